Context: an optimization exercise on an open-source flow, tuned for small area, a short achievable clock period and few clock cycles per item. The choices shown serve that exercise and are no tape-out recipe. At most, simulation tests tie the RTL to the original design; equivalence was not proved. The runs stand in the order in which they began. Some may have run side by side, so a run need not build on the results above it, and the first need not be the original design. Some runs may be left out. An edit can pass the tests and still lose a function that they never use. Function not checked in runs 7 to 9, 12, 15 to 20, 28 and 29: the RTL went through the layout flow alone. No activity file was given, so power comes from the tool's default toggle rates.

--- flow/design.v ---
module alu #(
    parameter INST_W = 4,
    parameter INT_W  = 6,
    parameter FRAC_W = 10,
    parameter DATA_W = INT_W + FRAC_W
)(
    input                      i_clk,
    input                      i_rst_n,
    input                      i_in_valid,
    output                     o_busy,
    input         [INST_W-1:0] i_inst,
    input  signed [DATA_W-1:0] i_data_a,
    input  signed [DATA_W-1:0] i_data_b,
    output                     o_out_valid,
    output        [DATA_W-1:0] o_data
);
localparam IDLE = 3'b000;
localparam INPUT = 3'b001;
localparam COMPUTE = 3'b010;
localparam TEMP = 3'b011; 
localparam OUTPUT = 3'b100;
reg o_busy_in ;
reg out_valid_in;
reg signed [DATA_W-1:0] i_A, i_B, nxt_i_A, nxt_i_B;
reg [INST_W-1:0] inst, nxt_inst;
reg signed [DATA_W-1:0] out1, nxt_out1;
reg [2:0] state, nxt_state;
reg       busy, nxt_busy;
reg       valid, nxt_valid;
reg signed [DATA_W:0] add, sub;
reg signed [2*DATA_W-1 :0] mul, nxt_mul;
reg signed [22:0] mul_part, sat_mul;
reg signed [22:0] round_mul;
reg signed  [2*DATA_W - 1:0] left, part_left;
reg [DATA_W - 1:0] revermatch; 
reg signed [DATA_W+3:0] data_acc [0:DATA_W-1], nxt_data_acc [0:DATA_W-1];
reg signed [20:0] temp_data_acc;
wire [3:0] index ;
reg flag ;
reg signed [15:0] mul_temp;
reg signed [45:0] soft_mul;
reg signed [15:0] soft_test;
reg signed [15:0] soft_neg; 
reg [15:0] val16;
reg [7:0] val8;
reg [3:0] val4;
reg [4:0] result;
assign o_data = out1;
assign index  = i_A[3:0];  
assign o_busy = o_busy_in;
assign o_out_valid = out_valid_in;
always @(*) begin
    if (state == COMPUTE) begin
        flag = 1'b1;
    end
    else flag = 1'b0;
end
always @(*) begin
    case (state)
        IDLE:begin
            nxt_state = INPUT;
        end 
        INPUT:begin
            if (i_in_valid) begin
                nxt_state = COMPUTE;
            end
            else nxt_state = state;
        end
        COMPUTE:begin
            nxt_state = TEMP;
        end
        TEMP:begin
            nxt_state = OUTPUT;
        end
        OUTPUT:begin
            nxt_state = IDLE;
        end
        default: nxt_state = state;
    endcase
end
always @(*) begin
    case (state)
        INPUT:begin
        if (i_in_valid) begin
            nxt_i_A = i_data_a;
            nxt_i_B = i_data_b;
            nxt_inst = i_inst;
        end
        else begin
            nxt_i_A = i_A;
            nxt_i_B = i_B;
            nxt_inst = inst;
        end
        end 
        default: begin
            nxt_i_A = i_A;
            nxt_i_B = i_B;
            nxt_inst = inst;
        end
    endcase
end
always @(*) begin
    if (state == OUTPUT) begin
        out_valid_in = 1'b1;  
    end
    else out_valid_in = 1'b0;  
end
always @(*) begin
    if (state == INPUT) begin
        o_busy_in = 1'b0;
    end
    else o_busy_in = 1'b1;
end
integer i;
always @(*) begin
    for(i=0;i<DATA_W;i=i+1)begin
    nxt_data_acc[i] = data_acc[i];
    end
    add = 0; sub = 0; mul = 0; mul_part = 0; round_mul = 0; sat_mul = 0;
    temp_data_acc = 0; soft_mul = 0; soft_test = 0; soft_neg = 0;
    left = 0; part_left = 0; result = 0; val16 = 0; val8 = 0; val4 = 0;
    case (inst)
        0: begin
            add = i_A + i_B;
            nxt_out1 = (!add[DATA_W] && add[DATA_W - 1]) ? 16'b0111_1111_1111_1111 :
                      (add[DATA_W] && !add[DATA_W - 1]) ? 16'b1000_0000_0000_0000 : add[DATA_W-1:0];
        end
        1:begin
            sub = i_A - i_B;
            nxt_out1 = (!sub[DATA_W] && sub[DATA_W - 1]) ?  16'b0111_1111_1111_1111 : 
                      (sub[DATA_W] && !sub[DATA_W - 1]) ?  16'b1000_0000_0000_0000 : sub[DATA_W-1:0];
        end
        2:begin
            mul = i_A*i_B;  
            mul_part = mul[2*DATA_W-1:9]; 
            if(mul_part[0] == 1'b1)begin
                round_mul = mul_part + 1'b1;
            end
            else begin
                round_mul = mul_part ;
            end
            sat_mul = (!round_mul[22] && (round_mul[21:11]> 11'b000_0001_1111)) ? 23'b011_1111_1111_1111_1111_1111 :  
                      (round_mul[22]  && (round_mul[21:11]< 11'b111_1110_0000)) ? 23'b100_0000_0000_0000_0000_0000 : round_mul;
            if ((sat_mul == 23'b011_1111_1111_1111_1111_1111) || (sat_mul == 23'b100_0000_0000_0000_0000_0000)) begin
                nxt_out1 = sat_mul[22:7];
            end
            else nxt_out1 = sat_mul[16:1];
        end
        3:begin
            if (flag == 1'b1) begin
            temp_data_acc = data_acc[index] + i_B;
            nxt_data_acc[index] = temp_data_acc[19:0]; 
            end
            else nxt_data_acc[index] = data_acc[index];
            nxt_out1 = (!data_acc[index][DATA_W+3] && (data_acc[index][19:10]>10'b00_0001_1111))? 16'b0111_1111_1111_1111 :
                       (data_acc[index][DATA_W+3]  && (data_acc[index][19:10]<10'b11_1110_0000)) ? 16'b1000_0000_0000_0000 : data_acc[index][DATA_W-1:0];
        end
        4:begin  
            if(!i_A[DATA_W-1] &&  i_A[14:10]>=5'b00010) soft_mul = {6'b0,i_A,24'b0};  
            else if (!i_A[DATA_W-1] && i_A[15:10]>=5'b0) begin   
                    soft_mul = ((i_A<<<1'b1) + 16'b0000_1000_0000_0000)*(30'b000000_01010101010101_0101_010101);
            end
            else if (i_A[15:10] == 6'b111111) begin    
                soft_test = i_A + 16'b0000_1000_0000_0000;
                soft_mul = (soft_test)*(30'b000000_01010101010101_0101_010101);
            end
            else if (i_A[15:10] == 6'b111110) begin
                soft_neg = (i_A<<<1'b1) + 16'b0001_0100_0000_0000;
                soft_mul = soft_neg*(30'b000000_000111000111000111_000111);
            end
            else if (i_A[15:10] == 6'b111101) begin
                soft_neg = (i_A + 16'b0000_1100_0000_0000);
                soft_mul = soft_neg*(30'b000000_000111000111000111_000111);
            end
            else soft_mul = 46'b0;
            nxt_out1 = ((soft_mul != 46'b01_1111_1111_1111_1111_1111_1111_1111_1111_1111_1111_1111) || (soft_mul != 46'b10_0000_0000_0000_0000_0000_0000_0000_0000_0000_0000_0000)) && (soft_mul[23] == 1'b1)?
                      soft_mul[DATA_W+23:24] + 1'b1:
                      ((soft_mul != 46'b01_1111_1111_1111_1111_1111_1111_1111_1111_1111_1111_1111) || (soft_mul != 46'b10_0000_0000_0000_0000_0000_0000_0000_0000_0000_0000_0000)) && (soft_mul[23] == 1'b0)?
                      soft_mul[DATA_W+23:24]:soft_mul[39:24];
        end
        5:begin   
            nxt_out1 = i_A ^ i_B;
        end
        6:begin   
            nxt_out1 = i_A >>> i_B;
        end
        7:begin   
            left = {i_A,i_A};
            part_left = left << i_B;
            nxt_out1 = part_left[2*DATA_W-1:DATA_W];
        end
        8:begin   
            result[4] = (i_A[15:0] == 16'b0) ? 1 : 0;
            val16     = (result[4]) ? 16'b1111_1111_1111_1111 : i_A;
            result[3] = (val16[15:8] == 8'b0) ? 1 : 0;
            val8      = (result[3]) ? val16[7:0] : val16[15:8];
            result[2] = (val8[7:4] == 4'b0) ? 1 : 0;
            val4      = (result[2]) ? val8[3:0] : val8[7:4];
            result[1] = (val4[3:2] == 2'b0) ? 1 : 0;
            result[0] = (result[1]) ? ~val4[1] : ~val4[3];
            nxt_out1 = {11'b0,result};
        end
        9:begin   
            nxt_out1[0] = (i_A[3:0] == i_B[15:12])  ? 1'b1 : 1'b0;
            nxt_out1[1] = (i_A[4:1] == i_B[14:11])  ? 1'b1 : 1'b0;
            nxt_out1[2] = (i_A[5:2] == i_B[13:10])  ? 1'b1 : 1'b0;
            nxt_out1[3] = (i_A[6:3] == i_B[12:9])   ? 1'b1 : 1'b0;
            nxt_out1[4] = (i_A[7:4] == i_B[11:8])   ? 1'b1 : 1'b0;
            nxt_out1[5] = (i_A[8:5] == i_B[10:7])   ? 1'b1 : 1'b0;
            nxt_out1[6] = (i_A[9:6] == i_B[9:6])    ? 1'b1 : 1'b0;
            nxt_out1[7] = (i_A[10:7] == i_B[8:5])   ? 1'b1 : 1'b0;
            nxt_out1[8] = (i_A[11:8] == i_B[7:4])   ? 1'b1 : 1'b0;
            nxt_out1[9] = (i_A[12:9] == i_B[6:3])   ? 1'b1 : 1'b0;
            nxt_out1[10] = (i_A[13:10] == i_B[5:2]) ? 1'b1 : 1'b0;
            nxt_out1[11] = (i_A[14:11] == i_B[4:1]) ? 1'b1 : 1'b0;
            nxt_out1[12] = (i_A[15:12] == i_B[3:0]) ? 1'b1 : 1'b0;
            nxt_out1[15:13] = 3'b000;
            end
        default: begin 
            nxt_out1 = out1;
        end
    endcase
end
    always @(posedge i_clk or negedge i_rst_n) begin
        if (!i_rst_n) begin
            out1 <= 0;
            i_A <= 0;
            i_B <= 0;
            state <= 0;
            inst <= 0;
            for ( i=0 ;i<DATA_W ;i=i+1) begin
                data_acc[i] <= 0;
            end
        end
        else begin
            out1 <= nxt_out1;
            i_A <= nxt_i_A;
            i_B <= nxt_i_B;
            state <= nxt_state;
            inst <= nxt_inst;
            for ( i=0 ;i<DATA_W ;i=i+1) begin
                data_acc[i] <= nxt_data_acc[i];
            end
        end
    end
endmodule
--- flow/run.sh ---
#!/bin/bash
# synth_recipe.tcl (not shown) runs the flow's synth.tcl, then flattens the netlist and writes it again
# the make line also repeats each setting of config.mk as NAME=value (left out here)
make -C /OpenROAD-flow-scripts/flow DESIGN_CONFIG=/design/flow/config.mk WORK_HOME=/design/flow/orfs CLKGATE_MAP_FILE= SYNTH_SCRIPT=/design/flow/synth_recipe.tcl finish
--- flow/config.mk ---
export PLATFORM = sky130hd
export DESIGN_NAME = alu
export DESIGN_NICKNAME = alu
export VERILOG_FILES = /design/flow/design.v
export SDC_FILE = /design/flow/constraint.sdc
export NUM_CORES = 4
export LEC_CHECK = 0
export CAP_MARGIN = 20
export CORE_MARGIN = 2
export CORE_UTILIZATION = 40
export SLEW_MARGIN = 20
--- flow/constraint.sdc ---
create_clock -name core_clock -period 10.0 [get_ports {i_clk}]
set_input_delay 2.0000 -clock core_clock [delete_from_list [all_inputs] [get_ports {i_clk}]]
set_output_delay 2.0000 -clock core_clock [all_outputs]
set_load 0.01 [all_outputs]
==> run_results.csv, run 1 <==
group,metric,value,unit
sta,setup_violations,0,
clocking,clockBufferDepth,3,
sta,fmax,106.8,MHz
clocking,cts_setup_buffers,0,
final_layout,final_common_cell,"inv_1",
sta,max_slew_margin,26.31,%
logic_synthesis,async_reset_ff_share,100.0,%
worst_setup_path,critPathKind,"flip-flop to flip-flop",
routing,ant_nets,0,
sta,final-hold-violation-count,0,
job,max-cap-violations,0,
floorplanning,fp.dieArea,125800,µm²
final_layout,drive_gt1_share,5.410,%
logic_synthesis,yosys-top-cells-area,"fa_1, dfrtp_1, ha_1",
logic_synthesis,synth_fp_nets,6804,
sta,worst_pin_slew,1091,ps
clocking,clk_latency,640,ps
final_layout,n_fill_cell,12015,
worst_setup_path,critPathArrivalTime,9890,ps
floorplanning,die_h,354.7,µm
place,io_buffers,56,
final_layout,final_cell_mix,"inv_1, ha_1, nand2_1, fa_1, nor2_1",
clocking,cts_resized,0,
global_route,grt_pass1_vias,42404,
global_route,grt_max_degree,77,
routing,wirelength,173.6,mm
worst_setup_path,crit_fanout,25,
clocking,hold_buffers,0,
worst_setup_path,cp.required,10520,ps
routing,firstDrtPassIters,8,
final_layout,multiInputGateArea,35980,µm²
hold_path,min_path_type,"flip-flop to flip-flop",
sta,min_period,9363,ps
routing,routed-wl-met2,77.59,mm
logic_synthesis,avgSynthCellArea,8.772,µm²
sta,fin_skew,70.80,ps
final_layout,fin_nets,6768,
clocking,numCtsBuffers,41,
floorplanning,die_x,354.7,µm
clocking,cts.root.buffer_cell,"clkbuf_16",
routing,dr.max_layer_used,"met5",
routing,first_iter_violations,3579,
logic_synthesis,yosys_warnings,3,
logic_synthesis,synth_edf_count,0,
floorplanning,ioPinCount,57,
routing,route.detailed.drc,0,
global_route,track_usage,27.72,%
routing,m1WireLength,76.24,mm
floorplanning,num_rows,128,
final_layout,ff_latch_area,9389,µm²
clocking,clkSlewWorstSetupHoldPaths,70,ps
sta,post-route-period-util,93.63,%
logic_synthesis,synth_top_area_share,21.33,%
worst_setup_path,critPathCaptureType,"flip-flop",
logic_synthesis,yosys.area.top_type,"fa_1",
clocking,cts_max_level,2,
status,outcome,"no timing/DRC/antenna violations",
sta,finalMaxSlewViolations,0,
logic_synthesis,ys.flop_type,"dfrtp_1",
routing,wl_met3,12.01,mm
place,hpwl,135.8,mm
logic_synthesis,synth_cell_type_count,93,
logic_synthesis,syn_area,49190,µm²
logic_synthesis,ys_seq_elements,375,
global_route,overflow,0,
clocking,cts_tree,"built",
place,gp_congestion,1.016,
worst_setup_path,startpoint_type,"flip-flop",
routing,avgViaCountPerCell,5.817,
logic_synthesis,syn_inst,5607,
routing,wl_per_cell,24.03,µm
global_route,grt_pass1_wl,266.7,mm
floorplanning,start_util,40.36,%
final_layout,syn2layout_area_growth,8.254,%
sta,fin_hold_ws,480.2,ps
sta,grt_setup_unrepaired,"no",
floorplanning,core_area,121900,µm²
logic_synthesis,seq_area_frac_synth,19.08,%
clocking,cts_sinks,375,
routing,dr_total_vias,42038,
global_route,antenna_found_initial,5,
sta,tns,0,ps
## cells in the mapped netlist (15+ instances only)
cell type,n
a211oi_1,52
a21o_1,56
a21oi_1,338
a221oi_1,39
a222oi_1,23
a22o_1,31
a22oi_1,68
a31oi_1,25
a41oi_1,18
and2_1,43
and3_1,47
buf_1,28
clkbuf_1,230
dfrtp_1,375
fa_1,524
ha_1,634
inv_1,759
mux2_2,28
mux2i_1,62
nand2_1,524
nand2b_1,35
nand3_1,93
nand4_1,46
nor2_1,441
nor2b_1,17
nor3_1,81
nor4_1,22
o211ai_1,29
o21a_1,29
o21ai_0,387
o21ai_1,21
o21bai_1,20
o221ai_1,15
o22ai_1,33
o31ai_1,16
or2_2,17
or3_1,21
or4_1,19
xnor2_1,97
xor2_1,41
## per-layer routing
metal / GRT usage, % / vias up
met3: 3.805 / 350
met5: 0 / -
met2: 43.33 / 1622
met4: 11.23 / 6
li1: - / 19097
met1: 38.71 / 20963
## worst max-delay path, cell delays in order, from the launching register on
cell	delay, ps
dfrtp_1	700
buf_4	480
nand2_1	320
fa_1	530
fa_1	420
fa_1	490
inv_1	50
fa_1	520
fa_1	570
inv_1	60
fa_1	540
inv_1	50
ha_1	400
a21oi_1	180
o21a_1	190
a211oi_1	520
a2111oi_0	210
nor3_1	420
or4b_1	530
or2_1	340
nor4_4	250
xnor2_1	360
and3_1	700
a21oi_2	220
a21oi_1	190
## state kept, by name, summed over array words and instances, names as in the netlist
| register | count |
|---|---|
| data_acc | 320 |
| inst | 4 |
| i_B | 16 |
| i_A | 16 |
| out1 | 16 |
| state | 3 |
## kinds of logic after synthesis
group | count (synthesis) | synth area share [%]
xor+xnor | 138 | 2.457
fa+ha+maj | 1159 | 37.47
compound gates | 1345 | 17.46
flops | 375 | 19.08
buf+inv | 1039 | 7.985
mux | 94 | 2.063
simple gates | 1457 | 13.48
## final timing paths
| check | startpoint | to | slack, ps | cells after the start |
|---|---|---|---|---|
| max | i_A[14] | out1[12] | 640 | 24 |
| max reg2reg | i_A[14] | out1[12] | 640 | 24 |
| min reg2reg | data_acc[11][10] | data_acc[11][10] | 480 | 2 |
| min | data_acc[11][10] | data_acc[11][10] | 480 | 2 |
| max in group asynchronous | i_rst_n | i_B[1] | 6480 | 3 |
| min in group asynchronous | i_rst_n | data_acc[12][4] | 1340 | 1 |
## area by class of cell
| type | instances | area share, % |
|---|---|---|
| antenna | 1 | 0.004700 |
| clock buffer | 55 | 2.214 |
| clock inverter | 18 | 0.3877 |
| inverter | 774 | 5.456 |
| multi-input combinational | 4193 | 67.57 |
| sequential | 375 | 17.63 |
| tap | 1625 | 3.818 |
| timing repair buffer | 186 | 2.918 |
## stage by stage
stage | setup slack [ps] | instances | cell area, µm² | utilization [%]
final | 636.5 | 7227 | 53250 | 43.69
after global routing | 107.8 | 7226 | 53240 | 43.69
after CTS | 755.6 | 7225 | 53200 | 43.65
after detailed placement | 796.7 | 7152 | 51820 | 42.52
after global placement | 779.2 | 7152 | 51800 | 42.50
after floorplan | 1496 | 5607 | 49190 | -
Testbench counts, summed over its fixed seeds: cycles 15,992, items 3,200.
Power of run 1 is not shown: default switching activity piles up to over one toggle a cycle in this logic, so the estimate is an artifact.
==> inputs of run 2 (changes only) <==
==> flow/design.v (replaced) <==
module alu #(
    parameter INST_W = 4,
    parameter INT_W  = 6,
    parameter FRAC_W = 10,
    parameter DATA_W = INT_W + FRAC_W
)(
    input                      i_clk,
    input                      i_rst_n,
    input                      i_in_valid,
    output                     o_busy,
    input         [INST_W-1:0] i_inst,
    input  signed [DATA_W-1:0] i_data_a,
    input  signed [DATA_W-1:0] i_data_b,
    output                     o_out_valid,
    output        [DATA_W-1:0] o_data
);
reg        busy_q;
reg        v1;
reg [3:0]  inst1;
reg [15:0] a1, b1;
wire sp_c1 = (i_data_a[15:11] == 5'b00000);             
wire sp_c5 = !i_data_a[15] && !sp_c1;                   
wire sp_c2 = (i_data_a[15:10] == 6'b111111);            
wire sp_c3 = (i_data_a[15:10] == 6'b111110);            
wire sp_c4 = (i_data_a[15:10] == 6'b111101);            
wire [15:0] sp_k = sp_c1 ? 16'd10922 :
                   sp_c2 ? 16'd5461  :
                   sp_c3 ? 16'd3641  :
                   sp_c4 ? 16'd1820  :
                   sp_c5 ? 16'd16384 : 16'd0;
wire [15:0] op_b = (i_inst == 4'd4) ? sp_k : i_data_b;
assign o_busy = busy_q;
always @(posedge i_clk or negedge i_rst_n) begin
    if (!i_rst_n) begin
        busy_q <= 1'b1;
        v1     <= 1'b0;
    end else begin
        busy_q <= 1'b0;
        v1     <= i_in_valid && !busy_q;
    end
end
always @(posedge i_clk) begin
    inst1 <= i_inst;
    a1    <= i_data_a;
    b1    <= op_b;
end
reg        v2;
reg [1:0]  kind2;      
reg [1:0]  icode2;     
reg [19:0] x2;         
reg [23:0] ph2;        
reg [19:0] acc [0:15];
reg [15:0] accw;
wire [3:0] idx = a1[3:0];
reg [19:0] acc_rd;
integer i;
always @(*) begin
    acc_rd = 20'd0;
    for (i = 0; i < 16; i = i + 1)
        if (idx == i) acc_rd = acc[i];
end
wire [19:0] acc_cur = accw[idx] ? acc_rd : 20'd0;
wire [19:0] acc_sum = acc_cur + {{4{b1[15]}}, b1};
wire        acc_we  = v1 && (inst1 == 4'd3);
always @(posedge i_clk) begin
    for (i = 0; i < 16; i = i + 1)
        if (acc_we && idx == i) acc[i] <= acc_sum;
end
always @(posedge i_clk or negedge i_rst_n) begin
    if (!i_rst_n) accw <= 16'd0;
    else if (acc_we) accw[idx] <= 1'b1;
end
wire signed [15:0] sa1 = a1;
wire signed [15:0] sb1 = b1;
wire signed [8:0]  blo = {1'b0, b1[7:0]};
wire signed [7:0]  bhi = b1[15:8];
wire signed [23:0] pl = sa1 * blo;
wire signed [23:0] ph = sa1 * bhi;
wire signed [16:0] add = sa1 + sb1;
wire signed [16:0] sub = sa1 - sb1;
wire [15:0] add_s = (!add[16] && add[15]) ? 16'h7fff : (add[16] && !add[15]) ? 16'h8000 : add[15:0];
wire [15:0] sub_s = (!sub[16] && sub[15]) ? 16'h7fff : (sub[16] && !sub[15]) ? 16'h8000 : sub[15:0];
wire [15:0] asr   = sa1 >>> b1;
wire [31:0] rot   = {a1, a1} << b1;
reg  [4:0]  clz;
always @(*) begin
    clz = 5'd16;
    for (i = 0; i < 16; i = i + 1)
        if (a1[i]) clz = 5'd15 - i[4:0];
end
reg [15:0] rmatch;
always @(*) begin
    rmatch = 16'd0;
    for (i = 0; i < 13; i = i + 1)
        rmatch[i] = (a1[i +: 4] == {b1[15-i], b1[14-i], b1[13-i], b1[12-i]});
end
reg [15:0] simple;
always @(*) begin
    case (inst1)
        4'd0:    simple = add_s;
        4'd1:    simple = sub_s;
        4'd5:    simple = a1 ^ b1;
        4'd6:    simple = asr;
        4'd7:    simple = rot[31:16];
        4'd8:    simple = {11'd0, clz};
        default: simple = rmatch;
    endcase
end
wire is_mul = (inst1 == 4'd2);
wire is_sp  = (inst1 == 4'd4);
wire is_acc = (inst1 == 4'd3);
always @(posedge i_clk or negedge i_rst_n) begin
    if (!i_rst_n) v2 <= 1'b0;
    else          v2 <= v1;
end
always @(posedge i_clk) begin
    kind2  <= is_acc ? 2'd1 : is_mul ? 2'd2 : is_sp ? 2'd3 : 2'd0;
    icode2 <= !is_sp ? 2'd0 :
              (a1[15:11] == 5'b00000 || a1[15:10] == 6'b111111) ? 2'd1 :
              (a1[15:10] == 6'b111110) ? 2'd2 :
              (a1[15:10] == 6'b111101) ? 2'd3 : 2'd0;
    x2     <= is_acc ? acc_sum : (is_mul || is_sp) ? {4'd0, pl[23:8]} : {4'd0, simple};
    ph2    <= ph;
end
reg        vo;
reg [15:0] out_q;
wire [23:0] icst = (icode2 == 2'd1) ? 24'd43720 :
                   (icode2 == 2'd2) ? 24'd36440 :
                   (icode2 == 2'd3) ? 24'd21872 : 24'd2;
wire [23:0] t = ph2 + {{8{x2[15]}}, x2[15:0]} + icst;
wire [15:0] mul_r = (t[23:17] == 7'h00 || t[23:17] == 7'h7f) ? t[17:2] :
                    t[23] ? 16'h8000 : 16'h7fff;
wire [15:0] acc_r = (x2[19:15] == 5'h00 || x2[19:15] == 5'h1f) ? x2[15:0] :
                    x2[19] ? 16'h8000 : 16'h7fff;
always @(posedge i_clk or negedge i_rst_n) begin
    if (!i_rst_n) vo <= 1'b0;
    else          vo <= v2;
end
always @(posedge i_clk) begin
    case (kind2)
        2'd1:    out_q <= acc_r;
        2'd2:    out_q <= mul_r;
        2'd3:    out_q <= t[21:6];
        default: out_q <= x2[15:0];
    endcase
end
assign o_out_valid = vo;
assign o_data      = out_q;
endmodule
==> run 2 against run 1 <==
Still clean on timing, DRC and antenna. Critical path depth unchanged. Non-clock buffer count decreased by 47. Synthesized cell count decreased by 45%. Wire length decreased by 46%. Clock skew decreased by 12 ps. Hold slack got worse by 130 ps. Utilization increased by 1.4 points. Global-route usage decreased by 4.6 points. Register-to-register slack improved by 1500 ps. Die area decreased by 36%. Final area decreased by 34%. Sequential share of layout area increased by 17 points. Critical path type unchanged. Critical endpoint is now x2[19].
==> run_results.csv, run 2 <==
group,metric,value,unit
status,outcome,"no timing/DRC/antenna violations",
final_layout,multiInputGateArea,17460,µm²
hold_path,hold_depth,0,
clocking,clk_latency,630,ps
floorplanning,die_x,284.1,µm
logic_synthesis,syn_area,31370,µm²
global_route,grt_pass1_wl,144.0,mm
final_layout,largest_register,"acc",
clocking,cts_sinks,440,
sta,layout_setup_ws,2162,ps
final_layout,final_cell_mix,"inv_1, edfxtp_1, nor2_1, nand2_1, ha_1",
final_layout,drive_gt1_share,6.918,%
global_route,track_usage,23.10,%
global_route,grt_pass1_vias,23671,
worst_setup_path,timing.critical_path.cells,"inv_1, ha_1, and2_1, a221oi_1, nor3_1, a221oi_1, o211ai_1, o211ai_1, a311oi_1, a21oi_1, a211o_1, inv_1, ha_1, a21o_1, a21oi_1, o21bai_1, a21boi_1, o21bai_1, a21o_1, a2111oi_0, o31ai_1, o41ai_1, xnor2_2, and2_1",
worst_setup_path,crit_fanout,22,
sta,tns,0,ps
pwr,leakage,0.01426,µW
worst_setup_path,cp_slowest_cell,"and2_1",
floorplanning,num_rows,102,
hold_path,min_path_type,"flip-flop to flip-flop",
final_layout,fin_nets,3600,
pwr,power.density,224.5,nW/µm²
worst_setup_path,max_stage_delay,790,ps
place,io_buffers,56,
logic_synthesis,avgSynthCellArea,10.21,µm²
final_layout,ff_latch_area,12120,µm²
logic_synthesis,syn_inst,3073,
job,max-cap-violations,0,
final_layout,syn2layout_area_growth,11.63,%
logic_synthesis,synth_common_cells,"inv_1, edfxtp_1, nor2_1, nand2_1, ha_1",
logic_synthesis,yosys_warnings,2,
floorplanning,ioPinCount,57,
sta,post-route-period-util,78.38,%
worst_setup_path,r2r_cells,24,
routing,ant_nets,0,
logic_synthesis,yosys-top-cells-area,"edfxtp_1, fa_1, ha_1",
logic_synthesis,async_reset_ff_share,4.545,%
pwr,ir_worst_vdd,0.1534,mV
logic_synthesis,ys_seq_elements,440,
routing,route.detailed.drc,0,
floorplanning,fp.dieArea,80690,µm²
logic_synthesis,synth_top_area_share,30.63,%
clocking,cts_setup_buffers,0,
clocking,cts_resized,0,
clocking,clockBufferDepth,3,
worst_setup_path,cp.required,10470,ps
sta,grt_setup_unrepaired,"no",
final_layout,n_fill_cell,7409,
routing,first_iter_violations,2780,
worst_setup_path,startpoint,"a1[1]",
routing,dr_total_vias,23919,
logic_synthesis,synth_fp_nets,3561,
sta,worst_pin_slew,1094,ps
place,dp_slack,2417,ps
floorplanning,die_h,284.1,µm
clocking,clkSlewWorstSetupHoldPaths,60,ps
sta,setup_violations,0,
worst_setup_path,rr_endpoint,"x2[19]",
sta,fin_skew,58.83,ps
worst_setup_path,critPathCaptureType,"flip-flop",
worst_setup_path,critPathArrivalTime,8310,ps
logic_synthesis,synth.most_common_cell,"inv_1",
sta,max_slew_margin,27.04,%
hold_path,holdPathEnd,"vo",
routing,firstDrtPassIters,6,
sta,min_period,7838,ps
logic_synthesis,seq_area_frac_synth,38.61,%
hold_path,hp-start,"v2",
clocking,cts_max_level,2,
routing,wirelength,93.48,mm
clocking,hold_buffers,0,
clocking,cts_tree,"built",
final_layout,largest_reg_flops,320,
pwr,total_power,7861,µW
floorplanning,core_area,77590,µm²
clocking,cts.root.buffer_cell,"clkbuf_16",
routing,wl_per_cell,22.29,µm
sta,final-hold-violation-count,0,
worst_setup_path,startpoint_type,"flip-flop",
sta,fmax,127.6,MHz
logic_synthesis,ys.flop_type,"edfxtp_1",
final_layout,final_common_cell,"inv_1",
worst_setup_path,r2r-start,"a1[1]",
clocking,numCtsBuffers,48,
global_route,overflow,0,
logic_synthesis,synth_edf_count,320,
final_layout,top_regs,"acc: 320 flops, ph2: 24 flops, x2: 20 flops",
logic_synthesis,yosys.area.top_type,"edfxtp_1",
place,hpwl,68.41,mm
global_route,antenna_found_initial,2,
place,gp_congestion,0.9550,
floorplanning,start_util,40.43,%
routing,avgViaCountPerCell,5.705,
sta,finalMaxSlewViolations,0,
worst_setup_path,critPathKind,"flip-flop to flip-flop",
worst_setup_path,r2r_slack,2160,ps
worst_setup_path,cpLargestDelayFamily,"compound AO/OA/AOI/OAI gates",
global_route,grt_max_degree,47,
logic_synthesis,synth_cell_type_count,96,
worst_setup_path,crit_buf_inv,2,
-- run 2: cell types whose count changed after synthesis, moves of 279 or more --
cell	change
inv_1	-424
ha_1	-405
dfrtp_1	-356
edfxtp_1	+320
fa_1	-304
nand2_1	-279
-- run 2: worst max path at each step --
stage	slack, ps	end	cells past startpoint
2_1_floorplan	3700	x2[15]	24
3_3_place_gp	2600	acc[6][19]	23
3_5_place_dp	2420	acc[10][19]	23
4_1_cts	2190	acc[5][19]	23
5_1_grt	1610	x2[19]	24
6_report	2160	x2[19]	24
-- run 2: metrics by stage --
step | instances | area, µm² | hold WS, ps | util [%]
final | 4193 | 35020 | 348.8 | 45.14
after global routing | 4191 | 35020 | 367.5 | 45.13
after CTS | 4191 | 35000 | 351.5 | 45.10
after detailed placement | 4102 | 33340 | 345.1 | 42.97
after global placement | 4102 | 33340 | 332.8 | 42.97
after floorplan | 3073 | 31370 | 331.2 | -
-- run 2: power breakdown --
part	switching (µW)	leakage, µW	internal, µW
sequential	106	0.00399	2170
combinational	2160	0.00948	1560
clock	782	0.000788	1080
total	3050	0.0143	4810
-- run 2: metal layers --
layer	vias to the layer above	track usage, %	share of wire, %
met4	0	7.671	3.5
li1	10997	-	-
met3	171	3.668	7.9
met2	981	35.18	44
met1	11770	33.55	45
met5	-	0	0
-- run 2: cell type report --
cell class	instances	area share, %
tap	1040	3.715
antenna	2	0.01429
sequential	440	34.60
multi-input combinational	2134	49.84
clock buffer	61	3.569
clock inverter	28	1.154
timing repair buffer	139	3.365
inverter	349	3.741
-- run 2: kinds of logic (layout without fill, tap and decap cells) --
group | Yosys count | in the layout | share of synthesized area [%]
AND/OR/NAND/NOR | 840 | 840 | 12.26
AO/OA/AOI/OAI | 712 | 712 | 15.56
buffers and inverters | 499 | 577 | 6.038
adder cells (fa/ha/maj) | 449 | 449 | 23.17
flip-flops | 440 | 440 | 38.61
XOR/XNOR | 95 | 95 | 2.652
multiplexers | 37 | 37 | 1.695
other | 1 | 3 | 0.01195
-- run 2: worst register-to-register path, cell delays in order, from the launching register on --
cell	delay, ps
dfxtp_1	610
inv_1	630
ha_1	700
and2_1	790
a221oi_1	180
nor3_1	220
a221oi_1	90
o211ai_1	230
o211ai_1	140
a311oi_1	260
a21oi_1	70
a211o_1	330
inv_1	70
ha_1	220
a21o_1	170
a21oi_1	210
o21bai_1	110
a21boi_1	270
o21bai_1	120
a21o_1	230
a2111oi_0	670
o31ai_1	240
o41ai_1	540
xnor2_2	360
and2_1	240
Testbench counts for the RTL of run 2, summed over its fixed seeds: cycles 3,224, items 3,200.
==> inputs of run 3 (changes only) <==
--- a/flow/config.mk
+++ b/flow/config.mk
@@ -6,6 +6,8 @@
 export NUM_CORES = 4
 export LEC_CHECK = 0
+export ABC_CLOCK_PERIOD_IN_PS = 2500
 export CAP_MARGIN = 20
 export CORE_MARGIN = 2
 export CORE_UTILIZATION = 40
+export SETUP_SLACK_MARGIN = 5
 export SLEW_MARGIN = 20
==> run 3 against run 2 <==
Still clean on timing, DRC and antenna. Sequential power hardly changed. Register-to-register slack better by 2600 ps. Final area is 9.0% higher. Clock power hardly changed. Wire length is 8.8% higher. Hold slack better by 17 ps. Utilization is 4.0 points higher. Largest power group unchanged.
==> run_results.csv, run 3 <==
group,metric,value,unit
status,outcome,"no timing/DRC/antenna violations",
worst_setup_path,cp.required,10450,ps
global_route,use_met3,5.875,%
logic_synthesis,avgSynthCellArea,10.21,µm²
logic_synthesis,seq_area_frac_synth,38.61,%
floorplanning,start_util,40.43,%
global_route,track_usage,24.75,%
worst_setup_path,startpoint_type,"flip-flop",
sta,max_slew_margin,27.31,%
pwr,seqPwrFrac,27.2,%
sta,tns,0,ps
sta,fin_skew,37.34,ps
routing,wl_per_cell,23.28,µm
final_layout,top_regs,"acc: 320 flops, ph2: 24 flops, x2: 20 flops",
clocking,clkSlewWorstSetupHoldPaths,70,ps
sta,setup_violations,0,
floorplanning,ioPinCount,57,
floorplanning,num_rows,102,
global_route,grtUsageMet1,34.24,%
logic_synthesis,async_reset_ff_share,4.545,%
hold_path,hold_depth,0,
logic_synthesis,yosys_warnings,2,
place,dpl_cell_area,33530,µm²
sta,fmax,192.4,MHz
sta,min_period,5197,ps
pwr,power.density,219.1,nW/µm²
worst_setup_path,critPathCaptureType,"flip-flop",
routing,first_iter_violations,2659,
global_route,grt_util_met2,38.00,%
routing,route.detailed.drc,0,
logic_synthesis,yosys.area.top_type,"edfxtp_1",
worst_setup_path,critPathArrivalTime,5650,ps
sta,worst_pin_slew,1080,ps
routing,ant_nets,0,
job,max-cap-violations,0,
worst_setup_path,rr_endpoint,"x2[10]",
pwr,p_int,5102,µW
logic_synthesis,ys_seq_elements,440,
final_layout,final_common_cell,"edfxtp_1",
floorplanning,fp.dieArea,80690,µm²
logic_synthesis,synth_top_area_share,30.63,%
place,hpwl,68.85,mm
sta,grt_setup_unrepaired,"yes",
pwr,leakage,0.01563,µW
global_route,grt_max_degree,38,
pwr,netSwitchingFraction,38.99,%
floorplanning,core_area,77590,µm²
floorplanning,die_x,284.1,µm
pwr,ir_worst_vdd,0.1527,mV
worst_setup_path,r2r_slack,4800,ps
routing,wirelength,101.7,mm
place,io_buffers,56,
clocking,cts.root.buffer_cell,"clkbuf_16",
pwr,clockPowerShare,21.9,%
pwr,p_switching,3260,µW
logic_synthesis,ys.flop_type,"edfxtp_1",
routing,dr_total_vias,25166,
worst_setup_path,r2r-start,"b1[4]",
logic_synthesis,synth_edf_count,320,
final_layout,largest_register,"acc",
logic_synthesis,synth_fp_nets,3561,
logic_synthesis,yosys-top-cells-area,"edfxtp_1, fa_1, ha_1",
final_layout,final_cell_mix,"edfxtp_1, inv_1, nor2_1, nand2_1, fa_1",
worst_setup_path,crit_fanout,4,
final_layout,largest_reg_flops,320,
pwr,pwr-share-comb,50.9,%
hold_path,holdPathEnd,"vo",
routing,firstDrtPassIters,6,
sta,fin_hold_ws,365.9,ps
hold_path,min_path_type,"flip-flop to flip-flop",
floorplanning,die_h,284.1,µm
logic_synthesis,synth_common_cells,"inv_1, edfxtp_1, nor2_1, nand2_1, ha_1",
final_layout,finalNonFillerCells,4370,
sta,post-route-period-util,51.97,%
clocking,clockBufferDepth,3,
final_layout,syn2layout_area_growth,21.64,%
global_route,gr-max-usage-layer,"met2",
routing,avgViaCountPerCell,5.759,
clocking,numCtsBuffers,48,
logic_synthesis,syn_area,31370,µm²
clocking,clk_latency,620,ps
hold_path,hp-start,"v2",
logic_synthesis,synth.most_common_cell,"inv_1",
final_layout,final_cell_area,38160,µm²
place,dp_cells,4105,
sta,finalMaxSlewViolations,0,
global_route,grt_pass1_vias,24665,
worst_setup_path,r2r_cells,21,
global_route,grt_pass1_wl,152.7,mm
clocking,cts_tree,"built",
logic_synthesis,synth_cell_type_count,96,
clocking,cts_sinks,440,
global_route,overflow,0,
final_layout,fin_nets,3778,
global_route,antenna_found_initial,5,
worst_setup_path,critPathKind,"flip-flop to flip-flop",
logic_synthesis,syn_inst,3073,
final_layout,drive_gt1_share,16.97,%
clocking,cts_max_level,2,
sta,final-hold-violation-count,0,
place,gp_congestion,0.9745,
-- run 3: changes by cell type in the layout (fill, tap and decap cells not counted), moves of 17 or more --
cell	change
buf_6	+19
ha_1	-20
inv_1	-17
buf_4	+108
o21ai_0	-18
buf_12	+27
-- run 3: cell type report --
cell class                      instances  area, µm²
Fill cell                            7079      39430
Multi-Input combinational cell       2136      18350
Sequential cell                       440      12170
Timing Repair Buffer                  314       3297
Inverter                              349       1395
Tap cell                             1040       1301
Clock buffer                           53       1220
Clock inverter                         36      414.1
Timing Repair inverter                  1      8.758
Antenna cell                            1      2.502
-- run 3: kinds of logic after synthesis --
family | share of synthesized area, %
multiplexers | 1.695
flip-flops | 38.61
XOR/XNOR | 2.652
other | 0.01195
adder cells (fa/ha/maj) | 23.17
buffers and inverters | 6.038
AO/OA/AOI/OAI | 15.56
AND/OR/NAND/NOR | 12.26
-- run 3: worst max-delay path: stages (launching register included) --
cell        delay [ps]
dfxtp_4            360
buf_12             130
clkinvlp_4         150
nor2_4             150
fa_1               440
fa_1               510
inv_2               40
fa_1               490
inv_2               40
fa_1               560
ha_4               230
a21o_1             190
a211o_1            310
a41oi_2            210
o21ai_2            130
a31oi_4            250
nor2b_1             70
nor2_1             140
nor2b_1             70
or3_1              310
a32oi_1            170
o211ai_1           100
-- run 3: worst max-delay path by stage --
stage                        to  slack, ps  startpoint
floorplan                x2[15]       4660       b1[2]
global placement     acc[0][18]       3370       a1[1]
detailed placement   acc[2][18]       3250       a1[1]
CTS                 acc[11][19]       4870       a1[1]
global route             x2[15]       4630       b1[4]
finish                   x2[10]       4800       b1[4]
-- run 3: power by group through the flow --
stage | logic, µW | clock network, µW | registers [µW]
after floorplan | 2790 | 0 | 2280
final | 4250 | 1830 | 2280
after detailed placement | 3710 | 0 | 2320
after CTS | 4010 | 1860 | 2280
after global placement | 3660 | 0 | 2320
after global routing | 4720 | 1940 | 2290
-- run 3: through the flow --
| step | utilization [%] | power [µW] | setup slack, ps |
|---|---|---|---|
| final | 49.18 | 8362 | 4803 |
| after global routing | 49.18 | 8952 | 4626 |
| after CTS | 48.02 | 8145 | 4869 |
| after global placement | 43.21 | 5980 | 3373 |
| after floorplan | - | 5070 | 4656 |
| after detailed placement | 43.21 | 6028 | 3247 |
-- run 3: routing by layer --
| layer | vias to the layer above | share of wire [%] |
|---|---|---|
| li1 | 11355 | - |
| met1 | 12428 | 42 |
| met2 | 1179 | 44 |
| met3 | 200 | 9.6 |
| met4 | 4 | 3.7 |
| met5 | - | 0.025 |
-- run 3: timing repair --
action | CTS | global route
hold buffers | 0 | 0
setup endpoints to repair | 285 | 163
gates cloned | 15 | 3
pin swaps | 49 | 70
gates resized for setup | 201 | 101
setup buffers | 100 | 57
==> inputs of run 4 (changes only) <==
==> flow/flow/run.sh (new file) <==
#!/bin/bash
cd "$(dirname "$0")/.."
echo "export SETUP_SLACK_MARGIN = 7" >> config.mk
bash standard.sh > standard.log 2>&1
==> flow/standard.sh (new file) <==
#!/bin/bash
# synth_recipe.tcl (not shown) runs the flow's synth.tcl, then flattens the netlist and writes it again
# the make line also repeats each setting of config.mk as NAME=value (left out here)
make -C /OpenROAD-flow-scripts/flow DESIGN_CONFIG=/design/flow/config.mk WORK_HOME=/design/flow/orfs CLKGATE_MAP_FILE= SYNTH_SCRIPT=/design/flow/synth_recipe.tcl "${@:-finish}"
--- a/flow/config.mk
+++ b/flow/config.mk
@@ -6,8 +6,7 @@
 export NUM_CORES = 4
 export LEC_CHECK = 0
-export ABC_CLOCK_PERIOD_IN_PS = 2500
 export CAP_MARGIN = 20
 export CORE_MARGIN = 2
 export CORE_UTILIZATION = 40
-export SETUP_SLACK_MARGIN = 5
 export SLEW_MARGIN = 20
+export SETUP_SLACK_MARGIN = 7
removed: flow/run.sh
==> run 4 against run 3 <==
Critical path depth unchanged. Die area unchanged. Final area increased by 5.4%. Setup slack got worse by 77 ps. Final cell count increased by 1.2%. Sequential share of layout area decreased by 1.5 points. Area after synthesis unchanged. Utilization increased by 2.6 points. Combinational power increased by 21%. Largest cell class unchanged. Largest power group unchanged.
==> run_results.csv, run 4 <==
group,metric,value,unit
hold_path,min_path_type,"flip-flop to flip-flop",
pwr,ir_worst_vdd,0.1391,mV
floorplanning,core_area,77590,µm²
global_route,grt_pass1_vias,26218,
clocking,cts_sinks,440,
logic_synthesis,ys_seq_elements,440,
logic_synthesis,synth_common_cells,"inv_1, edfxtp_1, nor2_1, nand2_1, ha_1",
hold_path,hold_depth,0,
final_layout,fin_util,51.82,%
sta,setup_violations,0,
routing,first_iter_violations,2628,
logic_synthesis,avgSynthCellArea,10.21,µm²
global_route,antenna_found_initial,7,
routing,route.detailed.drc,0,
logic_synthesis,yosys_warnings,2,
place,gp_congestion,0.9700,
global_route,grt_max_degree,40,
routing,ant_nets,0,
final_layout,largest_reg_flops,320,
floorplanning,die_x,284.1,µm
logic_synthesis,yosys-top-cells-area,"edfxtp_1, fa_1, ha_1",
logic_synthesis,synth_fp_nets,3561,
final_layout,drive_gt1_share,24.18,%
routing,wl_per_cell,24.82,µm
worst_setup_path,r2r_cells,21,
worst_setup_path,critPathKind,"flip-flop to flip-flop",
final_layout,final_cell_mix,"edfxtp_1, inv_1, nor2_1, nand2_1, fa_1",
worst_setup_path,startpoint_type,"flip-flop",
logic_synthesis,synth_top_area_share,30.63,%
clocking,clkSlewWorstSetupHoldPaths,70,ps
worst_setup_path,startpoint,"a1[8]",
clocking,numCtsBuffers,50,
worst_setup_path,r2r-start,"a1[8]",
worst_setup_path,rr_endpoint,"x2[15]",
logic_synthesis,synth_cell_type_count,96,
sta,fin_skew,86.05,ps
floorplanning,ioPinCount,57,
worst_setup_path,r2r_slack,4730,ps
floorplanning,num_rows,102,
final_layout,n_fill_cell,6820,
clocking,clk_latency,670,ps
clocking,clockBufferDepth,3,
sta,final-hold-violation-count,0,
final_layout,finalNonFillerCells,4421,
worst_setup_path,crit_fanout,13,
global_route,grt_pass1_wl,164.4,mm
worst_setup_path,cp.required,10500,ps
place,dp_cells,4086,
floorplanning,fp.dieArea,80690,µm²
logic_synthesis,ys.flop_type,"edfxtp_1",
worst_setup_path,critPathCaptureType,"flip-flop",
worst_setup_path,critPathArrivalTime,5770,ps
final_layout,largest_register,"acc",
sta,worst_pin_slew,1122,ps
status,outcome,"no timing/DRC/antenna violations",
final_layout,final_cell_area,40210,µm²
final_layout,syn2layout_area_growth,28.16,%
logic_synthesis,async_reset_ff_share,4.545,%
logic_synthesis,syn_area,31370,µm²
logic_synthesis,seq_area_frac_synth,38.61,%
clocking,cts_tree,"built",
sta,max_slew_margin,25.14,%
sta,fin_hold_ws,350.4,ps
clocking,hold_buffers,0,
floorplanning,start_util,40.43,%
pwr,leakage,0.01630,µW
final_layout,fin_nets,3825,
final_layout,final_common_cell,"edfxtp_1",
hold_path,holdPathEnd,"vo",
sta,fmax,189.6,MHz
sta,finalMaxSlewViolations,0,
place,io_buffers,56,
routing,wirelength,109.7,mm
place,dpl_cell_area,33950,µm²
hold_path,hp-start,"v2",
sta,min_period,5274,ps
logic_synthesis,synth_edf_count,320,
sta,post-route-period-util,52.74,%
final_layout,top_regs,"acc: 320 flops, ph2: 24 flops, x2: 20 flops",
routing,firstDrtPassIters,6,
logic_synthesis,synth.most_common_cell,"inv_1",
floorplanning,die_h,284.1,µm
logic_synthesis,syn_inst,3073,
place,hpwl,73.85,mm
job,max-cap-violations,0,
pwr,power.density,236.2,nW/µm²
sta,tns,0,ps
clocking,cts.root.buffer_cell,"clkbuf_16",
routing,dr_total_vias,25911,
global_route,track_usage,26.74,%
routing,avgViaCountPerCell,5.861,
clocking,cts_max_level,2,
global_route,overflow,0,
logic_synthesis,yosys.area.top_type,"edfxtp_1",
sta,grt_setup_unrepaired,"yes",
==> run 4: changes by cell type in the layout (fill, tap and decap cells not counted), moves of 12 or more <==
cell | previous run | this run
buf_6 | 19 | 62
ha_1 | 209 | 179
ha_4 | 11 | 37
clkdlybuf4s50_1 | 55 | 36
dfxtp_1 | 83 | 64
a21oi_1 | 142 | 125
inv_1 | 318 | 303
nand2_1 | 242 | 229
nor2_1 | 262 | 249
dfxtp_2 | 3 | 15
nand2_2 | 0 | 12
==> run 4: layout make-up <==
type                            instances  area, µm²  share of cell area (%)
Clock inverter                         38      555.5                   1.382
Timing Repair Buffer                  355       3695                   9.189
Sequential cell                       440      12210                   30.37
Clock buffer                           56       1284                   3.193
Antenna cell                            2      5.005                 0.01245
Tap cell                             1040       1301                   3.236
Inverter                              349       1416                   3.523
Multi-Input combinational cell       2140      19730                   49.07
Timing Repair inverter                  1      8.758                 0.02178
==> run 4: how the worst max path moves through the flow <==
stage / to / slack [ps]
final: x2[15] / 4730
after global routing: acc[0][18] / 4510
after CTS: acc[9][19] / 4750
after detailed placement: acc[9][18] / 2950
after global placement: acc[0][18] / 3120
after floorplan: x2[15] / 4660
==> run 4: power breakdown <==
part | internal (µW) | switching [µW]
Sequential | 2170 | 119
Clock | 1230 | 828
Combinational | 2370 | 2780
==> run 4: through the flow <==
stage / setup slack, ps / total power (µW)
finish: 4726 / 9496
global route: 4507 / 10070
CTS: 4746 / 9065
detailed placement: 2948 / 6299
global placement: 3116 / 6221
floorplan: 4661 / 5261
==> run 4: kinds of logic (layout without fill, tap and decap cells) <==
kind of cell	count (synthesis)	after routing	share of synthesized area (%)
AND/OR/NAND/NOR	840	841	12.26
AO/OA/AOI/OAI	712	712	15.56
buffers and inverters	499	799	6.038
adder cells (fa/ha/maj)	449	449	23.17
flip-flops	440	440	38.61
XOR/XNOR	95	100	2.652
multiplexers	37	37	1.695
other	1	3	0.01195
==> run 4: metal layers <==
| metal | wire length [µm] | global-route usage, % | share of wire [%] |
|---|---|---|---|
| met1 | 45700 | 36.30 | 42 |
| met2 | 50540 | 43.21 | 46 |
| met3 | 8603 | 3.981 | 7.8 |
| met4 | 4863 | 10.43 | 4.4 |
| met5 | 31 | 0 | 0.028 |
==> run 4: worst max-delay path, cell delays in order, from the launching register on <==
cell     delay [ps]
dfxtp_4         360
buf_12          160
nand2_2         110
fa_1            510
inv_1            50
fa_1            480
inv_1            60
fa_1            530
inv_1            50
fa_1            520
ha_4            210
a21o_1          190
a211o_1         300
a41oi_2         210
o21ai_2         120
a31oi_4         250
o21ai_4         110
a31oi_4         210
o21ai_2          90
xnor2_1         180
nor2_2           80
o32a_1          370
==> run 4: timing repair <==
item / CTS / global route
pin swaps: 118 / 102
gates cloned: 15 / 3
resized for setup: 401 / 165
endpoints found under the setup margin: 519 / 400
buffers inserted: 171 / 50
==> inputs of run 5 (changes only) <==
--- a/flow/design.v
+++ b/flow/design.v
@@ -47,7 +47,7 @@
 reg        v2;
 reg [1:0]  kind2;      
-reg [1:0]  icode2;     
 reg [19:0] x2;         
-reg [23:0] ph2;        
+reg [23:0] m0, m1;     
+reg        mc;         
 reg [19:0] acc [0:15];
 reg [15:0] accw;
@@ -71,21 +71,447 @@
     else if (acc_we) accw[idx] <= 1'b1;
 end
-wire signed [15:0] sa1 = a1;
-wire signed [15:0] sb1 = b1;
-wire signed [8:0]  blo = {1'b0, b1[7:0]};
-wire signed [7:0]  bhi = b1[15:8];
-wire signed [23:0] pl = sa1 * blo;
-wire signed [23:0] ph = sa1 * bhi;
-wire signed [16:0] add = sa1 + sb1;
-wire signed [16:0] sub = sa1 - sb1;
-wire [15:0] add_s = (!add[16] && add[15]) ? 16'h7fff : (add[16] && !add[15]) ? 16'h8000 : add[15:0];
-wire [15:0] sub_s = (!sub[16] && sub[15]) ? 16'h7fff : (sub[16] && !sub[15]) ? 16'h8000 : sub[15:0];
-wire [15:0] asr   = sa1 >>> b1;
-wire [31:0] rot   = {a1, a1} << b1;
+wire is_mul = (inst1 == 4'd2);
+wire is_sp  = (inst1 == 4'd4);
+wire is_acc = (inst1 == 4'd3);
+wire [1:0] icode = !is_sp ? 2'd0 :
+                   (a1[15:11] == 5'b00000 || a1[15:10] == 6'b111111) ? 2'd1 :
+                   (a1[15:10] == 6'b111110) ? 2'd2 :
+                   (a1[15:10] == 6'b111101) ? 2'd3 : 2'd0;
+wire bo0 = b1[0] ^ 1'b0;
+wire bt0 = (b1[1] & ~b1[0] & ~1'b0) | (~b1[1] & b1[0] & 1'b0);
+wire bn0 = b1[1];
+wire pp0_0 = ((bo0 & a1[0]) | (bt0 & 1'b0)) ^ bn0;
+wire pp0_1 = ((bo0 & a1[1]) | (bt0 & a1[0])) ^ bn0;
+wire pp0_2 = ((bo0 & a1[2]) | (bt0 & a1[1])) ^ bn0;
+wire pp0_3 = ((bo0 & a1[3]) | (bt0 & a1[2])) ^ bn0;
+wire pp0_4 = ((bo0 & a1[4]) | (bt0 & a1[3])) ^ bn0;
+wire pp0_5 = ((bo0 & a1[5]) | (bt0 & a1[4])) ^ bn0;
+wire pp0_6 = ((bo0 & a1[6]) | (bt0 & a1[5])) ^ bn0;
+wire pp0_7 = ((bo0 & a1[7]) | (bt0 & a1[6])) ^ bn0;
+wire pp0_8 = ((bo0 & a1[8]) | (bt0 & a1[7])) ^ bn0;
+wire pp0_9 = ((bo0 & a1[9]) | (bt0 & a1[8])) ^ bn0;
+wire pp0_10 = ((bo0 & a1[10]) | (bt0 & a1[9])) ^ bn0;
+wire pp0_11 = ((bo0 & a1[11]) | (bt0 & a1[10])) ^ bn0;
+wire pp0_12 = ((bo0 & a1[12]) | (bt0 & a1[11])) ^ bn0;
+wire pp0_13 = ((bo0 & a1[13]) | (bt0 & a1[12])) ^ bn0;
+wire pp0_14 = ((bo0 & a1[14]) | (bt0 & a1[13])) ^ bn0;
+wire pp0_15 = ((bo0 & a1[15]) | (bt0 & a1[14])) ^ bn0;
+wire pp0_16 = ~(((bo0 & a1[15]) | (bt0 & a1[15])) ^ bn0);
+wire bo1 = b1[2] ^ b1[1];
+wire bt1 = (b1[3] & ~b1[2] & ~b1[1]) | (~b1[3] & b1[2] & b1[1]);
+wire bn1 = b1[3];
+wire pp1_0 = ((bo1 & a1[0]) | (bt1 & 1'b0)) ^ bn1;
+wire pp1_1 = ((bo1 & a1[1]) | (bt1 & a1[0])) ^ bn1;
+wire pp1_2 = ((bo1 & a1[2]) | (bt1 & a1[1])) ^ bn1;
+wire pp1_3 = ((bo1 & a1[3]) | (bt1 & a1[2])) ^ bn1;
+wire pp1_4 = ((bo1 & a1[4]) | (bt1 & a1[3])) ^ bn1;
+wire pp1_5 = ((bo1 & a1[5]) | (bt1 & a1[4])) ^ bn1;
+wire pp1_6 = ((bo1 & a1[6]) | (bt1 & a1[5])) ^ bn1;
+wire pp1_7 = ((bo1 & a1[7]) | (bt1 & a1[6])) ^ bn1;
+wire pp1_8 = ((bo1 & a1[8]) | (bt1 & a1[7])) ^ bn1;
+wire pp1_9 = ((bo1 & a1[9]) | (bt1 & a1[8])) ^ bn1;
+wire pp1_10 = ((bo1 & a1[10]) | (bt1 & a1[9])) ^ bn1;
+wire pp1_11 = ((bo1 & a1[11]) | (bt1 & a1[10])) ^ bn1;
+wire pp1_12 = ((bo1 & a1[12]) | (bt1 & a1[11])) ^ bn1;
+wire pp1_13 = ((bo1 & a1[13]) | (bt1 & a1[12])) ^ bn1;
+wire pp1_14 = ((bo1 & a1[14]) | (bt1 & a1[13])) ^ bn1;
+wire pp1_15 = ((bo1 & a1[15]) | (bt1 & a1[14])) ^ bn1;
+wire pp1_16 = ~(((bo1 & a1[15]) | (bt1 & a1[15])) ^ bn1);
+wire bo2 = b1[4] ^ b1[3];
+wire bt2 = (b1[5] & ~b1[4] & ~b1[3]) | (~b1[5] & b1[4] & b1[3]);
+wire bn2 = b1[5];
+wire pp2_0 = ((bo2 & a1[0]) | (bt2 & 1'b0)) ^ bn2;
+wire pp2_1 = ((bo2 & a1[1]) | (bt2 & a1[0])) ^ bn2;
+wire pp2_2 = ((bo2 & a1[2]) | (bt2 & a1[1])) ^ bn2;
+wire pp2_3 = ((bo2 & a1[3]) | (bt2 & a1[2])) ^ bn2;
+wire pp2_4 = ((bo2 & a1[4]) | (bt2 & a1[3])) ^ bn2;
+wire pp2_5 = ((bo2 & a1[5]) | (bt2 & a1[4])) ^ bn2;
+wire pp2_6 = ((bo2 & a1[6]) | (bt2 & a1[5])) ^ bn2;
+wire pp2_7 = ((bo2 & a1[7]) | (bt2 & a1[6])) ^ bn2;
+wire pp2_8 = ((bo2 & a1[8]) | (bt2 & a1[7])) ^ bn2;
+wire pp2_9 = ((bo2 & a1[9]) | (bt2 & a1[8])) ^ bn2;
+wire pp2_10 = ((bo2 & a1[10]) | (bt2 & a1[9])) ^ bn2;
+wire pp2_11 = ((bo2 & a1[11]) | (bt2 & a1[10])) ^ bn2;
+wire pp2_12 = ((bo2 & a1[12]) | (bt2 & a1[11])) ^ bn2;
+wire pp2_13 = ((bo2 & a1[13]) | (bt2 & a1[12])) ^ bn2;
+wire pp2_14 = ((bo2 & a1[14]) | (bt2 & a1[13])) ^ bn2;
+wire pp2_15 = ((bo2 & a1[15]) | (bt2 & a1[14])) ^ bn2;
+wire pp2_16 = ~(((bo2 & a1[15]) | (bt2 & a1[15])) ^ bn2);
+wire bo3 = b1[6] ^ b1[5];
+wire bt3 = (b1[7] & ~b1[6] & ~b1[5]) | (~b1[7] & b1[6] & b1[5]);
+wire bn3 = b1[7];
+wire pp3_0 = ((bo3 & a1[0]) | (bt3 & 1'b0)) ^ bn3;
+wire pp3_1 = ((bo3 & a1[1]) | (bt3 & a1[0])) ^ bn3;
+wire pp3_2 = ((bo3 & a1[2]) | (bt3 & a1[1])) ^ bn3;
+wire pp3_3 = ((bo3 & a1[3]) | (bt3 & a1[2])) ^ bn3;
+wire pp3_4 = ((bo3 & a1[4]) | (bt3 & a1[3])) ^ bn3;
+wire pp3_5 = ((bo3 & a1[5]) | (bt3 & a1[4])) ^ bn3;
+wire pp3_6 = ((bo3 & a1[6]) | (bt3 & a1[5])) ^ bn3;
+wire pp3_7 = ((bo3 & a1[7]) | (bt3 & a1[6])) ^ bn3;
+wire pp3_8 = ((bo3 & a1[8]) | (bt3 & a1[7])) ^ bn3;
+wire pp3_9 = ((bo3 & a1[9]) | (bt3 & a1[8])) ^ bn3;
+wire pp3_10 = ((bo3 & a1[10]) | (bt3 & a1[9])) ^ bn3;
+wire pp3_11 = ((bo3 & a1[11]) | (bt3 & a1[10])) ^ bn3;
+wire pp3_12 = ((bo3 & a1[12]) | (bt3 & a1[11])) ^ bn3;
+wire pp3_13 = ((bo3 & a1[13]) | (bt3 & a1[12])) ^ bn3;
+wire pp3_14 = ((bo3 & a1[14]) | (bt3 & a1[13])) ^ bn3;
+wire pp3_15 = ((bo3 & a1[15]) | (bt3 & a1[14])) ^ bn3;
+wire pp3_16 = ~(((bo3 & a1[15]) | (bt3 & a1[15])) ^ bn3);
+wire bo4 = b1[8] ^ b1[7];
+wire bt4 = (b1[9] & ~b1[8] & ~b1[7]) | (~b1[9] & b1[8] & b1[7]);
+wire bn4 = b1[9];
+wire pp4_0 = ((bo4 & a1[0]) | (bt4 & 1'b0)) ^ bn4;
+wire pp4_1 = ((bo4 & a1[1]) | (bt4 & a1[0])) ^ bn4;
+wire pp4_2 = ((bo4 & a1[2]) | (bt4 & a1[1])) ^ bn4;
+wire pp4_3 = ((bo4 & a1[3]) | (bt4 & a1[2])) ^ bn4;
+wire pp4_4 = ((bo4 & a1[4]) | (bt4 & a1[3])) ^ bn4;
+wire pp4_5 = ((bo4 & a1[5]) | (bt4 & a1[4])) ^ bn4;
+wire pp4_6 = ((bo4 & a1[6]) | (bt4 & a1[5])) ^ bn4;
+wire pp4_7 = ((bo4 & a1[7]) | (bt4 & a1[6])) ^ bn4;
+wire pp4_8 = ((bo4 & a1[8]) | (bt4 & a1[7])) ^ bn4;
+wire pp4_9 = ((bo4 & a1[9]) | (bt4 & a1[8])) ^ bn4;
+wire pp4_10 = ((bo4 & a1[10]) | (bt4 & a1[9])) ^ bn4;
+wire pp4_11 = ((bo4 & a1[11]) | (bt4 & a1[10])) ^ bn4;
+wire pp4_12 = ((bo4 & a1[12]) | (bt4 & a1[11])) ^ bn4;
+wire pp4_13 = ((bo4 & a1[13]) | (bt4 & a1[12])) ^ bn4;
+wire pp4_14 = ((bo4 & a1[14]) | (bt4 & a1[13])) ^ bn4;
+wire pp4_15 = ((bo4 & a1[15]) | (bt4 & a1[14])) ^ bn4;
+wire pp4_16 = ~(((bo4 & a1[15]) | (bt4 & a1[15])) ^ bn4);
+wire bo5 = b1[10] ^ b1[9];
+wire bt5 = (b1[11] & ~b1[10] & ~b1[9]) | (~b1[11] & b1[10] & b1[9]);
+wire bn5 = b1[11];
+wire pp5_0 = ((bo5 & a1[0]) | (bt5 & 1'b0)) ^ bn5;
+wire pp5_1 = ((bo5 & a1[1]) | (bt5 & a1[0])) ^ bn5;
+wire pp5_2 = ((bo5 & a1[2]) | (bt5 & a1[1])) ^ bn5;
+wire pp5_3 = ((bo5 & a1[3]) | (bt5 & a1[2])) ^ bn5;
+wire pp5_4 = ((bo5 & a1[4]) | (bt5 & a1[3])) ^ bn5;
+wire pp5_5 = ((bo5 & a1[5]) | (bt5 & a1[4])) ^ bn5;
+wire pp5_6 = ((bo5 & a1[6]) | (bt5 & a1[5])) ^ bn5;
+wire pp5_7 = ((bo5 & a1[7]) | (bt5 & a1[6])) ^ bn5;
+wire pp5_8 = ((bo5 & a1[8]) | (bt5 & a1[7])) ^ bn5;
+wire pp5_9 = ((bo5 & a1[9]) | (bt5 & a1[8])) ^ bn5;
+wire pp5_10 = ((bo5 & a1[10]) | (bt5 & a1[9])) ^ bn5;
+wire pp5_11 = ((bo5 & a1[11]) | (bt5 & a1[10])) ^ bn5;
+wire pp5_12 = ((bo5 & a1[12]) | (bt5 & a1[11])) ^ bn5;
+wire pp5_13 = ((bo5 & a1[13]) | (bt5 & a1[12])) ^ bn5;
+wire pp5_14 = ((bo5 & a1[14]) | (bt5 & a1[13])) ^ bn5;
+wire pp5_15 = ((bo5 & a1[15]) | (bt5 & a1[14])) ^ bn5;
+wire pp5_16 = ~(((bo5 & a1[15]) | (bt5 & a1[15])) ^ bn5);
+wire bo6 = b1[12] ^ b1[11];
+wire bt6 = (b1[13] & ~b1[12] & ~b1[11]) | (~b1[13] & b1[12] & b1[11]);
+wire bn6 = b1[13];
+wire pp6_0 = ((bo6 & a1[0]) | (bt6 & 1'b0)) ^ bn6;
+wire pp6_1 = ((bo6 & a1[1]) | (bt6 & a1[0])) ^ bn6;
+wire pp6_2 = ((bo6 & a1[2]) | (bt6 & a1[1])) ^ bn6;
+wire pp6_3 = ((bo6 & a1[3]) | (bt6 & a1[2])) ^ bn6;
+wire pp6_4 = ((bo6 & a1[4]) | (bt6 & a1[3])) ^ bn6;
+wire pp6_5 = ((bo6 & a1[5]) | (bt6 & a1[4])) ^ bn6;
+wire pp6_6 = ((bo6 & a1[6]) | (bt6 & a1[5])) ^ bn6;
+wire pp6_7 = ((bo6 & a1[7]) | (bt6 & a1[6])) ^ bn6;
+wire pp6_8 = ((bo6 & a1[8]) | (bt6 & a1[7])) ^ bn6;
+wire pp6_9 = ((bo6 & a1[9]) | (bt6 & a1[8])) ^ bn6;
+wire pp6_10 = ((bo6 & a1[10]) | (bt6 & a1[9])) ^ bn6;
+wire pp6_11 = ((bo6 & a1[11]) | (bt6 & a1[10])) ^ bn6;
+wire pp6_12 = ((bo6 & a1[12]) | (bt6 & a1[11])) ^ bn6;
+wire pp6_13 = ((bo6 & a1[13]) | (bt6 & a1[12])) ^ bn6;
+wire pp6_14 = ((bo6 & a1[14]) | (bt6 & a1[13])) ^ bn6;
+wire pp6_15 = ((bo6 & a1[15]) | (bt6 & a1[14])) ^ bn6;
+wire pp6_16 = ~(((bo6 & a1[15]) | (bt6 & a1[15])) ^ bn6);
+wire bo7 = b1[14] ^ b1[13];
+wire bt7 = (b1[15] & ~b1[14] & ~b1[13]) | (~b1[15] & b1[14] & b1[13]);
+wire bn7 = b1[15];
+wire pp7_0 = ((bo7 & a1[0]) | (bt7 & 1'b0)) ^ bn7;
+wire pp7_1 = ((bo7 & a1[1]) | (bt7 & a1[0])) ^ bn7;
+wire pp7_2 = ((bo7 & a1[2]) | (bt7 & a1[1])) ^ bn7;
+wire pp7_3 = ((bo7 & a1[3]) | (bt7 & a1[2])) ^ bn7;
+wire pp7_4 = ((bo7 & a1[4]) | (bt7 & a1[3])) ^ bn7;
+wire pp7_5 = ((bo7 & a1[5]) | (bt7 & a1[4])) ^ bn7;
+wire pp7_6 = ((bo7 & a1[6]) | (bt7 & a1[5])) ^ bn7;
+wire pp7_7 = ((bo7 & a1[7]) | (bt7 & a1[6])) ^ bn7;
+wire pp7_8 = ((bo7 & a1[8]) | (bt7 & a1[7])) ^ bn7;
+wire pp7_9 = ((bo7 & a1[9]) | (bt7 & a1[8])) ^ bn7;
+wire pp7_10 = ((bo7 & a1[10]) | (bt7 & a1[9])) ^ bn7;
+wire pp7_11 = ((bo7 & a1[11]) | (bt7 & a1[10])) ^ bn7;
+wire pp7_12 = ((bo7 & a1[12]) | (bt7 & a1[11])) ^ bn7;
+wire pp7_13 = ((bo7 & a1[13]) | (bt7 & a1[12])) ^ bn7;
+wire pp7_14 = ((bo7 & a1[14]) | (bt7 & a1[13])) ^ bn7;
+wire pp7_15 = ((bo7 & a1[15]) | (bt7 & a1[14])) ^ bn7;
+wire pp7_16 = ~(((bo7 & a1[15]) | (bt7 & a1[15])) ^ bn7);
+wire kc9 = (icode == 2'd0);
+wire kc11 = (icode == 2'd1) | (icode == 2'd2);
+wire kc12 = (icode == 2'd2) | (icode == 2'd3);
+wire kc13 = (icode == 2'd3);
+wire kc14 = (icode == 2'd1) | (icode == 2'd2) | (icode == 2'd3);
+wire kc15 = (icode == 2'd1);
+wire kc16 = (icode == 2'd0) | (icode == 2'd1) | (icode == 2'd2);
+wire kc17 = (icode == 2'd0);
+wire kc18 = (icode == 2'd1);
+wire kc19 = (icode == 2'd0) | (icode == 2'd2);
+wire kc20 = (icode == 2'd1) | (icode == 2'd2);
+wire kc21 = (icode == 2'd0) | (icode == 2'd2);
+wire kc22 = (icode == 2'd1);
+wire kc23 = (icode == 2'd0);
+wire kc24 = (icode == 2'd1) | (icode == 2'd2) | (icode == 2'd3);
+wire fs0 = bn1 ^ pp0_2 ^ pp1_0;
+wire fc0 = (bn1 & pp0_2) | (bn1 & pp1_0) | (pp0_2 & pp1_0);
+wire fs1 = pp0_3 ^ pp1_1 ^ fc0;
+wire fc1 = (pp0_3 & pp1_1) | (pp0_3 & fc0) | (pp1_1 & fc0);
+wire fs2 = bn2 ^ pp0_4 ^ pp1_2;
+wire fc2 = (bn2 & pp0_4) | (bn2 & pp1_2) | (pp0_4 & pp1_2);
+wire fs3 = pp2_0 ^ fs2 ^ fc1;
+wire fc3 = (pp2_0 & fs2) | (pp2_0 & fc1) | (fs2 & fc1);
+wire fs4 = pp0_5 ^ pp1_3 ^ pp2_1;
+wire fc4 = (pp0_5 & pp1_3) | (pp0_5 & pp2_1) | (pp1_3 & pp2_1);
+wire fs5 = fc2 ^ fs4 ^ fc3;
+wire fc5 = (fc2 & fs4) | (fc2 & fc3) | (fs4 & fc3);
+wire fs6 = bn3 ^ pp0_6 ^ pp1_4;
+wire fc6 = (bn3 & pp0_6) | (bn3 & pp1_4) | (pp0_6 & pp1_4);
+wire fs7 = pp2_2 ^ pp3_0 ^ fc4;
+wire fc7 = (pp2_2 & pp3_0) | (pp2_2 & fc4) | (pp3_0 & fc4);
+wire fs8 = fs6 ^ fs7 ^ fc5;
+wire fc8 = (fs6 & fs7) | (fs6 & fc5) | (fs7 & fc5);
+wire fs9 = pp0_7 ^ pp1_5 ^ pp2_3;
+wire fc9 = (pp0_7 & pp1_5) | (pp0_7 & pp2_3) | (pp1_5 & pp2_3);
+wire fs10 = pp3_1 ^ fc6 ^ fs9;
+wire fc10 = (pp3_1 & fc6) | (pp3_1 & fs9) | (fc6 & fs9);
+wire fs11 = fc7 ^ fs10 ^ fc8;
+wire fc11 = (fc7 & fs10) | (fc7 & fc8) | (fs10 & fc8);
+wire fs12 = bn4 ^ pp0_8 ^ pp1_6;
+wire fc12 = (bn4 & pp0_8) | (bn4 & pp1_6) | (pp0_8 & pp1_6);
+wire fs13 = pp2_4 ^ pp3_2 ^ pp4_0;
+wire fc13 = (pp2_4 & pp3_2) | (pp2_4 & pp4_0) | (pp3_2 & pp4_0);
+wire fs14 = fc9 ^ fs12 ^ fs13;
+wire fc14 = (fc9 & fs12) | (fc9 & fs13) | (fs12 & fs13);
+wire fs15 = fc10 ^ fs14 ^ fc11;
+wire fc15 = (fc10 & fs14) | (fc10 & fc11) | (fs14 & fc11);
+wire fs16 = kc9 ^ pp0_9 ^ pp1_7;
+wire fc16 = (kc9 & pp0_9) | (kc9 & pp1_7) | (pp0_9 & pp1_7);
+wire fs17 = pp2_5 ^ pp3_3 ^ pp4_1;
+wire fc17 = (pp2_5 & pp3_3) | (pp2_5 & pp4_1) | (pp3_3 & pp4_1);
+wire fs18 = fc12 ^ fc13 ^ fs16;
+wire fc18 = (fc12 & fc13) | (fc12 & fs16) | (fc13 & fs16);
+wire fs19 = fs17 ^ fc14 ^ fs18;
+wire fc19 = (fs17 & fc14) | (fs17 & fs18) | (fc14 & fs18);
+wire fs20 = bn5 ^ pp0_10 ^ pp1_8;
+wire fc20 = (bn5 & pp0_10) | (bn5 & pp1_8) | (pp0_10 & pp1_8);
+wire fs21 = pp2_6 ^ pp3_4 ^ pp4_2;
+wire fc21 = (pp2_6 & pp3_4) | (pp2_6 & pp4_2) | (pp3_4 & pp4_2);
+wire fs22 = pp5_0 ^ fc16 ^ fc17;
+wire fc22 = (pp5_0 & fc16) | (pp5_0 & fc17) | (fc16 & fc17);
+wire fs23 = fs20 ^ fs21 ^ fc18;
+wire fc23 = (fs20 & fs21) | (fs20 & fc18) | (fs21 & fc18);
+wire fs24 = fs22 ^ fc19 ^ fs23;
+wire fc24 = (fs22 & fc19) | (fs22 & fs23) | (fc19 & fs23);
+wire fs25 = kc11 ^ pp0_11 ^ pp1_9;
+wire fc25 = (kc11 & pp0_11) | (kc11 & pp1_9) | (pp0_11 & pp1_9);
+wire fs26 = pp2_7 ^ pp3_5 ^ pp4_3;
+wire fc26 = (pp2_7 & pp3_5) | (pp2_7 & pp4_3) | (pp3_5 & pp4_3);
+wire fs27 = pp5_1 ^ fc20 ^ fc21;
+wire fc27 = (pp5_1 & fc20) | (pp5_1 & fc21) | (fc20 & fc21);
+wire fs28 = fs25 ^ fs26 ^ fc22;
+wire fc28 = (fs25 & fs26) | (fs25 & fc22) | (fs26 & fc22);
+wire fs29 = fs27 ^ fc23 ^ fs28;
+wire fc29 = (fs27 & fc23) | (fs27 & fs28) | (fc23 & fs28);
+wire fs30 = bn6 ^ kc12 ^ pp0_12;
+wire fc30 = (bn6 & kc12) | (bn6 & pp0_12) | (kc12 & pp0_12);
+wire fs31 = pp1_10 ^ pp2_8 ^ pp3_6;
+wire fc31 = (pp1_10 & pp2_8) | (pp1_10 & pp3_6) | (pp2_8 & pp3_6);
+wire fs32 = pp4_4 ^ pp5_2 ^ pp6_0;
+wire fc32 = (pp4_4 & pp5_2) | (pp4_4 & pp6_0) | (pp5_2 & pp6_0);
+wire fs33 = fc25 ^ fc26 ^ fs30;
+wire fc33 = (fc25 & fc26) | (fc25 & fs30) | (fc26 & fs30);
+wire fs34 = fs31 ^ fs32 ^ fc27;
+wire fc34 = (fs31 & fs32) | (fs31 & fc27) | (fs32 & fc27);
+wire fs35 = fs33 ^ fc28 ^ fs34;
+wire fc35 = (fs33 & fc28) | (fs33 & fs34) | (fc28 & fs34);
+wire fs36 = kc13 ^ pp0_13 ^ pp1_11;
+wire fc36 = (kc13 & pp0_13) | (kc13 & pp1_11) | (pp0_13 & pp1_11);
+wire fs37 = pp2_9 ^ pp3_7 ^ pp4_5;
+wire fc37 = (pp2_9 & pp3_7) | (pp2_9 & pp4_5) | (pp3_7 & pp4_5);
+wire fs38 = pp5_3 ^ pp6_1 ^ fc30;
+wire fc38 = (pp5_3 & pp6_1) | (pp5_3 & fc30) | (pp6_1 & fc30);
+wire fs39 = fc31 ^ fc32 ^ fs36;
+wire fc39 = (fc31 & fc32) | (fc31 & fs36) | (fc32 & fs36);
+wire fs40 = fs37 ^ fc33 ^ fs38;
+wire fc40 = (fs37 & fc33) | (fs37 & fs38) | (fc33 & fs38);
+wire fs41 = fs39 ^ fc34 ^ fs40;
+wire fc41 = (fs39 & fc34) | (fs39 & fs40) | (fc34 & fs40);
+wire fs42 = bn7 ^ kc14 ^ pp0_14;
+wire fc42 = (bn7 & kc14) | (bn7 & pp0_14) | (kc14 & pp0_14);
+wire fs43 = pp1_12 ^ pp2_10 ^ pp3_8;
+wire fc43 = (pp1_12 & pp2_10) | (pp1_12 & pp3_8) | (pp2_10 & pp3_8);
+wire fs44 = pp4_6 ^ pp5_4 ^ pp6_2;
+wire fc44 = (pp4_6 & pp5_4) | (pp4_6 & pp6_2) | (pp5_4 & pp6_2);
+wire fs45 = pp7_0 ^ fc36 ^ fc37;
+wire fc45 = (pp7_0 & fc36) | (pp7_0 & fc37) | (fc36 & fc37);
+wire fs46 = fs42 ^ fs43 ^ fs44;
+wire fc46 = (fs42 & fs43) | (fs42 & fs44) | (fs43 & fs44);
+wire fs47 = fc38 ^ fc39 ^ fs45;
+wire fc47 = (fc38 & fc39) | (fc38 & fs45) | (fc39 & fs45);
+wire fs48 = fs46 ^ fc40 ^ fs47;
+wire fc48 = (fs46 & fc40) | (fs46 & fs47) | (fc40 & fs47);
+wire fs49 = kc15 ^ pp0_15 ^ pp1_13;
+wire fc49 = (kc15 & pp0_15) | (kc15 & pp1_13) | (pp0_15 & pp1_13);
+wire fs50 = pp2_11 ^ pp3_9 ^ pp4_7;
+wire fc50 = (pp2_11 & pp3_9) | (pp2_11 & pp4_7) | (pp3_9 & pp4_7);
+wire fs51 = pp5_5 ^ pp6_3 ^ pp7_1;
+wire fc51 = (pp5_5 & pp6_3) | (pp5_5 & pp7_1) | (pp6_3 & pp7_1);
+wire fs52 = fc42 ^ fc43 ^ fc44;
+wire fc52 = (fc42 & fc43) | (fc42 & fc44) | (fc43 & fc44);
+wire fs53 = fs49 ^ fs50 ^ fs51;
+wire fc53 = (fs49 & fs50) | (fs49 & fs51) | (fs50 & fs51);
+wire fs54 = fc45 ^ fc46 ^ fs52;
+wire fc54 = (fc45 & fc46) | (fc45 & fs52) | (fc46 & fs52);
+wire fs55 = fs53 ^ fc47 ^ fs54;
+wire fc55 = (fs53 & fc47) | (fs53 & fs54) | (fc47 & fs54);
+wire fs56 = kc16 ^ pp0_16 ^ pp1_14;
+wire fc56 = (kc16 & pp0_16) | (kc16 & pp1_14) | (pp0_16 & pp1_14);
+wire fs57 = pp2_12 ^ pp3_10 ^ pp4_8;
+wire fc57 = (pp2_12 & pp3_10) | (pp2_12 & pp4_8) | (pp3_10 & pp4_8);
+wire fs58 = pp5_6 ^ pp6_4 ^ pp7_2;
+wire fc58 = (pp5_6 & pp6_4) | (pp5_6 & pp7_2) | (pp6_4 & pp7_2);
+wire fs59 = fc49 ^ fc50 ^ fc51;
+wire fc59 = (fc49 & fc50) | (fc49 & fc51) | (fc50 & fc51);
+wire fs60 = fs56 ^ fs57 ^ fs58;
+wire fc60 = (fs56 & fs57) | (fs56 & fs58) | (fs57 & fs58);
+wire fs61 = fc52 ^ fc53 ^ fs59;
+wire fc61 = (fc52 & fc53) | (fc52 & fs59) | (fc53 & fs59);
+wire fs62 = fs60 ^ fc54 ^ fs61;
+wire fc62 = (fs60 & fc54) | (fs60 & fs61) | (fc54 & fs61);
+wire fs63 = kc17 ^ pp1_15 ^ pp2_13;
+wire fc63 = (kc17 & pp1_15) | (kc17 & pp2_13) | (pp1_15 & pp2_13);
+wire fs64 = pp3_11 ^ pp4_9 ^ pp5_7;
+wire fc64 = (pp3_11 & pp4_9) | (pp3_11 & pp5_7) | (pp4_9 & pp5_7);
+wire fs65 = pp6_5 ^ pp7_3 ^ fc56;
+wire fc65 = (pp6_5 & pp7_3) | (pp6_5 & fc56) | (pp7_3 & fc56);
+wire fs66 = fc57 ^ fc58 ^ fs63;
+wire fc66 = (fc57 & fc58) | (fc57 & fs63) | (fc58 & fs63);
+wire fs67 = fs64 ^ fc59 ^ fc60;
+wire fc67 = (fs64 & fc59) | (fs64 & fc60) | (fc59 & fc60);
+wire fs68 = fs65 ^ fs66 ^ fc61;
+wire fc68 = (fs65 & fs66) | (fs65 & fc61) | (fs66 & fc61);
+wire fs69 = fs67 ^ fc62 ^ fs68;
+wire fc69 = (fs67 & fc62) | (fs67 & fs68) | (fc62 & fs68);
+wire fs70 = kc18 ^ pp1_16 ^ pp2_14;
+wire fc70 = (kc18 & pp1_16) | (kc18 & pp2_14) | (pp1_16 & pp2_14);
+wire fs71 = pp3_12 ^ pp4_10 ^ pp5_8;
+wire fc71 = (pp3_12 & pp4_10) | (pp3_12 & pp5_8) | (pp4_10 & pp5_8);
+wire fs72 = pp6_6 ^ pp7_4 ^ fc63;
+wire fc72 = (pp6_6 & pp7_4) | (pp6_6 & fc63) | (pp7_4 & fc63);
+wire fs73 = fc64 ^ fs70 ^ fs71;
+wire fc73 = (fc64 & fs70) | (fc64 & fs71) | (fs70 & fs71);
+wire fs74 = fc65 ^ fc66 ^ fs72;
+wire fc74 = (fc65 & fc66) | (fc65 & fs72) | (fc66 & fs72);
+wire fs75 = fs73 ^ fc67 ^ fs74;
+wire fc75 = (fs73 & fc67) | (fs73 & fs74) | (fc67 & fs74);
+wire fs76 = fc68 ^ fs75 ^ fc69;
+wire fc76 = (fc68 & fs75) | (fc68 & fc69) | (fs75 & fc69);
+wire fs77 = kc19 ^ pp2_15 ^ pp3_13;
+wire fc77 = (kc19 & pp2_15) | (kc19 & pp3_13) | (pp2_15 & pp3_13);
+wire fs78 = pp4_11 ^ pp5_9 ^ pp6_7;
+wire fc78 = (pp4_11 & pp5_9) | (pp4_11 & pp6_7) | (pp5_9 & pp6_7);
+wire fs79 = pp7_5 ^ fc70 ^ fc71;
+wire fc79 = (pp7_5 & fc70) | (pp7_5 & fc71) | (fc70 & fc71);
+wire fs80 = fs77 ^ fs78 ^ fc72;
+wire fc80 = (fs77 & fs78) | (fs77 & fc72) | (fs78 & fc72);
+wire fs81 = fc73 ^ fs79 ^ fc74;
+wire fc81 = (fc73 & fs79) | (fc73 & fc74) | (fs79 & fc74);
+wire fs82 = fs80 ^ fc75 ^ fs81;
+wire fc82 = (fs80 & fc75) | (fs80 & fs81) | (fc75 & fs81);
+wire fs83 = kc20 ^ pp2_16 ^ pp3_14;
+wire fc83 = (kc20 & pp2_16) | (kc20 & pp3_14) | (pp2_16 & pp3_14);
+wire fs84 = pp4_12 ^ pp5_10 ^ pp6_8;
+wire fc84 = (pp4_12 & pp5_10) | (pp4_12 & pp6_8) | (pp5_10 & pp6_8);
+wire fs85 = pp7_6 ^ fc77 ^ fc78;
+wire fc85 = (pp7_6 & fc77) | (pp7_6 & fc78) | (fc77 & fc78);
+wire fs86 = fs83 ^ fs84 ^ fc79;
+wire fc86 = (fs83 & fs84) | (fs83 & fc79) | (fs84 & fc79);
+wire fs87 = fs85 ^ fc80 ^ fs86;
+wire fc87 = (fs85 & fc80) | (fs85 & fs86) | (fc80 & fs86);
+wire fs88 = fc81 ^ fs87 ^ fc82;
+wire fc88 = (fc81 & fs87) | (fc81 & fc82) | (fs87 & fc82);
+wire fs89 = kc21 ^ pp3_15 ^ pp4_13;
+wire fc89 = (kc21 & pp3_15) | (kc21 & pp4_13) | (pp3_15 & pp4_13);
+wire fs90 = pp5_11 ^ pp6_9 ^ pp7_7;
+wire fc90 = (pp5_11 & pp6_9) | (pp5_11 & pp7_7) | (pp6_9 & pp7_7);
+wire fs91 = fc83 ^ fc84 ^ fs89;
+wire fc91 = (fc83 & fc84) | (fc83 & fs89) | (fc84 & fs89);
+wire fs92 = fs90 ^ fc85 ^ fs91;
+wire fc92 = (fs90 & fc85) | (fs90 & fs91) | (fc85 & fs91);
+wire fs93 = fc86 ^ fs92 ^ fc87;
+wire fc93 = (fc86 & fs92) | (fc86 & fc87) | (fs92 & fc87);
+wire fs94 = kc22 ^ pp3_16 ^ pp4_14;
+wire fc94 = (kc22 & pp3_16) | (kc22 & pp4_14) | (pp3_16 & pp4_14);
+wire fs95 = pp5_12 ^ pp6_10 ^ pp7_8;
+wire fc95 = (pp5_12 & pp6_10) | (pp5_12 & pp7_8) | (pp6_10 & pp7_8);
+wire fs96 = fc89 ^ fc90 ^ fs94;
+wire fc96 = (fc89 & fc90) | (fc89 & fs94) | (fc90 & fs94);
+wire fs97 = fs95 ^ fc91 ^ fs96;
+wire fc97 = (fs95 & fc91) | (fs95 & fs96) | (fc91 & fs96);
+wire fs98 = fc92 ^ fs97 ^ fc93;
+wire fc98 = (fc92 & fs97) | (fc92 & fc93) | (fs97 & fc93);
+wire fs99 = kc23 ^ pp4_15 ^ pp5_13;
+wire fc99 = (kc23 & pp4_15) | (kc23 & pp5_13) | (pp4_15 & pp5_13);
+wire fs100 = pp6_11 ^ pp7_9 ^ fc94;
+wire fc100 = (pp6_11 & pp7_9) | (pp6_11 & fc94) | (pp7_9 & fc94);
+wire fs101 = fc95 ^ fs99 ^ fc96;
+wire fc101 = (fc95 & fs99) | (fc95 & fc96) | (fs99 & fc96);
+wire fs102 = fs100 ^ fc97 ^ fs101;
+wire fc102 = (fs100 & fc97) | (fs100 & fs101) | (fc97 & fs101);
+wire fs103 = kc24 ^ pp4_16 ^ pp5_14;
+wire fc103 = (kc24 & pp4_16) | (kc24 & pp5_14) | (pp4_16 & pp5_14);
+wire fs104 = pp6_12 ^ pp7_10 ^ fc99;
+wire fc104 = (pp6_12 & pp7_10) | (pp6_12 & fc99) | (pp7_10 & fc99);
+wire fs105 = fs103 ^ fc100 ^ fs104;
+wire fc105 = (fs103 & fc100) | (fs103 & fs104) | (fc100 & fs104);
+wire fs106 = fc101 ^ fs105 ^ fc102;
+wire fc106 = (fc101 & fs105) | (fc101 & fc102) | (fs105 & fc102);
+wire fs107 = 1'b1 ^ pp5_15 ^ pp6_13;
+wire fc107 = (1'b1 & pp5_15) | (1'b1 & pp6_13) | (pp5_15 & pp6_13);
+wire fs108 = pp7_11 ^ fc103 ^ fs107;
+wire fc108 = (pp7_11 & fc103) | (pp7_11 & fs107) | (fc103 & fs107);
+wire fs109 = fc104 ^ fs108 ^ fc105;
+wire fc109 = (fc104 & fs108) | (fc104 & fc105) | (fs108 & fc105);
+wire fs110 = pp5_16 ^ pp6_14 ^ pp7_12;
+wire fc110 = (pp5_16 & pp6_14) | (pp5_16 & pp7_12) | (pp6_14 & pp7_12);
+wire fs111 = fc107 ^ fs110 ^ fc108;
+wire fc111 = (fc107 & fs110) | (fc107 & fc108) | (fs110 & fc108);
+wire fs112 = 1'b1 ^ pp6_15 ^ pp7_13;
+wire fc112 = (1'b1 & pp6_15) | (1'b1 & pp7_13) | (pp6_15 & pp7_13);
+wire fs113 = fc110 ^ fs112 ^ fc111;
+wire fc113 = (fc110 & fs112) | (fc110 & fc111) | (fs112 & fc111);
+wire fs114 = pp6_16 ^ pp7_14 ^ fc112;
+wire fc114 = (pp6_16 & pp7_14) | (pp6_16 & fc112) | (pp7_14 & fc112);
+wire fs115 = 1'b1 ^ pp7_15 ^ fc114;
+wire fc115 = (1'b1 & pp7_15) | (1'b1 & fc114) | (pp7_15 & fc114);
+wire [31:0] mr0 = {1'b1, pp7_16, fs115, fc113, fs113, fc109, fc106, fs106, fc98, fs98, fc88, fs88, fc76, fs76, fs69, fc55, fc48, fc41, fc35, fc29, fc24, fs24, fc15, fs15, fs11, fs8, fs5, fs3, fs1, fs0, pp0_1, pp0_0};
+wire [31:0] mr1 = {1'b0, fc115, 1'b0, fs114, 1'b0, fs111, fs109, 1'b0, fs102, 1'b0, fs93, 1'b0, fs82, 1'b0, 1'b0, fs62, fs55, fs48, fs41, fs35, fs29, 1'b0, fs19, 1'b0, 1'b0, 1'b0, 1'b0, 1'b0, 1'b0, 1'b0, 1'b0, bn0};
+wire [8:0] mlow = {1'b0, mr0[7:0]} + {1'b0, mr1[7:0]};
+wire        sub  = inst1[0];
+wire [15:0] bx   = b1 ^ {16{sub}};
+wire [16:0] as   = {a1[15], a1} + {bx[15], bx} + {16'd0, sub};
+wire [15:0] as_s = (as[16] == as[15]) ? as[15:0] : as[16] ? 16'h8000 : 16'h7fff;
+wire        is_rot = inst1[0];
+wire [3:0]  sh   = is_rot ? (4'd0 - b1[3:0]) : b1[3:0];
+wire [15:0] rr   = ({a1, a1} >> sh);
+reg  [15:0] therm;                        
+always @(*) begin
+    for (i = 0; i < 16; i = i + 1)
+        therm[i] = (b1[3:0] > i);
+end
+reg  [15:0] shf;
+always @(*) begin
+    for (i = 0; i < 16; i = i + 1) begin
+        if (is_rot)
+            shf[i] = (b1[15:5] != 11'd0 || (b1[4] && therm[i])) ? 1'b0 : rr[i];
+        else
+            shf[i] = (b1[15:4] != 12'd0 || therm[15-i]) ? a1[15] : rr[i];
+    end
+end
 reg  [4:0]  clz;
 always @(*) begin
     clz = 5'd16;
     for (i = 0; i < 16; i = i + 1)
-        if (a1[i]) clz = 5'd15 - i[4:0];
+        if (a1[i]) clz = 5'd15 - i;
 end
 reg [15:0] rmatch;
@@ -98,16 +524,11 @@
 always @(*) begin
     case (inst1)
-        4'd0:    simple = add_s;
-        4'd1:    simple = sub_s;
-        4'd5:    simple = a1 ^ b1;
-        4'd6:    simple = asr;
-        4'd7:    simple = rot[31:16];
-        4'd8:    simple = {11'd0, clz};
-        default: simple = rmatch;
+        4'd0, 4'd1: simple = as_s;
+        4'd5:       simple = a1 ^ b1;
+        4'd6, 4'd7: simple = shf;
+        4'd8:       simple = {11'd0, clz};
+        default:    simple = rmatch;
     endcase
 end
-wire is_mul = (inst1 == 4'd2);
-wire is_sp  = (inst1 == 4'd4);
-wire is_acc = (inst1 == 4'd3);
 always @(posedge i_clk or negedge i_rst_n) begin
     if (!i_rst_n) v2 <= 1'b0;
@@ -115,18 +536,13 @@
 end
 always @(posedge i_clk) begin
-    kind2  <= is_acc ? 2'd1 : is_mul ? 2'd2 : is_sp ? 2'd3 : 2'd0;
-    icode2 <= !is_sp ? 2'd0 :
-              (a1[15:11] == 5'b00000 || a1[15:10] == 6'b111111) ? 2'd1 :
-              (a1[15:10] == 6'b111110) ? 2'd2 :
-              (a1[15:10] == 6'b111101) ? 2'd3 : 2'd0;
-    x2     <= is_acc ? acc_sum : (is_mul || is_sp) ? {4'd0, pl[23:8]} : {4'd0, simple};
-    ph2    <= ph;
+    kind2 <= is_acc ? 2'd1 : is_mul ? 2'd2 : is_sp ? 2'd3 : 2'd0;
+    x2    <= is_acc ? acc_sum : {4'd0, simple};
+    m0    <= mr0[31:8];
+    m1    <= mr1[31:8];
+    mc    <= mlow[8];
 end
 reg        vo;
 reg [15:0] out_q;
-wire [23:0] icst = (icode2 == 2'd1) ? 24'd43720 :
-                   (icode2 == 2'd2) ? 24'd36440 :
-                   (icode2 == 2'd3) ? 24'd21872 : 24'd2;
-wire [23:0] t = ph2 + {{8{x2[15]}}, x2[15:0]} + icst;
+wire [23:0] t = m0 + m1 + {23'd0, mc};
 wire [15:0] mul_r = (t[23:17] == 7'h00 || t[23:17] == 7'h7f) ? t[17:2] :
                     t[23] ? 16'h8000 : 16'h7fff;
==> flow/run.sh (new file) <==
#!/bin/bash
# synth_recipe.tcl (not shown) runs the flow's synth.tcl, then flattens the netlist and writes it again
# the make line also repeats each setting of config.mk as NAME=value (left out here)
make -C /OpenROAD-flow-scripts/flow DESIGN_CONFIG=/design/flow/config.mk WORK_HOME=/design/flow/orfs CLKGATE_MAP_FILE= SYNTH_SCRIPT=/design/flow/synth_recipe.tcl finish
--- a/flow/config.mk
+++ b/flow/config.mk
@@ -9,4 +9,4 @@
 export CORE_MARGIN = 2
 export CORE_UTILIZATION = 40
+export SETUP_SLACK_MARGIN = 5
 export SLEW_MARGIN = 20
-export SETUP_SLACK_MARGIN = 7
removed: flow/flow/run.sh
removed: flow/standard.sh
==> run 5 against run 4 <==
Register-to-register slack better by 280 ps. First-iteration DRC count is 3.5% lower. Die area is 13% lower. Combinational power is 53% lower. Hold slack worse by 4.2 ps. Clock power is 8% lower. Global-route usage is 2.5 points lower. Critical path type unchanged. Critical endpoint is now acc[9][18]. Highest routed layer is now met4.
==> run_results.csv, run 5 <==
group,metric,value,unit
logic_synthesis,synth_cell_type_count,94,
clocking,clockBufferDepth,3,
final_layout,diodes,0,
sta,fin_hold_ws,346.1,ps
routing,ant_nets,0,
routing,wirelength,88.56,mm
worst_setup_path,crit_buf_inv,5,
global_route,track_usage,24.20,%
clocking,cts_sinks,452,
routing,avgViaCountPerCell,6.098,
pwr,ir_worst_vdd,0.1492,mV
sta,max_slew_margin,34.58,%
final_layout,fin_nets,2849,
logic_synthesis,synth_edf_count,320,
routing,wl_met3,7.012,mm
floorplanning,core_area,67510,µm²
global_route,grt_pass1_wl,130.5,mm
worst_setup_path,startpoint_type,"flip-flop",
floorplanning,start_util,40.57,%
logic_synthesis,synth_common_cells,"edfxtp_1, xnor2_1, nor2_1, inv_1, clkbuf_1",
logic_synthesis,synth_adder_area_share,11.67,%
logic_synthesis,async_reset_ff_share,4.425,%
clocking,cts_max_level,2,
place,gp_congestion,0.9056,
global_route,grt_pass1_vias,20966,
logic_synthesis,yosys-top-cells-area,"edfxtp_1, fa_1, dfxtp_1",
worst_setup_path,r2r-start,"a1[1]",
final_layout,top_regs,"acc: 320 flops, m0: 23 flops, x2: 20 flops",
logic_synthesis,synth_top_family_by_area,"compound AO/OA/AOI/OAI gates",
sta,grt_setup_unrepaired,"yes",
worst_setup_path,cp.required,10480,ps
clocking,cts.root.buffer_cell,"clkbuf_16",
logic_synthesis,ys.flop_type,"edfxtp_1",
pwr,total_power,6610,µW
worst_setup_path,critPathCaptureType,"flip-flop",
final_layout,syn2layout_area_growth,16.33,%
place,io_buffers,56,
routing,wl_per_cell,25.05,µm
routing,m1WireLength,37.07,mm
pwr,leakage,0.01181,µW
routing,dr_total_vias,21563,
worst_setup_path,crit_fanout,8,
worst_setup_path,cp_slowest_cell,"a2111oi_4",
hold_path,min_path_type,"flip-flop to flip-flop",
clocking,clkSlewWorstSetupHoldPaths,60,ps
worst_setup_path,worst-path-stages,25,
hold_path,hp-start,"v2",
logic_synthesis,synth_mux_area_share,2.736,%
routing,firstDrtPassIters,6,
global_route,antenna_found_initial,1,
place,dp_slack,3674,ps
sta,fin_skew,29.57,ps
routing,routed-wl-met2,41.09,mm
logic_synthesis,synth_top_area_share,35.08,%
hold_path,holdPathEnd,"vo",
routing,route.detailed.drc,0,
sta,post-route-period-util,49.97,%
global_route,overflow,0,
clocking,clk_latency,620,ps
sta,worst_pin_slew,978.2,ps
floorplanning,num_rows,95,
sta,tns,0,ps
floorplanning,ioPinCount,57,
hold_path,hold_depth,0,
logic_synthesis,synth-compound-area-share,18.57,%
logic_synthesis,synth_fp_nets,2779,
floorplanning,fp.dieArea,70580,µm²
final_layout,n_fill_cell,6107,
worst_setup_path,cpLargestDelayFamily,"compound AO/OA/AOI/OAI gates",
logic_synthesis,avgSynthCellArea,10.73,µm²
floorplanning,die_h,265.7,µm
sta,final-hold-violation-count,0,
logic_synthesis,syn_inst,2553,
logic_synthesis,yosys_warnings,2,
clocking,cts_tree,"built",
global_route,grt_max_degree,53,
sta,setup_violations,0,
clocking,hold_buffers,0,
worst_setup_path,critPathKind,"flip-flop to flip-flop",
routing,dr.max_layer_used,"met4",
final_layout,largest_register,"acc",
worst_setup_path,max_stage_delay,430,ps
floorplanning,die_x,265.7,µm
final_layout,largest_reg_flops,320,
job,max-cap-violations,0,
sta,finalMaxSlewViolations,0,
worst_setup_path,r2r_cells,25,
logic_synthesis,synthSimpleGateAreaFrac,8.725,%
logic_synthesis,seq_area_frac_synth,45.10,%
final_layout,final_common_cell,"edfxtp_1",
sta,layout_setup_ws,5003,ps
logic_synthesis,ys_seq_elements,452,
place,hpwl,58.02,mm
status,outcome,"no timing/DRC/antenna violations",
clocking,numCtsBuffers,49,
logic_synthesis,yosys.area.top_type,"edfxtp_1",
final_layout,final_cell_mix,"edfxtp_1, xnor2_1, nor2_1, inv_1, buf_4",
worst_setup_path,critPathArrivalTime,5480,ps
worst_setup_path,rr_endpoint,"acc[9][18]",
logic_synthesis,syn_area,27390,µm²
routing,first_iter_violations,2536,
sta,fmax,200.1,MHz
sta,min_period,4997,ps
pwr,power.density,207.4,nW/µm²
logic_synthesis,synth-xor-area-share,7.962,%
logic_synthesis,synth.most_common_cell,"edfxtp_1",
final_layout,drive_gt1_share,13.89,%
worst_setup_path,r2r_slack,5000,ps
-- run 5: changes by cell type in the layout (fill, tap and decap cells not counted), moves of 62 or more --
cell	change
fa_1	-94
xnor2_1	+115
nor2_1	-86
nand2_1	-109
ha_1	-118
a22oi_1	+104
xor2_1	+64
inv_1	-155
buf_4	-62
-- run 5: timing repair --
action / CTS / global route
gates resized for setup: 43 / 47
pin swaps: 7 / 15
endpoints found under the setup margin: 304 / 151
gates cloned: 1 / 9
setup buffers: 21 / 45
-- run 5: final cells by class --
| type | count | area (µm²) | share of cell area [%] |
|---|---|---|---|
| Tap cell | 873 | 1092 | 3.428 |
| Timing Repair Buffer | 218 | 2002 | 6.283 |
| Clock inverter | 26 | 331.6 | 1.041 |
| Timing Repair inverter | 1 | 5.005 | 0.01571 |
| Inverter | 162 | 629.4 | 1.975 |
| Clock buffer | 65 | 1343 | 4.213 |
| Multi-Input combinational cell | 1739 | 14090 | 44.22 |
| Sequential cell | 452 | 12370 | 38.83 |
-- run 5: logic make-up after synthesis --
group,count (synthesis)
AOI/OAI and AO/OA,734
and+or+nand+nor,500
DFF,452
buffers and inverters,364
xor gates and xnor gates,249
adders and majority gates,187
muxes,66
other,1
-- run 5: how the worst max path moves through the flow --
stage                      from           to  slack [ps]
after CTS                 a1[2]  acc[10][18]        5000
final                     a1[1]   acc[9][18]        5000
after global placement    a1[0]   acc[0][18]        3780
after floorplan           a1[1]   acc[0][18]        4940
after detailed placement  a1[0]   acc[1][18]        3670
after global routing      a1[1]       x2[18]        4740
-- run 5: where the power goes --
part           total [µW]  switching [µW]  internal [µW]
sequential           2310            79.6           2230
combinational        2430            1450            980
clock                1880             788           1090
total                6610            2310           4290
-- run 5: metrics by stage --
step,instance area [µm²],instances,util (%)
floorplan,27550,2553,-
global placement,29010,3367,42.97
detailed placement,29030,3368,42.99
CTS,31120,3481,46.09
global route,31860,3536,47.19
finish,31860,3536,47.19
-- run 5: routing by layer --
layer,GRT usage [%],vias to the layer above
met3,3.777,205
met1,33.21,10778
li1,-,9501
met4,9.095,0
met2,38.70,1079
met5,0,-
Testbench counts for the RTL of run 5, summed over its fixed seeds: cycles 3,224, items 3,200.
==> inputs of run 6 (changes only) <==
==> flow/flow/run.sh (new file) <==
#!/bin/bash
# The standard layout, with two setting changes: no full/half adder cells
# in synthesis (abc maps all logic), and repair_timing aiming for more slack.
cd "$(dirname "$0")/.."
echo "export SETUP_SLACK_MARGIN = 7" >> config.mk
bash standard.sh ADDER_MAP_FILE= finish > standard.log 2>&1
==> flow/standard.sh (new file) <==
#!/bin/bash
# synth_recipe.tcl (not shown) runs the flow's synth.tcl, then flattens the netlist and writes it again
# the make line also repeats each setting of config.mk as NAME=value (left out here)
make -C /OpenROAD-flow-scripts/flow DESIGN_CONFIG=/design/flow/config.mk WORK_HOME=/design/flow/orfs CLKGATE_MAP_FILE= SYNTH_SCRIPT=/design/flow/synth_recipe.tcl "${@:-finish}"
--- a/flow/config.mk
+++ b/flow/config.mk
@@ -9,4 +9,4 @@
 export CORE_MARGIN = 2
 export CORE_UTILIZATION = 40
-export SETUP_SLACK_MARGIN = 5
 export SLEW_MARGIN = 20
+export SETUP_SLACK_MARGIN = 7
removed: flow/run.sh
==> run 6 against run 5 <==
Still clean. Count of clock-buffer cells in the layout down 6. Combinational power up 65%. Clock skew down 1.2 ps. Critical path depth down 8. Sequential cell count unchanged. Final cell count up 35%. Hold slack better by 2.2 ps. Largest cell class unchanged. Highest routed layer is now met5.
==> run_results.csv, run 6 <==
group,metric,value,unit
pwr,clockPowerShare,23.0,%
pwr,ir_worst_vdd,0.1652,mV
logic_synthesis,syn_inst,3463,
clocking,cts_sinks,452,
worst_setup_path,crit_fanout,8,
worst_setup_path,critPathArrivalTime,4720,ps
sta,final-hold-violation-count,0,
worst_setup_path,critPathKind,"flip-flop to flip-flop",
clocking,numCtsBuffers,50,
sta,post-route-period-util,43.58,%
final_layout,syn2layout_area_growth,35.65,%
logic_synthesis,ys.flop_type,"edfxtp_1",
global_route,track_usage,31.23,%
place,gp_congestion,0.9241,
pwr,p_int,5086,µW
clocking,clkSlewWorstSetupHoldPaths,60,ps
sta,tns,0,ps
routing,wl_per_cell,28.85,µm
pwr,pwr-share-comb,48.5,%
logic_synthesis,ys_seq_elements,452,
sta,min_period,4358,ps
final_layout,finalNonFillerCells,4779,
floorplanning,core_area,77340,µm²
routing,firstDrtPassIters,7,
logic_synthesis,async_reset_ff_share,4.425,%
place,dp_cells,4321,
pwr,seqPwrFrac,28.5,%
logic_synthesis,synth_common_cells,"a21oi_1, edfxtp_1, nor2_1, xnor2_1, nand2_1",
floorplanning,start_util,40.41,%
logic_synthesis,yosys.area.top_type,"edfxtp_1",
final_layout,n_fill_cell,6605,
hold_path,min_path_type,"flip-flop to flip-flop",
clocking,cts.root.buffer_cell,"clkbuf_16",
worst_setup_path,r2r_slack,5640,ps
sta,fmax,229.4,MHz
pwr,netSwitchingFraction,38.55,%
logic_synthesis,synth.most_common_cell,"a21oi_1",
pwr,power.density,195.2,nW/µm²
floorplanning,ioPinCount,57,
logic_synthesis,synth_top_area_share,30.75,%
logic_synthesis,synth_fp_nets,3502,
logic_synthesis,synth_cell_type_count,96,
global_route,grt_max_degree,53,
floorplanning,num_rows,102,
routing,wirelength,137.9,mm
sta,max_slew_margin,32.14,%
routing,avgViaCountPerCell,6.503,
global_route,overflow,0,
pwr,p_switching,3190,µW
place,hpwl,72.43,mm
sta,finalMaxSlewViolations,0,
routing,ant_nets,0,
sta,setup_violations,0,
status,outcome,"no timing/DRC/antenna violations",
final_layout,drive_gt1_share,31.41,%
clocking,clockBufferDepth,3,
final_layout,ff_latch_area,12480,µm²
clocking,clk_latency,640,ps
logic_synthesis,avgSynthCellArea,9.024,µm²
logic_synthesis,syn_area,31250,µm²
sta,grt_setup_unrepaired,"yes",
routing,dr_total_vias,31077,
logic_synthesis,yosys-top-cells-area,"edfxtp_1, xnor2_1, dfxtp_1",
worst_setup_path,critPathCaptureType,"flip-flop",
floorplanning,die_h,283.5,µm
clocking,cts_max_level,2,
job,max-cap-violations,0,
sta,fin_hold_ws,348.4,ps
final_layout,final_common_cell,"edfxtp_1",
final_layout,fin_nets,3737,
worst_setup_path,startpoint_type,"flip-flop",
floorplanning,fp.dieArea,80380,µm²
place,io_buffers,56,
final_layout,top_regs,"acc: 320 flops, m0: 23 flops, x2: 20 flops",
routing,first_iter_violations,4856,
final_layout,largest_reg_flops,320,
logic_synthesis,seq_area_frac_synth,39.53,%
logic_synthesis,yosys_warnings,2,
clocking,cts_tree,"built",
routing,route.detailed.drc,0,
logic_synthesis,synth_edf_count,320,
final_layout,final_cell_mix,"edfxtp_1, a21oi_1, nor2_1, buf_4, nand2_1",
global_route,antenna_found_initial,3,
final_layout,fin_util,54.81,%
sta,fin_skew,28.35,ps
pwr,leakage,0.01546,µW
pwr,total_power,8276,µW
final_layout,multiInputGateArea,20370,µm²
final_layout,largest_register,"acc",
sta,worst_pin_slew,1007,ps
global_route,grt_pass1_wl,189.3,mm
worst_setup_path,cp.required,10360,ps
floorplanning,die_x,283.5,µm
global_route,grt_pass1_vias,28126,
==> run 6: cell type report <==
type / instances / share of cell area, %
Clock buffer: 59 / 3.081
Sequential cell: 452 / 29.44
Timing Repair Buffer: 492 / 14.72
Antenna cell: 1 / 0.005903
Inverter: 66 / 0.7556
Tap cell: 1040 / 3.069
Multi-Input combinational cell: 2634 / 48.05
Clock inverter: 33 / 0.8530
Timing Repair inverter: 2 / 0.02951
==> run 6: kinds of logic (layout without fill, tap and decap cells) <==
kind of cell,after synthesis,count (layout),share of synthesized area [%]
compound gates,1130,1131,23.23
mux,128,128,4.452
buf+inv,382,652,5.217
flops,452,452,39.53
fa+ha+maj,101,101,3.247
xor+xnor,399,399,11.37
simple gates,870,874,12.94
other cells,1,2,0.01200
==> run 6: critical path, cell delays in order, from the launching register on <==
cell and delay [ps]:
dfxtp_4 440, buf_12 150, buf_4 140, nand3b_1 150, buf_4 160, nor2_2 50
a221o_1 410, a32oi_2 340, nor3_4 110, a211oi_2 300, a41oi_4 80, a41oi_4 300
a311o_1 360, a221oi_4 110, buf_4 170, or3b_4 370, a21o_1 250, and2_4 200
==> run 6: metrics by stage <==
| step | setup slack, ps | area, µm² |
|---|---|---|
| finish | 5642 | 42390 |
| floorplan | 6169 | 32590 |
| CTS | 5721 | 39900 |
| global placement | 4138 | 33390 |
| global route | 5539 | 42390 |
| detailed placement | 3977 | 33390 |
==> run 6: timing repair <==
action | CTS | global route
hold buffers | 0 | 0
buffers inserted | 205 | 97
endpoints found under the setup margin | 666 | 396
gates resized for setup | 496 | 309
pin swaps | 119 | 149
gates cloned | 44 | 19
==> run 6: worst paths after layout <==
path | from | cells after the start | to
worst max-delay path | a1[3] | 17 | acc[0][16]
worst min-delay path | v2 | 0 | vo
worst max register to register | a1[3] | 17 | acc[0][16]
worst min register to register | v2 | 0 | vo
max in group asynchronous | i_rst_n | 2 | busy_q
min in group asynchronous | i_rst_n | 2 | accw[7]
==> run 6: power by group through the flow <==
stage,registers (µW),clock network [µW],logic [µW]
floorplan,2340,0,2230
global placement,2400,0,2890
detailed placement,2400,0,2930
CTS,2350,1920,3520
global route,2370,1990,4250
finish,2360,1900,4010
==> run 6: routing by layer <==
layer / GRT usage, % / vias to the layer above / wire length, µm
li1: - / 13288 / -
met1: 38.31 / 14770 / 48740
met2: 48.71 / 2266 / 60080
met3: 7.291 / 751 / 16600
met4: 21.57 / 2 / 12450
met5: 0 / - / 18
==> inputs of run 7 (changes only) <==
--- a/flow/design.v
+++ b/flow/design.v
@@ -19,4 +19,5 @@
 reg [3:0]  inst1;
 reg [15:0] a1, b1;
+reg [15:0] asel1;      
 wire sp_c1 = (i_data_a[15:11] == 5'b00000);             
 wire sp_c5 = !i_data_a[15] && !sp_c1;                   
@@ -31,11 +32,15 @@
 wire [15:0] op_b = (i_inst == 4'd4) ? sp_k : i_data_b;
 assign o_busy = busy_q;
+integer i;
 always @(posedge i_clk or negedge i_rst_n) begin
     if (!i_rst_n) begin
         busy_q <= 1'b1;
         v1     <= 1'b0;
+        asel1  <= 16'd0;
     end else begin
         busy_q <= 1'b0;
         v1     <= i_in_valid && !busy_q;
+        for (i = 0; i < 16; i = i + 1)
+            asel1[i] <= i_in_valid && !busy_q && (i_inst == 4'd3) && (i_data_a[3:0] == i);
     end
 end
@@ -52,22 +57,18 @@
 reg [19:0] acc [0:15];
 reg [15:0] accw;
-wire [3:0] idx = a1[3:0];
-reg [19:0] acc_rd;
-integer i;
+reg [19:0] acc_cur;
 always @(*) begin
-    acc_rd = 20'd0;
+    acc_cur = 20'd0;
     for (i = 0; i < 16; i = i + 1)
-        if (idx == i) acc_rd = acc[i];
+        acc_cur = acc_cur | ({20{asel1[i] & accw[i]}} & acc[i]);
 end
-wire [19:0] acc_cur = accw[idx] ? acc_rd : 20'd0;
 wire [19:0] acc_sum = acc_cur + {{4{b1[15]}}, b1};
-wire        acc_we  = v1 && (inst1 == 4'd3);
 always @(posedge i_clk) begin
     for (i = 0; i < 16; i = i + 1)
-        if (acc_we && idx == i) acc[i] <= acc_sum;
+        if (asel1[i]) acc[i] <= acc_sum;
 end
 always @(posedge i_clk or negedge i_rst_n) begin
     if (!i_rst_n) accw <= 16'd0;
-    else if (acc_we) accw[idx] <= 1'b1;
+    else          accw <= accw | asel1;
 end
 wire is_mul = (inst1 == 4'd2);
==> flow/flow/run.sh (replaced) <==
#!/bin/bash
cd "$(dirname "$0")/.."
echo "export SETUP_SLACK_MARGIN = 7" >> config.mk
bash standard.sh > standard.log 2>&1
==> run 7 against run 6 <==
Sequential cell count up 16. Count of clock-buffer cells in the layout is 2 higher. Register-to-register slack better by 320 ps. Global-route usage decreased by 2.4 points. Via count fell by 27%. Die area fell by 13%. First-iteration DRC count decreased by 41%. Fmax increased by 8.0%. Utilization fell by 0.10 points. Sequential share of layout area increased by 5.7 points. Sequential power decreased by 2%. Largest cell class unchanged.
==> run_results.csv, run 7 <==
group,metric,value,unit
global_route,grt_pass1_vias,21614,
global_route,overflow,0,
logic_synthesis,yosys.area.top_type,"edfxtp_1",
clocking,cts_sinks,468,
logic_synthesis,synth_top_area_share,35.59,%
sta,fin_skew,19.50,ps
floorplanning,ioPinCount,57,
clocking,numCtsBuffers,49,
routing,route.detailed.drc,0,
floorplanning,die_x,263.8,µm
worst_setup_path,cp.required,10480,ps
final_layout,top_regs,"acc: 320 flops, m0: 23 flops, x2: 20 flops",
floorplanning,start_util,40.28,%
floorplanning,num_rows,95,
worst_setup_path,rr_endpoint,"acc[7][18]",
status,outcome,"no timing/DRC/antenna violations",
floorplanning,die_h,263.8,µm
pwr,leakage,0.01381,µW
worst_setup_path,timing.critical_path.cells,"and2_4, buf_12, buf_4, a22o_1, a221oi_2, nand4_1, ha_4, nand4_1, a2111oi_4, o31a_1, o21a_1, o21ai_4, and4b_2, nor3_4, buf_12",
worst_setup_path,critPathCaptureType,"flip-flop",
logic_synthesis,synth_fp_nets,2578,
pwr,power.density,194.5,nW/µm²
final_layout,final_cell_area,36680,µm²
routing,firstDrtPassIters,6,
worst_setup_path,critPathArrivalTime,4520,ps
worst_setup_path,r2r_slack,5960,ps
sta,finalMaxSlewViolations,0,
logic_synthesis,yosys_warnings,2,
final_layout,final_common_cell,"edfxtp_1",
hold_path,hold_depth,0,
global_route,grt_max_degree,45,
clocking,cts_tree,"built",
logic_synthesis,syn_area,27000,µm²
global_route,grt_pass1_wl,148.1,mm
clocking,clockBufferDepth,3,
floorplanning,fp.dieArea,69600,µm²
pwr,ir_worst_vdd,0.1321,mV
sta,post-route-period-util,40.36,%
final_layout,drive_gt1_share,36.22,%
logic_synthesis,synth_common_cells,"edfxtp_1, xnor2_1, inv_1, clkbuf_1, a22oi_1",
sta,setup_violations,0,
clocking,clk_latency,620,ps
worst_setup_path,crit_fanout,8,
sta,final-hold-violation-count,0,
final_layout,multiInputGateArea,15280,µm²
worst_setup_path,max_stage_delay,500,ps
clocking,clkSlewWorstSetupHoldPaths,60,ps
logic_synthesis,async_reset_ff_share,7.692,%
final_layout,ff_latch_area,12900,µm²
clocking,cts.root.buffer_cell,"clkbuf_16",
routing,avgViaCountPerCell,6.245,
job,max-cap-violations,0,
hold_path,min_path_type,"flip-flop to flip-flop",
final_layout,largest_reg_flops,320,
sta,grt_setup_unrepaired,"yes",
logic_synthesis,synth_edf_count,320,
floorplanning,core_area,67040,µm²
worst_setup_path,critPathKind,"flip-flop to flip-flop",
worst_setup_path,startpoint,"asel1[3]",
logic_synthesis,yosys-top-cells-area,"edfxtp_1, fa_1, dfxtp_1",
global_route,track_usage,28.80,%
routing,ant_nets,0,
clocking,hold_buffers,0,
worst_setup_path,r2r-start,"asel1[3]",
logic_synthesis,ys_seq_elements,468,
final_layout,largest_register,"acc",
logic_synthesis,synth_cell_type_count,93,
place,dpl_cell_area,29000,µm²
hold_path,holdPathEnd,"vo",
worst_setup_path,cp_slowest_cell,"dfrtp_4",
routing,wirelength,102.8,mm
place,io_buffers,56,
final_layout,n_fill_cell,5401,
routing,wl_per_cell,28.47,µm
routing,first_iter_violations,2888,
hold_path,hp-start,"v2",
sta,worst_pin_slew,1105,ps
sta,fmax,247.8,MHz
logic_synthesis,synth.most_common_cell,"edfxtp_1",
logic_synthesis,avgSynthCellArea,11.44,µm²
sta,min_period,4036,ps
global_route,antenna_found_initial,10,
final_layout,fin_nets,2905,
logic_synthesis,ys.flop_type,"edfxtp_1",
place,hpwl,52.19,mm
worst_setup_path,cpLargestDelayFamily,"compound AO/OA/AOI/OAI gates",
worst_setup_path,crit_buf_inv,3,
final_layout,fin_util,54.71,%
sta,max_slew_margin,26.31,%
worst_setup_path,r2r_cells,15,
final_layout,syn2layout_area_growth,35.84,%
logic_synthesis,syn_inst,2360,
worst_setup_path,startpoint_type,"flip-flop",
logic_synthesis,seq_area_frac_synth,47.23,%
place,gp_congestion,0.9314,
routing,dr_total_vias,22545,
clocking,cts_max_level,2,
final_layout,final_cell_mix,"edfxtp_1, buf_4, xnor2_1, nor2_1, inv_1",
sta,tns,0,ps
[run 7: per-layer routing]
metal,routed length (µm),up-vias,global-route usage (%)
li1,-,9414,-
met1,40280,11244,39.71
met2,44990,1560,43.58
met3,12440,317,7.392
met4,5011,10,11.18
met5,64,-,0
[run 7: worst reg2reg max path: stages (launching register included)]
cell and delay (ps):
dfrtp_4 500, and2_4 180, buf_12 150, buf_4 150, a22o_1 200, a221oi_2 240
nand4_1 280, ha_4 360, nand4_1 160, a2111oi_4 450, o31a_1 210, o21a_1 180
o21ai_4 80, and4b_2 250, nor3_4 340, buf_12 180
[run 7: kinds of logic (layout without fill, tap and decap cells)]
| kind of cell | Yosys count | count (layout) | share of synthesized area, % |
|---|---|---|---|
| muxes | 60 | 60 | 3.276 |
| buffers and inverters | 332 | 683 | 4.708 |
| DFF | 468 | 468 | 47.23 |
| AOI/OAI and AO/OA | 641 | 641 | 17.02 |
| xor gates and xnor gates | 244 | 245 | 7.970 |
| adders and majority gates | 189 | 189 | 11.83 |
| and+or+nand+nor | 425 | 441 | 7.947 |
| other | 1 | 10 | 0.01389 |
[run 7: area by class of cell]
type | count | area share, %
multi-input cells | 1577 | 41.67
repair buffers | 437 | 13.48
well taps | 873 | 2.978
clock buffers | 61 | 3.554
flip-flops and latches | 468 | 35.17
diodes | 9 | 0.06140
inverters | 153 | 1.849
clock inverters | 31 | 1.221
repair inverters | 1 | 0.02047
[run 7: stage by stage]
| stage | hold slack [ps] | total power (µW) | cells | setup slack (ps) |
|---|---|---|---|---|
| 2_1_floorplan | 331.2 | 3950 | 2360 | 5895 |
| 3_3_place_gp | 345.1 | 4612 | 3154 | 4949 |
| 3_5_place_dp | 336.3 | 4668 | 3154 | 4885 |
| 4_1_cts | 360.4 | 6949 | 3546 | 6032 |
| 5_1_grt | 368.8 | 7515 | 3601 | 5882 |
| 6_report | 354.6 | 7132 | 3610 | 5964 |
[run 7: worst max-delay path by stage]
stage	end	slack (ps)	depth (start not counted)
finish	acc[7][18]	5960	15
global route	acc[7][18]	5880	18
CTS	m0[12]	6030	15
detailed placement	acc[4][18]	4890	16
global placement	acc[14][18]	4950	16
floorplan	m0[12]	5890	16
[run 7: power by group]
group          switching (µW)  internal, µW  total [µW]  leakage, µW
clock network             818          1150        1970     0.000845
registers                83.8          2230        2310      0.00430
logic                    1580          1270        2850      0.00867
[run 7: timing repair]
item                                   4_1_cts  5_1_grt
pin swaps                                  149      136
resized for setup                          476      169
endpoints found under the hold margin        0        0
setup endpoints to repair                  402      363
buffers inserted                           260       47
gates cloned                                40        8
==> inputs of run 8 (changes only) <==
--- a/flow/design.v
+++ b/flow/design.v
@@ -15,4 +15,5 @@
     output        [DATA_W-1:0] o_data
 );
+integer i;
 reg        busy_q;
 reg        v1;
@@ -20,4 +21,5 @@
 reg [15:0] a1, b1;
 reg [15:0] asel1;      
+reg [7:0]  enc_one, enc_two, enc_neg;
 wire sp_c1 = (i_data_a[15:11] == 5'b00000);             
 wire sp_c5 = !i_data_a[15] && !sp_c1;                   
@@ -31,16 +33,14 @@
                    sp_c5 ? 16'd16384 : 16'd0;
 wire [15:0] op_b = (i_inst == 4'd4) ? sp_k : i_data_b;
+wire [16:0] op_bx = {op_b, 1'b0};
+wire        take = i_in_valid && !busy_q;
 assign o_busy = busy_q;
-integer i;
 always @(posedge i_clk or negedge i_rst_n) begin
     if (!i_rst_n) begin
         busy_q <= 1'b1;
         v1     <= 1'b0;
-        asel1  <= 16'd0;
     end else begin
         busy_q <= 1'b0;
-        v1     <= i_in_valid && !busy_q;
-        for (i = 0; i < 16; i = i + 1)
-            asel1[i] <= i_in_valid && !busy_q && (i_inst == 4'd3) && (i_data_a[3:0] == i);
+        v1     <= take;
     end
 end
@@ -49,22 +49,38 @@
     a1    <= i_data_a;
     b1    <= op_b;
+    for (i = 0; i < 16; i = i + 1)
+        asel1[i] <= take && (i_inst == 4'd3) && (i_data_a[3:0] == i);
+    for (i = 0; i < 8; i = i + 1) begin
+        enc_one[i] <= op_bx[2*i+1] ^ op_bx[2*i];
+        enc_two[i] <= (op_bx[2*i+2] & ~op_bx[2*i+1] & ~op_bx[2*i]) | (~op_bx[2*i+2] & op_bx[2*i+1] & op_bx[2*i]);
+        enc_neg[i] <= op_bx[2*i+2];
+    end
 end
 reg        v2;
 reg [1:0]  kind2;      
-reg [19:0] x2;         
+reg [15:0] x2;         
 reg [23:0] m0, m1;     
 reg        mc;         
-reg [19:0] acc [0:15];
+reg [15:0] asel2;
+reg        aw2;        
+reg        ac2;        
+reg [5:0]  bh2;        
+reg [9:0]  acc_lo [0:15];
+reg [9:0]  acc_hi [0:15];
 reg [15:0] accw;
-reg [19:0] acc_cur;
+reg [9:0]  lo_cur;
+reg        aw1;
 always @(*) begin
-    acc_cur = 20'd0;
-    for (i = 0; i < 16; i = i + 1)
-        acc_cur = acc_cur | ({20{asel1[i] & accw[i]}} & acc[i]);
+    lo_cur = 10'd0;
+    aw1    = 1'b0;
+    for (i = 0; i < 16; i = i + 1) begin
+        lo_cur = lo_cur | ({10{asel1[i] & accw[i]}} & acc_lo[i]);
+        aw1    = aw1 | (asel1[i] & accw[i]);
+    end
 end
-wire [19:0] acc_sum = acc_cur + {{4{b1[15]}}, b1};
+wire [10:0] lo_sum = {1'b0, lo_cur} + {1'b0, b1[9:0]};
 always @(posedge i_clk) begin
     for (i = 0; i < 16; i = i + 1)
-        if (asel1[i]) acc[i] <= acc_sum;
+        if (asel1[i]) acc_lo[i] <= lo_sum[9:0];
 end
 always @(posedge i_clk or negedge i_rst_n) begin
@@ -79,7 +95,7 @@
                    (a1[15:10] == 6'b111110) ? 2'd2 :
                    (a1[15:10] == 6'b111101) ? 2'd3 : 2'd0;
-wire bo0 = b1[0] ^ 1'b0;
-wire bt0 = (b1[1] & ~b1[0] & ~1'b0) | (~b1[1] & b1[0] & 1'b0);
-wire bn0 = b1[1];
+wire bo0 = enc_one[0];
+wire bt0 = enc_two[0];
+wire bn0 = enc_neg[0];
 wire pp0_0 = ((bo0 & a1[0]) | (bt0 & 1'b0)) ^ bn0;
 wire pp0_1 = ((bo0 & a1[1]) | (bt0 & a1[0])) ^ bn0;
@@ -99,7 +115,7 @@
 wire pp0_15 = ((bo0 & a1[15]) | (bt0 & a1[14])) ^ bn0;
 wire pp0_16 = ~(((bo0 & a1[15]) | (bt0 & a1[15])) ^ bn0);
-wire bo1 = b1[2] ^ b1[1];
-wire bt1 = (b1[3] & ~b1[2] & ~b1[1]) | (~b1[3] & b1[2] & b1[1]);
-wire bn1 = b1[3];
+wire bo1 = enc_one[1];
+wire bt1 = enc_two[1];
+wire bn1 = enc_neg[1];
 wire pp1_0 = ((bo1 & a1[0]) | (bt1 & 1'b0)) ^ bn1;
 wire pp1_1 = ((bo1 & a1[1]) | (bt1 & a1[0])) ^ bn1;
@@ -119,7 +135,7 @@
 wire pp1_15 = ((bo1 & a1[15]) | (bt1 & a1[14])) ^ bn1;
 wire pp1_16 = ~(((bo1 & a1[15]) | (bt1 & a1[15])) ^ bn1);
-wire bo2 = b1[4] ^ b1[3];
-wire bt2 = (b1[5] & ~b1[4] & ~b1[3]) | (~b1[5] & b1[4] & b1[3]);
-wire bn2 = b1[5];
+wire bo2 = enc_one[2];
+wire bt2 = enc_two[2];
+wire bn2 = enc_neg[2];
 wire pp2_0 = ((bo2 & a1[0]) | (bt2 & 1'b0)) ^ bn2;
 wire pp2_1 = ((bo2 & a1[1]) | (bt2 & a1[0])) ^ bn2;
@@ -139,7 +155,7 @@
 wire pp2_15 = ((bo2 & a1[15]) | (bt2 & a1[14])) ^ bn2;
 wire pp2_16 = ~(((bo2 & a1[15]) | (bt2 & a1[15])) ^ bn2);
-wire bo3 = b1[6] ^ b1[5];
-wire bt3 = (b1[7] & ~b1[6] & ~b1[5]) | (~b1[7] & b1[6] & b1[5]);
-wire bn3 = b1[7];
+wire bo3 = enc_one[3];
+wire bt3 = enc_two[3];
+wire bn3 = enc_neg[3];
 wire pp3_0 = ((bo3 & a1[0]) | (bt3 & 1'b0)) ^ bn3;
 wire pp3_1 = ((bo3 & a1[1]) | (bt3 & a1[0])) ^ bn3;
@@ -159,7 +175,7 @@
 wire pp3_15 = ((bo3 & a1[15]) | (bt3 & a1[14])) ^ bn3;
 wire pp3_16 = ~(((bo3 & a1[15]) | (bt3 & a1[15])) ^ bn3);
-wire bo4 = b1[8] ^ b1[7];
-wire bt4 = (b1[9] & ~b1[8] & ~b1[7]) | (~b1[9] & b1[8] & b1[7]);
-wire bn4 = b1[9];
+wire bo4 = enc_one[4];
+wire bt4 = enc_two[4];
+wire bn4 = enc_neg[4];
 wire pp4_0 = ((bo4 & a1[0]) | (bt4 & 1'b0)) ^ bn4;
 wire pp4_1 = ((bo4 & a1[1]) | (bt4 & a1[0])) ^ bn4;
@@ -179,7 +195,7 @@
 wire pp4_15 = ((bo4 & a1[15]) | (bt4 & a1[14])) ^ bn4;
 wire pp4_16 = ~(((bo4 & a1[15]) | (bt4 & a1[15])) ^ bn4);
-wire bo5 = b1[10] ^ b1[9];
-wire bt5 = (b1[11] & ~b1[10] & ~b1[9]) | (~b1[11] & b1[10] & b1[9]);
-wire bn5 = b1[11];
+wire bo5 = enc_one[5];
+wire bt5 = enc_two[5];
+wire bn5 = enc_neg[5];
 wire pp5_0 = ((bo5 & a1[0]) | (bt5 & 1'b0)) ^ bn5;
 wire pp5_1 = ((bo5 & a1[1]) | (bt5 & a1[0])) ^ bn5;
@@ -199,7 +215,7 @@
 wire pp5_15 = ((bo5 & a1[15]) | (bt5 & a1[14])) ^ bn5;
 wire pp5_16 = ~(((bo5 & a1[15]) | (bt5 & a1[15])) ^ bn5);
-wire bo6 = b1[12] ^ b1[11];
-wire bt6 = (b1[13] & ~b1[12] & ~b1[11]) | (~b1[13] & b1[12] & b1[11]);
-wire bn6 = b1[13];
+wire bo6 = enc_one[6];
+wire bt6 = enc_two[6];
+wire bn6 = enc_neg[6];
 wire pp6_0 = ((bo6 & a1[0]) | (bt6 & 1'b0)) ^ bn6;
 wire pp6_1 = ((bo6 & a1[1]) | (bt6 & a1[0])) ^ bn6;
@@ -219,7 +235,7 @@
 wire pp6_15 = ((bo6 & a1[15]) | (bt6 & a1[14])) ^ bn6;
 wire pp6_16 = ~(((bo6 & a1[15]) | (bt6 & a1[15])) ^ bn6);
-wire bo7 = b1[14] ^ b1[13];
-wire bt7 = (b1[15] & ~b1[14] & ~b1[13]) | (~b1[15] & b1[14] & b1[13]);
-wire bn7 = b1[15];
+wire bo7 = enc_one[7];
+wire bt7 = enc_two[7];
+wire bn7 = enc_neg[7];
 wire pp7_0 = ((bo7 & a1[0]) | (bt7 & 1'b0)) ^ bn7;
 wire pp7_1 = ((bo7 & a1[1]) | (bt7 & a1[0])) ^ bn7;
@@ -538,16 +554,32 @@
 always @(posedge i_clk) begin
     kind2 <= is_acc ? 2'd1 : is_mul ? 2'd2 : is_sp ? 2'd3 : 2'd0;
-    x2    <= is_acc ? acc_sum : {4'd0, simple};
+    x2    <= is_acc ? {6'd0, lo_sum[9:0]} : simple;
     m0    <= mr0[31:8];
     m1    <= mr1[31:8];
     mc    <= mlow[8];
+    asel2 <= asel1;
+    aw2   <= aw1;
+    ac2   <= lo_sum[10];
+    bh2   <= b1[15:10];
 end
 reg        vo;
 reg [15:0] out_q;
+reg [9:0] hi_rd;
+always @(*) begin
+    hi_rd = 10'd0;
+    for (i = 0; i < 16; i = i + 1)
+        hi_rd = hi_rd | ({10{asel2[i]}} & acc_hi[i]);
+end
+wire [9:0] hi_cur = aw2 ? hi_rd : 10'd0;
+wire [9:0] hi_sum = hi_cur + {{4{bh2[5]}}, bh2} + {9'd0, ac2};
+always @(posedge i_clk) begin
+    for (i = 0; i < 16; i = i + 1)
+        if (asel2[i]) acc_hi[i] <= hi_sum;
+end
 wire [23:0] t = m0 + m1 + {23'd0, mc};
 wire [15:0] mul_r = (t[23:17] == 7'h00 || t[23:17] == 7'h7f) ? t[17:2] :
                     t[23] ? 16'h8000 : 16'h7fff;
-wire [15:0] acc_r = (x2[19:15] == 5'h00 || x2[19:15] == 5'h1f) ? x2[15:0] :
-                    x2[19] ? 16'h8000 : 16'h7fff;
+wire [15:0] acc_r = (hi_sum[9:5] == 5'h00 || hi_sum[9:5] == 5'h1f) ? {hi_sum[5:0], x2[9:0]} :
+                    hi_sum[9] ? 16'h8000 : 16'h7fff;
 always @(posedge i_clk or negedge i_rst_n) begin
     if (!i_rst_n) vo <= 1'b0;
@@ -559,5 +591,5 @@
         2'd2:    out_q <= mul_r;
         2'd3:    out_q <= t[21:6];
-        default: out_q <= x2[15:0];
+        default: out_q <= x2;
     endcase
 end
==> run 8 against run 7 <==
Wire length down 16%. Synthesized cell count down 3.0%. Non-clock buffer count down 148. Hold slack worse by 5.5 ps. Final cell count down 6.1%. Sequential cell count up 35. Clock power about the same. Fmax down 3.3%. Critical endpoint is now m0[10]. Largest cell class unchanged.
==> run_results.csv, run 8 <==
group,metric,value,unit
floorplanning,num_rows,95,
pwr,netSwitchingFraction,34.64,%
sta,min_period,4172,ps
routing,route.detailed.drc,0,
worst_setup_path,cp.required,10500,ps
floorplanning,core_area,67040,µm²
worst_setup_path,critPathArrivalTime,4670,ps
pwr,ir_worst_vdd,0.1456,mV
global_route,use_met3,4.409,%
logic_synthesis,synth_common_cells,"edfxtp_1, dfxtp_1, a22oi_1, inv_1, xnor2_1",
final_layout,n_fill_cell,5878,
worst_setup_path,cp_slowest_cell,"fa_1",
sta,final-hold-violation-count,0,
logic_synthesis,syn_inst,2290,
sta,setup_violations,0,
routing,firstDrtPassIters,5,
floorplanning,ioPinCount,57,
clocking,cts_max_level,2,
routing,dr_total_vias,20013,
logic_synthesis,synth_fp_nets,2500,
global_route,grt_max_degree,46,
place,gp_congestion,0.8906,
final_layout,final_cell_mix,"edfxtp_1, buf_4, a22oi_1, xnor2_1, xor2_1",
floorplanning,fp.dieArea,69720,µm²
pwr,total_power,6960,µW
logic_synthesis,synth_edf_count,320,
sta,worst_pin_slew,920.2,ps
status,outcome,"no timing/DRC/antenna violations",
final_layout,top_regs,"acc_hi: 160 flops, acc_lo: 160 flops, m0: 23 flops",
final_layout,fin_nets,2680,
sta,fin_hold_ws,349.0,ps
routing,avgViaCountPerCell,5.902,
logic_synthesis,ys_seq_elements,503,
final_layout,drive_gt1_share,28.96,%
global_route,antenna_found_initial,3,
pwr,p_int,4549,µW
floorplanning,die_x,264.0,µm
logic_synthesis,syn_area,27050,µm²
global_route,track_usage,24.21,%
clocking,cts_tree,"built",
worst_setup_path,startpoint_type,"flip-flop",
clocking,cts.root.buffer_cell,"clkbuf_16",
pwr,seqPwrFrac,35.8,%
sta,grt_setup_unrepaired,"yes",
pwr,leakage,0.01270,µW
logic_synthesis,yosys-top-cells-area,"edfxtp_1, dfxtp_1, fa_1",
worst_setup_path,max_stage_delay,560,ps
final_layout,syn2layout_area_growth,25.43,%
final_layout,fin_util,50.61,%
clocking,numCtsBuffers,55,
clocking,clockBufferDepth,3,
sta,post-route-period-util,41.72,%
global_route,grtUsageMet1,33.75,%
logic_synthesis,avgSynthCellArea,11.81,µm²
routing,wirelength,86.70,mm
job,max-cap-violations,0,
logic_synthesis,seq_area_frac_synth,49.44,%
worst_setup_path,critPathCaptureType,"flip-flop",
floorplanning,start_util,40.35,%
worst_setup_path,crit_fanout,2,
global_route,gr-max-usage-layer,"met2",
logic_synthesis,synth_top_area_share,35.53,%
clocking,clkSlewWorstSetupHoldPaths,60,ps
place,dp_cells,3102,
logic_synthesis,ys.flop_type,"edfxtp_1",
logic_synthesis,yosys_warnings,3,
sta,fmax,239.7,MHz
clocking,clk_latency,650,ps
global_route,grt_pass1_wl,128.0,mm
clocking,cts_sinks,503,
routing,ant_nets,0,
worst_setup_path,worst_path_most_repeated_cell,"fa_2",
final_layout,finalNonFillerCells,3391,
sta,fin_skew,56.34,ps
global_route,overflow,0,
logic_synthesis,synth.most_common_cell,"edfxtp_1",
logic_synthesis,async_reset_ff_share,3.976,%
global_route,grt_util_met2,38.34,%
sta,max_slew_margin,38.57,%
routing,first_iter_violations,1981,
global_route,grt_pass1_vias,19973,
routing,wl_per_cell,25.57,µm
floorplanning,die_h,264.0,µm
pwr,pwr-share-comb,35.9,%
worst_setup_path,timing.critical_path.cells,"buf_12, buf_4, buf_6, xor2_1, and3_4, or2_4, buf_4, buf_6, buf_6, fa_2, fa_2, fa_1, inv_2, fa_2, inv_2, fa_2, fa_2",
pwr,p_switching,2411,µW
hold_path,min_path_type,"flip-flop to flip-flop",
sta,tns,0,ps
pwr,clockPowerShare,28.3,%
place,io_buffers,56,
worst_setup_path,critPathKind,"flip-flop to flip-flop",
pwr,power.density,205.1,nW/µm²
logic_synthesis,yosys.area.top_type,"edfxtp_1",
final_layout,final_common_cell,"edfxtp_1",
place,hpwl,51.37,mm
logic_synthesis,synth_cell_type_count,88,
sta,finalMaxSlewViolations,0,
run 8: cell types whose count changed after synthesis, sizes merged, moves of 20 or more:
cell	delta
dfxtp	+51
xor2	+43
nor2	-27
xnor2	-25
a22oi	+22
a21oi	-20
run 8: logic make-up (layout without fill, tap and decap cells):
family                     Yosys count  in the layout  synth area share [%]
DFF                                503            503                 49.44
adders and majority gates          171            171                 11.13
other                                1              2               0.01386
AOI/OAI and AO/OA                  579            579                 15.75
muxes                               60             60                 3.039
and+or+nand+nor                    402            402                 7.633
buffers and inverters              312            539                 4.505
xor gates and xnor gates           262            262                 8.484
run 8: final cells by class:
cell class,count,area (µm²),area share (%)
clock buffers,74,1498,4.414
diodes,1,2.502,0.007376
flip-flops and latches,503,13520,39.85
inverters,146,555.5,1.637
clock inverters,30,274.0,0.8076
well taps,873,1092,3.220
multi-input cells,1475,13820,40.75
repair buffers,289,3162,9.319
run 8: repair_timing:
item	CTS	global route
hold buffers	0	0
gates resized for setup	423	117
setup endpoints to repair	370	299
cloned	13	4
buffers inserted	129	38
pin swaps	111	69
hold endpoints to repair	0	0
run 8: power by group through the flow:
| stage | Combinational, µW | Sequential [µW] | Clock (µW) |
|---|---|---|---|
| after detailed placement | 2220 | 2530 | 0 |
| after CTS | 2430 | 2490 | 2000 |
| after global placement | 2170 | 2530 | 0 |
| final | 2500 | 2490 | 1970 |
| after global routing | 2820 | 2500 | 2080 |
| after floorplan | 1640 | 2470 | 0 |
run 8: layer usage:
| layer | wire length, µm | share of wire (%) |
|---|---|---|
| met1 | 37350 | 43 |
| met2 | 39640 | 46 |
| met3 | 6853 | 7.9 |
| met4 | 2839 | 3.3 |
| met5 | 14 | 0.016 |
run 8: final timing paths:
kind | start | to | slack (ps) | depth (start not counted)
max reg2reg | a1[11] | m0[10] | 5830 | 17
max | a1[11] | m0[10] | 5830 | 17
max in group asynchronous | i_rst_n | busy_q | 8330 | 1
min in group asynchronous | i_rst_n | accw[12] | 1310 | 1
min reg2reg | v1 | v2 | 350 | 0
min | v1 | v2 | 350 | 0
run 8: worst max-delay path: cells and delay by family, from the launching register on:
kind,cells,cell delay [ps]
adders and majority gates,6,2300
buffers and inverters,8,820
and+or+nand+nor,2,440
DFF,1,350
xor gates and xnor gates,1,140
run 8: metrics by stage:
stage	setup WS, ps	cell area (µm²)
after floorplan	5845	27910
after CTS	5853	33170
final	5828	33930
after global routing	5733	33930
after detailed placement	5222	28910
after global placement	5297	28910
==> inputs of run 9 (changes only) <==
==> flow/flow/run.sh (replaced) <==
#!/bin/bash
cd "$(dirname "$0")/.."
echo "export SETUP_SLACK_MARGIN = 7" >> config.mk
echo "export TNS_END_PERCENT = 10" >> config.mk
bash standard.sh > standard.log 2>&1
--- a/flow/config.mk
+++ b/flow/config.mk
@@ -11,2 +11,3 @@
 export SLEW_MARGIN = 20
 export SETUP_SLACK_MARGIN = 7
+export TNS_END_PERCENT = 10
==> run 9 against run 8 <==
Still clean. Die area unchanged. Total power grew 0.19%. Area after synthesis unchanged. Via count fell by 1.1%. Hold slack gained 2.7 ps. Setup slack better by 59 ps. Global-route usage fell by 0.23 points. Final area fell by 3.4%. Wire length is 1.8% lower.
==> run_results.csv, run 9 <==
group,metric,value,unit
pwr,ir_worst_vdd,0.1575,mV
sta,post-route-period-util,41.12,%
sta,fmax,243.2,MHz
sta,finalMaxSlewViolations,0,
worst_setup_path,cp.required,10460,ps
final_layout,diodes,0,
logic_synthesis,yosys_warnings,3,
global_route,grt_pass1_vias,19852,
routing,wirelength,85.13,mm
global_route,overflow,0,
global_route,grt_pass1_wl,126.4,mm
logic_synthesis,synth_edf_count,320,
floorplanning,core_area,67040,µm²
sta,worst_pin_slew,939.5,ps
final_layout,syn2layout_area_growth,21.19,%
job,max-cap-violations,0,
floorplanning,ioPinCount,57,
routing,route.detailed.drc,0,
clocking,cts_max_level,2,
worst_setup_path,cpLargestDelayFamily,"compound AO/OA/AOI/OAI gates",
global_route,track_usage,23.98,%
clocking,cts_sinks,503,
floorplanning,fp.dieArea,69720,µm²
final_layout,top_regs,"acc_hi: 160 flops, acc_lo: 160 flops, m0: 23 flops",
hold_path,min_path_type,"flip-flop to flip-flop",
final_layout,drive_gt1_share,20.65,%
final_layout,fin_nets,2605,
final_layout,n_fill_cell,5887,
clocking,numCtsBuffers,54,
floorplanning,start_util,40.35,%
final_layout,final_cell_mix,"edfxtp_1, a22oi_1, inv_1, xnor2_1, xor2_1",
logic_synthesis,synth.most_common_cell,"edfxtp_1",
global_route,grt_max_degree,34,
place,dp_cells,3104,
sta,grt_setup_unrepaired,"yes",
clocking,clkSlewWorstSetupHoldPaths,60,ps
logic_synthesis,synth_fp_nets,2500,
logic_synthesis,synth_top_area_share,35.53,%
logic_synthesis,async_reset_ff_share,3.976,%
routing,ant_nets,0,
routing,first_iter_violations,2010,
final_layout,final_cell_area,32780,µm²
sta,final-hold-violation-count,0,
place,gp_congestion,0.9276,
logic_synthesis,avgSynthCellArea,11.81,µm²
worst_setup_path,timing.critical_path.cells,"buf_12, buf_4, buf_4, a22o_1, a221oi_1, a31oi_1, ha_1, and3_4, a221oi_2, xor2_1, inv_2, or4_4, o21a_4, a222oi_1, o211ai_1",
worst_setup_path,critPathArrivalTime,4570,ps
floorplanning,num_rows,95,
worst_setup_path,max_stage_delay,480,ps
logic_synthesis,synth_cell_type_count,88,
status,outcome,"no timing/DRC/antenna violations",
final_layout,final_common_cell,"edfxtp_1",
place,dpl_cell_area,28600,µm²
worst_setup_path,worst_path_most_repeated_cell,"buf_4",
logic_synthesis,seq_area_frac_synth,49.44,%
floorplanning,die_x,264.0,µm
worst_setup_path,startpoint_type,"flip-flop",
worst_setup_path,critPathCaptureType,"flip-flop",
global_route,antenna_found_initial,1,
logic_synthesis,ys.flop_type,"edfxtp_1",
logic_synthesis,yosys.area.top_type,"edfxtp_1",
pwr,leakage,0.01215,µW
routing,firstDrtPassIters,6,
clocking,clk_latency,650,ps
floorplanning,die_h,264.0,µm
clocking,cts_tree,"built",
sta,max_slew_margin,37.28,%
sta,setup_violations,0,
sta,tns,0,ps
routing,dr_total_vias,19786,
routing,avgViaCountPerCell,5.970,
worst_setup_path,crit_buf_inv,4,
place,hpwl,51.29,mm
worst_setup_path,crit_fanout,8,
pwr,power.density,212.7,nW/µm²
worst_setup_path,critPathKind,"flip-flop to flip-flop",
logic_synthesis,ys_seq_elements,503,
logic_synthesis,synth_common_cells,"edfxtp_1, dfxtp_1, a22oi_1, inv_1, xnor2_1",
worst_setup_path,cp_slowest_cell,"or4_4",
logic_synthesis,syn_area,27050,µm²
sta,fin_skew,54.44,ps
logic_synthesis,yosys-top-cells-area,"edfxtp_1, dfxtp_1, fa_1",
sta,min_period,4112,ps
clocking,clockBufferDepth,3,
final_layout,finalNonFillerCells,3314,
clocking,cts.root.buffer_cell,"clkbuf_16",
routing,wl_per_cell,25.69,µm
place,io_buffers,56,
clocking,hold_buffers,0,
logic_synthesis,syn_inst,2290,
-- run 9: cell counts after synthesis --
Identical to the previous run, type by type.
-- run 9: stage by stage --
| stage | util [%] | hold WS, ps | power [µW] | setup WS, ps |
|---|---|---|---|---|
| CTS | 48.10 | 349.8 | 6956 | 5814 |
| global placement | 42.61 | 337.1 | 4689 | 5067 |
| finish | 48.90 | 351.7 | 6973 | 5888 |
| floorplan | - | 329.0 | 4064 | 5833 |
| detailed placement | 42.67 | 335.6 | 4767 | 4958 |
| global route | 48.90 | 368.7 | 7399 | 5691 |
-- run 9: final timing paths --
path | slack, ps | depth (start not counted) | startpoint | endpoint
min in group asynchronous | 1320 | 1 | i_rst_n | accw[8]
max | 5890 | 15 | asel2[12] | out_q[9]
min reg2reg | 350 | 0 | v1 | v2
min | 350 | 0 | v1 | v2
max in group asynchronous | 8320 | 1 | i_rst_n | busy_q
max reg2reg | 5890 | 15 | asel2[12] | out_q[9]
-- run 9: repair_timing --
action	in CTS	in global routing
endpoints found under the setup margin	387	338
pin swaps	52	49
cloned	14	2
setup buffers	68	24
hold endpoints to repair	0	0
gates resized for setup	222	78
-- run 9: logic make-up (layout without fill, tap and decap cells) --
logic type / count (synthesis) / in the layout / synth area share (%)
AO/OA/AOI/OAI: 579 / 580 / 15.75
XOR/XNOR: 262 / 262 / 8.484
adder cells (fa/ha/maj): 171 / 171 / 11.13
buffers and inverters: 312 / 462 / 4.505
flip-flops: 503 / 503 / 49.44
multiplexers: 60 / 60 / 3.039
other: 1 / 1 / 0.01386
AND/OR/NAND/NOR: 402 / 402 / 7.633
-- run 9: per-layer routing --
| layer | share of wire (%) | vias up | global-route usage (%) | wire [µm] |
|---|---|---|---|---|
| met1 | 42 | 9871 | 33.09 | 35740 |
| met3 | 8.7 | 234 | 4.446 | 7430 |
| li1 | - | 8650 | - | - |
| met2 | 45 | 1029 | 37.59 | 38450 |
| met5 | 0.011 | - | 0 | 9 |
| met4 | 4.1 | 2 | 9.168 | 3502 |
-- run 9: final cells by class --
| class | instances | area, µm² | area share [%] |
|---|---|---|---|
| clock buffers | 68 | 1424 | 4.344 |
| flip-flops and latches | 503 | 13490 | 41.14 |
| inverters | 146 | 560.5 | 1.710 |
| clock inverters | 34 | 439.2 | 1.340 |
| repair buffers | 214 | 2477 | 7.558 |
| well taps | 873 | 1092 | 3.332 |
| multi-input cells | 1476 | 13300 | 40.57 |
-- run 9: power breakdown --
part           internal (µW)  switching [µW]
logic                   1020            1380
clock network           1230             852
registers               2370             127
total                   4610            2360
==> inputs of run 10 (changes only) <==
==> flow/design.v (replaced) <==
module alu #(
    parameter INST_W = 4,
    parameter INT_W  = 6,
    parameter FRAC_W = 10,
    parameter DATA_W = INT_W + FRAC_W
)(
    input                      i_clk,
    input                      i_rst_n,
    input                      i_in_valid,
    output                     o_busy,
    input         [INST_W-1:0] i_inst,
    input  signed [DATA_W-1:0] i_data_a,
    input  signed [DATA_W-1:0] i_data_b,
    output                     o_out_valid,
    output        [DATA_W-1:0] o_data
);
integer i;
reg        busy_q;
reg        v1;
reg [3:0]  inst1;
reg [15:0] a1, b1;
reg [15:0] asel1;      
reg [7:0]  enc_one, enc_two, enc_neg;
reg [1:0]  icode;      
wire sp_c1 = (i_data_a[15:11] == 5'b00000);             
wire sp_c5 = !i_data_a[15] && !sp_c1;                   
wire sp_c2 = (i_data_a[15:10] == 6'b111111);            
wire sp_c3 = (i_data_a[15:10] == 6'b111110);            
wire sp_c4 = (i_data_a[15:10] == 6'b111101);            
wire [15:0] sp_k = sp_c1 ? 16'd10922 :
                   sp_c2 ? 16'd5461  :
                   sp_c3 ? 16'd3641  :
                   sp_c4 ? 16'd1820  :
                   sp_c5 ? 16'd16384 : 16'd0;
wire        in_sp = (i_inst == 4'd4);
wire [15:0] op_b = in_sp ? sp_k : i_data_b;
wire [16:0] op_bx = {op_b, 1'b0};
wire        take = i_in_valid && !busy_q;
assign o_busy = busy_q;
always @(posedge i_clk or negedge i_rst_n) begin
    if (!i_rst_n) begin
        busy_q <= 1'b1;
        v1     <= 1'b0;
    end else begin
        busy_q <= 1'b0;
        v1     <= take;
    end
end
always @(posedge i_clk) begin
    inst1 <= i_inst;
    a1    <= i_data_a;
    b1    <= op_b;
    for (i = 0; i < 16; i = i + 1)
        asel1[i] <= take && (i_inst == 4'd3) && (i_data_a[3:0] == i);
    icode <= !in_sp ? 2'd0 : (sp_c1 || sp_c2) ? 2'd1 : sp_c3 ? 2'd2 : sp_c4 ? 2'd3 : 2'd0;
    for (i = 0; i < 8; i = i + 1) begin
        enc_one[i] <= op_bx[2*i+1] ^ op_bx[2*i];
        enc_two[i] <= (op_bx[2*i+2] & ~op_bx[2*i+1] & ~op_bx[2*i]) | (~op_bx[2*i+2] & op_bx[2*i+1] & op_bx[2*i]);
        enc_neg[i] <= op_bx[2*i+2];
    end
end
reg        v2;
reg [1:0]  kind2;      
reg [15:0] x2;         
reg [23:0] m0, m1;     
reg        mc;         
reg [15:0] asel2;
reg [9:0]  hi_rd2;     
reg        ac2;        
reg [5:0]  bh2;        
reg [9:0]  acc_lo [0:15];
reg [9:0]  acc_hi [0:15];
reg [15:0] accw;
reg [9:0]  lo_cur, hi_arr;
always @(*) begin
    lo_cur = 10'd0;
    hi_arr = 10'd0;
    for (i = 0; i < 16; i = i + 1) begin
        lo_cur = lo_cur | ({10{asel1[i] & accw[i]}} & acc_lo[i]);
        hi_arr = hi_arr | ({10{asel1[i] & accw[i]}} & acc_hi[i]);
    end
end
wire       hi_fwd = |(asel1 & asel2);
wire [9:0] hi_sum;
wire [9:0] hi_cur = hi_fwd ? hi_sum : hi_arr;
wire [10:0] lo_sum = {1'b0, lo_cur} + {1'b0, b1[9:0]};
always @(posedge i_clk) begin
    for (i = 0; i < 16; i = i + 1)
        if (asel1[i]) acc_lo[i] <= lo_sum[9:0];
end
always @(posedge i_clk or negedge i_rst_n) begin
    if (!i_rst_n) accw <= 16'd0;
    else          accw <= accw | asel1;
end
wire is_mul = (inst1 == 4'd2);
wire is_sp  = (inst1 == 4'd4);
wire is_acc = (inst1 == 4'd3);
wire bo0 = enc_one[0];
wire bt0 = enc_two[0];
wire bn0 = enc_neg[0];
wire pp0_0 = ((bo0 & a1[0]) | (bt0 & 1'b0)) ^ bn0;
wire pp0_1 = ((bo0 & a1[1]) | (bt0 & a1[0])) ^ bn0;
wire pp0_2 = ((bo0 & a1[2]) | (bt0 & a1[1])) ^ bn0;
wire pp0_3 = ((bo0 & a1[3]) | (bt0 & a1[2])) ^ bn0;
wire pp0_4 = ((bo0 & a1[4]) | (bt0 & a1[3])) ^ bn0;
wire pp0_5 = ((bo0 & a1[5]) | (bt0 & a1[4])) ^ bn0;
wire pp0_6 = ((bo0 & a1[6]) | (bt0 & a1[5])) ^ bn0;
wire pp0_7 = ((bo0 & a1[7]) | (bt0 & a1[6])) ^ bn0;
wire pp0_8 = ((bo0 & a1[8]) | (bt0 & a1[7])) ^ bn0;
wire pp0_9 = ((bo0 & a1[9]) | (bt0 & a1[8])) ^ bn0;
wire pp0_10 = ((bo0 & a1[10]) | (bt0 & a1[9])) ^ bn0;
wire pp0_11 = ((bo0 & a1[11]) | (bt0 & a1[10])) ^ bn0;
wire pp0_12 = ((bo0 & a1[12]) | (bt0 & a1[11])) ^ bn0;
wire pp0_13 = ((bo0 & a1[13]) | (bt0 & a1[12])) ^ bn0;
wire pp0_14 = ((bo0 & a1[14]) | (bt0 & a1[13])) ^ bn0;
wire pp0_15 = ((bo0 & a1[15]) | (bt0 & a1[14])) ^ bn0;
wire pp0_16 = ~(((bo0 & a1[15]) | (bt0 & a1[15])) ^ bn0);
wire bo1 = enc_one[1];
wire bt1 = enc_two[1];
wire bn1 = enc_neg[1];
wire pp1_0 = ((bo1 & a1[0]) | (bt1 & 1'b0)) ^ bn1;
wire pp1_1 = ((bo1 & a1[1]) | (bt1 & a1[0])) ^ bn1;
wire pp1_2 = ((bo1 & a1[2]) | (bt1 & a1[1])) ^ bn1;
wire pp1_3 = ((bo1 & a1[3]) | (bt1 & a1[2])) ^ bn1;
wire pp1_4 = ((bo1 & a1[4]) | (bt1 & a1[3])) ^ bn1;
wire pp1_5 = ((bo1 & a1[5]) | (bt1 & a1[4])) ^ bn1;
wire pp1_6 = ((bo1 & a1[6]) | (bt1 & a1[5])) ^ bn1;
wire pp1_7 = ((bo1 & a1[7]) | (bt1 & a1[6])) ^ bn1;
wire pp1_8 = ((bo1 & a1[8]) | (bt1 & a1[7])) ^ bn1;
wire pp1_9 = ((bo1 & a1[9]) | (bt1 & a1[8])) ^ bn1;
wire pp1_10 = ((bo1 & a1[10]) | (bt1 & a1[9])) ^ bn1;
wire pp1_11 = ((bo1 & a1[11]) | (bt1 & a1[10])) ^ bn1;
wire pp1_12 = ((bo1 & a1[12]) | (bt1 & a1[11])) ^ bn1;
wire pp1_13 = ((bo1 & a1[13]) | (bt1 & a1[12])) ^ bn1;
wire pp1_14 = ((bo1 & a1[14]) | (bt1 & a1[13])) ^ bn1;
wire pp1_15 = ((bo1 & a1[15]) | (bt1 & a1[14])) ^ bn1;
wire pp1_16 = ~(((bo1 & a1[15]) | (bt1 & a1[15])) ^ bn1);
wire bo2 = enc_one[2];
wire bt2 = enc_two[2];
wire bn2 = enc_neg[2];
wire pp2_0 = ((bo2 & a1[0]) | (bt2 & 1'b0)) ^ bn2;
wire pp2_1 = ((bo2 & a1[1]) | (bt2 & a1[0])) ^ bn2;
wire pp2_2 = ((bo2 & a1[2]) | (bt2 & a1[1])) ^ bn2;
wire pp2_3 = ((bo2 & a1[3]) | (bt2 & a1[2])) ^ bn2;
wire pp2_4 = ((bo2 & a1[4]) | (bt2 & a1[3])) ^ bn2;
wire pp2_5 = ((bo2 & a1[5]) | (bt2 & a1[4])) ^ bn2;
wire pp2_6 = ((bo2 & a1[6]) | (bt2 & a1[5])) ^ bn2;
wire pp2_7 = ((bo2 & a1[7]) | (bt2 & a1[6])) ^ bn2;
wire pp2_8 = ((bo2 & a1[8]) | (bt2 & a1[7])) ^ bn2;
wire pp2_9 = ((bo2 & a1[9]) | (bt2 & a1[8])) ^ bn2;
wire pp2_10 = ((bo2 & a1[10]) | (bt2 & a1[9])) ^ bn2;
wire pp2_11 = ((bo2 & a1[11]) | (bt2 & a1[10])) ^ bn2;
wire pp2_12 = ((bo2 & a1[12]) | (bt2 & a1[11])) ^ bn2;
wire pp2_13 = ((bo2 & a1[13]) | (bt2 & a1[12])) ^ bn2;
wire pp2_14 = ((bo2 & a1[14]) | (bt2 & a1[13])) ^ bn2;
wire pp2_15 = ((bo2 & a1[15]) | (bt2 & a1[14])) ^ bn2;
wire pp2_16 = ~(((bo2 & a1[15]) | (bt2 & a1[15])) ^ bn2);
wire bo3 = enc_one[3];
wire bt3 = enc_two[3];
wire bn3 = enc_neg[3];
wire pp3_0 = ((bo3 & a1[0]) | (bt3 & 1'b0)) ^ bn3;
wire pp3_1 = ((bo3 & a1[1]) | (bt3 & a1[0])) ^ bn3;
wire pp3_2 = ((bo3 & a1[2]) | (bt3 & a1[1])) ^ bn3;
wire pp3_3 = ((bo3 & a1[3]) | (bt3 & a1[2])) ^ bn3;
wire pp3_4 = ((bo3 & a1[4]) | (bt3 & a1[3])) ^ bn3;
wire pp3_5 = ((bo3 & a1[5]) | (bt3 & a1[4])) ^ bn3;
wire pp3_6 = ((bo3 & a1[6]) | (bt3 & a1[5])) ^ bn3;
wire pp3_7 = ((bo3 & a1[7]) | (bt3 & a1[6])) ^ bn3;
wire pp3_8 = ((bo3 & a1[8]) | (bt3 & a1[7])) ^ bn3;
wire pp3_9 = ((bo3 & a1[9]) | (bt3 & a1[8])) ^ bn3;
wire pp3_10 = ((bo3 & a1[10]) | (bt3 & a1[9])) ^ bn3;
wire pp3_11 = ((bo3 & a1[11]) | (bt3 & a1[10])) ^ bn3;
wire pp3_12 = ((bo3 & a1[12]) | (bt3 & a1[11])) ^ bn3;
wire pp3_13 = ((bo3 & a1[13]) | (bt3 & a1[12])) ^ bn3;
wire pp3_14 = ((bo3 & a1[14]) | (bt3 & a1[13])) ^ bn3;
wire pp3_15 = ((bo3 & a1[15]) | (bt3 & a1[14])) ^ bn3;
wire pp3_16 = ~(((bo3 & a1[15]) | (bt3 & a1[15])) ^ bn3);
wire bo4 = enc_one[4];
wire bt4 = enc_two[4];
wire bn4 = enc_neg[4];
wire pp4_0 = ((bo4 & a1[0]) | (bt4 & 1'b0)) ^ bn4;
wire pp4_1 = ((bo4 & a1[1]) | (bt4 & a1[0])) ^ bn4;
wire pp4_2 = ((bo4 & a1[2]) | (bt4 & a1[1])) ^ bn4;
wire pp4_3 = ((bo4 & a1[3]) | (bt4 & a1[2])) ^ bn4;
wire pp4_4 = ((bo4 & a1[4]) | (bt4 & a1[3])) ^ bn4;
wire pp4_5 = ((bo4 & a1[5]) | (bt4 & a1[4])) ^ bn4;
wire pp4_6 = ((bo4 & a1[6]) | (bt4 & a1[5])) ^ bn4;
wire pp4_7 = ((bo4 & a1[7]) | (bt4 & a1[6])) ^ bn4;
wire pp4_8 = ((bo4 & a1[8]) | (bt4 & a1[7])) ^ bn4;
wire pp4_9 = ((bo4 & a1[9]) | (bt4 & a1[8])) ^ bn4;
wire pp4_10 = ((bo4 & a1[10]) | (bt4 & a1[9])) ^ bn4;
wire pp4_11 = ((bo4 & a1[11]) | (bt4 & a1[10])) ^ bn4;
wire pp4_12 = ((bo4 & a1[12]) | (bt4 & a1[11])) ^ bn4;
wire pp4_13 = ((bo4 & a1[13]) | (bt4 & a1[12])) ^ bn4;
wire pp4_14 = ((bo4 & a1[14]) | (bt4 & a1[13])) ^ bn4;
wire pp4_15 = ((bo4 & a1[15]) | (bt4 & a1[14])) ^ bn4;
wire pp4_16 = ~(((bo4 & a1[15]) | (bt4 & a1[15])) ^ bn4);
wire bo5 = enc_one[5];
wire bt5 = enc_two[5];
wire bn5 = enc_neg[5];
wire pp5_0 = ((bo5 & a1[0]) | (bt5 & 1'b0)) ^ bn5;
wire pp5_1 = ((bo5 & a1[1]) | (bt5 & a1[0])) ^ bn5;
wire pp5_2 = ((bo5 & a1[2]) | (bt5 & a1[1])) ^ bn5;
wire pp5_3 = ((bo5 & a1[3]) | (bt5 & a1[2])) ^ bn5;
wire pp5_4 = ((bo5 & a1[4]) | (bt5 & a1[3])) ^ bn5;
wire pp5_5 = ((bo5 & a1[5]) | (bt5 & a1[4])) ^ bn5;
wire pp5_6 = ((bo5 & a1[6]) | (bt5 & a1[5])) ^ bn5;
wire pp5_7 = ((bo5 & a1[7]) | (bt5 & a1[6])) ^ bn5;
wire pp5_8 = ((bo5 & a1[8]) | (bt5 & a1[7])) ^ bn5;
wire pp5_9 = ((bo5 & a1[9]) | (bt5 & a1[8])) ^ bn5;
wire pp5_10 = ((bo5 & a1[10]) | (bt5 & a1[9])) ^ bn5;
wire pp5_11 = ((bo5 & a1[11]) | (bt5 & a1[10])) ^ bn5;
wire pp5_12 = ((bo5 & a1[12]) | (bt5 & a1[11])) ^ bn5;
wire pp5_13 = ((bo5 & a1[13]) | (bt5 & a1[12])) ^ bn5;
wire pp5_14 = ((bo5 & a1[14]) | (bt5 & a1[13])) ^ bn5;
wire pp5_15 = ((bo5 & a1[15]) | (bt5 & a1[14])) ^ bn5;
wire pp5_16 = ~(((bo5 & a1[15]) | (bt5 & a1[15])) ^ bn5);
wire bo6 = enc_one[6];
wire bt6 = enc_two[6];
wire bn6 = enc_neg[6];
wire pp6_0 = ((bo6 & a1[0]) | (bt6 & 1'b0)) ^ bn6;
wire pp6_1 = ((bo6 & a1[1]) | (bt6 & a1[0])) ^ bn6;
wire pp6_2 = ((bo6 & a1[2]) | (bt6 & a1[1])) ^ bn6;
wire pp6_3 = ((bo6 & a1[3]) | (bt6 & a1[2])) ^ bn6;
wire pp6_4 = ((bo6 & a1[4]) | (bt6 & a1[3])) ^ bn6;
wire pp6_5 = ((bo6 & a1[5]) | (bt6 & a1[4])) ^ bn6;
wire pp6_6 = ((bo6 & a1[6]) | (bt6 & a1[5])) ^ bn6;
wire pp6_7 = ((bo6 & a1[7]) | (bt6 & a1[6])) ^ bn6;
wire pp6_8 = ((bo6 & a1[8]) | (bt6 & a1[7])) ^ bn6;
wire pp6_9 = ((bo6 & a1[9]) | (bt6 & a1[8])) ^ bn6;
wire pp6_10 = ((bo6 & a1[10]) | (bt6 & a1[9])) ^ bn6;
wire pp6_11 = ((bo6 & a1[11]) | (bt6 & a1[10])) ^ bn6;
wire pp6_12 = ((bo6 & a1[12]) | (bt6 & a1[11])) ^ bn6;
wire pp6_13 = ((bo6 & a1[13]) | (bt6 & a1[12])) ^ bn6;
wire pp6_14 = ((bo6 & a1[14]) | (bt6 & a1[13])) ^ bn6;
wire pp6_15 = ((bo6 & a1[15]) | (bt6 & a1[14])) ^ bn6;
wire pp6_16 = ~(((bo6 & a1[15]) | (bt6 & a1[15])) ^ bn6);
wire bo7 = enc_one[7];
wire bt7 = enc_two[7];
wire bn7 = enc_neg[7];
wire pp7_0 = ((bo7 & a1[0]) | (bt7 & 1'b0)) ^ bn7;
wire pp7_1 = ((bo7 & a1[1]) | (bt7 & a1[0])) ^ bn7;
wire pp7_2 = ((bo7 & a1[2]) | (bt7 & a1[1])) ^ bn7;
wire pp7_3 = ((bo7 & a1[3]) | (bt7 & a1[2])) ^ bn7;
wire pp7_4 = ((bo7 & a1[4]) | (bt7 & a1[3])) ^ bn7;
wire pp7_5 = ((bo7 & a1[5]) | (bt7 & a1[4])) ^ bn7;
wire pp7_6 = ((bo7 & a1[6]) | (bt7 & a1[5])) ^ bn7;
wire pp7_7 = ((bo7 & a1[7]) | (bt7 & a1[6])) ^ bn7;
wire pp7_8 = ((bo7 & a1[8]) | (bt7 & a1[7])) ^ bn7;
wire pp7_9 = ((bo7 & a1[9]) | (bt7 & a1[8])) ^ bn7;
wire pp7_10 = ((bo7 & a1[10]) | (bt7 & a1[9])) ^ bn7;
wire pp7_11 = ((bo7 & a1[11]) | (bt7 & a1[10])) ^ bn7;
wire pp7_12 = ((bo7 & a1[12]) | (bt7 & a1[11])) ^ bn7;
wire pp7_13 = ((bo7 & a1[13]) | (bt7 & a1[12])) ^ bn7;
wire pp7_14 = ((bo7 & a1[14]) | (bt7 & a1[13])) ^ bn7;
wire pp7_15 = ((bo7 & a1[15]) | (bt7 & a1[14])) ^ bn7;
wire pp7_16 = ~(((bo7 & a1[15]) | (bt7 & a1[15])) ^ bn7);
wire kc9 = (icode == 2'd0);
wire kc11 = (icode == 2'd1) | (icode == 2'd2);
wire kc12 = (icode == 2'd2) | (icode == 2'd3);
wire kc13 = (icode == 2'd3);
wire kc14 = (icode == 2'd1) | (icode == 2'd2) | (icode == 2'd3) | bn7;
wire kc15 = (icode == 2'd1);
wire kc16 = (icode == 2'd0) | (icode == 2'd1) | (icode == 2'd2);
wire kc17 = (icode == 2'd0);
wire kc18 = (icode == 2'd1);
wire kc19 = (icode == 2'd0) | (icode == 2'd2);
wire kc20 = (icode == 2'd1) | (icode == 2'd2);
wire kc21 = (icode == 2'd0) | (icode == 2'd2);
wire kc22 = (icode == 2'd1);
wire kc23 = (icode == 2'd0);
wire kc24 = (icode == 2'd1) | (icode == 2'd2) | (icode == 2'd3);
wire hs0 = bn5 ^ pp0_10;
wire hc0 = bn5 & pp0_10;
wire fs0 = kc11 ^ pp0_11 ^ pp1_9;
wire fc0 = (kc11 & pp0_11) | (kc11 & pp1_9) | (pp0_11 & pp1_9);
wire fs1 = bn6 ^ kc12 ^ pp0_12;
wire fc1 = (bn6 & kc12) | (bn6 & pp0_12) | (kc12 & pp0_12);
wire fs2 = pp1_10 ^ pp2_8 ^ pp3_6;
wire fc2 = (pp1_10 & pp2_8) | (pp1_10 & pp3_6) | (pp2_8 & pp3_6);
wire fs3 = kc13 ^ pp0_13 ^ pp1_11;
wire fc3 = (kc13 & pp0_13) | (kc13 & pp1_11) | (pp0_13 & pp1_11);
wire fs4 = pp2_9 ^ pp3_7 ^ pp4_5;
wire fc4 = (pp2_9 & pp3_7) | (pp2_9 & pp4_5) | (pp3_7 & pp4_5);
wire fs5 = kc14 ^ pp0_14 ^ pp1_12;
wire fc5 = (kc14 & pp0_14) | (kc14 & pp1_12) | (pp0_14 & pp1_12);
wire fs6 = pp2_10 ^ pp3_8 ^ pp4_6;
wire fc6 = (pp2_10 & pp3_8) | (pp2_10 & pp4_6) | (pp3_8 & pp4_6);
wire hs1 = pp5_4 ^ pp6_2;
wire hc1 = pp5_4 & pp6_2;
wire fs7 = kc15 ^ pp0_15 ^ pp1_13;
wire fc7 = (kc15 & pp0_15) | (kc15 & pp1_13) | (pp0_15 & pp1_13);
wire fs8 = pp2_11 ^ pp3_9 ^ pp4_7;
wire fc8 = (pp2_11 & pp3_9) | (pp2_11 & pp4_7) | (pp3_9 & pp4_7);
wire fs9 = pp5_5 ^ pp6_3 ^ pp7_1;
wire fc9 = (pp5_5 & pp6_3) | (pp5_5 & pp7_1) | (pp6_3 & pp7_1);
wire fs10 = kc16 ^ pp0_16 ^ pp1_14;
wire fc10 = (kc16 & pp0_16) | (kc16 & pp1_14) | (pp0_16 & pp1_14);
wire fs11 = pp2_12 ^ pp3_10 ^ pp4_8;
wire fc11 = (pp2_12 & pp3_10) | (pp2_12 & pp4_8) | (pp3_10 & pp4_8);
wire fs12 = pp5_6 ^ pp6_4 ^ pp7_2;
wire fc12 = (pp5_6 & pp6_4) | (pp5_6 & pp7_2) | (pp6_4 & pp7_2);
wire fs13 = kc17 ^ pp1_15 ^ pp2_13;
wire fc13 = (kc17 & pp1_15) | (kc17 & pp2_13) | (pp1_15 & pp2_13);
wire fs14 = pp3_11 ^ pp4_9 ^ pp5_7;
wire fc14 = (pp3_11 & pp4_9) | (pp3_11 & pp5_7) | (pp4_9 & pp5_7);
wire hs2 = pp6_5 ^ pp7_3;
wire hc2 = pp6_5 & pp7_3;
wire fs15 = kc18 ^ pp1_16 ^ pp2_14;
wire fc15 = (kc18 & pp1_16) | (kc18 & pp2_14) | (pp1_16 & pp2_14);
wire fs16 = pp3_12 ^ pp4_10 ^ pp5_8;
wire fc16 = (pp3_12 & pp4_10) | (pp3_12 & pp5_8) | (pp4_10 & pp5_8);
wire hs3 = pp6_6 ^ pp7_4;
wire hc3 = pp6_6 & pp7_4;
wire fs17 = kc19 ^ pp2_15 ^ pp3_13;
wire fc17 = (kc19 & pp2_15) | (kc19 & pp3_13) | (pp2_15 & pp3_13);
wire fs18 = pp4_11 ^ pp5_9 ^ pp6_7;
wire fc18 = (pp4_11 & pp5_9) | (pp4_11 & pp6_7) | (pp5_9 & pp6_7);
wire fs19 = kc20 ^ pp2_16 ^ pp3_14;
wire fc19 = (kc20 & pp2_16) | (kc20 & pp3_14) | (pp2_16 & pp3_14);
wire hs4 = pp4_12 ^ pp5_10;
wire hc4 = pp4_12 & pp5_10;
wire fs20 = kc21 ^ pp3_15 ^ pp4_13;
wire fc20 = (kc21 & pp3_15) | (kc21 & pp4_13) | (pp3_15 & pp4_13);
wire hs5 = kc22 ^ pp3_16;
wire hc5 = kc22 & pp3_16;
wire hs6 = bn3 ^ pp0_6;
wire hc6 = bn3 & pp0_6;
wire hs7 = pp0_7 ^ pp1_5;
wire hc7 = pp0_7 & pp1_5;
wire fs21 = bn4 ^ pp0_8 ^ pp1_6;
wire fc21 = (bn4 & pp0_8) | (bn4 & pp1_6) | (pp0_8 & pp1_6);
wire hs8 = pp2_4 ^ pp3_2;
wire hc8 = pp2_4 & pp3_2;
wire fs22 = kc9 ^ pp0_9 ^ pp1_7;
wire fc22 = (kc9 & pp0_9) | (kc9 & pp1_7) | (pp0_9 & pp1_7);
wire fs23 = pp2_5 ^ pp3_3 ^ pp4_1;
wire fc23 = (pp2_5 & pp3_3) | (pp2_5 & pp4_1) | (pp3_3 & pp4_1);
wire fs24 = pp1_8 ^ pp2_6 ^ pp3_4;
wire fc24 = (pp1_8 & pp2_6) | (pp1_8 & pp3_4) | (pp2_6 & pp3_4);
wire fs25 = pp4_2 ^ pp5_0 ^ hs0;
wire fc25 = (pp4_2 & pp5_0) | (pp4_2 & hs0) | (pp5_0 & hs0);
wire fs26 = pp2_7 ^ pp3_5 ^ pp4_3;
wire fc26 = (pp2_7 & pp3_5) | (pp2_7 & pp4_3) | (pp3_5 & pp4_3);
wire fs27 = pp5_1 ^ hc0 ^ fs0;
wire fc27 = (pp5_1 & hc0) | (pp5_1 & fs0) | (hc0 & fs0);
wire fs28 = pp4_4 ^ pp5_2 ^ pp6_0;
wire fc28 = (pp4_4 & pp5_2) | (pp4_4 & pp6_0) | (pp5_2 & pp6_0);
wire fs29 = fc0 ^ fs1 ^ fs2;
wire fc29 = (fc0 & fs1) | (fc0 & fs2) | (fs1 & fs2);
wire fs30 = pp5_3 ^ pp6_1 ^ fc1;
wire fc30 = (pp5_3 & pp6_1) | (pp5_3 & fc1) | (pp6_1 & fc1);
wire fs31 = fc2 ^ fs3 ^ fs4;
wire fc31 = (fc2 & fs3) | (fc2 & fs4) | (fs3 & fs4);
wire fs32 = pp7_0 ^ hs1 ^ fc3;
wire fc32 = (pp7_0 & hs1) | (pp7_0 & fc3) | (hs1 & fc3);
wire fs33 = fc4 ^ fs5 ^ fs6;
wire fc33 = (fc4 & fs5) | (fc4 & fs6) | (fs5 & fs6);
wire fs34 = hc1 ^ fc5 ^ fc6;
wire fc34 = (hc1 & fc5) | (hc1 & fc6) | (fc5 & fc6);
wire fs35 = fs7 ^ fs8 ^ fs9;
wire fc35 = (fs7 & fs8) | (fs7 & fs9) | (fs8 & fs9);
wire fs36 = fc7 ^ fc8 ^ fc9;
wire fc36 = (fc7 & fc8) | (fc7 & fc9) | (fc8 & fc9);
wire fs37 = fs10 ^ fs11 ^ fs12;
wire fc37 = (fs10 & fs11) | (fs10 & fs12) | (fs11 & fs12);
wire fs38 = hs2 ^ fc10 ^ fc11;
wire fc38 = (hs2 & fc10) | (hs2 & fc11) | (fc10 & fc11);
wire fs39 = fc12 ^ fs13 ^ fs14;
wire fc39 = (fc12 & fs13) | (fc12 & fs14) | (fs13 & fs14);
wire fs40 = hc2 ^ hs3 ^ fc13;
wire fc40 = (hc2 & hs3) | (hc2 & fc13) | (hs3 & fc13);
wire fs41 = fc14 ^ fs15 ^ fs16;
wire fc41 = (fc14 & fs15) | (fc14 & fs16) | (fs15 & fs16);
wire fs42 = pp7_5 ^ hc3 ^ fc15;
wire fc42 = (pp7_5 & hc3) | (pp7_5 & fc15) | (hc3 & fc15);
wire fs43 = fc16 ^ fs17 ^ fs18;
wire fc43 = (fc16 & fs17) | (fc16 & fs18) | (fs17 & fs18);
wire fs44 = pp6_8 ^ pp7_6 ^ hs4;
wire fc44 = (pp6_8 & pp7_6) | (pp6_8 & hs4) | (pp7_6 & hs4);
wire fs45 = fc17 ^ fc18 ^ fs19;
wire fc45 = (fc17 & fc18) | (fc17 & fs19) | (fc18 & fs19);
wire fs46 = pp5_11 ^ pp6_9 ^ pp7_7;
wire fc46 = (pp5_11 & pp6_9) | (pp5_11 & pp7_7) | (pp6_9 & pp7_7);
wire fs47 = hc4 ^ fc19 ^ fs20;
wire fc47 = (hc4 & fc19) | (hc4 & fs20) | (fc19 & fs20);
wire fs48 = pp4_14 ^ pp5_12 ^ pp6_10;
wire fc48 = (pp4_14 & pp5_12) | (pp4_14 & pp6_10) | (pp5_12 & pp6_10);
wire fs49 = pp7_8 ^ hs5 ^ fc20;
wire fc49 = (pp7_8 & hs5) | (pp7_8 & fc20) | (hs5 & fc20);
wire fs50 = kc23 ^ pp4_15 ^ pp5_13;
wire fc50 = (kc23 & pp4_15) | (kc23 & pp5_13) | (pp4_15 & pp5_13);
wire fs51 = pp6_11 ^ pp7_9 ^ hc5;
wire fc51 = (pp6_11 & pp7_9) | (pp6_11 & hc5) | (pp7_9 & hc5);
wire fs52 = kc24 ^ pp4_16 ^ pp5_14;
wire fc52 = (kc24 & pp4_16) | (kc24 & pp5_14) | (pp4_16 & pp5_14);
wire hs9 = pp6_12 ^ pp7_10;
wire hc9 = pp6_12 & pp7_10;
wire fs53 = 1'b1 ^ pp5_15 ^ pp6_13;
wire fc53 = (1'b1 & pp5_15) | (1'b1 & pp6_13) | (pp5_15 & pp6_13);
wire hs10 = bn2 ^ pp0_4;
wire hc10 = bn2 & pp0_4;
wire hs11 = pp0_5 ^ pp1_3;
wire hc11 = pp0_5 & pp1_3;
wire fs54 = pp1_4 ^ pp2_2 ^ pp3_0;
wire fc54 = (pp1_4 & pp2_2) | (pp1_4 & pp3_0) | (pp2_2 & pp3_0);
wire fs55 = pp2_3 ^ pp3_1 ^ hc6;
wire fc55 = (pp2_3 & pp3_1) | (pp2_3 & hc6) | (pp3_1 & hc6);
wire fs56 = pp4_0 ^ hc7 ^ hs8;
wire fc56 = (pp4_0 & hc7) | (pp4_0 & hs8) | (hc7 & hs8);
wire fs57 = hc8 ^ fc21 ^ fs22;
wire fc57 = (hc8 & fc21) | (hc8 & fs22) | (fc21 & fs22);
wire fs58 = fc22 ^ fc23 ^ fs24;
wire fc58 = (fc22 & fc23) | (fc22 & fs24) | (fc23 & fs24);
wire fs59 = fc24 ^ fs26 ^ fc25;
wire fc59 = (fc24 & fs26) | (fc24 & fc25) | (fs26 & fc25);
wire fs60 = fc26 ^ fs28 ^ fc27;
wire fc60 = (fc26 & fs28) | (fc26 & fc27) | (fs28 & fc27);
wire fs61 = fc28 ^ fc29 ^ fs30;
wire fc61 = (fc28 & fc29) | (fc28 & fs30) | (fc29 & fs30);
wire fs62 = fc30 ^ fc31 ^ fs32;
wire fc62 = (fc30 & fc31) | (fc30 & fs32) | (fc31 & fs32);
wire fs63 = fc32 ^ fc33 ^ fs34;
wire fc63 = (fc32 & fc33) | (fc32 & fs34) | (fc33 & fs34);
wire fs64 = fc34 ^ fc35 ^ fs36;
wire fc64 = (fc34 & fc35) | (fc34 & fs36) | (fc35 & fs36);
wire fs65 = fc36 ^ fc37 ^ fs38;
wire fc65 = (fc36 & fc37) | (fc36 & fs38) | (fc37 & fs38);
wire fs66 = fc38 ^ fc39 ^ fs40;
wire fc66 = (fc38 & fc39) | (fc38 & fs40) | (fc39 & fs40);
wire fs67 = fc40 ^ fc41 ^ fs42;
wire fc67 = (fc40 & fc41) | (fc40 & fs42) | (fc41 & fs42);
wire fs68 = fc42 ^ fs44 ^ fc43;
wire fc68 = (fc42 & fs44) | (fc42 & fc43) | (fs44 & fc43);
wire fs69 = fs46 ^ fc44 ^ fc45;
wire fc69 = (fs46 & fc44) | (fs46 & fc45) | (fc44 & fc45);
wire fs70 = fc46 ^ fs48 ^ fc47;
wire fc70 = (fc46 & fs48) | (fc46 & fc47) | (fs48 & fc47);
wire fs71 = fc48 ^ fs50 ^ fs51;
wire fc71 = (fc48 & fs50) | (fc48 & fs51) | (fs50 & fs51);
wire fs72 = hs9 ^ fc50 ^ fs52;
wire fc72 = (hs9 & fc50) | (hs9 & fs52) | (fc50 & fs52);
wire fs73 = pp7_11 ^ hc9 ^ fc52;
wire fc73 = (pp7_11 & hc9) | (pp7_11 & fc52) | (hc9 & fc52);
wire fs74 = pp5_16 ^ pp6_14 ^ pp7_12;
wire fc74 = (pp5_16 & pp6_14) | (pp5_16 & pp7_12) | (pp6_14 & pp7_12);
wire hs12 = 1'b1 ^ pp6_15;
wire hc12 = 1'b1 & pp6_15;
wire hs13 = bn1 ^ pp0_2;
wire hc13 = bn1 & pp0_2;
wire hs14 = pp0_3 ^ pp1_1;
wire hc14 = pp0_3 & pp1_1;
wire fs75 = pp1_2 ^ pp2_0 ^ hs10;
wire fc75 = (pp1_2 & pp2_0) | (pp1_2 & hs10) | (pp2_0 & hs10);
wire fs76 = pp2_1 ^ hc10 ^ hs11;
wire fc76 = (pp2_1 & hc10) | (pp2_1 & hs11) | (hc10 & hs11);
wire fs77 = hc11 ^ hs6 ^ fs54;
wire fc77 = (hc11 & hs6) | (hc11 & fs54) | (hs6 & fs54);
wire fs78 = hs7 ^ fc54 ^ fs55;
wire fc78 = (hs7 & fc54) | (hs7 & fs55) | (fc54 & fs55);
wire fs79 = fs21 ^ fc55 ^ fs56;
wire fc79 = (fs21 & fc55) | (fs21 & fs56) | (fc55 & fs56);
wire fs80 = fs23 ^ fc56 ^ fs57;
wire fc80 = (fs23 & fc56) | (fs23 & fs57) | (fc56 & fs57);
wire fs81 = fs25 ^ fc57 ^ fs58;
wire fc81 = (fs25 & fc57) | (fs25 & fs58) | (fc57 & fs58);
wire fs82 = fc58 ^ fs27 ^ fs59;
wire fc82 = (fc58 & fs27) | (fc58 & fs59) | (fs27 & fs59);
wire fs83 = fs29 ^ fc59 ^ fs60;
wire fc83 = (fs29 & fc59) | (fs29 & fs60) | (fc59 & fs60);
wire fs84 = fs31 ^ fc60 ^ fs61;
wire fc84 = (fs31 & fc60) | (fs31 & fs61) | (fc60 & fs61);
wire fs85 = fs33 ^ fc61 ^ fs62;
wire fc85 = (fs33 & fc61) | (fs33 & fs62) | (fc61 & fs62);
wire fs86 = fs35 ^ fc62 ^ fs63;
wire fc86 = (fs35 & fc62) | (fs35 & fs63) | (fc62 & fs63);
wire fs87 = fs37 ^ fc63 ^ fs64;
wire fc87 = (fs37 & fc63) | (fs37 & fs64) | (fc63 & fs64);
wire fs88 = fs39 ^ fc64 ^ fs65;
wire fc88 = (fs39 & fc64) | (fs39 & fs65) | (fc64 & fs65);
wire fs89 = fs41 ^ fc65 ^ fs66;
wire fc89 = (fs41 & fc65) | (fs41 & fs66) | (fc65 & fs66);
wire fs90 = fs43 ^ fc66 ^ fs67;
wire fc90 = (fs43 & fc66) | (fs43 & fs67) | (fc66 & fs67);
wire fs91 = fs45 ^ fc67 ^ fs68;
wire fc91 = (fs45 & fc67) | (fs45 & fs68) | (fc67 & fs68);
wire fs92 = fs47 ^ fc68 ^ fs69;
wire fc92 = (fs47 & fc68) | (fs47 & fs69) | (fc68 & fs69);
wire fs93 = fs49 ^ fc69 ^ fs70;
wire fc93 = (fs49 & fc69) | (fs49 & fs70) | (fc69 & fs70);
wire fs94 = fc49 ^ fs71 ^ fc70;
wire fc94 = (fc49 & fs71) | (fc49 & fc70) | (fs71 & fc70);
wire fs95 = fc51 ^ fs72 ^ fc71;
wire fc95 = (fc51 & fs72) | (fc51 & fc71) | (fs72 & fc71);
wire fs96 = fs53 ^ fc72 ^ fs73;
wire fc96 = (fs53 & fc72) | (fs53 & fs73) | (fc72 & fs73);
wire fs97 = fc53 ^ fs74 ^ fc73;
wire fc97 = (fc53 & fs74) | (fc53 & fc73) | (fs74 & fc73);
wire fs98 = pp7_13 ^ hs12 ^ fc74;
wire fc98 = (pp7_13 & hs12) | (pp7_13 & fc74) | (hs12 & fc74);
wire fs99 = pp6_16 ^ pp7_14 ^ hc12;
wire fc99 = (pp6_16 & pp7_14) | (pp6_16 & hc12) | (pp7_14 & hc12);
wire hs15 = 1'b1 ^ pp7_15;
wire hc15 = 1'b1 & pp7_15;
wire [31:0] mr0 = {1'b1, pp7_16, fc99, fc98, fc97, fc96, fc95, fc94, fc93, fc92, fc91, fc90, fc89, fc88, fc87, fc86, fc85, fc84, fc83, fc82, fc81, fc80, fc79, fc78, fc77, fc76, fc75, hc14, hc13, pp1_0, pp0_1, bn0};
wire [31:0] mr1 = {1'b0, hc15, hs15, fs99, fs98, fs97, fs96, fs95, fs94, fs93, fs92, fs91, fs90, fs89, fs88, fs87, fs86, fs85, fs84, fs83, fs82, fs81, fs80, fs79, fs78, fs77, fs76, fs75, hs14, hs13, 1'b0, pp0_0};
wire [8:0] mlow = {1'b0, mr0[7:0]} + {1'b0, mr1[7:0]};
wire        sub  = inst1[0];
wire [15:0] bx   = b1 ^ {16{sub}};
wire [16:0] as   = {a1[15], a1} + {bx[15], bx} + {16'd0, sub};
wire [15:0] as_s = (as[16] == as[15]) ? as[15:0] : as[16] ? 16'h8000 : 16'h7fff;
wire        is_rot = inst1[0];
wire [3:0]  sh   = is_rot ? (4'd0 - b1[3:0]) : b1[3:0];
wire [15:0] rr   = ({a1, a1} >> sh);
reg  [15:0] therm;                        
always @(*) begin
    for (i = 0; i < 16; i = i + 1)
        therm[i] = (b1[3:0] > i);
end
reg  [15:0] shf;
always @(*) begin
    for (i = 0; i < 16; i = i + 1) begin
        if (is_rot)
            shf[i] = (b1[15:5] != 11'd0 || (b1[4] && therm[i])) ? 1'b0 : rr[i];
        else
            shf[i] = (b1[15:4] != 12'd0 || therm[15-i]) ? a1[15] : rr[i];
    end
end
reg  [4:0]  clz;
always @(*) begin
    clz = 5'd16;
    for (i = 0; i < 16; i = i + 1)
        if (a1[i]) clz = 5'd15 - i;
end
reg [15:0] rmatch;
always @(*) begin
    rmatch = 16'd0;
    for (i = 0; i < 13; i = i + 1)
        rmatch[i] = (a1[i +: 4] == {b1[15-i], b1[14-i], b1[13-i], b1[12-i]});
end
reg [15:0] simple;
always @(*) begin
    case (inst1)
        4'd0, 4'd1: simple = as_s;
        4'd5:       simple = a1 ^ b1;
        4'd6, 4'd7: simple = shf;
        4'd8:       simple = {11'd0, clz};
        default:    simple = rmatch;
    endcase
end
always @(posedge i_clk or negedge i_rst_n) begin
    if (!i_rst_n) v2 <= 1'b0;
    else          v2 <= v1;
end
always @(posedge i_clk) begin
    kind2 <= is_acc ? 2'd1 : is_mul ? 2'd2 : is_sp ? 2'd3 : 2'd0;
    x2    <= is_acc ? {6'd0, lo_sum[9:0]} : simple;
    m0    <= mr0[31:8];
    m1    <= mr1[31:8];
    mc    <= mlow[8];
    asel2 <= asel1;
    hi_rd2 <= hi_cur;
    ac2   <= lo_sum[10];
    bh2   <= b1[15:10];
end
reg        vo;
reg [15:0] out_q;
assign hi_sum = hi_rd2 + {{4{bh2[5]}}, bh2} + {9'd0, ac2};
always @(posedge i_clk) begin
    for (i = 0; i < 16; i = i + 1)
        if (asel2[i]) acc_hi[i] <= hi_sum;
end
wire [23:0] t = m0 + m1 + {23'd0, mc};
wire [15:0] mul_r = (t[23:17] == 7'h00 || t[23:17] == 7'h7f) ? t[17:2] :
                    t[23] ? 16'h8000 : 16'h7fff;
wire [15:0] acc_r = (hi_sum[9:5] == 5'h00 || hi_sum[9:5] == 5'h1f) ? {hi_sum[5:0], x2[9:0]} :
                    hi_sum[9] ? 16'h8000 : 16'h7fff;
always @(posedge i_clk or negedge i_rst_n) begin
    if (!i_rst_n) vo <= 1'b0;
    else          vo <= v2;
end
always @(posedge i_clk) begin
    case (kind2)
        2'd1:    out_q <= acc_r;
        2'd2:    out_q <= mul_r;
        2'd3:    out_q <= t[21:6];
        default: out_q <= x2;
    endcase
end
assign o_out_valid = vo;
assign o_data      = out_q;
endmodule
==> flow/flow/run.sh (replaced) <==
#!/bin/bash
cd "$(dirname "$0")/.."
echo "export SETUP_SLACK_MARGIN = 7" >> config.mk
echo "export TNS_END_PERCENT = 30" >> config.mk
bash standard.sh > standard.log 2>&1
--- a/flow/config.mk
+++ b/flow/config.mk
@@ -11,3 +11,3 @@
 export SLEW_MARGIN = 20
 export SETUP_SLACK_MARGIN = 7
-export TNS_END_PERCENT = 10
+export TNS_END_PERCENT = 30
==> run 10 against run 9 <==
Global-route usage increased by 1.8 points. Register-to-register slack improved by 710 ps. Critical path depth increased by 1. Die area increased by 2.4%. Sequential share of layout area decreased by 0.59 points. Critical endpoint is now acc_lo[15][9]. Largest power group is now combinational logic.
==> run_results.csv, run 10 <==
group,metric,value,unit
sta,tns,0,ps
logic_synthesis,synth_common_cells,"edfxtp_1, dfxtp_1, a22oi_1, xnor2_1, inv_1",
final_layout,diodes,0,
worst_setup_path,cp.required,10390,ps
worst_setup_path,critPathCaptureType,"flip-flop",
sta,min_period,3398,ps
clocking,clk_latency,650,ps
clocking,hold_buffers,0,
worst_setup_path,cpLargestDelayFamily,"compound AO/OA/AOI/OAI gates",
sta,fin_skew,71.16,ps
routing,wirelength,92.89,mm
final_layout,n_fill_cell,5904,
place,hpwl,55.46,mm
sta,max_slew_margin,27.62,%
global_route,grt_max_degree,32,
status,outcome,"no timing/DRC/antenna violations",
logic_synthesis,synth_edf_count,320,
worst_setup_path,critPathArrivalTime,3790,ps
worst_setup_path,crit_buf_inv,4,
routing,dr_total_vias,21011,
floorplanning,ioPinCount,57,
job,max-cap-violations,0,
sta,final-hold-violation-count,0,
worst_setup_path,startpoint_type,"flip-flop",
logic_synthesis,syn_area,27700,µm²
final_layout,top_regs,"acc_hi: 160 flops, acc_lo: 160 flops",
global_route,track_usage,25.80,%
routing,ant_nets,0,
final_layout,final_cell_mix,"edfxtp_1, a22oi_1, xnor2_1, buf_4, dfxtp_1",
pwr,ir_worst_vdd,0.1737,mV
worst_setup_path,timing.critical_path.cells,"and2_4, buf_6, a22o_1, a221oi_2, nand4_1, ha_4, a21oi_2, o21bai_1, a21oi_2, o21bai_1, a21oi_2, buf_6, o21ai_4, xor2_4, buf_6, buf_12",
routing,wl_per_cell,26.47,µm
final_layout,drive_gt1_share,22.19,%
place,dp_cells,3245,
worst_setup_path,max_stage_delay,360,ps
global_route,grt_pass1_wl,137.0,mm
final_layout,final_common_cell,"edfxtp_1",
logic_synthesis,yosys-top-cells-area,"edfxtp_1, dfxtp_1, fa_1",
logic_synthesis,synth_cell_type_count,83,
clocking,clkSlewWorstSetupHoldPaths,60,ps
routing,first_iter_violations,2112,
logic_synthesis,syn_inst,2374,
pwr,leakage,0.01298,µW
logic_synthesis,async_reset_ff_share,3.824,%
sta,post-route-period-util,33.98,%
clocking,numCtsBuffers,56,
clocking,cts_max_level,2,
floorplanning,num_rows,96,
hold_path,hp-start,"v1",
clocking,cts_sinks,523,
worst_setup_path,startpoint,"asel1[13]",
sta,worst_pin_slew,1083,ps
final_layout,syn2layout_area_growth,23.74,%
routing,avgViaCountPerCell,5.988,
logic_synthesis,yosys_warnings,3,
logic_synthesis,ys.flop_type,"edfxtp_1",
worst_setup_path,crit_fanout,11,
logic_synthesis,yosys.area.top_type,"edfxtp_1",
clocking,cts.root.buffer_cell,"clkbuf_16",
sta,finalMaxSlewViolations,0,
sta,setup_violations,0,
floorplanning,start_util,40.39,%
place,gp_congestion,0.9080,
logic_synthesis,seq_area_frac_synth,49.72,%
sta,fmax,294.3,MHz
floorplanning,die_h,267.2,µm
global_route,grt_pass1_vias,21102,
routing,firstDrtPassIters,6,
hold_path,min_path_type,"flip-flop to flip-flop",
logic_synthesis,ys_seq_elements,523,
clocking,clockBufferDepth,3,
pwr,power.density,220.8,nW/µm²
global_route,overflow,0,
global_route,antenna_found_initial,1,
floorplanning,fp.dieArea,71370,µm²
worst_setup_path,r2r-start,"asel1[13]",
worst_setup_path,critPathKind,"flip-flop to flip-flop",
floorplanning,die_x,267.2,µm
logic_synthesis,synth.most_common_cell,"edfxtp_1",
sta,grt_setup_unrepaired,"yes",
place,io_buffers,56,
final_layout,fin_nets,2759,
logic_synthesis,synth_top_area_share,34.69,%
logic_synthesis,avgSynthCellArea,11.67,µm²
pwr,total_power,7569,µW
floorplanning,core_area,68590,µm²
routing,route.detailed.drc,0,
clocking,cts_tree,"built",
final_layout,finalNonFillerCells,3509,
logic_synthesis,synth_fp_nets,2602,
worst_setup_path,cp_slowest_cell,"dfxtp_4",
run 10: cell types whose count changed after synthesis, moves of 13 or more:
cell / change
ha_1: +31
a22o_1: -13
nand4_1: +13
fa_1: -13
a221oi_1: -14
and3_1: -16
a21oi_1: +23
a22oi_1: +35
xor2_1: -15
dfxtp_1: +20
mux2i_1: +31
mux4_2: -17
xnor2_1: +21
run 10: timing repair:
| action | in CTS | in global routing |
|---|---|---|
| resized for setup | 308 | 52 |
| cloned | 15 | 0 |
| pin swaps | 77 | 48 |
| setup buffers | 121 | 23 |
| endpoints found under the setup margin | 277 | 224 |
run 10: final cells by class:
cell class | instances | area (µm²) | share of cell area, %
Multi-Input combinational cell | 1557 | 14080 | 41.07
Sequential cell | 523 | 13900 | 40.56
Timing Repair Buffer | 258 | 2635 | 7.687
Clock buffer | 65 | 1495 | 4.362
Tap cell | 931 | 1165 | 3.398
Inverter | 135 | 526.8 | 1.537
Clock inverter | 40 | 475.5 | 1.387
run 10: per-stage QoR:
stage	util [%]	setup WS, ps	cell area [µm²]	hold slack (ps)
CTS	49.33	6660	33840	354.0
floorplan	-	6449	28660	329.0
global placement	43.04	5452	29520	332.9
global route	49.98	6452	34280	361.8
finish	49.98	6602	34280	349.9
detailed placement	43.07	5457	29540	341.0
run 10: worst paths after layout:
| path | endpoint | slack (ps) | cells past startpoint |
|---|---|---|---|
| setup / recovery | acc_lo[15][9] | 6600 | 16 |
| hold / removal | v2 | 350 | 0 |
| setup reg to reg | acc_lo[15][9] | 6600 | 16 |
| hold reg to reg | v2 | 350 | 0 |
| max in group asynchronous | accw[2] | 8210 | 1 |
| min in group asynchronous | accw[0] | 1360 | 1 |
run 10: kinds of logic after synthesis:
group,Yosys count,share of synthesized area [%]
AND/OR/NAND/NOR,389,7.005
XOR/XNOR,268,8.473
flip-flops,523,49.72
adder cells (fa/ha/maj),191,11.40
multiplexers,71,2.638
buffers and inverters,301,4.137
AO/OA/AOI/OAI,630,16.61
other,1,0.01354
run 10: per-layer routing:
layer / global-route usage (%) / vias up / part of all wire (%)
met4: 10.60 / 0 / 4.2
met1: 35.50 / 10619 / 42
met2: 40.28 / 1109 / 45
met5: 0 / - / 0
met3: 4.551 / 207 / 8.7
li1: - / 9076 / -
run 10: where the power goes:
part / switching, µW / internal (µW)
Clock: 921 / 1270
Combinational: 1570 / 1200
Sequential: 149 / 2460
Testbench counts for the RTL of run 10, summed over its fixed seeds: cycles 3,224, items 3,200.
==> inputs of run 11 (changes only) <==
==> flow/flow/run.sh (replaced) <==
#!/bin/bash
cd "$(dirname "$0")/.."
echo "export SETUP_SLACK_MARGIN = 7" >> config.mk
echo "export TNS_END_PERCENT = 10" >> config.mk
bash standard.sh > standard.log 2>&1
--- a/flow/config.mk
+++ b/flow/config.mk
@@ -11,3 +11,3 @@
 export SLEW_MARGIN = 20
 export SETUP_SLACK_MARGIN = 7
-export TNS_END_PERCENT = 30
+export TNS_END_PERCENT = 10
==> run 11 against run 10 <==
First-iteration DRC count up 11%. Count of clock-buffer cells in the layout increased by 13. Clock skew fell by 15 ps. Via count decreased by 2.3%. Critical endpoint is now x2[12]. Still clean on timing, DRC and antenna. Die area did not move.
==> run_results.csv, run 11 <==
group,metric,value,unit
final_layout,diodes,0,
final_layout,ff_latch_area,13870,µm²
logic_synthesis,seq_area_frac_synth,49.72,%
sta,min_period,3464,ps
final_layout,multiInputGateArea,13810,µm²
worst_setup_path,r2r_slack,6540,ps
routing,avgViaCountPerCell,5.890,
global_route,grt_max_degree,32,
floorplanning,ioPinCount,57,
clocking,cts_tree,"built",
hold_path,min_path_type,"flip-flop to flip-flop",
floorplanning,fp.dieArea,71370,µm²
sta,tns,0,ps
logic_synthesis,yosys.area.top_type,"edfxtp_1",
clocking,hold_buffers,0,
hold_path,holdPathEnd,"vo",
final_layout,top_regs,"acc_hi: 160 flops, acc_lo: 160 flops",
logic_synthesis,synth_top_area_share,34.69,%
sta,finalMaxSlewViolations,0,
worst_setup_path,rr_endpoint,"x2[12]",
floorplanning,die_x,267.2,µm
pwr,clockPowerShare,28.7,%
pwr,pwr-share-comb,36.0,%
routing,first_iter_violations,2347,
worst_setup_path,timing.critical_path.cells,"buf_4, fa_2, a21o_1, a21oi_4, o21bai_4, a2111oi_4, o41a_1, o211ai_1, o21ai_2, xnor2_2, buf_4, o21ai_2, o211ai_1",
pwr,netSwitchingFraction,34.51,%
worst_setup_path,startpoint_type,"flip-flop",
global_route,track_usage,24.86,%
final_layout,syn2layout_area_growth,21.83,%
final_layout,fin_nets,2736,
final_layout,finalNonFillerCells,3485,
place,hpwl,54.08,mm
pwr,seqPwrFrac,35.3,%
worst_setup_path,cp_slowest_cell,"o41a_1",
job,max-cap-violations,0,
logic_synthesis,yosys-top-cells-area,"edfxtp_1, dfxtp_1, fa_1",
pwr,leakage,0.01275,µW
routing,dr_total_vias,20528,
worst_setup_path,critPathCaptureType,"flip-flop",
logic_synthesis,syn_inst,2374,
pwr,p_switching,2538,µW
worst_setup_path,cpLargestDelayFamily,"compound AO/OA/AOI/OAI gates",
sta,fin_hold_ws,350.8,ps
sta,post-route-period-util,34.64,%
worst_setup_path,crit_fanout,26,
final_layout,n_fill_cell,5960,
logic_synthesis,synth_fp_nets,2602,
logic_synthesis,syn_area,27700,µm²
sta,setup_violations,0,
sta,max_slew_margin,42.82,%
routing,wl_per_cell,25.85,µm
routing,route.detailed.drc,0,
worst_setup_path,crit_buf_inv,2,
worst_setup_path,max_stage_delay,470,ps
sta,fin_skew,55.71,ps
global_route,antenna_found_initial,4,
routing,firstDrtPassIters,5,
clocking,numCtsBuffers,55,
worst_setup_path,critPathArrivalTime,3880,ps
place,gp_congestion,0.8789,
clocking,cts.root.buffer_cell,"clkbuf_16",
status,outcome,"no timing/DRC/antenna violations",
logic_synthesis,avgSynthCellArea,11.67,µm²
clocking,clockBufferDepth,3,
global_route,overflow,0,
final_layout,fin_util,49.21,%
worst_setup_path,critPathKind,"flip-flop to flip-flop",
pwr,power.density,217.9,nW/µm²
clocking,cts_sinks,523,
clocking,cts_max_level,2,
routing,wirelength,90.08,mm
worst_setup_path,r2r_cells,13,
worst_setup_path,cp.required,10420,ps
place,dp_slack,5514,ps
clocking,clk_latency,640,ps
final_layout,final_cell_mix,"edfxtp_1, a22oi_1, dfxtp_1, xnor2_1, buf_4",
logic_synthesis,synth.most_common_cell,"edfxtp_1",
sta,grt_setup_unrepaired,"yes",
logic_synthesis,async_reset_ff_share,3.824,%
sta,final-hold-violation-count,0,
sta,fmax,288.7,MHz
hold_path,hp-start,"v2",
routing,ant_nets,0,
global_route,grt_pass1_wl,132.0,mm
logic_synthesis,synth_common_cells,"edfxtp_1, dfxtp_1, a22oi_1, xnor2_1, inv_1",
floorplanning,num_rows,96,
floorplanning,start_util,40.39,%
floorplanning,die_h,267.2,µm
logic_synthesis,ys.flop_type,"edfxtp_1",
pwr,ir_worst_vdd,0.1825,mV
final_layout,drive_gt1_share,19.11,%
sta,worst_pin_slew,856.5,ps
final_layout,final_common_cell,"edfxtp_1",
logic_synthesis,synth_edf_count,320,
clocking,clkSlewWorstSetupHoldPaths,60,ps
sta,layout_setup_ws,6536,ps
global_route,grt_pass1_vias,20244,
place,io_buffers,56,
pwr,p_int,4817,µW
logic_synthesis,yosys_warnings,3,
floorplanning,core_area,68590,µm²
hold_path,hold_depth,0,
logic_synthesis,ys_seq_elements,523,
worst_setup_path,r2r-start,"a1[1]",
place,dp_cells,3250,
logic_synthesis,synth_cell_type_count,83,
## run 11: cell types whose count changed in the layout (fill, tap and decap cells not counted), sizes merged
cell / delta
and2: -2
buf: -24
bufbuf: +2
bufinv: -4
clkbuf: +17
clkdlybuf4s15: -4
clkdlybuf4s50: +3
clkinv: -6
clkinvlp: +1
dlygate4sd2: +1
inv: -6
xnor2: -2
## run 11: worst max-delay path by stage
stage,endpoint,from,slack [ps],cells past startpoint
final,x2[12],a1[1],6540,13
after global routing,x2[12],inst1[0],6460,14
after CTS,x2[12],inst1[0],6640,13
after detailed placement,enc_two[6],i_inst[0],5510,8
after global placement,x2[10],enc_neg[0],5480,12
after floorplan,enc_two[4],i_inst[0],6450,6
## run 11: routing by layer
layer | share of wire [%] | GRT usage (%)
met5 | 0.030 | 0
met4 | 3.9 | 9.596
met3 | 8.5 | 3.751
met2 | 46 | 39.31
met1 | 42 | 34.44
## run 11: power by group through the flow
stage,Combinational (µW),Sequential [µW],Clock [µW]
detailed placement,2310,2620,0
CTS,2580,2590,2150
finish,2650,2600,2110
global placement,2250,2620,0
global route,2930,2610,2230
floorplan,1690,2550,0
## run 11: per-stage QoR
step / cell area, µm² / power [µW]
2_1_floorplan: 28470 / 4239
3_3_place_gp: 29460 / 4868
3_5_place_dp: 29480 / 4925
4_1_cts: 33290 / 7324
5_1_grt: 33750 / 7766
6_report: 33750 / 7355
## run 11: final cells by class
class	count	share of cell area [%]
Sequential cell	523	41.09
Multi-Input combinational cell	1553	40.91
Timing Repair Buffer	240	7.348
Clock buffer	78	4.786
Tap cell	931	3.452
Inverter	135	1.535
Clock inverter	25	0.8749
## run 11: timing repair
item	4_1_cts	5_1_grt
buffers inserted	93	23
resized for setup	231	40
gates cloned	12	4
endpoints found under the hold margin	0	0
setup endpoints to repair	244	215
pin swaps	70	33
## run 11: cell families after synthesis
| group | Yosys count | synth area share [%] |
|---|---|---|
| AO/OA/AOI/OAI | 630 | 16.61 |
| AND/OR/NAND/NOR | 389 | 7.005 |
| multiplexers | 71 | 2.638 |
| flip-flops | 523 | 49.72 |
| other | 1 | 0.01354 |
| XOR/XNOR | 268 | 8.473 |
| buffers and inverters | 301 | 4.137 |
| adder cells (fa/ha/maj) | 191 | 11.40 |
## run 11: worst reg2reg max path, stage by stage (launching register included)
cell	delay, ps
dfxtp_1	340
buf_4	380
fa_2	340
a21o_1	180
a21oi_4	80
o21bai_4	180
a2111oi_4	100
o41a_1	470
o211ai_1	360
o21ai_2	130
xnor2_2	200
buf_4	160
o21ai_2	140
o211ai_1	180
==> inputs of run 12 (changes only) <==
--- a/flow/design.v
+++ b/flow/design.v
@@ -18,9 +18,11 @@
 reg        busy_q;
 reg        v1;
-reg [3:0]  inst1;
 reg [15:0] a1, b1;
 reg [15:0] asel1;      
 reg [7:0]  enc_one, enc_two, enc_neg;
 reg [1:0]  icode;      
+reg [1:0]  kind1;      
+reg        sub1, rot1;                       
+reg        op_as1, op_xor1, op_sh1, op_clz1;  
 wire sp_c1 = (i_data_a[15:11] == 5'b00000);             
 wire sp_c5 = !i_data_a[15] && !sp_c1;                   
@@ -48,9 +50,15 @@
 end
 always @(posedge i_clk) begin
-    inst1 <= i_inst;
     a1    <= i_data_a;
     b1    <= op_b;
     for (i = 0; i < 16; i = i + 1)
         asel1[i] <= take && (i_inst == 4'd3) && (i_data_a[3:0] == i);
+    kind1   <= (i_inst == 4'd3) ? 2'd1 : (i_inst == 4'd2) ? 2'd2 : in_sp ? 2'd3 : 2'd0;
+    sub1    <= (i_inst == 4'd1);
+    rot1    <= (i_inst == 4'd7);
+    op_as1  <= (i_inst == 4'd0) || (i_inst == 4'd1);
+    op_xor1 <= (i_inst == 4'd5);
+    op_sh1  <= (i_inst == 4'd6) || (i_inst == 4'd7);
+    op_clz1 <= (i_inst == 4'd8);
     icode <= !in_sp ? 2'd0 : (sp_c1 || sp_c2) ? 2'd1 : sp_c3 ? 2'd2 : sp_c4 ? 2'd3 : 2'd0;
     for (i = 0; i < 8; i = i + 1) begin
@@ -93,7 +101,5 @@
     else          accw <= accw | asel1;
 end
-wire is_mul = (inst1 == 4'd2);
-wire is_sp  = (inst1 == 4'd4);
-wire is_acc = (inst1 == 4'd3);
+wire is_acc = (kind1 == 2'd1);
 wire bo0 = enc_one[0];
 wire bt0 = enc_two[0];
@@ -506,9 +512,9 @@
 wire [31:0] mr1 = {1'b0, hc15, hs15, fs99, fs98, fs97, fs96, fs95, fs94, fs93, fs92, fs91, fs90, fs89, fs88, fs87, fs86, fs85, fs84, fs83, fs82, fs81, fs80, fs79, fs78, fs77, fs76, fs75, hs14, hs13, 1'b0, pp0_0};
 wire [8:0] mlow = {1'b0, mr0[7:0]} + {1'b0, mr1[7:0]};
-wire        sub  = inst1[0];
+wire        sub  = sub1;
 wire [15:0] bx   = b1 ^ {16{sub}};
 wire [16:0] as   = {a1[15], a1} + {bx[15], bx} + {16'd0, sub};
 wire [15:0] as_s = (as[16] == as[15]) ? as[15:0] : as[16] ? 16'h8000 : 16'h7fff;
-wire        is_rot = inst1[0];
+wire        is_rot = rot1;
 wire [3:0]  sh   = is_rot ? (4'd0 - b1[3:0]) : b1[3:0];
 wire [15:0] rr   = ({a1, a1} >> sh);
@@ -539,14 +545,10 @@
         rmatch[i] = (a1[i +: 4] == {b1[15-i], b1[14-i], b1[13-i], b1[12-i]});
 end
-reg [15:0] simple;
-always @(*) begin
-    case (inst1)
-        4'd0, 4'd1: simple = as_s;
-        4'd5:       simple = a1 ^ b1;
-        4'd6, 4'd7: simple = shf;
-        4'd8:       simple = {11'd0, clz};
-        default:    simple = rmatch;
-    endcase
-end
+wire op_rm1 = !(op_as1 || op_xor1 || op_sh1 || op_clz1);
+wire [15:0] simple = ({16{op_as1}}  & as_s) |
+                     ({16{op_xor1}} & (a1 ^ b1)) |
+                     ({16{op_sh1}}  & shf) |
+                     ({16{op_clz1}} & {11'd0, clz}) |
+                     ({16{op_rm1}}  & rmatch);
 always @(posedge i_clk or negedge i_rst_n) begin
     if (!i_rst_n) v2 <= 1'b0;
@@ -554,5 +556,5 @@
 end
 always @(posedge i_clk) begin
-    kind2 <= is_acc ? 2'd1 : is_mul ? 2'd2 : is_sp ? 2'd3 : 2'd0;
+    kind2 <= kind1;
     x2    <= is_acc ? {6'd0, lo_sum[9:0]} : simple;
     m0    <= mr0[31:8];
==> flow/flow/run.sh (replaced) <==
#!/bin/bash
cd "$(dirname "$0")/.."
cat >> config.mk <<'EOC'
export SETUP_SLACK_MARGIN = 7
export TNS_END_PERCENT = 10
export BUFFER_PORTS_ARGS = -buffer_cell sky130_fd_sc_hd__buf_2
export CTS_ARGS = -sink_clustering_enable -repair_clock_nets -dont_use_dummy_load
EOC
bash standard.sh > standard.log 2>&1
--- a/flow/config.mk
+++ b/flow/config.mk
@@ -12,2 +12,4 @@
 export SETUP_SLACK_MARGIN = 7
 export TNS_END_PERCENT = 10
+export BUFFER_PORTS_ARGS = -buffer_cell sky130_fd_sc_hd__buf_2
+export CTS_ARGS = -sink_clustering_enable -repair_clock_nets -dont_use_dummy_load
==> run 12 against run 11 <==
Non-clock buffer count shrank 14. Highest routed layer unchanged. Sequential cell count grew 4. Clock power down 15%. Critical path type unchanged. Wire length increased by 1.0%. Count of clock-buffer cells in the layout decreased by 20. Fmax rose by 1.5%. Global-route usage decreased by 0.41 points. Still clean. Clock skew rose by 47 ps.
==> run_results.csv, run 12 <==
group,metric,value,unit
final_layout,n_fill_cell,6156,
logic_synthesis,yosys_warnings,3,
place,gp_congestion,0.8680,
logic_synthesis,yosys-top-cells-area,"edfxtp_1, dfxtp_1, fa_1",
hold_path,hp-start,"v2",
logic_synthesis,synth-xor-area-share,8.092,%
logic_synthesis,synth_top_family_by_area,"compound AO/OA/AOI/OAI gates",
routing,route.detailed.drc,0,
sta,fmax,293.1,MHz
worst_setup_path,critPathKind,"flip-flop to flip-flop",
worst_setup_path,critPathArrivalTime,3910,ps
global_route,grt_pass1_wl,135.4,mm
clocking,clk_latency,660,ps
sta,post-route-period-util,34.12,%
place,hpwl,57.55,mm
sta,setup_violations,0,
routing,ant_nets,0,
worst_setup_path,r2r-start,"accw[2]",
floorplanning,fp.dieArea,72490,µm²
final_layout,ff_latch_area,13950,µm²
routing,avgViaCountPerCell,5.964,
logic_synthesis,synth_fp_nets,2652,
pwr,leakage,0.01255,µW
global_route,grt_max_degree,30,
logic_synthesis,avgSynthCellArea,11.61,µm²
sta,min_period,3412,ps
routing,wl_per_cell,26.16,µm
logic_synthesis,ys.flop_type,"edfxtp_1",
logic_synthesis,syn_area,28140,µm²
final_layout,drive_gt1_share,21.44,%
clocking,cts_tree,"built",
floorplanning,die_h,269.2,µm
logic_synthesis,yosys.area.top_type,"edfxtp_1",
clocking,clkSlewWorstSetupHoldPaths,60,ps
worst_setup_path,cp.required,10500,ps
clocking,cts_max_level,2,
logic_synthesis,synth.most_common_cell,"edfxtp_1",
clocking,clockBufferDepth,3,
routing,firstDrtPassIters,5,
pwr,total_power,7145,µW
clocking,cts.root.buffer_cell,"clkbuf_16",
worst_setup_path,startpoint,"accw[2]",
final_layout,multiInputGateArea,14150,µm²
final_layout,finalNonFillerCells,3478,
logic_synthesis,syn_inst,2424,
worst_setup_path,startpoint_type,"flip-flop",
status,outcome,"no timing/DRC/antenna violations",
sta,worst_pin_slew,1127,ps
sta,final-hold-violation-count,0,
floorplanning,num_rows,97,
worst_setup_path,critPathCaptureType,"flip-flop",
final_layout,top_regs,"acc_hi: 160 flops, acc_lo: 160 flops",
pwr,ir_worst_vdd,0.1697,mV
floorplanning,die_x,269.2,µm
clocking,numCtsBuffers,58,
logic_synthesis,synth_cell_type_count,93,
job,max-cap-violations,0,
logic_synthesis,async_reset_ff_share,3.795,%
sta,tns,0,ps
clocking,hold_buffers,0,
global_route,grt_pass1_vias,21017,
sta,finalMaxSlewViolations,0,
logic_synthesis,synth_edf_count,320,
logic_synthesis,ys_seq_elements,527,
routing,wirelength,90.98,mm
clocking,cts_sinks,527,
routing,first_iter_violations,1991,
sta,grt_setup_unrepaired,"yes",
routing,dr_total_vias,20744,
floorplanning,start_util,40.32,%
place,dp_cells,3300,
place,io_buffers,56,
sta,fin_skew,102.6,ps
logic_synthesis,synth_mux_area_share,2.574,%
worst_setup_path,crit_fanout,17,
logic_synthesis,synth_top_area_share,34.15,%
global_route,track_usage,24.45,%
final_layout,fin_nets,2767,
logic_synthesis,seq_area_frac_synth,49.23,%
pwr,power.density,213.7,nW/µm²
sta,max_slew_margin,24.70,%
floorplanning,ioPinCount,57,
logic_synthesis,synth_common_cells,"edfxtp_1, dfxtp_1, a22oi_1, xnor2_1, inv_1",
logic_synthesis,synthSimpleGateAreaFrac,8.034,%
global_route,antenna_found_initial,1,
final_layout,final_common_cell,"edfxtp_1",
final_layout,syn2layout_area_growth,18.83,%
logic_synthesis,synth-compound-area-share,16.49,%
logic_synthesis,synth_adder_area_share,11.15,%
hold_path,min_path_type,"flip-flop to flip-flop",
global_route,overflow,0,
final_layout,final_cell_mix,"edfxtp_1, a22oi_1, dfxtp_1, inv_1, xnor2_1",
floorplanning,core_area,69790,µm²
## run 12: changes by cell type after synthesis, moves of 11 or more
| cell | previous run | this run |
|---|---|---|
| mux4_2 | 0 | 17 |
| nor3_1 | 30 | 41 |
| a21oi_1 | 94 | 78 |
| mux2i_1 | 67 | 33 |
| nand3_1 | 27 | 51 |
| nand2_1 | 95 | 106 |
## run 12: worst max-delay path: stages, from the launching register on
cell	delay (ps)
dfrtp_1	380
and2_4	170
buf_12	130
a22o_1	230
a221oi_2	300
nand4_1	200
ha_4	340
a21o_1	170
a21oi_4	70
buf_4	140
xnor2_2	830
o22a_1	290
## run 12: kinds of logic (layout without fill, tap and decap cells)
| kind of cell | count (synthesis) | after routing |
|---|---|---|
| buffers and inverters | 315 | 427 |
| multiplexers | 51 | 51 |
| XOR/XNOR | 260 | 260 |
| AND/OR/NAND/NOR | 452 | 453 |
| flip-flops | 527 | 527 |
| adder cells (fa/ha/maj) | 189 | 189 |
| AO/OA/AOI/OAI | 629 | 629 |
| other | 1 | 2 |
## run 12: per-stage QoR
| step | setup slack, ps | cell area, µm² | utilization, % | hold WS (ps) |
|---|---|---|---|---|
| floorplan | 6727 | 28990 | - | 329.0 |
| global placement | 5806 | 29610 | 42.43 | 332.9 |
| CTS | 6563 | 32750 | 46.92 | 354.4 |
| finish | 6588 | 33440 | 47.92 | 354.6 |
| global route | 6472 | 33440 | 47.92 | 362.2 |
| detailed placement | 5692 | 29620 | 42.44 | 342.6 |
## run 12: path summary, 6_finish.rpt
| check | endpoint | slack, ps | cells after the start |
|---|---|---|---|
| max | x2[4] | 6590 | 11 |
| min in group asynchronous | accw[1] | 1350 | 1 |
| max reg2reg | x2[4] | 6590 | 11 |
| min reg2reg | vo | 350 | 0 |
| max in group asynchronous | accw[6] | 8170 | 1 |
| min | vo | 350 | 0 |
## run 12: metal layers
layer  wire (µm)  part of all wire [%]  global-route usage [%]  vias up
met3        6777                   7.4                   3.366      175
met2       43080                    47                   40.39      992
met1       38180                    42                   33.37    10454
met4        2907                   3.2                   7.468        2
li1            -                     -                       -     9121
met5          45                 0.049                  0.4605        -
## run 12: what timing repair did
action                     in CTS  in global routing
pin swaps                      33                 48
gates cloned                   12                  1
gates resized for setup       160                100
buffers inserted               76                 30
setup endpoints to repair     225                236
## run 12: layout make-up
| type | count | share of cell area (%) |
|---|---|---|
| diodes | 1 | 0.007483 |
| clock buffers | 58 | 4.340 |
| inverters | 143 | 1.665 |
| multi-input cells | 1583 | 42.31 |
| flip-flops and latches | 527 | 41.70 |
| well taps | 940 | 3.517 |
| repair buffers | 226 | 6.458 |
## run 12: power by group
part	leakage [µW]	total, µW	switching [µW]	internal (µW)
Sequential	0.00472	2610	133	2480
Combinational	0.00711	2740	1620	1120
Clock	0.000715	1800	791	1000
==> inputs of run 13 (changes only) <==
==> flow/design.v: back to that of run 10 <==
==> flow/flow/run.sh (replaced) <==
#!/bin/bash
cd "$(dirname "$0")/.."
cat >> config.mk <<'EOC'
export SETUP_SLACK_MARGIN = 7
export TNS_END_PERCENT = 10
export BUFFER_PORTS_ARGS = -buffer_cell sky130_fd_sc_hd__buf_2
export CTS_ARGS = -sink_clustering_enable -repair_clock_nets -dont_use_dummy_load -sink_clustering_size 22 -sink_clustering_max_diameter 120
EOC
bash standard.sh > standard.log 2>&1
--- a/flow/config.mk
+++ b/flow/config.mk
@@ -13,3 +13,3 @@
 export TNS_END_PERCENT = 10
 export BUFFER_PORTS_ARGS = -buffer_cell sky130_fd_sc_hd__buf_2
-export CTS_ARGS = -sink_clustering_enable -repair_clock_nets -dont_use_dummy_load
+export CTS_ARGS = -sink_clustering_enable -repair_clock_nets -dont_use_dummy_load -sink_clustering_size 22 -sink_clustering_max_diameter 120
==> run 13 against run 12 <==
Non-clock buffer count fell by 13. Sequential share of layout area rose by 1.9 points. Final area fell by 4.9%. Critical path type is now input pin to flip-flop.
==> run_results.csv, run 13 <==
group,metric,value,unit
routing,first_iter_violations,2250,
final_layout,final_common_cell,"edfxtp_1",
logic_synthesis,synth_common_cells,"edfxtp_1, dfxtp_1, a22oi_1, xnor2_1, inv_1",
floorplanning,ioPinCount,57,
logic_synthesis,seq_area_frac_synth,49.72,%
final_layout,syn2layout_area_growth,14.76,%
worst_setup_path,critPathKind,"input pin to flip-flop",
global_route,antenna_found_initial,2,
clocking,clk_latency,600,ps
routing,wl_per_cell,26.25,µm
sta,tns,0,ps
worst_setup_path,crit_fanout,21,
clocking,cts_tree,"built",
logic_synthesis,async_reset_ff_share,3.824,%
clocking,clkSlewWorstSetupHoldPaths,100,ps
sta,fmax,288.9,MHz
place,io_buffers,56,
hold_path,min_path_type,"flip-flop to flip-flop",
global_route,overflow,0,
place,dp_slack,5765,ps
worst_setup_path,r2r-start,"enc_one[5]",
floorplanning,start_util,40.39,%
sta,final-hold-violation-count,0,
final_layout,diodes,0,
floorplanning,fp.dieArea,71370,µm²
worst_setup_path,critPathArrivalTime,3980,ps
job,max-cap-violations,0,
logic_synthesis,synth_top_area_share,34.69,%
logic_synthesis,avgSynthCellArea,11.67,µm²
logic_synthesis,synth_cell_type_count,83,
worst_setup_path,critPathCaptureType,"flip-flop",
global_route,grt_max_degree,32,
sta,finalMaxSlewViolations,0,
pwr,pwr-share-comb,40.8,%
clocking,hold_buffers,0,
worst_setup_path,cp.required,10510,ps
floorplanning,die_h,267.2,µm
routing,route.detailed.drc,0,
logic_synthesis,yosys.area.top_type,"edfxtp_1",
routing,avgViaCountPerCell,5.996,
clocking,cts.root.buffer_cell,"clkbuf_16",
pwr,clockPowerShare,18.2,%
final_layout,final_cell_mix,"edfxtp_1, a22oi_1, dfxtp_1, xnor2_1, inv_1",
pwr,leakage,0.01196,µW
global_route,track_usage,24.49,%
routing,ant_nets,0,
logic_synthesis,yosys-top-cells-area,"edfxtp_1, dfxtp_1, fa_1",
clocking,clockBufferDepth,3,
floorplanning,core_area,68590,µm²
clocking,cts_sinks,523,
sta,min_period,3462,ps
floorplanning,die_x,267.2,µm
pwr,ir_worst_vdd,0.1375,mV
worst_setup_path,startpoint,"i_inst[1]",
final_layout,top_regs,"acc_hi: 160 flops, acc_lo: 160 flops",
global_route,grt_pass1_vias,20183,
sta,worst_pin_slew,1004,ps
sta,max_slew_margin,32.92,%
final_layout,drive_gt1_share,17.06,%
logic_synthesis,synth_edf_count,320,
clocking,numCtsBuffers,27,
pwr,seqPwrFrac,41.0,%
pwr,total_power,6315,µW
worst_setup_path,crit_buf_inv,1,
hold_path,hp-start,"v2",
logic_synthesis,syn_area,27700,µm²
pwr,power.density,198.6,nW/µm²
logic_synthesis,ys.flop_type,"edfxtp_1",
status,outcome,"no timing/DRC/antenna violations",
worst_setup_path,startpoint_type,"input pin",
sta,grt_setup_unrepaired,"yes",
pwr,netSwitchingFraction,36.24,%
worst_setup_path,max_stage_delay,700,ps
pwr,p_switching,2289,µW
clocking,cts_max_level,1,
routing,firstDrtPassIters,6,
global_route,grt_pass1_wl,130.7,mm
logic_synthesis,synth_fp_nets,2602,
floorplanning,num_rows,96,
logic_synthesis,syn_inst,2374,
sta,post-route-period-util,34.62,%
pwr,p_int,4026,µW
place,gp_congestion,0.9378,
worst_setup_path,timing.critical_path.cells,"buf_2, or4b_4, or3b_4, o21ai_0, a21o_1, nand2_1, o22ai_1",
worst_setup_path,cp_slowest_cell,"or4b_4",
sta,fin_skew,36.65,ps
sta,layout_setup_ws,6538,ps
logic_synthesis,synth.most_common_cell,"edfxtp_1",
routing,wirelength,88.75,mm
logic_synthesis,yosys_warnings,3,
worst_setup_path,cpLargestDelayFamily,"simple AND/OR/NAND/NOR gates",
logic_synthesis,ys_seq_elements,523,
sta,setup_violations,0,
place,hpwl,54.85,mm
final_layout,fin_nets,2680,
routing,dr_total_vias,20274,
run 13: area by class of cell:
| type | count | area, µm² |
|---|---|---|
| Sequential cell | 523 | 13860 |
| Fill cell | 6132 | 36790 |
| Multi-Input combinational cell | 1552 | 13570 |
| Clock buffer | 27 | 675.6 |
| Tap cell | 931 | 1165 |
| Timing Repair Buffer | 213 | 1998 |
| Inverter | 135 | 519.2 |
run 13: logic make-up after synthesis:
group | after synthesis | share of synthesized area, %
AO/OA/AOI/OAI | 630 | 16.61
flip-flops | 523 | 49.72
AND/OR/NAND/NOR | 389 | 7.005
buffers and inverters | 301 | 4.137
XOR/XNOR | 268 | 8.473
adder cells (fa/ha/maj) | 191 | 11.40
multiplexers | 71 | 2.638
other | 1 | 0.01354
run 13: worst paths after layout:
kind | endpoint | slack [ps] | cells past startpoint
worst max-delay path | enc_two[6] | 6540 | 7
worst min-delay path | vo | 340 | 0
worst max register to register | m1[10] | 6570 | 8
worst min register to register | vo | 340 | 0
max in group asynchronous | accw[4] | 8230 | 1
min in group asynchronous | accw[3] | 1380 | 1
run 13: power groups by stage:
stage / Sequential, µW / Combinational [µW] / Clock, µW
2_1_floorplan: 2550 / 1690 / 0
3_3_place_gp: 2620 / 2270 / 0
3_5_place_dp: 2620 / 2300 / 0
4_1_cts: 2590 / 2530 / 1160
5_1_grt: 2600 / 2850 / 1240
6_report: 2590 / 2580 / 1150
run 13: repair_timing:
action | in CTS | in global routing
endpoints found under the setup margin | 223 | 206
setup buffers | 61 | 27
gates resized for setup | 153 | 45
cloned | 11 | 4
pin swaps | 55 | 41
run 13: stage by stage:
step	hold slack [ps]	cells	instance area [µm²]	util [%]
3_5_place_dp	340.2	3251	29180	42.55
6_report	337.0	3381	31790	46.35
2_1_floorplan	329.0	2374	28470	-
4_1_cts	349.3	3350	31310	45.65
5_1_grt	364.2	3381	31790	46.35
3_3_place_gp	332.4	3250	29180	42.54
run 13: per-layer routing:
layer  part of all wire (%)  GRT usage, %  vias to the layer above
met2                     46         39.45                     1015
met1                     42         34.39                    10233
met3                    8.7         3.420                      154
li1                       -             -                     8872
met4                    2.9         7.152                        0
met5                      0             0                        -
Testbench counts for the RTL of run 13, summed over its fixed seeds: cycles 3,224, items 3,200.
==> inputs of run 14 (changes only) <==
==> flow/flow/run.sh (replaced) <==
#!/bin/bash
cd "$(dirname "$0")/.."
cat >> config.mk <<'EOC'
export SETUP_SLACK_MARGIN = 7
export TNS_END_PERCENT = 10
export BUFFER_PORTS_ARGS = -buffer_cell sky130_fd_sc_hd__buf_2
export CTS_ARGS = -sink_clustering_enable -repair_clock_nets -dont_use_dummy_load
EOC
bash standard.sh > standard.log 2>&1
--- a/flow/config.mk
+++ b/flow/config.mk
@@ -13,3 +13,3 @@
 export TNS_END_PERCENT = 10
 export BUFFER_PORTS_ARGS = -buffer_cell sky130_fd_sc_hd__buf_2
-export CTS_ARGS = -sink_clustering_enable -repair_clock_nets -dont_use_dummy_load -sink_clustering_size 22 -sink_clustering_max_diameter 120
+export CTS_ARGS = -sink_clustering_enable -repair_clock_nets -dont_use_dummy_load
==> run 14 against run 13 <==
Still clean. First-iteration DRC count grew 0.93%. Global-route usage grew 0.33 points. Fmax grew 4.2%. Count of clock-buffer cells in the layout grew 26. Area after synthesis is the same. Clock power grew 46%. Register-to-register slack gained 110 ps. Total power grew 12%. Combinational power grew 7%.
==> run_results.csv, run 14 <==
group,metric,value,unit
floorplanning,ioPinCount,57,
logic_synthesis,ys_seq_elements,523,
final_layout,fin_nets,2753,
clocking,clockBufferDepth,3,
logic_synthesis,async_reset_ff_share,3.824,%
clocking,cts_sinks,523,
logic_synthesis,yosys.area.top_type,"edfxtp_1",
global_route,grt_pass1_wl,132.1,mm
worst_setup_path,cpLargestDelayFamily,"compound AO/OA/AOI/OAI gates",
logic_synthesis,synth_top_area_share,34.69,%
floorplanning,die_h,267.2,µm
clocking,clk_latency,630,ps
sta,max_slew_margin,31.29,%
sta,fin_skew,85.87,ps
global_route,grt_pass1_vias,20358,
routing,wl_per_cell,26.51,µm
sta,grt_setup_unrepaired,"yes",
worst_setup_path,crit_buf_inv,1,
hold_path,min_path_type,"flip-flop to flip-flop",
logic_synthesis,syn_inst,2374,
final_layout,diodes,0,
pwr,power.density,211.6,nW/µm²
pwr,pwr-share-comb,39.2,%
logic_synthesis,ys.flop_type,"edfxtp_1",
place,gp_congestion,0.9378,
routing,avgViaCountPerCell,6.035,
worst_setup_path,cp_slowest_cell,"dfxtp_4",
clocking,cts_max_level,2,
sta,min_period,3323,ps
logic_synthesis,synth.most_common_cell,"edfxtp_1",
routing,ant_nets,0,
sta,worst_pin_slew,1028,ps
logic_synthesis,avgSynthCellArea,11.67,µm²
pwr,netSwitchingFraction,34.83,%
final_layout,final_cell_mix,"edfxtp_1, a22oi_1, xnor2_1, buf_4, dfxtp_1",
sta,fmax,300.9,MHz
global_route,track_usage,24.82,%
final_layout,final_common_cell,"edfxtp_1",
sta,setup_violations,0,
final_layout,drive_gt1_share,21.56,%
worst_setup_path,worst_path_most_repeated_cell,"mux2_4",
clocking,numCtsBuffers,53,
worst_setup_path,critPathCaptureType,"flip-flop",
pwr,leakage,0.01263,µW
worst_setup_path,r2r_cells,13,
worst_setup_path,critPathKind,"flip-flop to flip-flop",
global_route,antenna_found_initial,1,
place,dp_slack,5765,ps
routing,dr_total_vias,20846,
clocking,clkSlewWorstSetupHoldPaths,60,ps
sta,post-route-period-util,33.23,%
floorplanning,num_rows,96,
pwr,p_switching,2455,µW
worst_setup_path,critPathArrivalTime,3710,ps
job,max-cap-violations,0,
place,hpwl,54.85,mm
sta,tns,0,ps
final_layout,syn2layout_area_growth,20.28,%
pwr,seqPwrFrac,37.0,%
logic_synthesis,synth_common_cells,"edfxtp_1, dfxtp_1, a22oi_1, xnor2_1, inv_1",
logic_synthesis,yosys-top-cells-area,"edfxtp_1, dfxtp_1, fa_1",
floorplanning,start_util,40.39,%
logic_synthesis,synth_fp_nets,2602,
clocking,cts_tree,"built",
worst_setup_path,startpoint_type,"flip-flop",
pwr,p_int,4594,µW
global_route,overflow,0,
clocking,cts.root.buffer_cell,"clkbuf_16",
pwr,clockPowerShare,23.8,%
worst_setup_path,timing.critical_path.cells,"buf_12, mux2_4, fa_2, a21o_1, a21oi_2, o21bai_2, a2111oi_4, o41a_1, o211ai_1, mux2_4, and2_4, o21ai_2, nand4_1",
logic_synthesis,synth_edf_count,320,
logic_synthesis,seq_area_frac_synth,49.72,%
sta,finalMaxSlewViolations,0,
routing,firstDrtPassIters,8,
floorplanning,fp.dieArea,71370,µm²
worst_setup_path,worst-path-stages,13,
routing,route.detailed.drc,0,
logic_synthesis,syn_area,27700,µm²
routing,first_iter_violations,2271,
floorplanning,die_x,267.2,µm
worst_setup_path,cp.required,10390,ps
status,outcome,"no timing/DRC/antenna violations",
logic_synthesis,synth_cell_type_count,83,
pwr,ir_worst_vdd,0.1469,mV
logic_synthesis,yosys_warnings,3,
sta,final-hold-violation-count,0,
hold_path,hold_depth,0,
global_route,grt_max_degree,32,
worst_setup_path,crit_fanout,5,
sta,layout_setup_ws,6677,ps
worst_setup_path,max_stage_delay,350,ps
clocking,hold_buffers,0,
routing,wirelength,91.56,mm
floorplanning,core_area,68590,µm²
place,io_buffers,56,
final_layout,top_regs,"acc_hi: 160 flops, acc_lo: 160 flops",
-- run 14: cell counts after synthesis --
Identical to the previous run, type by type.
-- run 14: power by group through the flow --
stage | logic [µW] | registers [µW] | clock network [µW]
floorplan | 1690 | 2550 | 0
global placement | 2270 | 2620 | 0
detailed placement | 2300 | 2620 | 0
CTS | 2520 | 2590 | 1710
global route | 3030 | 2620 | 1790
finish | 2760 | 2610 | 1680
-- run 14: timing repair --
item                       in CTS  in global routing
setup endpoints to repair     207                190
cloned                         13                  5
gates resized for setup       159                176
pin swaps                      58                 66
setup buffers                  71                 61
-- run 14: area by class of cell --
class / instances / area (µm²)
repair buffers: 258 / 2559
multi-input cells: 1554 / 13840
clock buffers: 53 / 1326
well taps: 931 / 1165
fillers: 6014 / 35270
flip-flops and latches: 523 / 13910
inverters: 135 / 519.2
-- run 14: per-stage QoR --
stage | cell area, µm² | hold WS, ps | instances | total power [µW] | util (%)
3_3_place_gp | 29180 | 332.4 | 3250 | 4889 | 42.54
6_report | 33320 | 347.7 | 3454 | 7050 | 48.58
2_1_floorplan | 28470 | 329.0 | 2374 | 4239 | -
4_1_cts | 32080 | 349.4 | 3388 | 6824 | 46.77
3_5_place_dp | 29180 | 340.2 | 3251 | 4916 | 42.55
5_1_grt | 33320 | 365.7 | 3454 | 7434 | 48.58
-- run 14: kinds of logic (layout without fill, tap and decap cells) --
family / Yosys count / after routing / synth area share (%)
xor gates and xnor gates: 268 / 269 / 8.473
muxes: 71 / 71 / 2.638
AOI/OAI and AO/OA: 630 / 630 / 16.61
and+or+nand+nor: 389 / 392 / 7.005
DFF: 523 / 523 / 49.72
buffers and inverters: 301 / 446 / 4.137
adders and majority gates: 191 / 191 / 11.40
other: 1 / 1 / 0.01354
-- run 14: per-layer routing --
layer,track usage (%),share of wire [%],vias to the layer above
li1,-,-,9035
met1,34.66,42,10494
met2,39.20,46,1104
met3,4.147,8.8,213
met4,8.305,3.7,0
met5,0,0,-
-- run 14: final timing paths --
kind                            slack, ps       start  endpoint
worst max register to register       6680  enc_one[0]     x2[8]
worst min-delay path                  350          v2        vo
min in group asynchronous            1390     i_rst_n  accw[11]
worst max-delay path                 6680  enc_one[0]     x2[8]
max in group asynchronous            8210     i_rst_n   accw[4]
worst min register to register        350          v2        vo
==> inputs of run 15 (changes only) <==
--- a/flow/design.v
+++ b/flow/design.v
@@ -18,9 +18,11 @@
 reg        busy_q;
 reg        v1;
-reg [3:0]  inst1;
 reg [15:0] a1, b1;
 reg [15:0] asel1;      
 reg [7:0]  enc_one, enc_two, enc_neg;
 reg [1:0]  icode;      
+reg [1:0]  kind1;      
+reg        sub1, rot1;                       
+reg        op_as1, op_xor1, op_sh1, op_clz1;  
 wire sp_c1 = (i_data_a[15:11] == 5'b00000);             
 wire sp_c5 = !i_data_a[15] && !sp_c1;                   
@@ -48,9 +50,15 @@
 end
 always @(posedge i_clk) begin
-    inst1 <= i_inst;
     a1    <= i_data_a;
     b1    <= op_b;
     for (i = 0; i < 16; i = i + 1)
         asel1[i] <= take && (i_inst == 4'd3) && (i_data_a[3:0] == i);
+    kind1   <= (i_inst == 4'd3) ? 2'd1 : (i_inst == 4'd2) ? 2'd2 : in_sp ? 2'd3 : 2'd0;
+    sub1    <= (i_inst == 4'd1);
+    rot1    <= (i_inst == 4'd7);
+    op_as1  <= (i_inst == 4'd0) || (i_inst == 4'd1);
+    op_xor1 <= (i_inst == 4'd5);
+    op_sh1  <= (i_inst == 4'd6) || (i_inst == 4'd7);
+    op_clz1 <= (i_inst == 4'd8);
     icode <= !in_sp ? 2'd0 : (sp_c1 || sp_c2) ? 2'd1 : sp_c3 ? 2'd2 : sp_c4 ? 2'd3 : 2'd0;
     for (i = 0; i < 8; i = i + 1) begin
@@ -65,8 +73,8 @@
 reg [23:0] m0, m1;     
 reg        mc;         
-reg [15:0] asel2;
-reg [9:0]  hi_rd2;     
+reg [3:0]  idx2;       
+reg        acc2;       
+reg [9:0]  hi_pre2;    
 reg        ac2;        
-reg [5:0]  bh2;        
 reg [9:0]  acc_lo [0:15];
 reg [9:0]  acc_hi [0:15];
@@ -81,7 +89,8 @@
     end
 end
-wire       hi_fwd = |(asel1 & asel2);
+wire       hi_fwd = acc2 && asel1[idx2];
 wire [9:0] hi_sum;
 wire [9:0] hi_cur = hi_fwd ? hi_sum : hi_arr;
+wire [9:0] hi_pre = hi_cur + {{4{b1[15]}}, b1[15:10]};
 wire [10:0] lo_sum = {1'b0, lo_cur} + {1'b0, b1[9:0]};
 always @(posedge i_clk) begin
@@ -93,7 +102,5 @@
     else          accw <= accw | asel1;
 end
-wire is_mul = (inst1 == 4'd2);
-wire is_sp  = (inst1 == 4'd4);
-wire is_acc = (inst1 == 4'd3);
+wire is_acc = (kind1 == 2'd1);
 wire bo0 = enc_one[0];
 wire bt0 = enc_two[0];
@@ -506,9 +513,9 @@
 wire [31:0] mr1 = {1'b0, hc15, hs15, fs99, fs98, fs97, fs96, fs95, fs94, fs93, fs92, fs91, fs90, fs89, fs88, fs87, fs86, fs85, fs84, fs83, fs82, fs81, fs80, fs79, fs78, fs77, fs76, fs75, hs14, hs13, 1'b0, pp0_0};
 wire [8:0] mlow = {1'b0, mr0[7:0]} + {1'b0, mr1[7:0]};
-wire        sub  = inst1[0];
+wire        sub  = sub1;
 wire [15:0] bx   = b1 ^ {16{sub}};
 wire [16:0] as   = {a1[15], a1} + {bx[15], bx} + {16'd0, sub};
 wire [15:0] as_s = (as[16] == as[15]) ? as[15:0] : as[16] ? 16'h8000 : 16'h7fff;
-wire        is_rot = inst1[0];
+wire        is_rot = rot1;
 wire [3:0]  sh   = is_rot ? (4'd0 - b1[3:0]) : b1[3:0];
 wire [15:0] rr   = ({a1, a1} >> sh);
@@ -539,14 +546,10 @@
         rmatch[i] = (a1[i +: 4] == {b1[15-i], b1[14-i], b1[13-i], b1[12-i]});
 end
-reg [15:0] simple;
-always @(*) begin
-    case (inst1)
-        4'd0, 4'd1: simple = as_s;
-        4'd5:       simple = a1 ^ b1;
-        4'd6, 4'd7: simple = shf;
-        4'd8:       simple = {11'd0, clz};
-        default:    simple = rmatch;
-    endcase
-end
+wire op_rm1 = !(op_as1 || op_xor1 || op_sh1 || op_clz1);
+wire [15:0] simple = ({16{op_as1}}  & as_s) |
+                     ({16{op_xor1}} & (a1 ^ b1)) |
+                     ({16{op_sh1}}  & shf) |
+                     ({16{op_clz1}} & {11'd0, clz}) |
+                     ({16{op_rm1}}  & rmatch);
 always @(posedge i_clk or negedge i_rst_n) begin
     if (!i_rst_n) v2 <= 1'b0;
@@ -554,20 +557,20 @@
 end
 always @(posedge i_clk) begin
-    kind2 <= is_acc ? 2'd1 : is_mul ? 2'd2 : is_sp ? 2'd3 : 2'd0;
+    kind2 <= kind1;
     x2    <= is_acc ? {6'd0, lo_sum[9:0]} : simple;
     m0    <= mr0[31:8];
     m1    <= mr1[31:8];
     mc    <= mlow[8];
-    asel2 <= asel1;
-    hi_rd2 <= hi_cur;
+    idx2  <= a1[3:0];
+    acc2  <= |asel1;
+    hi_pre2 <= hi_pre;
     ac2   <= lo_sum[10];
-    bh2   <= b1[15:10];
 end
 reg        vo;
 reg [15:0] out_q;
-assign hi_sum = hi_rd2 + {{4{bh2[5]}}, bh2} + {9'd0, ac2};
+assign hi_sum = hi_pre2 + {9'd0, ac2};
 always @(posedge i_clk) begin
     for (i = 0; i < 16; i = i + 1)
-        if (asel2[i]) acc_hi[i] <= hi_sum;
+        if (acc2 && idx2 == i) acc_hi[i] <= hi_sum;
 end
 wire [23:0] t = m0 + m1 + {23'd0, mc};
--- a/flow/flow/run.sh
+++ b/flow/flow/run.sh
@@ -7,3 +7,3 @@
 export CTS_ARGS = -sink_clustering_enable -repair_clock_nets -dont_use_dummy_load
 EOC
-bash standard.sh > standard.log 2>&1
+bash standard.sh CORE_UTILIZATION=60 PLACE_DENSITY=0.7 finish > standard.log 2>&1
==> run 15 against run 14 <==
Still clean on timing, DRC and antenna. Utilization rose by 22 points. Sequential power is 3% lower. Critical path depth fell by 4. Setup slack got worse by 26 ps. Global-route usage is 13 points higher. Largest power group unchanged. Highest routed layer unchanged.
==> run_results.csv, run 15 <==
group,metric,value,unit
routing,firstDrtPassIters,6,
worst_setup_path,max_stage_delay,570,ps
clocking,cts.root.buffer_cell,"clkbuf_16",
routing,avgViaCountPerCell,6.799,
logic_synthesis,synth_edf_count,320,
final_layout,syn2layout_area_growth,17.25,%
sta,setup_violations,0,
clocking,clkSlewWorstSetupHoldPaths,60,ps
sta,fmax,298.6,MHz
worst_setup_path,critPathKind,"flip-flop to flip-flop",
floorplanning,num_rows,79,
sta,post-route-period-util,33.49,%
worst_setup_path,crit_fanout,15,
logic_synthesis,syn_inst,2428,
job,max-cap-violations,0,
pwr,pwr-share-comb,39.8,%
logic_synthesis,yosys_warnings,3,
worst_setup_path,crit_buf_inv,4,
place,hpwl,53.57,mm
logic_synthesis,ys_seq_elements,510,
global_route,overflow,0,
worst_setup_path,cp_slowest_cell,"fa_1",
logic_synthesis,async_reset_ff_share,3.922,%
status,outcome,"no timing/DRC/antenna violations",
clocking,clockBufferDepth,3,
pwr,clockPowerShare,23.4,%
floorplanning,ioPinCount,57,
routing,ant_nets,0,
global_route,grt_pass1_wl,134.4,mm
pwr,ir_worst_vdd,0.2243,mV
routing,first_iter_violations,3236,
logic_synthesis,synth_common_cells,"edfxtp_1, a22oi_1, dfxtp_1, xnor2_1, inv_1",
floorplanning,core_area,46360,µm²
global_route,track_usage,38.02,%
worst_setup_path,startpoint_type,"flip-flop",
logic_synthesis,seq_area_frac_synth,48.21,%
place,io_buffers,56,
floorplanning,die_x,220.1,µm
sta,min_period,3349,ps
logic_synthesis,avgSynthCellArea,11.54,µm²
clocking,numCtsBuffers,51,
floorplanning,start_util,60.47,%
worst_setup_path,worst_path_most_repeated_cell,"fa_1",
logic_synthesis,synth_cell_type_count,90,
global_route,grt_pass1_vias,20670,
hold_path,min_path_type,"flip-flop to flip-flop",
clocking,cts_tree,"built",
sta,worst_pin_slew,1103,ps
final_layout,finalNonFillerCells,3180,
place,dp_cells,2975,
final_layout,fin_nets,2802,
clocking,clk_latency,610,ps
place,gp_congestion,0.9639,
sta,fin_hold_ws,345.7,ps
pwr,seqPwrFrac,36.8,%
worst_setup_path,cpLargestDelayFamily,"adder cells",
routing,dr_total_vias,21621,
logic_synthesis,syn_area,28030,µm²
pwr,leakage,0.01261,µW
sta,grt_setup_unrepaired,"yes",
final_layout,final_cell_mix,"edfxtp_1, a22oi_1, xnor2_1, buf_4, inv_1",
logic_synthesis,yosys.area.top_type,"edfxtp_1",
worst_setup_path,critPathArrivalTime,3760,ps
logic_synthesis,ys.flop_type,"edfxtp_1",
sta,fin_skew,67.45,ps
clocking,cts_max_level,2,
routing,wl_per_cell,28.66,µm
sta,final-hold-violation-count,0,
logic_synthesis,yosys-top-cells-area,"edfxtp_1, dfxtp_1, fa_1",
worst_setup_path,critPathCaptureType,"flip-flop",
clocking,hold_buffers,0,
routing,route.detailed.drc,0,
logic_synthesis,synth_top_area_share,34.28,%
pwr,p_int,4419,µW
routing,wirelength,91.13,mm
floorplanning,fp.dieArea,48460,µm²
final_layout,drive_gt1_share,22.02,%
sta,finalMaxSlewViolations,0,
pwr,p_switching,2468,µW
global_route,grt_max_degree,31,
clocking,cts_sinks,510,
pwr,power.density,209.6,nW/µm²
sta,max_slew_margin,26.04,%
final_layout,final_common_cell,"edfxtp_1",
logic_synthesis,synth.most_common_cell,"edfxtp_1",
logic_synthesis,synth_fp_nets,2658,
worst_setup_path,cp.required,10410,ps
final_layout,top_regs,"acc_hi: 160 flops, acc_lo: 160 flops",
worst_setup_path,timing.critical_path.cells,"buf_4, clkinvlp_4, buf_12, xnor2_1, fa_1, fa_1, fa_1, inv_1, fa_1",
global_route,antenna_found_initial,1,
sta,tns,0,ps
pwr,netSwitchingFraction,35.84,%
floorplanning,die_h,220.1,µm
## run 15: power groups by stage
stage               sequential [µW]  combinational (µW)  clock, µW
CTS                            2520                2640       1620
global placement               2560                2490          0
floorplan                      2500                1830          0
finish                         2530                2740       1610
detailed placement             2560                2520          0
global route                   2540                3020       1700
## run 15: final timing paths
check                           slack [ps]       to  cells past startpoint        from
min in group asynchronous             1360  accw[4]                      1     i_rst_n
worst max register to register        6650   m1[11]                      9  enc_neg[4]
max in group asynchronous             8230   busy_q                      1     i_rst_n
worst min register to register         350       vo                      0          v2
worst max-delay path                  6650   m1[11]                      9  enc_neg[4]
worst min-delay path                   350       vo                      0          v2
## run 15: timing repair
action                     4_1_cts  5_1_grt
cloned                          19        0
gates resized for setup        172       30
buffers inserted               118       13
setup endpoints to repair      215      212
pin swaps                       52       23
## run 15: routing by layer
layer | track usage (%) | vias to the layer above | wire length (µm)
met5 | 0 | - | 0
met4 | 12.82 | 0 | 3484
met3 | 9.265 | 267 | 12620
met2 | 56.90 | 1506 | 39800
met1 | 54.68 | 10613 | 35230
li1 | - | 9235 | -
## run 15: cells by family after synthesis
logic type	after synthesis	share of synthesized area [%]
AOI/OAI and AO/OA	637	16.69
xor gates and xnor gates	262	8.186
muxes	59	3.102
buffers and inverters	318	4.352
and+or+nand+nor	450	8.187
DFF	510	48.21
adders and majority gates	191	11.26
other	1	0.01338
## run 15: through the flow
stage / utilization [%] / total power (µW) / instance area (µm²) / setup WS [ps]
2_1_floorplan: - / 4333 / 28910 / 6576
3_3_place_gp: 62.97 / 5047 / 29190 / 5657
3_5_place_dp: 62.99 / 5083 / 29200 / 5599
4_1_cts: 70.31 / 6783 / 32590 / 6679
5_1_grt: 70.88 / 7259 / 32860 / 6543
6_report: 70.89 / 6887 / 32870 / 6651
## run 15: cell type report
type	instances	area [µm²]
antenna	3	7.507
clock buffer	51	1276
fill	3217	13490
inverter	145	576.8
multi-input combinational	1607	14160
sequential	510	13630
tap	607	759.5
timing repair buffer	257	2454
==> inputs of run 16 (changes only) <==
==> flow/flow/run.sh (replaced) <==
#!/bin/bash
cd "$(dirname "$0")/.."
cat >> config.mk <<'EOC'
export ABC_AREA = 1
export SETUP_SLACK_MARGIN = 7
export TNS_END_PERCENT = 10
export BUFFER_PORTS_ARGS = -buffer_cell sky130_fd_sc_hd__buf_2
export CTS_ARGS = -sink_clustering_enable -repair_clock_nets -dont_use_dummy_load -sink_clustering_size 22 -sink_clustering_max_diameter 120
EOC
bash standard.sh > standard.log 2>&1
--- a/flow/config.mk
+++ b/flow/config.mk
@@ -10,6 +10,7 @@
 export CORE_UTILIZATION = 40
 export SLEW_MARGIN = 20
+export ABC_AREA = 1
 export SETUP_SLACK_MARGIN = 7
 export TNS_END_PERCENT = 10
 export BUFFER_PORTS_ARGS = -buffer_cell sky130_fd_sc_hd__buf_2
-export CTS_ARGS = -sink_clustering_enable -repair_clock_nets -dont_use_dummy_load
+export CTS_ARGS = -sink_clustering_enable -repair_clock_nets -dont_use_dummy_load -sink_clustering_size 22 -sink_clustering_max_diameter 120
==> run 16 against run 15 <==
Non-clock buffer count is 18 lower. Clock skew is 12 ps lower. Synthesized cell count is 29% higher. Sequential cell count stayed put. Setup slack better by 36 ps. Highest routed layer unchanged. Register-to-register slack better by 40 ps. Hold slack better by 16 ps. Critical endpoint is now m1[9]. Final cell count is 32% higher. Largest cell class unchanged. Still clean.
==> run_results.csv, run 16 <==
group,metric,value,unit
logic_synthesis,synth_common_cells,"nand2_1, inv_1, edfxtp_1, xor2_1, dfxtp_1",
routing,ant_nets,0,
final_layout,final_cell_mix,"nand2_1, edfxtp_1, inv_1, xor2_1, nor2_1",
final_layout,ff_latch_area,13600,µm²
final_layout,fin_nets,3490,
sta,grt_setup_unrepaired,"yes",
floorplanning,die_x,273.4,µm
clocking,clockBufferDepth,3,
logic_synthesis,avgSynthCellArea,9.294,µm²
clocking,cts_sinks,510,
sta,fmax,301.8,MHz
status,outcome,"no timing/DRC/antenna violations",
routing,firstDrtPassIters,6,
global_route,grt_pass1_wl,137.2,mm
clocking,clk_latency,610,ps
hold_path,min_path_type,"flip-flop to flip-flop",
sta,tns,0,ps
routing,first_iter_violations,2376,
worst_setup_path,r2r_cells,11,
floorplanning,core_area,71610,µm²
sta,max_slew_margin,31.56,%
final_layout,multiInputGateArea,14320,µm²
floorplanning,start_util,40.53,%
clocking,hold_buffers,0,
logic_synthesis,syn_area,29020,µm²
place,gp_congestion,0.9358,
worst_setup_path,startpoint_type,"flip-flop",
worst_setup_path,r2r_slack,6690,ps
global_route,grt_pass1_vias,22397,
logic_synthesis,ys.flop_type,"edfxtp_1",
job,max-cap-violations,0,
floorplanning,ioPinCount,57,
pwr,leakage,0.01382,µW
global_route,grt_max_degree,42,
pwr,ir_worst_vdd,0.1110,mV
global_route,antenna_found_initial,1,
clocking,cts.root.buffer_cell,"clkbuf_16",
routing,avgViaCountPerCell,5.499,
hold_path,hp-start,"v2",
sta,fin_hold_ws,361.9,ps
hold_path,holdPathEnd,"vo",
worst_setup_path,crit_fanout,18,
clocking,clkSlewWorstSetupHoldPaths,90,ps
worst_setup_path,critPathKind,"flip-flop to flip-flop",
routing,wl_per_cell,21.94,µm
final_layout,syn2layout_area_growth,15.23,%
place,hpwl,62.03,mm
clocking,cts_max_level,1,
global_route,overflow,0,
final_layout,drive_gt1_share,18.26,%
logic_synthesis,synth.most_common_cell,"nand2_1",
sta,post-route-period-util,33.13,%
floorplanning,fp.dieArea,74730,µm²
final_layout,diodes,0,
worst_setup_path,critPathCaptureType,"flip-flop",
floorplanning,die_h,273.4,µm
hold_path,hold_depth,0,
sta,finalMaxSlewViolations,0,
final_layout,top_regs,"acc_hi: 160 flops, acc_lo: 160 flops",
sta,final-hold-violation-count,0,
worst_setup_path,cp.required,10460,ps
clocking,numCtsBuffers,27,
pwr,power.density,190.2,nW/µm²
logic_synthesis,synth_fp_nets,3353,
sta,fin_skew,55.30,ps
final_layout,final_common_cell,"nand2_1",
logic_synthesis,ys_seq_elements,510,
logic_synthesis,synth_cell_type_count,66,
worst_setup_path,r2r-start,"enc_neg[2]",
final_layout,n_fill_cell,6753,
logic_synthesis,synth_top_area_share,33.11,%
global_route,track_usage,24.27,%
clocking,cts_tree,"built",
worst_setup_path,critPathArrivalTime,3780,ps
logic_synthesis,yosys-top-cells-area,"edfxtp_1, dfxtp_1, nand2_1",
routing,wirelength,92.32,mm
logic_synthesis,yosys.area.top_type,"edfxtp_1",
sta,setup_violations,0,
sta,min_period,3313,ps
floorplanning,num_rows,98,
routing,dr_total_vias,23139,
logic_synthesis,seq_area_frac_synth,46.56,%
logic_synthesis,synth_edf_count,320,
routing,route.detailed.drc,0,
worst_setup_path,rr_endpoint,"m1[9]",
logic_synthesis,yosys_warnings,3,
logic_synthesis,syn_inst,3123,
sta,worst_pin_slew,1023,ps
logic_synthesis,async_reset_ff_share,3.922,%
place,io_buffers,56,
## run 16: changes by cell type in the layout (fill, tap and decap cells not counted), moves of 30 or more
cell      previous run  this run
nand4_1             39        81
nand3_1             35        88
xor2_1              90       189
o22ai_1              3       119
o21ai_0             60       131
a22o_1              59        14
a22oi_1            175         5
inv_1              138       298
mux2i_1             30         0
xnor2_1            162        30
a221oi_1            45        12
a21oi_1             80       133
nand2_1             69       637
## run 16: worst max-delay path, cell delays in order (launching register included)
cell and delay (ps):
dfxtp_1 320, buf_4 360, clkinvlp_4 180, buf_4 190, xor2_1 180, fa_1 540
inv_1 60, fa_1 370, inv_1 80, fa_1 410, inv_1 80, fa_1 400
## run 16: what timing repair did
action                                  4_1_cts  5_1_grt
cloned                                        9        2
endpoints found under the setup margin      259      214
resized for setup                           161      110
setup buffers                                93       50
pin swaps                                    17       34
## run 16: layout make-up
type | instances | share of cell area (%)
inverter | 374 | 4.751
tap | 950 | 3.554
timing repair inverter | 9 | 0.1721
sequential | 510 | 40.67
clock buffer | 27 | 2.020
timing repair buffer | 239 | 6.016
multi-input combinational | 2099 | 42.81
## run 16: power by group
part / switching [µW] / total [µW] / internal (µW)
combinational: 1780 / 2740 / 959
clock: 660 / 1140 / 479
sequential: 86.0 / 2490 / 2400
## run 16: layer usage
metal	global-route usage, %	part of all wire [%]	vias to the layer above
met3	4.789	8.6	221
li1	-	-	10734
met1	33.31	43	11108
met5	0	0	-
met4	9.735	4.2	0
met2	37.67	44	1076
## run 16: how the worst max path moves through the flow
stage	cells after the start	startpoint	endpoint
final	11	enc_neg[2]	m1[9]
after global routing	20	accw[1]	x2[8]
after CTS	1	busy_q	o_busy
after detailed placement	16	asel1[3]	acc_lo[7][9]
after global placement	16	asel1[3]	acc_lo[5][9]
after floorplan	12	asel1[3]	acc_lo[0][5]
## run 16: cells by family after synthesis
family | share of synthesized area, %
AO/OA/AOI/OAI | 11.42
XOR/XNOR | 6.975
adder cells (fa/ha/maj) | 10.87
buffers and inverters | 7.048
flip-flops | 46.56
multiplexers | 0.03880
other | 0.01292
AND/OR/NAND/NOR | 17.07
## run 16: through the flow
step | instance area [µm²] | power [µW] | setup slack (ps) | utilization, % | instances
floorplan | 29370 | 4393 | 6911 | - | 3123
global placement | 30350 | 5163 | 5691 | 42.38 | 4025
detailed placement | 30370 | 5191 | 5646 | 42.41 | 4026
CTS | 32580 | 6349 | 6739 | 45.50 | 4155
global route | 33440 | 6784 | 6576 | 46.70 | 4208
finish | 33440 | 6361 | 6687 | 46.70 | 4208
==> inputs of run 17 (changes only) <==
--- a/flow/flow/run.sh
+++ b/flow/flow/run.sh
@@ -2,5 +2,4 @@
 cd "$(dirname "$0")/.."
 cat >> config.mk <<'EOC'
-export ABC_AREA = 1
 export SETUP_SLACK_MARGIN = 7
 export TNS_END_PERCENT = 10
--- a/flow/config.mk
+++ b/flow/config.mk
@@ -10,5 +10,4 @@
 export CORE_UTILIZATION = 40
 export SLEW_MARGIN = 20
-export ABC_AREA = 1
 export SETUP_SLACK_MARGIN = 7
 export TNS_END_PERCENT = 10
==> run 17 against run 16 <==
Clock power about the same. Critical path type unchanged. Final area decreased by 2.3%. Highest routed layer is now met5. Hold slack got worse by 61 ps. Final cell count decreased by 17%. Die area shrank 3.4%. Sequential cell count is the same. Clock skew rose by 25 ps. Global-route usage up 1.4 points. Largest power group unchanged. Synthesized cell count shrank 22%. Via count fell by 8.2%. First-iteration DRC count up 3.1%.
==> run_results.csv, run 17 <==
group,metric,value,unit
status,outcome,"no timing/DRC/antenna violations",
logic_synthesis,ys.flop_type,"edfxtp_1",
floorplanning,num_rows,97,
sta,finalMaxSlewViolations,0,
hold_path,min_path_type,"flip-flop to flip-flop",
final_layout,n_fill_cell,6320,
sta,worst_pin_slew,977.4,ps
clocking,cts_max_level,1,
pwr,leakage,0.01232,µW
worst_setup_path,critPathArrivalTime,3870,ps
floorplanning,ioPinCount,57,
hold_path,hold_depth,0,
global_route,track_usage,25.71,%
sta,post-route-period-util,34.49,%
floorplanning,die_h,268.7,µm
sta,fin_skew,80.66,ps
place,hpwl,57.27,mm
sta,fmax,289.9,MHz
hold_path,hp-start,"v2",
worst_setup_path,startpoint_type,"flip-flop",
final_layout,final_cell_area,32660,µm²
logic_synthesis,synth_common_cells,"edfxtp_1, a22oi_1, dfxtp_1, xnor2_1, inv_1",
worst_setup_path,r2r_cells,8,
global_route,grt_max_degree,31,
logic_synthesis,synth_cell_type_count,90,
clocking,hold_buffers,0,
routing,avgViaCountPerCell,6.093,
clocking,cts_tree,"built",
logic_synthesis,async_reset_ff_share,3.922,%
sta,fin_hold_ws,301.2,ps
place,io_buffers,56,
floorplanning,core_area,69660,µm²
logic_synthesis,yosys-top-cells-area,"edfxtp_1, dfxtp_1, fa_1",
sta,max_slew_margin,34.60,%
clocking,numCtsBuffers,28,
logic_synthesis,ys_seq_elements,510,
logic_synthesis,seq_area_frac_synth,48.21,%
final_layout,drive_gt1_share,21.44,%
final_layout,final_common_cell,"edfxtp_1",
final_layout,fin_nets,2779,
sta,min_period,3449,ps
place,dpl_cell_area,29590,µm²
logic_synthesis,avgSynthCellArea,11.54,µm²
final_layout,finalNonFillerCells,3487,
routing,first_iter_violations,2450,
logic_synthesis,synth_edf_count,320,
worst_setup_path,critPathKind,"flip-flop to flip-flop",
logic_synthesis,yosys_warnings,3,
final_layout,syn2layout_area_growth,16.52,%
global_route,overflow,0,
sta,tns,0,ps
job,max-cap-violations,0,
sta,setup_violations,0,
worst_setup_path,rr_endpoint,"m1[6]",
logic_synthesis,syn_area,28030,µm²
floorplanning,start_util,40.24,%
hold_path,holdPathEnd,"vo",
sta,final-hold-violation-count,0,
worst_setup_path,critPathCaptureType,"flip-flop",
pwr,ir_worst_vdd,0.1234,mV
floorplanning,fp.dieArea,72210,µm²
logic_synthesis,synth_fp_nets,2658,
clocking,cts.root.buffer_cell,"clkbuf_16",
pwr,power.density,197.7,nW/µm²
global_route,antenna_found_initial,2,
routing,wirelength,94.09,mm
logic_synthesis,syn_inst,2428,
worst_setup_path,crit_fanout,16,
worst_setup_path,r2r_slack,6550,ps
routing,wl_per_cell,26.98,µm
global_route,grt_pass1_wl,137.3,mm
routing,ant_nets,0,
logic_synthesis,synth.most_common_cell,"edfxtp_1",
final_layout,diodes,0,
place,dp_cells,3306,
routing,dr_total_vias,21245,
routing,route.detailed.drc,0,
final_layout,top_regs,"acc_hi: 160 flops, acc_lo: 160 flops",
worst_setup_path,cp.required,10420,ps
worst_setup_path,r2r-start,"enc_two[4]",
clocking,clk_latency,620,ps
global_route,grt_pass1_vias,20524,
logic_synthesis,yosys.area.top_type,"edfxtp_1",
sta,grt_setup_unrepaired,"yes",
clocking,cts_sinks,510,
floorplanning,die_x,268.7,µm
clocking,clkSlewWorstSetupHoldPaths,90,ps
final_layout,final_cell_mix,"edfxtp_1, a22oi_1, xnor2_1, buf_4, inv_1",
clocking,clockBufferDepth,3,
logic_synthesis,synth_top_area_share,34.28,%
place,gp_congestion,0.9362,
routing,firstDrtPassIters,6,
==> run 17: changes by cell type in the layout (fill, tap and decap cells not counted), sizes merged, moves of 45 or more <==
cell	change
a21oi	-62
a22o	+45
a22oi	+178
inv	-192
nand2	-607
nand3	-73
nor2	-51
o21ai	-107
o22ai	-121
xnor2	+138
xor2	-105
==> run 17: repair_timing <==
item	CTS	global route
setup endpoints to repair	250	245
pin swaps	51	42
gates resized for setup	165	33
cloned	17	1
hold endpoints to repair	0	0
buffers inserted	111	24
==> run 17: stage by stage <==
stage	power, µW	setup slack, ps	utilization [%]
detailed placement	5095	5942	42.48
CTS	6304	6661	46.33
floorplan	4333	6576	-
global route	6820	6510	46.88
finish	6456	6551	46.88
global placement	5082	6003	42.46
==> run 17: worst max-delay path by stage <==
stage	from	endpoint	cells past startpoint
2_1_floorplan	i_inst[1]	enc_two[2]	8
4_1_cts	accw[11]	acc_lo[9][9]	14
3_5_place_dp	enc_neg[0]	x2[13]	11
5_1_grt	asel1[15]	hi_pre2[9]	14
6_report	enc_two[4]	m1[6]	8
3_3_place_gp	enc_neg[0]	x2[11]	9
==> run 17: routing by layer <==
layer | global-route usage, % | up-vias | part of all wire, %
met5 | 0 | - | 0.013
met4 | 7.853 | 2 | 3.4
met3 | 4.767 | 186 | 9.8
met2 | 39.82 | 1181 | 44
met1 | 36.64 | 10685 | 43
li1 | - | 9191 | -
==> run 17: logic make-up (layout without fill, tap and decap cells) <==
kind of cell	count (synthesis)	count (layout)	synth area share (%)
xor gates and xnor gates	262	262	8.186
muxes	59	59	3.102
and+or+nand+nor	450	457	8.187
buffers and inverters	318	429	4.352
adders and majority gates	191	191	11.26
AOI/OAI and AO/OA	637	638	16.69
DFF	510	510	48.21
other	1	1	0.01338
==> run 17: layout make-up <==
class	instances	area, µm²	share of cell area (%)
repair buffers	256	2421	7.413
clock buffers	28	700.7	2.145
well taps	940	1176	3.601
flip-flops and latches	510	13620	41.71
multi-input cells	1608	14170	43.40
inverters	145	565.5	1.732
==> run 17: power by group <==
group	switching [µW]	internal, µW
Combinational	1640	1130
Sequential	131	2410
Clock	656	496
==> run 17: worst max-delay path, cell delays in order (launching register included) <==
cell,delay [ps]
dfxtp_1,930
a22oi_1,190
xnor2_1,200
fa_1,490
inv_1,50
fa_1,390
fa_1,520
inv_1,50
fa_1,480
==> inputs of run 18 (changes only) <==
==> flow/flow/run.sh (replaced) <==
#!/bin/bash
cd "$(dirname "$0")/.."
cat >> config.mk <<'EOC'
export TNS_END_PERCENT = 10
export BUFFER_PORTS_ARGS = -buffer_cell sky130_fd_sc_hd__buf_2
export CTS_ARGS = -sink_clustering_enable -repair_clock_nets -dont_use_dummy_load -sink_clustering_size 22 -sink_clustering_max_diameter 120
EOC
cp config.mk config_cts.mk
echo "export SETUP_SLACK_MARGIN = 7" >> config.mk
bash standard.sh cts > standard_cts.log 2>&1
cp config_cts.mk config.mk
echo "export SETUP_SLACK_MARGIN = 6.3" >> config.mk
bash standard.sh finish > standard.log 2>&1
--- a/flow/config.mk
+++ b/flow/config.mk
@@ -10,6 +10,6 @@
 export CORE_UTILIZATION = 40
 export SLEW_MARGIN = 20
-export SETUP_SLACK_MARGIN = 7
 export TNS_END_PERCENT = 10
 export BUFFER_PORTS_ARGS = -buffer_cell sky130_fd_sc_hd__buf_2
 export CTS_ARGS = -sink_clustering_enable -repair_clock_nets -dont_use_dummy_load -sink_clustering_size 22 -sink_clustering_max_diameter 120
+export SETUP_SLACK_MARGIN = 6.3
==> run 18 against run 17 <==
Synthesized cell count stayed put. Combinational power is 5% lower. Hold slack hardly changed. Setup slack hardly changed. Total power is 2.1% lower. Still clean on timing, DRC and antenna. Count of clock-buffer cells in the layout stayed put. Wire length is 0.55% lower. Area after synthesis stayed put. Register-to-register slack hardly changed. Sequential power hardly changed. Global-route usage stayed put. Largest power group unchanged.
==> run_results.csv, run 18 <==
group,metric,value,unit
logic_synthesis,synth_fp_nets,2658,
hold_path,min_path_type,"flip-flop to flip-flop",
logic_synthesis,synthSimpleGateAreaFrac,8.186,%
logic_synthesis,ys_seq_elements,510,
pwr,seqPwrFrac,40.1,%
floorplanning,die_x,268.7,µm
sta,worst_pin_slew,959.3,ps
worst_setup_path,cp.required,10430,ps
worst_setup_path,critPathCaptureType,"flip-flop",
job,max-cap-violations,0,
routing,wirelength,93.57,mm
logic_synthesis,syn_inst,2428,
pwr,power.density,195.7,nW/µm²
logic_synthesis,synth-compound-area-share,16.69,%
sta,setup_violations,0,
place,gp_congestion,0.9362,
final_layout,final_common_cell,"edfxtp_1",
final_layout,top_regs,"acc_hi: 160 flops, acc_lo: 160 flops",
logic_synthesis,synth_adder_area_share,11.26,%
logic_synthesis,async_reset_ff_share,3.922,%
pwr,pwr-share-comb,41.6,%
logic_synthesis,yosys.area.top_type,"edfxtp_1",
global_route,grt_pass1_wl,137.3,mm
place,io_buffers,56,
clocking,clockBufferDepth,3,
pwr,netSwitchingFraction,37.38,%
final_layout,final_cell_mix,"edfxtp_1, a22oi_1, xnor2_1, inv_1, dfxtp_1",
clocking,cts_tree,"built",
floorplanning,num_rows,97,
floorplanning,start_util,40.24,%
pwr,leakage,0.01216,µW
floorplanning,ioPinCount,57,
global_route,grt_pass1_vias,20524,
worst_setup_path,startpoint_type,"flip-flop",
logic_synthesis,synth_cell_type_count,90,
logic_synthesis,seq_area_frac_synth,48.21,%
sta,grt_setup_unrepaired,"no",
clocking,cts_sinks,510,
logic_synthesis,synth-xor-area-share,8.186,%
logic_synthesis,yosys_warnings,3,
routing,avgViaCountPerCell,6.104,
routing,dr_total_vias,21132,
pwr,ir_worst_vdd,0.1212,mV
hold_path,hold_depth,0,
sta,tns,0,ps
global_route,antenna_found_initial,2,
final_layout,n_fill_cell,6364,
sta,fmax,289.9,MHz
logic_synthesis,synth_edf_count,320,
floorplanning,core_area,69660,µm²
logic_synthesis,synth_top_family_by_area,"compound AO/OA/AOI/OAI gates",
sta,final-hold-violation-count,0,
clocking,numCtsBuffers,28,
pwr,p_int,3957,µW
routing,ant_nets,0,
final_layout,fin_util,46.34,%
logic_synthesis,avgSynthCellArea,11.54,µm²
sta,min_period,3449,ps
final_layout,diodes,0,
worst_setup_path,critPathArrivalTime,3880,ps
final_layout,fin_nets,2754,
sta,fin_skew,82.75,ps
logic_synthesis,synth_mux_area_share,3.102,%
clocking,clkSlewWorstSetupHoldPaths,90,ps
final_layout,syn2layout_area_growth,15.16,%
routing,firstDrtPassIters,5,
logic_synthesis,synth.most_common_cell,"edfxtp_1",
global_route,track_usage,25.71,%
pwr,p_switching,2362,µW
pwr,clockPowerShare,18.3,%
worst_setup_path,crit_fanout,16,
global_route,grt_max_degree,31,
worst_setup_path,r2r_cells,8,
logic_synthesis,synth_top_area_share,34.28,%
floorplanning,fp.dieArea,72210,µm²
routing,first_iter_violations,2346,
status,outcome,"no timing/DRC/antenna violations",
sta,post-route-period-util,34.49,%
clocking,cts_max_level,1,
logic_synthesis,yosys-top-cells-area,"edfxtp_1, dfxtp_1, fa_1",
final_layout,drive_gt1_share,19.79,%
routing,wl_per_cell,27.03,µm
routing,route.detailed.drc,0,
logic_synthesis,syn_area,28030,µm²
global_route,overflow,0,
worst_setup_path,critPathKind,"flip-flop to flip-flop",
floorplanning,die_h,268.7,µm
clocking,clk_latency,620,ps
place,hpwl,57.27,mm
sta,finalMaxSlewViolations,0,
logic_synthesis,ys.flop_type,"edfxtp_1",
clocking,cts.root.buffer_cell,"clkbuf_16",
logic_synthesis,synth_common_cells,"edfxtp_1, a22oi_1, dfxtp_1, xnor2_1, inv_1",
sta,max_slew_margin,35.81,%
## run 18: cell counts after synthesis
No cell type changed its count.
## run 18: cell type report
class	instances	area, µm²	area share [%]
multi-input combinational	1607	14020	43.44
sequential	510	13620	42.19
timing repair buffer	232	2196	6.802
tap	940	1176	3.643
clock buffer	28	700.7	2.171
inverter	145	565.5	1.752
## run 18: layer usage
metal | global-route usage [%] | vias up | part of all wire (%)
li1 | - | 9144 | -
met1 | 36.64 | 10627 | 42
met2 | 39.82 | 1194 | 45
met3 | 4.767 | 165 | 10
met4 | 7.853 | 2 | 3.1
met5 | 0 | - | 0.011
## run 18: kinds of logic after synthesis
group / Yosys count
other: 1
AO/OA/AOI/OAI: 637
adder cells (fa/ha/maj): 191
buffers and inverters: 318
flip-flops: 510
AND/OR/NAND/NOR: 450
XOR/XNOR: 262
multiplexers: 59
## run 18: through the flow
| step | hold WS [ps] | cell area, µm² | std cells | setup WS [ps] | power [µW] |
|---|---|---|---|---|---|
| after global placement | 338.3 | 29580 | 3306 | 6003 | 5082 |
| after floorplan | 331.2 | 28910 | 2428 | 6576 | 4333 |
| after global routing | 313.3 | 32280 | 3462 | 6366 | 6684 |
| final | 301.2 | 32280 | 3462 | 6551 | 6319 |
| after detailed placement | 338.7 | 29590 | 3306 | 5942 | 5095 |
| after CTS | 308.0 | 32280 | 3462 | 6661 | 6304 |
## run 18: final timing paths
kind | slack, ps | start | end
worst min-delay path | 300 | v2 | vo
worst min register to register | 300 | v2 | vo
worst max register to register | 6550 | enc_two[4] | m1[6]
max in group asynchronous | 8200 | i_rst_n | accw[2]
min in group asynchronous | 1370 | i_rst_n | accw[6]
worst max-delay path | 6550 | enc_two[4] | m1[6]
## run 18: timing repair
item                       in CTS  in global routing
hold buffers                    0                  0
resized for setup             165                  0
setup endpoints to repair     250                  0
buffers inserted              111                  0
## run 18: power by group through the flow
stage	clock, µW	combinational (µW)	sequential, µW
2_1_floorplan	0	1830	2500
3_3_place_gp	0	2510	2570
3_5_place_dp	0	2520	2580
4_1_cts	1170	2610	2530
5_1_grt	1240	2900	2550
6_report	1160	2630	2530
## run 18: critical path: stages (launching register included)
cell     delay (ps)
dfxtp_1         940
a22oi_1         190
xnor2_1         200
fa_1            490
inv_1            50
fa_1            390
fa_1            520
inv_1            50
fa_1            470
==> inputs of run 19 (changes only) <==
--- a/flow/design.v
+++ b/flow/design.v
@@ -73,8 +73,8 @@
 reg [23:0] m0, m1;     
 reg        mc;         
-reg [3:0]  idx2;       
-reg        acc2;       
-reg [9:0]  hi_pre2;    
+reg [15:0] asel2;
+reg [9:0]  hi_rd2;     
 reg        ac2;        
+reg [5:0]  bh2;        
 reg [9:0]  acc_lo [0:15];
 reg [9:0]  acc_hi [0:15];
@@ -89,8 +89,7 @@
     end
 end
-wire       hi_fwd = acc2 && asel1[idx2];
+wire       hi_fwd = |(asel1 & asel2);
 wire [9:0] hi_sum;
 wire [9:0] hi_cur = hi_fwd ? hi_sum : hi_arr;
-wire [9:0] hi_pre = hi_cur + {{4{b1[15]}}, b1[15:10]};
 wire [10:0] lo_sum = {1'b0, lo_cur} + {1'b0, b1[9:0]};
 always @(posedge i_clk) begin
@@ -562,15 +561,15 @@
     m1    <= mr1[31:8];
     mc    <= mlow[8];
-    idx2  <= a1[3:0];
-    acc2  <= |asel1;
-    hi_pre2 <= hi_pre;
+    asel2 <= asel1;
+    hi_rd2 <= hi_cur;
     ac2   <= lo_sum[10];
+    bh2   <= b1[15:10];
 end
 reg        vo;
 reg [15:0] out_q;
-assign hi_sum = hi_pre2 + {9'd0, ac2};
+assign hi_sum = hi_rd2 + {{4{bh2[5]}}, bh2} + {9'd0, ac2};
 always @(posedge i_clk) begin
     for (i = 0; i < 16; i = i + 1)
-        if (acc2 && idx2 == i) acc_hi[i] <= hi_sum;
+        if (asel2[i]) acc_hi[i] <= hi_sum;
 end
 wire [23:0] t = m0 + m1 + {23'd0, mc};
==> run 19 against run 18 <==
Area after synthesis rose by 0.39%. Register-to-register slack barely moved. Utilization fell by 0.36 points. Total power barely moved. Final area fell by 0.60%. Count of clock-buffer cells in the layout rose by 1. Fmax rose by 0.26%. Synthesized cell count fell by 0.16%. Clock skew fell by 6.6 ps. Sequential share of layout area rose by 1.2 points. Critical path depth fell by 1. Global-route usage fell by 1.6 points.
==> run_results.csv, run 19 <==
group,metric,value,unit
final_layout,fin_nets,2709,
hold_path,hold_depth,0,
logic_synthesis,avgSynthCellArea,11.61,µm²
floorplanning,fp.dieArea,72490,µm²
final_layout,drive_gt1_share,17.43,%
sta,min_period,3440,ps
global_route,grt_max_degree,42,
logic_synthesis,syn_area,28140,µm²
logic_synthesis,yosys_warnings,3,
floorplanning,die_x,269.2,µm
floorplanning,core_area,69790,µm²
final_layout,final_common_cell,"edfxtp_1",
clocking,cts_tree,"built",
worst_setup_path,crit_fanout,17,
logic_synthesis,ys.flop_type,"edfxtp_1",
global_route,overflow,0,
logic_synthesis,synth_cell_type_count,93,
worst_setup_path,r2r_slack,6560,ps
sta,fmax,290.7,MHz
sta,worst_pin_slew,1083,ps
routing,avgViaCountPerCell,5.938,
routing,wirelength,88.70,mm
sta,setup_violations,0,
clocking,cts.root.buffer_cell,"clkbuf_16",
logic_synthesis,yosys.area.top_type,"edfxtp_1",
routing,route.detailed.drc,0,
clocking,numCtsBuffers,29,
place,dp_slack,5692,ps
global_route,antenna_found_initial,1,
logic_synthesis,async_reset_ff_share,3.795,%
worst_setup_path,cp.required,10460,ps
place,io_buffers,56,
worst_setup_path,critPathArrivalTime,3900,ps
sta,final-hold-violation-count,0,
logic_synthesis,seq_area_frac_synth,49.23,%
worst_setup_path,critPathCaptureType,"flip-flop",
sta,max_slew_margin,27.46,%
worst_setup_path,r2r_cells,7,
routing,dr_total_vias,20302,
routing,wl_per_cell,25.94,µm
worst_setup_path,rr_endpoint,"m1[9]",
place,hpwl,57.55,mm
hold_path,min_path_type,"flip-flop to flip-flop",
final_layout,finalNonFillerCells,3419,
place,gp_congestion,0.8680,
logic_synthesis,synth_common_cells,"edfxtp_1, dfxtp_1, a22oi_1, xnor2_1, inv_1",
clocking,cts_sinks,527,
global_route,grt_pass1_wl,133.4,mm
pwr,ir_worst_vdd,0.1426,mV
floorplanning,start_util,40.32,%
logic_synthesis,yosys-top-cells-area,"edfxtp_1, dfxtp_1, fa_1",
hold_path,hp-start,"v1",
sta,post-route-period-util,34.40,%
routing,first_iter_violations,2075,
final_layout,top_regs,"acc_hi: 160 flops, acc_lo: 160 flops",
global_route,grt_pass1_vias,20789,
clocking,cts_max_level,1,
logic_synthesis,synth_fp_nets,2652,
global_route,track_usage,24.10,%
final_layout,final_cell_mix,"edfxtp_1, dfxtp_1, a22oi_1, inv_1, xnor2_1",
status,outcome,"no timing/DRC/antenna violations",
sta,fin_skew,76.16,ps
pwr,power.density,196.8,nW/µm²
routing,ant_nets,0,
logic_synthesis,syn_inst,2424,
place,dp_cells,3300,
sta,grt_setup_unrepaired,"no",
routing,firstDrtPassIters,6,
floorplanning,num_rows,97,
worst_setup_path,r2r-start,"enc_one[2]",
logic_synthesis,synth_edf_count,320,
sta,layout_setup_ws,6560,ps
final_layout,syn2layout_area_growth,14.03,%
logic_synthesis,synth.most_common_cell,"edfxtp_1",
clocking,clk_latency,630,ps
sta,finalMaxSlewViolations,0,
pwr,leakage,0.01199,µW
final_layout,diodes,0,
logic_synthesis,synth_top_area_share,34.15,%
floorplanning,die_h,269.2,µm
pwr,total_power,6314,µW
hold_path,holdPathEnd,"v2",
worst_setup_path,critPathKind,"flip-flop to flip-flop",
sta,fin_hold_ws,360.4,ps
clocking,clkSlewWorstSetupHoldPaths,90,ps
logic_synthesis,ys_seq_elements,527,
floorplanning,ioPinCount,57,
sta,tns,0,ps
job,max-cap-violations,0,
clocking,hold_buffers,0,
clocking,clockBufferDepth,3,
worst_setup_path,startpoint_type,"flip-flop",
## run 19: kinds of logic (layout without fill, tap and decap cells)
logic type / count (synthesis) / after routing / share of synthesized area (%)
xor+xnor: 260 / 262 / 8.092
fa+ha+maj: 189 / 189 / 11.15
buf+inv: 315 / 367 / 4.415
compound gates: 629 / 629 / 16.49
flops: 527 / 527 / 49.23
other cells: 1 / 1 / 0.01333
mux: 51 / 51 / 2.574
simple gates: 452 / 453 / 8.034
## run 19: area by class of cell
cell class / count / area, µm²
Sequential cell: 527 / 13930
Tap cell: 940 / 1176
Timing Repair Buffer: 195 / 1887
Clock buffer: 29 / 725.7
Multi-Input combinational cell: 1585 / 13810
Fill cell: 6267 / 37700
Inverter: 143 / 556.8
## run 19: worst max-delay path: stages (launching register included)
cell	delay [ps]
dfxtp_1	890
a22oi_1	230
xor2_1	230
fa_1	470
fa_2	560
fa_1	420
inv_1	110
fa_1	420
## run 19: worst max path at each step
stage	from	endpoint	slack [ps]	cells after the start
after detailed placement	enc_one[0]	x2[2]	5690	10
after global placement	asel1[8]	acc_lo[12][9]	5810	13
after global routing	m0[1]	out_q[11]	6330	10
after CTS	m0[0]	out_q[9]	6600	12
after floorplan	i_inst[1]	enc_two[4]	6730	6
final	enc_one[2]	m1[9]	6560	7
## run 19: layer usage
metal,GRT usage [%],up-vias,part of all wire (%)
li1,-,9018,-
met1,32.37,10160,42
met2,39.32,963,47
met3,4.649,161,8.7
met4,7.615,0,3.3
met5,0,-,0
## run 19: metrics by stage
stage               utilization (%)  area (µm²)
CTS                           45.98       32090
global placement              42.43       29610
floorplan                         -       28990
global route                  45.98       32090
finish                        45.98       32090
detailed placement            42.44       29620
## run 19: power breakdown
group,internal [µW],total (µW),switching (µW)
clock,513,1180,670
sequential,2470,2590,124
combinational,1000,2540,1530
## run 19: what timing repair did
action	in CTS	in global routing
resized for setup	180	0
setup buffers	77	0
setup endpoints to repair	234	0
==> inputs of run 20 (changes only) <==
--- a/flow/design.v
+++ b/flow/design.v
@@ -16,5 +16,5 @@
 );
 integer i;
-reg        busy_q;
+reg        ready_q;    
 reg        v1;
 reg [15:0] a1, b1;
@@ -36,14 +36,14 @@
                    sp_c5 ? 16'd16384 : 16'd0;
 wire        in_sp = (i_inst == 4'd4);
-wire [15:0] op_b = in_sp ? sp_k : i_data_b;
-wire [16:0] op_bx = {op_b, 1'b0};
-wire        take = i_in_valid && !busy_q;
-assign o_busy = busy_q;
+wire [16:0] bx_in = {i_data_b, 1'b0};
+wire [16:0] bx_sp = {sp_k, 1'b0};
+wire        take = i_in_valid && ready_q;
+assign o_busy = !ready_q;
 always @(posedge i_clk or negedge i_rst_n) begin
     if (!i_rst_n) begin
-        busy_q <= 1'b1;
+        ready_q <= 1'b0;
         v1     <= 1'b0;
     end else begin
-        busy_q <= 1'b0;
+        ready_q <= 1'b1;
         v1     <= take;
     end
@@ -51,5 +51,5 @@
 always @(posedge i_clk) begin
     a1    <= i_data_a;
-    b1    <= op_b;
+    b1    <= i_data_b;
     for (i = 0; i < 16; i = i + 1)
         asel1[i] <= take && (i_inst == 4'd3) && (i_data_a[3:0] == i);
@@ -63,7 +63,8 @@
     icode <= !in_sp ? 2'd0 : (sp_c1 || sp_c2) ? 2'd1 : sp_c3 ? 2'd2 : sp_c4 ? 2'd3 : 2'd0;
     for (i = 0; i < 8; i = i + 1) begin
-        enc_one[i] <= op_bx[2*i+1] ^ op_bx[2*i];
-        enc_two[i] <= (op_bx[2*i+2] & ~op_bx[2*i+1] & ~op_bx[2*i]) | (~op_bx[2*i+2] & op_bx[2*i+1] & op_bx[2*i]);
-        enc_neg[i] <= op_bx[2*i+2];
+        enc_one[i] <= in_sp ? (bx_sp[2*i+1] ^ bx_sp[2*i]) : (bx_in[2*i+1] ^ bx_in[2*i]);
+        enc_two[i] <= in_sp ? ((bx_sp[2*i+2] & ~bx_sp[2*i+1] & ~bx_sp[2*i]) | (~bx_sp[2*i+2] & bx_sp[2*i+1] & bx_sp[2*i]))
+                            : ((bx_in[2*i+2] & ~bx_in[2*i+1] & ~bx_in[2*i]) | (~bx_in[2*i+2] & bx_in[2*i+1] & bx_in[2*i]));
+        enc_neg[i] <= in_sp ? bx_sp[2*i+2] : bx_in[2*i+2];
     end
 end
@@ -73,8 +74,8 @@
 reg [23:0] m0, m1;     
 reg        mc;         
-reg [15:0] asel2;
-reg [9:0]  hi_rd2;     
+reg [3:0]  idx2;       
+reg        acc2;       
+reg [9:0]  hi_pre2;    
 reg        ac2;        
-reg [5:0]  bh2;        
 reg [9:0]  acc_lo [0:15];
 reg [9:0]  acc_hi [0:15];
@@ -89,7 +90,8 @@
     end
 end
-wire       hi_fwd = |(asel1 & asel2);
+wire       hi_fwd = acc2 && asel1[idx2];
 wire [9:0] hi_sum;
 wire [9:0] hi_cur = hi_fwd ? hi_sum : hi_arr;
+wire [9:0] hi_pre = hi_cur + {{4{b1[15]}}, b1[15:10]};
 wire [10:0] lo_sum = {1'b0, lo_cur} + {1'b0, b1[9:0]};
 always @(posedge i_clk) begin
@@ -561,15 +563,15 @@
     m1    <= mr1[31:8];
     mc    <= mlow[8];
-    asel2 <= asel1;
-    hi_rd2 <= hi_cur;
+    idx2  <= a1[3:0];
+    acc2  <= |asel1;
+    hi_pre2 <= hi_pre;
     ac2   <= lo_sum[10];
-    bh2   <= b1[15:10];
 end
 reg        vo;
 reg [15:0] out_q;
-assign hi_sum = hi_rd2 + {{4{bh2[5]}}, bh2} + {9'd0, ac2};
+assign hi_sum = hi_pre2 + {9'd0, ac2};
 always @(posedge i_clk) begin
     for (i = 0; i < 16; i = i + 1)
-        if (asel2[i]) acc_hi[i] <= hi_sum;
+        if (acc2 && idx2 == i) acc_hi[i] <= hi_sum;
 end
 wire [23:0] t = m0 + m1 + {23'd0, mc};
==> run 20 against run 19 <==
Still clean. Sequential cell count down 8. Non-clock buffer count up 29. Final area down 1.3%. First-iteration DRC count up 28%. Critical path type unchanged. Fmax down 4.5%.
==> run_results.csv, run 20 <==
group,metric,value,unit
sta,max_slew_margin,24.73,%
logic_synthesis,synth_fp_nets,2687,
clocking,cts_max_level,1,
final_layout,final_common_cell,"edfxtp_1",
worst_setup_path,critPathArrivalTime,4070,ps
global_route,antenna_found_initial,3,
clocking,clkSlewWorstSetupHoldPaths,90,ps
global_route,grt_max_degree,29,
logic_synthesis,synth_edf_count,320,
final_layout,n_fill_cell,6153,
routing,avgViaCountPerCell,5.999,
routing,dr_total_vias,20877,
global_route,grt_pass1_wl,134.1,mm
clocking,hold_buffers,0,
logic_synthesis,seq_area_frac_synth,49.08,%
final_layout,top_regs,"acc_hi: 160 flops, acc_lo: 160 flops",
clocking,cts_tree,"built",
sta,grt_setup_unrepaired,"yes",
place,gp_congestion,0.9010,
logic_synthesis,synth.most_common_cell,"edfxtp_1",
pwr,ir_worst_vdd,0.1398,mV
clocking,numCtsBuffers,29,
routing,wl_met3,7.935,mm
floorplanning,num_rows,96,
floorplanning,fp.dieArea,71880,µm²
worst_setup_path,startpoint_type,"flip-flop",
global_route,grt_pass1_vias,20543,
sta,finalMaxSlewViolations,0,
sta,setup_violations,0,
logic_synthesis,syn_inst,2459,
logic_synthesis,ys_seq_elements,519,
routing,m1WireLength,37.20,mm
sta,min_period,3604,ps
worst_setup_path,r2r_cells,12,
routing,routed-wl-met2,42.29,mm
routing,route.detailed.drc,0,
logic_synthesis,syn_area,27900,µm²
pwr,power.density,193.0,nW/µm²
logic_synthesis,yosys-top-cells-area,"edfxtp_1, dfxtp_1, fa_1",
sta,fmax,277.5,MHz
sta,worst_pin_slew,1128,ps
sta,post-route-period-util,36.04,%
hold_path,min_path_type,"flip-flop to flip-flop",
final_layout,drive_gt1_share,16.64,%
logic_synthesis,yosys_warnings,3,
logic_synthesis,synth_top_area_share,34.44,%
worst_setup_path,cp_slowest_cell,"or4b_1",
final_layout,final_cell_mix,"edfxtp_1, a22oi_1, dfxtp_1, xnor2_1, buf_4",
routing,dr.max_layer_used,"met5",
place,io_buffers,56,
worst_setup_path,max_stage_delay,540,ps
sta,fin_skew,63.30,ps
routing,firstDrtPassIters,6,
clocking,cts.root.buffer_cell,"clkbuf_16",
pwr,leakage,0.01202,µW
worst_setup_path,critPathKind,"flip-flop to flip-flop",
logic_synthesis,yosys.area.top_type,"edfxtp_1",
floorplanning,ioPinCount,57,
clocking,cts_sinks,519,
global_route,track_usage,24.96,%
worst_setup_path,critPathCaptureType,"flip-flop",
final_layout,fin_nets,2778,
floorplanning,die_h,268.1,µm
status,outcome,"no timing/DRC/antenna violations",
sta,final-hold-violation-count,0,
hold_path,hold_depth,0,
worst_setup_path,cp.required,10470,ps
logic_synthesis,synth_common_cells,"edfxtp_1, dfxtp_1, a22oi_1, xnor2_1, inv_1",
final_layout,syn2layout_area_growth,13.55,%
floorplanning,start_util,40.54,%
routing,first_iter_violations,2664,
clocking,clockBufferDepth,3,
clocking,clk_latency,610,ps
routing,wl_per_cell,25.93,µm
pwr,total_power,6115,µW
logic_synthesis,ys.flop_type,"edfxtp_1",
place,hpwl,57.66,mm
worst_setup_path,crit_fanout,8,
logic_synthesis,async_reset_ff_share,3.854,%
routing,wirelength,90.23,mm
logic_synthesis,synth_cell_type_count,80,
job,max-cap-violations,0,
global_route,overflow,0,
floorplanning,core_area,68830,µm²
logic_synthesis,avgSynthCellArea,11.35,µm²
sta,tns,0,ps
floorplanning,die_x,268.1,µm
routing,ant_nets,0,
worst_setup_path,timing.critical_path.cells,"ha_1, o21a_1, or2_1, a311o_1, a211o_1, and3_4, or2_0, or4b_1, mux2_4, buf_4, o21ai_1, nand2_2",
-- run 20: changes by cell type in the layout (fill, tap and decap cells not counted), moves of 14 or more --
cell and delta:
nor2_1 +40, nand3_1 -20, a22oi_1 +14, buf_4 +43, mux2i_1 +33, o22a_1 -15
-- run 20: final cells by class --
type	count	area, µm²	share of cell area, %
flip-flops and latches	519	13780	43.51
multi-input cells	1635	13710	43.28
well taps	931	1165	3.677
inverters	141	538.0	1.698
clock buffers	29	725.7	2.291
repair buffers	224	1754	5.537
diodes	1	2.502	0.007899
-- run 20: what timing repair did --
action	in CTS	in global routing
setup buffers	114	1
cloned	11	0
resized for setup	125	6
setup endpoints to repair	244	12
pin swaps	57	4
-- run 20: critical path: cells and delay by family (launching register included) --
kind / cells / cell delay (ps)
buffers and inverters: 1 / 170
and+or+nand+nor: 5 / 1280
muxes: 1 / 340
DFF: 1 / 310
adders and majority gates: 1 / 310
AOI/OAI and AO/OA: 4 / 1070
-- run 20: logic make-up after synthesis --
family	count (synthesis)	share of synthesized area, %
muxes	73	2.911
adders and majority gates	189	11.22
DFF	519	49.08
buffers and inverters	313	4.251
and+or+nand+nor	489	8.665
other	1	0.01344
xor gates and xnor gates	260	8.162
AOI/OAI and AO/OA	615	15.70
-- run 20: where the power goes --
group | switching (µW) | total, µW | leakage, µW | internal, µW
clock | 664 | 1180 | 0.000357 | 513
combinational | 1370 | 2370 | 0.00701 | 998
sequential | 137 | 2570 | 0.00465 | 2430
total | 2170 | 6110 | 0.0120 | 3940
-- run 20: stage by stage --
stage / utilization [%] / instance area (µm²) / std cells / hold slack (ps) / setup slack, ps
detailed placement: 42.64 / 29340 / 3323 / 339.5 / 5763
global route: 46.02 / 31680 / 3479 / 374.5 / 6246
finish: 46.03 / 31680 / 3480 / 359.4 / 6396
floorplan: - / 28340 / 2459 / 331.2 / 6663
global placement: 42.60 / 29320 / 3323 / 332.1 / 5854
CTS: 45.93 / 31610 / 3477 / 359.7 / 6474
-- run 20: routing by layer --
| metal | GRT usage, % | up-vias |
|---|---|---|
| li1 | - | 9142 |
| met1 | 34.67 | 10457 |
| met2 | 41.39 | 1117 |
| met3 | 2.905 | 159 |
| met4 | 6.749 | 2 |
| met5 | 0 | - |
-- run 20: worst paths after layout --
kind	start	endpoint	slack [ps]
worst max-delay path	m1[4]	out_q[9]	6400
worst min-delay path	v1	v2	360
worst max register to register	m1[4]	out_q[9]	6400
worst min register to register	v1	v2	360
max in group asynchronous	i_rst_n	accw[2]	8120
min in group asynchronous	i_rst_n	accw[8]	1400
==> inputs of run 21 (changes only) <==
==> flow/design.v: back to that of run 10 <==
==> flow/flow/run.sh (replaced) <==
#!/bin/bash
cd "$(dirname "$0")/.."
cat >> config.mk <<'EOC'
export TNS_END_PERCENT = 5
export BUFFER_PORTS_ARGS = -buffer_cell sky130_fd_sc_hd__buf_2
export CTS_ARGS = -sink_clustering_enable -repair_clock_nets -dont_use_dummy_load -sink_clustering_size 22 -sink_clustering_max_diameter 120
EOC
cp config.mk config_cts.mk
echo "export SETUP_SLACK_MARGIN = 7.3" >> config.mk
bash standard.sh cts > standard_cts.log 2>&1
cp config_cts.mk config.mk
echo "export SETUP_SLACK_MARGIN = 6.3" >> config.mk
bash standard.sh finish > standard.log 2>&1
--- a/flow/config.mk
+++ b/flow/config.mk
@@ -10,5 +10,5 @@
 export CORE_UTILIZATION = 40
 export SLEW_MARGIN = 20
-export TNS_END_PERCENT = 10
+export TNS_END_PERCENT = 5
 export BUFFER_PORTS_ARGS = -buffer_cell sky130_fd_sc_hd__buf_2
 export CTS_ARGS = -sink_clustering_enable -repair_clock_nets -dont_use_dummy_load -sink_clustering_size 22 -sink_clustering_max_diameter 120
==> run 21 against run 20 <==
Synthesized cell count shrank 3.5%. Sequential share of layout area is 0.69 points higher. Clock power about the same. Clock skew is 43 ps higher. First-iteration DRC count down 18%. Via count is 3.3% lower. Global-route usage rose by 0.20 points. Count of clock-buffer cells in the layout fell by 1.
==> run_results.csv, run 21 <==
group,metric,value,unit
routing,dr_total_vias,20188,
clocking,hold_buffers,0,
final_layout,final_cell_area,31330,µm²
place,io_buffers,56,
worst_setup_path,critPathArrivalTime,3990,ps
pwr,leakage,0.01179,µW
worst_setup_path,max_stage_delay,910,ps
routing,route.detailed.drc,0,
hold_path,min_path_type,"flip-flop to flip-flop",
routing,first_iter_violations,2181,
final_layout,syn2layout_area_growth,13.10,%
routing,wirelength,89.86,mm
logic_synthesis,ys.flop_type,"edfxtp_1",
global_route,antenna_found_initial,1,
final_layout,drive_gt1_share,14.76,%
floorplanning,die_h,267.2,µm
logic_synthesis,syn_area,27700,µm²
sta,layout_setup_ws,6433,ps
routing,avgViaCountPerCell,6.015,
worst_setup_path,worst_path_most_repeated_cell,"fa_1",
clocking,cts_max_level,1,
routing,firstDrtPassIters,6,
logic_synthesis,avgSynthCellArea,11.67,µm²
sta,grt_setup_unrepaired,"yes",
worst_setup_path,startpoint_type,"flip-flop",
sta,tns,0,ps
floorplanning,fp.dieArea,71370,µm²
hold_path,hp-start,"v2",
clocking,clkSlewWorstSetupHoldPaths,90,ps
final_layout,n_fill_cell,6169,
sta,fmax,280.3,MHz
final_layout,ff_latch_area,13850,µm²
global_route,overflow,0,
clocking,cts.root.buffer_cell,"clkbuf_16",
clocking,cts_sinks,523,
routing,ant_nets,0,
global_route,grt_pass1_wl,133.7,mm
logic_synthesis,yosys.area.top_type,"edfxtp_1",
logic_synthesis,async_reset_ff_share,3.824,%
worst_setup_path,endpoint,"m1[8]",
worst_setup_path,critPathKind,"flip-flop to flip-flop",
final_layout,fin_nets,2655,
logic_synthesis,ys_seq_elements,523,
final_layout,diodes,0,
floorplanning,core_area,68590,µm²
pwr,power.density,198.5,nW/µm²
worst_setup_path,r2r_slack,6430,ps
logic_synthesis,yosys_warnings,3,
worst_setup_path,cp.required,10420,ps
worst_setup_path,startpoint,"enc_one[2]",
floorplanning,ioPinCount,57,
floorplanning,num_rows,96,
clocking,clk_latency,630,ps
place,gp_congestion,0.9167,
logic_synthesis,syn_inst,2374,
floorplanning,start_util,40.39,%
sta,fin_skew,106.2,ps
clocking,cts_tree,"built",
place,hpwl,57.33,mm
sta,min_period,3567,ps
logic_synthesis,synth_fp_nets,2602,
worst_setup_path,timing.critical_path.cells,"a22oi_1, xor2_1, fa_1, inv_1, fa_1, inv_1, fa_1, inv_1, fa_1",
clocking,numCtsBuffers,28,
worst_setup_path,rr_endpoint,"m1[8]",
global_route,grt_pass1_vias,20020,
sta,finalMaxSlewViolations,0,
worst_setup_path,r2r_cells,9,
sta,worst_pin_slew,977.5,ps
pwr,ir_worst_vdd,0.1463,mV
logic_synthesis,synth_edf_count,320,
sta,post-route-period-util,35.67,%
worst_setup_path,r2r-start,"enc_one[2]",
logic_synthesis,synth_top_area_share,34.69,%
logic_synthesis,yosys-top-cells-area,"edfxtp_1, dfxtp_1, fa_1",
final_layout,final_common_cell,"edfxtp_1",
place,dpl_cell_area,29070,µm²
sta,max_slew_margin,34.51,%
sta,setup_violations,0,
clocking,clockBufferDepth,3,
worst_setup_path,cp_slowest_cell,"dfxtp_1",
global_route,grt_max_degree,32,
final_layout,multiInputGateArea,13430,µm²
worst_setup_path,critPathCaptureType,"flip-flop",
job,max-cap-violations,0,
logic_synthesis,synth.most_common_cell,"edfxtp_1",
logic_synthesis,seq_area_frac_synth,49.72,%
final_layout,final_cell_mix,"edfxtp_1, a22oi_1, dfxtp_1, xnor2_1, inv_1",
worst_setup_path,crit_fanout,17,
final_layout,top_regs,"acc_hi: 160 flops, acc_lo: 160 flops",
global_route,track_usage,25.16,%
floorplanning,die_x,267.2,µm
logic_synthesis,synth_common_cells,"edfxtp_1, dfxtp_1, a22oi_1, xnor2_1, inv_1",
sta,final-hold-violation-count,0,
routing,wl_per_cell,26.78,µm
place,dp_slack,5266,ps
status,outcome,"no timing/DRC/antenna violations",
logic_synthesis,synth_cell_type_count,83,
## run 21: cell count changes after synthesis, sizes merged, moves of 7 or more
| cell | previous run | this run |
|---|---|---|
| nor2 | 132 | 92 |
| clkbuf | 136 | 117 |
| nand2 | 109 | 95 |
| buf | 36 | 49 |
| o21ai | 88 | 75 |
| nand2b | 25 | 14 |
| nor3 | 40 | 30 |
| o22a | 0 | 8 |
| and3 | 11 | 4 |
| xnor2 | 147 | 154 |
## run 21: worst min path at each step
stage,to,slack (ps),depth (start not counted)
after detailed placement,vo,340,0
after floorplan,bh2[0],330,0
after CTS,vo,360,0
final,vo,360,0
after global placement,vo,330,0
after global routing,vo,370,0
## run 21: critical path, delay by kind of cell (launching register included)
| kind | cells | cell delay (ps) |
|---|---|---|
| adders and majority gates | 4 | 1830 |
| DFF | 1 | 910 |
| AOI/OAI and AO/OA | 1 | 230 |
| buffers and inverters | 3 | 230 |
| xor gates and xnor gates | 1 | 220 |
## run 21: repair_timing
item | 4_1_cts | 5_1_grt
cloned | 12 | 0
setup buffers | 66 | 1
endpoints found under the setup margin | 284 | 23
pin swaps | 42 | 2
resized for setup | 167 | 0
## run 21: final cells by class
cell class	instances	area share, %
flip-flops and latches	523	44.20
multi-input cells	1555	42.85
well taps	931	3.718
repair buffers	184	5.343
inverters	135	1.653
clock buffers	28	2.236
## run 21: through the flow
stage	instances	util, %	hold WS, ps	power [µW]
after floorplan	2374	-	329.0	4216
after global placement	3249	42.36	333.6	4958
after detailed placement	3249	42.38	341.6	4998
after CTS	3355	45.65	357.3	6207
after global routing	3356	45.68	373.0	6570
final	3356	45.68	359.1	6220
## run 21: kinds of logic after synthesis
group	share of synthesized area (%)
AO/OA/AOI/OAI	16.61
flip-flops	49.72
AND/OR/NAND/NOR	7.005
buffers and inverters	4.137
XOR/XNOR	8.473
adder cells (fa/ha/maj)	11.40
multiplexers	2.638
other	0.01354
## run 21: metal layers
| layer | global-route usage (%) | wire [µm] | vias up | share of wire, % |
|---|---|---|---|---|
| met4 | 7.561 | 2831 | 0 | 3.2 |
| met1 | 35.00 | 37530 | 10165 | 42 |
| met2 | 40.78 | 41980 | 1051 | 47 |
| met3 | 3.558 | 7517 | 166 | 8.4 |
| li1 | - | - | 8806 | - |
| met5 | 0 | 0 | - | 0 |
## run 21: where the power goes
part           internal [µW]  switching [µW]
logic                    983            1500
clock network            497             677
registers               2450             119
Testbench counts for the RTL of run 21, summed over its fixed seeds: cycles 3,224, items 3,200.
==> inputs of run 22 (changes only) <==
==> flow/flow/run.sh (replaced) <==
#!/bin/bash
cd "$(dirname "$0")/.."
cat >> config.mk <<'EOC'
export TNS_END_PERCENT = 10
export BUFFER_PORTS_ARGS = -buffer_cell sky130_fd_sc_hd__buf_2
export CTS_ARGS = -sink_clustering_enable -repair_clock_nets -dont_use_dummy_load -sink_clustering_size 22 -sink_clustering_max_diameter 120
EOC
cp config.mk config_cts.mk
echo "export SETUP_SLACK_MARGIN = 7" >> config.mk
bash standard.sh cts > standard_cts.log 2>&1
cp config_cts.mk config.mk
echo "export SETUP_SLACK_MARGIN = 6.3" >> config.mk
bash standard.sh finish > standard.log 2>&1
--- a/flow/config.mk
+++ b/flow/config.mk
@@ -10,5 +10,5 @@
 export CORE_UTILIZATION = 40
 export SLEW_MARGIN = 20
-export TNS_END_PERCENT = 5
+export TNS_END_PERCENT = 10
 export BUFFER_PORTS_ARGS = -buffer_cell sky130_fd_sc_hd__buf_2
 export CTS_ARGS = -sink_clustering_enable -repair_clock_nets -dont_use_dummy_load -sink_clustering_size 22 -sink_clustering_max_diameter 120
==> run 22 against run 21 <==
Global-route usage decreased by 0.67 points. Sequential share of layout area about the same. Wire length decreased by 2.1%. Register-to-register slack improved by 80 ps. Synthesized cell count unchanged. Clock power about the same.
==> run_results.csv, run 22 <==
group,metric,value,unit
status,outcome,"no timing/DRC/antenna violations",
floorplanning,fp.dieArea,71370,µm²
global_route,overflow,0,
routing,ant_nets,0,
routing,avgViaCountPerCell,5.997,
final_layout,diodes,0,
sta,fin_skew,33.59,ps
final_layout,top_regs,"acc_hi: 160 flops, acc_lo: 160 flops",
logic_synthesis,seq_area_frac_synth,49.72,%
clocking,numCtsBuffers,27,
worst_setup_path,max_stage_delay,510,ps
floorplanning,start_util,40.39,%
worst_setup_path,endpoint,"m1[7]",
global_route,grt_max_degree,32,
global_route,track_usage,24.49,%
logic_synthesis,syn_inst,2374,
worst_setup_path,critPathArrivalTime,3960,ps
worst_setup_path,cp.required,10470,ps
routing,first_iter_violations,2072,
sta,grt_setup_unrepaired,"yes",
global_route,grt_pass1_wl,130.7,mm
sta,max_slew_margin,33.68,%
worst_setup_path,crit_buf_inv,3,
worst_setup_path,cp_slowest_cell,"fa_1",
routing,wl_per_cell,26.25,µm
place,io_buffers,56,
sta,finalMaxSlewViolations,0,
worst_setup_path,startpoint,"enc_neg[1]",
sta,post-route-period-util,34.92,%
sta,fmax,286.4,MHz
place,gp_congestion,0.9378,
final_layout,n_fill_cell,6164,
logic_synthesis,ys_seq_elements,523,
worst_setup_path,r2r_cells,8,
final_layout,final_cell_area,31330,µm²
clocking,cts_sinks,523,
global_route,grt_util_met2,39.45,%
final_layout,final_common_cell,"edfxtp_1",
logic_synthesis,synth.most_common_cell,"edfxtp_1",
logic_synthesis,avgSynthCellArea,11.67,µm²
floorplanning,die_h,267.2,µm
place,dp_slack,5765,ps
floorplanning,num_rows,96,
logic_synthesis,synth_fp_nets,2602,
final_layout,drive_gt1_share,15.45,%
floorplanning,die_x,267.2,µm
place,hpwl,54.85,mm
routing,firstDrtPassIters,8,
clocking,cts.root.buffer_cell,"clkbuf_16",
logic_synthesis,yosys.area.top_type,"edfxtp_1",
worst_setup_path,worst_path_most_repeated_cell,"fa_1",
sta,layout_setup_ws,6508,ps
sta,min_period,3492,ps
logic_synthesis,yosys_warnings,3,
final_layout,syn2layout_area_growth,13.10,%
floorplanning,core_area,68590,µm²
job,max-cap-violations,0,
global_route,gr-max-usage-layer,"met2",
worst_setup_path,r2r-start,"enc_neg[1]",
clocking,cts_max_level,1,
global_route,grt_pass1_vias,20183,
clocking,cts_tree,"built",
final_layout,fin_util,45.68,%
worst_setup_path,critPathCaptureType,"flip-flop",
sta,worst_pin_slew,992.7,ps
global_route,use_met3,3.420,%
global_route,grtUsageMet1,34.39,%
logic_synthesis,yosys-top-cells-area,"edfxtp_1, dfxtp_1, fa_1",
hold_path,min_path_type,"flip-flop to flip-flop",
sta,final-hold-violation-count,0,
clocking,clockBufferDepth,3,
logic_synthesis,ys.flop_type,"edfxtp_1",
worst_setup_path,timing.critical_path.cells,"buf_4, clkinv_4, xnor2_1, fa_1, fa_1, fa_1, inv_1, fa_1",
sta,fin_hold_ws,349.8,ps
worst_setup_path,startpoint_type,"flip-flop",
logic_synthesis,syn_area,27700,µm²
sta,tns,0,ps
logic_synthesis,synth_cell_type_count,83,
global_route,antenna_found_initial,2,
logic_synthesis,synth_common_cells,"edfxtp_1, dfxtp_1, a22oi_1, xnor2_1, inv_1",
routing,dr_total_vias,20097,
worst_setup_path,worst-path-stages,8,
worst_setup_path,critPathKind,"flip-flop to flip-flop",
sta,setup_violations,0,
pwr,power.density,200.8,nW/µm²
logic_synthesis,async_reset_ff_share,3.824,%
final_layout,final_cell_mix,"edfxtp_1, a22oi_1, dfxtp_1, xnor2_1, inv_1",
pwr,ir_worst_vdd,0.1376,mV
routing,route.detailed.drc,0,
worst_setup_path,rr_endpoint,"m1[7]",
place,dpl_cell_area,29180,µm²
pwr,leakage,0.01174,µW
logic_synthesis,synth_edf_count,320,
final_layout,fin_nets,2650,
worst_setup_path,cpLargestDelayFamily,"adder cells",
worst_setup_path,crit_fanout,31,
floorplanning,ioPinCount,57,
worst_setup_path,r2r_slack,6510,ps
routing,wirelength,87.96,mm
logic_synthesis,synth_top_area_share,34.69,%
clocking,clk_latency,600,ps
clocking,clkSlewWorstSetupHoldPaths,100,ps
-- run 22: worst reg2reg max path: stages, from the launching register on --
cell and delay [ps]:
dfxtp_1 320, buf_4 490, clkinv_4 360, xnor2_1 300, fa_1 480, fa_1 430
fa_1 510, inv_1 70, fa_1 420
-- run 22: worst min-delay path by stage --
| stage | slack (ps) | from | endpoint | cells after the start |
|---|---|---|---|---|
| after floorplan | 330 | b1[10] | bh2[0] | 0 |
| after global placement | 330 | v2 | vo | 0 |
| after detailed placement | 340 | v2 | vo | 0 |
| after CTS | 350 | v2 | vo | 0 |
| after global routing | 360 | v2 | vo | 0 |
| final | 350 | v2 | vo | 0 |
-- run 22: what timing repair did --
item / in CTS / in global routing
resized for setup: 153 / 1
cloned: 11 / 0
hold endpoints to repair: 0 / 0
setup buffers: 61 / 1
endpoints found under the setup margin: 223 / 19
pin swaps: 55 / 2
hold buffers: 0 / 0
-- run 22: routing by layer --
metal  wire length [µm]  share of wire [%]
met2              40530                 46
met1              37780                 43
met4               2644                3.0
met5                  0                  0
met3               7012                8.0
-- run 22: report_power, final --
part | internal (µW) | total, µW | leakage (µW) | switching [µW]
Sequential | 2450 | 2590 | 0.00469 | 137
Clock | 480 | 1150 | 0.000333 | 665
Combinational | 1080 | 2560 | 0.00671 | 1480
-- run 22: logic make-up after synthesis --
| family | synth area share, % |
|---|---|
| and+or+nand+nor | 7.005 |
| other | 0.01354 |
| muxes | 2.638 |
| xor gates and xnor gates | 8.473 |
| DFF | 49.72 |
| adders and majority gates | 11.40 |
| AOI/OAI and AO/OA | 16.61 |
| buffers and inverters | 4.137 |
-- run 22: area by class of cell --
class	count	area (µm²)	area share (%)
Inverter	135	518.0	1.653
Timing Repair Buffer	183	1632	5.207
Clock buffer	27	675.6	2.156
Tap cell	931	1165	3.718
Sequential cell	523	13860	44.24
Multi-Input combinational cell	1552	13480	43.03
-- run 22: stage by stage --
step | instances | power, µW
final | 3351 | 6292
after global routing | 3351 | 6663
after CTS | 3350 | 6285
after detailed placement | 3251 | 4916
after global placement | 3250 | 4889
after floorplan | 2374 | 4239
==> inputs of run 23 (changes only) <==
--- a/flow/flow/run.sh
+++ b/flow/flow/run.sh
@@ -7,7 +7,7 @@
 EOC
 cp config.mk config_cts.mk
-echo "export SETUP_SLACK_MARGIN = 7" >> config.mk
+echo "export SETUP_SLACK_MARGIN = 6.0" >> config.mk
 bash standard.sh cts > standard_cts.log 2>&1
 cp config_cts.mk config.mk
-echo "export SETUP_SLACK_MARGIN = 6.3" >> config.mk
+echo "export SETUP_SLACK_MARGIN = 6.0" >> config.mk
 bash standard.sh finish > standard.log 2>&1
--- a/flow/config.mk
+++ b/flow/config.mk
@@ -13,3 +13,3 @@
 export BUFFER_PORTS_ARGS = -buffer_cell sky130_fd_sc_hd__buf_2
 export CTS_ARGS = -sink_clustering_enable -repair_clock_nets -dont_use_dummy_load -sink_clustering_size 22 -sink_clustering_max_diameter 120
-export SETUP_SLACK_MARGIN = 6.3
+export SETUP_SLACK_MARGIN = 6.0
==> run 23 against run 22 <==
Clock power rose by 4%. Setup slack got worse by 510 ps. Final area fell by 4.1%. Final cell count fell by 1.8%. Count of clock-buffer cells in the layout rose by 2.
==> run_results.csv, run 23 <==
group,metric,value,unit
final_layout,top_regs,"acc_hi: 160 flops, acc_lo: 160 flops",
worst_setup_path,cp.required,10340,ps
final_layout,diodes,0,
logic_synthesis,ys_seq_elements,523,
final_layout,syn2layout_area_growth,8.509,%
routing,dr_total_vias,19632,
logic_synthesis,syn_area,27700,µm²
clocking,clockBufferDepth,3,
pwr,power.density,204.9,nW/µm²
floorplanning,num_rows,96,
final_layout,final_common_cell,"edfxtp_1",
clocking,cts_max_level,1,
worst_setup_path,cp_slowest_cell,"dfxtp_1",
worst_setup_path,crit_fanout,20,
routing,route.detailed.drc,0,
worst_setup_path,critPathArrivalTime,4340,ps
logic_synthesis,yosys-top-cells-area,"edfxtp_1, dfxtp_1, fa_1",
global_route,grt_pass1_wl,129.8,mm
sta,fin_skew,62.95,ps
routing,first_iter_violations,2227,
floorplanning,start_util,40.39,%
place,gp_congestion,0.9505,
status,outcome,"no timing/DRC/antenna violations",
logic_synthesis,synth_cell_type_count,83,
worst_setup_path,critPathKind,"flip-flop to flip-flop",
final_layout,final_cell_mix,"edfxtp_1, a22oi_1, dfxtp_1, xnor2_1, inv_1",
clocking,clk_latency,620,ps
sta,worst_pin_slew,1055,ps
worst_setup_path,crit_buf_inv,3,
global_route,overflow,0,
clocking,cts_sinks,523,
final_layout,finalNonFillerCells,3290,
logic_synthesis,yosys.area.top_type,"edfxtp_1",
logic_synthesis,async_reset_ff_share,3.824,%
routing,wirelength,88.91,mm
clocking,hold_buffers,0,
logic_synthesis,seq_area_frac_synth,49.72,%
routing,wl_per_cell,27.03,µm
clocking,clkSlewWorstSetupHoldPaths,80,ps
sta,finalMaxSlewViolations,0,
clocking,numCtsBuffers,29,
logic_synthesis,yosys_warnings,3,
routing,ant_nets,0,
floorplanning,fp.dieArea,71370,µm²
logic_synthesis,ys.flop_type,"edfxtp_1",
routing,firstDrtPassIters,5,
final_layout,drive_gt1_share,9.919,%
worst_setup_path,timing.critical_path.cells,"and2_1, buf_4, a22o_1, a221oi_1, nand4_1, ha_1, a21oi_2, o21bai_1, a21oi_2, buf_4, o21ai_1, xor2_4, buf_4",
global_route,track_usage,24.52,%
logic_synthesis,synth_common_cells,"edfxtp_1, dfxtp_1, a22oi_1, xnor2_1, inv_1",
routing,avgViaCountPerCell,5.967,
sta,grt_setup_unrepaired,"yes",
floorplanning,die_h,267.2,µm
sta,tns,0,ps
sta,fmax,250.0,MHz
worst_setup_path,startpoint_type,"flip-flop",
pwr,leakage,0.01125,µW
sta,setup_violations,0,
worst_setup_path,cpLargestDelayFamily,"compound AO/OA/AOI/OAI gates",
clocking,cts.root.buffer_cell,"clkbuf_16",
sta,max_slew_margin,29.32,%
global_route,grt_pass1_vias,19175,
final_layout,fin_nets,2589,
job,max-cap-violations,0,
place,dp_cells,3246,
place,io_buffers,56,
hold_path,min_path_type,"flip-flop to flip-flop",
pwr,ir_worst_vdd,0.1402,mV
floorplanning,core_area,68590,µm²
global_route,antenna_found_initial,2,
logic_synthesis,syn_inst,2374,
worst_setup_path,critPathCaptureType,"flip-flop",
logic_synthesis,synth_top_area_share,34.69,%
worst_setup_path,worst_path_most_repeated_cell,"buf_4",
final_layout,n_fill_cell,6331,
logic_synthesis,synth_edf_count,320,
logic_synthesis,synth.most_common_cell,"edfxtp_1",
sta,post-route-period-util,40.00,%
logic_synthesis,synth_fp_nets,2602,
global_route,grt_max_degree,41,
sta,final-hold-violation-count,0,
floorplanning,ioPinCount,57,
logic_synthesis,avgSynthCellArea,11.67,µm²
clocking,cts_tree,"built",
worst_setup_path,max_stage_delay,510,ps
sta,min_period,4000,ps
place,hpwl,60.71,mm
floorplanning,die_x,267.2,µm
[run 23: layer usage]
layer	vias to the layer above	routed length (µm)	global-route usage (%)
met2	965	41560	40.18
li1	8657	-	-
met1	9862	37670	34.09
met5	-	20	0
met3	144	6732	3.273
met4	4	2934	6.757
[run 23: area by class of cell]
class,count,area (µm²),share of cell area (%)
Clock buffer,29,725.7,2.414
Inverter,135,513.0,1.707
Multi-Input combinational cell,1550,13010,43.28
Sequential cell,523,13790,45.88
Tap cell,931,1165,3.875
Timing Repair Buffer,122,854.6,2.843
[run 23: kinds of logic after synthesis]
family / count (synthesis) / synth area share, %
DFF: 523 / 49.72
adders and majority gates: 191 / 11.40
AOI/OAI and AO/OA: 630 / 16.61
and+or+nand+nor: 389 / 7.005
muxes: 71 / 2.638
other: 1 / 0.01354
xor gates and xnor gates: 268 / 8.473
buffers and inverters: 301 / 4.137
[run 23: final timing paths]
path | startpoint | endpoint | slack [ps] | depth (start not counted)
worst max-delay path | asel1[1] | acc_lo[1][9] | 6000 | 13
worst min-delay path | v1 | v2 | 350 | 0
worst max register to register | asel1[1] | acc_lo[1][9] | 6000 | 13
worst min register to register | v1 | v2 | 350 | 0
max in group asynchronous | i_rst_n | accw[1] | 8070 | 1
min in group asynchronous | i_rst_n | v2 | 1420 | 1
[run 23: power by group]
| group | internal, µW | total (µW) | switching [µW] |
|---|---|---|---|
| Sequential | 2450 | 2560 | 109 |
| Combinational | 941 | 2400 | 1460 |
| Clock | 513 | 1200 | 687 |
| Total | 3910 | 6160 | 2250 |
[run 23: stage by stage]
stage	util, %	total power, µW	instance area (µm²)	hold WS (ps)	setup WS, ps
final	43.83	6160	30060	350.7	6000
after global routing	43.83	6511	30060	362.3	5805
after CTS	43.48	6142	29820	349.9	5880
after detailed placement	42.28	4957	29000	334.7	4971
after global placement	42.28	4901	29000	333.4	5106
after floorplan	-	4208	27720	329.0	6047
[run 23: what timing repair did]
action	4_1_cts	5_1_grt
gates resized for setup	26	23
pin swaps	1	10
buffers inserted	4	9
setup endpoints to repair	84	89
gates cloned	0	1
==> inputs of run 24 (changes only) <==
--- a/flow/flow/run.sh
+++ b/flow/flow/run.sh
@@ -10,4 +10,4 @@
 bash standard.sh cts > standard_cts.log 2>&1
 cp config_cts.mk config.mk
-echo "export SETUP_SLACK_MARGIN = 6.0" >> config.mk
+echo "export SETUP_SLACK_MARGIN = 5.8" >> config.mk
 bash standard.sh finish > standard.log 2>&1
--- a/flow/config.mk
+++ b/flow/config.mk
@@ -13,3 +13,3 @@
 export BUFFER_PORTS_ARGS = -buffer_cell sky130_fd_sc_hd__buf_2
 export CTS_ARGS = -sink_clustering_enable -repair_clock_nets -dont_use_dummy_load -sink_clustering_size 22 -sink_clustering_max_diameter 120
-export SETUP_SLACK_MARGIN = 6.0
+export SETUP_SLACK_MARGIN = 5.8
==> run 24 against run 23 <==
Still clean. Synthesized cell count did not move. Utilization is 0.14 points lower. Sequential power barely moved. Sequential cell count did not move. Critical path type unchanged. Largest cell class unchanged. Largest power group unchanged.
==> run_results.csv, run 24 <==
group,metric,value,unit
sta,worst_pin_slew,1077,ps
logic_synthesis,ys_seq_elements,523,
floorplanning,ioPinCount,57,
logic_synthesis,synth_top_family_by_area,"compound AO/OA/AOI/OAI gates",
logic_synthesis,syn_inst,2374,
logic_synthesis,synth_adder_area_share,11.40,%
place,dp_cells,3246,
sta,final-hold-violation-count,0,
final_layout,final_common_cell,"edfxtp_1",
routing,wl_per_cell,26.97,µm
logic_synthesis,synth_fp_nets,2602,
hold_path,hold_depth,0,
worst_setup_path,worst_path_most_repeated_cell,"buf_4",
sta,grt_setup_unrepaired,"yes",
status,outcome,"no timing/DRC/antenna violations",
global_route,overflow,0,
logic_synthesis,synth_edf_count,320,
logic_synthesis,synth_common_cells,"edfxtp_1, dfxtp_1, a22oi_1, xnor2_1, inv_1",
worst_setup_path,crit_fanout,20,
logic_synthesis,synthSimpleGateAreaFrac,7.005,%
worst_setup_path,max_stage_delay,500,ps
routing,route.detailed.drc,0,
routing,ant_nets,0,
worst_setup_path,startpoint,"asel1[1]",
clocking,clkSlewWorstSetupHoldPaths,80,ps
worst_setup_path,crit_buf_inv,2,
routing,wirelength,88.59,mm
hold_path,min_path_type,"flip-flop to flip-flop",
sta,fin_skew,64.73,ps
global_route,grt_pass1_vias,19175,
final_layout,top_regs,"acc_hi: 160 flops, acc_lo: 160 flops",
logic_synthesis,yosys.area.top_type,"edfxtp_1",
logic_synthesis,synth_cell_type_count,83,
clocking,cts_sinks,523,
worst_setup_path,r2r_slack,5910,ps
job,max-cap-violations,0,
logic_synthesis,yosys_warnings,3,
logic_synthesis,synth_mux_area_share,2.638,%
pwr,leakage,0.01121,µW
place,hpwl,60.71,mm
sta,max_slew_margin,27.87,%
floorplanning,fp.dieArea,71370,µm²
global_route,grt_max_degree,41,
final_layout,finalNonFillerCells,3285,
floorplanning,core_area,68590,µm²
worst_setup_path,critPathKind,"flip-flop to flip-flop",
final_layout,fin_nets,2584,
logic_synthesis,avgSynthCellArea,11.67,µm²
logic_synthesis,yosys-top-cells-area,"edfxtp_1, dfxtp_1, fa_1",
place,gp_congestion,0.9505,
pwr,ir_worst_vdd,0.1395,mV
sta,finalMaxSlewViolations,0,
worst_setup_path,rr_endpoint,"acc_lo[1][9]",
clocking,numCtsBuffers,29,
worst_setup_path,cp.required,10340,ps
clocking,cts.root.buffer_cell,"clkbuf_16",
sta,setup_violations,0,
clocking,cts_tree,"built",
worst_setup_path,cp_slowest_cell,"dfxtp_1",
logic_synthesis,async_reset_ff_share,3.824,%
final_layout,syn2layout_area_growth,8.157,%
logic_synthesis,syn_area,27700,µm²
global_route,track_usage,24.52,%
routing,first_iter_violations,2245,
worst_setup_path,cpLargestDelayFamily,"compound AO/OA/AOI/OAI gates",
logic_synthesis,synth-compound-area-share,16.61,%
sta,tns,0,ps
worst_setup_path,startpoint_type,"flip-flop",
clocking,cts_max_level,1,
global_route,antenna_found_initial,2,
logic_synthesis,seq_area_frac_synth,49.72,%
floorplanning,die_x,267.2,µm
logic_synthesis,synth_top_area_share,34.69,%
global_route,grt_pass1_wl,129.8,mm
routing,firstDrtPassIters,6,
place,dp_slack,4971,ps
final_layout,fin_util,43.68,%
floorplanning,die_h,267.2,µm
sta,min_period,4089,ps
logic_synthesis,synth.most_common_cell,"edfxtp_1",
sta,layout_setup_ws,5911,ps
worst_setup_path,r2r_cells,12,
pwr,power.density,205.5,nW/µm²
hold_path,hp-start,"v1",
worst_setup_path,r2r-start,"asel1[1]",
logic_synthesis,ys.flop_type,"edfxtp_1",
floorplanning,start_util,40.39,%
final_layout,diodes,0,
worst_setup_path,critPathCaptureType,"flip-flop",
routing,avgViaCountPerCell,5.985,
final_layout,final_cell_mix,"edfxtp_1, a22oi_1, dfxtp_1, xnor2_1, inv_1",
place,io_buffers,56,
sta,post-route-period-util,40.89,%
routing,dr_total_vias,19660,
floorplanning,num_rows,96,
logic_synthesis,synth-xor-area-share,8.473,%
worst_setup_path,critPathArrivalTime,4430,ps
worst_setup_path,timing.critical_path.cells,"and2_1, buf_4, a22o_1, a221oi_1, nand4_1, ha_1, a21oi_1, o21bai_1, a21oi_2, o21ai_1, xor2_4, buf_4",
clocking,hold_buffers,0,
hold_path,holdPathEnd,"v2",
final_layout,drive_gt1_share,9.346,%
sta,fmax,244.5,MHz
clocking,clk_latency,620,ps
clocking,clockBufferDepth,3,
-- run 24: metrics by stage --
stage	power [µW]	area [µm²]	hold slack (ps)
after floorplan	4208	27720	329.0
after global placement	4901	29000	333.4
after detailed placement	4957	29000	334.7
after CTS	6142	29820	349.9
after global routing	6505	29960	362.3
final	6156	29960	351.1
-- run 24: power breakdown --
part / switching [µW] / leakage, µW / internal [µW]
registers: 108 / 0.00468 / 2450
logic: 1460 / 0.00617 / 937
clock network: 685 / 0.000357 / 513
total: 2250 / 0.0112 / 3900
-- run 24: cells by family (layout without fill, tap and decap cells) --
family | after synthesis | count (layout)
AND/OR/NAND/NOR | 389 | 389
XOR/XNOR | 268 | 268
other | 1 | 1
AO/OA/AOI/OAI | 630 | 630
flip-flops | 523 | 523
multiplexers | 71 | 71
adder cells (fa/ha/maj) | 191 | 191
buffers and inverters | 301 | 281
-- run 24: final cells by class --
class	count	area [µm²]
fillers	6332	38620
flip-flops and latches	523	13780
multi-input cells	1550	12990
well taps	931	1165
repair buffers	117	787.0
clock buffers	29	725.7
inverters	135	513.0
-- run 24: how the worst max path moves through the flow --
stage | end | slack (ps) | cells after the start
2_1_floorplan | x2[7] | 6050 | 16
3_3_place_gp | x2[9] | 5110 | 15
3_5_place_dp | x2[9] | 4970 | 15
4_1_cts | x2[7] | 5880 | 15
5_1_grt | out_q[10] | 5740 | 14
6_report | acc_lo[1][9] | 5910 | 12
-- run 24: what timing repair did --
item	4_1_cts	5_1_grt
pin swaps	1	3
buffers inserted	4	5
gates resized for setup	26	12
setup endpoints to repair	84	62
endpoints found under the hold margin	0	0
-- run 24: metal layers --
layer / track usage [%] / share of wire [%] / vias to the layer above
li1: - / - / 8641
met1: 34.09 / 42 / 9972
met2: 40.18 / 47 / 906
met3: 3.273 / 7.5 / 137
met4: 6.757 / 3.0 / 4
met5: 0 / 0.023 / -
==> inputs of run 25 (changes only) <==
--- a/flow/flow/run.sh
+++ b/flow/flow/run.sh
@@ -7,7 +7,7 @@
 EOC
 cp config.mk config_cts.mk
-echo "export SETUP_SLACK_MARGIN = 6.0" >> config.mk
+echo "export SETUP_SLACK_MARGIN = 6.55" >> config.mk
 bash standard.sh cts > standard_cts.log 2>&1
 cp config_cts.mk config.mk
-echo "export SETUP_SLACK_MARGIN = 5.8" >> config.mk
+echo "export SETUP_SLACK_MARGIN = 6.2" >> config.mk
 bash standard.sh finish > standard.log 2>&1
--- a/flow/config.mk
+++ b/flow/config.mk
@@ -13,3 +13,3 @@
 export BUFFER_PORTS_ARGS = -buffer_cell sky130_fd_sc_hd__buf_2
 export CTS_ARGS = -sink_clustering_enable -repair_clock_nets -dont_use_dummy_load -sink_clustering_size 22 -sink_clustering_max_diameter 120
-export SETUP_SLACK_MARGIN = 5.8
+export SETUP_SLACK_MARGIN = 6.2
==> run 25 against run 24 <==
Hold slack worse by 8.8 ps. Total power shrank 0.17%. First-iteration DRC count decreased by 0.58%. Global-route usage shrank 0.80 points. Setup slack better by 550 ps. Critical path depth is 2 lower. Combinational power is essentially flat. Final cell count is 0.79% higher. Count of clock-buffer cells in the layout fell by 1. Largest cell class unchanged. Sequential share of layout area down 0.72 points. Final area increased by 2.0%. Critical endpoint is now m1[12]. Register-to-register slack better by 550 ps.
==> run_results.csv, run 25 <==
group,metric,value,unit
final_layout,diodes,0,
sta,max_slew_margin,35.41,%
place,dp_slack,5219,ps
floorplanning,core_area,68590,µm²
clocking,hold_buffers,0,
global_route,grt_max_degree,32,
logic_synthesis,async_reset_ff_share,3.824,%
final_layout,final_common_cell,"edfxtp_1",
floorplanning,die_h,267.2,µm
logic_synthesis,synth_fp_nets,2602,
clocking,cts.root.buffer_cell,"clkbuf_16",
hold_path,hold_depth,0,
final_layout,final_cell_area,30560,µm²
final_layout,top_regs,"acc_hi: 160 flops, acc_lo: 160 flops",
floorplanning,die_x,267.2,µm
sta,fmax,282.4,MHz
sta,layout_setup_ws,6459,ps
floorplanning,start_util,40.39,%
logic_synthesis,synth_edf_count,320,
logic_synthesis,synth.most_common_cell,"edfxtp_1",
pwr,total_power,6146,µW
worst_setup_path,r2r_cells,10,
clocking,cts_max_level,1,
clocking,clockBufferDepth,3,
worst_setup_path,critPathArrivalTime,3980,ps
floorplanning,ioPinCount,57,
logic_synthesis,synth_common_cells,"edfxtp_1, dfxtp_1, a22oi_1, xnor2_1, inv_1",
worst_setup_path,critPathCaptureType,"flip-flop",
place,hpwl,54.96,mm
worst_setup_path,rr_endpoint,"m1[12]",
final_layout,syn2layout_area_growth,10.32,%
clocking,cts_tree,"built",
worst_setup_path,r2r_slack,6460,ps
logic_synthesis,yosys_warnings,3,
logic_synthesis,synth_top_area_share,34.69,%
worst_setup_path,endpoint,"m1[12]",
logic_synthesis,avgSynthCellArea,11.67,µm²
sta,min_period,3541,ps
routing,wl_per_cell,25.70,µm
job,max-cap-violations,0,
final_layout,final_cell_mix,"edfxtp_1, a22oi_1, dfxtp_1, xnor2_1, inv_1",
global_route,grt_pass1_vias,19737,
sta,worst_pin_slew,964.1,ps
logic_synthesis,seq_area_frac_synth,49.72,%
clocking,clk_latency,630,ps
pwr,ir_worst_vdd,0.1353,mV
final_layout,n_fill_cell,6304,
logic_synthesis,ys_seq_elements,523,
place,io_buffers,56,
global_route,overflow,0,
global_route,grt_pass1_wl,127.3,mm
floorplanning,fp.dieArea,71370,µm²
sta,tns,0,ps
sta,fin_skew,91.65,ps
worst_setup_path,startpoint,"enc_neg[4]",
routing,first_iter_violations,2232,
logic_synthesis,synth_cell_type_count,83,
worst_setup_path,crit_fanout,15,
routing,avgViaCountPerCell,5.968,
global_route,track_usage,23.72,%
final_layout,fin_nets,2610,
clocking,clkSlewWorstSetupHoldPaths,90,ps
sta,final-hold-violation-count,0,
worst_setup_path,cp.required,10440,ps
clocking,numCtsBuffers,28,
worst_setup_path,r2r-start,"enc_neg[4]",
place,dpl_cell_area,29050,µm²
worst_setup_path,critPathKind,"flip-flop to flip-flop",
final_layout,fin_util,44.56,%
clocking,cts_sinks,523,
logic_synthesis,yosys-top-cells-area,"edfxtp_1, dfxtp_1, fa_1",
logic_synthesis,ys.flop_type,"edfxtp_1",
sta,grt_setup_unrepaired,"no",
sta,setup_violations,0,
sta,finalMaxSlewViolations,0,
pwr,power.density,201.1,nW/µm²
routing,route.detailed.drc,0,
status,outcome,"no timing/DRC/antenna violations",
routing,dr_total_vias,19761,
place,gp_congestion,0.9115,
sta,post-route-period-util,35.41,%
logic_synthesis,syn_inst,2374,
worst_setup_path,startpoint_type,"flip-flop",
pwr,leakage,0.01148,µW
logic_synthesis,syn_area,27700,µm²
routing,ant_nets,0,
floorplanning,num_rows,96,
hold_path,min_path_type,"flip-flop to flip-flop",
routing,wirelength,85.09,mm
routing,firstDrtPassIters,7,
global_route,antenna_found_initial,1,
final_layout,drive_gt1_share,12.14,%
logic_synthesis,yosys.area.top_type,"edfxtp_1",
## run 25: cell type report
cell class	count	area [µm²]	share of cell area, %
clock buffers	28	700.7	2.293
inverters	135	514.2	1.683
multi-input cells	1552	13200	43.21
flip-flops and latches	523	13840	45.29
well taps	931	1165	3.812
repair buffers	142	1137	3.722
## run 25: worst max-delay path, cell delays in order (launching register included)
cell,delay [ps]
dfxtp_1,310
buf_4,340
inv_1,470
xnor2_1,310
fa_1,570
inv_1,50
fa_1,360
inv_1,80
fa_1,400
inv_1,80
fa_1,450
## run 25: worst min path at each step
stage | end | start | slack [ps]
3_5_place_dp | v2 | v1 | 340
6_report | v2 | v1 | 340
3_3_place_gp | v2 | v1 | 330
2_1_floorplan | bh2[0] | b1[10] | 330
5_1_grt | v2 | v1 | 360
4_1_cts | v2 | v1 | 340
## run 25: what timing repair did
item,in CTS,in global routing
endpoints found under the setup margin,184,0
resized for setup,102,0
buffers inserted,32,0
## run 25: per-layer routing
metal / up-vias / global-route usage (%) / wire length [µm]
met2: 905 / 38.91 / 40230
met5: - / 0 / 0
met4: 0 / 7.136 / 2523
met1: 10019 / 33.02 / 36160
li1: 8707 / - / -
met3: 130 / 2.694 / 6186
## run 25: per-stage QoR
stage | hold WS (ps) | std cells
after floorplan | 329.0 | 2374
after global placement | 332.6 | 3244
after detailed placement | 338.1 | 3244
after CTS | 338.0 | 3310
after global routing | 356.6 | 3311
final | 342.3 | 3311
## run 25: kinds of logic after synthesis
group / after synthesis / synth area share, %
mux: 71 / 2.638
xor+xnor: 268 / 8.473
simple gates: 389 / 7.005
other cells: 1 / 0.01354
fa+ha+maj: 191 / 11.40
compound gates: 630 / 16.61
flops: 523 / 49.72
buf+inv: 301 / 4.137
## run 25: report_power, final
part           internal, µW  switching (µW)  leakage, µW  total, µW
Sequential             2450             111      0.00469       2560
Combinational           960            1460      0.00644       2420
Clock                   496             666     0.000345       1160
==> inputs of run 26 (changes only) <==
--- a/flow/flow/run.sh
+++ b/flow/flow/run.sh
@@ -7,7 +7,7 @@
 EOC
 cp config.mk config_cts.mk
-echo "export SETUP_SLACK_MARGIN = 6.55" >> config.mk
+echo "export SETUP_SLACK_MARGIN = 6.75" >> config.mk
 bash standard.sh cts > standard_cts.log 2>&1
 cp config_cts.mk config.mk
-echo "export SETUP_SLACK_MARGIN = 6.2" >> config.mk
+echo "export SETUP_SLACK_MARGIN = 6.4" >> config.mk
 bash standard.sh finish > standard.log 2>&1
--- a/flow/config.mk
+++ b/flow/config.mk
@@ -13,3 +13,3 @@
 export BUFFER_PORTS_ARGS = -buffer_cell sky130_fd_sc_hd__buf_2
 export CTS_ARGS = -sink_clustering_enable -repair_clock_nets -dont_use_dummy_load -sink_clustering_size 22 -sink_clustering_max_diameter 120
-export SETUP_SLACK_MARGIN = 6.2
+export SETUP_SLACK_MARGIN = 6.4
==> run 26 against run 25 <==
Combinational power is 8.7% higher. Final area grew 3.7%. Area after synthesis unchanged. Via count grew 2.5%. Count of clock-buffer cells in the layout stayed put. Wire length is 5.7% higher. Global-route usage increased by 1.4 points.
==> run_results.csv, run 26 <==
group,metric,value,unit
status,outcome,"no timing/DRC/antenna violations",
sta,post-route-period-util,35.52,%
clocking,cts_tree,"built",
worst_setup_path,crit_fanout,22,
sta,tns,0,ps
clocking,numCtsBuffers,28,
final_layout,drive_gt1_share,16.41,%
logic_synthesis,synth_common_cells,"edfxtp_1, dfxtp_1, a22oi_1, xnor2_1, inv_1",
logic_synthesis,ys_seq_elements,523,
worst_setup_path,critPathArrivalTime,4030,ps
routing,route.detailed.drc,0,
worst_setup_path,cp.required,10480,ps
routing,first_iter_violations,2306,
clocking,cts_sinks,523,
sta,fin_hold_ws,357.7,ps
clocking,clk_latency,640,ps
logic_synthesis,syn_area,27700,µm²
place,gp_congestion,0.9121,
sta,setup_violations,0,
global_route,overflow,0,
worst_setup_path,startpoint,"b1[2]",
final_layout,syn2layout_area_growth,14.43,%
worst_setup_path,critPathCaptureType,"flip-flop",
logic_synthesis,syn_inst,2374,
job,max-cap-violations,0,
worst_setup_path,crit_buf_inv,1,
floorplanning,fp.dieArea,71370,µm²
global_route,grt_pass1_wl,133.9,mm
sta,worst_pin_slew,1144,ps
final_layout,fin_nets,2668,
routing,avgViaCountPerCell,6.009,
pwr,clockPowerShare,18.3,%
clocking,clkSlewWorstSetupHoldPaths,100,ps
pwr,netSwitchingFraction,36.61,%
routing,wl_per_cell,26.68,µm
logic_synthesis,synth_cell_type_count,83,
hold_path,min_path_type,"flip-flop to flip-flop",
pwr,leakage,0.01192,µW
sta,min_period,3552,ps
clocking,cts_max_level,1,
logic_synthesis,yosys-top-cells-area,"edfxtp_1, dfxtp_1, fa_1",
final_layout,final_cell_mix,"edfxtp_1, a22oi_1, dfxtp_1, xnor2_1, inv_1",
final_layout,final_common_cell,"edfxtp_1",
worst_setup_path,startpoint_type,"flip-flop",
floorplanning,start_util,40.39,%
worst_setup_path,max_stage_delay,430,ps
place,hpwl,56.60,mm
logic_synthesis,async_reset_ff_share,3.824,%
pwr,ir_worst_vdd,0.1392,mV
routing,wirelength,89.90,mm
sta,final-hold-violation-count,0,
sta,grt_setup_unrepaired,"yes",
logic_synthesis,yosys.area.top_type,"edfxtp_1",
worst_setup_path,critPathKind,"flip-flop to flip-flop",
floorplanning,ioPinCount,57,
floorplanning,die_x,267.2,µm
pwr,p_switching,2339,µW
logic_synthesis,yosys_warnings,3,
worst_setup_path,r2r_cells,13,
final_layout,fin_util,46.22,%
logic_synthesis,synth_edf_count,320,
clocking,cts.root.buffer_cell,"clkbuf_16",
sta,fin_skew,105.0,ps
final_layout,top_regs,"acc_hi: 160 flops, acc_lo: 160 flops",
logic_synthesis,avgSynthCellArea,11.67,µm²
global_route,grt_max_degree,32,
global_route,grt_pass1_vias,20455,
place,io_buffers,56,
worst_setup_path,r2r_slack,6450,ps
floorplanning,die_h,267.2,µm
logic_synthesis,seq_area_frac_synth,49.72,%
clocking,clockBufferDepth,3,
logic_synthesis,ys.flop_type,"edfxtp_1",
pwr,seqPwrFrac,40.5,%
floorplanning,core_area,68590,µm²
logic_synthesis,synth.most_common_cell,"edfxtp_1",
place,dp_cells,3248,
logic_synthesis,synth_top_area_share,34.69,%
routing,dr_total_vias,20252,
sta,max_slew_margin,23.57,%
sta,finalMaxSlewViolations,0,
logic_synthesis,synth_fp_nets,2602,
worst_setup_path,cp_slowest_cell,"xnor2_2",
routing,ant_nets,0,
worst_setup_path,worst-path-stages,13,
worst_setup_path,rr_endpoint,"x2[11]",
routing,firstDrtPassIters,5,
worst_setup_path,timing.critical_path.cells,"buf_4, xor2_1, ha_1, a21o_1, a21oi_2, o21bai_1, a2111oi_2, o41a_1, o211ai_1, o21ai_1, xnor2_2, o21ai_2, a31oi_2",
global_route,track_usage,25.09,%
pwr,power.density,201.5,nW/µm²
pwr,p_int,4049,µW
pwr,pwr-share-comb,41.2,%
worst_setup_path,r2r-start,"b1[2]",
worst_setup_path,endpoint,"x2[11]",
final_layout,finalNonFillerCells,3370,
sta,fmax,281.5,MHz
floorplanning,num_rows,96,
global_route,antenna_found_initial,3,
worst_setup_path,cpLargestDelayFamily,"compound AO/OA/AOI/OAI gates",
run 26: cell counts after synthesis:
No cell type changed its count.
run 26: repair_timing:
action	in CTS	in global routing
cloned	15	0
hold endpoints to repair	0	0
hold buffers	0	0
setup buffers	77	1
setup endpoints to repair	215	29
pin swaps	70	3
gates resized for setup	204	0
run 26: area by class of cell:
cell class | instances | area, µm²
sequential | 523 | 13860
antenna | 1 | 2.502
fill | 6153 | 36890
timing repair buffer | 199 | 1888
clock buffer | 28 | 700.7
multi-input combinational | 1553 | 13570
inverter | 135 | 518.0
tap | 931 | 1165
run 26: cells by family (layout without fill, tap and decap cells):
kind of cell | after synthesis | after routing | synth area share (%)
compound gates | 630 | 630 | 16.61
flops | 523 | 523 | 49.72
simple gates | 389 | 392 | 7.005
buf+inv | 301 | 362 | 4.137
xor+xnor | 268 | 268 | 8.473
fa+ha+maj | 191 | 191 | 11.40
mux | 71 | 71 | 2.638
other cells | 1 | 2 | 0.01354
run 26: metrics by stage:
stage / setup slack (ps) / total power [µW] / cell area (µm²)
4_1_cts: 6582 / 6373 / 31690
2_1_floorplan: 6445 / 4217 / 27870
6_report: 6448 / 6387 / 31700
3_5_place_dp: 5371 / 4994 / 29080
3_3_place_gp: 5391 / 4937 / 29070
5_1_grt: 6326 / 6751 / 31700
run 26: metal layers:
| metal | GRT usage, % | part of all wire, % | vias up |
|---|---|---|---|
| met1 | 34.02 | 41 | 10113 |
| met5 | 0 | 0.014 | - |
| met3 | 4.487 | 8.8 | 209 |
| met2 | 40.12 | 46 | 1084 |
| met4 | 9.444 | 4.0 | 2 |
| li1 | - | - | 8844 |
run 26: worst min-delay path by stage:
stage | depth (start not counted) | end | slack [ps] | from
detailed placement | 0 | vo | 340 | v2
global route | 0 | vo | 360 | v2
CTS | 0 | vo | 360 | v2
finish | 0 | vo | 360 | v2
global placement | 0 | vo | 330 | v2
floorplan | 0 | bh2[0] | 330 | b1[10]
run 26: power groups by stage:
stage                     sequential (µW)  combinational, µW  clock [µW]
final                                2590               2630        1170
after global routing                 2600               2900        1250
after CTS                            2590               2600        1190
after detailed placement             2610               2380           0
after global placement               2610               2320           0
after floorplan                      2550               1670           0
==> inputs of run 27 (changes only) <==
==> flow/flow/run.sh (replaced) <==
#!/bin/bash
cd "$(dirname "$0")/.."
cat >> config.mk <<'EOC'
export TNS_END_PERCENT = 20
export BUFFER_PORTS_ARGS = -buffer_cell sky130_fd_sc_hd__buf_2
export CTS_ARGS = -sink_clustering_enable -repair_clock_nets -dont_use_dummy_load -sink_clustering_size 22 -sink_clustering_max_diameter 120
EOC
cp config.mk config_cts.mk
echo "export SETUP_SLACK_MARGIN = 6.55" >> config.mk
bash standard.sh cts > standard_cts.log 2>&1
cp config_cts.mk config.mk
echo "export SETUP_SLACK_MARGIN = 6.2" >> config.mk
bash standard.sh finish > standard.log 2>&1
--- a/flow/config.mk
+++ b/flow/config.mk
@@ -10,6 +10,6 @@
 export CORE_UTILIZATION = 40
 export SLEW_MARGIN = 20
-export TNS_END_PERCENT = 10
+export TNS_END_PERCENT = 20
 export BUFFER_PORTS_ARGS = -buffer_cell sky130_fd_sc_hd__buf_2
 export CTS_ARGS = -sink_clustering_enable -repair_clock_nets -dont_use_dummy_load -sink_clustering_size 22 -sink_clustering_max_diameter 120
-export SETUP_SLACK_MARGIN = 6.4
+export SETUP_SLACK_MARGIN = 6.2
==> run 27 against run 26 <==
Final cell count is 1.9% lower. First-iteration DRC count decreased by 8.0%. Setup slack worse by 25 ps. Sequential cell count unchanged. Die area is the same. Critical path type unchanged. Largest cell class unchanged. Largest power group is now registers.
==> run_results.csv, run 27 <==
group,metric,value,unit
final_layout,diodes,0,
pwr,power.density,201.7,nW/µm²
place,hpwl,55.45,mm
pwr,clockPowerShare,19.1,%
sta,fin_skew,82.79,ps
clocking,cts_tree,"built",
routing,wirelength,85.68,mm
logic_synthesis,syn_inst,2374,
worst_setup_path,timing.critical_path.cells,"and2_1, buf_8, a22o_1, a221oi_2, nand4_1, ha_1, fa_1, a21oi_1, nor2_1, nor2_2, o21bai_1, a21oi_2, o21bai_1, a21oi_2, buf_4, xnor2_4, buf_12",
final_layout,top_regs,"acc_hi: 160 flops, acc_lo: 160 flops",
final_layout,final_common_cell,"edfxtp_1",
worst_setup_path,cp.required,10390,ps
worst_setup_path,crit_fanout,20,
sta,setup_violations,0,
logic_synthesis,synth_top_area_share,34.69,%
place,io_buffers,56,
floorplanning,die_h,267.2,µm
sta,max_slew_margin,29.29,%
logic_synthesis,synth.most_common_cell,"edfxtp_1",
logic_synthesis,yosys-top-cells-area,"edfxtp_1, dfxtp_1, fa_1",
sta,finalMaxSlewViolations,0,
final_layout,fin_util,44.59,%
job,max-cap-violations,0,
logic_synthesis,seq_area_frac_synth,49.72,%
logic_synthesis,yosys_warnings,3,
place,gp_congestion,0.9507,
pwr,netSwitchingFraction,36.63,%
worst_setup_path,critPathCaptureType,"flip-flop",
floorplanning,die_x,267.2,µm
logic_synthesis,synth_fp_nets,2602,
final_layout,drive_gt1_share,12.00,%
worst_setup_path,cp_slowest_cell,"fa_1",
clocking,cts_sinks,523,
status,outcome,"no timing/DRC/antenna violations",
sta,worst_pin_slew,1055,ps
logic_synthesis,avgSynthCellArea,11.67,µm²
global_route,track_usage,23.80,%
pwr,ir_worst_vdd,0.1324,mV
hold_path,min_path_type,"flip-flop to flip-flop",
logic_synthesis,yosys.area.top_type,"edfxtp_1",
pwr,pwr-share-comb,39.3,%
worst_setup_path,critPathKind,"flip-flop to flip-flop",
floorplanning,fp.dieArea,71370,µm²
pwr,seqPwrFrac,41.5,%
routing,wl_per_cell,25.92,µm
final_layout,final_cell_mix,"edfxtp_1, a22oi_1, dfxtp_1, xnor2_1, inv_1",
global_route,grt_max_degree,32,
sta,fmax,279.6,MHz
pwr,leakage,0.01147,µW
sta,grt_setup_unrepaired,"no",
logic_synthesis,synth_edf_count,320,
worst_setup_path,max_stage_delay,440,ps
hold_path,hp-start,"v1",
logic_synthesis,async_reset_ff_share,3.824,%
logic_synthesis,ys.flop_type,"edfxtp_1",
clocking,clkSlewWorstSetupHoldPaths,90,ps
clocking,numCtsBuffers,28,
global_route,grt_pass1_wl,127.4,mm
pwr,p_int,3910,µW
clocking,clk_latency,640,ps
logic_synthesis,synth_cell_type_count,83,
sta,post-route-period-util,35.77,%
clocking,clockBufferDepth,3,
worst_setup_path,r2r-start,"accw[2]",
sta,final-hold-violation-count,0,
floorplanning,ioPinCount,57,
routing,ant_nets,0,
pwr,p_switching,2260,µW
routing,avgViaCountPerCell,5.964,
sta,tns,0,ps
routing,first_iter_violations,2121,
clocking,cts.root.buffer_cell,"clkbuf_16",
floorplanning,core_area,68590,µm²
global_route,antenna_found_initial,1,
routing,firstDrtPassIters,7,
final_layout,fin_nets,2605,
clocking,hold_buffers,0,
routing,route.detailed.drc,0,
routing,dr_total_vias,19717,
global_route,overflow,0,
worst_setup_path,critPathArrivalTime,3970,ps
logic_synthesis,ys_seq_elements,523,
global_route,grt_pass1_vias,19362,
floorplanning,start_util,40.39,%
final_layout,syn2layout_area_growth,10.41,%
logic_synthesis,synth_common_cells,"edfxtp_1, dfxtp_1, a22oi_1, xnor2_1, inv_1",
sta,min_period,3577,ps
clocking,cts_max_level,1,
floorplanning,num_rows,96,
worst_setup_path,startpoint_type,"flip-flop",
logic_synthesis,syn_area,27700,µm²
worst_setup_path,startpoint,"accw[2]",
run 27: path summary, 6_finish.rpt:
kind,to,slack [ps],depth (start not counted)
setup reg to reg,acc_lo[6][8],6420,17
max in group asynchronous,accw[7],8190,1
setup / recovery,acc_lo[6][8],6420,17
hold / removal,v2,350,0
min in group asynchronous,v2,1370,1
hold reg to reg,v2,350,0
run 27: power by group through the flow:
stage                     Sequential (µW)  Combinational, µW  Clock (µW)
after floorplan                      2550               1660           0
after global placement               2610               2290           0
after detailed placement             2610               2340           0
after CTS                            2560               2400        1200
after global routing                 2570               2690        1270
final                                2560               2430        1180
run 27: repair_timing:
| action | 4_1_cts | 5_1_grt |
|---|---|---|
| resized for setup | 103 | 0 |
| buffers inserted | 30 | 0 |
| setup endpoints to repair | 165 | 0 |
run 27: worst max-delay path: cells and delay by family, from the launching register on:
kind | cells | cell delay (ps)
xor+xnor | 1 | 90
compound gates | 7 | 1120
flops | 1 | 380
buf+inv | 3 | 500
simple gates | 4 | 540
fa+ha+maj | 2 | 690
run 27: logic make-up (layout without fill, tap and decap cells):
logic type / Yosys count / count (layout) / share of synthesized area [%]
multiplexers: 71 / 71 / 2.638
AND/OR/NAND/NOR: 389 / 389 / 7.005
AO/OA/AOI/OAI: 630 / 630 / 16.61
flip-flops: 523 / 523 / 49.72
XOR/XNOR: 268 / 268 / 8.473
other: 1 / 1 / 0.01354
buffers and inverters: 301 / 302 / 4.137
adder cells (fa/ha/maj): 191 / 191 / 11.40
run 27: layer usage:
metal  wire [µm]  share of wire, %  global-route usage, %  up-vias
met5          13             0.015                      0        -
met2       39640                46                  38.25      951
met4        2278               2.7                  6.301        2
met3        6789               7.9                  3.558      138
li1            -                 -                      -     8692
met1       36950                43                  33.58     9934
run 27: through the flow:
step | power, µW | instance area [µm²] | hold WS, ps | cells | setup WS (ps)
floorplan | 4215 | 27870 | 329.0 | 2374 | 6445
global placement | 4907 | 29030 | 331.5 | 3244 | 5506
detailed placement | 4951 | 29040 | 336.3 | 3244 | 5378
CTS | 6163 | 30560 | 354.8 | 3306 | 6473
global route | 6532 | 30580 | 368.2 | 3306 | 6221
finish | 6170 | 30580 | 353.5 | 3306 | 6423
run 27: layout make-up:
type                       instances  area, µm²
inverter                         135      513.0
tap                              931       1165
sequential                       523      13840
fill                            6240      38000
multi-input combinational       1550      13240
clock buffer                      28      700.7
timing repair buffer             139       1127
==> inputs of run 28 (changes only) <==
--- a/flow/design.v
+++ b/flow/design.v
@@ -16,5 +16,5 @@
 );
 integer i;
-reg        busy_q;
+reg        ready_q;    
 reg        v1;
 reg [3:0]  inst1;
@@ -34,14 +34,14 @@
                    sp_c5 ? 16'd16384 : 16'd0;
 wire        in_sp = (i_inst == 4'd4);
-wire [15:0] op_b = in_sp ? sp_k : i_data_b;
-wire [16:0] op_bx = {op_b, 1'b0};
-wire        take = i_in_valid && !busy_q;
-assign o_busy = busy_q;
+wire [16:0] bx_in = {i_data_b, 1'b0};
+wire [16:0] bx_sp = {sp_k, 1'b0};
+wire        take = i_in_valid && ready_q;
+assign o_busy = !ready_q;
 always @(posedge i_clk or negedge i_rst_n) begin
     if (!i_rst_n) begin
-        busy_q <= 1'b1;
+        ready_q <= 1'b0;
         v1     <= 1'b0;
     end else begin
-        busy_q <= 1'b0;
+        ready_q <= 1'b1;
         v1     <= take;
     end
@@ -50,12 +50,13 @@
     inst1 <= i_inst;
     a1    <= i_data_a;
-    b1    <= op_b;
+    b1    <= i_data_b;
     for (i = 0; i < 16; i = i + 1)
         asel1[i] <= take && (i_inst == 4'd3) && (i_data_a[3:0] == i);
     icode <= !in_sp ? 2'd0 : (sp_c1 || sp_c2) ? 2'd1 : sp_c3 ? 2'd2 : sp_c4 ? 2'd3 : 2'd0;
     for (i = 0; i < 8; i = i + 1) begin
-        enc_one[i] <= op_bx[2*i+1] ^ op_bx[2*i];
-        enc_two[i] <= (op_bx[2*i+2] & ~op_bx[2*i+1] & ~op_bx[2*i]) | (~op_bx[2*i+2] & op_bx[2*i+1] & op_bx[2*i]);
-        enc_neg[i] <= op_bx[2*i+2];
+        enc_one[i] <= in_sp ? (bx_sp[2*i+1] ^ bx_sp[2*i]) : (bx_in[2*i+1] ^ bx_in[2*i]);
+        enc_two[i] <= in_sp ? ((bx_sp[2*i+2] & ~bx_sp[2*i+1] & ~bx_sp[2*i]) | (~bx_sp[2*i+2] & bx_sp[2*i+1] & bx_sp[2*i]))
+                            : ((bx_in[2*i+2] & ~bx_in[2*i+1] & ~bx_in[2*i]) | (~bx_in[2*i+2] & bx_in[2*i+1] & bx_in[2*i]));
+        enc_neg[i] <= in_sp ? bx_sp[2*i+2] : bx_in[2*i+2];
     end
 end
--- a/flow/flow/run.sh
+++ b/flow/flow/run.sh
@@ -2,5 +2,5 @@
 cd "$(dirname "$0")/.."
 cat >> config.mk <<'EOC'
-export TNS_END_PERCENT = 20
+export TNS_END_PERCENT = 10
 export BUFFER_PORTS_ARGS = -buffer_cell sky130_fd_sc_hd__buf_2
 export CTS_ARGS = -sink_clustering_enable -repair_clock_nets -dont_use_dummy_load -sink_clustering_size 22 -sink_clustering_max_diameter 120
--- a/flow/config.mk
+++ b/flow/config.mk
@@ -10,5 +10,5 @@
 export CORE_UTILIZATION = 40
 export SLEW_MARGIN = 20
-export TNS_END_PERCENT = 20
+export TNS_END_PERCENT = 10
 export BUFFER_PORTS_ARGS = -buffer_cell sky130_fd_sc_hd__buf_2
 export CTS_ARGS = -sink_clustering_enable -repair_clock_nets -dont_use_dummy_load -sink_clustering_size 22 -sink_clustering_max_diameter 120
==> run 28 against run 27 <==
Wire length fell by 0.42%. Largest power group unchanged. Hold slack got worse by 66 ps. Synthesized cell count rose by 1.3%. Sequential cell count rose by 9. Utilization rose by 0.15 points. Total power fell by 3.1%. Die area rose by 1.1%. Critical path depth fell by 3. Clock skew rose by 11 ps. Critical endpoint is now out_q[12].
==> run_results.csv, run 28 <==
group,metric,value,unit
hold_path,hp-start,"v2",
floorplanning,fp.dieArea,72130,µm²
routing,firstDrtPassIters,6,
global_route,track_usage,23.52,%
worst_setup_path,rr_endpoint,"out_q[12]",
logic_synthesis,ys_seq_elements,532,
routing,avgViaCountPerCell,5.926,
routing,dr_total_vias,19983,
logic_synthesis,seq_area_frac_synth,49.84,%
sta,fmax,280.5,MHz
sta,max_slew_margin,31.39,%
clocking,cts_tree,"built",
status,outcome,"no timing/DRC/antenna violations",
place,hpwl,56.32,mm
clocking,cts_max_level,1,
routing,wirelength,85.31,mm
worst_setup_path,critPathKind,"flip-flop to flip-flop",
logic_synthesis,synth_cell_type_count,88,
global_route,grt_pass1_vias,20003,
sta,finalMaxSlewViolations,0,
pwr,ir_worst_vdd,0.1556,mV
sta,grt_setup_unrepaired,"no",
clocking,numCtsBuffers,29,
floorplanning,start_util,40.19,%
routing,first_iter_violations,2359,
clocking,clockBufferDepth,3,
sta,tns,0,ps
logic_synthesis,yosys-top-cells-area,"edfxtp_1, dfxtp_1, fa_1",
clocking,cts_sinks,532,
sta,setup_violations,0,
logic_synthesis,ys.flop_type,"edfxtp_1",
worst_setup_path,startpoint_type,"flip-flop",
logic_synthesis,synth_edf_count,320,
place,dp_slack,5354,ps
sta,post-route-period-util,35.64,%
hold_path,min_path_type,"flip-flop to flip-flop",
routing,wl_per_cell,25.30,µm
sta,layout_setup_ws,6436,ps
clocking,hold_buffers,0,
logic_synthesis,synth.most_common_cell,"edfxtp_1",
global_route,antenna_found_initial,2,
final_layout,top_regs,"acc_hi: 160 flops, acc_lo: 160 flops",
global_route,grt_pass1_wl,127.6,mm
pwr,leakage,0.01169,µW
clocking,cts.root.buffer_cell,"clkbuf_16",
pwr,power.density,191.7,nW/µm²
routing,ant_nets,0,
logic_synthesis,synth_fp_nets,2630,
final_layout,final_cell_mix,"edfxtp_1, a22oi_1, dfxtp_1, xnor2_1, inv_1",
worst_setup_path,r2r_slack,6440,ps
logic_synthesis,syn_inst,2404,
final_layout,n_fill_cell,6458,
logic_synthesis,synth_top_area_share,34.32,%
job,max-cap-violations,0,
final_layout,drive_gt1_share,12.95,%
worst_setup_path,r2r-start,"hi_rd2[0]",
worst_setup_path,crit_fanout,19,
clocking,clk_latency,620,ps
worst_setup_path,critPathCaptureType,"flip-flop",
final_layout,fin_nets,2660,
floorplanning,core_area,69660,µm²
global_route,overflow,0,
floorplanning,num_rows,97,
routing,route.detailed.drc,0,
place,io_buffers,56,
floorplanning,die_h,268.6,µm
logic_synthesis,yosys.area.top_type,"edfxtp_1",
clocking,clkSlewWorstSetupHoldPaths,90,ps
floorplanning,ioPinCount,57,
hold_path,hold_depth,0,
place,gp_congestion,0.9201,
worst_setup_path,cp.required,10480,ps
final_layout,ff_latch_area,14010,µm²
sta,worst_pin_slew,1024,ps
final_layout,diodes,0,
sta,fin_skew,94.03,ps
final_layout,syn2layout_area_growth,11.32,%
floorplanning,die_x,268.6,µm
logic_synthesis,synth_common_cells,"edfxtp_1, dfxtp_1, a22oi_1, xnor2_1, clkbuf_1",
final_layout,multiInputGateArea,13250,µm²
global_route,grt_max_degree,40,
sta,min_period,3565,ps
logic_synthesis,avgSynthCellArea,11.65,µm²
final_layout,final_common_cell,"edfxtp_1",
worst_setup_path,r2r_cells,14,
logic_synthesis,syn_area,28000,µm²
logic_synthesis,async_reset_ff_share,3.759,%
worst_setup_path,critPathArrivalTime,4040,ps
sta,final-hold-violation-count,0,
logic_synthesis,yosys_warnings,3,
hold_path,holdPathEnd,"vo",
run 28: changes by cell type in the layout (fill, tap and decap cells not counted), moves of 8 or more:
cell,before,now
dfxtp_1,163,173
o32a_1,0,8
nand3_1,27,42
o21ai_0,64,75
and3_1,4,12
a221oi_2,11,3
o22a_1,8,20
buf_4,61,87
run 28: worst max-delay path, stage by stage, from the launching register on:
cell and delay [ps]:
dfxtp_1 330, fa_1 460, inv_1 90, fa_2 240, nor2b_1 70, o31a_1 270
o21ai_2 170, a21oi_1 100, xor2_1 160, buf_6 170, nor4_4 380, o21a_1 210
nand2b_1 160, o22a_1 260, o32a_1 370
run 28: area by class of cell:
cell class / count / share of cell area (%)
repair buffers: 172 / 4.829
well taps: 940 / 3.773
inverters: 131 / 1.594
clock buffers: 29 / 2.328
multi-input cells: 1568 / 42.52
flip-flops and latches: 532 / 44.96
run 28: cell families (layout without fill, tap and decap cells):
| kind of cell | after synthesis | after routing | share of synthesized area (%) |
|---|---|---|---|
| buffers and inverters | 305 | 332 | 4.147 |
| other | 1 | 1 | 0.01339 |
| XOR/XNOR | 264 | 264 | 8.258 |
| flip-flops | 532 | 532 | 49.84 |
| multiplexers | 67 | 67 | 2.467 |
| adder cells (fa/ha/maj) | 194 | 194 | 11.37 |
| AND/OR/NAND/NOR | 421 | 422 | 7.771 |
| AO/OA/AOI/OAI | 620 | 620 | 16.14 |
run 28: metal layers:
metal | up-vias | part of all wire [%] | global-route usage (%)
met4 | 0 | 3.0 | 6.982
met2 | 874 | 47 | 39.24
met3 | 158 | 7.5 | 3.114
met5 | - | 0 | 0
met1 | 10083 | 42 | 31.98
li1 | 8868 | - | -
run 28: metrics by stage:
stage | power, µW | utilization [%] | instance area, µm² | cells | hold WS [ps]
after floorplan | 4147 | - | 28110 | 2404 | 329.0
after global placement | 4758 | 42.10 | 29330 | 3282 | 332.6
after detailed placement | 4805 | 42.10 | 29330 | 3282 | 336.3
after CTS | 6001 | 44.72 | 31150 | 3372 | 295.8
after global routing | 6350 | 44.74 | 31170 | 3372 | 300.7
final | 5976 | 44.74 | 31170 | 3372 | 287.0
run 28: where the power goes:
| group | internal, µW | switching [µW] | total, µW |
|---|---|---|---|
| Combinational | 869 | 1340 | 2210 |
| Sequential | 2480 | 110 | 2590 |
| Clock | 513 | 667 | 1180 |
run 28: timing repair:
action | in CTS | in global routing
cloned | 7 | 0
pin swaps | 27 | 1
setup endpoints to repair | 172 | 1
gates resized for setup | 118 | 1
setup buffers | 54 | 0
run 28: worst max path at each step:
stage | startpoint | to | cells after the start
after floorplan | a1[7] | m1[10] | 11
after CTS | asel1[2] | x2[9] | 16
final | hi_rd2[0] | out_q[12] | 14
after global placement | asel1[12] | acc_lo[1][8] | 15
after global routing | accw[10] | x2[8] | 19
after detailed placement | asel1[12] | x2[8] | 17
==> inputs of run 29 (changes only) <==
--- a/flow/design.v
+++ b/flow/design.v
@@ -21,4 +21,6 @@
 reg [15:0] a1, b1;
 reg [15:0] asel1;      
+reg [15:0] aen1;       
+reg [15:0] accw;       
 reg [7:0]  enc_one, enc_two, enc_neg;
 reg [1:0]  icode;      
@@ -51,6 +53,8 @@
     a1    <= i_data_a;
     b1    <= i_data_b;
-    for (i = 0; i < 16; i = i + 1)
+    for (i = 0; i < 16; i = i + 1) begin
         asel1[i] <= take && (i_inst == 4'd3) && (i_data_a[3:0] == i);
+        aen1[i]  <= take && (i_inst == 4'd3) && (i_data_a[3:0] == i) && (accw[i] || asel1[i]);
+    end
     icode <= !in_sp ? 2'd0 : (sp_c1 || sp_c2) ? 2'd1 : sp_c3 ? 2'd2 : sp_c4 ? 2'd3 : 2'd0;
     for (i = 0; i < 8; i = i + 1) begin
@@ -72,5 +76,4 @@
 reg [9:0]  acc_lo [0:15];
 reg [9:0]  acc_hi [0:15];
-reg [15:0] accw;
 reg [9:0]  lo_cur, hi_arr;
 always @(*) begin
@@ -78,6 +81,6 @@
     hi_arr = 10'd0;
     for (i = 0; i < 16; i = i + 1) begin
-        lo_cur = lo_cur | ({10{asel1[i] & accw[i]}} & acc_lo[i]);
-        hi_arr = hi_arr | ({10{asel1[i] & accw[i]}} & acc_hi[i]);
+        lo_cur = lo_cur | ({10{aen1[i]}} & acc_lo[i]);
+        hi_arr = hi_arr | ({10{aen1[i]}} & acc_hi[i]);
     end
 end
==> run 29 against run 28 <==
Sequential share of layout area grew 1.3 points. Register-to-register slack lost 170 ps. Largest power group unchanged. Area after synthesis grew 2.2%. Clock skew shrank 9.5 ps. Final cell count grew 0.74%. Non-clock buffer count shrank 49. Total power grew 5.8%. Hold slack gained 80 ps. Sequential power grew 3%. Die area grew 2.2%.
==> run_results.csv, run 29 <==
group,metric,value,unit
job,max-cap-violations,0,
global_route,overflow,0,
pwr,ir_worst_vdd,0.1439,mV
sta,fin_skew,84.49,ps
clocking,cts.root.buffer_cell,"clkbuf_16",
place,io_buffers,56,
clocking,cts_max_level,1,
logic_synthesis,avgSynthCellArea,11.59,µm²
logic_synthesis,ys.flop_type,"edfxtp_1",
sta,setup_violations,0,
logic_synthesis,synth_adder_area_share,10.87,%
logic_synthesis,synth_top_family_by_area,"compound AO/OA/AOI/OAI gates",
pwr,total_power,6321,µW
routing,wirelength,84.20,mm
clocking,numCtsBuffers,30,
floorplanning,die_x,271.5,µm
floorplanning,fp.dieArea,73720,µm²
logic_synthesis,synth_cell_type_count,84,
worst_setup_path,critPathKind,"flip-flop to flip-flop",
final_layout,fin_nets,2675,
routing,ant_nets,0,
sta,min_period,3731,ps
place,gp_congestion,0.9450,
logic_synthesis,ys_seq_elements,548,
sta,fmax,268.0,MHz
logic_synthesis,yosys.area.top_type,"edfxtp_1",
logic_synthesis,synth-compound-area-share,16.71,%
final_layout,drive_gt1_share,10.22,%
pwr,power.density,204.8,nW/µm²
sta,post-route-period-util,37.31,%
global_route,antenna_found_initial,0,
logic_synthesis,synth_fp_nets,2695,
final_layout,syn2layout_area_growth,7.819,%
floorplanning,ioPinCount,57,
clocking,clk_latency,640,ps
worst_setup_path,critPathCaptureType,"flip-flop",
sta,grt_setup_unrepaired,"yes",
floorplanning,num_rows,98,
logic_synthesis,syn_inst,2469,
sta,final-hold-violation-count,0,
worst_setup_path,startpoint_type,"flip-flop",
floorplanning,die_h,271.5,µm
final_layout,final_cell_mix,"edfxtp_1, dfxtp_1, a22oi_1, inv_1, xnor2_1",
routing,first_iter_violations,2348,
global_route,grt_pass1_vias,19763,
final_layout,final_common_cell,"edfxtp_1",
pwr,leakage,0.01144,µW
routing,firstDrtPassIters,8,
sta,tns,0,ps
logic_synthesis,synth_top_area_share,33.57,%
worst_setup_path,critPathArrivalTime,4200,ps
clocking,cts_sinks,548,
final_layout,final_cell_area,30860,µm²
clocking,clkSlewWorstSetupHoldPaths,90,ps
routing,wl_per_cell,24.79,µm
routing,avgViaCountPerCell,5.940,
final_layout,multiInputGateArea,13260,µm²
logic_synthesis,seq_area_frac_synth,49.86,%
sta,worst_pin_slew,1163,ps
global_route,grt_pass1_wl,126.3,mm
final_layout,ff_latch_area,14290,µm²
logic_synthesis,yosys_warnings,3,
final_layout,fin_util,43.40,%
hold_path,min_path_type,"flip-flop to flip-flop",
floorplanning,core_area,71120,µm²
worst_setup_path,crit_fanout,8,
clocking,cts_tree,"built",
sta,finalMaxSlewViolations,0,
clocking,clockBufferDepth,3,
place,hpwl,57.16,mm
routing,route.detailed.drc,0,
logic_synthesis,synth-xor-area-share,7.920,%
logic_synthesis,synthSimpleGateAreaFrac,7.487,%
global_route,grt_max_degree,51,
logic_synthesis,synth_edf_count,320,
sta,max_slew_margin,22.38,%
worst_setup_path,cp.required,10470,ps
logic_synthesis,synth.most_common_cell,"edfxtp_1",
logic_synthesis,yosys-top-cells-area,"edfxtp_1, dfxtp_1, fa_1",
final_layout,top_regs,"acc_hi: 160 flops, acc_lo: 160 flops",
routing,dr_total_vias,20178,
final_layout,diodes,0,
floorplanning,start_util,40.25,%
place,dpl_cell_area,29880,µm²
logic_synthesis,synth_common_cells,"edfxtp_1, dfxtp_1, a22oi_1, inv_1, xnor2_1",
final_layout,n_fill_cell,6665,
status,outcome,"no timing/DRC/antenna violations",
logic_synthesis,synth_mux_area_share,2.810,%
logic_synthesis,syn_area,28630,µm²
logic_synthesis,async_reset_ff_share,3.650,%
global_route,track_usage,22.48,%
==> run 29: cell count changes after synthesis, moves of 9 or more <==
cell | previous run | this run
dfxtp_1 | 192 | 208
o22a_1 | 20 | 0
inv_1 | 129 | 143
nor2_1 | 86 | 114
xnor2_1 | 147 | 137
mux4_2 | 1 | 17
a21oi_1 | 87 | 103
nand2_1 | 90 | 99
o21ai_0 | 78 | 99
mux2i_1 | 62 | 35
==> run 29: cell families after synthesis <==
| family | after synthesis |
|---|---|
| buf+inv | 318 |
| simple gates | 430 |
| xor+xnor | 258 |
| compound gates | 669 |
| flops | 548 |
| fa+ha+maj | 187 |
| other cells | 1 |
| mux | 58 |
==> run 29: through the flow <==
step / hold slack (ps) / worst slack (ps) / cells
after floorplan: 329.0 / 6499 / 2469
after global placement: 333.5 / 5704 / 3361
after detailed placement: 339.6 / 5754 / 3361
after CTS: 362.3 / 6312 / 3396
after global routing: 378.0 / 6126 / 3397
final: 366.6 / 6269 / 3397
==> run 29: report_power, final <==
part / internal, µW / switching, µW
Combinational: 936 / 1510
Sequential: 2540 / 113
Clock: 529 / 692
==> run 29: final timing paths <==
check                           slack [ps]     from       end  cells after the start
worst min register to register         370       v1        v2                      0
worst min-delay path                   370       v1        v2                      0
min in group asynchronous             1300  i_rst_n        vo                      1
worst max-delay path                  6270   m0[14]  out_q[9]                     10
max in group asynchronous             8380  i_rst_n  accw[14]                      1
worst max register to register        6270   m0[14]  out_q[9]                     10
==> run 29: per-layer routing <==
layer	GRT usage, %	wire length (µm)
met1	32.85	37120
met2	34.66	37330
met3	4.007	7831
met4	5.379	1915
met5	0	0
==> run 29: cell type report <==
cell class / instances / share of cell area (%)
repair buffers: 123 / 2.728
multi-input cells: 1603 / 42.97
flip-flops and latches: 548 / 46.28
clock buffers: 30 / 2.432
inverters: 143 / 1.739
well taps: 950 / 3.851
==> run 29: repair_timing <==
| item | in CTS | in global routing |
|---|---|---|
| pin swaps | 3 | 1 |
| cloned | 0 | 0 |
| gates resized for setup | 22 | 11 |
| setup buffers | 5 | 1 |
| endpoints found under the setup margin | 130 | 42 |
| hold buffers | 0 | 0 |
==> run 29: worst max-delay path: stages, from the launching register on <==
cell and delay, ps:
dfxtp_1 310, ha_1 380, a21oi_2 250, nand2_1 160, a221oi_1 460, mux2_2 390
a311oi_2 430, nor2_1 140, a31oi_2 480, nand2_2 240, a32oi_1 370

==> afterwards: timing with drivers on the ports <==
The flow's constraints put no driver on any port. The routed layouts listed below were extracted and timed again, unchanged, in two steps.
Step 1 assumes that a clkbuf_16 drives the clock port and a buf_2 every other input.
Step 2 adds t to the input delays and takes it off the output delays; t is the mean of the earliest and latest rising clock arrival at the registers after step 1. Input paths then give back, and output paths get back, about the clock's delay inside the block.
Three values: no drivers, after step 1, after step 2; two values: the first two.
run	t, ns	setup WS [ns]	latest minus earliest clock arrival (ns)	cell pins on the clock port's net
run 1	0.678	0.637 / 0.637 / 0.637	0.071 / 0.071	1
run 2	0.663	2.162 / 2.162 / 2.162	0.059 / 0.059	1
run 3	0.671	4.803 / 4.803 / 4.803	0.037 / 0.037	1
run 4	0.691	4.726 / 4.726 / 4.726	0.087 / 0.086	1
run 5	0.663	5.003 / 5.003 / 5.003	0.032 / 0.033	1
run 6	0.694	5.642 / 5.642 / 5.642	0.029 / 0.029	1
run 7	0.671	5.964 / 5.964 / 5.964	0.020 / 0.019	1
run 8	0.684	5.828 / 5.828 / 5.828	0.059 / 0.059	1
run 9	0.678	5.888 / 5.888 / 5.469	0.055 / 0.056	1
run 10	0.678	6.602 / 6.602 / 6.085	0.074 / 0.074	1
run 11	0.682	6.536 / 6.536 / 5.983	0.060 / 0.060	1
run 12	0.673	6.588 / 6.588 / 5.994	0.108 / 0.108	1
run 13	0.652	6.538 / 6.573 / 5.926	0.038 / 0.038	1
run 14	0.653	6.677 / 6.677 / 6.054	0.088 / 0.089	1
run 15	0.639	6.651 / 6.651 / 6.084	0.084 / 0.083	1
run 16	0.647	6.687 / 6.687 / 6.276	0.064 / 0.065	1
run 17	0.641	6.551 / 6.551 / 6.066	0.084 / 0.083	1
run 18	0.642	6.551 / 6.551 / 6.075	0.085 / 0.084	1
run 19	0.654	6.560 / 6.560 / 6.016	0.076 / 0.076	1
run 20	0.647	6.396 / 6.396 / 6.232	0.063 / 0.063	1
run 21	0.651	6.433 / 6.433 / 5.917	0.116 / 0.116	1
run 22	0.653	6.508 / 6.508 / 5.918	0.035 / 0.035	1
run 23	0.654	6.000 / 6.000 / 5.554	0.067 / 0.067	1
run 24	0.653	5.911 / 5.911 / 5.562	0.066 / 0.067	1
run 25	0.654	6.459 / 6.459 / 5.883	0.092 / 0.092	1
run 26	0.654	6.448 / 6.448 / 5.940	0.116 / 0.115	1
run 27	0.668	6.423 / 6.423 / 5.830	0.084 / 0.084	1
run 28	0.637	6.435 / 6.435 / 6.248	0.098 / 0.097	1
run 29	0.662	6.269 / 6.269 / 6.269	0.093 / 0.093	1
After both steps setup and hold are still met in every run listed. For run 14, which loses most, drivers alone change the setup slack by 0.000 ns; drivers and shift together by -0.623 ns.
